This design comes from an exercise in tuning for small area on the open sky130 flow, not from production work.
RTL that was checked went through simulation tests only; none was proved equivalent to the original.
Order is by start time. A run may have started before the one above it ended, and the first run may already hold edits.
Some runs may be left out. An edit can pass the tests and still lose a function that they never use.
No functional check of the RTL was part of runs 2 to 4, 12 and 13.
Power figures rest on the tool's default switching activity, not on a simulated workload.

<file path="flow/config.mk">
export PLATFORM = sky130hd
export DESIGN_NAME = ALU_16_bit
export DESIGN_NICKNAME = ALU_16_bit
export VERILOG_FILES = /design/flow/design.v
export SDC_FILE = /design/flow/constraint.sdc
export NUM_CORES = 4
export LEC_CHECK = 0
export CAP_MARGIN = 20
export CORE_MARGIN = 2
export CORE_UTILIZATION = 40
export SLEW_MARGIN = 20
</file>
<file path="flow/constraint.sdc">
create_clock -name core_clock -period 31.0 [get_ports {clk}]
set_input_delay 6.2000 -clock core_clock [delete_from_list [all_inputs] [get_ports {clk}]]
set_output_delay 6.2000 -clock core_clock [all_outputs]
set_load 0.01 [all_outputs]
</file>
<file path="flow/design.v">
module ALU_16_bit(
input wire [15:0] A,
input wire [15:0] B,
input wire [3:0] ALU_FUN,
input wire clk,
output reg [15:0] ALU_OUT,
output reg Carry_Flag,
output reg Arith_Flag,
output reg Logic_Flag,
output reg CMP_Flag,
output reg Shift_Flag
);
reg [15:0] ALU_OUT_Comb;
always @ (*)
 begin
  Arith_Flag = 0;
  Logic_Flag = 0;
  CMP_Flag = 0;
  Shift_Flag = 0;
  Carry_Flag = 0;
  case (ALU_FUN)
    4'b0000: begin
	          {Carry_Flag, ALU_OUT_Comb} = A + B;
	          Arith_Flag = 1; 
			 end
	4'b0001: begin 
	          {Carry_Flag, ALU_OUT_Comb} = A - B;
	          Arith_Flag = 1;
 			 end
	4'b0010: begin 
	          ALU_OUT_Comb = A * B;
	          Arith_Flag = 1; 
			 end
	4'b0011: begin
	          if (B != 16'b0)
	           begin
			    ALU_OUT_Comb = A / B;
				Arith_Flag = 1;
			   end
			  else
			   begin
			    ALU_OUT_Comb = 16'b0;
				Arith_Flag = 1;
			   end
			 end
	4'b0100: begin 
	          ALU_OUT_Comb = A & B;
	          Logic_Flag = 1; 
			 end
	4'b0101: begin
	          ALU_OUT_Comb = A | B;
	          Logic_Flag = 1;
			 end
	4'b0110: begin 
	          ALU_OUT_Comb = ~ (A & B);
	          Logic_Flag = 1;
			 end
	4'b0111: begin
	          ALU_OUT_Comb = ~ (A | B);
	          Logic_Flag = 1;
			 end
	4'b1000: begin
	          ALU_OUT_Comb = A ^ B;
	          Logic_Flag = 1;
			 end
	4'b1001: begin 
	          ALU_OUT_Comb = ~ (A ^ B);
	          Logic_Flag = 1;
			 end
	4'b1010: begin
	          if (A == B)
	           begin
			    ALU_OUT_Comb = 16'b1;
				CMP_Flag = 1;
			   end
			  else
			   begin
			    ALU_OUT_Comb = 16'b0;
				CMP_Flag = 1;
			   end
			 end
	4'b1011: begin
	          if (A > B)
	           begin
			    ALU_OUT_Comb = 16'b10;
				CMP_Flag = 1;
			   end
			  else
			   begin
			    ALU_OUT_Comb = 16'b0;
				CMP_Flag = 1;
			   end
			 end
	4'b1100: begin
	          if (A < B)
	           begin
			    ALU_OUT_Comb = 16'b11;
				CMP_Flag = 1;
			   end
			  else
			   begin
			    ALU_OUT_Comb = 16'b0;
				CMP_Flag = 1;
			   end
			 end
	4'b1101: begin 
	          ALU_OUT_Comb = A >> 1 ;
	          Shift_Flag = 1;
			 end
	4'b1110: begin
           	  ALU_OUT_Comb = A << 1 ;
	          Shift_Flag = 1;
			 end
	default: ALU_OUT_Comb = 16'b0;
  endcase
 end
always @ (posedge clk)
 begin
  ALU_OUT <= ALU_OUT_Comb;
 end 
endmodule
</file>
<file path="flow/run.sh">
#!/bin/bash
# synth_recipe.tcl (not shown) runs the flow's synth.tcl, then flattens the netlist and writes it again
# the make line also repeats each setting of config.mk as NAME=value (left out here)
make -C /OpenROAD-flow-scripts/flow DESIGN_CONFIG=/design/flow/config.mk WORK_HOME=/design/flow/orfs CLKGATE_MAP_FILE= SYNTH_SCRIPT=/design/flow/synth_recipe.tcl finish
</file>
==> results.cfg, run 1 <==
[yosys]
synthArstFlopShare_pct = 0
muxShareOfSynthArea_pct = 2.72
synth_edf_count = 0
ys_seq_area_share_pct = 2.27
ys_warn_count = 1
synth-xor-area-share_pct = 7.00
synth_top_family_by_area = adder cells
synth-simple-area-share_pct = 20.4
ys_seq_elements = 16
syn-num-nets = 2285
synthAdderAreaFrac_pct = 32.5
ys.flop_type = dfxtp_1
synth_area_per_cell_um2 = 7.32
synth-compound-area-share_pct = 27.8
yosysUniqueCellTypes = 93
syn_area_um2 = 14100
syn_inst = 1930

[cts]
cts_made_buffers = 3
cts.sinks = 16
htreeDepth = 1
path_clk_slew_ns = 0.07
cts_buffer_depth = 2
cts_tree = yes
cts_hold_buf = 0
cts_root_buffer = clkbuf_16

[routing]
first_iter_violations = 1539
ant_nets = 0
drc = 0
wire_per_inst_um = 23.6
num_vias = 16100
drt_pre_antenna_iters = 6
viasPerCell = 6.21
wl_mm = 61.3

[timing]
finalCritPeriodShare_pct = 97.2
worstMarginPinSlew_ns = 1.14
tns_ns = 0
hold_viol_final = 0
min_period_ns = 30.14
slew_headroom_pct = 23.1
slew_viol_final = 0
report.final.setup_viol = 0
fmax_mhz = 33.2

[layout]
largest_reg_flops = 16
fin_nets = 2496
fillers = 3424
drive_gt1_share_pct = 19.9
top_register = ALU_OUT
final_area_um2 = 17600
syn2layout_area_growth_pct = 24.8
diodes = 0
largestRegisters = ALU_OUT (16)

[die]
die_h_um = 192
ioPinCount = 58
initial_core_util_pct = 40.8
dieArea_um2 = 36800
core_area_um2 = 34600
num_rows = 68
die_w_um = 192

[power]
power.internal_mw = 0.339
clkPwrFrac_pct = 4.4
leakagePower_nw = 8.01
vdd_drop_max_v = 0.000113
p_seq_share_pct = 3.7
p_comb_share_pct = 91.9
switching_power_mw = 0.436
netSwitchingFraction_pct = 56.3
power_density_nw_per_um2 = 43.9

[run]
maxCapViolCount = 0

[setup_path]
critical_path_class = primary input to register
arrival_ns = 30.31
max_stage_delay_ns = 0.65
start_kind = primary input
cp_slowest_cell = or4b_2
path_max_fanout = 8
critPathBufInv = 14
crit_family = compound AO/OA/AOI/OAI gates
endpoint_kind = register
cp_common_cell = ha_1
cp.required_ns = 31.17

[placed_design]
gp_congestion = 1.00
port_buffers = 57
dpl_cell_area_um2 = 16400
dpl.hpwl_mm = 46.6

[global_routing]
grt_max_degree = 37
globalRouteMet2Util_pct = 52.5
met3_usage_pct = 3.73
antenna_found_initial = 0
met1_usage_pct = 44.1
grt_pass1_vias = 15100
grt_usage_pct = 32.4
grt_pass1_wl_mm = 90.5
grt_overflow = 0
busiest_layer = met2

[worst_hold_path]
hp-class = primary input to register

[outcome]
status = complete, no violations
[layer usage]
metal,up-vias,part of all wire [%]
li1,7365,-
met1,7755,42
met2,828,44
met3,163,8.9
met4,0,4.6
met5,-,0
[final timing paths]
path / slack [ns] / to / cells past startpoint / startpoint
min: 6.79 / ALU_OUT[6] / 6 / B[10]
max: 0.86 / ALU_OUT[0] / 114 / B[0]
[through the flow]
step                      instances  util (%)  setup slack, ns  total power, mW  hold slack [ns]
after CTS                      2553      47.7           0.0480            0.741             6.94
after floorplan                1930         -           0.0720            0.481             6.44
after global routing           2595      50.9           -0.293            0.845             6.85
after detailed placement       2549      47.3           -0.941            0.700             6.94
after global placement         2549      47.3           -0.470            0.691             6.94
final                          2595      50.9            0.857            0.775             6.79
[repair_timing]
action | in CTS | in global routing
setup endpoints to repair | 1 | 2
buffers inserted | 0 | 41
endpoints found under the hold margin | 0 | 0
gates cloned | 0 | 1
pin swaps | 1 | 61
resized for setup | 16 | 160
[logic make-up (layout without fill, tap and decap cells)]
family	Yosys count	count (layout)
and+or+nand+nor	620	621
AOI/OAI and AO/OA	563	563
adders and majority gates	318	318
buffers and inverters	265	474
xor gates and xnor gates	113	113
muxes	35	35
DFF	16	16
[cell usage in the layout, fill, tap and decap left out, types with 16 or more instances in the layout]
cell type	count
a211oi_1	18
a21o_1	28
a21oi_1	98
a21oi_2	27
a31oi_1	16
buf_4	221
clkdlybuf4s50_1	49
dfxtp_1	16
fa_1	82
ha_1	211
ha_4	17
inv_1	180
mux2_2	17
nand2_1	198
nand3_1	28
nor2_1	192
nor2b_1	18
nor3_1	43
o211ai_1	30
o21a_1	28
o21ai_0	81
o21bai_1	16
o221ai_1	18
o22ai_1	16
or3_1	18
xnor2_1	74
xor2_1	38
[layout make-up]
type | instances | area [µm²] | area share [%]
multi-input combinational | 1650 | 13600 | 77.3
timing repair buffer | 285 | 2340 | 13.3
inverter | 185 | 694 | 3.94
tap | 455 | 569 | 3.23
sequential | 16 | 320 | 1.82
clock buffer | 4 | 88.8 | 0.504
[synth_stat cells, types with 20 or more instances]
master / number / share of area [%]
fa_1: 82 / 12
a211oi_1: 23 / 1.2
xor2_1: 39 / 2.4
xnor2_1: 74 / 4.6
o211ai_1: 30 / 1.6
nor2_1: 199 / 5.3
ha_1: 236 / 21
o21a_1: 31 / 1.6
nand2_1: 199 / 5.3
inv_1: 180 / 4.8
nand3_1: 30 / 1.1
a21oi_1: 124 / 4.4
o21ai_0: 94 / 3.3
clkbuf_1: 64 / 1.7
nor3_1: 49 / 1.7
or3_1: 20 / 0.89
a21o_1: 30 / 1.6
[power by group through the flow]
stage	Combinational [mW]	Clock, mW	Sequential, mW
floorplan	0.450	0	0.0315
global placement	0.661	0	0.0294
detailed placement	0.670	0	0.0294
CTS	0.677	0.0348	0.0290
global route	0.781	0.0347	0.0292
finish	0.712	0.0338	0.0289
==> run 2, diff against run 1 <==
==> flow/design.v (replaced) <==
module ALU_16_bit(
input wire [15:0] A,
input wire [15:0] B,
input wire [3:0] ALU_FUN,
input wire clk,
output reg [15:0] ALU_OUT,
output wire Carry_Flag,
output wire Arith_Flag,
output wire Logic_Flag,
output wire CMP_Flag,
output wire Shift_Flag
);
wire is_add = ALU_FUN == 4'b0000;
wire is_sub = ALU_FUN == 4'b0001;
wire is_mul = ALU_FUN == 4'b0010;
wire is_div = ALU_FUN == 4'b0011;
wire is_as  = is_add | is_sub;
wire is_shr = ALU_FUN == 4'b1101;
wire is_shl = ALU_FUN == 4'b1110;
wire is_eq  = ALU_FUN == 4'b1010;
wire is_gt  = ALU_FUN == 4'b1011;
wire is_lt  = ALU_FUN == 4'b1100;
assign Arith_Flag = ALU_FUN[3:2] == 2'b00;
assign Logic_Flag = (ALU_FUN[3:2] == 2'b01) | (ALU_FUN[3:1] == 3'b100);
assign CMP_Flag   = is_eq | is_gt | is_lt;
assign Shift_Flag = is_shr | is_shl;
wire asub = ~(is_add | is_mul);
wire [15:0] bx = B ^ {16{asub}};
wire [16:0] cc;
assign cc[0] = asub;
genvar gi;
generate for (gi = 0; gi < 16; gi = gi + 1) begin : cchain
  assign cc[gi+1] = (A[gi] & bx[gi]) | ((A[gi] | bx[gi]) & cc[gi]);
end endgenerate
wire ge = cc[16];
wire eq = ~|(A ^ B);
assign Carry_Flag = (is_add & ge) | (is_sub & ~ge);
wire [15:0] zhi;
assign zhi[0] = 1'b1;
generate for (gi = 1; gi < 16; gi = gi + 1) begin : zh
  assign zhi[gi] = zhi[gi-1] & ~B[16-gi];
end endgenerate
wire bnz = |B;
wire [15:0] zd = zhi & {16{is_div & bnz}};
wire [15:0] ma = A & {16{is_mul}};
wire [15:0] q;
assign x16 = A & {16{is_div | is_as}};
wire [15:0] x0;
wire [15:0] x1;
wire [15:0] x2;
wire [15:0] x3;
wire [15:0] x4;
wire [15:0] x5;
wire [15:0] x6;
wire [15:0] x7;
wire [15:0] x8;
wire [15:0] x9;
wire [15:0] x10;
wire [15:0] x11;
wire [15:0] x12;
wire [15:0] x13;
wire [15:0] x14;
wire [15:0] x15;
wire [15:0] x16;
wire r15_g0;
wire r15_t0;
wire r15_h0;
wire co15;
wire sel15;
wire r15_s0;
wire r14_g0;
wire r14_t0;
wire r14_h0;
wire r14_g1;
wire r14_t1;
wire r14_h1;
wire r14_s0_1_g;
wire r14_s0_1_t;
wire co14;
wire sel14;
wire r14_s0;
wire r14_s1;
wire r13_g0;
wire r13_t0;
wire r13_h0;
wire r13_g1;
wire r13_t1;
wire r13_h1;
wire r13_g2;
wire r13_t2;
wire r13_h2;
wire r13_s0_1_g;
wire r13_s0_1_t;
wire r13_s1_2_g;
wire r13_s1_2_t;
wire co13;
wire sel13;
wire r13_s0;
wire r13_s1;
wire r13_s2;
wire r12_g0;
wire r12_t0;
wire r12_h0;
wire r12_g1;
wire r12_t1;
wire r12_h1;
wire r12_g2;
wire r12_t2;
wire r12_h2;
wire r12_g3;
wire r12_t3;
wire r12_h3;
wire r12_s0_1_g;
wire r12_s0_1_t;
wire r12_s0_3_g;
wire r12_s0_3_t;
wire r12_s1_2_g;
wire r12_s1_2_t;
wire r12_s1_3_g;
wire r12_s1_3_t;
wire co12;
wire sel12;
wire r12_s0;
wire r12_s1;
wire r12_s2;
wire r12_s3;
wire r11_g0;
wire r11_t0;
wire r11_h0;
wire r11_g1;
wire r11_t1;
wire r11_h1;
wire r11_g2;
wire r11_t2;
wire r11_h2;
wire r11_g3;
wire r11_t3;
wire r11_h3;
wire r11_g4;
wire r11_t4;
wire r11_h4;
wire r11_s0_1_g;
wire r11_s0_1_t;
wire r11_s0_3_g;
wire r11_s0_3_t;
wire r11_s1_2_g;
wire r11_s1_2_t;
wire r11_s1_3_g;
wire r11_s1_3_t;
wire r11_s2_4_g;
wire r11_s2_4_t;
wire co11;
wire sel11;
wire r11_s0;
wire r11_s1;
wire r11_s2;
wire r11_s3;
wire r11_s4;
wire r10_g0;
wire r10_t0;
wire r10_h0;
wire r10_g1;
wire r10_t1;
wire r10_h1;
wire r10_g2;
wire r10_t2;
wire r10_h2;
wire r10_g3;
wire r10_t3;
wire r10_h3;
wire r10_g4;
wire r10_t4;
wire r10_h4;
wire r10_g5;
wire r10_t5;
wire r10_h5;
wire r10_s0_1_g;
wire r10_s0_1_t;
wire r10_s0_3_g;
wire r10_s0_3_t;
wire r10_s0_5_g;
wire r10_s0_5_t;
wire r10_s1_2_g;
wire r10_s1_2_t;
wire r10_s1_3_g;
wire r10_s1_3_t;
wire r10_s2_4_g;
wire r10_s2_4_t;
wire r10_s2_5_g;
wire r10_s2_5_t;
wire co10;
wire sel10;
wire r10_s0;
wire r10_s1;
wire r10_s2;
wire r10_s3;
wire r10_s4;
wire r10_s5;
wire r9_g0;
wire r9_t0;
wire r9_h0;
wire r9_g1;
wire r9_t1;
wire r9_h1;
wire r9_g2;
wire r9_t2;
wire r9_h2;
wire r9_g3;
wire r9_t3;
wire r9_h3;
wire r9_g4;
wire r9_t4;
wire r9_h4;
wire r9_g5;
wire r9_t5;
wire r9_h5;
wire r9_g6;
wire r9_t6;
wire r9_h6;
wire r9_s0_1_g;
wire r9_s0_1_t;
wire r9_s0_3_g;
wire r9_s0_3_t;
wire r9_s0_5_g;
wire r9_s0_5_t;
wire r9_s1_2_g;
wire r9_s1_2_t;
wire r9_s1_3_g;
wire r9_s1_3_t;
wire r9_s1_6_g;
wire r9_s1_6_t;
wire r9_s2_4_g;
wire r9_s2_4_t;
wire r9_s2_5_g;
wire r9_s2_5_t;
wire r9_s2_6_g;
wire r9_s2_6_t;
wire co9;
wire sel9;
wire r9_s0;
wire r9_s1;
wire r9_s2;
wire r9_s3;
wire r9_s4;
wire r9_s5;
wire r9_s6;
wire r8_g0;
wire r8_t0;
wire r8_h0;
wire r8_g1;
wire r8_t1;
wire r8_h1;
wire r8_g2;
wire r8_t2;
wire r8_h2;
wire r8_g3;
wire r8_t3;
wire r8_h3;
wire r8_g4;
wire r8_t4;
wire r8_h4;
wire r8_g5;
wire r8_t5;
wire r8_h5;
wire r8_g6;
wire r8_t6;
wire r8_h6;
wire r8_g7;
wire r8_t7;
wire r8_h7;
wire r8_s0_1_g;
wire r8_s0_1_t;
wire r8_s0_3_g;
wire r8_s0_3_t;
wire r8_s0_5_g;
wire r8_s0_5_t;
wire r8_s0_7_g;
wire r8_s0_7_t;
wire r8_s1_2_g;
wire r8_s1_2_t;
wire r8_s1_3_g;
wire r8_s1_3_t;
wire r8_s1_6_g;
wire r8_s1_6_t;
wire r8_s1_7_g;
wire r8_s1_7_t;
wire r8_s2_4_g;
wire r8_s2_4_t;
wire r8_s2_5_g;
wire r8_s2_5_t;
wire r8_s2_6_g;
wire r8_s2_6_t;
wire r8_s2_7_g;
wire r8_s2_7_t;
wire co8;
wire sel8;
wire r8_s0;
wire r8_s1;
wire r8_s2;
wire r8_s3;
wire r8_s4;
wire r8_s5;
wire r8_s6;
wire r8_s7;
wire r7_g0;
wire r7_t0;
wire r7_h0;
wire r7_g1;
wire r7_t1;
wire r7_h1;
wire r7_g2;
wire r7_t2;
wire r7_h2;
wire r7_g3;
wire r7_t3;
wire r7_h3;
wire r7_g4;
wire r7_t4;
wire r7_h4;
wire r7_g5;
wire r7_t5;
wire r7_h5;
wire r7_g6;
wire r7_t6;
wire r7_h6;
wire r7_g7;
wire r7_t7;
wire r7_h7;
wire r7_g8;
wire r7_t8;
wire r7_h8;
wire r7_s0_1_g;
wire r7_s0_1_t;
wire r7_s0_3_g;
wire r7_s0_3_t;
wire r7_s0_5_g;
wire r7_s0_5_t;
wire r7_s0_7_g;
wire r7_s0_7_t;
wire r7_s1_2_g;
wire r7_s1_2_t;
wire r7_s1_3_g;
wire r7_s1_3_t;
wire r7_s1_6_g;
wire r7_s1_6_t;
wire r7_s1_7_g;
wire r7_s1_7_t;
wire r7_s2_4_g;
wire r7_s2_4_t;
wire r7_s2_5_g;
wire r7_s2_5_t;
wire r7_s2_6_g;
wire r7_s2_6_t;
wire r7_s2_7_g;
wire r7_s2_7_t;
wire r7_s3_8_g;
wire r7_s3_8_t;
wire co7;
wire sel7;
wire r7_s0;
wire r7_s1;
wire r7_s2;
wire r7_s3;
wire r7_s4;
wire r7_s5;
wire r7_s6;
wire r7_s7;
wire r7_s8;
wire r6_g0;
wire r6_t0;
wire r6_h0;
wire r6_g1;
wire r6_t1;
wire r6_h1;
wire r6_g2;
wire r6_t2;
wire r6_h2;
wire r6_g3;
wire r6_t3;
wire r6_h3;
wire r6_g4;
wire r6_t4;
wire r6_h4;
wire r6_g5;
wire r6_t5;
wire r6_h5;
wire r6_g6;
wire r6_t6;
wire r6_h6;
wire r6_g7;
wire r6_t7;
wire r6_h7;
wire r6_g8;
wire r6_t8;
wire r6_h8;
wire r6_g9;
wire r6_t9;
wire r6_h9;
wire r6_s0_1_g;
wire r6_s0_1_t;
wire r6_s0_3_g;
wire r6_s0_3_t;
wire r6_s0_5_g;
wire r6_s0_5_t;
wire r6_s0_7_g;
wire r6_s0_7_t;
wire r6_s0_9_g;
wire r6_s0_9_t;
wire r6_s1_2_g;
wire r6_s1_2_t;
wire r6_s1_3_g;
wire r6_s1_3_t;
wire r6_s1_6_g;
wire r6_s1_6_t;
wire r6_s1_7_g;
wire r6_s1_7_t;
wire r6_s2_4_g;
wire r6_s2_4_t;
wire r6_s2_5_g;
wire r6_s2_5_t;
wire r6_s2_6_g;
wire r6_s2_6_t;
wire r6_s2_7_g;
wire r6_s2_7_t;
wire r6_s3_8_g;
wire r6_s3_8_t;
wire r6_s3_9_g;
wire r6_s3_9_t;
wire co6;
wire sel6;
wire r6_s0;
wire r6_s1;
wire r6_s2;
wire r6_s3;
wire r6_s4;
wire r6_s5;
wire r6_s6;
wire r6_s7;
wire r6_s8;
wire r6_s9;
wire r5_g0;
wire r5_t0;
wire r5_h0;
wire r5_g1;
wire r5_t1;
wire r5_h1;
wire r5_g2;
wire r5_t2;
wire r5_h2;
wire r5_g3;
wire r5_t3;
wire r5_h3;
wire r5_g4;
wire r5_t4;
wire r5_h4;
wire r5_g5;
wire r5_t5;
wire r5_h5;
wire r5_g6;
wire r5_t6;
wire r5_h6;
wire r5_g7;
wire r5_t7;
wire r5_h7;
wire r5_g8;
wire r5_t8;
wire r5_h8;
wire r5_g9;
wire r5_t9;
wire r5_h9;
wire r5_g10;
wire r5_t10;
wire r5_h10;
wire r5_s0_1_g;
wire r5_s0_1_t;
wire r5_s0_3_g;
wire r5_s0_3_t;
wire r5_s0_5_g;
wire r5_s0_5_t;
wire r5_s0_7_g;
wire r5_s0_7_t;
wire r5_s0_9_g;
wire r5_s0_9_t;
wire r5_s1_2_g;
wire r5_s1_2_t;
wire r5_s1_3_g;
wire r5_s1_3_t;
wire r5_s1_6_g;
wire r5_s1_6_t;
wire r5_s1_7_g;
wire r5_s1_7_t;
wire r5_s1_10_g;
wire r5_s1_10_t;
wire r5_s2_4_g;
wire r5_s2_4_t;
wire r5_s2_5_g;
wire r5_s2_5_t;
wire r5_s2_6_g;
wire r5_s2_6_t;
wire r5_s2_7_g;
wire r5_s2_7_t;
wire r5_s3_8_g;
wire r5_s3_8_t;
wire r5_s3_9_g;
wire r5_s3_9_t;
wire r5_s3_10_g;
wire r5_s3_10_t;
wire co5;
wire sel5;
wire r5_s0;
wire r5_s1;
wire r5_s2;
wire r5_s3;
wire r5_s4;
wire r5_s5;
wire r5_s6;
wire r5_s7;
wire r5_s8;
wire r5_s9;
wire r5_s10;
wire r4_g0;
wire r4_t0;
wire r4_h0;
wire r4_g1;
wire r4_t1;
wire r4_h1;
wire r4_g2;
wire r4_t2;
wire r4_h2;
wire r4_g3;
wire r4_t3;
wire r4_h3;
wire r4_g4;
wire r4_t4;
wire r4_h4;
wire r4_g5;
wire r4_t5;
wire r4_h5;
wire r4_g6;
wire r4_t6;
wire r4_h6;
wire r4_g7;
wire r4_t7;
wire r4_h7;
wire r4_g8;
wire r4_t8;
wire r4_h8;
wire r4_g9;
wire r4_t9;
wire r4_h9;
wire r4_g10;
wire r4_t10;
wire r4_h10;
wire r4_g11;
wire r4_t11;
wire r4_h11;
wire r4_s0_1_g;
wire r4_s0_1_t;
wire r4_s0_3_g;
wire r4_s0_3_t;
wire r4_s0_5_g;
wire r4_s0_5_t;
wire r4_s0_7_g;
wire r4_s0_7_t;
wire r4_s0_9_g;
wire r4_s0_9_t;
wire r4_s0_11_g;
wire r4_s0_11_t;
wire r4_s1_2_g;
wire r4_s1_2_t;
wire r4_s1_3_g;
wire r4_s1_3_t;
wire r4_s1_6_g;
wire r4_s1_6_t;
wire r4_s1_7_g;
wire r4_s1_7_t;
wire r4_s1_10_g;
wire r4_s1_10_t;
wire r4_s1_11_g;
wire r4_s1_11_t;
wire r4_s2_4_g;
wire r4_s2_4_t;
wire r4_s2_5_g;
wire r4_s2_5_t;
wire r4_s2_6_g;
wire r4_s2_6_t;
wire r4_s2_7_g;
wire r4_s2_7_t;
wire r4_s3_8_g;
wire r4_s3_8_t;
wire r4_s3_9_g;
wire r4_s3_9_t;
wire r4_s3_10_g;
wire r4_s3_10_t;
wire r4_s3_11_g;
wire r4_s3_11_t;
wire co4;
wire sel4;
wire r4_s0;
wire r4_s1;
wire r4_s2;
wire r4_s3;
wire r4_s4;
wire r4_s5;
wire r4_s6;
wire r4_s7;
wire r4_s8;
wire r4_s9;
wire r4_s10;
wire r4_s11;
wire r3_g0;
wire r3_t0;
wire r3_h0;
wire r3_g1;
wire r3_t1;
wire r3_h1;
wire r3_g2;
wire r3_t2;
wire r3_h2;
wire r3_g3;
wire r3_t3;
wire r3_h3;
wire r3_g4;
wire r3_t4;
wire r3_h4;
wire r3_g5;
wire r3_t5;
wire r3_h5;
wire r3_g6;
wire r3_t6;
wire r3_h6;
wire r3_g7;
wire r3_t7;
wire r3_h7;
wire r3_g8;
wire r3_t8;
wire r3_h8;
wire r3_g9;
wire r3_t9;
wire r3_h9;
wire r3_g10;
wire r3_t10;
wire r3_h10;
wire r3_g11;
wire r3_t11;
wire r3_h11;
wire r3_g12;
wire r3_t12;
wire r3_h12;
wire r3_s0_1_g;
wire r3_s0_1_t;
wire r3_s0_3_g;
wire r3_s0_3_t;
wire r3_s0_5_g;
wire r3_s0_5_t;
wire r3_s0_7_g;
wire r3_s0_7_t;
wire r3_s0_9_g;
wire r3_s0_9_t;
wire r3_s0_11_g;
wire r3_s0_11_t;
wire r3_s1_2_g;
wire r3_s1_2_t;
wire r3_s1_3_g;
wire r3_s1_3_t;
wire r3_s1_6_g;
wire r3_s1_6_t;
wire r3_s1_7_g;
wire r3_s1_7_t;
wire r3_s1_10_g;
wire r3_s1_10_t;
wire r3_s1_11_g;
wire r3_s1_11_t;
wire r3_s2_4_g;
wire r3_s2_4_t;
wire r3_s2_5_g;
wire r3_s2_5_t;
wire r3_s2_6_g;
wire r3_s2_6_t;
wire r3_s2_7_g;
wire r3_s2_7_t;
wire r3_s2_12_g;
wire r3_s2_12_t;
wire r3_s3_8_g;
wire r3_s3_8_t;
wire r3_s3_9_g;
wire r3_s3_9_t;
wire r3_s3_10_g;
wire r3_s3_10_t;
wire r3_s3_11_g;
wire r3_s3_11_t;
wire r3_s3_12_g;
wire r3_s3_12_t;
wire co3;
wire sel3;
wire r3_s0;
wire r3_s1;
wire r3_s2;
wire r3_s3;
wire r3_s4;
wire r3_s5;
wire r3_s6;
wire r3_s7;
wire r3_s8;
wire r3_s9;
wire r3_s10;
wire r3_s11;
wire r3_s12;
wire r2_g0;
wire r2_t0;
wire r2_h0;
wire r2_g1;
wire r2_t1;
wire r2_h1;
wire r2_g2;
wire r2_t2;
wire r2_h2;
wire r2_g3;
wire r2_t3;
wire r2_h3;
wire r2_g4;
wire r2_t4;
wire r2_h4;
wire r2_g5;
wire r2_t5;
wire r2_h5;
wire r2_g6;
wire r2_t6;
wire r2_h6;
wire r2_g7;
wire r2_t7;
wire r2_h7;
wire r2_g8;
wire r2_t8;
wire r2_h8;
wire r2_g9;
wire r2_t9;
wire r2_h9;
wire r2_g10;
wire r2_t10;
wire r2_h10;
wire r2_g11;
wire r2_t11;
wire r2_h11;
wire r2_g12;
wire r2_t12;
wire r2_h12;
wire r2_g13;
wire r2_t13;
wire r2_h13;
wire r2_s0_1_g;
wire r2_s0_1_t;
wire r2_s0_3_g;
wire r2_s0_3_t;
wire r2_s0_5_g;
wire r2_s0_5_t;
wire r2_s0_7_g;
wire r2_s0_7_t;
wire r2_s0_9_g;
wire r2_s0_9_t;
wire r2_s0_11_g;
wire r2_s0_11_t;
wire r2_s0_13_g;
wire r2_s0_13_t;
wire r2_s1_2_g;
wire r2_s1_2_t;
wire r2_s1_3_g;
wire r2_s1_3_t;
wire r2_s1_6_g;
wire r2_s1_6_t;
wire r2_s1_7_g;
wire r2_s1_7_t;
wire r2_s1_10_g;
wire r2_s1_10_t;
wire r2_s1_11_g;
wire r2_s1_11_t;
wire r2_s2_4_g;
wire r2_s2_4_t;
wire r2_s2_5_g;
wire r2_s2_5_t;
wire r2_s2_6_g;
wire r2_s2_6_t;
wire r2_s2_7_g;
wire r2_s2_7_t;
wire r2_s2_12_g;
wire r2_s2_12_t;
wire r2_s2_13_g;
wire r2_s2_13_t;
wire r2_s3_8_g;
wire r2_s3_8_t;
wire r2_s3_9_g;
wire r2_s3_9_t;
wire r2_s3_10_g;
wire r2_s3_10_t;
wire r2_s3_11_g;
wire r2_s3_11_t;
wire r2_s3_12_g;
wire r2_s3_12_t;
wire r2_s3_13_g;
wire r2_s3_13_t;
wire co2;
wire sel2;
wire r2_s0;
wire r2_s1;
wire r2_s2;
wire r2_s3;
wire r2_s4;
wire r2_s5;
wire r2_s6;
wire r2_s7;
wire r2_s8;
wire r2_s9;
wire r2_s10;
wire r2_s11;
wire r2_s12;
wire r2_s13;
wire r1_g0;
wire r1_t0;
wire r1_h0;
wire r1_g1;
wire r1_t1;
wire r1_h1;
wire r1_g2;
wire r1_t2;
wire r1_h2;
wire r1_g3;
wire r1_t3;
wire r1_h3;
wire r1_g4;
wire r1_t4;
wire r1_h4;
wire r1_g5;
wire r1_t5;
wire r1_h5;
wire r1_g6;
wire r1_t6;
wire r1_h6;
wire r1_g7;
wire r1_t7;
wire r1_h7;
wire r1_g8;
wire r1_t8;
wire r1_h8;
wire r1_g9;
wire r1_t9;
wire r1_h9;
wire r1_g10;
wire r1_t10;
wire r1_h10;
wire r1_g11;
wire r1_t11;
wire r1_h11;
wire r1_g12;
wire r1_t12;
wire r1_h12;
wire r1_g13;
wire r1_t13;
wire r1_h13;
wire r1_g14;
wire r1_t14;
wire r1_h14;
wire r1_s0_1_g;
wire r1_s0_1_t;
wire r1_s0_3_g;
wire r1_s0_3_t;
wire r1_s0_5_g;
wire r1_s0_5_t;
wire r1_s0_7_g;
wire r1_s0_7_t;
wire r1_s0_9_g;
wire r1_s0_9_t;
wire r1_s0_11_g;
wire r1_s0_11_t;
wire r1_s0_13_g;
wire r1_s0_13_t;
wire r1_s1_2_g;
wire r1_s1_2_t;
wire r1_s1_3_g;
wire r1_s1_3_t;
wire r1_s1_6_g;
wire r1_s1_6_t;
wire r1_s1_7_g;
wire r1_s1_7_t;
wire r1_s1_10_g;
wire r1_s1_10_t;
wire r1_s1_11_g;
wire r1_s1_11_t;
wire r1_s1_14_g;
wire r1_s1_14_t;
wire r1_s2_4_g;
wire r1_s2_4_t;
wire r1_s2_5_g;
wire r1_s2_5_t;
wire r1_s2_6_g;
wire r1_s2_6_t;
wire r1_s2_7_g;
wire r1_s2_7_t;
wire r1_s2_12_g;
wire r1_s2_12_t;
wire r1_s2_13_g;
wire r1_s2_13_t;
wire r1_s2_14_g;
wire r1_s2_14_t;
wire r1_s3_8_g;
wire r1_s3_8_t;
wire r1_s3_9_g;
wire r1_s3_9_t;
wire r1_s3_10_g;
wire r1_s3_10_t;
wire r1_s3_11_g;
wire r1_s3_11_t;
wire r1_s3_12_g;
wire r1_s3_12_t;
wire r1_s3_13_g;
wire r1_s3_13_t;
wire r1_s3_14_g;
wire r1_s3_14_t;
wire co1;
wire sel1;
wire r1_s0;
wire r1_s1;
wire r1_s2;
wire r1_s3;
wire r1_s4;
wire r1_s5;
wire r1_s6;
wire r1_s7;
wire r1_s8;
wire r1_s9;
wire r1_s10;
wire r1_s11;
wire r1_s12;
wire r1_s13;
wire r1_s14;
wire r0_g0;
wire r0_t0;
wire r0_h0;
wire r0_g1;
wire r0_t1;
wire r0_h1;
wire r0_g2;
wire r0_t2;
wire r0_h2;
wire r0_g3;
wire r0_t3;
wire r0_h3;
wire r0_g4;
wire r0_t4;
wire r0_h4;
wire r0_g5;
wire r0_t5;
wire r0_h5;
wire r0_g6;
wire r0_t6;
wire r0_h6;
wire r0_g7;
wire r0_t7;
wire r0_h7;
wire r0_g8;
wire r0_t8;
wire r0_h8;
wire r0_g9;
wire r0_t9;
wire r0_h9;
wire r0_g10;
wire r0_t10;
wire r0_h10;
wire r0_g11;
wire r0_t11;
wire r0_h11;
wire r0_g12;
wire r0_t12;
wire r0_h12;
wire r0_g13;
wire r0_t13;
wire r0_h13;
wire r0_g14;
wire r0_t14;
wire r0_h14;
wire r0_g15;
wire r0_t15;
wire r0_h15;
wire r0_s0_1_g;
wire r0_s0_1_t;
wire r0_s0_3_g;
wire r0_s0_3_t;
wire r0_s0_5_g;
wire r0_s0_5_t;
wire r0_s0_7_g;
wire r0_s0_7_t;
wire r0_s0_9_g;
wire r0_s0_9_t;
wire r0_s0_11_g;
wire r0_s0_11_t;
wire r0_s0_13_g;
wire r0_s0_13_t;
wire r0_s0_15_g;
wire r0_s0_15_t;
wire r0_s1_2_g;
wire r0_s1_2_t;
wire r0_s1_3_g;
wire r0_s1_3_t;
wire r0_s1_6_g;
wire r0_s1_6_t;
wire r0_s1_7_g;
wire r0_s1_7_t;
wire r0_s1_10_g;
wire r0_s1_10_t;
wire r0_s1_11_g;
wire r0_s1_11_t;
wire r0_s1_14_g;
wire r0_s1_14_t;
wire r0_s1_15_g;
wire r0_s1_15_t;
wire r0_s2_4_g;
wire r0_s2_4_t;
wire r0_s2_5_g;
wire r0_s2_5_t;
wire r0_s2_6_g;
wire r0_s2_6_t;
wire r0_s2_7_g;
wire r0_s2_7_t;
wire r0_s2_12_g;
wire r0_s2_12_t;
wire r0_s2_13_g;
wire r0_s2_13_t;
wire r0_s2_14_g;
wire r0_s2_14_t;
wire r0_s2_15_g;
wire r0_s2_15_t;
wire r0_s3_8_g;
wire r0_s3_8_t;
wire r0_s3_9_g;
wire r0_s3_9_t;
wire r0_s3_10_g;
wire r0_s3_10_t;
wire r0_s3_11_g;
wire r0_s3_11_t;
wire r0_s3_12_g;
wire r0_s3_12_t;
wire r0_s3_13_g;
wire r0_s3_13_t;
wire r0_s3_14_g;
wire r0_s3_14_t;
wire r0_s3_15_g;
wire r0_s3_15_t;
wire co0;
wire sel0;
wire r0_s0;
wire r0_s1;
wire r0_s2;
wire r0_s3;
wire r0_s4;
wire r0_s5;
wire r0_s6;
wire r0_s7;
wire r0_s8;
wire r0_s9;
wire r0_s10;
wire r0_s11;
wire r0_s12;
wire r0_s13;
wire r0_s14;
wire r0_s15;
assign r15_g0 = (x16[15] & bx[0]) | ((x16[15] | bx[0]) & asub);
assign r15_t0 = x16[15] | bx[0];
assign r15_h0 = x16[15] ^ bx[0];
assign co15 = r15_g0;
assign sel15 = (co15 & zd[15]) | ma[15];
assign q[15] = co15 & zd[15];
assign r15_s0 = r15_h0 ^ asub;
assign x15[15] = sel15 ? r15_s0 : x16[15];
assign x15[14:0] = x16[14:0];
assign r14_g0 = (x15[14] & bx[0]) | ((x15[14] | bx[0]) & asub);
assign r14_t0 = x15[14] | bx[0];
assign r14_h0 = x15[14] ^ bx[0];
assign r14_g1 = x15[15] & bx[1];
assign r14_t1 = x15[15] | bx[1];
assign r14_h1 = x15[15] ^ bx[1];
assign r14_s0_1_g = r14_g1 | (r14_t1 & r14_g0);
assign r14_s0_1_t = r14_t1 & r14_t0;
assign co14 = r14_s0_1_g;
assign sel14 = (co14 & zd[14]) | ma[14];
assign q[14] = co14 & zd[14];
assign r14_s0 = r14_h0 ^ asub;
assign x14[14] = sel14 ? r14_s0 : x15[14];
assign r14_s1 = r14_h1 ^ r14_g0;
assign x14[15] = sel14 ? r14_s1 : x15[15];
assign x14[13:0] = x15[13:0];
assign r13_g0 = (x14[13] & bx[0]) | ((x14[13] | bx[0]) & asub);
assign r13_t0 = x14[13] | bx[0];
assign r13_h0 = x14[13] ^ bx[0];
assign r13_g1 = x14[14] & bx[1];
assign r13_t1 = x14[14] | bx[1];
assign r13_h1 = x14[14] ^ bx[1];
assign r13_g2 = x14[15] & bx[2];
assign r13_t2 = x14[15] | bx[2];
assign r13_h2 = x14[15] ^ bx[2];
assign r13_s0_1_g = r13_g1 | (r13_t1 & r13_g0);
assign r13_s0_1_t = r13_t1 & r13_t0;
assign r13_s1_2_g = r13_g2 | (r13_t2 & r13_s0_1_g);
assign r13_s1_2_t = r13_t2 & r13_s0_1_t;
assign co13 = r13_s1_2_g;
assign sel13 = (co13 & zd[13]) | ma[13];
assign q[13] = co13 & zd[13];
assign r13_s0 = r13_h0 ^ asub;
assign x13[13] = sel13 ? r13_s0 : x14[13];
assign r13_s1 = r13_h1 ^ r13_g0;
assign x13[14] = sel13 ? r13_s1 : x14[14];
assign r13_s2 = r13_h2 ^ r13_s0_1_g;
assign x13[15] = sel13 ? r13_s2 : x14[15];
assign x13[12:0] = x14[12:0];
assign r12_g0 = (x13[12] & bx[0]) | ((x13[12] | bx[0]) & asub);
assign r12_t0 = x13[12] | bx[0];
assign r12_h0 = x13[12] ^ bx[0];
assign r12_g1 = x13[13] & bx[1];
assign r12_t1 = x13[13] | bx[1];
assign r12_h1 = x13[13] ^ bx[1];
assign r12_g2 = x13[14] & bx[2];
assign r12_t2 = x13[14] | bx[2];
assign r12_h2 = x13[14] ^ bx[2];
assign r12_g3 = x13[15] & bx[3];
assign r12_t3 = x13[15] | bx[3];
assign r12_h3 = x13[15] ^ bx[3];
assign r12_s0_1_g = r12_g1 | (r12_t1 & r12_g0);
assign r12_s0_1_t = r12_t1 & r12_t0;
assign r12_s0_3_g = r12_g3 | (r12_t3 & r12_g2);
assign r12_s0_3_t = r12_t3 & r12_t2;
assign r12_s1_2_g = r12_g2 | (r12_t2 & r12_s0_1_g);
assign r12_s1_2_t = r12_t2 & r12_s0_1_t;
assign r12_s1_3_g = r12_s0_3_g | (r12_s0_3_t & r12_s0_1_g);
assign r12_s1_3_t = r12_s0_3_t & r12_s0_1_t;
assign co12 = r12_s1_3_g;
assign sel12 = (co12 & zd[12]) | ma[12];
assign q[12] = co12 & zd[12];
assign r12_s0 = r12_h0 ^ asub;
assign x12[12] = sel12 ? r12_s0 : x13[12];
assign r12_s1 = r12_h1 ^ r12_g0;
assign x12[13] = sel12 ? r12_s1 : x13[13];
assign r12_s2 = r12_h2 ^ r12_s0_1_g;
assign x12[14] = sel12 ? r12_s2 : x13[14];
assign r12_s3 = r12_h3 ^ r12_s1_2_g;
assign x12[15] = sel12 ? r12_s3 : x13[15];
assign x12[11:0] = x13[11:0];
assign r11_g0 = (x12[11] & bx[0]) | ((x12[11] | bx[0]) & asub);
assign r11_t0 = x12[11] | bx[0];
assign r11_h0 = x12[11] ^ bx[0];
assign r11_g1 = x12[12] & bx[1];
assign r11_t1 = x12[12] | bx[1];
assign r11_h1 = x12[12] ^ bx[1];
assign r11_g2 = x12[13] & bx[2];
assign r11_t2 = x12[13] | bx[2];
assign r11_h2 = x12[13] ^ bx[2];
assign r11_g3 = x12[14] & bx[3];
assign r11_t3 = x12[14] | bx[3];
assign r11_h3 = x12[14] ^ bx[3];
assign r11_g4 = x12[15] & bx[4];
assign r11_t4 = x12[15] | bx[4];
assign r11_h4 = x12[15] ^ bx[4];
assign r11_s0_1_g = r11_g1 | (r11_t1 & r11_g0);
assign r11_s0_1_t = r11_t1 & r11_t0;
assign r11_s0_3_g = r11_g3 | (r11_t3 & r11_g2);
assign r11_s0_3_t = r11_t3 & r11_t2;
assign r11_s1_2_g = r11_g2 | (r11_t2 & r11_s0_1_g);
assign r11_s1_2_t = r11_t2 & r11_s0_1_t;
assign r11_s1_3_g = r11_s0_3_g | (r11_s0_3_t & r11_s0_1_g);
assign r11_s1_3_t = r11_s0_3_t & r11_s0_1_t;
assign r11_s2_4_g = r11_g4 | (r11_t4 & r11_s1_3_g);
assign r11_s2_4_t = r11_t4 & r11_s1_3_t;
assign co11 = r11_s2_4_g;
assign sel11 = (co11 & zd[11]) | ma[11];
assign q[11] = co11 & zd[11];
assign r11_s0 = r11_h0 ^ asub;
assign x11[11] = sel11 ? r11_s0 : x12[11];
assign r11_s1 = r11_h1 ^ r11_g0;
assign x11[12] = sel11 ? r11_s1 : x12[12];
assign r11_s2 = r11_h2 ^ r11_s0_1_g;
assign x11[13] = sel11 ? r11_s2 : x12[13];
assign r11_s3 = r11_h3 ^ r11_s1_2_g;
assign x11[14] = sel11 ? r11_s3 : x12[14];
assign r11_s4 = r11_h4 ^ r11_s1_3_g;
assign x11[15] = sel11 ? r11_s4 : x12[15];
assign x11[10:0] = x12[10:0];
assign r10_g0 = (x11[10] & bx[0]) | ((x11[10] | bx[0]) & asub);
assign r10_t0 = x11[10] | bx[0];
assign r10_h0 = x11[10] ^ bx[0];
assign r10_g1 = x11[11] & bx[1];
assign r10_t1 = x11[11] | bx[1];
assign r10_h1 = x11[11] ^ bx[1];
assign r10_g2 = x11[12] & bx[2];
assign r10_t2 = x11[12] | bx[2];
assign r10_h2 = x11[12] ^ bx[2];
assign r10_g3 = x11[13] & bx[3];
assign r10_t3 = x11[13] | bx[3];
assign r10_h3 = x11[13] ^ bx[3];
assign r10_g4 = x11[14] & bx[4];
assign r10_t4 = x11[14] | bx[4];
assign r10_h4 = x11[14] ^ bx[4];
assign r10_g5 = x11[15] & bx[5];
assign r10_t5 = x11[15] | bx[5];
assign r10_h5 = x11[15] ^ bx[5];
assign r10_s0_1_g = r10_g1 | (r10_t1 & r10_g0);
assign r10_s0_1_t = r10_t1 & r10_t0;
assign r10_s0_3_g = r10_g3 | (r10_t3 & r10_g2);
assign r10_s0_3_t = r10_t3 & r10_t2;
assign r10_s0_5_g = r10_g5 | (r10_t5 & r10_g4);
assign r10_s0_5_t = r10_t5 & r10_t4;
assign r10_s1_2_g = r10_g2 | (r10_t2 & r10_s0_1_g);
assign r10_s1_2_t = r10_t2 & r10_s0_1_t;
assign r10_s1_3_g = r10_s0_3_g | (r10_s0_3_t & r10_s0_1_g);
assign r10_s1_3_t = r10_s0_3_t & r10_s0_1_t;
assign r10_s2_4_g = r10_g4 | (r10_t4 & r10_s1_3_g);
assign r10_s2_4_t = r10_t4 & r10_s1_3_t;
assign r10_s2_5_g = r10_s0_5_g | (r10_s0_5_t & r10_s1_3_g);
assign r10_s2_5_t = r10_s0_5_t & r10_s1_3_t;
assign co10 = r10_s2_5_g;
assign sel10 = (co10 & zd[10]) | ma[10];
assign q[10] = co10 & zd[10];
assign r10_s0 = r10_h0 ^ asub;
assign x10[10] = sel10 ? r10_s0 : x11[10];
assign r10_s1 = r10_h1 ^ r10_g0;
assign x10[11] = sel10 ? r10_s1 : x11[11];
assign r10_s2 = r10_h2 ^ r10_s0_1_g;
assign x10[12] = sel10 ? r10_s2 : x11[12];
assign r10_s3 = r10_h3 ^ r10_s1_2_g;
assign x10[13] = sel10 ? r10_s3 : x11[13];
assign r10_s4 = r10_h4 ^ r10_s1_3_g;
assign x10[14] = sel10 ? r10_s4 : x11[14];
assign r10_s5 = r10_h5 ^ r10_s2_4_g;
assign x10[15] = sel10 ? r10_s5 : x11[15];
assign x10[9:0] = x11[9:0];
assign r9_g0 = (x10[9] & bx[0]) | ((x10[9] | bx[0]) & asub);
assign r9_t0 = x10[9] | bx[0];
assign r9_h0 = x10[9] ^ bx[0];
assign r9_g1 = x10[10] & bx[1];
assign r9_t1 = x10[10] | bx[1];
assign r9_h1 = x10[10] ^ bx[1];
assign r9_g2 = x10[11] & bx[2];
assign r9_t2 = x10[11] | bx[2];
assign r9_h2 = x10[11] ^ bx[2];
assign r9_g3 = x10[12] & bx[3];
assign r9_t3 = x10[12] | bx[3];
assign r9_h3 = x10[12] ^ bx[3];
assign r9_g4 = x10[13] & bx[4];
assign r9_t4 = x10[13] | bx[4];
assign r9_h4 = x10[13] ^ bx[4];
assign r9_g5 = x10[14] & bx[5];
assign r9_t5 = x10[14] | bx[5];
assign r9_h5 = x10[14] ^ bx[5];
assign r9_g6 = x10[15] & bx[6];
assign r9_t6 = x10[15] | bx[6];
assign r9_h6 = x10[15] ^ bx[6];
assign r9_s0_1_g = r9_g1 | (r9_t1 & r9_g0);
assign r9_s0_1_t = r9_t1 & r9_t0;
assign r9_s0_3_g = r9_g3 | (r9_t3 & r9_g2);
assign r9_s0_3_t = r9_t3 & r9_t2;
assign r9_s0_5_g = r9_g5 | (r9_t5 & r9_g4);
assign r9_s0_5_t = r9_t5 & r9_t4;
assign r9_s1_2_g = r9_g2 | (r9_t2 & r9_s0_1_g);
assign r9_s1_2_t = r9_t2 & r9_s0_1_t;
assign r9_s1_3_g = r9_s0_3_g | (r9_s0_3_t & r9_s0_1_g);
assign r9_s1_3_t = r9_s0_3_t & r9_s0_1_t;
assign r9_s1_6_g = r9_g6 | (r9_t6 & r9_s0_5_g);
assign r9_s1_6_t = r9_t6 & r9_s0_5_t;
assign r9_s2_4_g = r9_g4 | (r9_t4 & r9_s1_3_g);
assign r9_s2_4_t = r9_t4 & r9_s1_3_t;
assign r9_s2_5_g = r9_s0_5_g | (r9_s0_5_t & r9_s1_3_g);
assign r9_s2_5_t = r9_s0_5_t & r9_s1_3_t;
assign r9_s2_6_g = r9_s1_6_g | (r9_s1_6_t & r9_s1_3_g);
assign r9_s2_6_t = r9_s1_6_t & r9_s1_3_t;
assign co9 = r9_s2_6_g;
assign sel9 = (co9 & zd[9]) | ma[9];
assign q[9] = co9 & zd[9];
assign r9_s0 = r9_h0 ^ asub;
assign x9[9] = sel9 ? r9_s0 : x10[9];
assign r9_s1 = r9_h1 ^ r9_g0;
assign x9[10] = sel9 ? r9_s1 : x10[10];
assign r9_s2 = r9_h2 ^ r9_s0_1_g;
assign x9[11] = sel9 ? r9_s2 : x10[11];
assign r9_s3 = r9_h3 ^ r9_s1_2_g;
assign x9[12] = sel9 ? r9_s3 : x10[12];
assign r9_s4 = r9_h4 ^ r9_s1_3_g;
assign x9[13] = sel9 ? r9_s4 : x10[13];
assign r9_s5 = r9_h5 ^ r9_s2_4_g;
assign x9[14] = sel9 ? r9_s5 : x10[14];
assign r9_s6 = r9_h6 ^ r9_s2_5_g;
assign x9[15] = sel9 ? r9_s6 : x10[15];
assign x9[8:0] = x10[8:0];
assign r8_g0 = (x9[8] & bx[0]) | ((x9[8] | bx[0]) & asub);
assign r8_t0 = x9[8] | bx[0];
assign r8_h0 = x9[8] ^ bx[0];
assign r8_g1 = x9[9] & bx[1];
assign r8_t1 = x9[9] | bx[1];
assign r8_h1 = x9[9] ^ bx[1];
assign r8_g2 = x9[10] & bx[2];
assign r8_t2 = x9[10] | bx[2];
assign r8_h2 = x9[10] ^ bx[2];
assign r8_g3 = x9[11] & bx[3];
assign r8_t3 = x9[11] | bx[3];
assign r8_h3 = x9[11] ^ bx[3];
assign r8_g4 = x9[12] & bx[4];
assign r8_t4 = x9[12] | bx[4];
assign r8_h4 = x9[12] ^ bx[4];
assign r8_g5 = x9[13] & bx[5];
assign r8_t5 = x9[13] | bx[5];
assign r8_h5 = x9[13] ^ bx[5];
assign r8_g6 = x9[14] & bx[6];
assign r8_t6 = x9[14] | bx[6];
assign r8_h6 = x9[14] ^ bx[6];
assign r8_g7 = x9[15] & bx[7];
assign r8_t7 = x9[15] | bx[7];
assign r8_h7 = x9[15] ^ bx[7];
assign r8_s0_1_g = r8_g1 | (r8_t1 & r8_g0);
assign r8_s0_1_t = r8_t1 & r8_t0;
assign r8_s0_3_g = r8_g3 | (r8_t3 & r8_g2);
assign r8_s0_3_t = r8_t3 & r8_t2;
assign r8_s0_5_g = r8_g5 | (r8_t5 & r8_g4);
assign r8_s0_5_t = r8_t5 & r8_t4;
assign r8_s0_7_g = r8_g7 | (r8_t7 & r8_g6);
assign r8_s0_7_t = r8_t7 & r8_t6;
assign r8_s1_2_g = r8_g2 | (r8_t2 & r8_s0_1_g);
assign r8_s1_2_t = r8_t2 & r8_s0_1_t;
assign r8_s1_3_g = r8_s0_3_g | (r8_s0_3_t & r8_s0_1_g);
assign r8_s1_3_t = r8_s0_3_t & r8_s0_1_t;
assign r8_s1_6_g = r8_g6 | (r8_t6 & r8_s0_5_g);
assign r8_s1_6_t = r8_t6 & r8_s0_5_t;
assign r8_s1_7_g = r8_s0_7_g | (r8_s0_7_t & r8_s0_5_g);
assign r8_s1_7_t = r8_s0_7_t & r8_s0_5_t;
assign r8_s2_4_g = r8_g4 | (r8_t4 & r8_s1_3_g);
assign r8_s2_4_t = r8_t4 & r8_s1_3_t;
assign r8_s2_5_g = r8_s0_5_g | (r8_s0_5_t & r8_s1_3_g);
assign r8_s2_5_t = r8_s0_5_t & r8_s1_3_t;
assign r8_s2_6_g = r8_s1_6_g | (r8_s1_6_t & r8_s1_3_g);
assign r8_s2_6_t = r8_s1_6_t & r8_s1_3_t;
assign r8_s2_7_g = r8_s1_7_g | (r8_s1_7_t & r8_s1_3_g);
assign r8_s2_7_t = r8_s1_7_t & r8_s1_3_t;
assign co8 = r8_s2_7_g;
assign sel8 = (co8 & zd[8]) | ma[8];
assign q[8] = co8 & zd[8];
assign r8_s0 = r8_h0 ^ asub;
assign x8[8] = sel8 ? r8_s0 : x9[8];
assign r8_s1 = r8_h1 ^ r8_g0;
assign x8[9] = sel8 ? r8_s1 : x9[9];
assign r8_s2 = r8_h2 ^ r8_s0_1_g;
assign x8[10] = sel8 ? r8_s2 : x9[10];
assign r8_s3 = r8_h3 ^ r8_s1_2_g;
assign x8[11] = sel8 ? r8_s3 : x9[11];
assign r8_s4 = r8_h4 ^ r8_s1_3_g;
assign x8[12] = sel8 ? r8_s4 : x9[12];
assign r8_s5 = r8_h5 ^ r8_s2_4_g;
assign x8[13] = sel8 ? r8_s5 : x9[13];
assign r8_s6 = r8_h6 ^ r8_s2_5_g;
assign x8[14] = sel8 ? r8_s6 : x9[14];
assign r8_s7 = r8_h7 ^ r8_s2_6_g;
assign x8[15] = sel8 ? r8_s7 : x9[15];
assign x8[7:0] = x9[7:0];
assign r7_g0 = (x8[7] & bx[0]) | ((x8[7] | bx[0]) & asub);
assign r7_t0 = x8[7] | bx[0];
assign r7_h0 = x8[7] ^ bx[0];
assign r7_g1 = x8[8] & bx[1];
assign r7_t1 = x8[8] | bx[1];
assign r7_h1 = x8[8] ^ bx[1];
assign r7_g2 = x8[9] & bx[2];
assign r7_t2 = x8[9] | bx[2];
assign r7_h2 = x8[9] ^ bx[2];
assign r7_g3 = x8[10] & bx[3];
assign r7_t3 = x8[10] | bx[3];
assign r7_h3 = x8[10] ^ bx[3];
assign r7_g4 = x8[11] & bx[4];
assign r7_t4 = x8[11] | bx[4];
assign r7_h4 = x8[11] ^ bx[4];
assign r7_g5 = x8[12] & bx[5];
assign r7_t5 = x8[12] | bx[5];
assign r7_h5 = x8[12] ^ bx[5];
assign r7_g6 = x8[13] & bx[6];
assign r7_t6 = x8[13] | bx[6];
assign r7_h6 = x8[13] ^ bx[6];
assign r7_g7 = x8[14] & bx[7];
assign r7_t7 = x8[14] | bx[7];
assign r7_h7 = x8[14] ^ bx[7];
assign r7_g8 = x8[15] & bx[8];
assign r7_t8 = x8[15] | bx[8];
assign r7_h8 = x8[15] ^ bx[8];
assign r7_s0_1_g = r7_g1 | (r7_t1 & r7_g0);
assign r7_s0_1_t = r7_t1 & r7_t0;
assign r7_s0_3_g = r7_g3 | (r7_t3 & r7_g2);
assign r7_s0_3_t = r7_t3 & r7_t2;
assign r7_s0_5_g = r7_g5 | (r7_t5 & r7_g4);
assign r7_s0_5_t = r7_t5 & r7_t4;
assign r7_s0_7_g = r7_g7 | (r7_t7 & r7_g6);
assign r7_s0_7_t = r7_t7 & r7_t6;
assign r7_s1_2_g = r7_g2 | (r7_t2 & r7_s0_1_g);
assign r7_s1_2_t = r7_t2 & r7_s0_1_t;
assign r7_s1_3_g = r7_s0_3_g | (r7_s0_3_t & r7_s0_1_g);
assign r7_s1_3_t = r7_s0_3_t & r7_s0_1_t;
assign r7_s1_6_g = r7_g6 | (r7_t6 & r7_s0_5_g);
assign r7_s1_6_t = r7_t6 & r7_s0_5_t;
assign r7_s1_7_g = r7_s0_7_g | (r7_s0_7_t & r7_s0_5_g);
assign r7_s1_7_t = r7_s0_7_t & r7_s0_5_t;
assign r7_s2_4_g = r7_g4 | (r7_t4 & r7_s1_3_g);
assign r7_s2_4_t = r7_t4 & r7_s1_3_t;
assign r7_s2_5_g = r7_s0_5_g | (r7_s0_5_t & r7_s1_3_g);
assign r7_s2_5_t = r7_s0_5_t & r7_s1_3_t;
assign r7_s2_6_g = r7_s1_6_g | (r7_s1_6_t & r7_s1_3_g);
assign r7_s2_6_t = r7_s1_6_t & r7_s1_3_t;
assign r7_s2_7_g = r7_s1_7_g | (r7_s1_7_t & r7_s1_3_g);
assign r7_s2_7_t = r7_s1_7_t & r7_s1_3_t;
assign r7_s3_8_g = r7_g8 | (r7_t8 & r7_s2_7_g);
assign r7_s3_8_t = r7_t8 & r7_s2_7_t;
assign co7 = r7_s3_8_g;
assign sel7 = (co7 & zd[7]) | ma[7];
assign q[7] = co7 & zd[7];
assign r7_s0 = r7_h0 ^ asub;
assign x7[7] = sel7 ? r7_s0 : x8[7];
assign r7_s1 = r7_h1 ^ r7_g0;
assign x7[8] = sel7 ? r7_s1 : x8[8];
assign r7_s2 = r7_h2 ^ r7_s0_1_g;
assign x7[9] = sel7 ? r7_s2 : x8[9];
assign r7_s3 = r7_h3 ^ r7_s1_2_g;
assign x7[10] = sel7 ? r7_s3 : x8[10];
assign r7_s4 = r7_h4 ^ r7_s1_3_g;
assign x7[11] = sel7 ? r7_s4 : x8[11];
assign r7_s5 = r7_h5 ^ r7_s2_4_g;
assign x7[12] = sel7 ? r7_s5 : x8[12];
assign r7_s6 = r7_h6 ^ r7_s2_5_g;
assign x7[13] = sel7 ? r7_s6 : x8[13];
assign r7_s7 = r7_h7 ^ r7_s2_6_g;
assign x7[14] = sel7 ? r7_s7 : x8[14];
assign r7_s8 = r7_h8 ^ r7_s2_7_g;
assign x7[15] = sel7 ? r7_s8 : x8[15];
assign x7[6:0] = x8[6:0];
assign r6_g0 = (x7[6] & bx[0]) | ((x7[6] | bx[0]) & asub);
assign r6_t0 = x7[6] | bx[0];
assign r6_h0 = x7[6] ^ bx[0];
assign r6_g1 = x7[7] & bx[1];
assign r6_t1 = x7[7] | bx[1];
assign r6_h1 = x7[7] ^ bx[1];
assign r6_g2 = x7[8] & bx[2];
assign r6_t2 = x7[8] | bx[2];
assign r6_h2 = x7[8] ^ bx[2];
assign r6_g3 = x7[9] & bx[3];
assign r6_t3 = x7[9] | bx[3];
assign r6_h3 = x7[9] ^ bx[3];
assign r6_g4 = x7[10] & bx[4];
assign r6_t4 = x7[10] | bx[4];
assign r6_h4 = x7[10] ^ bx[4];
assign r6_g5 = x7[11] & bx[5];
assign r6_t5 = x7[11] | bx[5];
assign r6_h5 = x7[11] ^ bx[5];
assign r6_g6 = x7[12] & bx[6];
assign r6_t6 = x7[12] | bx[6];
assign r6_h6 = x7[12] ^ bx[6];
assign r6_g7 = x7[13] & bx[7];
assign r6_t7 = x7[13] | bx[7];
assign r6_h7 = x7[13] ^ bx[7];
assign r6_g8 = x7[14] & bx[8];
assign r6_t8 = x7[14] | bx[8];
assign r6_h8 = x7[14] ^ bx[8];
assign r6_g9 = x7[15] & bx[9];
assign r6_t9 = x7[15] | bx[9];
assign r6_h9 = x7[15] ^ bx[9];
assign r6_s0_1_g = r6_g1 | (r6_t1 & r6_g0);
assign r6_s0_1_t = r6_t1 & r6_t0;
assign r6_s0_3_g = r6_g3 | (r6_t3 & r6_g2);
assign r6_s0_3_t = r6_t3 & r6_t2;
assign r6_s0_5_g = r6_g5 | (r6_t5 & r6_g4);
assign r6_s0_5_t = r6_t5 & r6_t4;
assign r6_s0_7_g = r6_g7 | (r6_t7 & r6_g6);
assign r6_s0_7_t = r6_t7 & r6_t6;
assign r6_s0_9_g = r6_g9 | (r6_t9 & r6_g8);
assign r6_s0_9_t = r6_t9 & r6_t8;
assign r6_s1_2_g = r6_g2 | (r6_t2 & r6_s0_1_g);
assign r6_s1_2_t = r6_t2 & r6_s0_1_t;
assign r6_s1_3_g = r6_s0_3_g | (r6_s0_3_t & r6_s0_1_g);
assign r6_s1_3_t = r6_s0_3_t & r6_s0_1_t;
assign r6_s1_6_g = r6_g6 | (r6_t6 & r6_s0_5_g);
assign r6_s1_6_t = r6_t6 & r6_s0_5_t;
assign r6_s1_7_g = r6_s0_7_g | (r6_s0_7_t & r6_s0_5_g);
assign r6_s1_7_t = r6_s0_7_t & r6_s0_5_t;
assign r6_s2_4_g = r6_g4 | (r6_t4 & r6_s1_3_g);
assign r6_s2_4_t = r6_t4 & r6_s1_3_t;
assign r6_s2_5_g = r6_s0_5_g | (r6_s0_5_t & r6_s1_3_g);
assign r6_s2_5_t = r6_s0_5_t & r6_s1_3_t;
assign r6_s2_6_g = r6_s1_6_g | (r6_s1_6_t & r6_s1_3_g);
assign r6_s2_6_t = r6_s1_6_t & r6_s1_3_t;
assign r6_s2_7_g = r6_s1_7_g | (r6_s1_7_t & r6_s1_3_g);
assign r6_s2_7_t = r6_s1_7_t & r6_s1_3_t;
assign r6_s3_8_g = r6_g8 | (r6_t8 & r6_s2_7_g);
assign r6_s3_8_t = r6_t8 & r6_s2_7_t;
assign r6_s3_9_g = r6_s0_9_g | (r6_s0_9_t & r6_s2_7_g);
assign r6_s3_9_t = r6_s0_9_t & r6_s2_7_t;
assign co6 = r6_s3_9_g;
assign sel6 = (co6 & zd[6]) | ma[6];
assign q[6] = co6 & zd[6];
assign r6_s0 = r6_h0 ^ asub;
assign x6[6] = sel6 ? r6_s0 : x7[6];
assign r6_s1 = r6_h1 ^ r6_g0;
assign x6[7] = sel6 ? r6_s1 : x7[7];
assign r6_s2 = r6_h2 ^ r6_s0_1_g;
assign x6[8] = sel6 ? r6_s2 : x7[8];
assign r6_s3 = r6_h3 ^ r6_s1_2_g;
assign x6[9] = sel6 ? r6_s3 : x7[9];
assign r6_s4 = r6_h4 ^ r6_s1_3_g;
assign x6[10] = sel6 ? r6_s4 : x7[10];
assign r6_s5 = r6_h5 ^ r6_s2_4_g;
assign x6[11] = sel6 ? r6_s5 : x7[11];
assign r6_s6 = r6_h6 ^ r6_s2_5_g;
assign x6[12] = sel6 ? r6_s6 : x7[12];
assign r6_s7 = r6_h7 ^ r6_s2_6_g;
assign x6[13] = sel6 ? r6_s7 : x7[13];
assign r6_s8 = r6_h8 ^ r6_s2_7_g;
assign x6[14] = sel6 ? r6_s8 : x7[14];
assign r6_s9 = r6_h9 ^ r6_s3_8_g;
assign x6[15] = sel6 ? r6_s9 : x7[15];
assign x6[5:0] = x7[5:0];
assign r5_g0 = (x6[5] & bx[0]) | ((x6[5] | bx[0]) & asub);
assign r5_t0 = x6[5] | bx[0];
assign r5_h0 = x6[5] ^ bx[0];
assign r5_g1 = x6[6] & bx[1];
assign r5_t1 = x6[6] | bx[1];
assign r5_h1 = x6[6] ^ bx[1];
assign r5_g2 = x6[7] & bx[2];
assign r5_t2 = x6[7] | bx[2];
assign r5_h2 = x6[7] ^ bx[2];
assign r5_g3 = x6[8] & bx[3];
assign r5_t3 = x6[8] | bx[3];
assign r5_h3 = x6[8] ^ bx[3];
assign r5_g4 = x6[9] & bx[4];
assign r5_t4 = x6[9] | bx[4];
assign r5_h4 = x6[9] ^ bx[4];
assign r5_g5 = x6[10] & bx[5];
assign r5_t5 = x6[10] | bx[5];
assign r5_h5 = x6[10] ^ bx[5];
assign r5_g6 = x6[11] & bx[6];
assign r5_t6 = x6[11] | bx[6];
assign r5_h6 = x6[11] ^ bx[6];
assign r5_g7 = x6[12] & bx[7];
assign r5_t7 = x6[12] | bx[7];
assign r5_h7 = x6[12] ^ bx[7];
assign r5_g8 = x6[13] & bx[8];
assign r5_t8 = x6[13] | bx[8];
assign r5_h8 = x6[13] ^ bx[8];
assign r5_g9 = x6[14] & bx[9];
assign r5_t9 = x6[14] | bx[9];
assign r5_h9 = x6[14] ^ bx[9];
assign r5_g10 = x6[15] & bx[10];
assign r5_t10 = x6[15] | bx[10];
assign r5_h10 = x6[15] ^ bx[10];
assign r5_s0_1_g = r5_g1 | (r5_t1 & r5_g0);
assign r5_s0_1_t = r5_t1 & r5_t0;
assign r5_s0_3_g = r5_g3 | (r5_t3 & r5_g2);
assign r5_s0_3_t = r5_t3 & r5_t2;
assign r5_s0_5_g = r5_g5 | (r5_t5 & r5_g4);
assign r5_s0_5_t = r5_t5 & r5_t4;
assign r5_s0_7_g = r5_g7 | (r5_t7 & r5_g6);
assign r5_s0_7_t = r5_t7 & r5_t6;
assign r5_s0_9_g = r5_g9 | (r5_t9 & r5_g8);
assign r5_s0_9_t = r5_t9 & r5_t8;
assign r5_s1_2_g = r5_g2 | (r5_t2 & r5_s0_1_g);
assign r5_s1_2_t = r5_t2 & r5_s0_1_t;
assign r5_s1_3_g = r5_s0_3_g | (r5_s0_3_t & r5_s0_1_g);
assign r5_s1_3_t = r5_s0_3_t & r5_s0_1_t;
assign r5_s1_6_g = r5_g6 | (r5_t6 & r5_s0_5_g);
assign r5_s1_6_t = r5_t6 & r5_s0_5_t;
assign r5_s1_7_g = r5_s0_7_g | (r5_s0_7_t & r5_s0_5_g);
assign r5_s1_7_t = r5_s0_7_t & r5_s0_5_t;
assign r5_s1_10_g = r5_g10 | (r5_t10 & r5_s0_9_g);
assign r5_s1_10_t = r5_t10 & r5_s0_9_t;
assign r5_s2_4_g = r5_g4 | (r5_t4 & r5_s1_3_g);
assign r5_s2_4_t = r5_t4 & r5_s1_3_t;
assign r5_s2_5_g = r5_s0_5_g | (r5_s0_5_t & r5_s1_3_g);
assign r5_s2_5_t = r5_s0_5_t & r5_s1_3_t;
assign r5_s2_6_g = r5_s1_6_g | (r5_s1_6_t & r5_s1_3_g);
assign r5_s2_6_t = r5_s1_6_t & r5_s1_3_t;
assign r5_s2_7_g = r5_s1_7_g | (r5_s1_7_t & r5_s1_3_g);
assign r5_s2_7_t = r5_s1_7_t & r5_s1_3_t;
assign r5_s3_8_g = r5_g8 | (r5_t8 & r5_s2_7_g);
assign r5_s3_8_t = r5_t8 & r5_s2_7_t;
assign r5_s3_9_g = r5_s0_9_g | (r5_s0_9_t & r5_s2_7_g);
assign r5_s3_9_t = r5_s0_9_t & r5_s2_7_t;
assign r5_s3_10_g = r5_s1_10_g | (r5_s1_10_t & r5_s2_7_g);
assign r5_s3_10_t = r5_s1_10_t & r5_s2_7_t;
assign co5 = r5_s3_10_g;
assign sel5 = (co5 & zd[5]) | ma[5];
assign q[5] = co5 & zd[5];
assign r5_s0 = r5_h0 ^ asub;
assign x5[5] = sel5 ? r5_s0 : x6[5];
assign r5_s1 = r5_h1 ^ r5_g0;
assign x5[6] = sel5 ? r5_s1 : x6[6];
assign r5_s2 = r5_h2 ^ r5_s0_1_g;
assign x5[7] = sel5 ? r5_s2 : x6[7];
assign r5_s3 = r5_h3 ^ r5_s1_2_g;
assign x5[8] = sel5 ? r5_s3 : x6[8];
assign r5_s4 = r5_h4 ^ r5_s1_3_g;
assign x5[9] = sel5 ? r5_s4 : x6[9];
assign r5_s5 = r5_h5 ^ r5_s2_4_g;
assign x5[10] = sel5 ? r5_s5 : x6[10];
assign r5_s6 = r5_h6 ^ r5_s2_5_g;
assign x5[11] = sel5 ? r5_s6 : x6[11];
assign r5_s7 = r5_h7 ^ r5_s2_6_g;
assign x5[12] = sel5 ? r5_s7 : x6[12];
assign r5_s8 = r5_h8 ^ r5_s2_7_g;
assign x5[13] = sel5 ? r5_s8 : x6[13];
assign r5_s9 = r5_h9 ^ r5_s3_8_g;
assign x5[14] = sel5 ? r5_s9 : x6[14];
assign r5_s10 = r5_h10 ^ r5_s3_9_g;
assign x5[15] = sel5 ? r5_s10 : x6[15];
assign x5[4:0] = x6[4:0];
assign r4_g0 = (x5[4] & bx[0]) | ((x5[4] | bx[0]) & asub);
assign r4_t0 = x5[4] | bx[0];
assign r4_h0 = x5[4] ^ bx[0];
assign r4_g1 = x5[5] & bx[1];
assign r4_t1 = x5[5] | bx[1];
assign r4_h1 = x5[5] ^ bx[1];
assign r4_g2 = x5[6] & bx[2];
assign r4_t2 = x5[6] | bx[2];
assign r4_h2 = x5[6] ^ bx[2];
assign r4_g3 = x5[7] & bx[3];
assign r4_t3 = x5[7] | bx[3];
assign r4_h3 = x5[7] ^ bx[3];
assign r4_g4 = x5[8] & bx[4];
assign r4_t4 = x5[8] | bx[4];
assign r4_h4 = x5[8] ^ bx[4];
assign r4_g5 = x5[9] & bx[5];
assign r4_t5 = x5[9] | bx[5];
assign r4_h5 = x5[9] ^ bx[5];
assign r4_g6 = x5[10] & bx[6];
assign r4_t6 = x5[10] | bx[6];
assign r4_h6 = x5[10] ^ bx[6];
assign r4_g7 = x5[11] & bx[7];
assign r4_t7 = x5[11] | bx[7];
assign r4_h7 = x5[11] ^ bx[7];
assign r4_g8 = x5[12] & bx[8];
assign r4_t8 = x5[12] | bx[8];
assign r4_h8 = x5[12] ^ bx[8];
assign r4_g9 = x5[13] & bx[9];
assign r4_t9 = x5[13] | bx[9];
assign r4_h9 = x5[13] ^ bx[9];
assign r4_g10 = x5[14] & bx[10];
assign r4_t10 = x5[14] | bx[10];
assign r4_h10 = x5[14] ^ bx[10];
assign r4_g11 = x5[15] & bx[11];
assign r4_t11 = x5[15] | bx[11];
assign r4_h11 = x5[15] ^ bx[11];
assign r4_s0_1_g = r4_g1 | (r4_t1 & r4_g0);
assign r4_s0_1_t = r4_t1 & r4_t0;
assign r4_s0_3_g = r4_g3 | (r4_t3 & r4_g2);
assign r4_s0_3_t = r4_t3 & r4_t2;
assign r4_s0_5_g = r4_g5 | (r4_t5 & r4_g4);
assign r4_s0_5_t = r4_t5 & r4_t4;
assign r4_s0_7_g = r4_g7 | (r4_t7 & r4_g6);
assign r4_s0_7_t = r4_t7 & r4_t6;
assign r4_s0_9_g = r4_g9 | (r4_t9 & r4_g8);
assign r4_s0_9_t = r4_t9 & r4_t8;
assign r4_s0_11_g = r4_g11 | (r4_t11 & r4_g10);
assign r4_s0_11_t = r4_t11 & r4_t10;
assign r4_s1_2_g = r4_g2 | (r4_t2 & r4_s0_1_g);
assign r4_s1_2_t = r4_t2 & r4_s0_1_t;
assign r4_s1_3_g = r4_s0_3_g | (r4_s0_3_t & r4_s0_1_g);
assign r4_s1_3_t = r4_s0_3_t & r4_s0_1_t;
assign r4_s1_6_g = r4_g6 | (r4_t6 & r4_s0_5_g);
assign r4_s1_6_t = r4_t6 & r4_s0_5_t;
assign r4_s1_7_g = r4_s0_7_g | (r4_s0_7_t & r4_s0_5_g);
assign r4_s1_7_t = r4_s0_7_t & r4_s0_5_t;
assign r4_s1_10_g = r4_g10 | (r4_t10 & r4_s0_9_g);
assign r4_s1_10_t = r4_t10 & r4_s0_9_t;
assign r4_s1_11_g = r4_s0_11_g | (r4_s0_11_t & r4_s0_9_g);
assign r4_s1_11_t = r4_s0_11_t & r4_s0_9_t;
assign r4_s2_4_g = r4_g4 | (r4_t4 & r4_s1_3_g);
assign r4_s2_4_t = r4_t4 & r4_s1_3_t;
assign r4_s2_5_g = r4_s0_5_g | (r4_s0_5_t & r4_s1_3_g);
assign r4_s2_5_t = r4_s0_5_t & r4_s1_3_t;
assign r4_s2_6_g = r4_s1_6_g | (r4_s1_6_t & r4_s1_3_g);
assign r4_s2_6_t = r4_s1_6_t & r4_s1_3_t;
assign r4_s2_7_g = r4_s1_7_g | (r4_s1_7_t & r4_s1_3_g);
assign r4_s2_7_t = r4_s1_7_t & r4_s1_3_t;
assign r4_s3_8_g = r4_g8 | (r4_t8 & r4_s2_7_g);
assign r4_s3_8_t = r4_t8 & r4_s2_7_t;
assign r4_s3_9_g = r4_s0_9_g | (r4_s0_9_t & r4_s2_7_g);
assign r4_s3_9_t = r4_s0_9_t & r4_s2_7_t;
assign r4_s3_10_g = r4_s1_10_g | (r4_s1_10_t & r4_s2_7_g);
assign r4_s3_10_t = r4_s1_10_t & r4_s2_7_t;
assign r4_s3_11_g = r4_s1_11_g | (r4_s1_11_t & r4_s2_7_g);
assign r4_s3_11_t = r4_s1_11_t & r4_s2_7_t;
assign co4 = r4_s3_11_g;
assign sel4 = (co4 & zd[4]) | ma[4];
assign q[4] = co4 & zd[4];
assign r4_s0 = r4_h0 ^ asub;
assign x4[4] = sel4 ? r4_s0 : x5[4];
assign r4_s1 = r4_h1 ^ r4_g0;
assign x4[5] = sel4 ? r4_s1 : x5[5];
assign r4_s2 = r4_h2 ^ r4_s0_1_g;
assign x4[6] = sel4 ? r4_s2 : x5[6];
assign r4_s3 = r4_h3 ^ r4_s1_2_g;
assign x4[7] = sel4 ? r4_s3 : x5[7];
assign r4_s4 = r4_h4 ^ r4_s1_3_g;
assign x4[8] = sel4 ? r4_s4 : x5[8];
assign r4_s5 = r4_h5 ^ r4_s2_4_g;
assign x4[9] = sel4 ? r4_s5 : x5[9];
assign r4_s6 = r4_h6 ^ r4_s2_5_g;
assign x4[10] = sel4 ? r4_s6 : x5[10];
assign r4_s7 = r4_h7 ^ r4_s2_6_g;
assign x4[11] = sel4 ? r4_s7 : x5[11];
assign r4_s8 = r4_h8 ^ r4_s2_7_g;
assign x4[12] = sel4 ? r4_s8 : x5[12];
assign r4_s9 = r4_h9 ^ r4_s3_8_g;
assign x4[13] = sel4 ? r4_s9 : x5[13];
assign r4_s10 = r4_h10 ^ r4_s3_9_g;
assign x4[14] = sel4 ? r4_s10 : x5[14];
assign r4_s11 = r4_h11 ^ r4_s3_10_g;
assign x4[15] = sel4 ? r4_s11 : x5[15];
assign x4[3:0] = x5[3:0];
assign r3_g0 = (x4[3] & bx[0]) | ((x4[3] | bx[0]) & asub);
assign r3_t0 = x4[3] | bx[0];
assign r3_h0 = x4[3] ^ bx[0];
assign r3_g1 = x4[4] & bx[1];
assign r3_t1 = x4[4] | bx[1];
assign r3_h1 = x4[4] ^ bx[1];
assign r3_g2 = x4[5] & bx[2];
assign r3_t2 = x4[5] | bx[2];
assign r3_h2 = x4[5] ^ bx[2];
assign r3_g3 = x4[6] & bx[3];
assign r3_t3 = x4[6] | bx[3];
assign r3_h3 = x4[6] ^ bx[3];
assign r3_g4 = x4[7] & bx[4];
assign r3_t4 = x4[7] | bx[4];
assign r3_h4 = x4[7] ^ bx[4];
assign r3_g5 = x4[8] & bx[5];
assign r3_t5 = x4[8] | bx[5];
assign r3_h5 = x4[8] ^ bx[5];
assign r3_g6 = x4[9] & bx[6];
assign r3_t6 = x4[9] | bx[6];
assign r3_h6 = x4[9] ^ bx[6];
assign r3_g7 = x4[10] & bx[7];
assign r3_t7 = x4[10] | bx[7];
assign r3_h7 = x4[10] ^ bx[7];
assign r3_g8 = x4[11] & bx[8];
assign r3_t8 = x4[11] | bx[8];
assign r3_h8 = x4[11] ^ bx[8];
assign r3_g9 = x4[12] & bx[9];
assign r3_t9 = x4[12] | bx[9];
assign r3_h9 = x4[12] ^ bx[9];
assign r3_g10 = x4[13] & bx[10];
assign r3_t10 = x4[13] | bx[10];
assign r3_h10 = x4[13] ^ bx[10];
assign r3_g11 = x4[14] & bx[11];
assign r3_t11 = x4[14] | bx[11];
assign r3_h11 = x4[14] ^ bx[11];
assign r3_g12 = x4[15] & bx[12];
assign r3_t12 = x4[15] | bx[12];
assign r3_h12 = x4[15] ^ bx[12];
assign r3_s0_1_g = r3_g1 | (r3_t1 & r3_g0);
assign r3_s0_1_t = r3_t1 & r3_t0;
assign r3_s0_3_g = r3_g3 | (r3_t3 & r3_g2);
assign r3_s0_3_t = r3_t3 & r3_t2;
assign r3_s0_5_g = r3_g5 | (r3_t5 & r3_g4);
assign r3_s0_5_t = r3_t5 & r3_t4;
assign r3_s0_7_g = r3_g7 | (r3_t7 & r3_g6);
assign r3_s0_7_t = r3_t7 & r3_t6;
assign r3_s0_9_g = r3_g9 | (r3_t9 & r3_g8);
assign r3_s0_9_t = r3_t9 & r3_t8;
assign r3_s0_11_g = r3_g11 | (r3_t11 & r3_g10);
assign r3_s0_11_t = r3_t11 & r3_t10;
assign r3_s1_2_g = r3_g2 | (r3_t2 & r3_s0_1_g);
assign r3_s1_2_t = r3_t2 & r3_s0_1_t;
assign r3_s1_3_g = r3_s0_3_g | (r3_s0_3_t & r3_s0_1_g);
assign r3_s1_3_t = r3_s0_3_t & r3_s0_1_t;
assign r3_s1_6_g = r3_g6 | (r3_t6 & r3_s0_5_g);
assign r3_s1_6_t = r3_t6 & r3_s0_5_t;
assign r3_s1_7_g = r3_s0_7_g | (r3_s0_7_t & r3_s0_5_g);
assign r3_s1_7_t = r3_s0_7_t & r3_s0_5_t;
assign r3_s1_10_g = r3_g10 | (r3_t10 & r3_s0_9_g);
assign r3_s1_10_t = r3_t10 & r3_s0_9_t;
assign r3_s1_11_g = r3_s0_11_g | (r3_s0_11_t & r3_s0_9_g);
assign r3_s1_11_t = r3_s0_11_t & r3_s0_9_t;
assign r3_s2_4_g = r3_g4 | (r3_t4 & r3_s1_3_g);
assign r3_s2_4_t = r3_t4 & r3_s1_3_t;
assign r3_s2_5_g = r3_s0_5_g | (r3_s0_5_t & r3_s1_3_g);
assign r3_s2_5_t = r3_s0_5_t & r3_s1_3_t;
assign r3_s2_6_g = r3_s1_6_g | (r3_s1_6_t & r3_s1_3_g);
assign r3_s2_6_t = r3_s1_6_t & r3_s1_3_t;
assign r3_s2_7_g = r3_s1_7_g | (r3_s1_7_t & r3_s1_3_g);
assign r3_s2_7_t = r3_s1_7_t & r3_s1_3_t;
assign r3_s2_12_g = r3_g12 | (r3_t12 & r3_s1_11_g);
assign r3_s2_12_t = r3_t12 & r3_s1_11_t;
assign r3_s3_8_g = r3_g8 | (r3_t8 & r3_s2_7_g);
assign r3_s3_8_t = r3_t8 & r3_s2_7_t;
assign r3_s3_9_g = r3_s0_9_g | (r3_s0_9_t & r3_s2_7_g);
assign r3_s3_9_t = r3_s0_9_t & r3_s2_7_t;
assign r3_s3_10_g = r3_s1_10_g | (r3_s1_10_t & r3_s2_7_g);
assign r3_s3_10_t = r3_s1_10_t & r3_s2_7_t;
assign r3_s3_11_g = r3_s1_11_g | (r3_s1_11_t & r3_s2_7_g);
assign r3_s3_11_t = r3_s1_11_t & r3_s2_7_t;
assign r3_s3_12_g = r3_s2_12_g | (r3_s2_12_t & r3_s2_7_g);
assign r3_s3_12_t = r3_s2_12_t & r3_s2_7_t;
assign co3 = r3_s3_12_g;
assign sel3 = (co3 & zd[3]) | ma[3];
assign q[3] = co3 & zd[3];
assign r3_s0 = r3_h0 ^ asub;
assign x3[3] = sel3 ? r3_s0 : x4[3];
assign r3_s1 = r3_h1 ^ r3_g0;
assign x3[4] = sel3 ? r3_s1 : x4[4];
assign r3_s2 = r3_h2 ^ r3_s0_1_g;
assign x3[5] = sel3 ? r3_s2 : x4[5];
assign r3_s3 = r3_h3 ^ r3_s1_2_g;
assign x3[6] = sel3 ? r3_s3 : x4[6];
assign r3_s4 = r3_h4 ^ r3_s1_3_g;
assign x3[7] = sel3 ? r3_s4 : x4[7];
assign r3_s5 = r3_h5 ^ r3_s2_4_g;
assign x3[8] = sel3 ? r3_s5 : x4[8];
assign r3_s6 = r3_h6 ^ r3_s2_5_g;
assign x3[9] = sel3 ? r3_s6 : x4[9];
assign r3_s7 = r3_h7 ^ r3_s2_6_g;
assign x3[10] = sel3 ? r3_s7 : x4[10];
assign r3_s8 = r3_h8 ^ r3_s2_7_g;
assign x3[11] = sel3 ? r3_s8 : x4[11];
assign r3_s9 = r3_h9 ^ r3_s3_8_g;
assign x3[12] = sel3 ? r3_s9 : x4[12];
assign r3_s10 = r3_h10 ^ r3_s3_9_g;
assign x3[13] = sel3 ? r3_s10 : x4[13];
assign r3_s11 = r3_h11 ^ r3_s3_10_g;
assign x3[14] = sel3 ? r3_s11 : x4[14];
assign r3_s12 = r3_h12 ^ r3_s3_11_g;
assign x3[15] = sel3 ? r3_s12 : x4[15];
assign x3[2:0] = x4[2:0];
assign r2_g0 = (x3[2] & bx[0]) | ((x3[2] | bx[0]) & asub);
assign r2_t0 = x3[2] | bx[0];
assign r2_h0 = x3[2] ^ bx[0];
assign r2_g1 = x3[3] & bx[1];
assign r2_t1 = x3[3] | bx[1];
assign r2_h1 = x3[3] ^ bx[1];
assign r2_g2 = x3[4] & bx[2];
assign r2_t2 = x3[4] | bx[2];
assign r2_h2 = x3[4] ^ bx[2];
assign r2_g3 = x3[5] & bx[3];
assign r2_t3 = x3[5] | bx[3];
assign r2_h3 = x3[5] ^ bx[3];
assign r2_g4 = x3[6] & bx[4];
assign r2_t4 = x3[6] | bx[4];
assign r2_h4 = x3[6] ^ bx[4];
assign r2_g5 = x3[7] & bx[5];
assign r2_t5 = x3[7] | bx[5];
assign r2_h5 = x3[7] ^ bx[5];
assign r2_g6 = x3[8] & bx[6];
assign r2_t6 = x3[8] | bx[6];
assign r2_h6 = x3[8] ^ bx[6];
assign r2_g7 = x3[9] & bx[7];
assign r2_t7 = x3[9] | bx[7];
assign r2_h7 = x3[9] ^ bx[7];
assign r2_g8 = x3[10] & bx[8];
assign r2_t8 = x3[10] | bx[8];
assign r2_h8 = x3[10] ^ bx[8];
assign r2_g9 = x3[11] & bx[9];
assign r2_t9 = x3[11] | bx[9];
assign r2_h9 = x3[11] ^ bx[9];
assign r2_g10 = x3[12] & bx[10];
assign r2_t10 = x3[12] | bx[10];
assign r2_h10 = x3[12] ^ bx[10];
assign r2_g11 = x3[13] & bx[11];
assign r2_t11 = x3[13] | bx[11];
assign r2_h11 = x3[13] ^ bx[11];
assign r2_g12 = x3[14] & bx[12];
assign r2_t12 = x3[14] | bx[12];
assign r2_h12 = x3[14] ^ bx[12];
assign r2_g13 = x3[15] & bx[13];
assign r2_t13 = x3[15] | bx[13];
assign r2_h13 = x3[15] ^ bx[13];
assign r2_s0_1_g = r2_g1 | (r2_t1 & r2_g0);
assign r2_s0_1_t = r2_t1 & r2_t0;
assign r2_s0_3_g = r2_g3 | (r2_t3 & r2_g2);
assign r2_s0_3_t = r2_t3 & r2_t2;
assign r2_s0_5_g = r2_g5 | (r2_t5 & r2_g4);
assign r2_s0_5_t = r2_t5 & r2_t4;
assign r2_s0_7_g = r2_g7 | (r2_t7 & r2_g6);
assign r2_s0_7_t = r2_t7 & r2_t6;
assign r2_s0_9_g = r2_g9 | (r2_t9 & r2_g8);
assign r2_s0_9_t = r2_t9 & r2_t8;
assign r2_s0_11_g = r2_g11 | (r2_t11 & r2_g10);
assign r2_s0_11_t = r2_t11 & r2_t10;
assign r2_s0_13_g = r2_g13 | (r2_t13 & r2_g12);
assign r2_s0_13_t = r2_t13 & r2_t12;
assign r2_s1_2_g = r2_g2 | (r2_t2 & r2_s0_1_g);
assign r2_s1_2_t = r2_t2 & r2_s0_1_t;
assign r2_s1_3_g = r2_s0_3_g | (r2_s0_3_t & r2_s0_1_g);
assign r2_s1_3_t = r2_s0_3_t & r2_s0_1_t;
assign r2_s1_6_g = r2_g6 | (r2_t6 & r2_s0_5_g);
assign r2_s1_6_t = r2_t6 & r2_s0_5_t;
assign r2_s1_7_g = r2_s0_7_g | (r2_s0_7_t & r2_s0_5_g);
assign r2_s1_7_t = r2_s0_7_t & r2_s0_5_t;
assign r2_s1_10_g = r2_g10 | (r2_t10 & r2_s0_9_g);
assign r2_s1_10_t = r2_t10 & r2_s0_9_t;
assign r2_s1_11_g = r2_s0_11_g | (r2_s0_11_t & r2_s0_9_g);
assign r2_s1_11_t = r2_s0_11_t & r2_s0_9_t;
assign r2_s2_4_g = r2_g4 | (r2_t4 & r2_s1_3_g);
assign r2_s2_4_t = r2_t4 & r2_s1_3_t;
assign r2_s2_5_g = r2_s0_5_g | (r2_s0_5_t & r2_s1_3_g);
assign r2_s2_5_t = r2_s0_5_t & r2_s1_3_t;
assign r2_s2_6_g = r2_s1_6_g | (r2_s1_6_t & r2_s1_3_g);
assign r2_s2_6_t = r2_s1_6_t & r2_s1_3_t;
assign r2_s2_7_g = r2_s1_7_g | (r2_s1_7_t & r2_s1_3_g);
assign r2_s2_7_t = r2_s1_7_t & r2_s1_3_t;
assign r2_s2_12_g = r2_g12 | (r2_t12 & r2_s1_11_g);
assign r2_s2_12_t = r2_t12 & r2_s1_11_t;
assign r2_s2_13_g = r2_s0_13_g | (r2_s0_13_t & r2_s1_11_g);
assign r2_s2_13_t = r2_s0_13_t & r2_s1_11_t;
assign r2_s3_8_g = r2_g8 | (r2_t8 & r2_s2_7_g);
assign r2_s3_8_t = r2_t8 & r2_s2_7_t;
assign r2_s3_9_g = r2_s0_9_g | (r2_s0_9_t & r2_s2_7_g);
assign r2_s3_9_t = r2_s0_9_t & r2_s2_7_t;
assign r2_s3_10_g = r2_s1_10_g | (r2_s1_10_t & r2_s2_7_g);
assign r2_s3_10_t = r2_s1_10_t & r2_s2_7_t;
assign r2_s3_11_g = r2_s1_11_g | (r2_s1_11_t & r2_s2_7_g);
assign r2_s3_11_t = r2_s1_11_t & r2_s2_7_t;
assign r2_s3_12_g = r2_s2_12_g | (r2_s2_12_t & r2_s2_7_g);
assign r2_s3_12_t = r2_s2_12_t & r2_s2_7_t;
assign r2_s3_13_g = r2_s2_13_g | (r2_s2_13_t & r2_s2_7_g);
assign r2_s3_13_t = r2_s2_13_t & r2_s2_7_t;
assign co2 = r2_s3_13_g;
assign sel2 = (co2 & zd[2]) | ma[2];
assign q[2] = co2 & zd[2];
assign r2_s0 = r2_h0 ^ asub;
assign x2[2] = sel2 ? r2_s0 : x3[2];
assign r2_s1 = r2_h1 ^ r2_g0;
assign x2[3] = sel2 ? r2_s1 : x3[3];
assign r2_s2 = r2_h2 ^ r2_s0_1_g;
assign x2[4] = sel2 ? r2_s2 : x3[4];
assign r2_s3 = r2_h3 ^ r2_s1_2_g;
assign x2[5] = sel2 ? r2_s3 : x3[5];
assign r2_s4 = r2_h4 ^ r2_s1_3_g;
assign x2[6] = sel2 ? r2_s4 : x3[6];
assign r2_s5 = r2_h5 ^ r2_s2_4_g;
assign x2[7] = sel2 ? r2_s5 : x3[7];
assign r2_s6 = r2_h6 ^ r2_s2_5_g;
assign x2[8] = sel2 ? r2_s6 : x3[8];
assign r2_s7 = r2_h7 ^ r2_s2_6_g;
assign x2[9] = sel2 ? r2_s7 : x3[9];
assign r2_s8 = r2_h8 ^ r2_s2_7_g;
assign x2[10] = sel2 ? r2_s8 : x3[10];
assign r2_s9 = r2_h9 ^ r2_s3_8_g;
assign x2[11] = sel2 ? r2_s9 : x3[11];
assign r2_s10 = r2_h10 ^ r2_s3_9_g;
assign x2[12] = sel2 ? r2_s10 : x3[12];
assign r2_s11 = r2_h11 ^ r2_s3_10_g;
assign x2[13] = sel2 ? r2_s11 : x3[13];
assign r2_s12 = r2_h12 ^ r2_s3_11_g;
assign x2[14] = sel2 ? r2_s12 : x3[14];
assign r2_s13 = r2_h13 ^ r2_s3_12_g;
assign x2[15] = sel2 ? r2_s13 : x3[15];
assign x2[1:0] = x3[1:0];
assign r1_g0 = (x2[1] & bx[0]) | ((x2[1] | bx[0]) & asub);
assign r1_t0 = x2[1] | bx[0];
assign r1_h0 = x2[1] ^ bx[0];
assign r1_g1 = x2[2] & bx[1];
assign r1_t1 = x2[2] | bx[1];
assign r1_h1 = x2[2] ^ bx[1];
assign r1_g2 = x2[3] & bx[2];
assign r1_t2 = x2[3] | bx[2];
assign r1_h2 = x2[3] ^ bx[2];
assign r1_g3 = x2[4] & bx[3];
assign r1_t3 = x2[4] | bx[3];
assign r1_h3 = x2[4] ^ bx[3];
assign r1_g4 = x2[5] & bx[4];
assign r1_t4 = x2[5] | bx[4];
assign r1_h4 = x2[5] ^ bx[4];
assign r1_g5 = x2[6] & bx[5];
assign r1_t5 = x2[6] | bx[5];
assign r1_h5 = x2[6] ^ bx[5];
assign r1_g6 = x2[7] & bx[6];
assign r1_t6 = x2[7] | bx[6];
assign r1_h6 = x2[7] ^ bx[6];
assign r1_g7 = x2[8] & bx[7];
assign r1_t7 = x2[8] | bx[7];
assign r1_h7 = x2[8] ^ bx[7];
assign r1_g8 = x2[9] & bx[8];
assign r1_t8 = x2[9] | bx[8];
assign r1_h8 = x2[9] ^ bx[8];
assign r1_g9 = x2[10] & bx[9];
assign r1_t9 = x2[10] | bx[9];
assign r1_h9 = x2[10] ^ bx[9];
assign r1_g10 = x2[11] & bx[10];
assign r1_t10 = x2[11] | bx[10];
assign r1_h10 = x2[11] ^ bx[10];
assign r1_g11 = x2[12] & bx[11];
assign r1_t11 = x2[12] | bx[11];
assign r1_h11 = x2[12] ^ bx[11];
assign r1_g12 = x2[13] & bx[12];
assign r1_t12 = x2[13] | bx[12];
assign r1_h12 = x2[13] ^ bx[12];
assign r1_g13 = x2[14] & bx[13];
assign r1_t13 = x2[14] | bx[13];
assign r1_h13 = x2[14] ^ bx[13];
assign r1_g14 = x2[15] & bx[14];
assign r1_t14 = x2[15] | bx[14];
assign r1_h14 = x2[15] ^ bx[14];
assign r1_s0_1_g = r1_g1 | (r1_t1 & r1_g0);
assign r1_s0_1_t = r1_t1 & r1_t0;
assign r1_s0_3_g = r1_g3 | (r1_t3 & r1_g2);
assign r1_s0_3_t = r1_t3 & r1_t2;
assign r1_s0_5_g = r1_g5 | (r1_t5 & r1_g4);
assign r1_s0_5_t = r1_t5 & r1_t4;
assign r1_s0_7_g = r1_g7 | (r1_t7 & r1_g6);
assign r1_s0_7_t = r1_t7 & r1_t6;
assign r1_s0_9_g = r1_g9 | (r1_t9 & r1_g8);
assign r1_s0_9_t = r1_t9 & r1_t8;
assign r1_s0_11_g = r1_g11 | (r1_t11 & r1_g10);
assign r1_s0_11_t = r1_t11 & r1_t10;
assign r1_s0_13_g = r1_g13 | (r1_t13 & r1_g12);
assign r1_s0_13_t = r1_t13 & r1_t12;
assign r1_s1_2_g = r1_g2 | (r1_t2 & r1_s0_1_g);
assign r1_s1_2_t = r1_t2 & r1_s0_1_t;
assign r1_s1_3_g = r1_s0_3_g | (r1_s0_3_t & r1_s0_1_g);
assign r1_s1_3_t = r1_s0_3_t & r1_s0_1_t;
assign r1_s1_6_g = r1_g6 | (r1_t6 & r1_s0_5_g);
assign r1_s1_6_t = r1_t6 & r1_s0_5_t;
assign r1_s1_7_g = r1_s0_7_g | (r1_s0_7_t & r1_s0_5_g);
assign r1_s1_7_t = r1_s0_7_t & r1_s0_5_t;
assign r1_s1_10_g = r1_g10 | (r1_t10 & r1_s0_9_g);
assign r1_s1_10_t = r1_t10 & r1_s0_9_t;
assign r1_s1_11_g = r1_s0_11_g | (r1_s0_11_t & r1_s0_9_g);
assign r1_s1_11_t = r1_s0_11_t & r1_s0_9_t;
assign r1_s1_14_g = r1_g14 | (r1_t14 & r1_s0_13_g);
assign r1_s1_14_t = r1_t14 & r1_s0_13_t;
assign r1_s2_4_g = r1_g4 | (r1_t4 & r1_s1_3_g);
assign r1_s2_4_t = r1_t4 & r1_s1_3_t;
assign r1_s2_5_g = r1_s0_5_g | (r1_s0_5_t & r1_s1_3_g);
assign r1_s2_5_t = r1_s0_5_t & r1_s1_3_t;
assign r1_s2_6_g = r1_s1_6_g | (r1_s1_6_t & r1_s1_3_g);
assign r1_s2_6_t = r1_s1_6_t & r1_s1_3_t;
assign r1_s2_7_g = r1_s1_7_g | (r1_s1_7_t & r1_s1_3_g);
assign r1_s2_7_t = r1_s1_7_t & r1_s1_3_t;
assign r1_s2_12_g = r1_g12 | (r1_t12 & r1_s1_11_g);
assign r1_s2_12_t = r1_t12 & r1_s1_11_t;
assign r1_s2_13_g = r1_s0_13_g | (r1_s0_13_t & r1_s1_11_g);
assign r1_s2_13_t = r1_s0_13_t & r1_s1_11_t;
assign r1_s2_14_g = r1_s1_14_g | (r1_s1_14_t & r1_s1_11_g);
assign r1_s2_14_t = r1_s1_14_t & r1_s1_11_t;
assign r1_s3_8_g = r1_g8 | (r1_t8 & r1_s2_7_g);
assign r1_s3_8_t = r1_t8 & r1_s2_7_t;
assign r1_s3_9_g = r1_s0_9_g | (r1_s0_9_t & r1_s2_7_g);
assign r1_s3_9_t = r1_s0_9_t & r1_s2_7_t;
assign r1_s3_10_g = r1_s1_10_g | (r1_s1_10_t & r1_s2_7_g);
assign r1_s3_10_t = r1_s1_10_t & r1_s2_7_t;
assign r1_s3_11_g = r1_s1_11_g | (r1_s1_11_t & r1_s2_7_g);
assign r1_s3_11_t = r1_s1_11_t & r1_s2_7_t;
assign r1_s3_12_g = r1_s2_12_g | (r1_s2_12_t & r1_s2_7_g);
assign r1_s3_12_t = r1_s2_12_t & r1_s2_7_t;
assign r1_s3_13_g = r1_s2_13_g | (r1_s2_13_t & r1_s2_7_g);
assign r1_s3_13_t = r1_s2_13_t & r1_s2_7_t;
assign r1_s3_14_g = r1_s2_14_g | (r1_s2_14_t & r1_s2_7_g);
assign r1_s3_14_t = r1_s2_14_t & r1_s2_7_t;
assign co1 = r1_s3_14_g;
assign sel1 = (co1 & zd[1]) | ma[1];
assign q[1] = co1 & zd[1];
assign r1_s0 = r1_h0 ^ asub;
assign x1[1] = sel1 ? r1_s0 : x2[1];
assign r1_s1 = r1_h1 ^ r1_g0;
assign x1[2] = sel1 ? r1_s1 : x2[2];
assign r1_s2 = r1_h2 ^ r1_s0_1_g;
assign x1[3] = sel1 ? r1_s2 : x2[3];
assign r1_s3 = r1_h3 ^ r1_s1_2_g;
assign x1[4] = sel1 ? r1_s3 : x2[4];
assign r1_s4 = r1_h4 ^ r1_s1_3_g;
assign x1[5] = sel1 ? r1_s4 : x2[5];
assign r1_s5 = r1_h5 ^ r1_s2_4_g;
assign x1[6] = sel1 ? r1_s5 : x2[6];
assign r1_s6 = r1_h6 ^ r1_s2_5_g;
assign x1[7] = sel1 ? r1_s6 : x2[7];
assign r1_s7 = r1_h7 ^ r1_s2_6_g;
assign x1[8] = sel1 ? r1_s7 : x2[8];
assign r1_s8 = r1_h8 ^ r1_s2_7_g;
assign x1[9] = sel1 ? r1_s8 : x2[9];
assign r1_s9 = r1_h9 ^ r1_s3_8_g;
assign x1[10] = sel1 ? r1_s9 : x2[10];
assign r1_s10 = r1_h10 ^ r1_s3_9_g;
assign x1[11] = sel1 ? r1_s10 : x2[11];
assign r1_s11 = r1_h11 ^ r1_s3_10_g;
assign x1[12] = sel1 ? r1_s11 : x2[12];
assign r1_s12 = r1_h12 ^ r1_s3_11_g;
assign x1[13] = sel1 ? r1_s12 : x2[13];
assign r1_s13 = r1_h13 ^ r1_s3_12_g;
assign x1[14] = sel1 ? r1_s13 : x2[14];
assign r1_s14 = r1_h14 ^ r1_s3_13_g;
assign x1[15] = sel1 ? r1_s14 : x2[15];
assign x1[0:0] = x2[0:0];
assign r0_g0 = (x1[0] & bx[0]) | ((x1[0] | bx[0]) & asub);
assign r0_t0 = x1[0] | bx[0];
assign r0_h0 = x1[0] ^ bx[0];
assign r0_g1 = x1[1] & bx[1];
assign r0_t1 = x1[1] | bx[1];
assign r0_h1 = x1[1] ^ bx[1];
assign r0_g2 = x1[2] & bx[2];
assign r0_t2 = x1[2] | bx[2];
assign r0_h2 = x1[2] ^ bx[2];
assign r0_g3 = x1[3] & bx[3];
assign r0_t3 = x1[3] | bx[3];
assign r0_h3 = x1[3] ^ bx[3];
assign r0_g4 = x1[4] & bx[4];
assign r0_t4 = x1[4] | bx[4];
assign r0_h4 = x1[4] ^ bx[4];
assign r0_g5 = x1[5] & bx[5];
assign r0_t5 = x1[5] | bx[5];
assign r0_h5 = x1[5] ^ bx[5];
assign r0_g6 = x1[6] & bx[6];
assign r0_t6 = x1[6] | bx[6];
assign r0_h6 = x1[6] ^ bx[6];
assign r0_g7 = x1[7] & bx[7];
assign r0_t7 = x1[7] | bx[7];
assign r0_h7 = x1[7] ^ bx[7];
assign r0_g8 = x1[8] & bx[8];
assign r0_t8 = x1[8] | bx[8];
assign r0_h8 = x1[8] ^ bx[8];
assign r0_g9 = x1[9] & bx[9];
assign r0_t9 = x1[9] | bx[9];
assign r0_h9 = x1[9] ^ bx[9];
assign r0_g10 = x1[10] & bx[10];
assign r0_t10 = x1[10] | bx[10];
assign r0_h10 = x1[10] ^ bx[10];
assign r0_g11 = x1[11] & bx[11];
assign r0_t11 = x1[11] | bx[11];
assign r0_h11 = x1[11] ^ bx[11];
assign r0_g12 = x1[12] & bx[12];
assign r0_t12 = x1[12] | bx[12];
assign r0_h12 = x1[12] ^ bx[12];
assign r0_g13 = x1[13] & bx[13];
assign r0_t13 = x1[13] | bx[13];
assign r0_h13 = x1[13] ^ bx[13];
assign r0_g14 = x1[14] & bx[14];
assign r0_t14 = x1[14] | bx[14];
assign r0_h14 = x1[14] ^ bx[14];
assign r0_g15 = x1[15] & bx[15];
assign r0_t15 = x1[15] | bx[15];
assign r0_h15 = x1[15] ^ bx[15];
assign r0_s0_1_g = r0_g1 | (r0_t1 & r0_g0);
assign r0_s0_1_t = r0_t1 & r0_t0;
assign r0_s0_3_g = r0_g3 | (r0_t3 & r0_g2);
assign r0_s0_3_t = r0_t3 & r0_t2;
assign r0_s0_5_g = r0_g5 | (r0_t5 & r0_g4);
assign r0_s0_5_t = r0_t5 & r0_t4;
assign r0_s0_7_g = r0_g7 | (r0_t7 & r0_g6);
assign r0_s0_7_t = r0_t7 & r0_t6;
assign r0_s0_9_g = r0_g9 | (r0_t9 & r0_g8);
assign r0_s0_9_t = r0_t9 & r0_t8;
assign r0_s0_11_g = r0_g11 | (r0_t11 & r0_g10);
assign r0_s0_11_t = r0_t11 & r0_t10;
assign r0_s0_13_g = r0_g13 | (r0_t13 & r0_g12);
assign r0_s0_13_t = r0_t13 & r0_t12;
assign r0_s0_15_g = r0_g15 | (r0_t15 & r0_g14);
assign r0_s0_15_t = r0_t15 & r0_t14;
assign r0_s1_2_g = r0_g2 | (r0_t2 & r0_s0_1_g);
assign r0_s1_2_t = r0_t2 & r0_s0_1_t;
assign r0_s1_3_g = r0_s0_3_g | (r0_s0_3_t & r0_s0_1_g);
assign r0_s1_3_t = r0_s0_3_t & r0_s0_1_t;
assign r0_s1_6_g = r0_g6 | (r0_t6 & r0_s0_5_g);
assign r0_s1_6_t = r0_t6 & r0_s0_5_t;
assign r0_s1_7_g = r0_s0_7_g | (r0_s0_7_t & r0_s0_5_g);
assign r0_s1_7_t = r0_s0_7_t & r0_s0_5_t;
assign r0_s1_10_g = r0_g10 | (r0_t10 & r0_s0_9_g);
assign r0_s1_10_t = r0_t10 & r0_s0_9_t;
assign r0_s1_11_g = r0_s0_11_g | (r0_s0_11_t & r0_s0_9_g);
assign r0_s1_11_t = r0_s0_11_t & r0_s0_9_t;
assign r0_s1_14_g = r0_g14 | (r0_t14 & r0_s0_13_g);
assign r0_s1_14_t = r0_t14 & r0_s0_13_t;
assign r0_s1_15_g = r0_s0_15_g | (r0_s0_15_t & r0_s0_13_g);
assign r0_s1_15_t = r0_s0_15_t & r0_s0_13_t;
assign r0_s2_4_g = r0_g4 | (r0_t4 & r0_s1_3_g);
assign r0_s2_4_t = r0_t4 & r0_s1_3_t;
assign r0_s2_5_g = r0_s0_5_g | (r0_s0_5_t & r0_s1_3_g);
assign r0_s2_5_t = r0_s0_5_t & r0_s1_3_t;
assign r0_s2_6_g = r0_s1_6_g | (r0_s1_6_t & r0_s1_3_g);
assign r0_s2_6_t = r0_s1_6_t & r0_s1_3_t;
assign r0_s2_7_g = r0_s1_7_g | (r0_s1_7_t & r0_s1_3_g);
assign r0_s2_7_t = r0_s1_7_t & r0_s1_3_t;
assign r0_s2_12_g = r0_g12 | (r0_t12 & r0_s1_11_g);
assign r0_s2_12_t = r0_t12 & r0_s1_11_t;
assign r0_s2_13_g = r0_s0_13_g | (r0_s0_13_t & r0_s1_11_g);
assign r0_s2_13_t = r0_s0_13_t & r0_s1_11_t;
assign r0_s2_14_g = r0_s1_14_g | (r0_s1_14_t & r0_s1_11_g);
assign r0_s2_14_t = r0_s1_14_t & r0_s1_11_t;
assign r0_s2_15_g = r0_s1_15_g | (r0_s1_15_t & r0_s1_11_g);
assign r0_s2_15_t = r0_s1_15_t & r0_s1_11_t;
assign r0_s3_8_g = r0_g8 | (r0_t8 & r0_s2_7_g);
assign r0_s3_8_t = r0_t8 & r0_s2_7_t;
assign r0_s3_9_g = r0_s0_9_g | (r0_s0_9_t & r0_s2_7_g);
assign r0_s3_9_t = r0_s0_9_t & r0_s2_7_t;
assign r0_s3_10_g = r0_s1_10_g | (r0_s1_10_t & r0_s2_7_g);
assign r0_s3_10_t = r0_s1_10_t & r0_s2_7_t;
assign r0_s3_11_g = r0_s1_11_g | (r0_s1_11_t & r0_s2_7_g);
assign r0_s3_11_t = r0_s1_11_t & r0_s2_7_t;
assign r0_s3_12_g = r0_s2_12_g | (r0_s2_12_t & r0_s2_7_g);
assign r0_s3_12_t = r0_s2_12_t & r0_s2_7_t;
assign r0_s3_13_g = r0_s2_13_g | (r0_s2_13_t & r0_s2_7_g);
assign r0_s3_13_t = r0_s2_13_t & r0_s2_7_t;
assign r0_s3_14_g = r0_s2_14_g | (r0_s2_14_t & r0_s2_7_g);
assign r0_s3_14_t = r0_s2_14_t & r0_s2_7_t;
assign r0_s3_15_g = r0_s2_15_g | (r0_s2_15_t & r0_s2_7_g);
assign r0_s3_15_t = r0_s2_15_t & r0_s2_7_t;
assign co0 = r0_s3_15_g;
assign sel0 = (co0 & zd[0]) | ma[0] | is_as;
assign q[0] = co0 & zd[0];
assign r0_s0 = r0_h0 ^ asub;
assign x0[0] = sel0 ? r0_s0 : x1[0];
assign r0_s1 = r0_h1 ^ r0_g0;
assign x0[1] = sel0 ? r0_s1 : x1[1];
assign r0_s2 = r0_h2 ^ r0_s0_1_g;
assign x0[2] = sel0 ? r0_s2 : x1[2];
assign r0_s3 = r0_h3 ^ r0_s1_2_g;
assign x0[3] = sel0 ? r0_s3 : x1[3];
assign r0_s4 = r0_h4 ^ r0_s1_3_g;
assign x0[4] = sel0 ? r0_s4 : x1[4];
assign r0_s5 = r0_h5 ^ r0_s2_4_g;
assign x0[5] = sel0 ? r0_s5 : x1[5];
assign r0_s6 = r0_h6 ^ r0_s2_5_g;
assign x0[6] = sel0 ? r0_s6 : x1[6];
assign r0_s7 = r0_h7 ^ r0_s2_6_g;
assign x0[7] = sel0 ? r0_s7 : x1[7];
assign r0_s8 = r0_h8 ^ r0_s2_7_g;
assign x0[8] = sel0 ? r0_s8 : x1[8];
assign r0_s9 = r0_h9 ^ r0_s3_8_g;
assign x0[9] = sel0 ? r0_s9 : x1[9];
assign r0_s10 = r0_h10 ^ r0_s3_9_g;
assign x0[10] = sel0 ? r0_s10 : x1[10];
assign r0_s11 = r0_h11 ^ r0_s3_10_g;
assign x0[11] = sel0 ? r0_s11 : x1[11];
assign r0_s12 = r0_h12 ^ r0_s3_11_g;
assign x0[12] = sel0 ? r0_s12 : x1[12];
assign r0_s13 = r0_h13 ^ r0_s3_12_g;
assign x0[13] = sel0 ? r0_s13 : x1[13];
assign r0_s14 = r0_h14 ^ r0_s3_13_g;
assign x0[14] = sel0 ? r0_s14 : x1[14];
assign r0_s15 = r0_h15 ^ r0_s3_14_g;
assign x0[15] = sel0 ? r0_s15 : x1[15];
reg [15:0] lg;
always @(*) begin
  case (ALU_FUN[2:0])
    3'b100: lg = A & B;
    3'b101: lg = A | B;
    3'b110: lg = ~(A & B);
    3'b111: lg = ~(A | B);
    3'b000: lg = A ^ B;
    default: lg = ~(A ^ B);
  endcase
end
wire is_lg = Logic_Flag;
wire [15:0] res =
    (x0 & {16{is_mul | is_as}}) |
    q |
    (lg & {16{is_lg}}) |
    ({1'b0, A[15:1]} & {16{is_shr}}) |
    ({A[14:0], 1'b0} & {16{is_shl}}) |
    {14'b0, (is_gt & ge & ~eq) | (is_lt & ~ge), (is_eq & eq) | (is_lt & ~ge)};
always @(posedge clk)
  ALU_OUT <= res;
endmodule
==> run 2 against run 1 <==
Compared with the run above:
- now fails the layout checks on negative setup slack
- sequential share of layout area fell by 0.23 points
- non-clock buffer count rose by 451
- via count fell by 4.0%
- critical path depth rose by 70
- synthesized cell count fell by 12%
- sequential power fell by 12%
- area after synthesis fell by 14%
- routed wire length fell by 9.9%
- worst hold slack got worse by 0.14 ns
- clock power fell by 25%
- flip-flop and latch count did not move
- critical endpoint is now ALU_OUT[15]
==> results.cfg, run 2 <==
[power]
netSwitchingFraction_pct = 47.7
power_density_nw_per_um2 = 24.6
switching_power_mw = 0.236
leakagePower_nw = 9.64
p_seq_share_pct = 5.1
power.internal_mw = 0.259
fin_total_pwr_mw = 0.495
vdd_drop_max_v = 0.0000203
p_comb_share_pct = 89.7
clkPwrFrac_pct = 5.1

[yosys]
ys_seq_elements = 16
ys_warn_count = 1
synth.top_cells.by_area = ha_1, inv_1, xnor2_1, nor2_1, a21oi_1
synth.largest_area_cell = ha_1
synth_edf_count = 0
yosysMostFrequentCell = ha_1
syn_inst = 1693
synth_area_per_cell_um2 = 7.14
synth_top_area_share_pct = 24.7
ys_top_cells_by_count = ha_1, inv_1, nor2_1
syn-num-nets = 1995
ys.flop_type = dfxtp_1
ys_seq_area_share_pct = 2.65
yosysUniqueCellTypes = 94
syn_area_um2 = 12100
synthArstFlopShare_pct = 0

[routing]
first_iter_violations = 1287
wl_mm = 55.2
drc = 0
drt_pre_antenna_iters = 5
num_vias = 15500
wire_per_inst_um = 20.0
ant_nets = 0
viasPerCell = 5.60

[outcome]
so_faults = negative setup slack
status = failed layout checks

[setup_path]
cp.required_ns = 31.13
path_max_fanout = 8
start_kind = primary input
max_stage_delay_ns = 0.53
cp_common_cell = buf_4
cp_slowest_cell = or4_4
arrival_ns = 35.25
critical_path_class = primary input to register
endpoint_kind = register

[global_routing]
antenna_found_initial = 1
grt_pass1_wl_mm = 83.8
grt_overflow = 0
grt_max_degree = 36
grt_usage_pct = 33.8
grt_pass1_vias = 15500

[timing]
hold_viol_final = 0
report.final.setup_viol = 16
rsz0062_at_grt = true
worstMarginPinSlew_ns = 0.952
slew_viol_final = 0
fmax_mhz = 28.5
finalCritPeriodShare_pct = 113
min_period_ns = 35.12
slew_headroom_pct = 36.1
tns_ns = -56.88
setup_slack_ns = -4.12

[cts]
htreeDepth = 1
cts_made_buffers = 3
path_clk_slew_ns = 0.05
cts_buffer_depth = 2
cts_tree = yes
cts_root_buffer = clkbuf_16
cts.sinks = 16

[placed_design]
dpl.hpwl_mm = 40.1
port_buffers = 57
dpl_cell_area_um2 = 17300
gp_congestion = 0.994

[layout]
fillers = 2372
syn2layout_area_growth_pct = 66.8
top_register = ALU_OUT
largest_reg_flops = 16
final_cell_mix = buf_4, ha_1, inv_1
drive_gt1_share_pct = 45.1
fin_nets = 2675
final_common_cell = buf_4
largestRegisters = ALU_OUT (16)
final_area_um2 = 20200

[die]
initial_core_util_pct = 40.7
core_area_um2 = 29700
ioPinCount = 58
die_w_um = 178
num_rows = 63
die_h_um = 178
dieArea_um2 = 31600

[worst_hold_path]
hp-class = primary input to register

[run]
maxCapViolCount = 0
-- run 2: metal layers --
| layer | track usage, % | up-vias | routed length (µm) |
|---|---|---|---|
| met5 | 0 | - | 0 |
| met4 | 14.5 | 0 | 2840 |
| met3 | 4.52 | 201 | 4310 |
| met2 | 57.8 | 673 | 25600 |
| met1 | 42.2 | 7362 | 22500 |
| li1 | - | 7226 | - |
-- run 2: worst paths after layout --
check	start	to	slack [ns]	cells after the start
setup / recovery	B[4]	ALU_OUT[15]	-4.12	184
hold / removal	B[15]	ALU_OUT[1]	6.65	5
-- run 2: cells by family after synthesis --
kind of cell | after synthesis | share of synthesized area, %
and+or+nand+nor | 503 | 20.5
DFF | 16 | 2.65
muxes | 54 | 4.61
AOI/OAI and AO/OA | 434 | 23.6
adders and majority gates | 275 | 29.9
buffers and inverters | 270 | 8.56
xor gates and xnor gates | 141 | 10.2
-- run 2: stage by stage --
stage | hold slack (ns) | utilization [%] | cells | setup WS (ns)
3_5_place_dp | 6.94 | 58.1 | 2563 | -5.81
4_1_cts | 6.66 | 65.1 | 2728 | -3.25
6_report | 6.65 | 67.8 | 2762 | -4.12
2_1_floorplan | 6.40 | - | 1693 | -3.56
3_3_place_gp | 6.94 | 58.1 | 2563 | -5.26
5_1_grt | 6.74 | 67.8 | 2761 | -5.56
-- run 2: power groups by stage --
stage / sequential [mW] / clock, mW / combinational, mW
after global placement: 0.0257 / 0 / 0.362
after floorplan: 0.0278 / 0 / 0.213
final: 0.0254 / 0.0255 / 0.445
after CTS: 0.0255 / 0.0257 / 0.412
after detailed placement: 0.0259 / 0 / 0.369
after global routing: 0.0257 / 0.0263 / 0.478
-- run 2: critical path, delay by kind of cell --
kind	cells	cell delay, ns
AND/OR/NAND/NOR	67	9.47
AO/OA/AOI/OAI	55	9.46
buffers and inverters	38	4.61
adder cells (fa/ha/maj)	17	4.10
multiplexers	5	1.12
XOR/XNOR	2	0.16
-- run 2: area by class of cell --
| cell class | instances | area (µm²) | share of cell area [%] |
|---|---|---|---|
| diodes | 1 | 2.50 | 0.0124 |
| multi-input cells | 1407 | 12700 | 63.1 |
| flip-flops and latches | 16 | 320 | 1.59 |
| repair buffers | 736 | 5770 | 28.6 |
| clock buffers | 3 | 75.1 | 0.372 |
| inverters | 209 | 790 | 3.92 |
| well taps | 390 | 488 | 2.42 |
-- run 2: what timing repair did --
item,in CTS,in global routing
hold buffers,0,0
buffers inserted,166,37
pin swaps,151,128
resized for setup,213,134
endpoints found under the setup margin,16,16
==> run 3, diff against run 2 <==
==> flow/design.v (replaced) <==
module ALU_16_bit(
input wire [15:0] A,
input wire [15:0] B,
input wire [3:0] ALU_FUN,
input wire clk,
output reg [15:0] ALU_OUT,
output wire Carry_Flag,
output wire Arith_Flag,
output wire Logic_Flag,
output wire CMP_Flag,
output wire Shift_Flag
);
wire is_add = ALU_FUN == 4'b0000;
wire is_sub = ALU_FUN == 4'b0001;
wire is_mul = ALU_FUN == 4'b0010;
wire is_div = ALU_FUN == 4'b0011;
wire is_as  = is_add | is_sub;
wire is_shr = ALU_FUN == 4'b1101;
wire is_shl = ALU_FUN == 4'b1110;
wire is_eq  = ALU_FUN == 4'b1010;
wire is_gt  = ALU_FUN == 4'b1011;
wire is_lt  = ALU_FUN == 4'b1100;
assign Arith_Flag = ALU_FUN[3:2] == 2'b00;
assign Logic_Flag = (ALU_FUN[3:2] == 2'b01) | (ALU_FUN[3:1] == 3'b100);
assign CMP_Flag   = is_eq | is_gt | is_lt;
assign Shift_Flag = is_shr | is_shl;
wire asub = ~(is_add | is_mul);
wire [15:0] bx = B ^ {16{asub}};
wire [16:0] cc;
assign cc[0] = asub;
genvar gi;
generate for (gi = 0; gi < 16; gi = gi + 1) begin : cchain
  assign cc[gi+1] = (A[gi] & bx[gi]) | ((A[gi] | bx[gi]) & cc[gi]);
end endgenerate
wire ge = cc[16];
wire eq = ~|(A ^ B);
assign Carry_Flag = (is_add & ge) | (is_sub & ~ge);
wire [15:0] zhi;
assign zhi[0] = 1'b1;
generate for (gi = 1; gi < 16; gi = gi + 1) begin : zh
  assign zhi[gi] = zhi[gi-1] & ~B[16-gi];
end endgenerate
wire bnz = |B;
wire [15:0] zd = zhi & {16{is_div & bnz}};
wire [15:0] ma = A & {16{is_mul}};
wire [15:0] q;
assign x16 = A & {16{is_div | is_as}};
wire [15:0] x0;
wire [15:0] x1;
wire [15:0] x2;
wire [15:0] x3;
wire [15:0] x4;
wire [15:0] x5;
wire [15:0] x6;
wire [15:0] x7;
wire [15:0] x8;
wire [15:0] x9;
wire [15:0] x10;
wire [15:0] x11;
wire [15:0] x12;
wire [15:0] x13;
wire [15:0] x14;
wire [15:0] x15;
wire [15:0] x16;
wire r15_g0;
wire r15_t0;
wire r15_h0;
wire co15;
wire sel15;
wire r15_s0;
wire r14_g0;
wire r14_t0;
wire r14_h0;
wire r14_g1;
wire r14_t1;
wire r14_h1;
wire co14;
wire sel14;
wire r14_s0;
wire r14_s1;
wire r13_g0;
wire r13_t0;
wire r13_h0;
wire r13_g1;
wire r13_t1;
wire r13_h1;
wire r13_g2;
wire r13_t2;
wire r13_h2;
wire co13;
wire sel13;
wire r13_s0;
wire r13_s1;
wire r13_s2;
wire r12_g0;
wire r12_t0;
wire r12_h0;
wire r12_g1;
wire r12_t1;
wire r12_h1;
wire r12_g2;
wire r12_t2;
wire r12_h2;
wire r12_g3;
wire r12_t3;
wire r12_h3;
wire co12;
wire sel12;
wire r12_s0;
wire r12_s1;
wire r12_s2;
wire r12_s3;
wire r11_g0;
wire r11_t0;
wire r11_h0;
wire r11_g1;
wire r11_t1;
wire r11_h1;
wire r11_g2;
wire r11_t2;
wire r11_h2;
wire r11_g3;
wire r11_t3;
wire r11_h3;
wire r11_g4;
wire r11_t4;
wire r11_h4;
wire co11;
wire sel11;
wire r11_s0;
wire r11_s1;
wire r11_s2;
wire r11_s3;
wire r11_s4;
wire r10_g0;
wire r10_t0;
wire r10_h0;
wire r10_g1;
wire r10_t1;
wire r10_h1;
wire r10_g2;
wire r10_t2;
wire r10_h2;
wire r10_g3;
wire r10_t3;
wire r10_h3;
wire r10_g4;
wire r10_t4;
wire r10_h4;
wire r10_g5;
wire r10_t5;
wire r10_h5;
wire co10;
wire sel10;
wire r10_s0;
wire r10_s1;
wire r10_s2;
wire r10_s3;
wire r10_s4;
wire r10_s5;
wire r9_g0;
wire r9_t0;
wire r9_h0;
wire r9_g1;
wire r9_t1;
wire r9_h1;
wire r9_g2;
wire r9_t2;
wire r9_h2;
wire r9_g3;
wire r9_t3;
wire r9_h3;
wire r9_g4;
wire r9_t4;
wire r9_h4;
wire r9_g5;
wire r9_t5;
wire r9_h5;
wire r9_g6;
wire r9_t6;
wire r9_h6;
wire co9;
wire sel9;
wire r9_s0;
wire r9_s1;
wire r9_s2;
wire r9_s3;
wire r9_s4;
wire r9_s5;
wire r9_s6;
wire r8_g0;
wire r8_t0;
wire r8_h0;
wire r8_g1;
wire r8_t1;
wire r8_h1;
wire r8_g2;
wire r8_t2;
wire r8_h2;
wire r8_g3;
wire r8_t3;
wire r8_h3;
wire r8_g4;
wire r8_t4;
wire r8_h4;
wire r8_g5;
wire r8_t5;
wire r8_h5;
wire r8_g6;
wire r8_t6;
wire r8_h6;
wire r8_g7;
wire r8_t7;
wire r8_h7;
wire co8;
wire sel8;
wire r8_s0;
wire r8_s1;
wire r8_s2;
wire r8_s3;
wire r8_s4;
wire r8_s5;
wire r8_s6;
wire r8_s7;
wire r7_g0;
wire r7_t0;
wire r7_h0;
wire r7_g1;
wire r7_t1;
wire r7_h1;
wire r7_g2;
wire r7_t2;
wire r7_h2;
wire r7_g3;
wire r7_t3;
wire r7_h3;
wire r7_g4;
wire r7_t4;
wire r7_h4;
wire r7_g5;
wire r7_t5;
wire r7_h5;
wire r7_g6;
wire r7_t6;
wire r7_h6;
wire r7_g7;
wire r7_t7;
wire r7_h7;
wire r7_g8;
wire r7_t8;
wire r7_h8;
wire co7;
wire sel7;
wire r7_s0;
wire r7_s1;
wire r7_s2;
wire r7_s3;
wire r7_s4;
wire r7_s5;
wire r7_s6;
wire r7_s7;
wire r7_s8;
wire r6_g0;
wire r6_t0;
wire r6_h0;
wire r6_g1;
wire r6_t1;
wire r6_h1;
wire r6_g2;
wire r6_t2;
wire r6_h2;
wire r6_g3;
wire r6_t3;
wire r6_h3;
wire r6_g4;
wire r6_t4;
wire r6_h4;
wire r6_g5;
wire r6_t5;
wire r6_h5;
wire r6_g6;
wire r6_t6;
wire r6_h6;
wire r6_g7;
wire r6_t7;
wire r6_h7;
wire r6_g8;
wire r6_t8;
wire r6_h8;
wire r6_g9;
wire r6_t9;
wire r6_h9;
wire co6;
wire sel6;
wire r6_s0;
wire r6_s1;
wire r6_s2;
wire r6_s3;
wire r6_s4;
wire r6_s5;
wire r6_s6;
wire r6_s7;
wire r6_s8;
wire r6_s9;
wire r5_g0;
wire r5_t0;
wire r5_h0;
wire r5_g1;
wire r5_t1;
wire r5_h1;
wire r5_g2;
wire r5_t2;
wire r5_h2;
wire r5_g3;
wire r5_t3;
wire r5_h3;
wire r5_g4;
wire r5_t4;
wire r5_h4;
wire r5_g5;
wire r5_t5;
wire r5_h5;
wire r5_g6;
wire r5_t6;
wire r5_h6;
wire r5_g7;
wire r5_t7;
wire r5_h7;
wire r5_g8;
wire r5_t8;
wire r5_h8;
wire r5_g9;
wire r5_t9;
wire r5_h9;
wire r5_g10;
wire r5_t10;
wire r5_h10;
wire co5;
wire sel5;
wire r5_s0;
wire r5_s1;
wire r5_s2;
wire r5_s3;
wire r5_s4;
wire r5_s5;
wire r5_s6;
wire r5_s7;
wire r5_s8;
wire r5_s9;
wire r5_s10;
wire r4_g0;
wire r4_t0;
wire r4_h0;
wire r4_g1;
wire r4_t1;
wire r4_h1;
wire r4_g2;
wire r4_t2;
wire r4_h2;
wire r4_g3;
wire r4_t3;
wire r4_h3;
wire r4_g4;
wire r4_t4;
wire r4_h4;
wire r4_g5;
wire r4_t5;
wire r4_h5;
wire r4_g6;
wire r4_t6;
wire r4_h6;
wire r4_g7;
wire r4_t7;
wire r4_h7;
wire r4_g8;
wire r4_t8;
wire r4_h8;
wire r4_g9;
wire r4_t9;
wire r4_h9;
wire r4_g10;
wire r4_t10;
wire r4_h10;
wire r4_g11;
wire r4_t11;
wire r4_h11;
wire co4;
wire sel4;
wire r4_s0;
wire r4_s1;
wire r4_s2;
wire r4_s3;
wire r4_s4;
wire r4_s5;
wire r4_s6;
wire r4_s7;
wire r4_s8;
wire r4_s9;
wire r4_s10;
wire r4_s11;
wire r3_g0;
wire r3_t0;
wire r3_h0;
wire r3_g1;
wire r3_t1;
wire r3_h1;
wire r3_g2;
wire r3_t2;
wire r3_h2;
wire r3_g3;
wire r3_t3;
wire r3_h3;
wire r3_g4;
wire r3_t4;
wire r3_h4;
wire r3_g5;
wire r3_t5;
wire r3_h5;
wire r3_g6;
wire r3_t6;
wire r3_h6;
wire r3_g7;
wire r3_t7;
wire r3_h7;
wire r3_g8;
wire r3_t8;
wire r3_h8;
wire r3_g9;
wire r3_t9;
wire r3_h9;
wire r3_g10;
wire r3_t10;
wire r3_h10;
wire r3_g11;
wire r3_t11;
wire r3_h11;
wire r3_g12;
wire r3_t12;
wire r3_h12;
wire co3;
wire sel3;
wire r3_s0;
wire r3_s1;
wire r3_s2;
wire r3_s3;
wire r3_s4;
wire r3_s5;
wire r3_s6;
wire r3_s7;
wire r3_s8;
wire r3_s9;
wire r3_s10;
wire r3_s11;
wire r3_s12;
wire r2_g0;
wire r2_t0;
wire r2_h0;
wire r2_g1;
wire r2_t1;
wire r2_h1;
wire r2_g2;
wire r2_t2;
wire r2_h2;
wire r2_g3;
wire r2_t3;
wire r2_h3;
wire r2_g4;
wire r2_t4;
wire r2_h4;
wire r2_g5;
wire r2_t5;
wire r2_h5;
wire r2_g6;
wire r2_t6;
wire r2_h6;
wire r2_g7;
wire r2_t7;
wire r2_h7;
wire r2_g8;
wire r2_t8;
wire r2_h8;
wire r2_g9;
wire r2_t9;
wire r2_h9;
wire r2_g10;
wire r2_t10;
wire r2_h10;
wire r2_g11;
wire r2_t11;
wire r2_h11;
wire r2_g12;
wire r2_t12;
wire r2_h12;
wire r2_g13;
wire r2_t13;
wire r2_h13;
wire co2;
wire sel2;
wire r2_s0;
wire r2_s1;
wire r2_s2;
wire r2_s3;
wire r2_s4;
wire r2_s5;
wire r2_s6;
wire r2_s7;
wire r2_s8;
wire r2_s9;
wire r2_s10;
wire r2_s11;
wire r2_s12;
wire r2_s13;
wire r1_g0;
wire r1_t0;
wire r1_h0;
wire r1_g1;
wire r1_t1;
wire r1_h1;
wire r1_g2;
wire r1_t2;
wire r1_h2;
wire r1_g3;
wire r1_t3;
wire r1_h3;
wire r1_g4;
wire r1_t4;
wire r1_h4;
wire r1_g5;
wire r1_t5;
wire r1_h5;
wire r1_g6;
wire r1_t6;
wire r1_h6;
wire r1_g7;
wire r1_t7;
wire r1_h7;
wire r1_g8;
wire r1_t8;
wire r1_h8;
wire r1_g9;
wire r1_t9;
wire r1_h9;
wire r1_g10;
wire r1_t10;
wire r1_h10;
wire r1_g11;
wire r1_t11;
wire r1_h11;
wire r1_g12;
wire r1_t12;
wire r1_h12;
wire r1_g13;
wire r1_t13;
wire r1_h13;
wire r1_g14;
wire r1_t14;
wire r1_h14;
wire co1;
wire sel1;
wire r1_s0;
wire r1_s1;
wire r1_s2;
wire r1_s3;
wire r1_s4;
wire r1_s5;
wire r1_s6;
wire r1_s7;
wire r1_s8;
wire r1_s9;
wire r1_s10;
wire r1_s11;
wire r1_s12;
wire r1_s13;
wire r1_s14;
wire r0_g0;
wire r0_t0;
wire r0_h0;
wire r0_g1;
wire r0_t1;
wire r0_h1;
wire r0_g2;
wire r0_t2;
wire r0_h2;
wire r0_g3;
wire r0_t3;
wire r0_h3;
wire r0_g4;
wire r0_t4;
wire r0_h4;
wire r0_g5;
wire r0_t5;
wire r0_h5;
wire r0_g6;
wire r0_t6;
wire r0_h6;
wire r0_g7;
wire r0_t7;
wire r0_h7;
wire r0_g8;
wire r0_t8;
wire r0_h8;
wire r0_g9;
wire r0_t9;
wire r0_h9;
wire r0_g10;
wire r0_t10;
wire r0_h10;
wire r0_g11;
wire r0_t11;
wire r0_h11;
wire r0_g12;
wire r0_t12;
wire r0_h12;
wire r0_g13;
wire r0_t13;
wire r0_h13;
wire r0_g14;
wire r0_t14;
wire r0_h14;
wire r0_g15;
wire r0_t15;
wire r0_h15;
wire co0;
wire sel0;
wire r0_s0;
wire r0_s1;
wire r0_s2;
wire r0_s3;
wire r0_s4;
wire r0_s5;
wire r0_s6;
wire r0_s7;
wire r0_s8;
wire r0_s9;
wire r0_s10;
wire r0_s11;
wire r0_s12;
wire r0_s13;
wire r0_s14;
wire r0_s15;
assign r15_g0 = (x16[15] & bx[0]) | ((x16[15] | bx[0]) & asub);
assign r15_t0 = x16[15] | bx[0];
assign r15_h0 = x16[15] ^ bx[0];
wire [0:0] r15_sum;
assign {co15, r15_sum} = {1'b0, x16[15:15]} + {1'b0, bx[0:0]} + asub;
assign sel15 = (co15 & zd[15]) | ma[15];
assign q[15] = co15 & zd[15];
assign r15_s0 = r15_sum[0];
assign x15[15] = sel15 ? r15_s0 : x16[15];
assign x15[14:0] = x16[14:0];
assign r14_g0 = (x15[14] & bx[0]) | ((x15[14] | bx[0]) & asub);
assign r14_t0 = x15[14] | bx[0];
assign r14_h0 = x15[14] ^ bx[0];
assign r14_g1 = x15[15] & bx[1];
assign r14_t1 = x15[15] | bx[1];
assign r14_h1 = x15[15] ^ bx[1];
wire [1:0] r14_sum;
assign {co14, r14_sum} = {1'b0, x15[15:14]} + {1'b0, bx[1:0]} + asub;
assign sel14 = (co14 & zd[14]) | ma[14];
assign q[14] = co14 & zd[14];
assign r14_s0 = r14_sum[0];
assign x14[14] = sel14 ? r14_s0 : x15[14];
assign r14_s1 = r14_sum[1];
assign x14[15] = sel14 ? r14_s1 : x15[15];
assign x14[13:0] = x15[13:0];
assign r13_g0 = (x14[13] & bx[0]) | ((x14[13] | bx[0]) & asub);
assign r13_t0 = x14[13] | bx[0];
assign r13_h0 = x14[13] ^ bx[0];
assign r13_g1 = x14[14] & bx[1];
assign r13_t1 = x14[14] | bx[1];
assign r13_h1 = x14[14] ^ bx[1];
assign r13_g2 = x14[15] & bx[2];
assign r13_t2 = x14[15] | bx[2];
assign r13_h2 = x14[15] ^ bx[2];
wire [2:0] r13_sum;
assign {co13, r13_sum} = {1'b0, x14[15:13]} + {1'b0, bx[2:0]} + asub;
assign sel13 = (co13 & zd[13]) | ma[13];
assign q[13] = co13 & zd[13];
assign r13_s0 = r13_sum[0];
assign x13[13] = sel13 ? r13_s0 : x14[13];
assign r13_s1 = r13_sum[1];
assign x13[14] = sel13 ? r13_s1 : x14[14];
assign r13_s2 = r13_sum[2];
assign x13[15] = sel13 ? r13_s2 : x14[15];
assign x13[12:0] = x14[12:0];
assign r12_g0 = (x13[12] & bx[0]) | ((x13[12] | bx[0]) & asub);
assign r12_t0 = x13[12] | bx[0];
assign r12_h0 = x13[12] ^ bx[0];
assign r12_g1 = x13[13] & bx[1];
assign r12_t1 = x13[13] | bx[1];
assign r12_h1 = x13[13] ^ bx[1];
assign r12_g2 = x13[14] & bx[2];
assign r12_t2 = x13[14] | bx[2];
assign r12_h2 = x13[14] ^ bx[2];
assign r12_g3 = x13[15] & bx[3];
assign r12_t3 = x13[15] | bx[3];
assign r12_h3 = x13[15] ^ bx[3];
wire [3:0] r12_sum;
assign {co12, r12_sum} = {1'b0, x13[15:12]} + {1'b0, bx[3:0]} + asub;
assign sel12 = (co12 & zd[12]) | ma[12];
assign q[12] = co12 & zd[12];
assign r12_s0 = r12_sum[0];
assign x12[12] = sel12 ? r12_s0 : x13[12];
assign r12_s1 = r12_sum[1];
assign x12[13] = sel12 ? r12_s1 : x13[13];
assign r12_s2 = r12_sum[2];
assign x12[14] = sel12 ? r12_s2 : x13[14];
assign r12_s3 = r12_sum[3];
assign x12[15] = sel12 ? r12_s3 : x13[15];
assign x12[11:0] = x13[11:0];
assign r11_g0 = (x12[11] & bx[0]) | ((x12[11] | bx[0]) & asub);
assign r11_t0 = x12[11] | bx[0];
assign r11_h0 = x12[11] ^ bx[0];
assign r11_g1 = x12[12] & bx[1];
assign r11_t1 = x12[12] | bx[1];
assign r11_h1 = x12[12] ^ bx[1];
assign r11_g2 = x12[13] & bx[2];
assign r11_t2 = x12[13] | bx[2];
assign r11_h2 = x12[13] ^ bx[2];
assign r11_g3 = x12[14] & bx[3];
assign r11_t3 = x12[14] | bx[3];
assign r11_h3 = x12[14] ^ bx[3];
assign r11_g4 = x12[15] & bx[4];
assign r11_t4 = x12[15] | bx[4];
assign r11_h4 = x12[15] ^ bx[4];
wire [4:0] r11_sum;
assign {co11, r11_sum} = {1'b0, x12[15:11]} + {1'b0, bx[4:0]} + asub;
assign sel11 = (co11 & zd[11]) | ma[11];
assign q[11] = co11 & zd[11];
assign r11_s0 = r11_sum[0];
assign x11[11] = sel11 ? r11_s0 : x12[11];
assign r11_s1 = r11_sum[1];
assign x11[12] = sel11 ? r11_s1 : x12[12];
assign r11_s2 = r11_sum[2];
assign x11[13] = sel11 ? r11_s2 : x12[13];
assign r11_s3 = r11_sum[3];
assign x11[14] = sel11 ? r11_s3 : x12[14];
assign r11_s4 = r11_sum[4];
assign x11[15] = sel11 ? r11_s4 : x12[15];
assign x11[10:0] = x12[10:0];
assign r10_g0 = (x11[10] & bx[0]) | ((x11[10] | bx[0]) & asub);
assign r10_t0 = x11[10] | bx[0];
assign r10_h0 = x11[10] ^ bx[0];
assign r10_g1 = x11[11] & bx[1];
assign r10_t1 = x11[11] | bx[1];
assign r10_h1 = x11[11] ^ bx[1];
assign r10_g2 = x11[12] & bx[2];
assign r10_t2 = x11[12] | bx[2];
assign r10_h2 = x11[12] ^ bx[2];
assign r10_g3 = x11[13] & bx[3];
assign r10_t3 = x11[13] | bx[3];
assign r10_h3 = x11[13] ^ bx[3];
assign r10_g4 = x11[14] & bx[4];
assign r10_t4 = x11[14] | bx[4];
assign r10_h4 = x11[14] ^ bx[4];
assign r10_g5 = x11[15] & bx[5];
assign r10_t5 = x11[15] | bx[5];
assign r10_h5 = x11[15] ^ bx[5];
wire [5:0] r10_sum;
assign {co10, r10_sum} = {1'b0, x11[15:10]} + {1'b0, bx[5:0]} + asub;
assign sel10 = (co10 & zd[10]) | ma[10];
assign q[10] = co10 & zd[10];
assign r10_s0 = r10_sum[0];
assign x10[10] = sel10 ? r10_s0 : x11[10];
assign r10_s1 = r10_sum[1];
assign x10[11] = sel10 ? r10_s1 : x11[11];
assign r10_s2 = r10_sum[2];
assign x10[12] = sel10 ? r10_s2 : x11[12];
assign r10_s3 = r10_sum[3];
assign x10[13] = sel10 ? r10_s3 : x11[13];
assign r10_s4 = r10_sum[4];
assign x10[14] = sel10 ? r10_s4 : x11[14];
assign r10_s5 = r10_sum[5];
assign x10[15] = sel10 ? r10_s5 : x11[15];
assign x10[9:0] = x11[9:0];
assign r9_g0 = (x10[9] & bx[0]) | ((x10[9] | bx[0]) & asub);
assign r9_t0 = x10[9] | bx[0];
assign r9_h0 = x10[9] ^ bx[0];
assign r9_g1 = x10[10] & bx[1];
assign r9_t1 = x10[10] | bx[1];
assign r9_h1 = x10[10] ^ bx[1];
assign r9_g2 = x10[11] & bx[2];
assign r9_t2 = x10[11] | bx[2];
assign r9_h2 = x10[11] ^ bx[2];
assign r9_g3 = x10[12] & bx[3];
assign r9_t3 = x10[12] | bx[3];
assign r9_h3 = x10[12] ^ bx[3];
assign r9_g4 = x10[13] & bx[4];
assign r9_t4 = x10[13] | bx[4];
assign r9_h4 = x10[13] ^ bx[4];
assign r9_g5 = x10[14] & bx[5];
assign r9_t5 = x10[14] | bx[5];
assign r9_h5 = x10[14] ^ bx[5];
assign r9_g6 = x10[15] & bx[6];
assign r9_t6 = x10[15] | bx[6];
assign r9_h6 = x10[15] ^ bx[6];
wire [6:0] r9_sum;
assign {co9, r9_sum} = {1'b0, x10[15:9]} + {1'b0, bx[6:0]} + asub;
assign sel9 = (co9 & zd[9]) | ma[9];
assign q[9] = co9 & zd[9];
assign r9_s0 = r9_sum[0];
assign x9[9] = sel9 ? r9_s0 : x10[9];
assign r9_s1 = r9_sum[1];
assign x9[10] = sel9 ? r9_s1 : x10[10];
assign r9_s2 = r9_sum[2];
assign x9[11] = sel9 ? r9_s2 : x10[11];
assign r9_s3 = r9_sum[3];
assign x9[12] = sel9 ? r9_s3 : x10[12];
assign r9_s4 = r9_sum[4];
assign x9[13] = sel9 ? r9_s4 : x10[13];
assign r9_s5 = r9_sum[5];
assign x9[14] = sel9 ? r9_s5 : x10[14];
assign r9_s6 = r9_sum[6];
assign x9[15] = sel9 ? r9_s6 : x10[15];
assign x9[8:0] = x10[8:0];
assign r8_g0 = (x9[8] & bx[0]) | ((x9[8] | bx[0]) & asub);
assign r8_t0 = x9[8] | bx[0];
assign r8_h0 = x9[8] ^ bx[0];
assign r8_g1 = x9[9] & bx[1];
assign r8_t1 = x9[9] | bx[1];
assign r8_h1 = x9[9] ^ bx[1];
assign r8_g2 = x9[10] & bx[2];
assign r8_t2 = x9[10] | bx[2];
assign r8_h2 = x9[10] ^ bx[2];
assign r8_g3 = x9[11] & bx[3];
assign r8_t3 = x9[11] | bx[3];
assign r8_h3 = x9[11] ^ bx[3];
assign r8_g4 = x9[12] & bx[4];
assign r8_t4 = x9[12] | bx[4];
assign r8_h4 = x9[12] ^ bx[4];
assign r8_g5 = x9[13] & bx[5];
assign r8_t5 = x9[13] | bx[5];
assign r8_h5 = x9[13] ^ bx[5];
assign r8_g6 = x9[14] & bx[6];
assign r8_t6 = x9[14] | bx[6];
assign r8_h6 = x9[14] ^ bx[6];
assign r8_g7 = x9[15] & bx[7];
assign r8_t7 = x9[15] | bx[7];
assign r8_h7 = x9[15] ^ bx[7];
wire [7:0] r8_sum;
assign {co8, r8_sum} = {1'b0, x9[15:8]} + {1'b0, bx[7:0]} + asub;
assign sel8 = (co8 & zd[8]) | ma[8];
assign q[8] = co8 & zd[8];
assign r8_s0 = r8_sum[0];
assign x8[8] = sel8 ? r8_s0 : x9[8];
assign r8_s1 = r8_sum[1];
assign x8[9] = sel8 ? r8_s1 : x9[9];
assign r8_s2 = r8_sum[2];
assign x8[10] = sel8 ? r8_s2 : x9[10];
assign r8_s3 = r8_sum[3];
assign x8[11] = sel8 ? r8_s3 : x9[11];
assign r8_s4 = r8_sum[4];
assign x8[12] = sel8 ? r8_s4 : x9[12];
assign r8_s5 = r8_sum[5];
assign x8[13] = sel8 ? r8_s5 : x9[13];
assign r8_s6 = r8_sum[6];
assign x8[14] = sel8 ? r8_s6 : x9[14];
assign r8_s7 = r8_sum[7];
assign x8[15] = sel8 ? r8_s7 : x9[15];
assign x8[7:0] = x9[7:0];
assign r7_g0 = (x8[7] & bx[0]) | ((x8[7] | bx[0]) & asub);
assign r7_t0 = x8[7] | bx[0];
assign r7_h0 = x8[7] ^ bx[0];
assign r7_g1 = x8[8] & bx[1];
assign r7_t1 = x8[8] | bx[1];
assign r7_h1 = x8[8] ^ bx[1];
assign r7_g2 = x8[9] & bx[2];
assign r7_t2 = x8[9] | bx[2];
assign r7_h2 = x8[9] ^ bx[2];
assign r7_g3 = x8[10] & bx[3];
assign r7_t3 = x8[10] | bx[3];
assign r7_h3 = x8[10] ^ bx[3];
assign r7_g4 = x8[11] & bx[4];
assign r7_t4 = x8[11] | bx[4];
assign r7_h4 = x8[11] ^ bx[4];
assign r7_g5 = x8[12] & bx[5];
assign r7_t5 = x8[12] | bx[5];
assign r7_h5 = x8[12] ^ bx[5];
assign r7_g6 = x8[13] & bx[6];
assign r7_t6 = x8[13] | bx[6];
assign r7_h6 = x8[13] ^ bx[6];
assign r7_g7 = x8[14] & bx[7];
assign r7_t7 = x8[14] | bx[7];
assign r7_h7 = x8[14] ^ bx[7];
assign r7_g8 = x8[15] & bx[8];
assign r7_t8 = x8[15] | bx[8];
assign r7_h8 = x8[15] ^ bx[8];
wire [8:0] r7_sum;
assign {co7, r7_sum} = {1'b0, x8[15:7]} + {1'b0, bx[8:0]} + asub;
assign sel7 = (co7 & zd[7]) | ma[7];
assign q[7] = co7 & zd[7];
assign r7_s0 = r7_sum[0];
assign x7[7] = sel7 ? r7_s0 : x8[7];
assign r7_s1 = r7_sum[1];
assign x7[8] = sel7 ? r7_s1 : x8[8];
assign r7_s2 = r7_sum[2];
assign x7[9] = sel7 ? r7_s2 : x8[9];
assign r7_s3 = r7_sum[3];
assign x7[10] = sel7 ? r7_s3 : x8[10];
assign r7_s4 = r7_sum[4];
assign x7[11] = sel7 ? r7_s4 : x8[11];
assign r7_s5 = r7_sum[5];
assign x7[12] = sel7 ? r7_s5 : x8[12];
assign r7_s6 = r7_sum[6];
assign x7[13] = sel7 ? r7_s6 : x8[13];
assign r7_s7 = r7_sum[7];
assign x7[14] = sel7 ? r7_s7 : x8[14];
assign r7_s8 = r7_sum[8];
assign x7[15] = sel7 ? r7_s8 : x8[15];
assign x7[6:0] = x8[6:0];
assign r6_g0 = (x7[6] & bx[0]) | ((x7[6] | bx[0]) & asub);
assign r6_t0 = x7[6] | bx[0];
assign r6_h0 = x7[6] ^ bx[0];
assign r6_g1 = x7[7] & bx[1];
assign r6_t1 = x7[7] | bx[1];
assign r6_h1 = x7[7] ^ bx[1];
assign r6_g2 = x7[8] & bx[2];
assign r6_t2 = x7[8] | bx[2];
assign r6_h2 = x7[8] ^ bx[2];
assign r6_g3 = x7[9] & bx[3];
assign r6_t3 = x7[9] | bx[3];
assign r6_h3 = x7[9] ^ bx[3];
assign r6_g4 = x7[10] & bx[4];
assign r6_t4 = x7[10] | bx[4];
assign r6_h4 = x7[10] ^ bx[4];
assign r6_g5 = x7[11] & bx[5];
assign r6_t5 = x7[11] | bx[5];
assign r6_h5 = x7[11] ^ bx[5];
assign r6_g6 = x7[12] & bx[6];
assign r6_t6 = x7[12] | bx[6];
assign r6_h6 = x7[12] ^ bx[6];
assign r6_g7 = x7[13] & bx[7];
assign r6_t7 = x7[13] | bx[7];
assign r6_h7 = x7[13] ^ bx[7];
assign r6_g8 = x7[14] & bx[8];
assign r6_t8 = x7[14] | bx[8];
assign r6_h8 = x7[14] ^ bx[8];
assign r6_g9 = x7[15] & bx[9];
assign r6_t9 = x7[15] | bx[9];
assign r6_h9 = x7[15] ^ bx[9];
wire [9:0] r6_sum;
assign {co6, r6_sum} = {1'b0, x7[15:6]} + {1'b0, bx[9:0]} + asub;
assign sel6 = (co6 & zd[6]) | ma[6];
assign q[6] = co6 & zd[6];
assign r6_s0 = r6_sum[0];
assign x6[6] = sel6 ? r6_s0 : x7[6];
assign r6_s1 = r6_sum[1];
assign x6[7] = sel6 ? r6_s1 : x7[7];
assign r6_s2 = r6_sum[2];
assign x6[8] = sel6 ? r6_s2 : x7[8];
assign r6_s3 = r6_sum[3];
assign x6[9] = sel6 ? r6_s3 : x7[9];
assign r6_s4 = r6_sum[4];
assign x6[10] = sel6 ? r6_s4 : x7[10];
assign r6_s5 = r6_sum[5];
assign x6[11] = sel6 ? r6_s5 : x7[11];
assign r6_s6 = r6_sum[6];
assign x6[12] = sel6 ? r6_s6 : x7[12];
assign r6_s7 = r6_sum[7];
assign x6[13] = sel6 ? r6_s7 : x7[13];
assign r6_s8 = r6_sum[8];
assign x6[14] = sel6 ? r6_s8 : x7[14];
assign r6_s9 = r6_sum[9];
assign x6[15] = sel6 ? r6_s9 : x7[15];
assign x6[5:0] = x7[5:0];
assign r5_g0 = (x6[5] & bx[0]) | ((x6[5] | bx[0]) & asub);
assign r5_t0 = x6[5] | bx[0];
assign r5_h0 = x6[5] ^ bx[0];
assign r5_g1 = x6[6] & bx[1];
assign r5_t1 = x6[6] | bx[1];
assign r5_h1 = x6[6] ^ bx[1];
assign r5_g2 = x6[7] & bx[2];
assign r5_t2 = x6[7] | bx[2];
assign r5_h2 = x6[7] ^ bx[2];
assign r5_g3 = x6[8] & bx[3];
assign r5_t3 = x6[8] | bx[3];
assign r5_h3 = x6[8] ^ bx[3];
assign r5_g4 = x6[9] & bx[4];
assign r5_t4 = x6[9] | bx[4];
assign r5_h4 = x6[9] ^ bx[4];
assign r5_g5 = x6[10] & bx[5];
assign r5_t5 = x6[10] | bx[5];
assign r5_h5 = x6[10] ^ bx[5];
assign r5_g6 = x6[11] & bx[6];
assign r5_t6 = x6[11] | bx[6];
assign r5_h6 = x6[11] ^ bx[6];
assign r5_g7 = x6[12] & bx[7];
assign r5_t7 = x6[12] | bx[7];
assign r5_h7 = x6[12] ^ bx[7];
assign r5_g8 = x6[13] & bx[8];
assign r5_t8 = x6[13] | bx[8];
assign r5_h8 = x6[13] ^ bx[8];
assign r5_g9 = x6[14] & bx[9];
assign r5_t9 = x6[14] | bx[9];
assign r5_h9 = x6[14] ^ bx[9];
assign r5_g10 = x6[15] & bx[10];
assign r5_t10 = x6[15] | bx[10];
assign r5_h10 = x6[15] ^ bx[10];
wire [10:0] r5_sum;
assign {co5, r5_sum} = {1'b0, x6[15:5]} + {1'b0, bx[10:0]} + asub;
assign sel5 = (co5 & zd[5]) | ma[5];
assign q[5] = co5 & zd[5];
assign r5_s0 = r5_sum[0];
assign x5[5] = sel5 ? r5_s0 : x6[5];
assign r5_s1 = r5_sum[1];
assign x5[6] = sel5 ? r5_s1 : x6[6];
assign r5_s2 = r5_sum[2];
assign x5[7] = sel5 ? r5_s2 : x6[7];
assign r5_s3 = r5_sum[3];
assign x5[8] = sel5 ? r5_s3 : x6[8];
assign r5_s4 = r5_sum[4];
assign x5[9] = sel5 ? r5_s4 : x6[9];
assign r5_s5 = r5_sum[5];
assign x5[10] = sel5 ? r5_s5 : x6[10];
assign r5_s6 = r5_sum[6];
assign x5[11] = sel5 ? r5_s6 : x6[11];
assign r5_s7 = r5_sum[7];
assign x5[12] = sel5 ? r5_s7 : x6[12];
assign r5_s8 = r5_sum[8];
assign x5[13] = sel5 ? r5_s8 : x6[13];
assign r5_s9 = r5_sum[9];
assign x5[14] = sel5 ? r5_s9 : x6[14];
assign r5_s10 = r5_sum[10];
assign x5[15] = sel5 ? r5_s10 : x6[15];
assign x5[4:0] = x6[4:0];
assign r4_g0 = (x5[4] & bx[0]) | ((x5[4] | bx[0]) & asub);
assign r4_t0 = x5[4] | bx[0];
assign r4_h0 = x5[4] ^ bx[0];
assign r4_g1 = x5[5] & bx[1];
assign r4_t1 = x5[5] | bx[1];
assign r4_h1 = x5[5] ^ bx[1];
assign r4_g2 = x5[6] & bx[2];
assign r4_t2 = x5[6] | bx[2];
assign r4_h2 = x5[6] ^ bx[2];
assign r4_g3 = x5[7] & bx[3];
assign r4_t3 = x5[7] | bx[3];
assign r4_h3 = x5[7] ^ bx[3];
assign r4_g4 = x5[8] & bx[4];
assign r4_t4 = x5[8] | bx[4];
assign r4_h4 = x5[8] ^ bx[4];
assign r4_g5 = x5[9] & bx[5];
assign r4_t5 = x5[9] | bx[5];
assign r4_h5 = x5[9] ^ bx[5];
assign r4_g6 = x5[10] & bx[6];
assign r4_t6 = x5[10] | bx[6];
assign r4_h6 = x5[10] ^ bx[6];
assign r4_g7 = x5[11] & bx[7];
assign r4_t7 = x5[11] | bx[7];
assign r4_h7 = x5[11] ^ bx[7];
assign r4_g8 = x5[12] & bx[8];
assign r4_t8 = x5[12] | bx[8];
assign r4_h8 = x5[12] ^ bx[8];
assign r4_g9 = x5[13] & bx[9];
assign r4_t9 = x5[13] | bx[9];
assign r4_h9 = x5[13] ^ bx[9];
assign r4_g10 = x5[14] & bx[10];
assign r4_t10 = x5[14] | bx[10];
assign r4_h10 = x5[14] ^ bx[10];
assign r4_g11 = x5[15] & bx[11];
assign r4_t11 = x5[15] | bx[11];
assign r4_h11 = x5[15] ^ bx[11];
wire [11:0] r4_sum;
assign {co4, r4_sum} = {1'b0, x5[15:4]} + {1'b0, bx[11:0]} + asub;
assign sel4 = (co4 & zd[4]) | ma[4];
assign q[4] = co4 & zd[4];
assign r4_s0 = r4_sum[0];
assign x4[4] = sel4 ? r4_s0 : x5[4];
assign r4_s1 = r4_sum[1];
assign x4[5] = sel4 ? r4_s1 : x5[5];
assign r4_s2 = r4_sum[2];
assign x4[6] = sel4 ? r4_s2 : x5[6];
assign r4_s3 = r4_sum[3];
assign x4[7] = sel4 ? r4_s3 : x5[7];
assign r4_s4 = r4_sum[4];
assign x4[8] = sel4 ? r4_s4 : x5[8];
assign r4_s5 = r4_sum[5];
assign x4[9] = sel4 ? r4_s5 : x5[9];
assign r4_s6 = r4_sum[6];
assign x4[10] = sel4 ? r4_s6 : x5[10];
assign r4_s7 = r4_sum[7];
assign x4[11] = sel4 ? r4_s7 : x5[11];
assign r4_s8 = r4_sum[8];
assign x4[12] = sel4 ? r4_s8 : x5[12];
assign r4_s9 = r4_sum[9];
assign x4[13] = sel4 ? r4_s9 : x5[13];
assign r4_s10 = r4_sum[10];
assign x4[14] = sel4 ? r4_s10 : x5[14];
assign r4_s11 = r4_sum[11];
assign x4[15] = sel4 ? r4_s11 : x5[15];
assign x4[3:0] = x5[3:0];
assign r3_g0 = (x4[3] & bx[0]) | ((x4[3] | bx[0]) & asub);
assign r3_t0 = x4[3] | bx[0];
assign r3_h0 = x4[3] ^ bx[0];
assign r3_g1 = x4[4] & bx[1];
assign r3_t1 = x4[4] | bx[1];
assign r3_h1 = x4[4] ^ bx[1];
assign r3_g2 = x4[5] & bx[2];
assign r3_t2 = x4[5] | bx[2];
assign r3_h2 = x4[5] ^ bx[2];
assign r3_g3 = x4[6] & bx[3];
assign r3_t3 = x4[6] | bx[3];
assign r3_h3 = x4[6] ^ bx[3];
assign r3_g4 = x4[7] & bx[4];
assign r3_t4 = x4[7] | bx[4];
assign r3_h4 = x4[7] ^ bx[4];
assign r3_g5 = x4[8] & bx[5];
assign r3_t5 = x4[8] | bx[5];
assign r3_h5 = x4[8] ^ bx[5];
assign r3_g6 = x4[9] & bx[6];
assign r3_t6 = x4[9] | bx[6];
assign r3_h6 = x4[9] ^ bx[6];
assign r3_g7 = x4[10] & bx[7];
assign r3_t7 = x4[10] | bx[7];
assign r3_h7 = x4[10] ^ bx[7];
assign r3_g8 = x4[11] & bx[8];
assign r3_t8 = x4[11] | bx[8];
assign r3_h8 = x4[11] ^ bx[8];
assign r3_g9 = x4[12] & bx[9];
assign r3_t9 = x4[12] | bx[9];
assign r3_h9 = x4[12] ^ bx[9];
assign r3_g10 = x4[13] & bx[10];
assign r3_t10 = x4[13] | bx[10];
assign r3_h10 = x4[13] ^ bx[10];
assign r3_g11 = x4[14] & bx[11];
assign r3_t11 = x4[14] | bx[11];
assign r3_h11 = x4[14] ^ bx[11];
assign r3_g12 = x4[15] & bx[12];
assign r3_t12 = x4[15] | bx[12];
assign r3_h12 = x4[15] ^ bx[12];
wire [12:0] r3_sum;
assign {co3, r3_sum} = {1'b0, x4[15:3]} + {1'b0, bx[12:0]} + asub;
assign sel3 = (co3 & zd[3]) | ma[3];
assign q[3] = co3 & zd[3];
assign r3_s0 = r3_sum[0];
assign x3[3] = sel3 ? r3_s0 : x4[3];
assign r3_s1 = r3_sum[1];
assign x3[4] = sel3 ? r3_s1 : x4[4];
assign r3_s2 = r3_sum[2];
assign x3[5] = sel3 ? r3_s2 : x4[5];
assign r3_s3 = r3_sum[3];
assign x3[6] = sel3 ? r3_s3 : x4[6];
assign r3_s4 = r3_sum[4];
assign x3[7] = sel3 ? r3_s4 : x4[7];
assign r3_s5 = r3_sum[5];
assign x3[8] = sel3 ? r3_s5 : x4[8];
assign r3_s6 = r3_sum[6];
assign x3[9] = sel3 ? r3_s6 : x4[9];
assign r3_s7 = r3_sum[7];
assign x3[10] = sel3 ? r3_s7 : x4[10];
assign r3_s8 = r3_sum[8];
assign x3[11] = sel3 ? r3_s8 : x4[11];
assign r3_s9 = r3_sum[9];
assign x3[12] = sel3 ? r3_s9 : x4[12];
assign r3_s10 = r3_sum[10];
assign x3[13] = sel3 ? r3_s10 : x4[13];
assign r3_s11 = r3_sum[11];
assign x3[14] = sel3 ? r3_s11 : x4[14];
assign r3_s12 = r3_sum[12];
assign x3[15] = sel3 ? r3_s12 : x4[15];
assign x3[2:0] = x4[2:0];
assign r2_g0 = (x3[2] & bx[0]) | ((x3[2] | bx[0]) & asub);
assign r2_t0 = x3[2] | bx[0];
assign r2_h0 = x3[2] ^ bx[0];
assign r2_g1 = x3[3] & bx[1];
assign r2_t1 = x3[3] | bx[1];
assign r2_h1 = x3[3] ^ bx[1];
assign r2_g2 = x3[4] & bx[2];
assign r2_t2 = x3[4] | bx[2];
assign r2_h2 = x3[4] ^ bx[2];
assign r2_g3 = x3[5] & bx[3];
assign r2_t3 = x3[5] | bx[3];
assign r2_h3 = x3[5] ^ bx[3];
assign r2_g4 = x3[6] & bx[4];
assign r2_t4 = x3[6] | bx[4];
assign r2_h4 = x3[6] ^ bx[4];
assign r2_g5 = x3[7] & bx[5];
assign r2_t5 = x3[7] | bx[5];
assign r2_h5 = x3[7] ^ bx[5];
assign r2_g6 = x3[8] & bx[6];
assign r2_t6 = x3[8] | bx[6];
assign r2_h6 = x3[8] ^ bx[6];
assign r2_g7 = x3[9] & bx[7];
assign r2_t7 = x3[9] | bx[7];
assign r2_h7 = x3[9] ^ bx[7];
assign r2_g8 = x3[10] & bx[8];
assign r2_t8 = x3[10] | bx[8];
assign r2_h8 = x3[10] ^ bx[8];
assign r2_g9 = x3[11] & bx[9];
assign r2_t9 = x3[11] | bx[9];
assign r2_h9 = x3[11] ^ bx[9];
assign r2_g10 = x3[12] & bx[10];
assign r2_t10 = x3[12] | bx[10];
assign r2_h10 = x3[12] ^ bx[10];
assign r2_g11 = x3[13] & bx[11];
assign r2_t11 = x3[13] | bx[11];
assign r2_h11 = x3[13] ^ bx[11];
assign r2_g12 = x3[14] & bx[12];
assign r2_t12 = x3[14] | bx[12];
assign r2_h12 = x3[14] ^ bx[12];
assign r2_g13 = x3[15] & bx[13];
assign r2_t13 = x3[15] | bx[13];
assign r2_h13 = x3[15] ^ bx[13];
wire [13:0] r2_sum;
assign {co2, r2_sum} = {1'b0, x3[15:2]} + {1'b0, bx[13:0]} + asub;
assign sel2 = (co2 & zd[2]) | ma[2];
assign q[2] = co2 & zd[2];
assign r2_s0 = r2_sum[0];
assign x2[2] = sel2 ? r2_s0 : x3[2];
assign r2_s1 = r2_sum[1];
assign x2[3] = sel2 ? r2_s1 : x3[3];
assign r2_s2 = r2_sum[2];
assign x2[4] = sel2 ? r2_s2 : x3[4];
assign r2_s3 = r2_sum[3];
assign x2[5] = sel2 ? r2_s3 : x3[5];
assign r2_s4 = r2_sum[4];
assign x2[6] = sel2 ? r2_s4 : x3[6];
assign r2_s5 = r2_sum[5];
assign x2[7] = sel2 ? r2_s5 : x3[7];
assign r2_s6 = r2_sum[6];
assign x2[8] = sel2 ? r2_s6 : x3[8];
assign r2_s7 = r2_sum[7];
assign x2[9] = sel2 ? r2_s7 : x3[9];
assign r2_s8 = r2_sum[8];
assign x2[10] = sel2 ? r2_s8 : x3[10];
assign r2_s9 = r2_sum[9];
assign x2[11] = sel2 ? r2_s9 : x3[11];
assign r2_s10 = r2_sum[10];
assign x2[12] = sel2 ? r2_s10 : x3[12];
assign r2_s11 = r2_sum[11];
assign x2[13] = sel2 ? r2_s11 : x3[13];
assign r2_s12 = r2_sum[12];
assign x2[14] = sel2 ? r2_s12 : x3[14];
assign r2_s13 = r2_sum[13];
assign x2[15] = sel2 ? r2_s13 : x3[15];
assign x2[1:0] = x3[1:0];
assign r1_g0 = (x2[1] & bx[0]) | ((x2[1] | bx[0]) & asub);
assign r1_t0 = x2[1] | bx[0];
assign r1_h0 = x2[1] ^ bx[0];
assign r1_g1 = x2[2] & bx[1];
assign r1_t1 = x2[2] | bx[1];
assign r1_h1 = x2[2] ^ bx[1];
assign r1_g2 = x2[3] & bx[2];
assign r1_t2 = x2[3] | bx[2];
assign r1_h2 = x2[3] ^ bx[2];
assign r1_g3 = x2[4] & bx[3];
assign r1_t3 = x2[4] | bx[3];
assign r1_h3 = x2[4] ^ bx[3];
assign r1_g4 = x2[5] & bx[4];
assign r1_t4 = x2[5] | bx[4];
assign r1_h4 = x2[5] ^ bx[4];
assign r1_g5 = x2[6] & bx[5];
assign r1_t5 = x2[6] | bx[5];
assign r1_h5 = x2[6] ^ bx[5];
assign r1_g6 = x2[7] & bx[6];
assign r1_t6 = x2[7] | bx[6];
assign r1_h6 = x2[7] ^ bx[6];
assign r1_g7 = x2[8] & bx[7];
assign r1_t7 = x2[8] | bx[7];
assign r1_h7 = x2[8] ^ bx[7];
assign r1_g8 = x2[9] & bx[8];
assign r1_t8 = x2[9] | bx[8];
assign r1_h8 = x2[9] ^ bx[8];
assign r1_g9 = x2[10] & bx[9];
assign r1_t9 = x2[10] | bx[9];
assign r1_h9 = x2[10] ^ bx[9];
assign r1_g10 = x2[11] & bx[10];
assign r1_t10 = x2[11] | bx[10];
assign r1_h10 = x2[11] ^ bx[10];
assign r1_g11 = x2[12] & bx[11];
assign r1_t11 = x2[12] | bx[11];
assign r1_h11 = x2[12] ^ bx[11];
assign r1_g12 = x2[13] & bx[12];
assign r1_t12 = x2[13] | bx[12];
assign r1_h12 = x2[13] ^ bx[12];
assign r1_g13 = x2[14] & bx[13];
assign r1_t13 = x2[14] | bx[13];
assign r1_h13 = x2[14] ^ bx[13];
assign r1_g14 = x2[15] & bx[14];
assign r1_t14 = x2[15] | bx[14];
assign r1_h14 = x2[15] ^ bx[14];
wire [14:0] r1_sum;
assign {co1, r1_sum} = {1'b0, x2[15:1]} + {1'b0, bx[14:0]} + asub;
assign sel1 = (co1 & zd[1]) | ma[1];
assign q[1] = co1 & zd[1];
assign r1_s0 = r1_sum[0];
assign x1[1] = sel1 ? r1_s0 : x2[1];
assign r1_s1 = r1_sum[1];
assign x1[2] = sel1 ? r1_s1 : x2[2];
assign r1_s2 = r1_sum[2];
assign x1[3] = sel1 ? r1_s2 : x2[3];
assign r1_s3 = r1_sum[3];
assign x1[4] = sel1 ? r1_s3 : x2[4];
assign r1_s4 = r1_sum[4];
assign x1[5] = sel1 ? r1_s4 : x2[5];
assign r1_s5 = r1_sum[5];
assign x1[6] = sel1 ? r1_s5 : x2[6];
assign r1_s6 = r1_sum[6];
assign x1[7] = sel1 ? r1_s6 : x2[7];
assign r1_s7 = r1_sum[7];
assign x1[8] = sel1 ? r1_s7 : x2[8];
assign r1_s8 = r1_sum[8];
assign x1[9] = sel1 ? r1_s8 : x2[9];
assign r1_s9 = r1_sum[9];
assign x1[10] = sel1 ? r1_s9 : x2[10];
assign r1_s10 = r1_sum[10];
assign x1[11] = sel1 ? r1_s10 : x2[11];
assign r1_s11 = r1_sum[11];
assign x1[12] = sel1 ? r1_s11 : x2[12];
assign r1_s12 = r1_sum[12];
assign x1[13] = sel1 ? r1_s12 : x2[13];
assign r1_s13 = r1_sum[13];
assign x1[14] = sel1 ? r1_s13 : x2[14];
assign r1_s14 = r1_sum[14];
assign x1[15] = sel1 ? r1_s14 : x2[15];
assign x1[0:0] = x2[0:0];
assign r0_g0 = (x1[0] & bx[0]) | ((x1[0] | bx[0]) & asub);
assign r0_t0 = x1[0] | bx[0];
assign r0_h0 = x1[0] ^ bx[0];
assign r0_g1 = x1[1] & bx[1];
assign r0_t1 = x1[1] | bx[1];
assign r0_h1 = x1[1] ^ bx[1];
assign r0_g2 = x1[2] & bx[2];
assign r0_t2 = x1[2] | bx[2];
assign r0_h2 = x1[2] ^ bx[2];
assign r0_g3 = x1[3] & bx[3];
assign r0_t3 = x1[3] | bx[3];
assign r0_h3 = x1[3] ^ bx[3];
assign r0_g4 = x1[4] & bx[4];
assign r0_t4 = x1[4] | bx[4];
assign r0_h4 = x1[4] ^ bx[4];
assign r0_g5 = x1[5] & bx[5];
assign r0_t5 = x1[5] | bx[5];
assign r0_h5 = x1[5] ^ bx[5];
assign r0_g6 = x1[6] & bx[6];
assign r0_t6 = x1[6] | bx[6];
assign r0_h6 = x1[6] ^ bx[6];
assign r0_g7 = x1[7] & bx[7];
assign r0_t7 = x1[7] | bx[7];
assign r0_h7 = x1[7] ^ bx[7];
assign r0_g8 = x1[8] & bx[8];
assign r0_t8 = x1[8] | bx[8];
assign r0_h8 = x1[8] ^ bx[8];
assign r0_g9 = x1[9] & bx[9];
assign r0_t9 = x1[9] | bx[9];
assign r0_h9 = x1[9] ^ bx[9];
assign r0_g10 = x1[10] & bx[10];
assign r0_t10 = x1[10] | bx[10];
assign r0_h10 = x1[10] ^ bx[10];
assign r0_g11 = x1[11] & bx[11];
assign r0_t11 = x1[11] | bx[11];
assign r0_h11 = x1[11] ^ bx[11];
assign r0_g12 = x1[12] & bx[12];
assign r0_t12 = x1[12] | bx[12];
assign r0_h12 = x1[12] ^ bx[12];
assign r0_g13 = x1[13] & bx[13];
assign r0_t13 = x1[13] | bx[13];
assign r0_h13 = x1[13] ^ bx[13];
assign r0_g14 = x1[14] & bx[14];
assign r0_t14 = x1[14] | bx[14];
assign r0_h14 = x1[14] ^ bx[14];
assign r0_g15 = x1[15] & bx[15];
assign r0_t15 = x1[15] | bx[15];
assign r0_h15 = x1[15] ^ bx[15];
wire [15:0] r0_sum;
assign {co0, r0_sum} = {1'b0, x1[15:0]} + {1'b0, bx[15:0]} + asub;
assign sel0 = (co0 & zd[0]) | ma[0] | is_as;
assign q[0] = co0 & zd[0];
assign r0_s0 = r0_sum[0];
assign x0[0] = sel0 ? r0_s0 : x1[0];
assign r0_s1 = r0_sum[1];
assign x0[1] = sel0 ? r0_s1 : x1[1];
assign r0_s2 = r0_sum[2];
assign x0[2] = sel0 ? r0_s2 : x1[2];
assign r0_s3 = r0_sum[3];
assign x0[3] = sel0 ? r0_s3 : x1[3];
assign r0_s4 = r0_sum[4];
assign x0[4] = sel0 ? r0_s4 : x1[4];
assign r0_s5 = r0_sum[5];
assign x0[5] = sel0 ? r0_s5 : x1[5];
assign r0_s6 = r0_sum[6];
assign x0[6] = sel0 ? r0_s6 : x1[6];
assign r0_s7 = r0_sum[7];
assign x0[7] = sel0 ? r0_s7 : x1[7];
assign r0_s8 = r0_sum[8];
assign x0[8] = sel0 ? r0_s8 : x1[8];
assign r0_s9 = r0_sum[9];
assign x0[9] = sel0 ? r0_s9 : x1[9];
assign r0_s10 = r0_sum[10];
assign x0[10] = sel0 ? r0_s10 : x1[10];
assign r0_s11 = r0_sum[11];
assign x0[11] = sel0 ? r0_s11 : x1[11];
assign r0_s12 = r0_sum[12];
assign x0[12] = sel0 ? r0_s12 : x1[12];
assign r0_s13 = r0_sum[13];
assign x0[13] = sel0 ? r0_s13 : x1[13];
assign r0_s14 = r0_sum[14];
assign x0[14] = sel0 ? r0_s14 : x1[14];
assign r0_s15 = r0_sum[15];
assign x0[15] = sel0 ? r0_s15 : x1[15];
reg [15:0] lg;
always @(*) begin
  case (ALU_FUN[2:0])
    3'b100: lg = A & B;
    3'b101: lg = A | B;
    3'b110: lg = ~(A & B);
    3'b111: lg = ~(A | B);
    3'b000: lg = A ^ B;
    default: lg = ~(A ^ B);
  endcase
end
wire is_lg = Logic_Flag;
wire [15:0] res =
    (x0 & {16{is_mul | is_as}}) |
    q |
    (lg & {16{is_lg}}) |
    ({1'b0, A[15:1]} & {16{is_shr}}) |
    ({A[14:0], 1'b0} & {16{is_shl}}) |
    {14'b0, (is_gt & ge & ~eq) | (is_lt & ~ge), (is_eq & eq) | (is_lt & ~ge)};
always @(posedge clk)
  ALU_OUT <= res;
endmodule
==> run 3 against run 2 <==
Compared with the run above:
- clock-buffer cell count rose by 1
- global-route usage increased by 0.95 points
- first-iteration DRC count increased by 13%
- die area is 8.3% lower
- sequential share of layout area grew 0.14 points
- synthesized cell count down 6.4%
- area after synthesis shrank 8.5%
- still fails the layout checks on negative setup slack
- setup slack better by 3.1 ns
- cell area down 8.4%
==> results.cfg, run 3 <==
[outcome]
status = failed layout checks
so_faults = negative setup slack

[timing]
fmax_mhz = 31.3
finalCritPeriodShare_pct = 103
rsz0062_at_grt = true
report.final.setup_viol = 16
tns_ns = -14.69
worstMarginPinSlew_ns = 1.29
slew_headroom_pct = 14.0
setup_slack_ns = -0.995
hold_viol_final = 0
min_period_ns = 31.99
slew_viol_final = 0

[cts]
htreeDepth = 1
cts_root_buffer = clkbuf_16
path_clk_slew_ns = 0.05
cts.sinks = 16
cts_tree = yes
cts_buffer_depth = 2
cts_made_buffers = 3

[setup_path]
path_max_fanout = 7
max_stage_delay_ns = 0.48
arrival_ns = 32.14
critPathBufInv = 27
crit_family = compound AO/OA/AOI/OAI gates
start_kind = primary input
cp_slowest_cell = or4_1
critical_path_class = primary input to register
cp.required_ns = 31.14
endpoint_kind = register
cp_common_cell = buf_4

[yosys]
synth.top_cells.by_area = ha_1, xnor2_1, o21ai_0, nor2_1, nand2_1
ys_warn_count = 1
yosysMostFrequentCell = ha_1
ys.flop_type = dfxtp_1
muxShareOfSynthArea_pct = 5.53
synth_area_per_cell_um2 = 6.98
synth-compound-area-share_pct = 32.6
syn_inst = 1584
yosysUniqueCellTypes = 88
synth-simple-area-share_pct = 22.6
synth-xor-area-share_pct = 10.8
synthAdderAreaFrac_pct = 19.8
syn_area_um2 = 11100
synth_edf_count = 0
syn-num-nets = 1787
ys_seq_area_share_pct = 2.90
synth_top_area_share_pct = 17.1
ys_top_cells_by_count = ha_1, nor2_1, nand2_1
synth.largest_area_cell = ha_1
synth_top_family_by_area = compound AO/OA/AOI/OAI gates
synthArstFlopShare_pct = 0
ys_seq_elements = 16

[routing]
viasPerCell = 6.09
drt_pre_antenna_iters = 6
num_vias = 15500
drc = 0
ant_nets = 0
wire_per_inst_um = 21.3
first_iter_violations = 1458
wl_mm = 54.1

[placed_design]
dpl_cell_area_um2 = 16100
dp.cells = 2407
port_buffers = 57
dpl.hpwl_mm = 38.8
gp_congestion = 1.02

[global_routing]
grt_pass1_wl_mm = 79.5
antenna_found_initial = 0
grt_max_degree = 32
grt_pass1_vias = 14900
grt_usage_pct = 34.7
grt_overflow = 0

[layout]
largestRegisters = ALU_OUT (16)
utilization_pct = 68.4
fin_nets = 2404
top_register = ALU_OUT
final_cell_mix = buf_4, nand2_1, nor2_1
multiInputGateArea_um2 = 11800
regArea_um2 = 320
syn2layout_area_growth_pct = 67.1
drive_gt1_share_pct = 42.7
instances_no_fill = 2541
fillers = 2162
final_common_cell = buf_4
diodes = 0
largest_reg_flops = 16
final_area_um2 = 18500

[worst_hold_path]
hp-class = primary input to register

[run]
maxCapViolCount = 0

[die]
dieArea_um2 = 29000
initial_core_util_pct = 40.9
core_area_um2 = 27000
ioPinCount = 58
num_rows = 60
die_h_um = 170
die_w_um = 170

[power]
power_density_nw_per_um2 = 28.3
vdd_drop_max_v = 0.0000236
leakagePower_nw = 8.97
[run 3: worst paths after layout]
| kind | start | endpoint | slack, ns | cells after the start |
|---|---|---|---|---|
| worst max-delay path | B[1] | ALU_OUT[7] | -0.99 | 138 |
| worst min-delay path | B[12] | ALU_OUT[4] | 6.65 | 4 |
[run 3: cells by family (layout without fill, tap and decap cells)]
logic type / after synthesis / after routing
AOI/OAI and AO/OA: 525 / 525
muxes: 57 / 57
DFF: 16 / 16
adders and majority gates: 166 / 166
xor gates and xnor gates: 136 / 136
buffers and inverters: 168 / 784
and+or+nand+nor: 516 / 516
[run 3: layout make-up]
| cell class | count | area share [%] |
|---|---|---|
| inverter | 87 | 1.85 |
| timing repair inverter | 1 | 0.0474 |
| clock buffer | 4 | 0.481 |
| sequential | 16 | 1.73 |
| tap | 341 | 2.31 |
| multi-input combinational | 1400 | 64.0 |
| timing repair buffer | 692 | 29.6 |
[run 3: where the power goes]
group / switching [mW] / total [mW] / internal [mW]
Sequential: 0.00122 / 0.0257 / 0.0245
Clock: 0.00973 / 0.0294 / 0.0197
Combinational: 0.231 / 0.468 / 0.237
[run 3: per-layer routing]
layer | up-vias | GRT usage [%] | wire length (µm)
li1 | 7100 | - | -
met1 | 7314 | 43.5 | 21500
met2 | 826 | 59.0 | 24400
met3 | 236 | 3.51 | 4460
met4 | 0 | 17.9 | 3720
met5 | - | 0 | 0
[run 3: repair_timing]
action                                  CTS  global route
pin swaps                               110           102
resized for setup                       165           125
endpoints found under the setup margin   16            16
hold buffers                              0             0
setup buffers                            85            42
hold endpoints to repair                  0             0
gates cloned                              2             1
[run 3: per-stage QoR]
| step | hold slack [ns] | total power, mW | setup WS [ns] |
|---|---|---|---|
| CTS | 6.67 | 0.485 | -0.178 |
| global route | 6.66 | 0.555 | -1.82 |
| detailed placement | 6.92 | 0.423 | -1.97 |
| global placement | 6.94 | 0.418 | -1.32 |
| floorplan | 6.41 | 0.251 | -1.24 |
| finish | 6.65 | 0.523 | -0.995 |
==> run 4, diff against run 3 <==
==> flow/design.v (replaced) <==
module ALU_16_bit(
input wire [15:0] A,
input wire [15:0] B,
input wire [3:0] ALU_FUN,
input wire clk,
output reg [15:0] ALU_OUT,
output wire Carry_Flag,
output wire Arith_Flag,
output wire Logic_Flag,
output wire CMP_Flag,
output wire Shift_Flag
);
wire is_add = ALU_FUN == 4'b0000;
wire is_sub = ALU_FUN == 4'b0001;
wire is_mul = ALU_FUN == 4'b0010;
wire is_div = ALU_FUN == 4'b0011;
wire is_as  = ALU_FUN[3:1] == 3'b000;
wire is_shr = ALU_FUN == 4'b1101;
wire is_shl = ALU_FUN == 4'b1110;
wire is_eq  = ALU_FUN == 4'b1010;
wire is_gt  = ALU_FUN == 4'b1011;
wire is_lt  = ALU_FUN == 4'b1100;
assign Arith_Flag = ALU_FUN[3:2] == 2'b00;
assign Logic_Flag = (ALU_FUN[3:2] == 2'b01) | (ALU_FUN[3:1] == 3'b100);
assign CMP_Flag   = is_eq | is_gt | is_lt;
assign Shift_Flag = is_shr | is_shl;
wire as_sub = ~is_add;
wire [15:0] bs = B ^ {16{as_sub}};
wire [16:0] cc;
assign cc[0] = as_sub;
genvar gi;
generate for (gi = 0; gi < 16; gi = gi + 1) begin : cchain
  assign cc[gi+1] = (A[gi] & bs[gi]) | ((A[gi] | bs[gi]) & cc[gi]);
end endgenerate
wire [15:0] as_sum = A ^ bs ^ cc[15:0];
wire ge = cc[16];
wire eq = ~|(A ^ B);
assign Carry_Flag = (is_add & ge) | (is_sub & ~ge);
wire [15:0] nb = ~B;
wire [15:0] zhi;
assign zhi[0] = 1'b1;
generate for (gi = 1; gi < 16; gi = gi + 1) begin : zh
  assign zhi[gi] = zhi[gi-1] & ~B[16-gi];
end endgenerate
wire bnz = |B;
wire [15:0] zd = zhi & {16{is_div & bnz}};
wire [15:0] ma = A & {16{is_mul}};
wire [15:0] q;
assign x16 = A | {16{is_mul}};
wire [15:0] x0;
wire [15:0] x1;
wire [15:0] x2;
wire [15:0] x3;
wire [15:0] x4;
wire [15:0] x5;
wire [15:0] x6;
wire [15:0] x7;
wire [15:0] x8;
wire [15:0] x9;
wire [15:0] x10;
wire [15:0] x11;
wire [15:0] x12;
wire [15:0] x13;
wire [15:0] x14;
wire [15:0] x15;
wire [15:0] x16;
wire co15;
wire sel15;
wire co14;
wire sel14;
wire co13;
wire sel13;
wire co12;
wire sel12;
wire co11;
wire sel11;
wire co10;
wire sel10;
wire co9;
wire sel9;
wire co8;
wire sel8;
wire co7;
wire sel7;
wire co6;
wire sel6;
wire co5;
wire sel5;
wire co4;
wire sel4;
wire co3;
wire sel3;
wire co2;
wire sel2;
wire co1;
wire sel1;
wire co0;
wire sel0;
wire [1:0] r15_d = {1'b1, x16[15:15]} - {1'b0, B[0:0]};
assign co15 = r15_d[1];
assign q[15] = co15 & zd[15];
assign sel15 = q[15] | ma[15];
assign x15[15] = sel15 ? r15_d[0] : x16[15];
assign x15[14:0] = x16[14:0];
wire [2:0] r14_d = {1'b1, x15[15:14]} - {1'b0, B[1:0]};
assign co14 = r14_d[2];
assign q[14] = co14 & zd[14];
assign sel14 = q[14] | ma[14];
assign x14[14] = sel14 ? r14_d[0] : x15[14];
assign x14[15] = sel14 ? r14_d[1] : x15[15];
assign x14[13:0] = x15[13:0];
wire [3:0] r13_d = {1'b1, x14[15:13]} - {1'b0, B[2:0]};
assign co13 = r13_d[3];
assign q[13] = co13 & zd[13];
assign sel13 = q[13] | ma[13];
assign x13[13] = sel13 ? r13_d[0] : x14[13];
assign x13[14] = sel13 ? r13_d[1] : x14[14];
assign x13[15] = sel13 ? r13_d[2] : x14[15];
assign x13[12:0] = x14[12:0];
wire [4:0] r12_d = {1'b1, x13[15:12]} - {1'b0, B[3:0]};
assign co12 = r12_d[4];
assign q[12] = co12 & zd[12];
assign sel12 = q[12] | ma[12];
assign x12[12] = sel12 ? r12_d[0] : x13[12];
assign x12[13] = sel12 ? r12_d[1] : x13[13];
assign x12[14] = sel12 ? r12_d[2] : x13[14];
assign x12[15] = sel12 ? r12_d[3] : x13[15];
assign x12[11:0] = x13[11:0];
wire [5:0] r11_d = {1'b1, x12[15:11]} - {1'b0, B[4:0]};
assign co11 = r11_d[5];
assign q[11] = co11 & zd[11];
assign sel11 = q[11] | ma[11];
assign x11[11] = sel11 ? r11_d[0] : x12[11];
assign x11[12] = sel11 ? r11_d[1] : x12[12];
assign x11[13] = sel11 ? r11_d[2] : x12[13];
assign x11[14] = sel11 ? r11_d[3] : x12[14];
assign x11[15] = sel11 ? r11_d[4] : x12[15];
assign x11[10:0] = x12[10:0];
wire [6:0] r10_d = {1'b1, x11[15:10]} - {1'b0, B[5:0]};
assign co10 = r10_d[6];
assign q[10] = co10 & zd[10];
assign sel10 = q[10] | ma[10];
assign x10[10] = sel10 ? r10_d[0] : x11[10];
assign x10[11] = sel10 ? r10_d[1] : x11[11];
assign x10[12] = sel10 ? r10_d[2] : x11[12];
assign x10[13] = sel10 ? r10_d[3] : x11[13];
assign x10[14] = sel10 ? r10_d[4] : x11[14];
assign x10[15] = sel10 ? r10_d[5] : x11[15];
assign x10[9:0] = x11[9:0];
wire [7:0] r9_d = {1'b1, x10[15:9]} - {1'b0, B[6:0]};
assign co9 = r9_d[7];
assign q[9] = co9 & zd[9];
assign sel9 = q[9] | ma[9];
assign x9[9] = sel9 ? r9_d[0] : x10[9];
assign x9[10] = sel9 ? r9_d[1] : x10[10];
assign x9[11] = sel9 ? r9_d[2] : x10[11];
assign x9[12] = sel9 ? r9_d[3] : x10[12];
assign x9[13] = sel9 ? r9_d[4] : x10[13];
assign x9[14] = sel9 ? r9_d[5] : x10[14];
assign x9[15] = sel9 ? r9_d[6] : x10[15];
assign x9[8:0] = x10[8:0];
wire [8:0] r8_d = {1'b1, x9[15:8]} - {1'b0, B[7:0]};
assign co8 = r8_d[8];
assign q[8] = co8 & zd[8];
assign sel8 = q[8] | ma[8];
assign x8[8] = sel8 ? r8_d[0] : x9[8];
assign x8[9] = sel8 ? r8_d[1] : x9[9];
assign x8[10] = sel8 ? r8_d[2] : x9[10];
assign x8[11] = sel8 ? r8_d[3] : x9[11];
assign x8[12] = sel8 ? r8_d[4] : x9[12];
assign x8[13] = sel8 ? r8_d[5] : x9[13];
assign x8[14] = sel8 ? r8_d[6] : x9[14];
assign x8[15] = sel8 ? r8_d[7] : x9[15];
assign x8[7:0] = x9[7:0];
wire [9:0] r7_d = {1'b1, x8[15:7]} - {1'b0, B[8:0]};
assign co7 = r7_d[9];
assign q[7] = co7 & zd[7];
assign sel7 = q[7] | ma[7];
assign x7[7] = sel7 ? r7_d[0] : x8[7];
assign x7[8] = sel7 ? r7_d[1] : x8[8];
assign x7[9] = sel7 ? r7_d[2] : x8[9];
assign x7[10] = sel7 ? r7_d[3] : x8[10];
assign x7[11] = sel7 ? r7_d[4] : x8[11];
assign x7[12] = sel7 ? r7_d[5] : x8[12];
assign x7[13] = sel7 ? r7_d[6] : x8[13];
assign x7[14] = sel7 ? r7_d[7] : x8[14];
assign x7[15] = sel7 ? r7_d[8] : x8[15];
assign x7[6:0] = x8[6:0];
wire [10:0] r6_d = {1'b1, x7[15:6]} - {1'b0, B[9:0]};
assign co6 = r6_d[10];
assign q[6] = co6 & zd[6];
assign sel6 = q[6] | ma[6];
assign x6[6] = sel6 ? r6_d[0] : x7[6];
assign x6[7] = sel6 ? r6_d[1] : x7[7];
assign x6[8] = sel6 ? r6_d[2] : x7[8];
assign x6[9] = sel6 ? r6_d[3] : x7[9];
assign x6[10] = sel6 ? r6_d[4] : x7[10];
assign x6[11] = sel6 ? r6_d[5] : x7[11];
assign x6[12] = sel6 ? r6_d[6] : x7[12];
assign x6[13] = sel6 ? r6_d[7] : x7[13];
assign x6[14] = sel6 ? r6_d[8] : x7[14];
assign x6[15] = sel6 ? r6_d[9] : x7[15];
assign x6[5:0] = x7[5:0];
wire [11:0] r5_d = {1'b1, x6[15:5]} - {1'b0, B[10:0]};
assign co5 = r5_d[11];
assign q[5] = co5 & zd[5];
assign sel5 = q[5] | ma[5];
assign x5[5] = sel5 ? r5_d[0] : x6[5];
assign x5[6] = sel5 ? r5_d[1] : x6[6];
assign x5[7] = sel5 ? r5_d[2] : x6[7];
assign x5[8] = sel5 ? r5_d[3] : x6[8];
assign x5[9] = sel5 ? r5_d[4] : x6[9];
assign x5[10] = sel5 ? r5_d[5] : x6[10];
assign x5[11] = sel5 ? r5_d[6] : x6[11];
assign x5[12] = sel5 ? r5_d[7] : x6[12];
assign x5[13] = sel5 ? r5_d[8] : x6[13];
assign x5[14] = sel5 ? r5_d[9] : x6[14];
assign x5[15] = sel5 ? r5_d[10] : x6[15];
assign x5[4:0] = x6[4:0];
wire [12:0] r4_d = {1'b1, x5[15:4]} - {1'b0, B[11:0]};
assign co4 = r4_d[12];
assign q[4] = co4 & zd[4];
assign sel4 = q[4] | ma[4];
assign x4[4] = sel4 ? r4_d[0] : x5[4];
assign x4[5] = sel4 ? r4_d[1] : x5[5];
assign x4[6] = sel4 ? r4_d[2] : x5[6];
assign x4[7] = sel4 ? r4_d[3] : x5[7];
assign x4[8] = sel4 ? r4_d[4] : x5[8];
assign x4[9] = sel4 ? r4_d[5] : x5[9];
assign x4[10] = sel4 ? r4_d[6] : x5[10];
assign x4[11] = sel4 ? r4_d[7] : x5[11];
assign x4[12] = sel4 ? r4_d[8] : x5[12];
assign x4[13] = sel4 ? r4_d[9] : x5[13];
assign x4[14] = sel4 ? r4_d[10] : x5[14];
assign x4[15] = sel4 ? r4_d[11] : x5[15];
assign x4[3:0] = x5[3:0];
wire [13:0] r3_d = {1'b1, x4[15:3]} - {1'b0, B[12:0]};
assign co3 = r3_d[13];
assign q[3] = co3 & zd[3];
assign sel3 = q[3] | ma[3];
assign x3[3] = sel3 ? r3_d[0] : x4[3];
assign x3[4] = sel3 ? r3_d[1] : x4[4];
assign x3[5] = sel3 ? r3_d[2] : x4[5];
assign x3[6] = sel3 ? r3_d[3] : x4[6];
assign x3[7] = sel3 ? r3_d[4] : x4[7];
assign x3[8] = sel3 ? r3_d[5] : x4[8];
assign x3[9] = sel3 ? r3_d[6] : x4[9];
assign x3[10] = sel3 ? r3_d[7] : x4[10];
assign x3[11] = sel3 ? r3_d[8] : x4[11];
assign x3[12] = sel3 ? r3_d[9] : x4[12];
assign x3[13] = sel3 ? r3_d[10] : x4[13];
assign x3[14] = sel3 ? r3_d[11] : x4[14];
assign x3[15] = sel3 ? r3_d[12] : x4[15];
assign x3[2:0] = x4[2:0];
wire [14:0] r2_d = {1'b1, x3[15:2]} - {1'b0, B[13:0]};
assign co2 = r2_d[14];
assign q[2] = co2 & zd[2];
assign sel2 = q[2] | ma[2];
assign x2[2] = sel2 ? r2_d[0] : x3[2];
assign x2[3] = sel2 ? r2_d[1] : x3[3];
assign x2[4] = sel2 ? r2_d[2] : x3[4];
assign x2[5] = sel2 ? r2_d[3] : x3[5];
assign x2[6] = sel2 ? r2_d[4] : x3[6];
assign x2[7] = sel2 ? r2_d[5] : x3[7];
assign x2[8] = sel2 ? r2_d[6] : x3[8];
assign x2[9] = sel2 ? r2_d[7] : x3[9];
assign x2[10] = sel2 ? r2_d[8] : x3[10];
assign x2[11] = sel2 ? r2_d[9] : x3[11];
assign x2[12] = sel2 ? r2_d[10] : x3[12];
assign x2[13] = sel2 ? r2_d[11] : x3[13];
assign x2[14] = sel2 ? r2_d[12] : x3[14];
assign x2[15] = sel2 ? r2_d[13] : x3[15];
assign x2[1:0] = x3[1:0];
wire [15:0] r1_d = {1'b1, x2[15:1]} - {1'b0, B[14:0]};
assign co1 = r1_d[15];
assign q[1] = co1 & zd[1];
assign sel1 = q[1] | ma[1];
assign x1[1] = sel1 ? r1_d[0] : x2[1];
assign x1[2] = sel1 ? r1_d[1] : x2[2];
assign x1[3] = sel1 ? r1_d[2] : x2[3];
assign x1[4] = sel1 ? r1_d[3] : x2[4];
assign x1[5] = sel1 ? r1_d[4] : x2[5];
assign x1[6] = sel1 ? r1_d[5] : x2[6];
assign x1[7] = sel1 ? r1_d[6] : x2[7];
assign x1[8] = sel1 ? r1_d[7] : x2[8];
assign x1[9] = sel1 ? r1_d[8] : x2[9];
assign x1[10] = sel1 ? r1_d[9] : x2[10];
assign x1[11] = sel1 ? r1_d[10] : x2[11];
assign x1[12] = sel1 ? r1_d[11] : x2[12];
assign x1[13] = sel1 ? r1_d[12] : x2[13];
assign x1[14] = sel1 ? r1_d[13] : x2[14];
assign x1[15] = sel1 ? r1_d[14] : x2[15];
assign x1[0:0] = x2[0:0];
wire [16:0] r0_d = {1'b1, x1[15:0]} - {1'b0, B[15:0]};
assign co0 = r0_d[16];
assign q[0] = co0 & zd[0];
assign sel0 = q[0] | ma[0];
assign x0[0] = sel0 ? r0_d[0] : x1[0];
assign x0[1] = sel0 ? r0_d[1] : x1[1];
assign x0[2] = sel0 ? r0_d[2] : x1[2];
assign x0[3] = sel0 ? r0_d[3] : x1[3];
assign x0[4] = sel0 ? r0_d[4] : x1[4];
assign x0[5] = sel0 ? r0_d[5] : x1[5];
assign x0[6] = sel0 ? r0_d[6] : x1[6];
assign x0[7] = sel0 ? r0_d[7] : x1[7];
assign x0[8] = sel0 ? r0_d[8] : x1[8];
assign x0[9] = sel0 ? r0_d[9] : x1[9];
assign x0[10] = sel0 ? r0_d[10] : x1[10];
assign x0[11] = sel0 ? r0_d[11] : x1[11];
assign x0[12] = sel0 ? r0_d[12] : x1[12];
assign x0[13] = sel0 ? r0_d[13] : x1[13];
assign x0[14] = sel0 ? r0_d[14] : x1[14];
assign x0[15] = sel0 ? r0_d[15] : x1[15];
reg [15:0] lg;
always @(*) begin
  case (ALU_FUN[2:0])
    3'b100: lg = A & B;
    3'b101: lg = A | B;
    3'b110: lg = ~(A & B);
    3'b111: lg = ~(A | B);
    3'b000: lg = A ^ B;
    default: lg = ~(A ^ B);
  endcase
end
wire [15:0] res =
    (~x0 & {16{is_mul}}) |
    q |
    (as_sum & {16{is_as}}) |
    (lg & {16{Logic_Flag}}) |
    ({1'b0, A[15:1]} & {16{is_shr}}) |
    ({A[14:0], 1'b0} & {16{is_shl}}) |
    {14'b0, (is_gt & ge & ~eq) | (is_lt & ~ge), (is_eq & eq) | (is_lt & ~ge)};
always @(posedge clk)
  ALU_OUT <= res;
endmodule
==> run 4 against run 3 <==
Compared with the run above:
- routed wire length shrank 2.9%
- critical path type unchanged
- sequential share of layout area about the same
- still fails the layout checks on negative setup slack
- cell area decreased by 1.1%
- core utilization increased by 1.3 points
- combinational power increased by 7.1%
- die area shrank 3.1%
- fmax rose by 1.5%
- sequential power fell by 2%
- power is 6.2% higher
==> results.cfg, run 4 <==
[outcome]
status = failed layout checks
so_faults = negative setup slack

[timing]
whs_ns = 6.72
setup_slack_ns = -0.509
tns_ns = -3.88
hold_viol_final = 0
rsz0062_at_grt = true
slew_headroom_pct = 30.0
min_period_ns = 31.51
slew_viol_final = 0
fmax_mhz = 31.7
worstMarginPinSlew_ns = 1.05
report.final.setup_viol = 11
finalCritPeriodShare_pct = 102

[setup_path]
cp_num_cells = 135
crit_start = B[3]
critical_path_class = primary input to register
path_max_fanout = 8
arrival_ns = 31.63
start_kind = primary input
crit_family = compound AO/OA/AOI/OAI gates
cp_common_cell = buf_4
cp_slowest_cell = clkdlybuf4s50_1
critPathCapture = ALU_OUT[3]
endpoint_kind = register
critPathBufInv = 24
cp.required_ns = 31.12
max_stage_delay_ns = 0.53

[layout]
largestRegisters = ALU_OUT (16)
final_common_cell = buf_4
largest_reg_flops = 16
instances_no_fill = 2439
syn2layout_area_growth_pct = 70.6
drive_gt1_share_pct = 44.3
utilization_pct = 69.7
final_area_um2 = 18300
fin_nets = 2339
top_register = ALU_OUT
final_cell_mix = buf_4, ha_1, nor2_1
diodes = 0

[global_routing]
grt_max_degree = 45
grt_usage_pct = 33.9
grt_overflow = 0
grt_pass1_wl_mm = 76.1
grt_pass1_vias = 14200
antenna_found_initial = 0

[routing]
num_vias = 14600
m1WireLength_mm = 21.0
wire_per_inst_um = 21.5
wl_mm = 52.5
routed-wl-met2_mm = 24.1
top_layer_used = met4
ant_nets = 0
drt_pre_antenna_iters = 6
drc = 0
viasPerCell = 5.99
route.met3.wl_mm = 4.38
first_iter_violations = 1360

[yosys]
synth.largest_area_cell = ha_1
ys_seq_elements = 16
synth.top_cells.by_area = ha_1, xnor2_1, fa_1, a21oi_1, nor2_1
ys_warn_count = 1
syn_area_um2 = 10700
synth_top_area_share_pct = 19.5
ys_seq_area_share_pct = 2.99
synth_area_per_cell_um2 = 7.30
syn-num-nets = 1701
syn_inst = 1467
ys.flop_type = dfxtp_1
synth_edf_count = 0
ys_top_cells_by_count = ha_1, nor2_1, nand2_1
synthArstFlopShare_pct = 0
yosysUniqueCellTypes = 90
yosysMostFrequentCell = ha_1

[power]
fin_total_pwr_mw = 0.555
leakagePower_nw = 8.41
vdd_drop_max_v = 0.0000374
power_density_nw_per_um2 = 30.4

[placed_design]
dpl_cell_area_um2 = 15600
dp.cells = 2296
place_ws_ns = -1.82
port_buffers = 57
gp_congestion = 0.974
dpl.hpwl_mm = 37.3

[die]
initial_core_util_pct = 40.9
num_rows = 59
die_h_um = 168
ioPinCount = 58
core_area_um2 = 26200
die_w_um = 168
dieArea_um2 = 28100

[cts]
cts_tree = yes
cts_buffer_depth = 2
cts.sinks = 16
htreeDepth = 1
path_clk_slew_ns = 0.06
cts_root_buffer = clkbuf_16
cts_made_buffers = 3

[worst_hold_path]
whs_path_depth = 4
hp-start = ALU_FUN[0]
hp-class = primary input to register

[run]
maxCapViolCount = 0
==> run 4: changes by cell type after synthesis, moves of 16 or more <==
| cell | change |
|---|---|
| nand2_1 | -23 |
| nor2_1 | -20 |
| inv_1 | +20 |
| o21ai_0 | -39 |
| clkbuf_1 | -39 |
| ha_1 | +16 |
==> run 4: logic make-up after synthesis <==
logic type | share of synthesized area [%]
xor gates and xnor gates | 9.82
muxes | 4.32
AOI/OAI and AO/OA | 30.8
buffers and inverters | 5.46
and+or+nand+nor | 21.5
DFF | 2.99
adders and majority gates | 25.1
==> run 4: tightest hold or removal path: stages <==
cell	delay, ns
buf_2	0.13
nand3b_1	0.14
buf_4	0.31
o31ai_1	0.13
==> run 4: power by group <==
group	internal, mW	switching, mW	total [mW]
combinational	0.256	0.245	0.501
clock	0.0197	0.00973	0.0294
sequential	0.0240	0.00125	0.0252
total	0.300	0.256	0.555
==> run 4: layout make-up <==
type | instances | area (µm²)
Timing Repair Buffer | 681 | 5400
Inverter | 105 | 397
Tap cell | 335 | 419
Clock buffer | 4 | 88.8
Fill cell | 2002 | 7940
Multi-Input combinational cell | 1298 | 11600
Sequential cell | 16 | 320
==> run 4: worst min path at each step <==
stage,to,slack [ns]
after floorplan,ALU_OUT[15],6.32
after global routing,ALU_OUT[15],6.73
after CTS,ALU_OUT[15],6.68
after global placement,ALU_OUT[15],6.93
after detailed placement,ALU_OUT[15],6.93
final,ALU_OUT[15],6.72
==> run 4: repair_timing <==
item | CTS | global route
pin swaps | 118 | 163
endpoints found under the setup margin | 16 | 16
hold endpoints to repair | 0 | 0
hold buffers | 0 | 0
setup buffers | 83 | 61
gates cloned | 1 | 1
resized for setup | 133 | 213
==> run 4: routing by layer <==
layer	up-vias	global-route usage, %
met1	6997	42.4
met4	0	12.9
met3	219	6.36
li1	6682	-
met5	-	0
met2	722	57.9
==> run 5: too many edits to list; what changed since run 4 <==
flow/design.v: 335 -> 2491 lines; modules unchanged: 0
  ALU_16_bit: edited, 335 -> 2491 lines, shown in part
==> module ALU_16_bit, changes in run 5, first 115 of 2577 lines <==
@@ -65,252 +65,2408 @@
 wire [15:0] x15;
 wire [15:0] x16;
 wire co15;
+wire r15_g0;
+wire r15_t0;
+wire r15_s0;
 wire sel15;
 wire co14;
+wire r14_g0;
+wire r14_t0;
+wire r14_g1;
+wire r14_t1;
+wire r14_k0_1_g;
+wire r14_k0_1_t;
+wire r14_s0;
+wire r14_s1;
 wire sel14;
 wire co13;
+wire r13_g0;
+wire r13_t0;
+wire r13_g1;
+wire r13_t1;
+wire r13_g2;
+wire r13_t2;
+wire r13_k0_1_g;
+wire r13_k0_1_t;
+wire r13_k0_2_g;
+wire r13_k0_2_t;
+wire r13_k1_2_g;
+wire r13_k1_2_t;
+wire r13_s0;
+wire r13_s1;
+wire r13_s2;
 wire sel13;
 wire co12;
+wire r12_g0;
+wire r12_t0;
+wire r12_g1;
+wire r12_t1;
+wire r12_g2;
+wire r12_t2;
+wire r12_g3;
+wire r12_t3;
+wire r12_k0_1_g;
+wire r12_k0_1_t;
+wire r12_k0_2_g;
+wire r12_k0_2_t;
+wire r12_k0_3_g;
+wire r12_k0_3_t;
+wire r12_k1_2_g;
+wire r12_k1_2_t;
+wire r12_k1_3_g;
+wire r12_k1_3_t;
+wire r12_s0;
+wire r12_s1;
+wire r12_s2;
+wire r12_s3;
 wire sel12;
 wire co11;
+wire r11_g0;
+wire r11_t0;
+wire r11_g1;
+wire r11_t1;
+wire r11_g2;
+wire r11_t2;
+wire r11_g3;
+wire r11_t3;
+wire r11_g4;
+wire r11_t4;
+wire r11_k0_1_g;
+wire r11_k0_1_t;
+wire r11_k0_2_g;
+wire r11_k0_2_t;
+wire r11_k0_3_g;
+wire r11_k0_3_t;
+wire r11_k0_4_g;
+wire r11_k0_4_t;
+wire r11_k1_2_g;
+wire r11_k1_2_t;
+wire r11_k1_3_g;
+wire r11_k1_3_t;
+wire r11_k1_4_g;
+wire r11_k1_4_t;
+wire r11_k2_4_g;
+wire r11_k2_4_t;
+wire r11_s0;
+wire r11_s1;
+wire r11_s2;
+wire r11_s3;
+wire r11_s4;
 wire sel11;
 wire co10;
+wire r10_g0;
+wire r10_t0;
+wire r10_g1;
+wire r10_t1;
+wire r10_g2;
+wire r10_t2;
+wire r10_g3;
+wire r10_t3;
+wire r10_g4;
+wire r10_t4;
+wire r10_g5;
+wire r10_t5;
+wire r10_k0_1_g;
+wire r10_k0_1_t;
+wire r10_k0_2_g;
+wire r10_k0_2_t;
+wire r10_k0_3_g;
+wire r10_k0_3_t;
+wire r10_k0_4_g;
+wire r10_k0_4_t;
+wire r10_k0_5_g;
+wire r10_k0_5_t;
--- a/flow/config.mk
+++ b/flow/config.mk
@@ -5,6 +5,7 @@
 export SDC_FILE = /design/flow/constraint.sdc
 export NUM_CORES = 4
 export LEC_CHECK = 0
+export ABC_AREA = 1
 export CAP_MARGIN = 20
 export CORE_MARGIN = 2
 export CORE_UTILIZATION = 40
==> run 5 against run 4 <==
Compared with the run above:
- critical path depth increased by 43
- setup slack improved by 2.8 ns
- power decreased by 36%
- cell area decreased by 28%
- via count decreased by 14%
- sequential share of layout area increased by 0.68 points
- now clean on timing, DRC and antenna
- clock-buffer cell count unchanged
- fmax increased by 9.6%
- routed wire length decreased by 23%
- largest cell class unchanged
- sequential power about the same
- final cell count decreased by 4.2%
- synthesized cell count increased by 29%
==> results.cfg, run 5 <==
[cts]
htreeDepth = 1
cts_root_buffer = clkbuf_16
cts_buffer_depth = 2
cts_made_buffers = 3
cts_tree = yes
cts.sinks = 16
path_clk_slew_ns = 0.05

[setup_path]
arrival_ns = 28.93
critical_path_class = primary input to register
max_stage_delay_ns = 0.45
endpoint_kind = register
cp_common_cell = nand2_1
cp.required_ns = 31.18
cp_slowest_cell = clkdlybuf4s50_1
path_max_fanout = 22
start_kind = primary input

[global_routing]
met1_usage_pct = 32.9
grt_pass1_vias = 12100
grt_max_degree = 47
antenna_found_initial = 1
grt_overflow = 0
globalRouteMet2Util_pct = 43.7
met3_usage_pct = 3.55
grt_pass1_wl_mm = 63.3
busiest_layer = met2
grt_usage_pct = 25.7

[layout]
syn2layout_area_growth_pct = 10.9
fin_nets = 2252
top_register = ALU_OUT
fillers = 3119
largestRegisters = ALU_OUT (16)
largest_reg_flops = 16
final_cell_mix = nand2_1, inv_1, ha_1
diodes = 0
final_common_cell = nand2_1
drive_gt1_share_pct = 9.40

[yosys]
ys_seq_area_share_pct = 2.70
ys_top_cells_by_count = nand2_1, inv_1, ha_1
syn_inst = 1889
syn-num-nets = 2194
synth_area_per_cell_um2 = 6.28
yosysUniqueCellTypes = 52
synthArstFlopShare_pct = 0
synth_edf_count = 0
ys.flop_type = dfxtp_1
yosysMostFrequentCell = nand2_1
synth.top_cells.by_area = ha_1, nand2_1, inv_1, xor2_1, nand3_1
syn_area_um2 = 11900
ys_warn_count = 1
synth_top_area_share_pct = 26.0
synth.largest_area_cell = ha_1
ys_seq_elements = 16

[routing]
first_iter_violations = 839
wire_per_inst_um = 17.3
drt_pre_antenna_iters = 5
drc = 0
wl_mm = 40.4
viasPerCell = 5.36
ant_nets = 0
num_vias = 12500

[die]
initial_core_util_pct = 40.4
ioPinCount = 58
die_h_um = 176
die_w_um = 176
num_rows = 63
core_area_um2 = 29400
dieArea_um2 = 31100

[placed_design]
port_buffers = 57
gp_congestion = 0.938
dpl.hpwl_mm = 31.2

[worst_hold_path]
holdPathEnd = ALU_OUT[0]
hp-class = primary input to register
whs_path_depth = 4
hp-start = ALU_FUN[2]

[power]
fin_total_pwr_mw = 0.357
power_density_nw_per_um2 = 27.1
leakagePower_nw = 6.93
vdd_drop_max_v = 0.0000182

[timing]
finalCritPeriodShare_pct = 92.7
worstMarginPinSlew_ns = 0.922
whs_ns = 6.60
hold_viol_final = 0
report.final.setup_viol = 0
min_period_ns = 28.75
slew_viol_final = 0
slew_headroom_pct = 37.6
fmax_mhz = 34.8
tns_ns = 0

[outcome]
status = complete, no violations

[run]
maxCapViolCount = 0
==> run 5: cell count changes after synthesis, moves of 37 or more <==
cell / change
nand2_1: +336
inv_1: +194
o21a_1: -37
ha_1: +80
xor2_1: +47
nand2_2: +66
xnor2_1: -47
nand3_1: +99
==> run 5: cell families (layout without fill, tap and decap cells) <==
family                   Yosys count  count (layout)  share of synthesized area [%]
AND/OR/NAND/NOR                  865             865                           33.4
buffers and inverters            347             404                           11.8
AO/OA/AOI/OAI                    273             273                           13.7
adder cells (fa/ha/maj)          268             268                           29.6
XOR/XNOR                         120             120                           8.86
flip-flops                        16              16                           2.70
==> run 5: report_power, final <==
| group | internal [mW] | switching (mW) | leakage [nW] |
|---|---|---|---|
| registers | 0.0242 | 0.00119 | 0.134 |
| logic | 0.119 | 0.185 | 6.75 |
| clock network | 0.0196 | 0.00848 | 0.0442 |
==> run 5: critical path: cells and delay by family <==
kind / cells / cell delay [ns]
xor+xnor: 3 / 0.38
compound gates: 31 / 4.79
fa+ha+maj: 15 / 3.27
buf+inv: 26 / 2.71
simple gates: 103 / 11.49
==> run 5: through the flow <==
step | util, % | instances | setup WS [ns] | instance area (µm²)
after floorplan | - | 1889 | 5.14 | 11900
after detailed placement | 44.0 | 2330 | 0.695 | 12900
final | 44.8 | 2336 | 2.25 | 13200
after global placement | 44.0 | 2330 | 1.38 | 12900
after global routing | 44.8 | 2336 | -0.0180 | 13200
after CTS | 44.3 | 2334 | 0.857 | 13000
==> run 5: layout make-up <==
cell class                      instances  area [µm²]  area share [%]
Multi-Input combinational cell       1526       10300            77.9
Inverter                              311        1170            8.90
Tap cell                              390         488            3.71
Sequential cell                        16         320            2.43
Timing Repair Buffer                   89         846            6.42
Clock buffer                            4        88.8           0.675
==> run 5: how the worst max path moves through the flow <==
stage	startpoint	end	slack, ns	cells past startpoint
3_5_place_dp	ALU_FUN[2]	ALU_OUT[1]	0.69	173
4_1_cts	ALU_FUN[2]	ALU_OUT[1]	0.86	174
5_1_grt	B[12]	ALU_OUT[1]	-0.02	179
3_3_place_gp	ALU_FUN[2]	ALU_OUT[1]	1.38	176
2_1_floorplan	ALU_FUN[1]	ALU_OUT[10]	5.14	178
6_report	B[12]	ALU_OUT[1]	2.25	178
==> run 5: what timing repair did <==
action / 4_1_cts / 5_1_grt
setup endpoints to repair: 0 / 16
resized for setup: 0 / 41
endpoints found under the hold margin: 0 / 0
hold buffers: 0 / 0
buffers inserted: 0 / 2
==> run 5: per-layer routing <==
metal,wire length [µm],vias up
li1,-,6222
met3,2650,112
met5,0,-
met4,1640,0
met1,17600,5716
met2,18500,473
==> run 6: too many edits to list; what changed since run 5 <==
flow/design.v: 2491 -> 1875 lines; modules unchanged: 0
  ALU_16_bit: edited, 2491 -> 1875 lines, shown in part
==> module ALU_16_bit, changes in run 6, first 105 of 2615 lines <==
@@ -74,8 +74,8 @@
 wire r14_t0;
 wire r14_g1;
 wire r14_t1;
-wire r14_k0_1_g;
-wire r14_k0_1_t;
+wire r14_u0_1_g;
+wire r14_u0_1_t;
 wire r14_s0;
 wire r14_s1;
 wire sel14;
@@ -86,12 +86,10 @@
 wire r13_t1;
 wire r13_g2;
 wire r13_t2;
-wire r13_k0_1_g;
-wire r13_k0_1_t;
-wire r13_k0_2_g;
-wire r13_k0_2_t;
-wire r13_k1_2_g;
-wire r13_k1_2_t;
+wire r13_u0_1_g;
+wire r13_u0_1_t;
+wire r13_d0_2_g;
+wire r13_d0_2_t;
 wire r13_s0;
 wire r13_s1;
 wire r13_s2;
@@ -105,16 +103,14 @@
 wire r12_t2;
 wire r12_g3;
 wire r12_t3;
-wire r12_k0_1_g;
-wire r12_k0_1_t;
-wire r12_k0_2_g;
-wire r12_k0_2_t;
-wire r12_k0_3_g;
-wire r12_k0_3_t;
-wire r12_k1_2_g;
-wire r12_k1_2_t;
-wire r12_k1_3_g;
-wire r12_k1_3_t;
+wire r12_u0_1_g;
+wire r12_u0_1_t;
+wire r12_u0_3_g;
+wire r12_u0_3_t;
+wire r12_u1_3_g;
+wire r12_u1_3_t;
+wire r12_d0_2_g;
+wire r12_d0_2_t;
 wire r12_s0;
 wire r12_s1;
 wire r12_s2;
@@ -131,22 +127,16 @@
 wire r11_t3;
 wire r11_g4;
 wire r11_t4;
-wire r11_k0_1_g;
-wire r11_k0_1_t;
-wire r11_k0_2_g;
-wire r11_k0_2_t;
-wire r11_k0_3_g;
-wire r11_k0_3_t;
-wire r11_k0_4_g;
-wire r11_k0_4_t;
-wire r11_k1_2_g;
-wire r11_k1_2_t;
-wire r11_k1_3_g;
-wire r11_k1_3_t;
-wire r11_k1_4_g;
-wire r11_k1_4_t;
-wire r11_k2_4_g;
-wire r11_k2_4_t;
+wire r11_u0_1_g;
+wire r11_u0_1_t;
+wire r11_u0_3_g;
+wire r11_u0_3_t;
+wire r11_u1_3_g;
+wire r11_u1_3_t;
+wire r11_d0_2_g;
+wire r11_d0_2_t;
+wire r11_d0_4_g;
+wire r11_d0_4_t;
 wire r11_s0;
 wire r11_s1;
 wire r11_s2;
@@ -166,28 +156,20 @@
 wire r10_t4;
 wire r10_g5;
 wire r10_t5;
-wire r10_k0_1_g;
-wire r10_k0_1_t;
-wire r10_k0_2_g;
-wire r10_k0_2_t;
-wire r10_k0_3_g;
-wire r10_k0_3_t;
-wire r10_k0_4_g;
-wire r10_k0_4_t;
-wire r10_k0_5_g;
-wire r10_k0_5_t;
-wire r10_k1_2_g;
-wire r10_k1_2_t;
-wire r10_k1_3_g;
-wire r10_k1_3_t;
-wire r10_k1_4_g;
==> run 6 against run 5 <==
Compared with the run above:
- sequential share of layout area increased by 0.35 points
- fmax down 0.62%
- synthesized cell count decreased by 17%
- cell area shrank 12%
- clock power is 3% higher
- clock-buffer cell count unchanged
==> results.cfg, run 6 <==
[placed_design]
gp_congestion = 0.923
port_buffers = 57
dpl_cell_area_um2 = 11000
place_ws_ns = -0.982
dpl.hpwl_mm = 26.1

[setup_path]
critical_path_class = primary input to register
endpoint_kind = register
cp_slowest_cell = clkdlybuf4s50_1
path_max_fanout = 14
arrival_ns = 29.04
cp_common_cell = nand2_1
cp.required_ns = 31.11
max_stage_delay_ns = 0.54
start_kind = primary input

[global_routing]
antenna_found_initial = 0
grt_usage_pct = 25.5
grt_pass1_vias = 10000
grt_pass1_wl_mm = 52.8
grt_max_degree = 33
grt_overflow = 0

[layout]
diodes = 0
largest_reg_flops = 16
final_cell_mix = nand2_1, inv_1, nand3_1
drive_gt1_share_pct = 21.8
final_area_um2 = 11500
syn2layout_area_growth_pct = 17.7
final_common_cell = nand2_1
top_register = ALU_OUT
largestRegisters = ALU_OUT (16)
fin_nets = 1816

[yosys]
ys_seq_area_share_pct = 3.27
syn_inst = 1559
synth-xor-area-share_pct = 9.17
synth_area_per_cell_um2 = 6.28
yosysUniqueCellTypes = 68
synth.top_cells.by_area = nand2_1, fa_1, nand3_1, inv_1, ha_1
muxShareOfSynthArea_pct = 0.345
ys_top_cells_by_count = nand2_1, inv_1, nand3_1
synth-compound-area-share_pct = 16.2
ys_warn_count = 1
yosysMostFrequentCell = nand2_1
syn_area_um2 = 9800
synth_top_area_share_pct = 16.5
synth_edf_count = 0
synth_top_family_by_area = simple AND/OR/NAND/NOR gates
synth-simple-area-share_pct = 40.2
ys.flop_type = dfxtp_1
synthAdderAreaFrac_pct = 18.3
synthArstFlopShare_pct = 0
synth.largest_area_cell = nand2_1
ys_seq_elements = 16
syn-num-nets = 1702

[power]
fin_total_pwr_mw = 0.305
power_density_nw_per_um2 = 26.4
leakagePower_nw = 5.70
vdd_drop_max_v = 0.0000178

[cts]
cts_tree = yes
htreeDepth = 1
cts_made_buffers = 3
cts.sinks = 16
cts_buffer_depth = 2
cts_root_buffer = clkbuf_16
path_clk_slew_ns = 0.05
cts_hold_buf = 0

[timing]
whs_ns = 6.70
setup_slack_ns = 2.07
report.final.setup_viol = 0
worstMarginPinSlew_ns = 1.06
fmax_mhz = 34.6
min_period_ns = 28.93
slew_viol_final = 0
finalCritPeriodShare_pct = 93.3
hold_viol_final = 0
slew_headroom_pct = 28.9

[die]
ioPinCount = 58
die_h_um = 161
dieArea_um2 = 25800
num_rows = 57
die_w_um = 161
initial_core_util_pct = 40.5
core_area_um2 = 24200

[routing]
drt_pre_antenna_iters = 7
routed-wl-met2_mm = 16.3
wl_mm = 33.5
wire_per_inst_um = 16.8
m1WireLength_mm = 14.7
drc = 0
num_vias = 10600
ant_nets = 0
first_iter_violations = 657
route.met3.wl_mm = 1.74
viasPerCell = 5.31
top_layer_used = met4

[run]
maxCapViolCount = 0

[worst_hold_path]
hp-class = primary input to register

[outcome]
status = complete, no violations
[run 6: critical path, delay by kind of cell]
family	cells	cell delay (ns)
AO/OA/AOI/OAI	41	5.32
XOR/XNOR	2	0.34
adder cells (fa/ha/maj)	11	3.82
buffers and inverters	19	2.14
AND/OR/NAND/NOR	111	11.12
[run 6: layer usage]
metal,GRT usage [%],vias to the layer above
met2,44.9,294
met3,1.83,60
met5,0,-
met1,33.7,4969
li1,-,5273
met4,7.08,0
[run 6: final timing paths]
check,depth (start not counted),endpoint,slack [ns],start
worst min-delay path,3,ALU_OUT[0],6.70,ALU_FUN[3]
worst max-delay path,184,ALU_OUT[14],2.07,B[12]
[run 6: cells by family (layout without fill, tap and decap cells)]
| family | after synthesis | in the layout |
|---|---|---|
| buffers and inverters | 260 | 372 |
| AOI/OAI and AO/OA | 239 | 239 |
| xor gates and xnor gates | 94 | 94 |
| and+or+nand+nor | 838 | 839 |
| DFF | 16 | 16 |
| adders and majority gates | 109 | 109 |
| muxes | 3 | 3 |
[run 6: cell type report]
type / instances / area, µm²
clock buffers: 4 / 88.8
fillers: 2507 / 12600
inverters: 206 / 800
multi-input cells: 1284 / 8550
flip-flops and latches: 16 / 320
well taps: 324 / 405
repair buffers: 162 / 1370
[run 6: what timing repair did]
action / in CTS / in global routing
cloned: 0 / 1
gates resized for setup: 8 / 83
setup endpoints to repair: 16 / 16
pin swaps: 0 / 29
buffers inserted: 1 / 21
[run 6: where the power goes]
group          internal (mW)  leakage (nW)  switching (mW)
Combinational          0.100          5.52           0.150
Clock                 0.0197        0.0442         0.00928
Sequential            0.0241         0.134        0.000817
[run 6: stage by stage]
| step | instances | TNS, ns | util [%] |
|---|---|---|---|
| after floorplan | 1559 | 0 | - |
| after global placement | 1969 | -0.543 | 45.3 |
| after detailed placement | 1969 | -12.13 | 45.3 |
| after CTS | 1974 | 0 | 45.8 |
| after global routing | 1996 | -1.03 | 47.7 |
| final | 1996 | 0 | 47.7 |
==> run 7, diff against run 6 <==
--- a/flow/config.mk
+++ b/flow/config.mk
@@ -9,4 +9,5 @@
 export CAP_MARGIN = 20
 export CORE_MARGIN = 2
 export CORE_UTILIZATION = 40
+export GPL_TIMING_DRIVEN = 0
 export SLEW_MARGIN = 20
==> run 7 against run 6 <==
Compared with the run above:
- die area unchanged
- final cell count increased by 0.20%
- clock-buffer cell count unchanged
- sequential share of layout area decreased by 0.080 points
- routed wire length decreased by 1.9%
- largest cell class unchanged
- still clean
==> results.cfg, run 7 <==
[setup_path]
path_max_fanout = 10
critical_path_class = primary input to register
arrival_ns = 29.46
start_kind = primary input
endpoint_kind = register
cp_common_cell = nand2_1
cp.required_ns = 31.14
cp_slowest_cell = fa_2
max_stage_delay_ns = 0.41

[cts]
path_clk_slew_ns = 0.05
htreeDepth = 1
cts_made_buffers = 3
cts_root_buffer = clkbuf_16
cts_buffer_depth = 2
cts.sinks = 16
cts_hold_buf = 0
cts_tree = yes

[placed_design]
dpl.hpwl_mm = 26.0
dpl_cell_area_um2 = 10800
place_ws_ns = -4.65
dp.cells = 1940
port_buffers = 57
gp_congestion = 0.932

[timing]
min_period_ns = 29.32
report.final.setup_viol = 0
setup_slack_ns = 1.68
slew_headroom_pct = 16.4
finalCritPeriodShare_pct = 94.6
hold_viol_final = 0
worstMarginPinSlew_ns = 1.22
fmax_mhz = 34.1
whs_ns = 6.40
slew_viol_final = 0

[yosys]
syn-num-nets = 1702
synth_area_per_cell_um2 = 6.28
synth.top_cells.by_area = nand2_1, fa_1, nand3_1, inv_1, ha_1
ys_warn_count = 1
ys_seq_area_share_pct = 3.27
yosysUniqueCellTypes = 68
ys.flop_type = dfxtp_1
yosysMostFrequentCell = nand2_1
syn_inst = 1559
synth.largest_area_cell = nand2_1
syn_area_um2 = 9800
synth_top_area_share_pct = 16.5
synth_edf_count = 0
ys_top_cells_by_count = nand2_1, inv_1, nand3_1
synthArstFlopShare_pct = 0
ys_seq_elements = 16

[global_routing]
grt_max_degree = 20
grt_pass1_wl_mm = 51.7
grt_overflow = 0
grt_usage_pct = 25.1
antenna_found_initial = 0
grt_pass1_vias = 9658

[routing]
first_iter_violations = 664
m1WireLength_mm = 14.9
wire_per_inst_um = 16.5
num_vias = 10600
ant_nets = 0
routed-wl-met2_mm = 15.7
viasPerCell = 5.30
wl_mm = 32.9
drc = 0
route.met3.wl_mm = 1.73
top_layer_used = met4
drt_pre_antenna_iters = 5

[layout]
largestRegisters = ALU_OUT (16)
final_cell_mix = nand2_1, inv_1, nand3_1
instances_no_fill = 2000
multiInputGateArea_um2 = 8780
top_register = ALU_OUT
syn2layout_area_growth_pct = 21.2
regArea_um2 = 320
utilization_pct = 49.1
fillers = 2492
largest_reg_flops = 16
drive_gt1_share_pct = 23.8
final_area_um2 = 11900
fin_nets = 1820
final_common_cell = nand2_1
diodes = 0

[power]
power_density_nw_per_um2 = 25.7
vdd_drop_max_v = 0.0000236
leakagePower_nw = 5.82

[worst_hold_path]
hp-class = primary input to register

[outcome]
status = complete, no violations

[die]
dieArea_um2 = 25800
die_h_um = 161
core_area_um2 = 24200
initial_core_util_pct = 40.5
num_rows = 57
die_w_um = 161
ioPinCount = 58

[run]
maxCapViolCount = 0
run 7: cell counts after synthesis:
Identical to the previous run, type by type.
run 7: area by class of cell:
type	count	area share, %
Multi-Input combinational cell	1283	74.0
Buffer	54	4.18
Clock buffer	4	0.748
Sequential cell	16	2.70
Inverter	206	6.79
Tap cell	324	3.42
Timing Repair Buffer	113	8.21
run 7: cell families after synthesis:
logic type                 count (synthesis)  share of synthesized area (%)
and+or+nand+nor                          838                           40.2
xor gates and xnor gates                  94                           9.17
DFF                                       16                           3.27
buffers and inverters                    260                           12.5
muxes                                      3                          0.345
AOI/OAI and AO/OA                        239                           16.2
adders and majority gates                109                           18.3
run 7: report_power, final:
group	internal, mW	total (mW)	switching (mW)	leakage, nW
registers	0.0241	0.0250	0.000859	0.134
logic	0.102	0.252	0.150	5.64
clock network	0.0196	0.0282	0.00858	0.0442
total	0.146	0.306	0.160	5.82
run 7: per-layer routing:
| metal | vias up | track usage [%] |
|---|---|---|
| li1 | 5299 | - |
| met1 | 4992 | 34.6 |
| met2 | 280 | 43.3 |
| met3 | 36 | 2.27 |
| met4 | 0 | 4.18 |
| met5 | - | 0 |
run 7: timing repair:
action	in CTS	in global routing
setup endpoints to repair	16	16
resized for setup	74	132
setup buffers	15	41
pin swaps	15	51
run 7: critical path: cells and delay by family:
kind	cells	cell delay, ns
simple gates	109	10.99
compound gates	44	5.28
fa+ha+maj	11	3.50
buf+inv	26	2.73
xor+xnor	3	0.64
run 7: final timing paths:
path                           to  slack (ns)  cells after the start        from
worst min-delay path   ALU_OUT[0]        6.40                      3  ALU_FUN[3]
worst max-delay path  ALU_OUT[15]        1.68                    193  ALU_FUN[0]
run 7: metrics by stage:
step / power, mW / setup TNS (ns)
6_report: 0.306 / 0
5_1_grt: 0.339 / -0.440
4_1_cts: 0.290 / 0
3_5_place_dp: 0.257 / -69.15
3_3_place_gp: 0.253 / -67.61
2_1_floorplan: 0.198 / 0
==> run 8, diff against run 7 <==
--- a/flow/config.mk
+++ b/flow/config.mk
@@ -6,8 +6,9 @@
 export NUM_CORES = 4
 export LEC_CHECK = 0
 export ABC_AREA = 1
-export CAP_MARGIN = 20
+export CAP_MARGIN = 0
 export CORE_MARGIN = 2
 export CORE_UTILIZATION = 40
+export CTS_BUF_LIST = sky130_fd_sc_hd__clkbuf_4
 export GPL_TIMING_DRIVEN = 0
-export SLEW_MARGIN = 20
+export SLEW_MARGIN = 0
==> run 8 against run 7 <==
Compared with the run above:
- area after synthesis unchanged
- routed wire length grew 0.43%
- worst hold slack worse by 0.057 ns
- clock power fell by 55%
- fmax about the same
- first-iteration DRC count up 12%
- cell area decreased by 0.98%
- setup slack worse by 0.0072 ns
- combinational power is essentially flat
- die area stayed put
- critical path type unchanged
- largest power group unchanged
==> results.cfg, run 8 <==
[power]
vdd_drop_max_v = 0.0000140
leakagePower_nw = 5.82
fin_total_pwr_mw = 0.290
power_density_nw_per_um2 = 24.7

[cts]
cts_hold_buf = 0
cts_root_buffer = clkbuf_4
cts_buffer_depth = 2
cts_tree = yes
path_clk_slew_ns = 0.11
cts.sinks = 16
cts_made_buffers = 3
htreeDepth = 1

[outcome]
status = complete, no violations

[timing]
min_period_ns = 29.32
worstMarginPinSlew_ns = 1.25
whs_ns = 6.35
slew_headroom_pct = 14.7
report.final.setup_viol = 0
fmax_mhz = 34.1
finalCritPeriodShare_pct = 94.6
slew_viol_final = 0
hold_viol_final = 0
tns_ns = 0

[layout]
utilization_pct = 48.6
instances_no_fill = 2005
final_common_cell = nand2_1
top_register = ALU_OUT
syn2layout_area_growth_pct = 20.0
largestRegisters = ALU_OUT (16)
diodes = 0
final_cell_mix = nand2_1, inv_1, nand3_1
drive_gt1_share_pct = 23.2
largest_reg_flops = 16
fin_nets = 1825
fillers = 2516

[yosys]
ys.flop_type = dfxtp_1
ys_top_cells_by_count = nand2_1, inv_1, nand3_1
ys_seq_area_share_pct = 3.27
ys_seq_elements = 16
ys_warn_count = 1
synth_top_area_share_pct = 16.5
syn_area_um2 = 9800
syn_inst = 1559
synth.top_cells.by_area = nand2_1, fa_1, nand3_1, inv_1, ha_1
synth.largest_area_cell = nand2_1
yosysMostFrequentCell = nand2_1
yosysUniqueCellTypes = 68
synth_area_per_cell_um2 = 6.28
synth_edf_count = 0
synthArstFlopShare_pct = 0
syn-num-nets = 1702

[global_routing]
grt_usage_pct = 24.7
grt_pass1_wl_mm = 50.6
grt_max_degree = 20
grt_pass1_vias = 9496
antenna_found_initial = 0
grt_overflow = 0

[die]
num_rows = 57
core_area_um2 = 24200
dieArea_um2 = 25800
initial_core_util_pct = 40.5
ioPinCount = 58
die_w_um = 161
die_h_um = 161

[setup_path]
cp.required_ns = 31.22
endpoint_kind = register
path_max_fanout = 10
start_kind = primary input
cp_common_cell = nand2_1
max_stage_delay_ns = 0.41
cp_slowest_cell = fa_2
arrival_ns = 29.54
critical_path_class = primary input to register

[placed_design]
gp_congestion = 0.932
dpl.hpwl_mm = 26.0
dp.cells = 1941
port_buffers = 57

[routing]
wire_per_inst_um = 16.5
wl_mm = 33.1
drt_pre_antenna_iters = 5
viasPerCell = 5.33
ant_nets = 0
drc = 0
num_vias = 10700
first_iter_violations = 744

[worst_hold_path]
hp-class = primary input to register

[run]
maxCapViolCount = 0
run 8: repair_timing:
item,CTS,global route
resized for setup,70,128
gates cloned,0,0
buffers inserted,14,45
pin swaps,15,55
setup endpoints to repair,16,16
run 8: report_power, final:
| part | internal (mW) | switching, mW | leakage [nW] |
|---|---|---|---|
| clock | 0.00472 | 0.00795 | 0.0154 |
| combinational | 0.102 | 0.150 | 5.67 |
| sequential | 0.0241 | 0.000858 | 0.134 |
| total | 0.131 | 0.159 | 5.82 |
run 8: cells by family (layout without fill, tap and decap cells):
kind of cell | Yosys count | count (layout) | synth area share (%)
AND/OR/NAND/NOR | 838 | 838 | 40.2
AO/OA/AOI/OAI | 239 | 239 | 16.2
XOR/XNOR | 94 | 94 | 9.17
buffers and inverters | 260 | 382 | 12.5
flip-flops | 16 | 16 | 3.27
multiplexers | 3 | 3 | 0.345
adder cells (fa/ha/maj) | 109 | 109 | 18.3
run 8: final timing paths:
path,start,end,slack [ns],depth (start not counted)
max,ALU_FUN[3],ALU_OUT[15],1.68,192
min,ALU_FUN[3],ALU_OUT[0],6.35,3
run 8: area by class of cell:
class / instances / area (µm²) / area share, %
Tap cell: 324 / 405 / 3.45
Multi-Input combinational cell: 1283 / 8700 / 74.0
Sequential cell: 16 / 320 / 2.73
Clock buffer: 3 / 22.5 / 0.192
Inverter: 206 / 803 / 6.83
Timing Repair Buffer: 118 / 1020 / 8.67
Clock inverter: 1 / 3.75 / 0.0319
Buffer: 54 / 480 / 4.09
run 8: worst max-delay path: cells and delay by family:
family,cells,cell delay [ns]
XOR/XNOR,3,0.52
AO/OA/AOI/OAI,43,5.03
buffers and inverters,25,2.51
adder cells (fa/ha/maj),11,3.63
AND/OR/NAND/NOR,110,11.52
run 8: metrics by stage:
step	area, µm²	setup WS (ns)
2_1_floorplan	9800	1.77
3_3_place_gp	10800	-4.55
3_5_place_dp	10800	-4.60
4_1_cts	11100	0.0434
5_1_grt	11800	-0.118
6_report	11800	1.68
run 8: layer usage:
| metal | GRT usage, % | up-vias | share of wire [%] |
|---|---|---|---|
| met5 | 0 | - | 0 |
| met4 | 5.77 | 0 | 2.3 |
| met3 | 2.45 | 47 | 6.5 |
| met2 | 41.9 | 322 | 47 |
| met1 | 33.9 | 5016 | 44 |
| li1 | - | 5293 | - |
==> run 9, diff against run 8 <==
--- a/flow/config.mk
+++ b/flow/config.mk
@@ -10,5 +10,4 @@
 export CORE_MARGIN = 2
 export CORE_UTILIZATION = 40
 export CTS_BUF_LIST = sky130_fd_sc_hd__clkbuf_4
-export GPL_TIMING_DRIVEN = 0
 export SLEW_MARGIN = 0
==> run 9 against run 8 <==
Compared with the run above:
- critical path depth is 7 lower
- critical path type unchanged
- clock power hardly changed
- critical endpoint unchanged
- final cell count is 0.50% lower
- still clean on timing, DRC and antenna
- setup slack better by 0.46 ns
==> results.cfg, run 9 <==
[outcome]
status = complete, no violations

[placed_design]
dp.cells = 1969
gp_congestion = 0.923
place_ws_ns = -0.982
port_buffers = 57
dpl.hpwl_mm = 26.1

[cts]
cts_root_buffer = clkbuf_4
path_clk_slew_ns = 0.11
cts_tree = yes
cts_buffer_depth = 2
cts_made_buffers = 3
htreeDepth = 1
cts.sinks = 16
cts_hold_buf = 0

[die]
die_w_um = 161
dieArea_um2 = 25800
num_rows = 57
initial_core_util_pct = 40.5
core_area_um2 = 24200
ioPinCount = 58
die_h_um = 161

[worst_hold_path]
hp-class = primary input to register
whs_path_depth = 3
holdPathEnd = ALU_OUT[0]
hp-start = ALU_FUN[3]

[layout]
instances_no_fill = 1995
drive_gt1_share_pct = 21.4
largestRegisters = ALU_OUT (16)
diodes = 0
fin_nets = 1815
largest_reg_flops = 16
final_common_cell = nand2_1
syn2layout_area_growth_pct = 16.7
final_cell_mix = nand2_1, inv_1, nand3_1
top_register = ALU_OUT

[yosys]
synth.top_cells.by_area = nand2_1, fa_1, nand3_1, inv_1, ha_1
yosysMostFrequentCell = nand2_1
synth.largest_area_cell = nand2_1
ys_seq_elements = 16
muxShareOfSynthArea_pct = 0.345
synth_top_area_share_pct = 16.5
synth_area_per_cell_um2 = 6.28
syn-num-nets = 1702
synth-compound-area-share_pct = 16.2
synth_top_family_by_area = simple AND/OR/NAND/NOR gates
synth_edf_count = 0
synth-simple-area-share_pct = 40.2
syn_inst = 1559
yosysUniqueCellTypes = 68
ys.flop_type = dfxtp_1
synth-xor-area-share_pct = 9.17
synthAdderAreaFrac_pct = 18.3
syn_area_um2 = 9800
ys_top_cells_by_count = nand2_1, inv_1, nand3_1
synthArstFlopShare_pct = 0
ys_seq_area_share_pct = 3.27
ys_warn_count = 1

[setup_path]
arrival_ns = 29.07
cp_slowest_cell = clkdlybuf4s50_1
cp.required_ns = 31.21
endpoint_kind = register
path_max_fanout = 13
start_kind = primary input
cp_common_cell = nand2_1
crit_family = simple AND/OR/NAND/NOR gates
critPathBufInv = 22
critical_path_class = primary input to register
max_stage_delay_ns = 0.54

[routing]
ant_nets = 0
num_vias = 10600
drc = 0
wl_mm = 33.5
wire_per_inst_um = 16.8
viasPerCell = 5.33
first_iter_violations = 707
drt_pre_antenna_iters = 6

[global_routing]
grt_max_degree = 33
antenna_found_initial = 0
grt_pass1_vias = 10000
grt_overflow = 0
grt_usage_pct = 25.5
grt_pass1_wl_mm = 52.8

[run]
maxCapViolCount = 0

[power]
fin_total_pwr_mw = 0.288
leakagePower_nw = 5.65
power_density_nw_per_um2 = 25.2
vdd_drop_max_v = 0.0000174

[timing]
hold_viol_final = 0
report.final.setup_viol = 0
whs_ns = 6.65
min_period_ns = 28.86
fmax_mhz = 34.7
slew_headroom_pct = 24.0
slew_viol_final = 0
setup_slack_ns = 2.14
finalCritPeriodShare_pct = 93.1
worstMarginPinSlew_ns = 1.14
-- run 9: where the power goes --
part           switching [mW]  leakage (nW)  internal (mW)  total (mW)
Sequential           0.000814         0.134         0.0241      0.0249
Combinational           0.150          5.50          0.100       0.250
Clock                 0.00799        0.0154        0.00470      0.0127
-- run 9: cell families (layout without fill, tap and decap cells) --
kind of cell             Yosys count  count (layout)
XOR/XNOR                          94              94
adder cells (fa/ha/maj)          109             109
AO/OA/AOI/OAI                    239             239
flip-flops                        16              16
multiplexers                       3               3
buffers and inverters            260             371
AND/OR/NAND/NOR                  838             839
-- run 9: area by class of cell --
| cell class | count | area (µm²) |
|---|---|---|
| clock buffers | 3 | 22.5 |
| clock inverters | 1 | 3.75 |
| fillers | 2521 | 12700 |
| inverters | 206 | 800 |
| multi-input cells | 1284 | 8530 |
| flip-flops and latches | 16 | 320 |
| well taps | 324 | 405 |
| repair buffers | 161 | 1350 |
-- run 9: worst max path at each step --
| stage | cells after the start | slack (ns) | from | to |
|---|---|---|---|---|
| 4_1_cts | 193 | 0.003 | ALU_FUN[1] | ALU_OUT[15] |
| 3_3_place_gp | 195 | -0.22 | ALU_FUN[1] | ALU_OUT[15] |
| 3_5_place_dp | 191 | -0.98 | B[15] | ALU_OUT[15] |
| 5_1_grt | 195 | -0.20 | ALU_FUN[1] | ALU_OUT[15] |
| 6_report | 185 | 2.14 | B[12] | ALU_OUT[15] |
| 2_1_floorplan | 181 | 1.77 | ALU_FUN[3] | ALU_OUT[15] |
-- run 9: routing by layer --
layer	routed length (µm)	part of all wire (%)	up-vias	track usage, %
met1	14900	45	5017	33.6
met4	884	2.6	0	7.33
li1	-	-	5266	-
met2	16100	48	290	44.9
met3	1570	4.7	69	1.86
met5	0	0	-	0
-- run 9: what timing repair did --
action	4_1_cts	5_1_grt
setup endpoints to repair	16	16
buffers inserted	1	20
pin swaps	0	23
resized for setup	7	77
gates cloned	0	1
-- run 9: through the flow --
stage          TNS, ns  instance area [µm²]  utilization (%)
4_1_cts              0                11000             45.5
6_report             0                11400             47.3
5_1_grt          -1.62                11400             47.3
3_3_place_gp    -0.543                11000             45.3
2_1_floorplan        0                 9800                -
3_5_place_dp    -12.13                11000             45.3
-- run 9: tightest hold or removal path: cells and delay by family --
kind            cells  cell delay (ns)
buf+inv             1             0.46
simple gates        1             0.14
compound gates      1             0.11
==> run 10, diff against run 9 <==
==> flow/design.v (replaced) <==
module ALU_16_bit(
input wire [15:0] A,
input wire [15:0] B,
input wire [3:0] ALU_FUN,
input wire clk,
output reg [15:0] ALU_OUT,
output wire Carry_Flag,
output wire Arith_Flag,
output wire Logic_Flag,
output wire CMP_Flag,
output wire Shift_Flag
);
wire is_add = ALU_FUN == 4'b0000;
wire is_sub = ALU_FUN == 4'b0001;
wire is_mul = ALU_FUN == 4'b0010;
wire is_div = ALU_FUN == 4'b0011;
wire is_as  = ALU_FUN[3:1] == 3'b000;
wire is_shr = ALU_FUN == 4'b1101;
wire is_shl = ALU_FUN == 4'b1110;
wire is_eq  = ALU_FUN == 4'b1010;
wire is_gt  = ALU_FUN == 4'b1011;
wire is_lt  = ALU_FUN == 4'b1100;
assign Arith_Flag = ALU_FUN[3:2] == 2'b00;
assign Logic_Flag = (ALU_FUN[3:2] == 2'b01) | (ALU_FUN[3:1] == 3'b100);
assign CMP_Flag   = is_eq | is_gt | is_lt;
assign Shift_Flag = is_shr | is_shl;
wire as_sub = ~is_add;
wire [15:0] bs = B ^ {16{as_sub}};
wire [16:0] cc;
assign cc[0] = as_sub;
genvar gi;
generate for (gi = 0; gi < 16; gi = gi + 1) begin : cchain
  assign cc[gi+1] = (A[gi] & bs[gi]) | ((A[gi] | bs[gi]) & cc[gi]);
end endgenerate
wire [15:0] as_sum = A ^ bs ^ cc[15:0];
wire ge = cc[16];
wire eq = ~|(A ^ B);
assign Carry_Flag = (is_add & ge) | (is_sub & ~ge);
wire [15:0] nb = ~B;
wire [15:0] zhi;
assign zhi[0] = 1'b1;
generate for (gi = 1; gi < 16; gi = gi + 1) begin : zh
  assign zhi[gi] = zhi[gi-1] & ~B[16-gi];
end endgenerate
wire bnz = |B;
wire [15:0] zd = zhi & {16{is_div & bnz}};
wire [15:0] ma = A & {16{is_mul}};
wire [15:0] q;
assign x16 = A | {16{is_mul}};
wire [15:0] x0;
wire [15:0] x1;
wire [15:0] x2;
wire [15:0] x3;
wire [15:0] x4;
wire [15:0] x5;
wire [15:0] x6;
wire [15:0] x7;
wire [15:0] x8;
wire [15:0] x9;
wire [15:0] x10;
wire [15:0] x11;
wire [15:0] x12;
wire [15:0] x13;
wire [15:0] x14;
wire [15:0] x15;
wire [15:0] x16;
wire co15;
wire r15_g0;
wire r15_t0;
wire r15_s0;
wire sel15;
wire co14;
wire r14_g0;
wire r14_t0;
wire r14_g1;
wire r14_t1;
wire r14_r1_g;
wire r14_s0;
wire r14_s1;
wire sel14;
wire co13;
wire r13_g0;
wire r13_t0;
wire r13_g1;
wire r13_t1;
wire r13_g2;
wire r13_t2;
wire r13_r1_g;
wire r13_r2_g;
wire r13_s0;
wire r13_s1;
wire r13_s2;
wire sel13;
wire co12;
wire r12_g0;
wire r12_t0;
wire r12_g1;
wire r12_t1;
wire r12_g2;
wire r12_t2;
wire r12_g3;
wire r12_t3;
wire r12_r1_g;
wire r12_r2_g;
wire r12_r3_g;
wire r12_s0;
wire r12_s1;
wire r12_s2;
wire r12_s3;
wire sel12;
wire co11;
wire r11_g0;
wire r11_t0;
wire r11_g1;
wire r11_t1;
wire r11_g2;
wire r11_t2;
wire r11_g3;
wire r11_t3;
wire r11_g4;
wire r11_t4;
wire r11_r1_g;
wire r11_r2_g;
wire r11_r3_g;
wire r11_r4_g;
wire r11_s0;
wire r11_s1;
wire r11_s2;
wire r11_s3;
wire r11_s4;
wire sel11;
wire co10;
wire r10_g0;
wire r10_t0;
wire r10_g1;
wire r10_t1;
wire r10_g2;
wire r10_t2;
wire r10_g3;
wire r10_t3;
wire r10_g4;
wire r10_t4;
wire r10_g5;
wire r10_t5;
wire r10_r1_g;
wire r10_r2_g;
wire r10_r3_g;
wire r10_r4_g;
wire r10_r5_g;
wire r10_s0;
wire r10_s1;
wire r10_s2;
wire r10_s3;
wire r10_s4;
wire r10_s5;
wire sel10;
wire co9;
wire r9_g0;
wire r9_t0;
wire r9_g1;
wire r9_t1;
wire r9_g2;
wire r9_t2;
wire r9_g3;
wire r9_t3;
wire r9_g4;
wire r9_t4;
wire r9_g5;
wire r9_t5;
wire r9_g6;
wire r9_t6;
wire r9_r1_g;
wire r9_r2_g;
wire r9_r3_g;
wire r9_r4_g;
wire r9_r5_g;
wire r9_r6_g;
wire r9_s0;
wire r9_s1;
wire r9_s2;
wire r9_s3;
wire r9_s4;
wire r9_s5;
wire r9_s6;
wire sel9;
wire co8;
wire r8_g0;
wire r8_t0;
wire r8_g1;
wire r8_t1;
wire r8_g2;
wire r8_t2;
wire r8_g3;
wire r8_t3;
wire r8_g4;
wire r8_t4;
wire r8_g5;
wire r8_t5;
wire r8_g6;
wire r8_t6;
wire r8_g7;
wire r8_t7;
wire r8_r1_g;
wire r8_r2_g;
wire r8_r3_g;
wire r8_r4_g;
wire r8_r5_g;
wire r8_r6_g;
wire r8_r7_g;
wire r8_s0;
wire r8_s1;
wire r8_s2;
wire r8_s3;
wire r8_s4;
wire r8_s5;
wire r8_s6;
wire r8_s7;
wire sel8;
wire co7;
wire r7_g0;
wire r7_t0;
wire r7_g1;
wire r7_t1;
wire r7_g2;
wire r7_t2;
wire r7_g3;
wire r7_t3;
wire r7_g4;
wire r7_t4;
wire r7_g5;
wire r7_t5;
wire r7_g6;
wire r7_t6;
wire r7_g7;
wire r7_t7;
wire r7_g8;
wire r7_t8;
wire r7_r1_g;
wire r7_r2_g;
wire r7_r3_g;
wire r7_r4_g;
wire r7_r5_g;
wire r7_r6_g;
wire r7_r7_g;
wire r7_r8_g;
wire r7_s0;
wire r7_s1;
wire r7_s2;
wire r7_s3;
wire r7_s4;
wire r7_s5;
wire r7_s6;
wire r7_s7;
wire r7_s8;
wire sel7;
wire co6;
wire r6_g0;
wire r6_t0;
wire r6_g1;
wire r6_t1;
wire r6_g2;
wire r6_t2;
wire r6_g3;
wire r6_t3;
wire r6_g4;
wire r6_t4;
wire r6_g5;
wire r6_t5;
wire r6_g6;
wire r6_t6;
wire r6_g7;
wire r6_t7;
wire r6_g8;
wire r6_t8;
wire r6_g9;
wire r6_t9;
wire r6_r1_g;
wire r6_r2_g;
wire r6_r3_g;
wire r6_r4_g;
wire r6_r5_g;
wire r6_r6_g;
wire r6_r7_g;
wire r6_r8_g;
wire r6_r9_g;
wire r6_s0;
wire r6_s1;
wire r6_s2;
wire r6_s3;
wire r6_s4;
wire r6_s5;
wire r6_s6;
wire r6_s7;
wire r6_s8;
wire r6_s9;
wire sel6;
wire co5;
wire r5_g0;
wire r5_t0;
wire r5_g1;
wire r5_t1;
wire r5_g2;
wire r5_t2;
wire r5_g3;
wire r5_t3;
wire r5_g4;
wire r5_t4;
wire r5_g5;
wire r5_t5;
wire r5_g6;
wire r5_t6;
wire r5_g7;
wire r5_t7;
wire r5_g8;
wire r5_t8;
wire r5_g9;
wire r5_t9;
wire r5_g10;
wire r5_t10;
wire r5_r1_g;
wire r5_r2_g;
wire r5_r3_g;
wire r5_r4_g;
wire r5_r5_g;
wire r5_r6_g;
wire r5_r7_g;
wire r5_r8_g;
wire r5_r9_g;
wire r5_r10_g;
wire r5_s0;
wire r5_s1;
wire r5_s2;
wire r5_s3;
wire r5_s4;
wire r5_s5;
wire r5_s6;
wire r5_s7;
wire r5_s8;
wire r5_s9;
wire r5_s10;
wire sel5;
wire co4;
wire r4_g0;
wire r4_t0;
wire r4_g1;
wire r4_t1;
wire r4_g2;
wire r4_t2;
wire r4_g3;
wire r4_t3;
wire r4_g4;
wire r4_t4;
wire r4_g5;
wire r4_t5;
wire r4_g6;
wire r4_t6;
wire r4_g7;
wire r4_t7;
wire r4_g8;
wire r4_t8;
wire r4_g9;
wire r4_t9;
wire r4_g10;
wire r4_t10;
wire r4_g11;
wire r4_t11;
wire r4_r1_g;
wire r4_r2_g;
wire r4_r3_g;
wire r4_r4_g;
wire r4_r5_g;
wire r4_r6_g;
wire r4_r7_g;
wire r4_r8_g;
wire r4_r9_g;
wire r4_r10_g;
wire r4_r11_g;
wire r4_s0;
wire r4_s1;
wire r4_s2;
wire r4_s3;
wire r4_s4;
wire r4_s5;
wire r4_s6;
wire r4_s7;
wire r4_s8;
wire r4_s9;
wire r4_s10;
wire r4_s11;
wire sel4;
wire co3;
wire r3_g0;
wire r3_t0;
wire r3_g1;
wire r3_t1;
wire r3_g2;
wire r3_t2;
wire r3_g3;
wire r3_t3;
wire r3_g4;
wire r3_t4;
wire r3_g5;
wire r3_t5;
wire r3_g6;
wire r3_t6;
wire r3_g7;
wire r3_t7;
wire r3_g8;
wire r3_t8;
wire r3_g9;
wire r3_t9;
wire r3_g10;
wire r3_t10;
wire r3_g11;
wire r3_t11;
wire r3_g12;
wire r3_t12;
wire r3_r1_g;
wire r3_r2_g;
wire r3_r3_g;
wire r3_r4_g;
wire r3_r5_g;
wire r3_r6_g;
wire r3_r7_g;
wire r3_r8_g;
wire r3_r9_g;
wire r3_r10_g;
wire r3_r11_g;
wire r3_r12_g;
wire r3_s0;
wire r3_s1;
wire r3_s2;
wire r3_s3;
wire r3_s4;
wire r3_s5;
wire r3_s6;
wire r3_s7;
wire r3_s8;
wire r3_s9;
wire r3_s10;
wire r3_s11;
wire r3_s12;
wire sel3;
wire co2;
wire r2_g0;
wire r2_t0;
wire r2_g1;
wire r2_t1;
wire r2_g2;
wire r2_t2;
wire r2_g3;
wire r2_t3;
wire r2_g4;
wire r2_t4;
wire r2_g5;
wire r2_t5;
wire r2_g6;
wire r2_t6;
wire r2_g7;
wire r2_t7;
wire r2_g8;
wire r2_t8;
wire r2_g9;
wire r2_t9;
wire r2_g10;
wire r2_t10;
wire r2_g11;
wire r2_t11;
wire r2_g12;
wire r2_t12;
wire r2_g13;
wire r2_t13;
wire r2_r1_g;
wire r2_r2_g;
wire r2_r3_g;
wire r2_r4_g;
wire r2_r5_g;
wire r2_r6_g;
wire r2_r7_g;
wire r2_r8_g;
wire r2_r9_g;
wire r2_r10_g;
wire r2_r11_g;
wire r2_r12_g;
wire r2_r13_g;
wire r2_s0;
wire r2_s1;
wire r2_s2;
wire r2_s3;
wire r2_s4;
wire r2_s5;
wire r2_s6;
wire r2_s7;
wire r2_s8;
wire r2_s9;
wire r2_s10;
wire r2_s11;
wire r2_s12;
wire r2_s13;
wire sel2;
wire co1;
wire r1_g0;
wire r1_t0;
wire r1_g1;
wire r1_t1;
wire r1_g2;
wire r1_t2;
wire r1_g3;
wire r1_t3;
wire r1_g4;
wire r1_t4;
wire r1_g5;
wire r1_t5;
wire r1_g6;
wire r1_t6;
wire r1_g7;
wire r1_t7;
wire r1_g8;
wire r1_t8;
wire r1_g9;
wire r1_t9;
wire r1_g10;
wire r1_t10;
wire r1_g11;
wire r1_t11;
wire r1_g12;
wire r1_t12;
wire r1_g13;
wire r1_t13;
wire r1_g14;
wire r1_t14;
wire r1_r1_g;
wire r1_r2_g;
wire r1_r3_g;
wire r1_r4_g;
wire r1_r5_g;
wire r1_r6_g;
wire r1_r7_g;
wire r1_r8_g;
wire r1_r9_g;
wire r1_r10_g;
wire r1_r11_g;
wire r1_r12_g;
wire r1_r13_g;
wire r1_r14_g;
wire r1_s0;
wire r1_s1;
wire r1_s2;
wire r1_s3;
wire r1_s4;
wire r1_s5;
wire r1_s6;
wire r1_s7;
wire r1_s8;
wire r1_s9;
wire r1_s10;
wire r1_s11;
wire r1_s12;
wire r1_s13;
wire r1_s14;
wire sel1;
wire co0;
wire r0_g0;
wire r0_t0;
wire r0_g1;
wire r0_t1;
wire r0_g2;
wire r0_t2;
wire r0_g3;
wire r0_t3;
wire r0_g4;
wire r0_t4;
wire r0_g5;
wire r0_t5;
wire r0_g6;
wire r0_t6;
wire r0_g7;
wire r0_t7;
wire r0_g8;
wire r0_t8;
wire r0_g9;
wire r0_t9;
wire r0_g10;
wire r0_t10;
wire r0_g11;
wire r0_t11;
wire r0_g12;
wire r0_t12;
wire r0_g13;
wire r0_t13;
wire r0_g14;
wire r0_t14;
wire r0_g15;
wire r0_t15;
wire r0_r1_g;
wire r0_r2_g;
wire r0_r3_g;
wire r0_r4_g;
wire r0_r5_g;
wire r0_r6_g;
wire r0_r7_g;
wire r0_r8_g;
wire r0_r9_g;
wire r0_r10_g;
wire r0_r11_g;
wire r0_r12_g;
wire r0_r13_g;
wire r0_r14_g;
wire r0_r15_g;
wire r0_s0;
wire r0_s1;
wire r0_s2;
wire r0_s3;
wire r0_s4;
wire r0_s5;
wire r0_s6;
wire r0_s7;
wire r0_s8;
wire r0_s9;
wire r0_s10;
wire r0_s11;
wire r0_s12;
wire r0_s13;
wire r0_s14;
wire r0_s15;
wire sel0;
assign r15_g0 = x16[15] | nb[0];
assign r15_t0 = x16[15] | nb[0];
assign co15 = r15_g0;
assign r15_s0 = x16[15] ^ (nb[0] ^ 1'b1);
assign q[15] = co15 & zd[15];
assign sel15 = q[15] | ma[15];
assign x15[15] = x16[15] ^ (sel15 & (nb[0] ^ 1'b1));
assign x15[14:0] = x16[14:0];
assign r14_g0 = x15[14] | nb[0];
assign r14_t0 = x15[14] | nb[0];
assign r14_g1 = x15[15] & nb[1];
assign r14_t1 = x15[15] | nb[1];
assign r14_r1_g = r14_g1 | (r14_t1 & r14_g0);
assign co14 = r14_r1_g;
assign r14_s0 = x15[14] ^ (nb[0] ^ 1'b1);
assign r14_s1 = x15[15] ^ (nb[1] ^ r14_g0);
assign q[14] = co14 & zd[14];
assign sel14 = q[14] | ma[14];
assign x14[14] = x15[14] ^ (sel14 & (nb[0] ^ 1'b1));
assign x14[15] = x15[15] ^ (sel14 & (nb[1] ^ r14_g0));
assign x14[13:0] = x15[13:0];
assign r13_g0 = x14[13] | nb[0];
assign r13_t0 = x14[13] | nb[0];
assign r13_g1 = x14[14] & nb[1];
assign r13_t1 = x14[14] | nb[1];
assign r13_g2 = x14[15] & nb[2];
assign r13_t2 = x14[15] | nb[2];
assign r13_r1_g = r13_g1 | (r13_t1 & r13_g0);
assign r13_r2_g = r13_g2 | (r13_t2 & r13_r1_g);
assign co13 = r13_r2_g;
assign r13_s0 = x14[13] ^ (nb[0] ^ 1'b1);
assign r13_s1 = x14[14] ^ (nb[1] ^ r13_g0);
assign r13_s2 = x14[15] ^ (nb[2] ^ r13_r1_g);
assign q[13] = co13 & zd[13];
assign sel13 = q[13] | ma[13];
assign x13[13] = x14[13] ^ (sel13 & (nb[0] ^ 1'b1));
assign x13[14] = x14[14] ^ (sel13 & (nb[1] ^ r13_g0));
assign x13[15] = x14[15] ^ (sel13 & (nb[2] ^ r13_r1_g));
assign x13[12:0] = x14[12:0];
assign r12_g0 = x13[12] | nb[0];
assign r12_t0 = x13[12] | nb[0];
assign r12_g1 = x13[13] & nb[1];
assign r12_t1 = x13[13] | nb[1];
assign r12_g2 = x13[14] & nb[2];
assign r12_t2 = x13[14] | nb[2];
assign r12_g3 = x13[15] & nb[3];
assign r12_t3 = x13[15] | nb[3];
assign r12_r1_g = r12_g1 | (r12_t1 & r12_g0);
assign r12_r2_g = r12_g2 | (r12_t2 & r12_r1_g);
assign r12_r3_g = r12_g3 | (r12_t3 & r12_r2_g);
assign co12 = r12_r3_g;
assign r12_s0 = x13[12] ^ (nb[0] ^ 1'b1);
assign r12_s1 = x13[13] ^ (nb[1] ^ r12_g0);
assign r12_s2 = x13[14] ^ (nb[2] ^ r12_r1_g);
assign r12_s3 = x13[15] ^ (nb[3] ^ r12_r2_g);
assign q[12] = co12 & zd[12];
assign sel12 = q[12] | ma[12];
assign x12[12] = x13[12] ^ (sel12 & (nb[0] ^ 1'b1));
assign x12[13] = x13[13] ^ (sel12 & (nb[1] ^ r12_g0));
assign x12[14] = x13[14] ^ (sel12 & (nb[2] ^ r12_r1_g));
assign x12[15] = x13[15] ^ (sel12 & (nb[3] ^ r12_r2_g));
assign x12[11:0] = x13[11:0];
assign r11_g0 = x12[11] | nb[0];
assign r11_t0 = x12[11] | nb[0];
assign r11_g1 = x12[12] & nb[1];
assign r11_t1 = x12[12] | nb[1];
assign r11_g2 = x12[13] & nb[2];
assign r11_t2 = x12[13] | nb[2];
assign r11_g3 = x12[14] & nb[3];
assign r11_t3 = x12[14] | nb[3];
assign r11_g4 = x12[15] & nb[4];
assign r11_t4 = x12[15] | nb[4];
assign r11_r1_g = r11_g1 | (r11_t1 & r11_g0);
assign r11_r2_g = r11_g2 | (r11_t2 & r11_r1_g);
assign r11_r3_g = r11_g3 | (r11_t3 & r11_r2_g);
assign r11_r4_g = r11_g4 | (r11_t4 & r11_r3_g);
assign co11 = r11_r4_g;
assign r11_s0 = x12[11] ^ (nb[0] ^ 1'b1);
assign r11_s1 = x12[12] ^ (nb[1] ^ r11_g0);
assign r11_s2 = x12[13] ^ (nb[2] ^ r11_r1_g);
assign r11_s3 = x12[14] ^ (nb[3] ^ r11_r2_g);
assign r11_s4 = x12[15] ^ (nb[4] ^ r11_r3_g);
assign q[11] = co11 & zd[11];
assign sel11 = q[11] | ma[11];
assign x11[11] = x12[11] ^ (sel11 & (nb[0] ^ 1'b1));
assign x11[12] = x12[12] ^ (sel11 & (nb[1] ^ r11_g0));
assign x11[13] = x12[13] ^ (sel11 & (nb[2] ^ r11_r1_g));
assign x11[14] = x12[14] ^ (sel11 & (nb[3] ^ r11_r2_g));
assign x11[15] = x12[15] ^ (sel11 & (nb[4] ^ r11_r3_g));
assign x11[10:0] = x12[10:0];
assign r10_g0 = x11[10] | nb[0];
assign r10_t0 = x11[10] | nb[0];
assign r10_g1 = x11[11] & nb[1];
assign r10_t1 = x11[11] | nb[1];
assign r10_g2 = x11[12] & nb[2];
assign r10_t2 = x11[12] | nb[2];
assign r10_g3 = x11[13] & nb[3];
assign r10_t3 = x11[13] | nb[3];
assign r10_g4 = x11[14] & nb[4];
assign r10_t4 = x11[14] | nb[4];
assign r10_g5 = x11[15] & nb[5];
assign r10_t5 = x11[15] | nb[5];
assign r10_r1_g = r10_g1 | (r10_t1 & r10_g0);
assign r10_r2_g = r10_g2 | (r10_t2 & r10_r1_g);
assign r10_r3_g = r10_g3 | (r10_t3 & r10_r2_g);
assign r10_r4_g = r10_g4 | (r10_t4 & r10_r3_g);
assign r10_r5_g = r10_g5 | (r10_t5 & r10_r4_g);
assign co10 = r10_r5_g;
assign r10_s0 = x11[10] ^ (nb[0] ^ 1'b1);
assign r10_s1 = x11[11] ^ (nb[1] ^ r10_g0);
assign r10_s2 = x11[12] ^ (nb[2] ^ r10_r1_g);
assign r10_s3 = x11[13] ^ (nb[3] ^ r10_r2_g);
assign r10_s4 = x11[14] ^ (nb[4] ^ r10_r3_g);
assign r10_s5 = x11[15] ^ (nb[5] ^ r10_r4_g);
assign q[10] = co10 & zd[10];
assign sel10 = q[10] | ma[10];
assign x10[10] = x11[10] ^ (sel10 & (nb[0] ^ 1'b1));
assign x10[11] = x11[11] ^ (sel10 & (nb[1] ^ r10_g0));
assign x10[12] = x11[12] ^ (sel10 & (nb[2] ^ r10_r1_g));
assign x10[13] = x11[13] ^ (sel10 & (nb[3] ^ r10_r2_g));
assign x10[14] = x11[14] ^ (sel10 & (nb[4] ^ r10_r3_g));
assign x10[15] = x11[15] ^ (sel10 & (nb[5] ^ r10_r4_g));
assign x10[9:0] = x11[9:0];
assign r9_g0 = x10[9] | nb[0];
assign r9_t0 = x10[9] | nb[0];
assign r9_g1 = x10[10] & nb[1];
assign r9_t1 = x10[10] | nb[1];
assign r9_g2 = x10[11] & nb[2];
assign r9_t2 = x10[11] | nb[2];
assign r9_g3 = x10[12] & nb[3];
assign r9_t3 = x10[12] | nb[3];
assign r9_g4 = x10[13] & nb[4];
assign r9_t4 = x10[13] | nb[4];
assign r9_g5 = x10[14] & nb[5];
assign r9_t5 = x10[14] | nb[5];
assign r9_g6 = x10[15] & nb[6];
assign r9_t6 = x10[15] | nb[6];
assign r9_r1_g = r9_g1 | (r9_t1 & r9_g0);
assign r9_r2_g = r9_g2 | (r9_t2 & r9_r1_g);
assign r9_r3_g = r9_g3 | (r9_t3 & r9_r2_g);
assign r9_r4_g = r9_g4 | (r9_t4 & r9_r3_g);
assign r9_r5_g = r9_g5 | (r9_t5 & r9_r4_g);
assign r9_r6_g = r9_g6 | (r9_t6 & r9_r5_g);
assign co9 = r9_r6_g;
assign r9_s0 = x10[9] ^ (nb[0] ^ 1'b1);
assign r9_s1 = x10[10] ^ (nb[1] ^ r9_g0);
assign r9_s2 = x10[11] ^ (nb[2] ^ r9_r1_g);
assign r9_s3 = x10[12] ^ (nb[3] ^ r9_r2_g);
assign r9_s4 = x10[13] ^ (nb[4] ^ r9_r3_g);
assign r9_s5 = x10[14] ^ (nb[5] ^ r9_r4_g);
assign r9_s6 = x10[15] ^ (nb[6] ^ r9_r5_g);
assign q[9] = co9 & zd[9];
assign sel9 = q[9] | ma[9];
assign x9[9] = x10[9] ^ (sel9 & (nb[0] ^ 1'b1));
assign x9[10] = x10[10] ^ (sel9 & (nb[1] ^ r9_g0));
assign x9[11] = x10[11] ^ (sel9 & (nb[2] ^ r9_r1_g));
assign x9[12] = x10[12] ^ (sel9 & (nb[3] ^ r9_r2_g));
assign x9[13] = x10[13] ^ (sel9 & (nb[4] ^ r9_r3_g));
assign x9[14] = x10[14] ^ (sel9 & (nb[5] ^ r9_r4_g));
assign x9[15] = x10[15] ^ (sel9 & (nb[6] ^ r9_r5_g));
assign x9[8:0] = x10[8:0];
assign r8_g0 = x9[8] | nb[0];
assign r8_t0 = x9[8] | nb[0];
assign r8_g1 = x9[9] & nb[1];
assign r8_t1 = x9[9] | nb[1];
assign r8_g2 = x9[10] & nb[2];
assign r8_t2 = x9[10] | nb[2];
assign r8_g3 = x9[11] & nb[3];
assign r8_t3 = x9[11] | nb[3];
assign r8_g4 = x9[12] & nb[4];
assign r8_t4 = x9[12] | nb[4];
assign r8_g5 = x9[13] & nb[5];
assign r8_t5 = x9[13] | nb[5];
assign r8_g6 = x9[14] & nb[6];
assign r8_t6 = x9[14] | nb[6];
assign r8_g7 = x9[15] & nb[7];
assign r8_t7 = x9[15] | nb[7];
assign r8_r1_g = r8_g1 | (r8_t1 & r8_g0);
assign r8_r2_g = r8_g2 | (r8_t2 & r8_r1_g);
assign r8_r3_g = r8_g3 | (r8_t3 & r8_r2_g);
assign r8_r4_g = r8_g4 | (r8_t4 & r8_r3_g);
assign r8_r5_g = r8_g5 | (r8_t5 & r8_r4_g);
assign r8_r6_g = r8_g6 | (r8_t6 & r8_r5_g);
assign r8_r7_g = r8_g7 | (r8_t7 & r8_r6_g);
assign co8 = r8_r7_g;
assign r8_s0 = x9[8] ^ (nb[0] ^ 1'b1);
assign r8_s1 = x9[9] ^ (nb[1] ^ r8_g0);
assign r8_s2 = x9[10] ^ (nb[2] ^ r8_r1_g);
assign r8_s3 = x9[11] ^ (nb[3] ^ r8_r2_g);
assign r8_s4 = x9[12] ^ (nb[4] ^ r8_r3_g);
assign r8_s5 = x9[13] ^ (nb[5] ^ r8_r4_g);
assign r8_s6 = x9[14] ^ (nb[6] ^ r8_r5_g);
assign r8_s7 = x9[15] ^ (nb[7] ^ r8_r6_g);
assign q[8] = co8 & zd[8];
assign sel8 = q[8] | ma[8];
assign x8[8] = x9[8] ^ (sel8 & (nb[0] ^ 1'b1));
assign x8[9] = x9[9] ^ (sel8 & (nb[1] ^ r8_g0));
assign x8[10] = x9[10] ^ (sel8 & (nb[2] ^ r8_r1_g));
assign x8[11] = x9[11] ^ (sel8 & (nb[3] ^ r8_r2_g));
assign x8[12] = x9[12] ^ (sel8 & (nb[4] ^ r8_r3_g));
assign x8[13] = x9[13] ^ (sel8 & (nb[5] ^ r8_r4_g));
assign x8[14] = x9[14] ^ (sel8 & (nb[6] ^ r8_r5_g));
assign x8[15] = x9[15] ^ (sel8 & (nb[7] ^ r8_r6_g));
assign x8[7:0] = x9[7:0];
assign r7_g0 = x8[7] | nb[0];
assign r7_t0 = x8[7] | nb[0];
assign r7_g1 = x8[8] & nb[1];
assign r7_t1 = x8[8] | nb[1];
assign r7_g2 = x8[9] & nb[2];
assign r7_t2 = x8[9] | nb[2];
assign r7_g3 = x8[10] & nb[3];
assign r7_t3 = x8[10] | nb[3];
assign r7_g4 = x8[11] & nb[4];
assign r7_t4 = x8[11] | nb[4];
assign r7_g5 = x8[12] & nb[5];
assign r7_t5 = x8[12] | nb[5];
assign r7_g6 = x8[13] & nb[6];
assign r7_t6 = x8[13] | nb[6];
assign r7_g7 = x8[14] & nb[7];
assign r7_t7 = x8[14] | nb[7];
assign r7_g8 = x8[15] & nb[8];
assign r7_t8 = x8[15] | nb[8];
assign r7_r1_g = r7_g1 | (r7_t1 & r7_g0);
assign r7_r2_g = r7_g2 | (r7_t2 & r7_r1_g);
assign r7_r3_g = r7_g3 | (r7_t3 & r7_r2_g);
assign r7_r4_g = r7_g4 | (r7_t4 & r7_r3_g);
assign r7_r5_g = r7_g5 | (r7_t5 & r7_r4_g);
assign r7_r6_g = r7_g6 | (r7_t6 & r7_r5_g);
assign r7_r7_g = r7_g7 | (r7_t7 & r7_r6_g);
assign r7_r8_g = r7_g8 | (r7_t8 & r7_r7_g);
assign co7 = r7_r8_g;
assign r7_s0 = x8[7] ^ (nb[0] ^ 1'b1);
assign r7_s1 = x8[8] ^ (nb[1] ^ r7_g0);
assign r7_s2 = x8[9] ^ (nb[2] ^ r7_r1_g);
assign r7_s3 = x8[10] ^ (nb[3] ^ r7_r2_g);
assign r7_s4 = x8[11] ^ (nb[4] ^ r7_r3_g);
assign r7_s5 = x8[12] ^ (nb[5] ^ r7_r4_g);
assign r7_s6 = x8[13] ^ (nb[6] ^ r7_r5_g);
assign r7_s7 = x8[14] ^ (nb[7] ^ r7_r6_g);
assign r7_s8 = x8[15] ^ (nb[8] ^ r7_r7_g);
assign q[7] = co7 & zd[7];
assign sel7 = q[7] | ma[7];
assign x7[7] = x8[7] ^ (sel7 & (nb[0] ^ 1'b1));
assign x7[8] = x8[8] ^ (sel7 & (nb[1] ^ r7_g0));
assign x7[9] = x8[9] ^ (sel7 & (nb[2] ^ r7_r1_g));
assign x7[10] = x8[10] ^ (sel7 & (nb[3] ^ r7_r2_g));
assign x7[11] = x8[11] ^ (sel7 & (nb[4] ^ r7_r3_g));
assign x7[12] = x8[12] ^ (sel7 & (nb[5] ^ r7_r4_g));
assign x7[13] = x8[13] ^ (sel7 & (nb[6] ^ r7_r5_g));
assign x7[14] = x8[14] ^ (sel7 & (nb[7] ^ r7_r6_g));
assign x7[15] = x8[15] ^ (sel7 & (nb[8] ^ r7_r7_g));
assign x7[6:0] = x8[6:0];
assign r6_g0 = x7[6] | nb[0];
assign r6_t0 = x7[6] | nb[0];
assign r6_g1 = x7[7] & nb[1];
assign r6_t1 = x7[7] | nb[1];
assign r6_g2 = x7[8] & nb[2];
assign r6_t2 = x7[8] | nb[2];
assign r6_g3 = x7[9] & nb[3];
assign r6_t3 = x7[9] | nb[3];
assign r6_g4 = x7[10] & nb[4];
assign r6_t4 = x7[10] | nb[4];
assign r6_g5 = x7[11] & nb[5];
assign r6_t5 = x7[11] | nb[5];
assign r6_g6 = x7[12] & nb[6];
assign r6_t6 = x7[12] | nb[6];
assign r6_g7 = x7[13] & nb[7];
assign r6_t7 = x7[13] | nb[7];
assign r6_g8 = x7[14] & nb[8];
assign r6_t8 = x7[14] | nb[8];
assign r6_g9 = x7[15] & nb[9];
assign r6_t9 = x7[15] | nb[9];
assign r6_r1_g = r6_g1 | (r6_t1 & r6_g0);
assign r6_r2_g = r6_g2 | (r6_t2 & r6_r1_g);
assign r6_r3_g = r6_g3 | (r6_t3 & r6_r2_g);
assign r6_r4_g = r6_g4 | (r6_t4 & r6_r3_g);
assign r6_r5_g = r6_g5 | (r6_t5 & r6_r4_g);
assign r6_r6_g = r6_g6 | (r6_t6 & r6_r5_g);
assign r6_r7_g = r6_g7 | (r6_t7 & r6_r6_g);
assign r6_r8_g = r6_g8 | (r6_t8 & r6_r7_g);
assign r6_r9_g = r6_g9 | (r6_t9 & r6_r8_g);
assign co6 = r6_r9_g;
assign r6_s0 = x7[6] ^ (nb[0] ^ 1'b1);
assign r6_s1 = x7[7] ^ (nb[1] ^ r6_g0);
assign r6_s2 = x7[8] ^ (nb[2] ^ r6_r1_g);
assign r6_s3 = x7[9] ^ (nb[3] ^ r6_r2_g);
assign r6_s4 = x7[10] ^ (nb[4] ^ r6_r3_g);
assign r6_s5 = x7[11] ^ (nb[5] ^ r6_r4_g);
assign r6_s6 = x7[12] ^ (nb[6] ^ r6_r5_g);
assign r6_s7 = x7[13] ^ (nb[7] ^ r6_r6_g);
assign r6_s8 = x7[14] ^ (nb[8] ^ r6_r7_g);
assign r6_s9 = x7[15] ^ (nb[9] ^ r6_r8_g);
assign q[6] = co6 & zd[6];
assign sel6 = q[6] | ma[6];
assign x6[6] = x7[6] ^ (sel6 & (nb[0] ^ 1'b1));
assign x6[7] = x7[7] ^ (sel6 & (nb[1] ^ r6_g0));
assign x6[8] = x7[8] ^ (sel6 & (nb[2] ^ r6_r1_g));
assign x6[9] = x7[9] ^ (sel6 & (nb[3] ^ r6_r2_g));
assign x6[10] = x7[10] ^ (sel6 & (nb[4] ^ r6_r3_g));
assign x6[11] = x7[11] ^ (sel6 & (nb[5] ^ r6_r4_g));
assign x6[12] = x7[12] ^ (sel6 & (nb[6] ^ r6_r5_g));
assign x6[13] = x7[13] ^ (sel6 & (nb[7] ^ r6_r6_g));
assign x6[14] = x7[14] ^ (sel6 & (nb[8] ^ r6_r7_g));
assign x6[15] = x7[15] ^ (sel6 & (nb[9] ^ r6_r8_g));
assign x6[5:0] = x7[5:0];
assign r5_g0 = x6[5] | nb[0];
assign r5_t0 = x6[5] | nb[0];
assign r5_g1 = x6[6] & nb[1];
assign r5_t1 = x6[6] | nb[1];
assign r5_g2 = x6[7] & nb[2];
assign r5_t2 = x6[7] | nb[2];
assign r5_g3 = x6[8] & nb[3];
assign r5_t3 = x6[8] | nb[3];
assign r5_g4 = x6[9] & nb[4];
assign r5_t4 = x6[9] | nb[4];
assign r5_g5 = x6[10] & nb[5];
assign r5_t5 = x6[10] | nb[5];
assign r5_g6 = x6[11] & nb[6];
assign r5_t6 = x6[11] | nb[6];
assign r5_g7 = x6[12] & nb[7];
assign r5_t7 = x6[12] | nb[7];
assign r5_g8 = x6[13] & nb[8];
assign r5_t8 = x6[13] | nb[8];
assign r5_g9 = x6[14] & nb[9];
assign r5_t9 = x6[14] | nb[9];
assign r5_g10 = x6[15] & nb[10];
assign r5_t10 = x6[15] | nb[10];
assign r5_r1_g = r5_g1 | (r5_t1 & r5_g0);
assign r5_r2_g = r5_g2 | (r5_t2 & r5_r1_g);
assign r5_r3_g = r5_g3 | (r5_t3 & r5_r2_g);
assign r5_r4_g = r5_g4 | (r5_t4 & r5_r3_g);
assign r5_r5_g = r5_g5 | (r5_t5 & r5_r4_g);
assign r5_r6_g = r5_g6 | (r5_t6 & r5_r5_g);
assign r5_r7_g = r5_g7 | (r5_t7 & r5_r6_g);
assign r5_r8_g = r5_g8 | (r5_t8 & r5_r7_g);
assign r5_r9_g = r5_g9 | (r5_t9 & r5_r8_g);
assign r5_r10_g = r5_g10 | (r5_t10 & r5_r9_g);
assign co5 = r5_r10_g;
assign r5_s0 = x6[5] ^ (nb[0] ^ 1'b1);
assign r5_s1 = x6[6] ^ (nb[1] ^ r5_g0);
assign r5_s2 = x6[7] ^ (nb[2] ^ r5_r1_g);
assign r5_s3 = x6[8] ^ (nb[3] ^ r5_r2_g);
assign r5_s4 = x6[9] ^ (nb[4] ^ r5_r3_g);
assign r5_s5 = x6[10] ^ (nb[5] ^ r5_r4_g);
assign r5_s6 = x6[11] ^ (nb[6] ^ r5_r5_g);
assign r5_s7 = x6[12] ^ (nb[7] ^ r5_r6_g);
assign r5_s8 = x6[13] ^ (nb[8] ^ r5_r7_g);
assign r5_s9 = x6[14] ^ (nb[9] ^ r5_r8_g);
assign r5_s10 = x6[15] ^ (nb[10] ^ r5_r9_g);
assign q[5] = co5 & zd[5];
assign sel5 = q[5] | ma[5];
assign x5[5] = x6[5] ^ (sel5 & (nb[0] ^ 1'b1));
assign x5[6] = x6[6] ^ (sel5 & (nb[1] ^ r5_g0));
assign x5[7] = x6[7] ^ (sel5 & (nb[2] ^ r5_r1_g));
assign x5[8] = x6[8] ^ (sel5 & (nb[3] ^ r5_r2_g));
assign x5[9] = x6[9] ^ (sel5 & (nb[4] ^ r5_r3_g));
assign x5[10] = x6[10] ^ (sel5 & (nb[5] ^ r5_r4_g));
assign x5[11] = x6[11] ^ (sel5 & (nb[6] ^ r5_r5_g));
assign x5[12] = x6[12] ^ (sel5 & (nb[7] ^ r5_r6_g));
assign x5[13] = x6[13] ^ (sel5 & (nb[8] ^ r5_r7_g));
assign x5[14] = x6[14] ^ (sel5 & (nb[9] ^ r5_r8_g));
assign x5[15] = x6[15] ^ (sel5 & (nb[10] ^ r5_r9_g));
assign x5[4:0] = x6[4:0];
assign r4_g0 = x5[4] | nb[0];
assign r4_t0 = x5[4] | nb[0];
assign r4_g1 = x5[5] & nb[1];
assign r4_t1 = x5[5] | nb[1];
assign r4_g2 = x5[6] & nb[2];
assign r4_t2 = x5[6] | nb[2];
assign r4_g3 = x5[7] & nb[3];
assign r4_t3 = x5[7] | nb[3];
assign r4_g4 = x5[8] & nb[4];
assign r4_t4 = x5[8] | nb[4];
assign r4_g5 = x5[9] & nb[5];
assign r4_t5 = x5[9] | nb[5];
assign r4_g6 = x5[10] & nb[6];
assign r4_t6 = x5[10] | nb[6];
assign r4_g7 = x5[11] & nb[7];
assign r4_t7 = x5[11] | nb[7];
assign r4_g8 = x5[12] & nb[8];
assign r4_t8 = x5[12] | nb[8];
assign r4_g9 = x5[13] & nb[9];
assign r4_t9 = x5[13] | nb[9];
assign r4_g10 = x5[14] & nb[10];
assign r4_t10 = x5[14] | nb[10];
assign r4_g11 = x5[15] & nb[11];
assign r4_t11 = x5[15] | nb[11];
assign r4_r1_g = r4_g1 | (r4_t1 & r4_g0);
assign r4_r2_g = r4_g2 | (r4_t2 & r4_r1_g);
assign r4_r3_g = r4_g3 | (r4_t3 & r4_r2_g);
assign r4_r4_g = r4_g4 | (r4_t4 & r4_r3_g);
assign r4_r5_g = r4_g5 | (r4_t5 & r4_r4_g);
assign r4_r6_g = r4_g6 | (r4_t6 & r4_r5_g);
assign r4_r7_g = r4_g7 | (r4_t7 & r4_r6_g);
assign r4_r8_g = r4_g8 | (r4_t8 & r4_r7_g);
assign r4_r9_g = r4_g9 | (r4_t9 & r4_r8_g);
assign r4_r10_g = r4_g10 | (r4_t10 & r4_r9_g);
assign r4_r11_g = r4_g11 | (r4_t11 & r4_r10_g);
assign co4 = r4_r11_g;
assign r4_s0 = x5[4] ^ (nb[0] ^ 1'b1);
assign r4_s1 = x5[5] ^ (nb[1] ^ r4_g0);
assign r4_s2 = x5[6] ^ (nb[2] ^ r4_r1_g);
assign r4_s3 = x5[7] ^ (nb[3] ^ r4_r2_g);
assign r4_s4 = x5[8] ^ (nb[4] ^ r4_r3_g);
assign r4_s5 = x5[9] ^ (nb[5] ^ r4_r4_g);
assign r4_s6 = x5[10] ^ (nb[6] ^ r4_r5_g);
assign r4_s7 = x5[11] ^ (nb[7] ^ r4_r6_g);
assign r4_s8 = x5[12] ^ (nb[8] ^ r4_r7_g);
assign r4_s9 = x5[13] ^ (nb[9] ^ r4_r8_g);
assign r4_s10 = x5[14] ^ (nb[10] ^ r4_r9_g);
assign r4_s11 = x5[15] ^ (nb[11] ^ r4_r10_g);
assign q[4] = co4 & zd[4];
assign sel4 = q[4] | ma[4];
assign x4[4] = x5[4] ^ (sel4 & (nb[0] ^ 1'b1));
assign x4[5] = x5[5] ^ (sel4 & (nb[1] ^ r4_g0));
assign x4[6] = x5[6] ^ (sel4 & (nb[2] ^ r4_r1_g));
assign x4[7] = x5[7] ^ (sel4 & (nb[3] ^ r4_r2_g));
assign x4[8] = x5[8] ^ (sel4 & (nb[4] ^ r4_r3_g));
assign x4[9] = x5[9] ^ (sel4 & (nb[5] ^ r4_r4_g));
assign x4[10] = x5[10] ^ (sel4 & (nb[6] ^ r4_r5_g));
assign x4[11] = x5[11] ^ (sel4 & (nb[7] ^ r4_r6_g));
assign x4[12] = x5[12] ^ (sel4 & (nb[8] ^ r4_r7_g));
assign x4[13] = x5[13] ^ (sel4 & (nb[9] ^ r4_r8_g));
assign x4[14] = x5[14] ^ (sel4 & (nb[10] ^ r4_r9_g));
assign x4[15] = x5[15] ^ (sel4 & (nb[11] ^ r4_r10_g));
assign x4[3:0] = x5[3:0];
assign r3_g0 = x4[3] | nb[0];
assign r3_t0 = x4[3] | nb[0];
assign r3_g1 = x4[4] & nb[1];
assign r3_t1 = x4[4] | nb[1];
assign r3_g2 = x4[5] & nb[2];
assign r3_t2 = x4[5] | nb[2];
assign r3_g3 = x4[6] & nb[3];
assign r3_t3 = x4[6] | nb[3];
assign r3_g4 = x4[7] & nb[4];
assign r3_t4 = x4[7] | nb[4];
assign r3_g5 = x4[8] & nb[5];
assign r3_t5 = x4[8] | nb[5];
assign r3_g6 = x4[9] & nb[6];
assign r3_t6 = x4[9] | nb[6];
assign r3_g7 = x4[10] & nb[7];
assign r3_t7 = x4[10] | nb[7];
assign r3_g8 = x4[11] & nb[8];
assign r3_t8 = x4[11] | nb[8];
assign r3_g9 = x4[12] & nb[9];
assign r3_t9 = x4[12] | nb[9];
assign r3_g10 = x4[13] & nb[10];
assign r3_t10 = x4[13] | nb[10];
assign r3_g11 = x4[14] & nb[11];
assign r3_t11 = x4[14] | nb[11];
assign r3_g12 = x4[15] & nb[12];
assign r3_t12 = x4[15] | nb[12];
assign r3_r1_g = r3_g1 | (r3_t1 & r3_g0);
assign r3_r2_g = r3_g2 | (r3_t2 & r3_r1_g);
assign r3_r3_g = r3_g3 | (r3_t3 & r3_r2_g);
assign r3_r4_g = r3_g4 | (r3_t4 & r3_r3_g);
assign r3_r5_g = r3_g5 | (r3_t5 & r3_r4_g);
assign r3_r6_g = r3_g6 | (r3_t6 & r3_r5_g);
assign r3_r7_g = r3_g7 | (r3_t7 & r3_r6_g);
assign r3_r8_g = r3_g8 | (r3_t8 & r3_r7_g);
assign r3_r9_g = r3_g9 | (r3_t9 & r3_r8_g);
assign r3_r10_g = r3_g10 | (r3_t10 & r3_r9_g);
assign r3_r11_g = r3_g11 | (r3_t11 & r3_r10_g);
assign r3_r12_g = r3_g12 | (r3_t12 & r3_r11_g);
assign co3 = r3_r12_g;
assign r3_s0 = x4[3] ^ (nb[0] ^ 1'b1);
assign r3_s1 = x4[4] ^ (nb[1] ^ r3_g0);
assign r3_s2 = x4[5] ^ (nb[2] ^ r3_r1_g);
assign r3_s3 = x4[6] ^ (nb[3] ^ r3_r2_g);
assign r3_s4 = x4[7] ^ (nb[4] ^ r3_r3_g);
assign r3_s5 = x4[8] ^ (nb[5] ^ r3_r4_g);
assign r3_s6 = x4[9] ^ (nb[6] ^ r3_r5_g);
assign r3_s7 = x4[10] ^ (nb[7] ^ r3_r6_g);
assign r3_s8 = x4[11] ^ (nb[8] ^ r3_r7_g);
assign r3_s9 = x4[12] ^ (nb[9] ^ r3_r8_g);
assign r3_s10 = x4[13] ^ (nb[10] ^ r3_r9_g);
assign r3_s11 = x4[14] ^ (nb[11] ^ r3_r10_g);
assign r3_s12 = x4[15] ^ (nb[12] ^ r3_r11_g);
assign q[3] = co3 & zd[3];
assign sel3 = q[3] | ma[3];
assign x3[3] = x4[3] ^ (sel3 & (nb[0] ^ 1'b1));
assign x3[4] = x4[4] ^ (sel3 & (nb[1] ^ r3_g0));
assign x3[5] = x4[5] ^ (sel3 & (nb[2] ^ r3_r1_g));
assign x3[6] = x4[6] ^ (sel3 & (nb[3] ^ r3_r2_g));
assign x3[7] = x4[7] ^ (sel3 & (nb[4] ^ r3_r3_g));
assign x3[8] = x4[8] ^ (sel3 & (nb[5] ^ r3_r4_g));
assign x3[9] = x4[9] ^ (sel3 & (nb[6] ^ r3_r5_g));
assign x3[10] = x4[10] ^ (sel3 & (nb[7] ^ r3_r6_g));
assign x3[11] = x4[11] ^ (sel3 & (nb[8] ^ r3_r7_g));
assign x3[12] = x4[12] ^ (sel3 & (nb[9] ^ r3_r8_g));
assign x3[13] = x4[13] ^ (sel3 & (nb[10] ^ r3_r9_g));
assign x3[14] = x4[14] ^ (sel3 & (nb[11] ^ r3_r10_g));
assign x3[15] = x4[15] ^ (sel3 & (nb[12] ^ r3_r11_g));
assign x3[2:0] = x4[2:0];
assign r2_g0 = x3[2] | nb[0];
assign r2_t0 = x3[2] | nb[0];
assign r2_g1 = x3[3] & nb[1];
assign r2_t1 = x3[3] | nb[1];
assign r2_g2 = x3[4] & nb[2];
assign r2_t2 = x3[4] | nb[2];
assign r2_g3 = x3[5] & nb[3];
assign r2_t3 = x3[5] | nb[3];
assign r2_g4 = x3[6] & nb[4];
assign r2_t4 = x3[6] | nb[4];
assign r2_g5 = x3[7] & nb[5];
assign r2_t5 = x3[7] | nb[5];
assign r2_g6 = x3[8] & nb[6];
assign r2_t6 = x3[8] | nb[6];
assign r2_g7 = x3[9] & nb[7];
assign r2_t7 = x3[9] | nb[7];
assign r2_g8 = x3[10] & nb[8];
assign r2_t8 = x3[10] | nb[8];
assign r2_g9 = x3[11] & nb[9];
assign r2_t9 = x3[11] | nb[9];
assign r2_g10 = x3[12] & nb[10];
assign r2_t10 = x3[12] | nb[10];
assign r2_g11 = x3[13] & nb[11];
assign r2_t11 = x3[13] | nb[11];
assign r2_g12 = x3[14] & nb[12];
assign r2_t12 = x3[14] | nb[12];
assign r2_g13 = x3[15] & nb[13];
assign r2_t13 = x3[15] | nb[13];
assign r2_r1_g = r2_g1 | (r2_t1 & r2_g0);
assign r2_r2_g = r2_g2 | (r2_t2 & r2_r1_g);
assign r2_r3_g = r2_g3 | (r2_t3 & r2_r2_g);
assign r2_r4_g = r2_g4 | (r2_t4 & r2_r3_g);
assign r2_r5_g = r2_g5 | (r2_t5 & r2_r4_g);
assign r2_r6_g = r2_g6 | (r2_t6 & r2_r5_g);
assign r2_r7_g = r2_g7 | (r2_t7 & r2_r6_g);
assign r2_r8_g = r2_g8 | (r2_t8 & r2_r7_g);
assign r2_r9_g = r2_g9 | (r2_t9 & r2_r8_g);
assign r2_r10_g = r2_g10 | (r2_t10 & r2_r9_g);
assign r2_r11_g = r2_g11 | (r2_t11 & r2_r10_g);
assign r2_r12_g = r2_g12 | (r2_t12 & r2_r11_g);
assign r2_r13_g = r2_g13 | (r2_t13 & r2_r12_g);
assign co2 = r2_r13_g;
assign r2_s0 = x3[2] ^ (nb[0] ^ 1'b1);
assign r2_s1 = x3[3] ^ (nb[1] ^ r2_g0);
assign r2_s2 = x3[4] ^ (nb[2] ^ r2_r1_g);
assign r2_s3 = x3[5] ^ (nb[3] ^ r2_r2_g);
assign r2_s4 = x3[6] ^ (nb[4] ^ r2_r3_g);
assign r2_s5 = x3[7] ^ (nb[5] ^ r2_r4_g);
assign r2_s6 = x3[8] ^ (nb[6] ^ r2_r5_g);
assign r2_s7 = x3[9] ^ (nb[7] ^ r2_r6_g);
assign r2_s8 = x3[10] ^ (nb[8] ^ r2_r7_g);
assign r2_s9 = x3[11] ^ (nb[9] ^ r2_r8_g);
assign r2_s10 = x3[12] ^ (nb[10] ^ r2_r9_g);
assign r2_s11 = x3[13] ^ (nb[11] ^ r2_r10_g);
assign r2_s12 = x3[14] ^ (nb[12] ^ r2_r11_g);
assign r2_s13 = x3[15] ^ (nb[13] ^ r2_r12_g);
assign q[2] = co2 & zd[2];
assign sel2 = q[2] | ma[2];
assign x2[2] = x3[2] ^ (sel2 & (nb[0] ^ 1'b1));
assign x2[3] = x3[3] ^ (sel2 & (nb[1] ^ r2_g0));
assign x2[4] = x3[4] ^ (sel2 & (nb[2] ^ r2_r1_g));
assign x2[5] = x3[5] ^ (sel2 & (nb[3] ^ r2_r2_g));
assign x2[6] = x3[6] ^ (sel2 & (nb[4] ^ r2_r3_g));
assign x2[7] = x3[7] ^ (sel2 & (nb[5] ^ r2_r4_g));
assign x2[8] = x3[8] ^ (sel2 & (nb[6] ^ r2_r5_g));
assign x2[9] = x3[9] ^ (sel2 & (nb[7] ^ r2_r6_g));
assign x2[10] = x3[10] ^ (sel2 & (nb[8] ^ r2_r7_g));
assign x2[11] = x3[11] ^ (sel2 & (nb[9] ^ r2_r8_g));
assign x2[12] = x3[12] ^ (sel2 & (nb[10] ^ r2_r9_g));
assign x2[13] = x3[13] ^ (sel2 & (nb[11] ^ r2_r10_g));
assign x2[14] = x3[14] ^ (sel2 & (nb[12] ^ r2_r11_g));
assign x2[15] = x3[15] ^ (sel2 & (nb[13] ^ r2_r12_g));
assign x2[1:0] = x3[1:0];
assign r1_g0 = x2[1] | nb[0];
assign r1_t0 = x2[1] | nb[0];
assign r1_g1 = x2[2] & nb[1];
assign r1_t1 = x2[2] | nb[1];
assign r1_g2 = x2[3] & nb[2];
assign r1_t2 = x2[3] | nb[2];
assign r1_g3 = x2[4] & nb[3];
assign r1_t3 = x2[4] | nb[3];
assign r1_g4 = x2[5] & nb[4];
assign r1_t4 = x2[5] | nb[4];
assign r1_g5 = x2[6] & nb[5];
assign r1_t5 = x2[6] | nb[5];
assign r1_g6 = x2[7] & nb[6];
assign r1_t6 = x2[7] | nb[6];
assign r1_g7 = x2[8] & nb[7];
assign r1_t7 = x2[8] | nb[7];
assign r1_g8 = x2[9] & nb[8];
assign r1_t8 = x2[9] | nb[8];
assign r1_g9 = x2[10] & nb[9];
assign r1_t9 = x2[10] | nb[9];
assign r1_g10 = x2[11] & nb[10];
assign r1_t10 = x2[11] | nb[10];
assign r1_g11 = x2[12] & nb[11];
assign r1_t11 = x2[12] | nb[11];
assign r1_g12 = x2[13] & nb[12];
assign r1_t12 = x2[13] | nb[12];
assign r1_g13 = x2[14] & nb[13];
assign r1_t13 = x2[14] | nb[13];
assign r1_g14 = x2[15] & nb[14];
assign r1_t14 = x2[15] | nb[14];
assign r1_r1_g = r1_g1 | (r1_t1 & r1_g0);
assign r1_r2_g = r1_g2 | (r1_t2 & r1_r1_g);
assign r1_r3_g = r1_g3 | (r1_t3 & r1_r2_g);
assign r1_r4_g = r1_g4 | (r1_t4 & r1_r3_g);
assign r1_r5_g = r1_g5 | (r1_t5 & r1_r4_g);
assign r1_r6_g = r1_g6 | (r1_t6 & r1_r5_g);
assign r1_r7_g = r1_g7 | (r1_t7 & r1_r6_g);
assign r1_r8_g = r1_g8 | (r1_t8 & r1_r7_g);
assign r1_r9_g = r1_g9 | (r1_t9 & r1_r8_g);
assign r1_r10_g = r1_g10 | (r1_t10 & r1_r9_g);
assign r1_r11_g = r1_g11 | (r1_t11 & r1_r10_g);
assign r1_r12_g = r1_g12 | (r1_t12 & r1_r11_g);
assign r1_r13_g = r1_g13 | (r1_t13 & r1_r12_g);
assign r1_r14_g = r1_g14 | (r1_t14 & r1_r13_g);
assign co1 = r1_r14_g;
assign r1_s0 = x2[1] ^ (nb[0] ^ 1'b1);
assign r1_s1 = x2[2] ^ (nb[1] ^ r1_g0);
assign r1_s2 = x2[3] ^ (nb[2] ^ r1_r1_g);
assign r1_s3 = x2[4] ^ (nb[3] ^ r1_r2_g);
assign r1_s4 = x2[5] ^ (nb[4] ^ r1_r3_g);
assign r1_s5 = x2[6] ^ (nb[5] ^ r1_r4_g);
assign r1_s6 = x2[7] ^ (nb[6] ^ r1_r5_g);
assign r1_s7 = x2[8] ^ (nb[7] ^ r1_r6_g);
assign r1_s8 = x2[9] ^ (nb[8] ^ r1_r7_g);
assign r1_s9 = x2[10] ^ (nb[9] ^ r1_r8_g);
assign r1_s10 = x2[11] ^ (nb[10] ^ r1_r9_g);
assign r1_s11 = x2[12] ^ (nb[11] ^ r1_r10_g);
assign r1_s12 = x2[13] ^ (nb[12] ^ r1_r11_g);
assign r1_s13 = x2[14] ^ (nb[13] ^ r1_r12_g);
assign r1_s14 = x2[15] ^ (nb[14] ^ r1_r13_g);
assign q[1] = co1 & zd[1];
assign sel1 = q[1] | ma[1];
assign x1[1] = x2[1] ^ (sel1 & (nb[0] ^ 1'b1));
assign x1[2] = x2[2] ^ (sel1 & (nb[1] ^ r1_g0));
assign x1[3] = x2[3] ^ (sel1 & (nb[2] ^ r1_r1_g));
assign x1[4] = x2[4] ^ (sel1 & (nb[3] ^ r1_r2_g));
assign x1[5] = x2[5] ^ (sel1 & (nb[4] ^ r1_r3_g));
assign x1[6] = x2[6] ^ (sel1 & (nb[5] ^ r1_r4_g));
assign x1[7] = x2[7] ^ (sel1 & (nb[6] ^ r1_r5_g));
assign x1[8] = x2[8] ^ (sel1 & (nb[7] ^ r1_r6_g));
assign x1[9] = x2[9] ^ (sel1 & (nb[8] ^ r1_r7_g));
assign x1[10] = x2[10] ^ (sel1 & (nb[9] ^ r1_r8_g));
assign x1[11] = x2[11] ^ (sel1 & (nb[10] ^ r1_r9_g));
assign x1[12] = x2[12] ^ (sel1 & (nb[11] ^ r1_r10_g));
assign x1[13] = x2[13] ^ (sel1 & (nb[12] ^ r1_r11_g));
assign x1[14] = x2[14] ^ (sel1 & (nb[13] ^ r1_r12_g));
assign x1[15] = x2[15] ^ (sel1 & (nb[14] ^ r1_r13_g));
assign x1[0:0] = x2[0:0];
assign r0_g0 = x1[0] | nb[0];
assign r0_t0 = x1[0] | nb[0];
assign r0_g1 = x1[1] & nb[1];
assign r0_t1 = x1[1] | nb[1];
assign r0_g2 = x1[2] & nb[2];
assign r0_t2 = x1[2] | nb[2];
assign r0_g3 = x1[3] & nb[3];
assign r0_t3 = x1[3] | nb[3];
assign r0_g4 = x1[4] & nb[4];
assign r0_t4 = x1[4] | nb[4];
assign r0_g5 = x1[5] & nb[5];
assign r0_t5 = x1[5] | nb[5];
assign r0_g6 = x1[6] & nb[6];
assign r0_t6 = x1[6] | nb[6];
assign r0_g7 = x1[7] & nb[7];
assign r0_t7 = x1[7] | nb[7];
assign r0_g8 = x1[8] & nb[8];
assign r0_t8 = x1[8] | nb[8];
assign r0_g9 = x1[9] & nb[9];
assign r0_t9 = x1[9] | nb[9];
assign r0_g10 = x1[10] & nb[10];
assign r0_t10 = x1[10] | nb[10];
assign r0_g11 = x1[11] & nb[11];
assign r0_t11 = x1[11] | nb[11];
assign r0_g12 = x1[12] & nb[12];
assign r0_t12 = x1[12] | nb[12];
assign r0_g13 = x1[13] & nb[13];
assign r0_t13 = x1[13] | nb[13];
assign r0_g14 = x1[14] & nb[14];
assign r0_t14 = x1[14] | nb[14];
assign r0_g15 = x1[15] & nb[15];
assign r0_t15 = x1[15] | nb[15];
assign r0_r1_g = r0_g1 | (r0_t1 & r0_g0);
assign r0_r2_g = r0_g2 | (r0_t2 & r0_r1_g);
assign r0_r3_g = r0_g3 | (r0_t3 & r0_r2_g);
assign r0_r4_g = r0_g4 | (r0_t4 & r0_r3_g);
assign r0_r5_g = r0_g5 | (r0_t5 & r0_r4_g);
assign r0_r6_g = r0_g6 | (r0_t6 & r0_r5_g);
assign r0_r7_g = r0_g7 | (r0_t7 & r0_r6_g);
assign r0_r8_g = r0_g8 | (r0_t8 & r0_r7_g);
assign r0_r9_g = r0_g9 | (r0_t9 & r0_r8_g);
assign r0_r10_g = r0_g10 | (r0_t10 & r0_r9_g);
assign r0_r11_g = r0_g11 | (r0_t11 & r0_r10_g);
assign r0_r12_g = r0_g12 | (r0_t12 & r0_r11_g);
assign r0_r13_g = r0_g13 | (r0_t13 & r0_r12_g);
assign r0_r14_g = r0_g14 | (r0_t14 & r0_r13_g);
assign r0_r15_g = r0_g15 | (r0_t15 & r0_r14_g);
assign co0 = r0_r15_g;
assign r0_s0 = x1[0] ^ (nb[0] ^ 1'b1);
assign r0_s1 = x1[1] ^ (nb[1] ^ r0_g0);
assign r0_s2 = x1[2] ^ (nb[2] ^ r0_r1_g);
assign r0_s3 = x1[3] ^ (nb[3] ^ r0_r2_g);
assign r0_s4 = x1[4] ^ (nb[4] ^ r0_r3_g);
assign r0_s5 = x1[5] ^ (nb[5] ^ r0_r4_g);
assign r0_s6 = x1[6] ^ (nb[6] ^ r0_r5_g);
assign r0_s7 = x1[7] ^ (nb[7] ^ r0_r6_g);
assign r0_s8 = x1[8] ^ (nb[8] ^ r0_r7_g);
assign r0_s9 = x1[9] ^ (nb[9] ^ r0_r8_g);
assign r0_s10 = x1[10] ^ (nb[10] ^ r0_r9_g);
assign r0_s11 = x1[11] ^ (nb[11] ^ r0_r10_g);
assign r0_s12 = x1[12] ^ (nb[12] ^ r0_r11_g);
assign r0_s13 = x1[13] ^ (nb[13] ^ r0_r12_g);
assign r0_s14 = x1[14] ^ (nb[14] ^ r0_r13_g);
assign r0_s15 = x1[15] ^ (nb[15] ^ r0_r14_g);
assign q[0] = co0 & zd[0];
assign sel0 = q[0] | ma[0];
assign x0[0] = x1[0] ^ (sel0 & (nb[0] ^ 1'b1));
assign x0[1] = x1[1] ^ (sel0 & (nb[1] ^ r0_g0));
assign x0[2] = x1[2] ^ (sel0 & (nb[2] ^ r0_r1_g));
assign x0[3] = x1[3] ^ (sel0 & (nb[3] ^ r0_r2_g));
assign x0[4] = x1[4] ^ (sel0 & (nb[4] ^ r0_r3_g));
assign x0[5] = x1[5] ^ (sel0 & (nb[5] ^ r0_r4_g));
assign x0[6] = x1[6] ^ (sel0 & (nb[6] ^ r0_r5_g));
assign x0[7] = x1[7] ^ (sel0 & (nb[7] ^ r0_r6_g));
assign x0[8] = x1[8] ^ (sel0 & (nb[8] ^ r0_r7_g));
assign x0[9] = x1[9] ^ (sel0 & (nb[9] ^ r0_r8_g));
assign x0[10] = x1[10] ^ (sel0 & (nb[10] ^ r0_r9_g));
assign x0[11] = x1[11] ^ (sel0 & (nb[11] ^ r0_r10_g));
assign x0[12] = x1[12] ^ (sel0 & (nb[12] ^ r0_r11_g));
assign x0[13] = x1[13] ^ (sel0 & (nb[13] ^ r0_r12_g));
assign x0[14] = x1[14] ^ (sel0 & (nb[14] ^ r0_r13_g));
assign x0[15] = x1[15] ^ (sel0 & (nb[15] ^ r0_r14_g));
reg [15:0] lg;
always @(*) begin
  case (ALU_FUN[2:0])
    3'b100: lg = A & B;
    3'b101: lg = A | B;
    3'b110: lg = ~(A & B);
    3'b111: lg = ~(A | B);
    3'b000: lg = A ^ B;
    default: lg = ~(A ^ B);
  endcase
end
wire [15:0] res =
    (~x0 & {16{is_mul}}) |
    q |
    (as_sum & {16{is_as}}) |
    (lg & {16{Logic_Flag}}) |
    ({1'b0, A[15:1]} & {16{is_shr}}) |
    ({A[14:0], 1'b0} & {16{is_shl}}) |
    {14'b0, (is_gt & ge & ~eq) | (is_lt & ~ge), (is_eq & eq) | (is_lt & ~ge)};
always @(posedge clk)
  ALU_OUT <= res;
endmodule
--- a/flow/config.mk
+++ b/flow/config.mk
@@ -6,8 +6,7 @@
 export NUM_CORES = 4
 export LEC_CHECK = 0
 export ABC_AREA = 1
-export CAP_MARGIN = 0
+export CAP_MARGIN = 20
 export CORE_MARGIN = 2
 export CORE_UTILIZATION = 40
-export CTS_BUF_LIST = sky130_fd_sc_hd__clkbuf_4
-export SLEW_MARGIN = 0
+export SLEW_MARGIN = 20
==> run 10 against run 9 <==
Compared with the run above:
- clock-buffer cell count unchanged
- final cell count up 1.2%
- largest power group unchanged
- setup slack better by 2.5 ns
- cell area down 7.1%
- worst hold slack better by 0.13 ns
- sequential share of layout area rose by 0.21 points
- core utilization decreased by 5.1 points
- still clean on timing, DRC and antenna
- clock power increased by 100%
- critical path type unchanged
- combinational power is 18% lower
- flip-flop and latch count did not move
==> results.cfg, run 10 <==
[setup_path]
arrival_ns = 26.45
max_stage_delay_ns = 0.57
crit_family = simple AND/OR/NAND/NOR gates
start_kind = primary input
path_max_fanout = 46
cp_common_cell = nand3_2
critical_path_class = primary input to register
endpoint_kind = register
cp_slowest_cell = clkdlybuf4s50_1
cp.required_ns = 31.10
critPathBufInv = 8

[global_routing]
grt_usage_pct = 22.2
grt_max_degree = 47
grt_overflow = 0
grt_pass1_wl_mm = 48.6
grt_pass1_vias = 9658
antenna_found_initial = 0

[cts]
htreeDepth = 1
cts_resized = 0
post-cts-setup-buffers = 0
cts_buffer_depth = 2
cts_hold_buf = 0
cts_root_buffer = clkbuf_16
cts.sinks = 16
cts_made_buffers = 3
cts_tree = yes
path_clk_slew_ns = 0.05

[power]
fin_total_pwr_mw = 0.256
power_density_nw_per_um2 = 24.1
vdd_drop_max_v = 0.0000292
leakagePower_nw = 5.27

[placed_design]
gp_congestion = 0.902
dpl.hpwl_mm = 22.4
port_buffers = 57

[timing]
slew_viol_final = 0
hold_viol_final = 0
worstMarginPinSlew_ns = 1.09
rsz0062_at_grt = false
fmax_mhz = 38.0
min_period_ns = 26.35
finalCritPeriodShare_pct = 85.0
report.final.setup_viol = 0
slew_headroom_pct = 26.7
tns_ns = 0

[layout]
diodes = 0
fillers = 2708
fin_nets = 1775
final_cell_mix = nand2_1, inv_1, nand3_1
largestRegisters = ALU_OUT (16)
final_common_cell = nand2_1
regArea_um2 = 320
multiInputGateArea_um2 = 8210
largest_reg_flops = 16
drive_gt1_share_pct = 16.6
syn2layout_area_growth_pct = 3.66
top_register = ALU_OUT

[outcome]
status = complete, no violations

[yosys]
yosysUniqueCellTypes = 51
yosysMostFrequentCell = nand2_1
ys_seq_area_share_pct = 3.13
synth.top_cells.by_area = nand2_1, nand3_2, nand3_1, xor2_1, inv_1
synth_edf_count = 0
synth.largest_area_cell = nand2_1
synth_area_per_cell_um2 = 6.08
ys.flop_type = dfxtp_1
ys_warn_count = 1
ys_seq_elements = 16
syn_area_um2 = 10200
synthArstFlopShare_pct = 0
ys_top_cells_by_count = nand2_1, inv_1, nand3_1
syn-num-nets = 1769
synth_top_area_share_pct = 18.6
syn_inst = 1685

[routing]
wire_per_inst_um = 14.7
ant_nets = 0
wl_mm = 29.7
drt_pre_antenna_iters = 5
viasPerCell = 5.17
num_vias = 10400
first_iter_violations = 576
drc = 0

[die]
die_w_um = 164
core_area_um2 = 25200
ioPinCount = 58
num_rows = 58
initial_core_util_pct = 40.7
die_h_um = 164
dieArea_um2 = 26900

[run]
maxCapViolCount = 0

[worst_hold_path]
hp-class = primary input to register
==> run 10: worst paths after layout <==
| path | from | endpoint | cells after the start |
|---|---|---|---|
| min | B[0] | ALU_OUT[1] | 7 |
| max | ALU_FUN[2] | ALU_OUT[4] | 207 |
==> run 10: cells by family after synthesis <==
group                      share of synthesized area [%]
and+or+nand+nor                                     52.3
adders and majority gates                           6.84
DFF                                                 3.13
xor gates and xnor gates                            12.5
buffers and inverters                               16.8
AOI/OAI and AO/OA                                   8.50
==> run 10: cell type report <==
cell class | instances | share of cell area, %
clock buffer | 3 | 0.707
sequential | 16 | 3.02
tap | 330 | 3.89
timing repair buffer | 79 | 6.88
inverter | 232 | 8.21
multi-input combinational | 1359 | 77.3
==> run 10: power by group <==
part / switching [mW] / internal [mW] / leakage, nW
registers: 0.00102 / 0.0241 / 0.134
clock network: 0.00865 / 0.0170 / 0.0370
logic: 0.133 / 0.0729 / 5.09
==> run 10: metrics by stage <==
step	hold WS (ns)	setup WS [ns]	area, µm²	cells	util, %
CTS	6.78	4.63	10600	2019	42.2
global placement	6.94	4.87	10500	2016	41.9
finish	6.78	4.65	10600	2019	42.2
floorplan	6.33	8.45	10200	1685	-
global route	6.83	1.96	10600	2019	42.2
detailed placement	6.93	4.46	10500	2016	41.9
==> run 10: metal layers <==
layer | wire (µm) | track usage, % | vias up | share of wire [%]
met2 | 13900 | 38.6 | 239 | 47
met3 | 1630 | 2.83 | 42 | 5.5
li1 | - | - | 5383 | -
met1 | 13600 | 29.4 | 4782 | 46
met5 | 0 | 0 | - | 0
met4 | 546 | 4.27 | 0 | 1.8
==> run 11, diff against run 10 <==
--- a/flow/config.mk
+++ b/flow/config.mk
@@ -6,7 +6,8 @@
 export NUM_CORES = 4
 export LEC_CHECK = 0
 export ABC_AREA = 1
-export CAP_MARGIN = 20
+export CAP_MARGIN = 0
 export CORE_MARGIN = 2
 export CORE_UTILIZATION = 40
-export SLEW_MARGIN = 20
+export CTS_BUF_LIST = sky130_fd_sc_hd__clkbuf_4
+export SLEW_MARGIN = 0
==> run 11 against run 10 <==
Compared with the run above:
- setup slack improved by 0.050 ns
- largest power group unchanged
- fmax rose by 0.19%
- critical path depth is the same
- power shrank 5.4%
- critical endpoint unchanged
- first-iteration DRC count increased by 13%
==> results.cfg, run 11 <==
[timing]
fmax_mhz = 38.0
tns_ns = 0
min_period_ns = 26.30
slew_headroom_pct = 14.3
hold_viol_final = 0
slew_viol_final = 0
rsz0062_at_grt = false
report.final.setup_viol = 0
worstMarginPinSlew_ns = 1.28
finalCritPeriodShare_pct = 84.8

[layout]
final_cell_mix = nand2_1, inv_1, nand3_1
regArea_um2 = 320
multiInputGateArea_um2 = 8210
fin_nets = 1775
largestRegisters = ALU_OUT (16)
syn2layout_area_growth_pct = 3.10
final_common_cell = nand2_1
largest_reg_flops = 16
diodes = 0
drive_gt1_share_pct = 16.5
fillers = 2713
top_register = ALU_OUT
final_area_um2 = 10600

[setup_path]
critPathBufInv = 8
cp_common_cell = nand3_2
max_stage_delay_ns = 0.57
critical_path_class = primary input to register
crit_family = simple AND/OR/NAND/NOR gates
cp_slowest_cell = clkdlybuf4s50_1
cp.required_ns = 31.16
endpoint_kind = register
start_kind = primary input
arrival_ns = 26.46
path_max_fanout = 46

[global_routing]
grt_usage_pct = 22.2
grt_pass1_vias = 9659
grt_overflow = 0
grt_max_degree = 47
antenna_found_initial = 0
grt_pass1_wl_mm = 48.6

[routing]
wl_mm = 29.6
num_vias = 10500
drc = 0
ant_nets = 0
wire_per_inst_um = 14.7
viasPerCell = 5.19
drt_pre_antenna_iters = 5
first_iter_violations = 648

[power]
vdd_drop_max_v = 0.0000142
fin_total_pwr_mw = 0.243
leakagePower_nw = 5.24
power_density_nw_per_um2 = 23.0

[cts]
cts_tree = yes
cts_resized = 0
cts_made_buffers = 3
cts_root_buffer = clkbuf_4
cts_buffer_depth = 2
cts_hold_buf = 0
cts.sinks = 16
htreeDepth = 1
path_clk_slew_ns = 0.11
post-cts-setup-buffers = 0

[die]
initial_core_util_pct = 40.7
die_w_um = 164
num_rows = 58
core_area_um2 = 25200
die_h_um = 164
dieArea_um2 = 26900
ioPinCount = 58

[yosys]
ys_top_cells_by_count = nand2_1, inv_1, nand3_1
synth.top_cells.by_area = nand2_1, nand3_2, nand3_1, xor2_1, inv_1
synthAdderAreaFrac_pct = 6.84
syn_area_um2 = 10200
ys_seq_elements = 16
synth_area_per_cell_um2 = 6.08
syn_inst = 1685
ys_warn_count = 1
synth-xor-area-share_pct = 12.5
synth_edf_count = 0
synth-compound-area-share_pct = 8.50
synthArstFlopShare_pct = 0
synth.largest_area_cell = nand2_1
synth_top_area_share_pct = 18.6
muxShareOfSynthArea_pct = 0
yosysMostFrequentCell = nand2_1
ys_seq_area_share_pct = 3.13
yosysUniqueCellTypes = 51
ys.flop_type = dfxtp_1
syn-num-nets = 1769
synth_top_family_by_area = simple AND/OR/NAND/NOR gates
synth-simple-area-share_pct = 52.3

[worst_hold_path]
whs_path_depth = 7
hp-class = primary input to register
hp-start = B[0]
holdPathEnd = ALU_OUT[1]

[placed_design]
port_buffers = 57
gp_congestion = 0.902
dpl_cell_area_um2 = 10500
dpl.hpwl_mm = 22.4

[run]
maxCapViolCount = 0

[outcome]
status = complete, no violations
run 11: cell types whose count changed in the layout (fill, tap and decap cells not counted):
| cell | delta |
|---|---|
| clkbuf_16 | -3 |
| clkbuf_4 | +3 |
| nor2_1 | +2 |
| nor2_2 | -2 |
run 11: layer usage:
metal	routed length, µm	part of all wire (%)	global-route usage [%]
met4	615	2.1	4.27
met3	1800	6.1	2.83
met5	0	0	0
met2	13800	47	38.6
met1	13400	45	29.4
run 11: kinds of logic after synthesis:
logic type / Yosys count
fa+ha+maj: 47
buf+inv: 310
simple gates: 1055
compound gates: 122
flops: 16
xor+xnor: 135
run 11: power breakdown:
| group | switching, mW | total, mW | internal, mW |
|---|---|---|---|
| combinational | 0.133 | 0.206 | 0.0728 |
| sequential | 0.00101 | 0.0250 | 0.0240 |
| clock | 0.00740 | 0.0119 | 0.00453 |
run 11: final cells by class:
type,count,area share [%]
sequential,16,3.03
timing repair buffer,79,6.92
multi-input combinational,1359,77.7
inverter,232,8.26
clock buffer,3,0.213
tap,330,3.91
run 11: worst max-delay path by stage:
stage,slack [ns],from,to,cells after the start
2_1_floorplan,8.45,ALU_FUN[2],ALU_OUT[3],197
3_3_place_gp,4.87,ALU_FUN[2],ALU_OUT[4],199
3_5_place_dp,4.46,ALU_FUN[2],ALU_OUT[4],204
4_1_cts,4.70,ALU_FUN[2],ALU_OUT[4],204
5_1_grt,2.03,ALU_FUN[2],ALU_OUT[4],204
6_report,4.70,ALU_FUN[2],ALU_OUT[4],207
run 11: stage by stage:
stage               setup slack (ns)  util [%]  hold WS, ns  cells
floorplan                       8.45         -         6.33   1685
detailed placement              4.46      41.9         6.93   2016
CTS                             4.70      42.0         6.71   2019
finish                          4.70      42.0         6.73   2019
global route                    2.03      42.0         6.76   2019
global placement                4.87      41.9         6.94   2016
==> run 12, diff against run 11 <==
--- a/flow/design.v
+++ b/flow/design.v
@@ -24,18 +24,16 @@
 assign Logic_Flag = (ALU_FUN[3:2] == 2'b01) | (ALU_FUN[3:1] == 3'b100);
 assign CMP_Flag   = is_eq | is_gt | is_lt;
 assign Shift_Flag = is_shr | is_shl;
-wire as_sub = ~is_add;
-wire [15:0] bs = B ^ {16{as_sub}};
+wire [15:0] ai = A ^ {16{is_add}};
 wire [16:0] cc;
-assign cc[0] = as_sub;
+assign cc[0] = 1'b1;
 genvar gi;
 generate for (gi = 0; gi < 16; gi = gi + 1) begin : cchain
-  assign cc[gi+1] = (A[gi] & bs[gi]) | ((A[gi] | bs[gi]) & cc[gi]);
+  assign cc[gi+1] = (ai[gi] & ~B[gi]) | ((ai[gi] | ~B[gi]) & cc[gi]);
 end endgenerate
-wire [15:0] as_sum = A ^ bs ^ cc[15:0];
 wire ge = cc[16];
 wire eq = ~|(A ^ B);
-assign Carry_Flag = (is_add & ge) | (is_sub & ~ge);
+assign Carry_Flag = is_as & ~ge;
 wire [15:0] nb = ~B;
 wire [15:0] zhi;
 assign zhi[0] = 1'b1;
@@ -46,7 +44,7 @@
 wire [15:0] zd = zhi & {16{is_div & bnz}};
 wire [15:0] ma = A & {16{is_mul}};
 wire [15:0] q;
-assign x16 = A | {16{is_mul}};
+assign x16 = ai | {16{is_mul}};
 wire [15:0] x0;
 wire [15:0] x1;
 wire [15:0] x2;
@@ -627,10 +625,10 @@
 assign r15_g0 = x16[15] | nb[0];
 assign r15_t0 = x16[15] | nb[0];
 assign co15 = r15_g0;
-assign r15_s0 = x16[15] ^ (nb[0] ^ 1'b1);
+assign r15_s0 = x16[15] ^ nb[0] ^ 1'b1;
 assign q[15] = co15 & zd[15];
 assign sel15 = q[15] | ma[15];
-assign x15[15] = x16[15] ^ (sel15 & (nb[0] ^ 1'b1));
+assign x15[15] = sel15 ? r15_s0 : x16[15];
 assign x15[14:0] = x16[14:0];
 assign r14_g0 = x15[14] | nb[0];
 assign r14_t0 = x15[14] | nb[0];
@@ -638,12 +636,12 @@
 assign r14_t1 = x15[15] | nb[1];
 assign r14_r1_g = r14_g1 | (r14_t1 & r14_g0);
 assign co14 = r14_r1_g;
-assign r14_s0 = x15[14] ^ (nb[0] ^ 1'b1);
-assign r14_s1 = x15[15] ^ (nb[1] ^ r14_g0);
+assign r14_s0 = x15[14] ^ nb[0] ^ 1'b1;
+assign r14_s1 = x15[15] ^ nb[1] ^ r14_g0;
 assign q[14] = co14 & zd[14];
 assign sel14 = q[14] | ma[14];
-assign x14[14] = x15[14] ^ (sel14 & (nb[0] ^ 1'b1));
-assign x14[15] = x15[15] ^ (sel14 & (nb[1] ^ r14_g0));
+assign x14[14] = sel14 ? r14_s0 : x15[14];
+assign x14[15] = sel14 ? r14_s1 : x15[15];
 assign x14[13:0] = x15[13:0];
 assign r13_g0 = x14[13] | nb[0];
 assign r13_t0 = x14[13] | nb[0];
@@ -654,14 +652,14 @@
 assign r13_r1_g = r13_g1 | (r13_t1 & r13_g0);
 assign r13_r2_g = r13_g2 | (r13_t2 & r13_r1_g);
 assign co13 = r13_r2_g;
-assign r13_s0 = x14[13] ^ (nb[0] ^ 1'b1);
-assign r13_s1 = x14[14] ^ (nb[1] ^ r13_g0);
-assign r13_s2 = x14[15] ^ (nb[2] ^ r13_r1_g);
+assign r13_s0 = x14[13] ^ nb[0] ^ 1'b1;
+assign r13_s1 = x14[14] ^ nb[1] ^ r13_g0;
+assign r13_s2 = x14[15] ^ nb[2] ^ r13_r1_g;
 assign q[13] = co13 & zd[13];
 assign sel13 = q[13] | ma[13];
-assign x13[13] = x14[13] ^ (sel13 & (nb[0] ^ 1'b1));
-assign x13[14] = x14[14] ^ (sel13 & (nb[1] ^ r13_g0));
-assign x13[15] = x14[15] ^ (sel13 & (nb[2] ^ r13_r1_g));
+assign x13[13] = sel13 ? r13_s0 : x14[13];
+assign x13[14] = sel13 ? r13_s1 : x14[14];
+assign x13[15] = sel13 ? r13_s2 : x14[15];
 assign x13[12:0] = x14[12:0];
 assign r12_g0 = x13[12] | nb[0];
 assign r12_t0 = x13[12] | nb[0];
@@ -675,16 +673,16 @@
 assign r12_r2_g = r12_g2 | (r12_t2 & r12_r1_g);
 assign r12_r3_g = r12_g3 | (r12_t3 & r12_r2_g);
 assign co12 = r12_r3_g;
-assign r12_s0 = x13[12] ^ (nb[0] ^ 1'b1);
-assign r12_s1 = x13[13] ^ (nb[1] ^ r12_g0);
-assign r12_s2 = x13[14] ^ (nb[2] ^ r12_r1_g);
-assign r12_s3 = x13[15] ^ (nb[3] ^ r12_r2_g);
+assign r12_s0 = x13[12] ^ nb[0] ^ 1'b1;
+assign r12_s1 = x13[13] ^ nb[1] ^ r12_g0;
+assign r12_s2 = x13[14] ^ nb[2] ^ r12_r1_g;
+assign r12_s3 = x13[15] ^ nb[3] ^ r12_r2_g;
 assign q[12] = co12 & zd[12];
 assign sel12 = q[12] | ma[12];
-assign x12[12] = x13[12] ^ (sel12 & (nb[0] ^ 1'b1));
-assign x12[13] = x13[13] ^ (sel12 & (nb[1] ^ r12_g0));
-assign x12[14] = x13[14] ^ (sel12 & (nb[2] ^ r12_r1_g));
-assign x12[15] = x13[15] ^ (sel12 & (nb[3] ^ r12_r2_g));
+assign x12[12] = sel12 ? r12_s0 : x13[12];
+assign x12[13] = sel12 ? r12_s1 : x13[13];
+assign x12[14] = sel12 ? r12_s2 : x13[14];
+assign x12[15] = sel12 ? r12_s3 : x13[15];
 assign x12[11:0] = x13[11:0];
 assign r11_g0 = x12[11] | nb[0];
 assign r11_t0 = x12[11] | nb[0];
@@ -1334,7 +1332,7 @@
 assign r0_s14 = x1[14] ^ (nb[14] ^ r0_r13_g);
 assign r0_s15 = x1[15] ^ (nb[15] ^ r0_r14_g);
 assign q[0] = co0 & zd[0];
-assign sel0 = q[0] | ma[0];
+assign sel0 = q[0] | ma[0] | is_as;
 assign x0[0] = x1[0] ^ (sel0 & (nb[0] ^ 1'b1));
 assign x0[1] = x1[1] ^ (sel0 & (nb[1] ^ r0_g0));
 assign x0[2] = x1[2] ^ (sel0 & (nb[2] ^ r0_r1_g));
@@ -1363,9 +1361,8 @@
   endcase
 end
 wire [15:0] res =
-    (~x0 & {16{is_mul}}) |
+    ((x0 ^ {16{is_mul | is_add}}) & {16{is_mul | is_as}}) |
     q |
-    (as_sum & {16{is_as}}) |
     (lg & {16{Logic_Flag}}) |
     ({1'b0, A[15:1]} & {16{is_shr}}) |
     ({A[14:0], 1'b0} & {16{is_shl}}) |
==> run 12 against run 11 <==
Compared with the run above:
- worst hold slack got worse by 0.035 ns
- largest power group unchanged
- core utilization increased by 2.7 points
- synthesized cell count grew 6.6%
==> results.cfg, run 12 <==
[layout]
largestRegisters = ALU_OUT (16)
final_common_cell = nand2_1
fin_nets = 1895
syn2layout_area_growth_pct = 8.65
utilization_pct = 44.6
diodes = 0
largest_reg_flops = 16
drive_gt1_share_pct = 11.6
fillers = 2618
top_register = ALU_OUT
final_cell_mix = nand2_1, inv_1, nand3_1

[die]
ioPinCount = 58
initial_core_util_pct = 41.1
num_rows = 56
core_area_um2 = 23600
dieArea_um2 = 25500
die_w_um = 160
die_h_um = 160

[yosys]
ys_top_cells_by_count = nand2_1, inv_1, nand3_1
synth_top_area_share_pct = 22.5
syn-num-nets = 1876
ys_seq_elements = 16
ys_seq_area_share_pct = 3.30
syn_area_um2 = 9700
ys.flop_type = dfxtp_1
yosysMostFrequentCell = nand2_1
syn_inst = 1797
yosysUniqueCellTypes = 51
synthArstFlopShare_pct = 0
synth.top_cells.by_area = nand2_1, xor2_1, nand3_1, inv_1, nand3_2
synth.largest_area_cell = nand2_1
synth_edf_count = 0
ys_warn_count = 1
synth_area_per_cell_um2 = 5.40

[routing]
ant_nets = 0
num_vias = 11000
first_iter_violations = 661
drc = 0
viasPerCell = 5.15
drt_pre_antenna_iters = 7
wl_mm = 31.3
wire_per_inst_um = 14.7

[timing]
hold_viol_final = 0
finalCritPeriodShare_pct = 91.0
slew_headroom_pct = 19.6
min_period_ns = 28.21
report.final.setup_viol = 0
slew_viol_final = 0
tns_ns = 0
rsz0062_at_grt = false
worstMarginPinSlew_ns = 1.20
fmax_mhz = 35.4

[power]
power_density_nw_per_um2 = 24.9
leakagePower_nw = 5.55
vdd_drop_max_v = 0.0000139

[setup_path]
arrival_ns = 28.35
critPathBufInv = 14
endpoint_kind = register
crit_family = simple AND/OR/NAND/NOR gates
critical_path_class = primary input to register
max_stage_delay_ns = 0.50
path_max_fanout = 32
cp_common_cell = nand3_2
cp_slowest_cell = clkdlybuf4s50_1
crit_start = ALU_FUN[1]
start_kind = primary input
cp.required_ns = 31.14

[worst_hold_path]
holdPathEnd = ALU_OUT[0]
hp-class = primary input to register
hp-start = ALU_FUN[2]
whs_path_depth = 6

[cts]
cts_hold_buf = 0
cts_made_buffers = 3
cts_tree = yes
cts.sinks = 16
cts_buffer_depth = 2
cts_root_buffer = clkbuf_4
post-cts-setup-buffers = 0
path_clk_slew_ns = 0.10
htreeDepth = 1

[global_routing]
grt_usage_pct = 24.2
antenna_found_initial = 0
grt_overflow = 0
grt_pass1_vias = 10100
grt_pass1_wl_mm = 50.9
grt_max_degree = 36

[run]
maxCapViolCount = 0

[placed_design]
gp_congestion = 0.908
port_buffers = 57
dpl.hpwl_mm = 24.1

[outcome]
status = complete, no violations
==> run 12: cell types whose count changed after synthesis, moves of 12 or more <==
cell / before / now
xnor2_1: 20 / 4
nand3_2: 117 / 76
fa_1: 15 / 3
clkbuf_8: 36 / 0
nand2_1: 509 / 581
buf_2: 2 / 23
inv_2: 12 / 31
buf_6: 23 / 9
o21ai_0: 25 / 69
inv_1: 216 / 237
xor2_1: 102 / 129
nand2_2: 86 / 41
nor2_1: 92 / 157
nand3_1: 207 / 178
==> run 12: report_power, final <==
| group | leakage [nW] | internal (mW) | total (mW) | switching, mW |
|---|---|---|---|---|
| Clock | 0.0154 | 0.00468 | 0.0113 | 0.00663 |
| Sequential | 0.134 | 0.0241 | 0.0249 | 0.000800 |
| Combinational | 5.40 | 0.0788 | 0.227 | 0.148 |
| Total | 5.55 | 0.108 | 0.263 | 0.155 |
==> run 12: stage by stage <==
stage / cells / power [mW] / setup WS, ns / cell area [µm²] / hold WS, ns
global placement: 2129 / 0.247 / 2.40 / 10500 / 6.94
CTS: 2133 / 0.262 / 2.24 / 10500 / 6.76
finish: 2134 / 0.263 / 2.79 / 10500 / 6.69
floorplan: 1797 / 0.196 / 6.38 / 9700 / 6.33
detailed placement: 2129 / 0.250 / 2.04 / 10500 / 6.93
global route: 2134 / 0.295 / 0.0236 / 10500 / 6.71
==> run 12: worst max path at each step <==
stage	end	slack (ns)	cells past startpoint
finish	ALU_OUT[7]	2.79	219
global route	ALU_OUT[6]	0.02	220
CTS	ALU_OUT[3]	2.24	215
detailed placement	ALU_OUT[3]	2.04	217
global placement	ALU_OUT[3]	2.40	212
floorplan	ALU_OUT[6]	6.38	207
==> run 12: kinds of logic after synthesis <==
logic type | count (synthesis) | synth area share [%]
adders and majority gates | 42 | 5.65
AOI/OAI and AO/OA | 157 | 10.4
buffers and inverters | 342 | 14.5
xor gates and xnor gates | 135 | 12.3
DFF | 16 | 3.30
and+or+nand+nor | 1105 | 53.8
==> run 12: layer usage <==
| layer | vias to the layer above | global-route usage (%) | share of wire (%) |
|---|---|---|---|
| li1 | 5707 | - | - |
| met1 | 4978 | 31.8 | 45 |
| met2 | 259 | 42.3 | 47 |
| met3 | 48 | 2.13 | 5.5 |
| met4 | 0 | 6.28 | 2.3 |
| met5 | - | 0 | 0 |
==> run 12: area by class of cell <==
class	count	area (µm²)	share of cell area (%)
Sequential cell	16	320	3.04
Clock buffer	3	22.5	0.214
Inverter	277	1050	9.96
Multi-Input combinational cell	1439	8010	76.0
Timing Repair inverter	1	5.00	0.0475
Timing Repair Buffer	78	731	6.93
Tap cell	319	399	3.79
Clock inverter	1	3.75	0.0356
==> run 12: timing repair <==
action,CTS,global route
endpoints found under the hold margin,0,0
gates resized for setup,0,12
setup endpoints to repair,0,16
==> run 13, diff against run 12 <==
==> flow/flow/run.sh (new file) <==
#!/bin/bash
# The standard layout (standard.sh) unchanged except for the cell that
# buffers the ports: buf_1 instead of ORFS's default choice. make's output
# goes to flow.log here; each ORFS step's to orfs/logs/.
set -euo pipefail
export BUFFER_PORTS_ARGS="-buffer_cell sky130_fd_sc_hd__buf_1"
bash standard.sh > flow.log 2>&1
==> flow/standard.sh (new file) <==
#!/bin/bash
# synth_recipe.tcl (not shown) runs the flow's synth.tcl, then flattens the netlist and writes it again
# the make line also repeats each setting of config.mk as NAME=value (left out here)
make -C /OpenROAD-flow-scripts/flow DESIGN_CONFIG=/design/flow/config.mk WORK_HOME=/design/flow/orfs CLKGATE_MAP_FILE= SYNTH_SCRIPT=/design/flow/synth_recipe.tcl "${@:-finish}"
removed: flow/run.sh
==> run 13 against run 12 <==
Compared with the run above:
- setup slack got worse by 0.11 ns
- area after synthesis stayed put
- clock power up 5%
- final cell count shrank 0.14%
- core utilization down 1.8 points
- global-route usage is 1.2 points lower
- cell area fell by 3.9%
- sequential share of layout area increased by 0.12 points
- combinational power decreased by 5%
- non-clock buffer count is 2 lower
- via count down 0.32%
- critical path type unchanged
- largest power group unchanged
- highest routed layer unchanged
==> results.cfg, run 13 <==
[timing]
rsz0062_at_grt = false
worstMarginPinSlew_ns = 1.18
fmax_mhz = 35.3
slew_headroom_pct = 21.1
slew_viol_final = 0
min_period_ns = 28.32
tns_ns = 0
hold_viol_final = 0
report.final.setup_viol = 0
finalCritPeriodShare_pct = 91.4

[global_routing]
grt_max_degree = 36
antenna_found_initial = 0
grt_usage_pct = 23.0
grt_overflow = 0
grt_pass1_wl_mm = 48.8
grt_pass1_vias = 9866

[layout]
largest_reg_flops = 16
drive_gt1_share_pct = 11.4
final_cell_mix = nand2_1, inv_1, nand3_1
final_area_um2 = 10100
multiInputGateArea_um2 = 7980
final_common_cell = nand2_1
largestRegisters = ALU_OUT (16)
regArea_um2 = 320
fin_nets = 1892
top_register = ALU_OUT
diodes = 0
syn2layout_area_growth_pct = 4.37
fillers = 2675

[worst_hold_path]
holdPathEnd = ALU_OUT[0]
whs_path_depth = 5
hp-class = primary input to register
hp-start = ALU_FUN[3]

[routing]
route.met3.wl_mm = 1.75
wl_mm = 30.1
m1WireLength_mm = 13.8
drc = 0
ant_nets = 0
top_layer_used = met4
viasPerCell = 5.14
drt_pre_antenna_iters = 5
num_vias = 11000
routed-wl-met2_mm = 13.9
wire_per_inst_um = 14.1
first_iter_violations = 808

[placed_design]
dpl_cell_area_um2 = 10100
port_buffers = 57
dpl.hpwl_mm = 23.1
gp_congestion = 0.955

[run]
maxCapViolCount = 0

[yosys]
synth_edf_count = 0
syn_inst = 1797
synthArstFlopShare_pct = 0
syn_area_um2 = 9700
ys_top_cells_by_count = nand2_1, inv_1, nand3_1
synth.largest_area_cell = nand2_1
yosysMostFrequentCell = nand2_1
yosysUniqueCellTypes = 51
synth.top_cells.by_area = nand2_1, xor2_1, nand3_1, inv_1, nand3_2
ys_warn_count = 1
synth_top_area_share_pct = 22.5
synth_area_per_cell_um2 = 5.40
ys.flop_type = dfxtp_1
syn-num-nets = 1876
ys_seq_area_share_pct = 3.30
ys_seq_elements = 16

[cts]
path_clk_slew_ns = 0.11
cts_buffer_depth = 2
post-cts-setup-buffers = 0
cts.sinks = 16
cts_root_buffer = clkbuf_4
cts_tree = yes
htreeDepth = 1
cts_made_buffers = 3

[power]
power_density_nw_per_um2 = 24.9
vdd_drop_max_v = 0.0000155
fin_total_pwr_mw = 0.253
leakagePower_nw = 5.38

[setup_path]
arrival_ns = 28.47
cp_common_cell = nand3_2
cp_slowest_cell = fa_1
path_max_fanout = 32
critical_path_class = primary input to register
start_kind = primary input
max_stage_delay_ns = 0.39
endpoint_kind = register
cp.required_ns = 31.15

[outcome]
status = complete, no violations

[die]
dieArea_um2 = 25500
die_h_um = 160
num_rows = 56
ioPinCount = 58
initial_core_util_pct = 41.1
core_area_um2 = 23600
die_w_um = 160
[run 13: cell count changes in the layout (fill, tap and decap cells not counted), moves of 2 or more]
cell / before / now
clkdlybuf4s50_1: 56 / 0
buf_1: 0 / 56
buf_4: 21 / 19
nand2_8: 4 / 2
[run 13: report_power, final]
part | internal, mW | switching, mW
Clock | 0.00468 | 0.00721
Combinational | 0.0706 | 0.145
Sequential | 0.0241 | 0.000833
Total | 0.0994 | 0.153
[run 13: routing by layer]
metal	vias up	GRT usage, %
li1	5693	-
met5	-	0
met4	0	5.29
met1	4920	30.5
met3	55	2.03
met2	289	40.3
[run 13: worst max path at each step]
stage | start | endpoint | slack, ns | cells after the start
6_report | ALU_FUN[2] | ALU_OUT[4] | 2.68 | 219
5_1_grt | ALU_FUN[2] | ALU_OUT[6] | 0.10 | 212
2_1_floorplan | ALU_FUN[3] | ALU_OUT[6] | 6.38 | 207
4_1_cts | ALU_FUN[1] | ALU_OUT[6] | 2.54 | 209
3_3_place_gp | ALU_FUN[2] | ALU_OUT[2] | 2.72 | 209
3_5_place_dp | ALU_FUN[1] | ALU_OUT[2] | 2.30 | 209
[run 13: logic make-up after synthesis]
group           after synthesis  share of synthesized area, %
fa+ha+maj                    42                          5.65
compound gates              157                          10.4
buf+inv                     342                          14.5
xor+xnor                    135                          12.3
simple gates               1105                          53.8
flops                        16                          3.30
[run 13: timing repair]
item | 4_1_cts | 5_1_grt
hold buffers | 0 | 0
setup endpoints to repair | 0 | 16
endpoints found under the hold margin | 0 | 0
resized for setup | 0 | 3
[run 13: through the flow]
stage	hold WS, ns	worst slack (ns)	util (%)	cells
2_1_floorplan	6.33	6.38	-	1797
3_3_place_gp	6.59	2.72	42.7	2127
3_5_place_dp	6.59	2.30	42.7	2127
4_1_cts	6.37	2.54	42.9	2131
5_1_grt	6.40	0.100	42.9	2131
6_report	6.38	2.68	42.9	2131
[run 13: cell type report]
cell class / instances / area share, %
inverter: 277 / 10.3
clock inverter: 1 / 0.0371
sequential: 16 / 3.16
timing repair buffer: 76 / 3.53
clock buffer: 3 / 0.222
tap: 319 / 3.94
multi-input combinational: 1439 / 78.8
[run 13: critical path: cells and delay by family]
kind	cells	cell delay, ns
buffers and inverters	12	1.15
AND/OR/NAND/NOR	192	18.35
XOR/XNOR	2	0.40
AO/OA/AOI/OAI	6	0.69
adder cells (fa/ha/maj)	7	1.62

==> separate check: timing with driven ports <==
Ports are ideal in the flow. The routed layouts listed here were re-timed in OpenROAD.
Step 1 sets driving cells, clkbuf_16 on the clock port and buf_2 on the other inputs (assumed; they add their load-dependent delay and slew).
Step 2 also shifts input and output timing later by t, the mid clock arrival at the registers, as if the neighbouring blocks saw the same clock.
Slacks: no drivers / after step 1 / after step 2; pairs: no drivers / after step 1.
run | t (ns) | slack for setup (ns) | latest minus earliest clock arrival (ns)
run 1 | 0.318 | 0.857 / 0.870 / 0.552 | 0.002 / 0.002
run 2 | 0.278 | -4.120 / -4.126 / -4.403 | 0.005 / 0.005
run 3 | 0.284 | -0.995 / -0.981 / -1.265 | 0.004 / 0.004
run 4 | 0.287 | -0.509 / -0.511 / -0.798 | 0.003 / 0.002
run 5 | 0.276 | 2.250 / 2.249 / 1.973 | 0.006 / 0.006
run 6 | 0.285 | 2.070 / 2.080 / 1.794 | 0.001 / 0.001
run 7 | 0.279 | 1.684 / 1.701 / 1.422 | 0.002 / 0.002
run 8 | 0.336 | 1.677 / 1.682 / 1.346 | 0.005 / 0.004
run 9 | 0.330 | 2.140 / 2.142 / 1.813 | 0.003 / 0.003
run 10 | 0.279 | 4.653 / 4.660 / 4.381 | 0.004 / 0.004
run 11 | 0.318 | 4.702 / 4.703 / 4.386 | 0.005 / 0.005
run 12 | 0.310 | 2.790 / 2.790 / 2.479 | 0.011 / 0.011
run 13 | 0.313 | 2.681 / 2.684 / 2.371 | 0.011 / 0.010
For run 8, which loses most, drivers alone change the setup slack by +0.005 ns; drivers and shift together by -0.331 ns.
